Background: an optimization exercise with open tools, aiming at small area and a short achievable clock period. Do not read the settings as production practice.
At most, simulation tests tie the RTL to the original design; equivalence was not proved.
Runs are listed by start time; runs that overlapped did not see each other's results, and the first one shown may already differ from the original design.
The series may have gaps, and a smaller design here may also do less where the tests do not look.
For run 25, only the layout was checked, not whether the RTL still works.
Power and IR drop assume default switching activity.

**flow/run.sh**
```bash
#!/bin/bash
# synth_recipe.tcl (not shown) runs the flow's synth.tcl, then flattens the netlist and writes it again
# the make line also repeats each setting of config.mk as NAME=value (left out here)
make -C /OpenROAD-flow-scripts/flow DESIGN_CONFIG=/design/flow/config.mk WORK_HOME=/design/flow/orfs CLKGATE_MAP_FILE= SYNTH_SCRIPT=/design/flow/synth_recipe.tcl finish
```
**flow/config.mk**
```make
export PLATFORM = sky130hd
export DESIGN_NAME = alu_top
export DESIGN_NICKNAME = alu_top
export VERILOG_FILES = /design/flow/design.v
export SDC_FILE = /design/flow/constraint.sdc
export NUM_CORES = 4
export LEC_CHECK = 0
export CAP_MARGIN = 20
export CORE_MARGIN = 2
export CORE_UTILIZATION = 40
export SLEW_MARGIN = 20
```
**flow/constraint.sdc**
```tcl
create_clock -name core_clock -period 130.0 [get_ports {CLK}]
set_input_delay 26.0000 -clock core_clock [delete_from_list [all_inputs] [get_ports {CLK}]]
set_output_delay 26.0000 -clock core_clock [all_outputs]
set_load 0.01 [all_outputs]
```
**flow/design.v**
```verilog
module Decoder_Unit (
    input [1 : 0] DEC_ALU_FUNC,
    output reg DEC_Arith_Enable, DEC_Logic_Enable, DEC_CMP_Enable, DEC_Shift_Enable
);
always @(*) begin
    DEC_Arith_Enable = 1'b0;
    DEC_Logic_Enable = 1'b0;
    DEC_CMP_Enable   = 1'b0;
    DEC_Shift_Enable = 1'b0;
    case (DEC_ALU_FUNC)
        2'b00: DEC_Arith_Enable = 1'b1;
        2'b01: DEC_Logic_Enable = 1'b1;
        2'b10: DEC_CMP_Enable   = 1'b1;
        2'b11: DEC_Shift_Enable = 1'b1;
        default: begin
            DEC_Arith_Enable = 1'b0;
            DEC_Logic_Enable = 1'b0;
            DEC_CMP_Enable   = 1'b0;
            DEC_Shift_Enable = 1'b0; 
    end
    endcase
end
endmodule
module Arithmetic_Unit #(
    parameter A_WIDTH = 16,
    parameter B_WIDTH = 16
) (
    input clk,rst,
    input [A_WIDTH - 1 : 0] A,
    input [B_WIDTH - 1 : 0] B,
    input [1 : 0] Arith_ALU_FUNC,
    input Arith_Enable,
    output reg [A_WIDTH + B_WIDTH - 1 : 0] Arith_OUT,
    output reg Carry_OUT, Arith_Flag       
);
reg [A_WIDTH + B_WIDTH - 1 : 0] ADD_Signal;
always @(posedge clk or negedge rst) begin
    if(!rst) begin 
        Arith_OUT  <=  'b0;
        Carry_OUT  <= 1'b0; 
        Arith_Flag <= 1'b0; 
end
else begin
    Arith_Flag <= Arith_Enable;
    if(Arith_Enable) begin
        case (Arith_ALU_FUNC)
            2'b00: begin
                if (A_WIDTH >= B_WIDTH) begin
                    Arith_OUT <= A + B;
                    {Carry_OUT,ADD_Signal[A_WIDTH - 1 : 0]} <= A + B;
                end
                else begin
                    Arith_OUT <= A + B;
                    {Carry_OUT,ADD_Signal[B_WIDTH - 1 : 0]} <= A + B;
                end
            end
            2'b01: Arith_OUT <= A - B;
            2'b10: Arith_OUT <= A * B;
            2'b11: Arith_OUT <= (B == 0) ? 'b0 : A / B;
            default: begin
                Arith_OUT <=  'b0;
                Carry_OUT <= 1'b0; 
            end
        endcase 
    end
  end
end
endmodule
module Logic_Unit #(
    parameter A_WIDTH = 16,
    parameter B_WIDTH = 16
) (
    input clk,rst,
    input [A_WIDTH - 1 : 0] A,
    input [B_WIDTH - 1 : 0] B,
    input [1 : 0] Logic_ALU_FUNC,
    input Logic_Enable,
    output reg [A_WIDTH + B_WIDTH - 1 : 0] Logic_OUT,
    output reg Logic_Flag       
);
always @(posedge clk or negedge rst) begin
    if(!rst) begin
    Logic_OUT  <= 16'b0;
    Logic_Flag <= 1'b0;
end
else begin
    Logic_Flag <= Logic_Enable;
    if(Logic_Enable) begin
        case (Logic_ALU_FUNC)
            2'b00: Logic_OUT <=   A & B; 
            2'b01: Logic_OUT <=   A | B;
            2'b10: Logic_OUT <= ~(A & B);
            2'b11: Logic_OUT <= ~(A | B);
            default: begin
                Logic_OUT <= 16'b0;
            end
        endcase
    end
  end
end
endmodule
module CMP_Unit #(
    parameter A_WIDTH = 16,
    parameter B_WIDTH = 16
) (
    input clk,rst,
    input [A_WIDTH - 1 : 0] A,
    input [B_WIDTH - 1 : 0] B,    
    input [1 : 0] CMP_ALU_FUNC,
    input CMP_Enable,
    output reg [A_WIDTH + B_WIDTH - 1 : 0] CMP_OUT,
    output reg CMP_Flag       
);
always @(posedge clk or negedge rst) begin
    if(!rst) begin
       CMP_OUT  <= 16'b0;
       CMP_Flag <= 1'b0;
    end
    else begin
    CMP_Flag <= CMP_Enable;    
    if(CMP_Enable) begin
        case (CMP_ALU_FUNC)
            2'b00: CMP_OUT <= 16'b0; 
            2'b01: begin
                if( A == B)
                CMP_OUT <= 16'b1;
                else
                CMP_OUT <= 16'b0;
            end
            2'b10:begin
                if( A > B)
                CMP_OUT <= 16'b10;
                else
                CMP_OUT <= 16'b0;
            end
            2'b11:begin
                if( A < B)
                CMP_OUT <= 16'b11;
                else
                CMP_OUT <= 16'b0;
            end
            default: begin
                CMP_OUT <= 16'b0;
            end
        endcase
    end
  end
end
endmodule
module Shift_Unit #(
    parameter A_WIDTH = 16,
    parameter B_WIDTH = 16
) (
    input clk,rst,
    input [A_WIDTH - 1 : 0] A,
    input [B_WIDTH - 1 : 0] B,
    input [1 : 0] Shift_ALU_FUNC,
    input Shift_Enable,
    output reg [A_WIDTH + B_WIDTH - 1 : 0] Shift_OUT,
    output reg Shift_Flag       
);
always @(posedge clk or negedge rst) begin
  if(!rst) begin
    Shift_OUT  <= 16'b0;
    Shift_Flag <= 1'b0;
end
else begin
    Shift_Flag <= Shift_Enable;
    if(Shift_Enable) begin
        case (Shift_ALU_FUNC)
            2'b00: Shift_OUT <= A >> 1; 
            2'b01: Shift_OUT <= A << 1;
            2'b10: Shift_OUT <= B >> 1;
            2'b11: Shift_OUT <= B << 1;
            default: begin
                Shift_OUT <= 16'b0;
            end
        endcase
    end
  end
end
endmodule
module alu_top #(
    parameter A_WIDTH_TOP = 16,
    parameter B_WIDTH_TOP = 16
) (
    input   CLK,rst,
    input   [3 : 0] ALU_FUNC,
    input   [A_WIDTH_TOP - 1 : 0] A,
    input   [B_WIDTH_TOP - 1 : 0] B,
    output  [A_WIDTH_TOP + B_WIDTH_TOP - 1 : 0] Arith_OUT, Logic_OUT, CMP_OUT,Shift_OUT,
    output  Carry_OUT, Arith_Flag, Logic_Flag, CMP_Flag, Shift_Flag
);
wire Arith_EN, Logic_EN, CMP_EN, Shift_EN;
Decoder_Unit U0 (
    .DEC_ALU_FUNC(ALU_FUNC[3 : 2]),
    .DEC_Arith_Enable(Arith_EN),
    .DEC_Logic_Enable(Logic_EN),
    .DEC_CMP_Enable  (CMP_EN),
    .DEC_Shift_Enable(Shift_EN)
);
Arithmetic_Unit #(.A_WIDTH(A_WIDTH_TOP), .B_WIDTH(B_WIDTH_TOP)) U1 (
    .clk(CLK),
    .rst(rst),
    .A(A),
    .B(B),
    .Arith_ALU_FUNC(ALU_FUNC[1 : 0]),
    .Arith_Enable(Arith_EN),
    .Arith_OUT(Arith_OUT),
    .Carry_OUT(Carry_OUT),
    .Arith_Flag(Arith_Flag)
);
Logic_Unit #(.A_WIDTH(A_WIDTH_TOP), .B_WIDTH(B_WIDTH_TOP)) U2 (
    .clk(CLK),
    .rst(rst),
    .A(A),
    .B(B),
    .Logic_ALU_FUNC(ALU_FUNC[1 : 0]),
    .Logic_Enable(Logic_EN),
    .Logic_OUT(Logic_OUT),
    .Logic_Flag(Logic_Flag)
);
CMP_Unit #(.A_WIDTH(A_WIDTH_TOP), .B_WIDTH(B_WIDTH_TOP)) U3 (
    .clk(CLK),
    .rst(rst),
    .A(A),
    .B(B),
    .CMP_ALU_FUNC(ALU_FUNC[1 : 0]),
    .CMP_Enable(CMP_EN),
    .CMP_OUT(CMP_OUT),
    .CMP_Flag(CMP_Flag)
);
Shift_Unit #(.A_WIDTH(A_WIDTH_TOP), .B_WIDTH(B_WIDTH_TOP)) U4 (
    .clk(CLK),
    .rst(rst),
    .A(A),
    .B(B),
    .Shift_ALU_FUNC(ALU_FUNC[1 : 0]),
    .Shift_Enable(Shift_EN),
    .Shift_OUT(Shift_OUT),
    .Shift_Flag(Shift_Flag)
);
endmodule
```
==> flow_metrics.py, run 1 <==
metrics = {
    "logic_synthesis": {
        "netlist_area_sq_um": 36080,
        "synth_seq_cells": 73,
        "syn_inst": 4761,
        "ys_async_sr_fraction_pct": 100.0,
        "yosysTopAreaCell": "ha_1",
        "synth_seq_area_share_pct": 5.063,
        "netlist-cell-type-count": 138,
        "syn_avg_cell_area_sq_um": 7.579,
        "synth_edf_count": 0,
        "ys_top_cells_by_area": "ha_1 19%, fa_1 11%, nand2_1 5.7%",
        "synth_top_area_share_pct": 18.93,
        "yosysWarnings": 5,
        "ys.flop_type": "dfrtp_1",
    },
    "floorplan": {
        "start_util_pct": 40.21,
        "core_area_sq_um": 89740,
        "pin_count": 171,
        "die_w_microns": 304.3,
        "die_area_sq_um": 92630,
        "dieHeight_microns": 304.3,
        "row_count": 110,
    },
    "sta": {
        "fin_crit_ns": 121.51,
        "worst_slew_pin_slew_ns": 1.058,
        "finalSetupViolations": 0,
        "holdWs_ns": 0.4800,
        "slew_headroom_pct": 29.46,
        "fin_skew_ns": 0,
        "rsz0062_at_grt": "false",
        "fin_tns_setup_ns": 0,
        "hold_viol_final": 0,
        "finalCritPeriodShare_pct": 93.47,
        "timing.final.ws_setup_ns": 8.485,
        "slew_violations": 0,
        "fmax_mhz": 8.229,
    },
    "layout": {
        "nNetsFinal": 5592,
        "final_cell_mix": "546 x nand2_1, 546 x ha_1, 443 x nor2_1, 319 x inv_1, 275 x a21oi_1",
        "syn_to_final_growth_pct": 7.320,
        "antennaDiodeCount": 0,
        "drive_gt1_share_pct": 7.474,
    },
    "setup_path": {
        "reg2reg_depth": 6,
        "crit_fanout": 41,
        "critPathCaptureType": "flip-flop",
        "r2r_end": "U1.Arith_OUT[0]",
        "cp_slowest_cell": "clkdlybuf4s50_1",
        "reg2reg_slack_ns": 128.04,
        "cp-start-kind": "primary input",
        "crit_top_cell": "o21a_1",
        "worstPathArrival_ns": 121.80,
        "path_class": "in -> reg",
        "cpPeakStageDelay_ns": 0.87,
        "r2r-start": "U1.Arith_OUT[0]",
        "cp.required_ns": 130.28,
    },
    "route": {
        "wl_per_cell_microns": 20.11,
        "ant_nets": 0,
        "dr.pass1.iters": 6,
        "via_per_inst": 5.893,
        "drc": 0,
        "dr.first_iter.drc_count": 2606,
        "wl_microns": 120500,
        "vias": 35316,
    },
    "flow_run": {
        "cap_violations": 0,
    },
    "placed_design": {
        "dp_slack_ns": 8.703,
        "io_buffers": 125,
        "place_congestion": 0.9380,
        "hpwl_microns": 93400,
    },
    "outcome": {
        "status": "complete, no violations",
    },
    "clock_tree": {
        "clkSlewWorstSetupHoldPaths_ns": 0.08,
        "cts_buffer_depth": 2,
        "cts_tree": "yes",
        "cts-buffers-inserted": 9,
        "cts.sinks": 73,
        "cts_max_level": 3,
        "cts-root-buf": "clkbuf_16",
        "cts_setup_buffers": 0,
        "worstSkewPairLatency_ns": 0.42,
    },
    "worst_hold_path": {
        "hold_end": "U4.Shift_OUT[2]",
        "hp-class": "reg -> reg",
        "min_path_cells": 2,
        "holdCritStartpoint": "U4.Shift_OUT[2]",
    },
    "grt": {
        "grt-ovfl-total": 0,
        "antenna_found_initial": 3,
        "first_global_vias": 33947,
        "grt_max_degree": 59,
        "grtUsageTotal_pct": 25.56,
        "grt_pass1_wl_microns": 190200,
    },
}
## per-layer routing
metal	routed length, microns	global-route usage (%)	part of all wire [%]	vias up
met5	0	0	0	-
met4	3767	7.875	3.1	0
met3	7361	2.918	6.1	189
met2	54650	42.43	45	1142
met1	54750	34.68	45	16824
li1	-	-	-	17161
## worst max path at each step
stage | slack [ns] | endpoint | startpoint | cells after the start
2_1_floorplan | 16.65 | U1.Arith_OUT[0] | B[1] | 439
3_3_place_gp | 11.06 | U1.Arith_OUT[0] | B[5] | 409
3_5_place_dp | 8.70 | U1.Arith_OUT[0] | B[1] | 404
4_1_cts | 8.85 | U1.Arith_OUT[0] | B[1] | 404
5_1_grt | 0.26 | U1.Arith_OUT[0] | B[5] | 410
6_report | 8.49 | U1.Arith_OUT[0] | B[1] | 404
## critical path: cells and delay by family
family	cells	cell delay (ns)
simple gates	85	19.48
mux	12	3.64
buf+inv	18	4.60
fa+ha+maj	31	9.61
compound gates	258	58.11
## state kept, by name (all words and copies together), names as in the netlist
signal and count:
U1.Arith_Flag 1, U1.Arith_OUT 32, U1.Carry_OUT 1, U2.Logic_Flag 1, U2.Logic_OUT 17, U3.CMP_Flag 1
U3.CMP_OUT 2, U4.Shift_Flag 1, U4.Shift_OUT 17
## cell usage after synthesis, types with 37 or more instances
master    instances
a21o_1           96
a21oi_1         276
buf_4            78
clkbuf_1        108
dfrtp_1          73
fa_1            196
ha_1            546
inv_1           328
mux2_2           81
mux2i_1          43
nand2_1         547
nand2b_1         37
nand3_1          62
nand4_1          42
nor2_1          445
nor3_1          218
o211ai_1         46
o21a_1          197
o21ai_0         217
o21ai_1          39
o21bai_1         39
o31ai_1         103
or2_2            57
or3_1            38
xnor2_1         169
xor2_1           87
## stage by stage
step / utilization, % / std cells / cell area, sq um
global placement: 42.83 / 5976 / 38440
floorplan: - / 4821 / 36310
CTS: 43.14 / 5993 / 38710
finish: 43.15 / 5993 / 38720
global route: 43.15 / 5993 / 38720
detailed placement: 42.84 / 5977 / 38440
## cell families (layout without fill, tap and decap cells)
| family | Yosys count | count (layout) | synth area share [%] |
|---|---|---|---|
| fa+ha+maj | 747 | 747 | 29.95 |
| compound gates | 1323 | 1323 | 25.22 |
| xor+xnor | 258 | 258 | 6.304 |
| mux | 146 | 146 | 4.924 |
| buf+inv | 564 | 560 | 6.848 |
| flops | 73 | 73 | 5.063 |
| simple gates | 1649 | 1649 | 21.69 |
| other cells | 1 | 61 | 0.01039 |
## final cells by class
class | count | area, sq um
Fill cell | 9256 | 51010
Multi-Input combinational cell | 4184 | 32040
Timing Repair Buffer | 206 | 1849
Sequential cell | 73 | 1827
Tap cell | 1176 | 1471
Inverter | 338 | 1269
Clock buffer | 10 | 229.0
Clock inverter | 6 | 42.54
## timing repair
| action | 4_1_cts | 5_1_grt |
|---|---|---|
| hold buffers | 0 | 0 |
| gates resized for setup | 0 | 2 |
| endpoints found under the setup margin | 0 | 1 |
| endpoints found under the hold margin | 0 | 0 |
Power of run 1 is left out: the tool's default activity adds up to more than one toggle a clock period on the data nets, which glitch-free logic cannot reach.
==> run 2: changes to the inputs <==
==> flow/design.v (replaced) <==
module Decoder_Unit (
    input [1 : 0] DEC_ALU_FUNC,
    output reg DEC_Arith_Enable, DEC_Logic_Enable, DEC_CMP_Enable, DEC_Shift_Enable
);
always @(*) begin
    DEC_Arith_Enable = 1'b0;
    DEC_Logic_Enable = 1'b0;
    DEC_CMP_Enable   = 1'b0;
    DEC_Shift_Enable = 1'b0;
    case (DEC_ALU_FUNC)
        2'b00: DEC_Arith_Enable = 1'b1;
        2'b01: DEC_Logic_Enable = 1'b1;
        2'b10: DEC_CMP_Enable   = 1'b1;
        2'b11: DEC_Shift_Enable = 1'b1;
        default: begin
            DEC_Arith_Enable = 1'b0;
            DEC_Logic_Enable = 1'b0;
            DEC_CMP_Enable   = 1'b0;
            DEC_Shift_Enable = 1'b0; 
    end
    endcase
end
endmodule
module Arithmetic_Unit (
    input clk,rst,
    input [15 : 0] A,
    input [15 : 0] B,
    input [1 : 0] Arith_ALU_FUNC,
    input Arith_Enable,
    input [16 : 0] Sum,           
    output reg [31 : 0] Arith_OUT,
    output reg Carry_OUT, Arith_Flag
);
wire [31 : 0] Prod = A * B;
wire [15 : 0] Quot;
Div_Unit DIV (.A(A), .B(B), .Q(Quot));
reg [31 : 0] Result;
always @(*) begin
    case (Arith_ALU_FUNC)
        2'b00: Result = {15'b0, Sum};
        2'b01: Result = {{16{~Sum[16]}}, Sum[15 : 0]};
        2'b10: Result = Prod;
        default: Result = {16'b0, Quot};
    endcase
end
always @(posedge clk or negedge rst) begin
    if (!rst) begin
        Arith_OUT  <= 32'b0;
        Carry_OUT  <= 1'b0;
        Arith_Flag <= 1'b0;
    end
    else begin
        Arith_Flag <= Arith_Enable;
        if (Arith_Enable) begin
            Arith_OUT <= Result;
            if (Arith_ALU_FUNC == 2'b00)
                Carry_OUT <= Sum[16];
        end
    end
end
endmodule
module Div_Unit (
    input  [15 : 0] A,
    input  [15 : 0] B,
    output [15 : 0] Q
);
wire bnz = |B;
wire [15 : 0] R [0 : 16];
assign R[16] = 16'd0;
genvar k;
generate
    for (k = 15; k >= 0; k = k - 1) begin : step
        localparam W = 16 - k;
        wire [W - 1 : 0] T;
        if (W == 1) begin : t1
            assign T = A[k];
        end
        else begin : tn
            assign T = {R[k + 1][W - 2 : 0], A[k]};
        end
        wire fits;
        if (W == 16) begin : f16
            assign fits = bnz;
        end
        else begin : fn
            assign fits = bnz & ~|B[15 : W];
        end
        wire [W : 0] D = {1'b0, T} - {1'b0, B[W - 1 : 0]};
        assign Q[k] = fits & ~D[W];
        assign R[k] = Q[k] ? D[W - 1 : 0] : T;
    end
endgenerate
endmodule
module Logic_Unit (
    input clk,rst,
    input [15 : 0] A,
    input [15 : 0] B,
    input [1 : 0] Logic_ALU_FUNC,
    input Logic_Enable,
    output [31 : 0] Logic_OUT,
    output reg Logic_Flag
);
reg [15 : 0] Low;
reg High;
assign Logic_OUT = {{16{High}}, Low};
always @(posedge clk or negedge rst) begin
    if (!rst) begin
        Low        <= 16'b0;
        High       <= 1'b0;
        Logic_Flag <= 1'b0;
    end
    else begin
        Logic_Flag <= Logic_Enable;
        if (Logic_Enable) begin
            High <= Logic_ALU_FUNC[1];
            case (Logic_ALU_FUNC)
                2'b00: Low <=   A & B;
                2'b01: Low <=   A | B;
                2'b10: Low <= ~(A & B);
                default: Low <= ~(A | B);
            endcase
        end
    end
end
endmodule
module CMP_Unit (
    input clk,rst,
    input [16 : 0] Sum,
    input [1 : 0] CMP_ALU_FUNC,
    input CMP_Enable,
    output [31 : 0] CMP_OUT,
    output reg CMP_Flag
);
reg [1 : 0] CMP_Val;
wire eq = ~|Sum[15 : 0];
wire lt = ~Sum[16];
wire gt = Sum[16] & ~eq;
assign CMP_OUT = {30'b0, CMP_Val};
always @(posedge clk or negedge rst) begin
    if (!rst) begin
        CMP_Val  <= 2'b0;
        CMP_Flag <= 1'b0;
    end
    else begin
        CMP_Flag <= CMP_Enable;
        if (CMP_Enable) begin
            case (CMP_ALU_FUNC)
                2'b00: CMP_Val <= 2'b00;
                2'b01: CMP_Val <= {1'b0, eq};
                2'b10: CMP_Val <= {gt, 1'b0};
                default: CMP_Val <= {lt, lt};
            endcase
        end
    end
end
endmodule
module Shift_Unit (
    input clk,rst,
    input [15 : 0] A,
    input [15 : 0] B,
    input [1 : 0] Shift_ALU_FUNC,
    input Shift_Enable,
    output [31 : 0] Shift_OUT,
    output reg Shift_Flag
);
reg [16 : 0] Val;
assign Shift_OUT = {15'b0, Val};
wire [15 : 0] X = Shift_ALU_FUNC[1] ? B : A;
always @(posedge clk or negedge rst) begin
    if (!rst) begin
        Val        <= 17'b0;
        Shift_Flag <= 1'b0;
    end
    else begin
        Shift_Flag <= Shift_Enable;
        if (Shift_Enable) begin
            if (Shift_ALU_FUNC[0])
                Val <= {X, 1'b0};
            else
                Val <= {2'b0, X[15 : 1]};
        end
    end
end
endmodule
module alu_top (
    input   CLK,rst,
    input   [3 : 0] ALU_FUNC,
    input   [15 : 0] A,
    input   [15 : 0] B,
    output  [31 : 0] Arith_OUT, Logic_OUT, CMP_OUT,Shift_OUT,
    output  Carry_OUT, Arith_Flag, Logic_Flag, CMP_Flag, Shift_Flag
);
wire Arith_EN, Logic_EN, CMP_EN, Shift_EN;
Decoder_Unit U0 (
    .DEC_ALU_FUNC(ALU_FUNC[3 : 2]),
    .DEC_Arith_Enable(Arith_EN),
    .DEC_Logic_Enable(Logic_EN),
    .DEC_CMP_Enable  (CMP_EN),
    .DEC_Shift_Enable(Shift_EN)
);
wire Sub = |ALU_FUNC;
wire [17 : 0] Sum_x = {1'b0, A, 1'b1} + {1'b0, B ^ {16{Sub}}, Sub};
wire [16 : 0] Sum = Sum_x[17 : 1];
Arithmetic_Unit U1 (
    .clk(CLK), .rst(rst), .A(A), .B(B),
    .Arith_ALU_FUNC(ALU_FUNC[1 : 0]), .Arith_Enable(Arith_EN), .Sum(Sum),
    .Arith_OUT(Arith_OUT), .Carry_OUT(Carry_OUT), .Arith_Flag(Arith_Flag)
);
Logic_Unit U2 (
    .clk(CLK), .rst(rst), .A(A), .B(B),
    .Logic_ALU_FUNC(ALU_FUNC[1 : 0]), .Logic_Enable(Logic_EN),
    .Logic_OUT(Logic_OUT), .Logic_Flag(Logic_Flag)
);
CMP_Unit U3 (
    .clk(CLK), .rst(rst), .Sum(Sum),
    .CMP_ALU_FUNC(ALU_FUNC[1 : 0]), .CMP_Enable(CMP_EN),
    .CMP_OUT(CMP_OUT), .CMP_Flag(CMP_Flag)
);
Shift_Unit U4 (
    .clk(CLK), .rst(rst), .A(A), .B(B),
    .Shift_ALU_FUNC(ALU_FUNC[1 : 0]), .Shift_Enable(Shift_EN),
    .Shift_OUT(Shift_OUT), .Shift_Flag(Shift_Flag)
);
endmodule
==> run 2 against run 1 <==
Net effect: global-route usage rose by 2.6 points; highest routed layer is now met5; count of clock-buffer cells in the layout decreased by 1; largest cell class unchanged; maximum frequency up 120%; synthesized cell count decreased by 46%; worst hold slack worse by 0.0024 ns; clock skew is the same; die area decreased by 42%; critical endpoint unchanged.
==> flow_metrics.py, run 2 <==
metrics = {
    "outcome": {
        "status": "complete, no violations",
    },
    "logic_synthesis": {
        "syn_avg_cell_area_sq_um": 8.044,
        "synth_edf_count": 0,
        "synthMostInstantiatedCell": "inv_1",
        "netlist_area_sq_um": 20840,
        "yosys-top-cells-count": "309 x inv_1, 304 x nand2_1, 272 x ha_1, 228 x nor2_1, 208 x fa_1",
        "syn_inst": 2591,
        "ys.flop_type": "dfrtp_1",
        "synth_top_area_share_pct": 19.98,
        "ys_async_sr_fraction_pct": 100.0,
        "yosysWarnings": 6,
        "ys_top_cells_by_area": "fa_1 20%, ha_1 16%, dfrtp_1 8.8%",
        "netlist-cell-type-count": 97,
        "synth_seq_cells": 73,
        "yosysTopAreaCell": "fa_1",
        "synth_seq_area_share_pct": 8.765,
    },
    "clock_tree": {
        "ctsResizeCount": 0,
        "worstSkewPairLatency_ns": 0.38,
        "cts_max_level": 3,
        "cts_setup_buffers": 0,
        "cts_tree": "yes",
        "clkSlewWorstSetupHoldPaths_ns": 0.07,
        "cts-buffers-inserted": 9,
        "ctsHoldBuffers": 0,
        "cts_buffer_depth": 2,
        "cts.sinks": 73,
        "cts-root-buf": "clkbuf_16",
    },
    "floorplan": {
        "core_area_sq_um": 51410,
        "die_area_sq_um": 53950,
        "start_util_pct": 40.55,
        "row_count": 83,
        "pin_count": 171,
        "die_w_microns": 232.3,
        "dieHeight_microns": 232.3,
    },
    "grt": {
        "grt-ovfl-total": 0,
        "first_global_vias": 19162,
        "grtUsageTotal_pct": 28.16,
        "grt_max_degree": 74,
        "antenna_found_initial": 4,
        "grt_pass1_wl_microns": 114500,
    },
    "worst_hold_path": {
        "min_path_cells": 2,
        "hp-class": "reg -> reg",
        "holdCritStartpoint": "U1.Arith_OUT[9]",
    },
    "placed_design": {
        "hpwl_microns": 57520,
        "place_congestion": 0.9639,
        "dp_slack_ns": 73.66,
        "io_buffers": 125,
    },
    "sta": {
        "hold_viol_final": 0,
        "slew_violations": 0,
        "fin_skew_ns": 0,
        "slew_headroom_pct": 28.91,
        "finalCritPeriodShare_pct": 43.36,
        "worst_slew_pin_slew_ns": 1.064,
        "fin_tns_setup_ns": 0,
        "finalSetupViolations": 0,
        "timing.final.ws_setup_ns": 73.63,
        "fmax_mhz": 17.74,
        "rsz0062_at_grt": "false",
        "fin_crit_ns": 56.37,
    },
    "route": {
        "vias": 19278,
        "dr.pass1.iters": 6,
        "ant_nets": 0,
        "wl_microns": 75800,
        "dr.first_iter.drc_count": 1616,
        "drc": 0,
        "wl_per_cell_microns": 22.66,
        "via_per_inst": 5.763,
    },
    "setup_path": {
        "crit_fanout": 26,
        "crit_start": "B[7]",
        "critPathCaptureType": "flip-flop",
        "r2r-start": "U1.Arith_OUT[31]",
        "reg2reg_depth": 4,
        "worstPathArrival_ns": 56.59,
        "cpPeakStageDelay_ns": 0.69,
        "cp.required_ns": 130.22,
        "crit_top_cell": "ha_1",
        "cp-start-kind": "primary input",
        "cp_slowest_cell": "o41ai_1",
        "path_class": "in -> reg",
    },
    "layout": {
        "antennaDiodeCount": 0,
        "multiInputGateArea_sq_um": 17110,
        "final_cell_mix": "307 x inv_1, 304 x nand2_1, 272 x ha_1, 228 x nor2_1, 208 x fa_1",
        "largest-register": "U1.Arith_OUT",
        "nNetsFinal": 3178,
        "n_fill_cell": 5200,
        "regArea_sq_um": 1827,
        "top_regs": "U1.Arith_OUT (32), U4.Val (17), U2.Low (16)",
        "largest_reg_flops": 32,
        "mostFrequentLayoutCell": "inv_1",
        "syn_to_final_growth_pct": 9.995,
        "drive_gt1_share_pct": 7.017,
    },
    "flow_run": {
        "cap_violations": 0,
    },
    "pwr": {
        "p_leak_nw": 10.82,
        "ir_worst_vdd_v": 0.00002243,
        "powerDensity_nw_per_um2": 18.40,
    },
}
-- run 2: cell count changes in the layout (fill, tap and decap cells not counted), moves of 68 or more --
| cell | change |
|---|---|
| a21oi_1 | -120 |
| ha_1 | -274 |
| nand2_1 | -242 |
| nor2_1 | -215 |
| nor3_1 | -175 |
| o21a_1 | -144 |
| o21ai_0 | -68 |
| o31ai_1 | -90 |
| xnor2_1 | -76 |
-- run 2: per-layer routing --
metal,part of all wire [%],routed length [microns],global-route usage [%],up-vias
li1,-,-,-,8818
met3,8.2,6245,4.470,189
met1,41,31440,36.82,9408
met2,46,34900,46.36,857
met5,0.057,43,0,-
met4,4.2,3170,11.22,6
-- run 2: final timing paths --
path	to	slack, ns
max	U1.Arith_OUT[0]	73.63
min	U1.Arith_OUT[9]	0.48
max reg2reg	U1.Arith_OUT[31]	128.91
min reg2reg	U1.Arith_OUT[9]	0.48
max in group asynchronous	U2.Low[4]	103.81
min in group asynchronous	U1.Arith_OUT[17]	25.67
-- run 2: cells by family (layout without fill, tap and decap cells) --
kind of cell             after synthesis  in the layout  synth area share [%]
AO/OA/AOI/OAI                        590            590                 18.60
XOR/XNOR                             124            124                 5.211
adder cells (fa/ha/maj)              480            480                 36.31
buffers and inverters                485            515                 10.06
flip-flops                            73             73                 8.765
multiplexers                          64             64                 4.178
other                                  1             45               0.01799
AND/OR/NAND/NOR                      774            774                 16.86
-- run 2: layout make-up --
| type | instances | share of cell area, % |
|---|---|---|
| multi-input cells | 2077 | 74.62 |
| flip-flops and latches | 73 | 7.968 |
| repair buffers | 178 | 7.122 |
| inverters | 321 | 5.256 |
| well taps | 680 | 3.711 |
| clock buffers | 9 | 0.9824 |
| clock inverters | 7 | 0.3438 |
-- run 2: power by group --
group / internal [mW] / total (mW) / switching [mW]
clock: 0.0151 / 0.0271 / 0.0121
sequential: 0.0288 / 0.0329 / 0.00411
combinational: 0.151 / 0.362 / 0.211
total: 0.195 / 0.422 / 0.227
-- run 2: per-stage QoR --
| stage | instances | hold slack [ns] | total power [mW] | utilization, % | area, sq um |
|---|---|---|---|---|---|
| 4_1_cts | 3345 | 0.4839 | 0.4200 | 44.59 | 22920 |
| 3_3_place_gp | 3329 | 0.4651 | 0.3870 | 43.99 | 22620 |
| 3_5_place_dp | 3329 | 0.4697 | 0.3901 | 44.00 | 22620 |
| 2_1_floorplan | 2635 | 0.5162 | 0.2883 | - | 21010 |
| 6_report | 3345 | 0.4775 | 0.4219 | 44.60 | 22930 |
| 5_1_grt | 3345 | 0.5060 | 0.4612 | 44.60 | 22930 |
-- run 2: worst max-delay path, delay by kind of cell --
| kind | cells | cell delay, ns |
|---|---|---|
| buf+inv | 11 | 2.10 |
| mux | 4 | 1.56 |
| fa+ha+maj | 15 | 4.46 |
| compound gates | 62 | 15.17 |
| simple gates | 30 | 7.21 |
==> run 3: changes to the inputs <==
--- a/flow/config.mk
+++ b/flow/config.mk
@@ -6,4 +6,5 @@
 export NUM_CORES = 4
 export LEC_CHECK = 0
+export ABC_AREA = 1
 export CAP_MARGIN = 20
 export CORE_MARGIN = 2
==> run 3 against run 2 <==
Net effect: via count shrank 5.9%; largest cell class unchanged; still clean; first-iteration DRC count shrank 31%; sequential power is essentially flat; clock skew is the same; count of clock-buffer cells in the layout is the same; flip-flop and latch count is the same; final cell count grew 5.4%; non-clock buffer count shrank 15; design area shrank 2.9%; core utilization shrank 0.15 points.
==> flow_metrics.py, run 3 <==
metrics = {
    "setup_path": {
        "reg2reg_depth": 2,
        "crit_fanout": 24,
        "cp.required_ns": 130.30,
        "worstPathArrival_ns": 56.05,
        "crit_top_cell": "nand2_1",
        "cpPeakStageDelay_ns": 1.01,
        "critPathCaptureType": "flip-flop",
        "r2r-start": "U2.High",
        "path_class": "in -> reg",
        "cp_slowest_cell": "clkdlybuf4s50_1",
        "reg2reg_slack_ns": 129.11,
        "cp-start-kind": "primary input",
        "r2r_end": "U2.High",
    },
    "worst_hold_path": {
        "hp-class": "reg -> reg",
        "min_path_cells": 2,
        "hold_end": "U4.Val[3]",
        "holdCritStartpoint": "U4.Val[3]",
    },
    "route": {
        "ant_nets": 0,
        "dr_wl_met2_microns": 33540,
        "top_layer": "met5",
        "wl_per_cell_microns": 19.01,
        "via_per_inst": 5.142,
        "drc": 0,
        "vias": 18132,
        "wl_met3_microns": 2789,
        "dr.pass1.iters": 6,
        "dr.first_iter.drc_count": 1121,
        "wirelength_met1_microns": 26930,
        "wl_microns": 67010,
    },
    "layout": {
        "largest-register": "U1.Arith_OUT",
        "stdcell_count": 3526,
        "syn_to_final_growth_pct": 9.676,
        "final_cell_mix": "654 x nand2_1, 528 x inv_1, 272 x ha_1, 208 x fa_1, 181 x a21oi_1",
        "top_regs": "U1.Arith_OUT (32), U4.Val (17), U2.Low (16)",
        "largest_reg_flops": 32,
        "drive_gt1_share_pct": 7.190,
        "nNetsFinal": 3364,
        "postLayoutCoreUtil_pct": 44.44,
        "n_fill_cell": 5168,
        "mostFrequentLayoutCell": "nand2_1",
        "fin_area_sq_um": 22250,
    },
    "placed_design": {
        "io_buffers": 125,
        "place_congestion": 0.9463,
        "place_area_sq_um": 21910,
        "hpwl_microns": 52870,
        "place_inst": 3507,
    },
    "clock_tree": {
        "cts_setup_buffers": 0,
        "cts.sinks": 73,
        "ctsHoldBuffers": 0,
        "cts-buffers-inserted": 9,
        "cts-root-buf": "clkbuf_16",
        "cts_tree": "yes",
        "ctsResizeCount": 0,
        "clkSlewWorstSetupHoldPaths_ns": 0.06,
        "cts_buffer_depth": 2,
        "worstSkewPairLatency_ns": 0.37,
        "cts_max_level": 3,
    },
    "pwr": {
        "p_leak_nw": 12.17,
        "switching_share_pct": 55.55,
        "p_sw_mw": 0.2083,
        "p_clk_share_pct": 7.8,
        "p_int_mw": 0.1666,
        "pwr-share-seq_pct": 8.7,
        "combPwrFrac_pct": 83.5,
        "ir_worst_vdd_v": 0.00002287,
        "powerDensity_nw_per_um2": 16.85,
    },
    "sta": {
        "fin_crit_ns": 55.75,
        "finalSetupViolations": 0,
        "finalCritPeriodShare_pct": 42.88,
        "rsz0062_at_grt": "false",
        "fin_skew_ns": 0,
        "fmax_mhz": 17.94,
        "worst_slew_pin_slew_ns": 1.064,
        "fin_tns_setup_ns": 0,
        "slew_headroom_pct": 29.02,
        "hold_viol_final": 0,
        "slew_violations": 0,
    },
    "logic_synthesis": {
        "yosys-top-cells-count": "654 x nand2_1, 528 x inv_1, 272 x ha_1, 208 x fa_1, 181 x a21oi_1",
        "synth_seq_area_share_pct": 9.003,
        "ys_async_sr_fraction_pct": 100.0,
        "ys.flop_type": "dfrtp_1",
        "synth_top_area_share_pct": 20.52,
        "netlist-cell-type-count": 65,
        "syn_avg_cell_area_sq_um": 7.285,
        "synth_seq_cells": 73,
        "syn_inst": 2785,
        "synth_edf_count": 0,
        "yosysWarnings": 6,
        "ys_top_cells_by_area": "fa_1 21%, ha_1 17%, nand2_1 12%",
        "yosysTopAreaCell": "fa_1",
        "netlist_area_sq_um": 20290,
        "synthMostInstantiatedCell": "nand2_1",
    },
    "floorplan": {
        "dieHeight_microns": 229.2,
        "pin_count": 171,
        "core_area_sq_um": 50070,
        "die_w_microns": 229.2,
        "start_util_pct": 40.52,
        "row_count": 82,
        "die_area_sq_um": 52540,
    },
    "outcome": {
        "status": "complete, no violations",
    },
    "flow_run": {
        "cap_violations": 0,
    },
    "grt": {
        "grtUsageTotal_pct": 25.99,
        "grt-ovfl-total": 0,
        "grt_max_degree": 70,
        "antenna_found_initial": 6,
        "first_global_vias": 18669,
        "grt_pass1_wl_microns": 105100,
    },
}
-- run 3: worst max path at each step --
stage / from / end / slack [ns] / cells after the start
global placement: A[15] / U1.Arith_OUT[0] / 75.05 / 193
finish: A[15] / U1.Arith_OUT[0] / 74.25 / 191
CTS: A[15] / U1.Arith_OUT[0] / 74.38 / 190
global route: A[15] / U1.Arith_OUT[0] / 70.60 / 194
floorplan: A[15] / U1.Arith_OUT[0] / 80.94 / 201
detailed placement: A[15] / U1.Arith_OUT[0] / 74.11 / 190
-- run 3: cell families after synthesis --
logic type,count (synthesis),synth area share [%]
AND/OR/NAND/NOR,983,21.32
other,1,0.01848
AO/OA/AOI/OAI,445,13.38
adder cells (fa/ha/maj),480,37.30
XOR/XNOR,100,4.317
flip-flops,73,9.003
multiplexers,1,0.1110
buffers and inverters,702,14.56
-- run 3: power groups by stage --
stage                     Combinational, mW  Sequential, mW  Clock, mW
after CTS                             0.316          0.0329     0.0299
after floorplan                       0.215          0.0344          0
final                                 0.313          0.0327     0.0292
after detailed placement              0.313          0.0331          0
after global routing                  0.360          0.0335     0.0306
after global placement                0.309          0.0332          0
-- run 3: worst max-delay path: cells and delay by family --
kind            cells  cell delay (ns)
simple gates       89            10.85
fa+ha+maj          16             5.67
buf+inv            18             3.98
compound gates     68             9.45
-- run 3: stage by stage --
stage	power, mW	hold WS (ns)	worst slack, ns
detailed placement	0.3459	0.4763	74.11
finish	0.3749	0.4992	74.25
floorplan	0.2493	0.5164	80.94
global route	0.4239	0.5266	70.60
CTS	0.3784	0.5007	74.38
global placement	0.3426	0.4835	75.05
-- run 3: area by class of cell --
type / count / area [sq um] / area share, %
Inverter: 545 / 2048 / 9.204
Timing Repair Buffer: 163 / 1528 / 6.865
Multi-Input combinational cell: 2054 / 15670 / 70.44
Tap cell: 672 / 840.8 / 3.778
Clock inverter: 7 / 102.6 / 0.4611
Sequential cell: 73 / 1827 / 8.209
Clock buffer: 9 / 225.2 / 1.012
Antenna cell: 3 / 7.507 / 0.03374
-- run 3: layer usage --
layer / global-route usage [%] / vias to the layer above
li1: - / 8760
met1: 30.80 / 8747
met2: 45.97 / 456
met3: 3.349 / 163
met4: 13.33 / 6
met5: 0 / -
==> run 4: changes to the inputs <==
--- a/flow/design.v
+++ b/flow/design.v
@@ -32,5 +32,6 @@
     output reg Carry_OUT, Arith_Flag
 );
-wire [31 : 0] Prod = A * B;
+wire [31 : 0] Prod;
+Mul_Unit MUL (.A(A), .B(B), .P(Prod));
 wire [15 : 0] Quot;
 Div_Unit DIV (.A(A), .B(B), .Q(Quot));
@@ -60,4 +61,750 @@
 end
 endmodule
+module Mul_Unit (
+    input  [15 : 0] A,
+    input  [15 : 0] B,
+    output [31 : 0] P
+);
+wire pp0_0 = ~(A[0] & B[0]);
+wire pp0_1 = ~(A[1] & B[0]);
+wire pp0_2 = ~(A[2] & B[0]);
+wire pp0_3 = ~(A[3] & B[0]);
+wire pp0_4 = ~(A[4] & B[0]);
+wire pp0_5 = ~(A[5] & B[0]);
+wire pp0_6 = ~(A[6] & B[0]);
+wire pp0_7 = ~(A[7] & B[0]);
+wire pp0_8 = ~(A[8] & B[0]);
+wire pp0_9 = ~(A[9] & B[0]);
+wire pp0_10 = ~(A[10] & B[0]);
+wire pp0_11 = ~(A[11] & B[0]);
+wire pp0_12 = ~(A[12] & B[0]);
+wire pp0_13 = ~(A[13] & B[0]);
+wire pp0_14 = ~(A[14] & B[0]);
+wire pp0_15 = ~(A[15] & B[0]);
+wire pp1_0 = ~(A[0] & B[1]);
+wire pp1_1 = ~(A[1] & B[1]);
+wire pp1_2 = ~(A[2] & B[1]);
+wire pp1_3 = ~(A[3] & B[1]);
+wire pp1_4 = ~(A[4] & B[1]);
+wire pp1_5 = ~(A[5] & B[1]);
+wire pp1_6 = ~(A[6] & B[1]);
+wire pp1_7 = ~(A[7] & B[1]);
+wire pp1_8 = ~(A[8] & B[1]);
+wire pp1_9 = ~(A[9] & B[1]);
+wire pp1_10 = ~(A[10] & B[1]);
+wire pp1_11 = ~(A[11] & B[1]);
+wire pp1_12 = ~(A[12] & B[1]);
+wire pp1_13 = ~(A[13] & B[1]);
+wire pp1_14 = ~(A[14] & B[1]);
+wire pp1_15 = ~(A[15] & B[1]);
+wire pp2_0 = ~(A[0] & B[2]);
+wire pp2_1 = ~(A[1] & B[2]);
+wire pp2_2 = ~(A[2] & B[2]);
+wire pp2_3 = ~(A[3] & B[2]);
+wire pp2_4 = ~(A[4] & B[2]);
+wire pp2_5 = ~(A[5] & B[2]);
+wire pp2_6 = ~(A[6] & B[2]);
+wire pp2_7 = ~(A[7] & B[2]);
+wire pp2_8 = ~(A[8] & B[2]);
+wire pp2_9 = ~(A[9] & B[2]);
+wire pp2_10 = ~(A[10] & B[2]);
+wire pp2_11 = ~(A[11] & B[2]);
+wire pp2_12 = ~(A[12] & B[2]);
+wire pp2_13 = ~(A[13] & B[2]);
+wire pp2_14 = ~(A[14] & B[2]);
+wire pp2_15 = ~(A[15] & B[2]);
+wire pp3_0 = ~(A[0] & B[3]);
+wire pp3_1 = ~(A[1] & B[3]);
+wire pp3_2 = ~(A[2] & B[3]);
+wire pp3_3 = ~(A[3] & B[3]);
+wire pp3_4 = ~(A[4] & B[3]);
+wire pp3_5 = ~(A[5] & B[3]);
+wire pp3_6 = ~(A[6] & B[3]);
+wire pp3_7 = ~(A[7] & B[3]);
+wire pp3_8 = ~(A[8] & B[3]);
+wire pp3_9 = ~(A[9] & B[3]);
+wire pp3_10 = ~(A[10] & B[3]);
+wire pp3_11 = ~(A[11] & B[3]);
+wire pp3_12 = ~(A[12] & B[3]);
+wire pp3_13 = ~(A[13] & B[3]);
+wire pp3_14 = ~(A[14] & B[3]);
+wire pp3_15 = ~(A[15] & B[3]);
+wire pp4_0 = ~(A[0] & B[4]);
+wire pp4_1 = ~(A[1] & B[4]);
+wire pp4_2 = ~(A[2] & B[4]);
+wire pp4_3 = ~(A[3] & B[4]);
+wire pp4_4 = ~(A[4] & B[4]);
+wire pp4_5 = ~(A[5] & B[4]);
+wire pp4_6 = ~(A[6] & B[4]);
+wire pp4_7 = ~(A[7] & B[4]);
+wire pp4_8 = ~(A[8] & B[4]);
+wire pp4_9 = ~(A[9] & B[4]);
+wire pp4_10 = ~(A[10] & B[4]);
+wire pp4_11 = ~(A[11] & B[4]);
+wire pp4_12 = ~(A[12] & B[4]);
+wire pp4_13 = ~(A[13] & B[4]);
+wire pp4_14 = ~(A[14] & B[4]);
+wire pp4_15 = ~(A[15] & B[4]);
+wire pp5_0 = ~(A[0] & B[5]);
+wire pp5_1 = ~(A[1] & B[5]);
+wire pp5_2 = ~(A[2] & B[5]);
+wire pp5_3 = ~(A[3] & B[5]);
+wire pp5_4 = ~(A[4] & B[5]);
+wire pp5_5 = ~(A[5] & B[5]);
+wire pp5_6 = ~(A[6] & B[5]);
+wire pp5_7 = ~(A[7] & B[5]);
+wire pp5_8 = ~(A[8] & B[5]);
+wire pp5_9 = ~(A[9] & B[5]);
+wire pp5_10 = ~(A[10] & B[5]);
+wire pp5_11 = ~(A[11] & B[5]);
+wire pp5_12 = ~(A[12] & B[5]);
+wire pp5_13 = ~(A[13] & B[5]);
+wire pp5_14 = ~(A[14] & B[5]);
+wire pp5_15 = ~(A[15] & B[5]);
+wire pp6_0 = ~(A[0] & B[6]);
+wire pp6_1 = ~(A[1] & B[6]);
+wire pp6_2 = ~(A[2] & B[6]);
+wire pp6_3 = ~(A[3] & B[6]);
+wire pp6_4 = ~(A[4] & B[6]);
+wire pp6_5 = ~(A[5] & B[6]);
+wire pp6_6 = ~(A[6] & B[6]);
+wire pp6_7 = ~(A[7] & B[6]);
+wire pp6_8 = ~(A[8] & B[6]);
+wire pp6_9 = ~(A[9] & B[6]);
+wire pp6_10 = ~(A[10] & B[6]);
+wire pp6_11 = ~(A[11] & B[6]);
+wire pp6_12 = ~(A[12] & B[6]);
+wire pp6_13 = ~(A[13] & B[6]);
+wire pp6_14 = ~(A[14] & B[6]);
+wire pp6_15 = ~(A[15] & B[6]);
+wire pp7_0 = ~(A[0] & B[7]);
+wire pp7_1 = ~(A[1] & B[7]);
+wire pp7_2 = ~(A[2] & B[7]);
+wire pp7_3 = ~(A[3] & B[7]);
+wire pp7_4 = ~(A[4] & B[7]);
+wire pp7_5 = ~(A[5] & B[7]);
+wire pp7_6 = ~(A[6] & B[7]);
+wire pp7_7 = ~(A[7] & B[7]);
+wire pp7_8 = ~(A[8] & B[7]);
+wire pp7_9 = ~(A[9] & B[7]);
+wire pp7_10 = ~(A[10] & B[7]);
+wire pp7_11 = ~(A[11] & B[7]);
+wire pp7_12 = ~(A[12] & B[7]);
+wire pp7_13 = ~(A[13] & B[7]);
+wire pp7_14 = ~(A[14] & B[7]);
+wire pp7_15 = ~(A[15] & B[7]);
+wire pp8_0 = ~(A[0] & B[8]);
+wire pp8_1 = ~(A[1] & B[8]);
+wire pp8_2 = ~(A[2] & B[8]);
+wire pp8_3 = ~(A[3] & B[8]);
+wire pp8_4 = ~(A[4] & B[8]);
+wire pp8_5 = ~(A[5] & B[8]);
+wire pp8_6 = ~(A[6] & B[8]);
+wire pp8_7 = ~(A[7] & B[8]);
+wire pp8_8 = ~(A[8] & B[8]);
+wire pp8_9 = ~(A[9] & B[8]);
+wire pp8_10 = ~(A[10] & B[8]);
+wire pp8_11 = ~(A[11] & B[8]);
+wire pp8_12 = ~(A[12] & B[8]);
+wire pp8_13 = ~(A[13] & B[8]);
+wire pp8_14 = ~(A[14] & B[8]);
+wire pp8_15 = ~(A[15] & B[8]);
+wire pp9_0 = ~(A[0] & B[9]);
+wire pp9_1 = ~(A[1] & B[9]);
+wire pp9_2 = ~(A[2] & B[9]);
+wire pp9_3 = ~(A[3] & B[9]);
+wire pp9_4 = ~(A[4] & B[9]);
+wire pp9_5 = ~(A[5] & B[9]);
+wire pp9_6 = ~(A[6] & B[9]);
+wire pp9_7 = ~(A[7] & B[9]);
+wire pp9_8 = ~(A[8] & B[9]);
+wire pp9_9 = ~(A[9] & B[9]);
+wire pp9_10 = ~(A[10] & B[9]);
+wire pp9_11 = ~(A[11] & B[9]);
+wire pp9_12 = ~(A[12] & B[9]);
+wire pp9_13 = ~(A[13] & B[9]);
+wire pp9_14 = ~(A[14] & B[9]);
+wire pp9_15 = ~(A[15] & B[9]);
+wire pp10_0 = ~(A[0] & B[10]);
+wire pp10_1 = ~(A[1] & B[10]);
+wire pp10_2 = ~(A[2] & B[10]);
+wire pp10_3 = ~(A[3] & B[10]);
+wire pp10_4 = ~(A[4] & B[10]);
+wire pp10_5 = ~(A[5] & B[10]);
+wire pp10_6 = ~(A[6] & B[10]);
+wire pp10_7 = ~(A[7] & B[10]);
+wire pp10_8 = ~(A[8] & B[10]);
+wire pp10_9 = ~(A[9] & B[10]);
+wire pp10_10 = ~(A[10] & B[10]);
+wire pp10_11 = ~(A[11] & B[10]);
+wire pp10_12 = ~(A[12] & B[10]);
+wire pp10_13 = ~(A[13] & B[10]);
+wire pp10_14 = ~(A[14] & B[10]);
+wire pp10_15 = ~(A[15] & B[10]);
+wire pp11_0 = ~(A[0] & B[11]);
+wire pp11_1 = ~(A[1] & B[11]);
+wire pp11_2 = ~(A[2] & B[11]);
+wire pp11_3 = ~(A[3] & B[11]);
+wire pp11_4 = ~(A[4] & B[11]);
+wire pp11_5 = ~(A[5] & B[11]);
+wire pp11_6 = ~(A[6] & B[11]);
+wire pp11_7 = ~(A[7] & B[11]);
+wire pp11_8 = ~(A[8] & B[11]);
+wire pp11_9 = ~(A[9] & B[11]);
+wire pp11_10 = ~(A[10] & B[11]);
+wire pp11_11 = ~(A[11] & B[11]);
+wire pp11_12 = ~(A[12] & B[11]);
+wire pp11_13 = ~(A[13] & B[11]);
+wire pp11_14 = ~(A[14] & B[11]);
+wire pp11_15 = ~(A[15] & B[11]);
+wire pp12_0 = ~(A[0] & B[12]);
+wire pp12_1 = ~(A[1] & B[12]);
+wire pp12_2 = ~(A[2] & B[12]);
+wire pp12_3 = ~(A[3] & B[12]);
+wire pp12_4 = ~(A[4] & B[12]);
+wire pp12_5 = ~(A[5] & B[12]);
+wire pp12_6 = ~(A[6] & B[12]);
+wire pp12_7 = ~(A[7] & B[12]);
+wire pp12_8 = ~(A[8] & B[12]);
+wire pp12_9 = ~(A[9] & B[12]);
+wire pp12_10 = ~(A[10] & B[12]);
+wire pp12_11 = ~(A[11] & B[12]);
+wire pp12_12 = ~(A[12] & B[12]);
+wire pp12_13 = ~(A[13] & B[12]);
+wire pp12_14 = ~(A[14] & B[12]);
+wire pp12_15 = ~(A[15] & B[12]);
+wire pp13_0 = ~(A[0] & B[13]);
+wire pp13_1 = ~(A[1] & B[13]);
+wire pp13_2 = ~(A[2] & B[13]);
+wire pp13_3 = ~(A[3] & B[13]);
+wire pp13_4 = ~(A[4] & B[13]);
+wire pp13_5 = ~(A[5] & B[13]);
+wire pp13_6 = ~(A[6] & B[13]);
+wire pp13_7 = ~(A[7] & B[13]);
+wire pp13_8 = ~(A[8] & B[13]);
+wire pp13_9 = ~(A[9] & B[13]);
+wire pp13_10 = ~(A[10] & B[13]);
+wire pp13_11 = ~(A[11] & B[13]);
+wire pp13_12 = ~(A[12] & B[13]);
+wire pp13_13 = ~(A[13] & B[13]);
+wire pp13_14 = ~(A[14] & B[13]);
+wire pp13_15 = ~(A[15] & B[13]);
+wire pp14_0 = ~(A[0] & B[14]);
+wire pp14_1 = ~(A[1] & B[14]);
+wire pp14_2 = ~(A[2] & B[14]);
+wire pp14_3 = ~(A[3] & B[14]);
+wire pp14_4 = ~(A[4] & B[14]);
+wire pp14_5 = ~(A[5] & B[14]);
+wire pp14_6 = ~(A[6] & B[14]);
+wire pp14_7 = ~(A[7] & B[14]);
+wire pp14_8 = ~(A[8] & B[14]);
+wire pp14_9 = ~(A[9] & B[14]);
+wire pp14_10 = ~(A[10] & B[14]);
+wire pp14_11 = ~(A[11] & B[14]);
+wire pp14_12 = ~(A[12] & B[14]);
+wire pp14_13 = ~(A[13] & B[14]);
+wire pp14_14 = ~(A[14] & B[14]);
+wire pp14_15 = ~(A[15] & B[14]);
+wire pp15_0 = ~(A[0] & B[15]);
+wire pp15_1 = ~(A[1] & B[15]);
+wire pp15_2 = ~(A[2] & B[15]);
+wire pp15_3 = ~(A[3] & B[15]);
+wire pp15_4 = ~(A[4] & B[15]);
+wire pp15_5 = ~(A[5] & B[15]);
+wire pp15_6 = ~(A[6] & B[15]);
+wire pp15_7 = ~(A[7] & B[15]);
+wire pp15_8 = ~(A[8] & B[15]);
+wire pp15_9 = ~(A[9] & B[15]);
+wire pp15_10 = ~(A[10] & B[15]);
+wire pp15_11 = ~(A[11] & B[15]);
+wire pp15_12 = ~(A[12] & B[15]);
+wire pp15_13 = ~(A[13] & B[15]);
+wire pp15_14 = ~(A[14] & B[15]);
+wire pp15_15 = ~(A[15] & B[15]);
+wire n1, n2;
+FA_Cell un1 (.a(pp0_13), .b(pp1_12), .c(1'b1), .s(n1), .co(n2));
+wire n3, n4;
+FA_Cell un3 (.a(pp0_14), .b(pp1_13), .c(pp2_12), .s(n3), .co(n4));
+wire n5, n6;
+FA_Cell un5 (.a(pp3_11), .b(pp4_10), .c(1'b1), .s(n5), .co(n6));
+wire n7, n8;
+FA_Cell un7 (.a(pp0_15), .b(pp1_14), .c(pp2_13), .s(n7), .co(n8));
+wire n9, n10;
+FA_Cell un9 (.a(pp3_12), .b(pp4_11), .c(pp5_10), .s(n9), .co(n10));
+wire n11, n12;
+FA_Cell un11 (.a(pp6_9), .b(pp7_8), .c(1'b1), .s(n11), .co(n12));
+wire n13, n14;
+FA_Cell un13 (.a(pp1_15), .b(pp2_14), .c(pp3_13), .s(n13), .co(n14));
+wire n15, n16;
+FA_Cell un15 (.a(pp4_12), .b(pp5_11), .c(pp6_10), .s(n15), .co(n16));
+wire n17, n18;
+FA_Cell un17 (.a(pp7_9), .b(pp8_8), .c(1'b1), .s(n17), .co(n18));
+wire n19, n20;
+FA_Cell un19 (.a(pp2_15), .b(pp3_14), .c(pp4_13), .s(n19), .co(n20));
+wire n21, n22;
+FA_Cell un21 (.a(pp5_12), .b(pp6_11), .c(pp7_10), .s(n21), .co(n22));
+wire n23, n24;
+FA_Cell un23 (.a(pp3_15), .b(pp4_14), .c(pp5_13), .s(n23), .co(n24));
+wire n25, n26;
+FA_Cell un25 (.a(pp0_9), .b(pp1_8), .c(1'b1), .s(n25), .co(n26));
+wire n27, n28;
+FA_Cell un27 (.a(pp0_10), .b(pp1_9), .c(pp2_8), .s(n27), .co(n28));
+wire n29, n30;
+FA_Cell un29 (.a(pp3_7), .b(pp4_6), .c(1'b1), .s(n29), .co(n30));
+wire n31, n32;
+FA_Cell un31 (.a(pp0_11), .b(pp1_10), .c(pp2_9), .s(n31), .co(n32));
+wire n33, n34;
+FA_Cell un33 (.a(pp3_8), .b(pp4_7), .c(pp5_6), .s(n33), .co(n34));
+wire n35, n36;
+FA_Cell un35 (.a(pp6_5), .b(pp7_4), .c(1'b1), .s(n35), .co(n36));
+wire n37, n38;
+FA_Cell un37 (.a(pp0_12), .b(pp1_11), .c(pp2_10), .s(n37), .co(n38));
+wire n39, n40;
+FA_Cell un39 (.a(pp3_9), .b(pp4_8), .c(pp5_7), .s(n39), .co(n40));
+wire n41, n42;
+FA_Cell un41 (.a(pp6_6), .b(pp7_5), .c(pp8_4), .s(n41), .co(n42));
+wire n43, n44;
+FA_Cell un43 (.a(pp9_3), .b(pp10_2), .c(1'b1), .s(n43), .co(n44));
+wire n45, n46;
+FA_Cell un45 (.a(n1), .b(pp2_11), .c(pp3_10), .s(n45), .co(n46));
+wire n47, n48;
+FA_Cell un47 (.a(pp4_9), .b(pp5_8), .c(pp6_7), .s(n47), .co(n48));
+wire n49, n50;
+FA_Cell un49 (.a(pp7_6), .b(pp8_5), .c(pp9_4), .s(n49), .co(n50));
+wire n51, n52;
+FA_Cell un51 (.a(pp10_3), .b(pp11_2), .c(pp12_1), .s(n51), .co(n52));
+wire n53, n54;
+FA_Cell un53 (.a(n2), .b(n3), .c(n5), .s(n53), .co(n54));
+wire n55, n56;
+FA_Cell un55 (.a(pp5_9), .b(pp6_8), .c(pp7_7), .s(n55), .co(n56));
+wire n57, n58;
+FA_Cell un57 (.a(pp8_6), .b(pp9_5), .c(pp10_4), .s(n57), .co(n58));
+wire n59, n60;
+FA_Cell un59 (.a(pp11_3), .b(pp12_2), .c(pp13_1), .s(n59), .co(n60));
+wire n61, n62;
+FA_Cell un61 (.a(n4), .b(n6), .c(n7), .s(n61), .co(n62));
+wire n63, n64;
+FA_Cell un63 (.a(n9), .b(n11), .c(pp8_7), .s(n63), .co(n64));
+wire n65, n66;
+FA_Cell un65 (.a(pp9_6), .b(pp10_5), .c(pp11_4), .s(n65), .co(n66));
+wire n67, n68;
+FA_Cell un67 (.a(pp12_3), .b(pp13_2), .c(pp14_1), .s(n67), .co(n68));
+wire n69, n70;
+FA_Cell un69 (.a(n8), .b(n10), .c(n12), .s(n69), .co(n70));
+wire n71, n72;
+FA_Cell un71 (.a(n13), .b(n15), .c(n17), .s(n71), .co(n72));
+wire n73, n74;
+FA_Cell un73 (.a(pp9_7), .b(pp10_6), .c(pp11_5), .s(n73), .co(n74));
+wire n75, n76;
+FA_Cell un75 (.a(pp12_4), .b(pp13_3), .c(pp14_2), .s(n75), .co(n76));
+wire n77, n78;
+FA_Cell un77 (.a(n14), .b(n16), .c(n18), .s(n77), .co(n78));
+wire n79, n80;
+FA_Cell un79 (.a(n19), .b(n21), .c(pp8_9), .s(n79), .co(n80));
+wire n81, n82;
+FA_Cell un81 (.a(pp9_8), .b(pp10_7), .c(pp11_6), .s(n81), .co(n82));
+wire n83, n84;
+FA_Cell un83 (.a(pp12_5), .b(pp13_4), .c(pp14_3), .s(n83), .co(n84));
+wire n85, n86;
+FA_Cell un85 (.a(n20), .b(n22), .c(n23), .s(n85), .co(n86));
+wire n87, n88;
+FA_Cell un87 (.a(pp6_12), .b(pp7_11), .c(pp8_10), .s(n87), .co(n88));
+wire n89, n90;
+FA_Cell un89 (.a(pp9_9), .b(pp10_8), .c(pp11_7), .s(n89), .co(n90));
+wire n91, n92;
+FA_Cell un91 (.a(pp12_6), .b(pp13_5), .c(pp14_4), .s(n91), .co(n92));
+wire n93, n94;
+FA_Cell un93 (.a(n24), .b(pp4_15), .c(pp5_14), .s(n93), .co(n94));
+wire n95, n96;
+FA_Cell un95 (.a(pp6_13), .b(pp7_12), .c(pp8_11), .s(n95), .co(n96));
+wire n97, n98;
+FA_Cell un97 (.a(pp9_10), .b(pp10_9), .c(pp11_8), .s(n97), .co(n98));
+wire n99, n100;
+FA_Cell un99 (.a(pp12_7), .b(pp13_6), .c(pp14_5), .s(n99), .co(n100));
+wire n101, n102;
+FA_Cell un101 (.a(pp5_15), .b(pp6_14), .c(pp7_13), .s(n101), .co(n102));
+wire n103, n104;
+FA_Cell un103 (.a(pp8_12), .b(pp9_11), .c(pp10_10), .s(n103), .co(n104));
+wire n105, n106;
+FA_Cell un105 (.a(pp11_9), .b(pp12_8), .c(pp13_7), .s(n105), .co(n106));
+wire n107, n108;
+FA_Cell un107 (.a(pp6_15), .b(pp7_14), .c(pp8_13), .s(n107), .co(n108));
+wire n109, n110;
+FA_Cell un109 (.a(pp9_12), .b(pp10_11), .c(pp11_10), .s(n109), .co(n110));
+wire n111, n112;
+FA_Cell un111 (.a(pp7_15), .b(pp8_14), .c(pp9_13), .s(n111), .co(n112));
+wire n113, n114;
+FA_Cell un113 (.a(pp0_6), .b(pp1_5), .c(1'b1), .s(n113), .co(n114));
+wire n115, n116;
+FA_Cell un115 (.a(pp0_7), .b(pp1_6), .c(pp2_5), .s(n115), .co(n116));
+wire n117, n118;
+FA_Cell un117 (.a(pp3_4), .b(pp4_3), .c(1'b1), .s(n117), .co(n118));
+wire n119, n120;
+FA_Cell un119 (.a(pp0_8), .b(pp1_7), .c(pp2_6), .s(n119), .co(n120));
+wire n121, n122;
+FA_Cell un121 (.a(pp3_5), .b(pp4_4), .c(pp5_3), .s(n121), .co(n122));
+wire n123, n124;
+FA_Cell un123 (.a(pp6_2), .b(pp7_1), .c(1'b1), .s(n123), .co(n124));
+wire n125, n126;
+FA_Cell un125 (.a(n25), .b(pp2_7), .c(pp3_6), .s(n125), .co(n126));
+wire n127, n128;
+FA_Cell un127 (.a(pp4_5), .b(pp5_4), .c(pp6_3), .s(n127), .co(n128));
+wire n129, n130;
+FA_Cell un129 (.a(pp7_2), .b(pp8_1), .c(pp9_0), .s(n129), .co(n130));
+wire n131, n132;
+FA_Cell un131 (.a(n26), .b(n27), .c(n29), .s(n131), .co(n132));
+wire n133, n134;
+FA_Cell un133 (.a(pp5_5), .b(pp6_4), .c(pp7_3), .s(n133), .co(n134));
+wire n135, n136;
+FA_Cell un135 (.a(pp8_2), .b(pp9_1), .c(pp10_0), .s(n135), .co(n136));
+wire n137, n138;
+FA_Cell un137 (.a(n28), .b(n30), .c(n31), .s(n137), .co(n138));
+wire n139, n140;
+FA_Cell un139 (.a(n33), .b(n35), .c(pp8_3), .s(n139), .co(n140));
+wire n141, n142;
+FA_Cell un141 (.a(pp9_2), .b(pp10_1), .c(pp11_0), .s(n141), .co(n142));
+wire n143, n144;
+FA_Cell un143 (.a(n32), .b(n34), .c(n36), .s(n143), .co(n144));
+wire n145, n146;
+FA_Cell un145 (.a(n37), .b(n39), .c(n41), .s(n145), .co(n146));
+wire n147, n148;
+FA_Cell un147 (.a(n43), .b(pp11_1), .c(pp12_0), .s(n147), .co(n148));
+wire n149, n150;
+FA_Cell un149 (.a(n38), .b(n40), .c(n42), .s(n149), .co(n150));
+wire n151, n152;
+FA_Cell un151 (.a(n44), .b(n45), .c(n47), .s(n151), .co(n152));
+wire n153, n154;
+FA_Cell un153 (.a(n49), .b(n51), .c(pp13_0), .s(n153), .co(n154));
+wire n155, n156;
+FA_Cell un155 (.a(n46), .b(n48), .c(n50), .s(n155), .co(n156));
+wire n157, n158;
+FA_Cell un157 (.a(n52), .b(n53), .c(n55), .s(n157), .co(n158));
+wire n159, n160;
+FA_Cell un159 (.a(n57), .b(n59), .c(pp14_0), .s(n159), .co(n160));
+wire n161, n162;
+FA_Cell un161 (.a(n54), .b(n56), .c(n58), .s(n161), .co(n162));
+wire n163, n164;
+FA_Cell un163 (.a(n60), .b(n61), .c(n63), .s(n163), .co(n164));
+wire n165, n166;
+FA_Cell un165 (.a(n65), .b(n67), .c(pp15_0), .s(n165), .co(n166));
+wire n167, n168;
+FA_Cell un167 (.a(n62), .b(n64), .c(n66), .s(n167), .co(n168));
+wire n169, n170;
+FA_Cell un169 (.a(n68), .b(n69), .c(n71), .s(n169), .co(n170));
+wire n171, n172;
+FA_Cell un171 (.a(n73), .b(n75), .c(pp15_1), .s(n171), .co(n172));
+wire n173, n174;
+FA_Cell un173 (.a(n70), .b(n72), .c(n74), .s(n173), .co(n174));
+wire n175, n176;
+FA_Cell un175 (.a(n76), .b(n77), .c(n79), .s(n175), .co(n176));
+wire n177, n178;
+FA_Cell un177 (.a(n81), .b(n83), .c(pp15_2), .s(n177), .co(n178));
+wire n179, n180;
+FA_Cell un179 (.a(n78), .b(n80), .c(n82), .s(n179), .co(n180));
+wire n181, n182;
+FA_Cell un181 (.a(n84), .b(n85), .c(n87), .s(n181), .co(n182));
+wire n183, n184;
+FA_Cell un183 (.a(n89), .b(n91), .c(pp15_3), .s(n183), .co(n184));
+wire n185, n186;
+FA_Cell un185 (.a(n86), .b(n88), .c(n90), .s(n185), .co(n186));
+wire n187, n188;
+FA_Cell un187 (.a(n92), .b(n93), .c(n95), .s(n187), .co(n188));
+wire n189, n190;
+FA_Cell un189 (.a(n97), .b(n99), .c(pp15_4), .s(n189), .co(n190));
+wire n191, n192;
+FA_Cell un191 (.a(n94), .b(n96), .c(n98), .s(n191), .co(n192));
+wire n193, n194;
+FA_Cell un193 (.a(n100), .b(n101), .c(n103), .s(n193), .co(n194));
+wire n195, n196;
+FA_Cell un195 (.a(n105), .b(pp14_6), .c(pp15_5), .s(n195), .co(n196));
+wire n197, n198;
+FA_Cell un197 (.a(n102), .b(n104), .c(n106), .s(n197), .co(n198));
+wire n199, n200;
+FA_Cell un199 (.a(n107), .b(n109), .c(pp12_9), .s(n199), .co(n200));
+wire n201, n202;
+FA_Cell un201 (.a(pp13_8), .b(pp14_7), .c(pp15_6), .s(n201), .co(n202));
+wire n203, n204;
+FA_Cell un203 (.a(n108), .b(n110), .c(n111), .s(n203), .co(n204));
+wire n205, n206;
+FA_Cell un205 (.a(pp10_12), .b(pp11_11), .c(pp12_10), .s(n205), .co(n206));
+wire n207, n208;
+FA_Cell un207 (.a(pp13_9), .b(pp14_8), .c(pp15_7), .s(n207), .co(n208));
+wire n209, n210;
+FA_Cell un209 (.a(n112), .b(pp8_15), .c(pp9_14), .s(n209), .co(n210));
+wire n211, n212;
+FA_Cell un211 (.a(pp10_13), .b(pp11_12), .c(pp12_11), .s(n211), .co(n212));
+wire n213, n214;
+FA_Cell un213 (.a(pp13_10), .b(pp14_9), .c(pp15_8), .s(n213), .co(n214));
+wire n215, n216;
+FA_Cell un215 (.a(pp9_15), .b(pp10_14), .c(pp11_13), .s(n215), .co(n216));
+wire n217, n218;
+FA_Cell un217 (.a(pp12_12), .b(pp13_11), .c(pp14_10), .s(n217), .co(n218));
+wire n219, n220;
+FA_Cell un219 (.a(pp10_15), .b(pp11_14), .c(pp12_13), .s(n219), .co(n220));
+wire n221, n222;
+FA_Cell un221 (.a(pp0_4), .b(pp1_3), .c(1'b1), .s(n221), .co(n222));
+wire n223, n224;
+FA_Cell un223 (.a(pp0_5), .b(pp1_4), .c(pp2_3), .s(n223), .co(n224));
+wire n225, n226;
+FA_Cell un225 (.a(pp3_2), .b(pp4_1), .c(1'b1), .s(n225), .co(n226));
+wire n227, n228;
+FA_Cell un227 (.a(n113), .b(pp2_4), .c(pp3_3), .s(n227), .co(n228));
+wire n229, n230;
+FA_Cell un229 (.a(pp4_2), .b(pp5_1), .c(pp6_0), .s(n229), .co(n230));
+wire n231, n232;
+FA_Cell un231 (.a(n114), .b(n115), .c(n117), .s(n231), .co(n232));
+wire n233, n234;
+FA_Cell un233 (.a(pp5_2), .b(pp6_1), .c(pp7_0), .s(n233), .co(n234));
+wire n235, n236;
+FA_Cell un235 (.a(n116), .b(n118), .c(n119), .s(n235), .co(n236));
+wire n237, n238;
+FA_Cell un237 (.a(n121), .b(n123), .c(pp8_0), .s(n237), .co(n238));
+wire n239, n240;
+FA_Cell un239 (.a(n120), .b(n122), .c(n124), .s(n239), .co(n240));
+wire n241, n242;
+FA_Cell un241 (.a(n125), .b(n127), .c(n129), .s(n241), .co(n242));
+wire n243, n244;
+FA_Cell un243 (.a(n126), .b(n128), .c(n130), .s(n243), .co(n244));
+wire n245, n246;
+FA_Cell un245 (.a(n131), .b(n133), .c(n135), .s(n245), .co(n246));
+wire n247, n248;
+FA_Cell un247 (.a(n132), .b(n134), .c(n136), .s(n247), .co(n248));
+wire n249, n250;
+FA_Cell un249 (.a(n137), .b(n139), .c(n141), .s(n249), .co(n250));
+wire n251, n252;
+FA_Cell un251 (.a(n138), .b(n140), .c(n142), .s(n251), .co(n252));
+wire n253, n254;
+FA_Cell un253 (.a(n143), .b(n145), .c(n147), .s(n253), .co(n254));
+wire n255, n256;
+FA_Cell un255 (.a(n144), .b(n146), .c(n148), .s(n255), .co(n256));
+wire n257, n258;
+FA_Cell un257 (.a(n149), .b(n151), .c(n153), .s(n257), .co(n258));
+wire n259, n260;
+FA_Cell un259 (.a(n150), .b(n152), .c(n154), .s(n259), .co(n260));
+wire n261, n262;
+FA_Cell un261 (.a(n155), .b(n157), .c(n159), .s(n261), .co(n262));
+wire n263, n264;
+FA_Cell un263 (.a(n156), .b(n158), .c(n160), .s(n263), .co(n264));
+wire n265, n266;
+FA_Cell un265 (.a(n161), .b(n163), .c(n165), .s(n265), .co(n266));
+wire n267, n268;
+FA_Cell un267 (.a(n162), .b(n164), .c(n166), .s(n267), .co(n268));
+wire n269, n270;
+FA_Cell un269 (.a(n167), .b(n169), .c(n171), .s(n269), .co(n270));
+wire n271, n272;
+FA_Cell un271 (.a(n168), .b(n170), .c(n172), .s(n271), .co(n272));
+wire n273, n274;
+FA_Cell un273 (.a(n173), .b(n175), .c(n177), .s(n273), .co(n274));
+wire n275, n276;
+FA_Cell un275 (.a(n174), .b(n176), .c(n178), .s(n275), .co(n276));
+wire n277, n278;
+FA_Cell un277 (.a(n179), .b(n181), .c(n183), .s(n277), .co(n278));
+wire n279, n280;
+FA_Cell un279 (.a(n180), .b(n182), .c(n184), .s(n279), .co(n280));
+wire n281, n282;
+FA_Cell un281 (.a(n185), .b(n187), .c(n189), .s(n281), .co(n282));
+wire n283, n284;
+FA_Cell un283 (.a(n186), .b(n188), .c(n190), .s(n283), .co(n284));
+wire n285, n286;
+FA_Cell un285 (.a(n191), .b(n193), .c(n195), .s(n285), .co(n286));
+wire n287, n288;
+FA_Cell un287 (.a(n192), .b(n194), .c(n196), .s(n287), .co(n288));
+wire n289, n290;
+FA_Cell un289 (.a(n197), .b(n199), .c(n201), .s(n289), .co(n290));
+wire n291, n292;
+FA_Cell un291 (.a(n198), .b(n200), .c(n202), .s(n291), .co(n292));
+wire n293, n294;
+FA_Cell un293 (.a(n203), .b(n205), .c(n207), .s(n293), .co(n294));
+wire n295, n296;
+FA_Cell un295 (.a(n204), .b(n206), .c(n208), .s(n295), .co(n296));
+wire n297, n298;
+FA_Cell un297 (.a(n209), .b(n211), .c(n213), .s(n297), .co(n298));
+wire n299, n300;
+FA_Cell un299 (.a(n210), .b(n212), .c(n214), .s(n299), .co(n300));
+wire n301, n302;
+FA_Cell un301 (.a(n215), .b(n217), .c(pp15_9), .s(n301), .co(n302));
+wire n303, n304;
+FA_Cell un303 (.a(n216), .b(n218), .c(n219), .s(n303), .co(n304));
+wire n305, n306;
+FA_Cell un305 (.a(pp13_12), .b(pp14_11), .c(pp15_10), .s(n305), .co(n306));
+wire n307, n308;
+FA_Cell un307 (.a(n220), .b(pp11_15), .c(pp12_14), .s(n307), .co(n308));
+wire n309, n310;
+FA_Cell un309 (.a(pp13_13), .b(pp14_12), .c(pp15_11), .s(n309), .co(n310));
+wire n311, n312;
+FA_Cell un311 (.a(pp12_15), .b(pp13_14), .c(pp14_13), .s(n311), .co(n312));
+wire n313, n314;
+FA_Cell un313 (.a(pp0_3), .b(pp1_2), .c(1'b1), .s(n313), .co(n314));
+wire n315, n316;
+FA_Cell un315 (.a(n221), .b(pp2_2), .c(pp3_1), .s(n315), .co(n316));
+wire n317, n318;
+FA_Cell un317 (.a(n222), .b(n223), .c(n225), .s(n317), .co(n318));
+wire n319, n320;
+FA_Cell un319 (.a(n224), .b(n226), .c(n227), .s(n319), .co(n320));
+wire n321, n322;
+FA_Cell un321 (.a(n228), .b(n230), .c(n231), .s(n321), .co(n322));
+wire n323, n324;
+FA_Cell un323 (.a(n232), .b(n234), .c(n235), .s(n323), .co(n324));
+wire n325, n326;
+FA_Cell un325 (.a(n236), .b(n238), .c(n239), .s(n325), .co(n326));
+wire n327, n328;
+FA_Cell un327 (.a(n240), .b(n242), .c(n243), .s(n327), .co(n328));
+wire n329, n330;
+FA_Cell un329 (.a(n244), .b(n246), .c(n247), .s(n329), .co(n330));
+wire n331, n332;
+FA_Cell un331 (.a(n248), .b(n250), .c(n251), .s(n331), .co(n332));
+wire n333, n334;
+FA_Cell un333 (.a(n252), .b(n254), .c(n255), .s(n333), .co(n334));
+wire n335, n336;
+FA_Cell un335 (.a(n256), .b(n258), .c(n259), .s(n335), .co(n336));
+wire n337, n338;
+FA_Cell un337 (.a(n260), .b(n262), .c(n263), .s(n337), .co(n338));
+wire n339, n340;
+FA_Cell un339 (.a(n264), .b(n266), .c(n267), .s(n339), .co(n340));
+wire n341, n342;
+FA_Cell un341 (.a(n268), .b(n270), .c(n271), .s(n341), .co(n342));
+wire n343, n344;
+FA_Cell un343 (.a(n272), .b(n274), .c(n275), .s(n343), .co(n344));
+wire n345, n346;
+FA_Cell un345 (.a(n276), .b(n278), .c(n279), .s(n345), .co(n346));
+wire n347, n348;
+FA_Cell un347 (.a(n280), .b(n282), .c(n283), .s(n347), .co(n348));
+wire n349, n350;
+FA_Cell un349 (.a(n284), .b(n286), .c(n287), .s(n349), .co(n350));
+wire n351, n352;
+FA_Cell un351 (.a(n288), .b(n290), .c(n291), .s(n351), .co(n352));
+wire n353, n354;
+FA_Cell un353 (.a(n292), .b(n294), .c(n295), .s(n353), .co(n354));
+wire n355, n356;
+FA_Cell un355 (.a(n296), .b(n298), .c(n299), .s(n355), .co(n356));
+wire n357, n358;
+FA_Cell un357 (.a(n300), .b(n302), .c(n303), .s(n357), .co(n358));
+wire n359, n360;
+FA_Cell un359 (.a(n304), .b(n306), .c(n307), .s(n359), .co(n360));
+wire n361, n362;
+FA_Cell un361 (.a(n308), .b(n310), .c(n311), .s(n361), .co(n362));
+wire n363, n364;
+FA_Cell un363 (.a(n312), .b(pp13_15), .c(pp14_14), .s(n363), .co(n364));
+wire n365, n366;
+FA_Cell un365 (.a(pp0_2), .b(pp1_1), .c(1'b1), .s(n365), .co(n366));
+wire n367, n368;
+FA_Cell un367 (.a(n313), .b(pp2_1), .c(pp3_0), .s(n367), .co(n368));
+wire n369, n370;
+FA_Cell un369 (.a(n314), .b(n315), .c(pp4_0), .s(n369), .co(n370));
+wire n371, n372;
+FA_Cell un371 (.a(n316), .b(n317), .c(pp5_0), .s(n371), .co(n372));
+wire n373, n374;
+FA_Cell un373 (.a(n318), .b(n319), .c(n229), .s(n373), .co(n374));
+wire n375, n376;
+FA_Cell un375 (.a(n320), .b(n321), .c(n233), .s(n375), .co(n376));
+wire n377, n378;
+FA_Cell un377 (.a(n322), .b(n323), .c(n237), .s(n377), .co(n378));
+wire n379, n380;
+FA_Cell un379 (.a(n324), .b(n325), .c(n241), .s(n379), .co(n380));
+wire n381, n382;
+FA_Cell un381 (.a(n326), .b(n327), .c(n245), .s(n381), .co(n382));
+wire n383, n384;
+FA_Cell un383 (.a(n328), .b(n329), .c(n249), .s(n383), .co(n384));
+wire n385, n386;
+FA_Cell un385 (.a(n330), .b(n331), .c(n253), .s(n385), .co(n386));
+wire n387, n388;
+FA_Cell un387 (.a(n332), .b(n333), .c(n257), .s(n387), .co(n388));
+wire n389, n390;
+FA_Cell un389 (.a(n334), .b(n335), .c(n261), .s(n389), .co(n390));
+wire n391, n392;
+FA_Cell un391 (.a(n336), .b(n337), .c(n265), .s(n391), .co(n392));
+wire n393, n394;
+FA_Cell un393 (.a(n338), .b(n339), .c(n269), .s(n393), .co(n394));
+wire n395, n396;
+FA_Cell un395 (.a(n340), .b(n341), .c(n273), .s(n395), .co(n396));
+wire n397, n398;
+FA_Cell un397 (.a(n342), .b(n343), .c(n277), .s(n397), .co(n398));
+wire n399, n400;
+FA_Cell un399 (.a(n344), .b(n345), .c(n281), .s(n399), .co(n400));
+wire n401, n402;
+FA_Cell un401 (.a(n346), .b(n347), .c(n285), .s(n401), .co(n402));
+wire n403, n404;
+FA_Cell un403 (.a(n348), .b(n349), .c(n289), .s(n403), .co(n404));
+wire n405, n406;
+FA_Cell un405 (.a(n350), .b(n351), .c(n293), .s(n405), .co(n406));
+wire n407, n408;
+FA_Cell un407 (.a(n352), .b(n353), .c(n297), .s(n407), .co(n408));
+wire n409, n410;
+FA_Cell un409 (.a(n354), .b(n355), .c(n301), .s(n409), .co(n410));
+wire n411, n412;
+FA_Cell un411 (.a(n356), .b(n357), .c(n305), .s(n411), .co(n412));
+wire n413, n414;
+FA_Cell un413 (.a(n358), .b(n359), .c(n309), .s(n413), .co(n414));
+wire n415, n416;
+FA_Cell un415 (.a(n360), .b(n361), .c(pp15_12), .s(n415), .co(n416));
+wire n417, n418;
+FA_Cell un417 (.a(n362), .b(n363), .c(pp15_13), .s(n417), .co(n418));
+wire n419, n420;
+FA_Cell un419 (.a(n364), .b(pp14_15), .c(pp15_14), .s(n419), .co(n420));
+wire n421, n422;
+FA_Cell un421 (.a(pp0_1), .b(pp1_0), .c(1'b1), .s(n421), .co(n422));
+wire n423, n424;
+FA_Cell un423 (.a(n365), .b(pp2_0), .c(n422), .s(n423), .co(n424));
+wire n425, n426;
+FA_Cell un425 (.a(n366), .b(n367), .c(n424), .s(n425), .co(n426));
+wire n427, n428;
+FA_Cell un427 (.a(n368), .b(n369), .c(n426), .s(n427), .co(n428));
+wire n429, n430;
+FA_Cell un429 (.a(n370), .b(n371), .c(n428), .s(n429), .co(n430));
+wire n431, n432;
+FA_Cell un431 (.a(n372), .b(n373), .c(n430), .s(n431), .co(n432));
+wire n433, n434;
+FA_Cell un433 (.a(n374), .b(n375), .c(n432), .s(n433), .co(n434));
+wire n435, n436;
+FA_Cell un435 (.a(n376), .b(n377), .c(n434), .s(n435), .co(n436));
+wire n437, n438;
+FA_Cell un437 (.a(n378), .b(n379), .c(n436), .s(n437), .co(n438));
+wire n439, n440;
+FA_Cell un439 (.a(n380), .b(n381), .c(n438), .s(n439), .co(n440));
+wire n441, n442;
+FA_Cell un441 (.a(n382), .b(n383), .c(n440), .s(n441), .co(n442));
+wire n443, n444;
+FA_Cell un443 (.a(n384), .b(n385), .c(n442), .s(n443), .co(n444));
+wire n445, n446;
+FA_Cell un445 (.a(n386), .b(n387), .c(n444), .s(n445), .co(n446));
+wire n447, n448;
+FA_Cell un447 (.a(n388), .b(n389), .c(n446), .s(n447), .co(n448));
+wire n449, n450;
+FA_Cell un449 (.a(n390), .b(n391), .c(n448), .s(n449), .co(n450));
+wire n451, n452;
+FA_Cell un451 (.a(n392), .b(n393), .c(n450), .s(n451), .co(n452));
+wire n453, n454;
+FA_Cell un453 (.a(n394), .b(n395), .c(n452), .s(n453), .co(n454));
+wire n455, n456;
+FA_Cell un455 (.a(n396), .b(n397), .c(n454), .s(n455), .co(n456));
+wire n457, n458;
+FA_Cell un457 (.a(n398), .b(n399), .c(n456), .s(n457), .co(n458));
+wire n459, n460;
+FA_Cell un459 (.a(n400), .b(n401), .c(n458), .s(n459), .co(n460));
+wire n461, n462;
+FA_Cell un461 (.a(n402), .b(n403), .c(n460), .s(n461), .co(n462));
+wire n463, n464;
+FA_Cell un463 (.a(n404), .b(n405), .c(n462), .s(n463), .co(n464));
+wire n465, n466;
+FA_Cell un465 (.a(n406), .b(n407), .c(n464), .s(n465), .co(n466));
+wire n467, n468;
+FA_Cell un467 (.a(n408), .b(n409), .c(n466), .s(n467), .co(n468));
+wire n469, n470;
+FA_Cell un469 (.a(n410), .b(n411), .c(n468), .s(n469), .co(n470));
+wire n471, n472;
+FA_Cell un471 (.a(n412), .b(n413), .c(n470), .s(n471), .co(n472));
+wire n473, n474;
+FA_Cell un473 (.a(n414), .b(n415), .c(n472), .s(n473), .co(n474));
+wire n475, n476;
+FA_Cell un475 (.a(n416), .b(n417), .c(n474), .s(n475), .co(n476));
+wire n477, n478;
+FA_Cell un477 (.a(n418), .b(n419), .c(n476), .s(n477), .co(n478));
+wire n479, n480;
+FA_Cell un479 (.a(n420), .b(pp15_15), .c(n478), .s(n479), .co(n480));
+assign P = ~{n480, n479, n477, n475, n473, n471, n469, n467, n465, n463, n461, n459, n457, n455, n453, n451, n449, n447, n445, n443, n441, n439, n437, n435, n433, n431, n429, n427, n425, n423, n421, pp0_0};
+endmodule
+module FA_Cell (input a, b, c, output s, co);
+assign {co, s} = a + b + c;
+endmodule
 module Div_Unit (
     input  [15 : 0] A,
@@ -66,29 +813,754 @@
 );
 wire bnz = |B;
-wire [15 : 0] R [0 : 16];
-assign R[16] = 16'd0;
-genvar k;
-generate
-    for (k = 15; k >= 0; k = k - 1) begin : step
-        localparam W = 16 - k;
-        wire [W - 1 : 0] T;
-        if (W == 1) begin : t1
-            assign T = A[k];
-        end
-        else begin : tn
-            assign T = {R[k + 1][W - 2 : 0], A[k]};
-        end
-        wire fits;
-        if (W == 16) begin : f16
-            assign fits = bnz;
-        end
-        else begin : fn
-            assign fits = bnz & ~|B[15 : W];
-        end
-        wire [W : 0] D = {1'b0, T} - {1'b0, B[W - 1 : 0]};
-        assign Q[k] = fits & ~D[W];
-        assign R[k] = Q[k] ? D[W - 1 : 0] : T;
-    end
-endgenerate
+wire [0 : 0] t15 = A[15];
+wire [0 : 0] g15 = ~t15 & B[0 : 0];
+wire [0 : 0] p15 = ~t15 | B[0 : 0];
+wire [0 : 0] r15;
+Div_Step_1 S15 (.G0(g15), .P0(p15), .T(t15), .fit(bnz & ~|B[15 : 1]), .q(Q[15]), .R(r15));
+wire [1 : 0] t14 = {r15[0 : 0], A[14]};
+wire [1 : 0] g14 = ~t14 & B[1 : 0];
+wire [1 : 0] p14 = ~t14 | B[1 : 0];
+wire [1 : 0] r14;
+Div_Step_2 S14 (.G0(g14), .P0(p14), .T(t14), .fit(bnz & ~|B[15 : 2]), .q(Q[14]), .R(r14));
+wire [2 : 0] t13 = {r14[1 : 0], A[13]};
+wire [2 : 0] g13 = ~t13 & B[2 : 0];
+wire [2 : 0] p13 = ~t13 | B[2 : 0];
+wire [2 : 0] r13;
+Div_Step_3 S13 (.G0(g13), .P0(p13), .T(t13), .fit(bnz & ~|B[15 : 3]), .q(Q[13]), .R(r13));
+wire [3 : 0] t12 = {r13[2 : 0], A[12]};
+wire [3 : 0] g12 = ~t12 & B[3 : 0];
+wire [3 : 0] p12 = ~t12 | B[3 : 0];
+wire [3 : 0] r12;
+Div_Step_4 S12 (.G0(g12), .P0(p12), .T(t12), .fit(bnz & ~|B[15 : 4]), .q(Q[12]), .R(r12));
+wire [4 : 0] t11 = {r12[3 : 0], A[11]};
+wire [4 : 0] g11 = ~t11 & B[4 : 0];
+wire [4 : 0] p11 = ~t11 | B[4 : 0];
+wire [4 : 0] r11;
+Div_Step_5 S11 (.G0(g11), .P0(p11), .T(t11), .fit(bnz & ~|B[15 : 5]), .q(Q[11]), .R(r11));
+wire [5 : 0] t10 = {r11[4 : 0], A[10]};
+wire [5 : 0] g10 = ~t10 & B[5 : 0];
+wire [5 : 0] p10 = ~t10 | B[5 : 0];
+wire [5 : 0] r10;
+Div_Step_6 S10 (.G0(g10), .P0(p10), .T(t10), .fit(bnz & ~|B[15 : 6]), .q(Q[10]), .R(r10));
+wire [6 : 0] t9 = {r10[5 : 0], A[9]};
+wire [6 : 0] g9 = ~t9 & B[6 : 0];
+wire [6 : 0] p9 = ~t9 | B[6 : 0];
+wire [6 : 0] r9;
+Div_Step_7 S9 (.G0(g9), .P0(p9), .T(t9), .fit(bnz & ~|B[15 : 7]), .q(Q[9]), .R(r9));
+wire [7 : 0] t8 = {r9[6 : 0], A[8]};
+wire [7 : 0] g8 = ~t8 & B[7 : 0];
+wire [7 : 0] p8 = ~t8 | B[7 : 0];
+wire [7 : 0] r8;
+Div_Step_8 S8 (.G0(g8), .P0(p8), .T(t8), .fit(bnz & ~|B[15 : 8]), .q(Q[8]), .R(r8));
+wire [8 : 0] t7 = {r8[7 : 0], A[7]};
+wire [8 : 0] g7 = ~t7 & B[8 : 0];
+wire [8 : 0] p7 = ~t7 | B[8 : 0];
+wire [8 : 0] r7;
+Div_Step_9 S7 (.G0(g7), .P0(p7), .T(t7), .fit(bnz & ~|B[15 : 9]), .q(Q[7]), .R(r7));
+wire [9 : 0] t6 = {r7[8 : 0], A[6]};
+wire [9 : 0] g6 = ~t6 & B[9 : 0];
+wire [9 : 0] p6 = ~t6 | B[9 : 0];
+wire [9 : 0] r6;
+Div_Step_10 S6 (.G0(g6), .P0(p6), .T(t6), .fit(bnz & ~|B[15 : 10]), .q(Q[6]), .R(r6));
+wire [10 : 0] t5 = {r6[9 : 0], A[5]};
+wire [10 : 0] g5 = ~t5 & B[10 : 0];
+wire [10 : 0] p5 = ~t5 | B[10 : 0];
+wire [10 : 0] r5;
+Div_Step_11 S5 (.G0(g5), .P0(p5), .T(t5), .fit(bnz & ~|B[15 : 11]), .q(Q[5]), .R(r5));
+wire [11 : 0] t4 = {r5[10 : 0], A[4]};
+wire [11 : 0] g4 = ~t4 & B[11 : 0];
+wire [11 : 0] p4 = ~t4 | B[11 : 0];
+wire [11 : 0] r4;
+Div_Step_12 S4 (.G0(g4), .P0(p4), .T(t4), .fit(bnz & ~|B[15 : 12]), .q(Q[4]), .R(r4));
+wire [12 : 0] t3 = {r4[11 : 0], A[3]};
+wire [12 : 0] g3 = ~t3 & B[12 : 0];
+wire [12 : 0] p3 = ~t3 | B[12 : 0];
+wire [12 : 0] r3;
+Div_Step_13 S3 (.G0(g3), .P0(p3), .T(t3), .fit(bnz & ~|B[15 : 13]), .q(Q[3]), .R(r3));
+wire [13 : 0] t2 = {r3[12 : 0], A[2]};
+wire [13 : 0] g2 = ~t2 & B[13 : 0];
+wire [13 : 0] p2 = ~t2 | B[13 : 0];
+wire [13 : 0] r2;
+Div_Step_14 S2 (.G0(g2), .P0(p2), .T(t2), .fit(bnz & ~|B[15 : 14]), .q(Q[2]), .R(r2));
+wire [14 : 0] t1 = {r2[13 : 0], A[1]};
+wire [14 : 0] g1 = ~t1 & B[14 : 0];
+wire [14 : 0] p1 = ~t1 | B[14 : 0];
+wire [14 : 0] r1;
+Div_Step_15 S1 (.G0(g1), .P0(p1), .T(t1), .fit(bnz & ~|B[15 : 15]), .q(Q[1]), .R(r1));
+wire [15 : 0] t0 = {r1[14 : 0], A[0]};
+wire [15 : 0] g0 = ~t0 & B[15 : 0];
+wire [15 : 0] p0 = ~t0 | B[15 : 0];
+Div_Step_16_L S0 (.G0(g0), .P0(p0), .T(t0), .fit(bnz), .q(Q[0]));
+endmodule
+module Div_Step_1 (
+    input  [0 : 0] G0, P0, T,
+    input  fit,
+    output q,
+    output [0 : 0] R
+);
+assign q = fit & ~G0[0];
+assign R[0] = q ? ((G0[0] | ~P0[0])) : T[0];
+endmodule
+module Div_Step_2 (
+    input  [1 : 0] G0, P0, T,
+    input  fit,
+    output q,
+    output [1 : 0] R
+);
+wire g1_1 = G0[1] | (P0[1] & G0[0]);
+wire p1_1 = P0[1] & P0[0];
+assign q = fit & ~g1_1;
+assign R[0] = q ? ((G0[0] | ~P0[0])) : T[0];
+assign R[1] = q ? ((G0[1] | ~P0[1]) ^ G0[0]) : T[1];
+endmodule
+module Div_Step_3 (
+    input  [2 : 0] G0, P0, T,
+    input  fit,
+    output q,
+    output [2 : 0] R
+);
+wire g1_1 = G0[1] | (P0[1] & G0[0]);
+wire p1_1 = P0[1] & P0[0];
+wire g2_2 = G0[2] | (P0[2] & g1_1);
+wire p2_2 = P0[2] & p1_1;
+assign q = fit & ~g2_2;
+assign R[0] = q ? ((G0[0] | ~P0[0])) : T[0];
+assign R[1] = q ? ((G0[1] | ~P0[1]) ^ G0[0]) : T[1];
+assign R[2] = q ? ((G0[2] | ~P0[2]) ^ g1_1) : T[2];
+endmodule
+module Div_Step_4 (
+    input  [3 : 0] G0, P0, T,
+    input  fit,
+    output q,
+    output [3 : 0] R
+);
+wire g1_1 = G0[1] | (P0[1] & G0[0]);
+wire p1_1 = P0[1] & P0[0];
+wire g3_1 = G0[3] | (P0[3] & G0[2]);
+wire p3_1 = P0[3] & P0[2];
+wire g2_2 = G0[2] | (P0[2] & g1_1);
+wire p2_2 = P0[2] & p1_1;
+wire g3_2 = g3_1 | (p3_1 & g1_1);
+wire p3_2 = p3_1 & p1_1;
+assign q = fit & ~g3_2;
+assign R[0] = q ? ((G0[0] | ~P0[0])) : T[0];
+assign R[1] = q ? ((G0[1] | ~P0[1]) ^ G0[0]) : T[1];
+assign R[2] = q ? ((G0[2] | ~P0[2]) ^ g1_1) : T[2];
+assign R[3] = q ? ((G0[3] | ~P0[3]) ^ g2_2) : T[3];
+endmodule
+module Div_Step_5 (
+    input  [4 : 0] G0, P0, T,
+    input  fit,
+    output q,
+    output [4 : 0] R
+);
+wire g1_1 = G0[1] | (P0[1] & G0[0]);
+wire p1_1 = P0[1] & P0[0];
+wire g3_1 = G0[3] | (P0[3] & G0[2]);
+wire p3_1 = P0[3] & P0[2];
+wire g2_2 = G0[2] | (P0[2] & g1_1);
+wire p2_2 = P0[2] & p1_1;
+wire g3_2 = g3_1 | (p3_1 & g1_1);
+wire p3_2 = p3_1 & p1_1;
+wire g4_3 = G0[4] | (P0[4] & g3_2);
+wire p4_3 = P0[4] & p3_2;
+assign q = fit & ~g4_3;
+assign R[0] = q ? ((G0[0] | ~P0[0])) : T[0];
+assign R[1] = q ? ((G0[1] | ~P0[1]) ^ G0[0]) : T[1];
+assign R[2] = q ? ((G0[2] | ~P0[2]) ^ g1_1) : T[2];
+assign R[3] = q ? ((G0[3] | ~P0[3]) ^ g2_2) : T[3];
+assign R[4] = q ? ((G0[4] | ~P0[4]) ^ g3_2) : T[4];
+endmodule
+module Div_Step_6 (
+    input  [5 : 0] G0, P0, T,
+    input  fit,
+    output q,
+    output [5 : 0] R
+);
+wire g1_1 = G0[1] | (P0[1] & G0[0]);
+wire p1_1 = P0[1] & P0[0];
+wire g3_1 = G0[3] | (P0[3] & G0[2]);
+wire p3_1 = P0[3] & P0[2];
+wire g5_1 = G0[5] | (P0[5] & G0[4]);
+wire p5_1 = P0[5] & P0[4];
+wire g2_2 = G0[2] | (P0[2] & g1_1);
+wire p2_2 = P0[2] & p1_1;
+wire g3_2 = g3_1 | (p3_1 & g1_1);
+wire p3_2 = p3_1 & p1_1;
+wire g4_3 = G0[4] | (P0[4] & g3_2);
+wire p4_3 = P0[4] & p3_2;
+wire g5_3 = g5_1 | (p5_1 & g3_2);
+wire p5_3 = p5_1 & p3_2;
+assign q = fit & ~g5_3;
+assign R[0] = q ? ((G0[0] | ~P0[0])) : T[0];
+assign R[1] = q ? ((G0[1] | ~P0[1]) ^ G0[0]) : T[1];
+assign R[2] = q ? ((G0[2] | ~P0[2]) ^ g1_1) : T[2];
+assign R[3] = q ? ((G0[3] | ~P0[3]) ^ g2_2) : T[3];
+assign R[4] = q ? ((G0[4] | ~P0[4]) ^ g3_2) : T[4];
+assign R[5] = q ? ((G0[5] | ~P0[5]) ^ g4_3) : T[5];
+endmodule
+module Div_Step_7 (
+    input  [6 : 0] G0, P0, T,
+    input  fit,
+    output q,
+    output [6 : 0] R
+);
+wire g1_1 = G0[1] | (P0[1] & G0[0]);
+wire p1_1 = P0[1] & P0[0];
+wire g3_1 = G0[3] | (P0[3] & G0[2]);
+wire p3_1 = P0[3] & P0[2];
+wire g5_1 = G0[5] | (P0[5] & G0[4]);
+wire p5_1 = P0[5] & P0[4];
+wire g2_2 = G0[2] | (P0[2] & g1_1);
+wire p2_2 = P0[2] & p1_1;
+wire g3_2 = g3_1 | (p3_1 & g1_1);
+wire p3_2 = p3_1 & p1_1;
+wire g6_2 = G0[6] | (P0[6] & g5_1);
+wire p6_2 = P0[6] & p5_1;
+wire g4_3 = G0[4] | (P0[4] & g3_2);
+wire p4_3 = P0[4] & p3_2;
+wire g5_3 = g5_1 | (p5_1 & g3_2);
+wire p5_3 = p5_1 & p3_2;
+wire g6_3 = g6_2 | (p6_2 & g3_2);
+wire p6_3 = p6_2 & p3_2;
+assign q = fit & ~g6_3;
+assign R[0] = q ? ((G0[0] | ~P0[0])) : T[0];
+assign R[1] = q ? ((G0[1] | ~P0[1]) ^ G0[0]) : T[1];
+assign R[2] = q ? ((G0[2] | ~P0[2]) ^ g1_1) : T[2];
+assign R[3] = q ? ((G0[3] | ~P0[3]) ^ g2_2) : T[3];
+assign R[4] = q ? ((G0[4] | ~P0[4]) ^ g3_2) : T[4];
+assign R[5] = q ? ((G0[5] | ~P0[5]) ^ g4_3) : T[5];
+assign R[6] = q ? ((G0[6] | ~P0[6]) ^ g5_3) : T[6];
+endmodule
+module Div_Step_8 (
+    input  [7 : 0] G0, P0, T,
+    input  fit,
+    output q,
+    output [7 : 0] R
+);
+wire g1_1 = G0[1] | (P0[1] & G0[0]);
+wire p1_1 = P0[1] & P0[0];
+wire g3_1 = G0[3] | (P0[3] & G0[2]);
+wire p3_1 = P0[3] & P0[2];
+wire g5_1 = G0[5] | (P0[5] & G0[4]);
+wire p5_1 = P0[5] & P0[4];
+wire g7_1 = G0[7] | (P0[7] & G0[6]);
+wire p7_1 = P0[7] & P0[6];
+wire g2_2 = G0[2] | (P0[2] & g1_1);
+wire p2_2 = P0[2] & p1_1;
+wire g3_2 = g3_1 | (p3_1 & g1_1);
+wire p3_2 = p3_1 & p1_1;
+wire g6_2 = G0[6] | (P0[6] & g5_1);
+wire p6_2 = P0[6] & p5_1;
+wire g7_2 = g7_1 | (p7_1 & g5_1);
+wire p7_2 = p7_1 & p5_1;
+wire g4_3 = G0[4] | (P0[4] & g3_2);
+wire p4_3 = P0[4] & p3_2;
+wire g5_3 = g5_1 | (p5_1 & g3_2);
+wire p5_3 = p5_1 & p3_2;
+wire g6_3 = g6_2 | (p6_2 & g3_2);
+wire p6_3 = p6_2 & p3_2;
+wire g7_3 = g7_2 | (p7_2 & g3_2);
+wire p7_3 = p7_2 & p3_2;
+assign q = fit & ~g7_3;
+assign R[0] = q ? ((G0[0] | ~P0[0])) : T[0];
+assign R[1] = q ? ((G0[1] | ~P0[1]) ^ G0[0]) : T[1];
+assign R[2] = q ? ((G0[2] | ~P0[2]) ^ g1_1) : T[2];
+assign R[3] = q ? ((G0[3] | ~P0[3]) ^ g2_2) : T[3];
+assign R[4] = q ? ((G0[4] | ~P0[4]) ^ g3_2) : T[4];
+assign R[5] = q ? ((G0[5] | ~P0[5]) ^ g4_3) : T[5];
+assign R[6] = q ? ((G0[6] | ~P0[6]) ^ g5_3) : T[6];
+assign R[7] = q ? ((G0[7] | ~P0[7]) ^ g6_3) : T[7];
+endmodule
+module Div_Step_9 (
+    input  [8 : 0] G0, P0, T,
+    input  fit,
+    output q,
+    output [8 : 0] R
+);
+wire g1_1 = G0[1] | (P0[1] & G0[0]);
+wire p1_1 = P0[1] & P0[0];
+wire g3_1 = G0[3] | (P0[3] & G0[2]);
+wire p3_1 = P0[3] & P0[2];
+wire g5_1 = G0[5] | (P0[5] & G0[4]);
+wire p5_1 = P0[5] & P0[4];
+wire g7_1 = G0[7] | (P0[7] & G0[6]);
+wire p7_1 = P0[7] & P0[6];
+wire g2_2 = G0[2] | (P0[2] & g1_1);
+wire p2_2 = P0[2] & p1_1;
+wire g3_2 = g3_1 | (p3_1 & g1_1);
+wire p3_2 = p3_1 & p1_1;
+wire g6_2 = G0[6] | (P0[6] & g5_1);
+wire p6_2 = P0[6] & p5_1;
+wire g7_2 = g7_1 | (p7_1 & g5_1);
+wire p7_2 = p7_1 & p5_1;
+wire g4_3 = G0[4] | (P0[4] & g3_2);
+wire p4_3 = P0[4] & p3_2;
+wire g5_3 = g5_1 | (p5_1 & g3_2);
+wire p5_3 = p5_1 & p3_2;
+wire g6_3 = g6_2 | (p6_2 & g3_2);
+wire p6_3 = p6_2 & p3_2;
+wire g7_3 = g7_2 | (p7_2 & g3_2);
+wire p7_3 = p7_2 & p3_2;
+wire g8_4 = G0[8] | (P0[8] & g7_3);
+wire p8_4 = P0[8] & p7_3;
+assign q = fit & ~g8_4;
+assign R[0] = q ? ((G0[0] | ~P0[0])) : T[0];
+assign R[1] = q ? ((G0[1] | ~P0[1]) ^ G0[0]) : T[1];
+assign R[2] = q ? ((G0[2] | ~P0[2]) ^ g1_1) : T[2];
+assign R[3] = q ? ((G0[3] | ~P0[3]) ^ g2_2) : T[3];
+assign R[4] = q ? ((G0[4] | ~P0[4]) ^ g3_2) : T[4];
+assign R[5] = q ? ((G0[5] | ~P0[5]) ^ g4_3) : T[5];
+assign R[6] = q ? ((G0[6] | ~P0[6]) ^ g5_3) : T[6];
+assign R[7] = q ? ((G0[7] | ~P0[7]) ^ g6_3) : T[7];
+assign R[8] = q ? ((G0[8] | ~P0[8]) ^ g7_3) : T[8];
+endmodule
+module Div_Step_10 (
+    input  [9 : 0] G0, P0, T,
+    input  fit,
+    output q,
+    output [9 : 0] R
+);
+wire g1_1 = G0[1] | (P0[1] & G0[0]);
+wire p1_1 = P0[1] & P0[0];
+wire g3_1 = G0[3] | (P0[3] & G0[2]);
+wire p3_1 = P0[3] & P0[2];
+wire g5_1 = G0[5] | (P0[5] & G0[4]);
+wire p5_1 = P0[5] & P0[4];
+wire g7_1 = G0[7] | (P0[7] & G0[6]);
+wire p7_1 = P0[7] & P0[6];
+wire g9_1 = G0[9] | (P0[9] & G0[8]);
+wire p9_1 = P0[9] & P0[8];
+wire g2_2 = G0[2] | (P0[2] & g1_1);
+wire p2_2 = P0[2] & p1_1;
+wire g3_2 = g3_1 | (p3_1 & g1_1);
+wire p3_2 = p3_1 & p1_1;
+wire g6_2 = G0[6] | (P0[6] & g5_1);
+wire p6_2 = P0[6] & p5_1;
+wire g7_2 = g7_1 | (p7_1 & g5_1);
+wire p7_2 = p7_1 & p5_1;
+wire g4_3 = G0[4] | (P0[4] & g3_2);
+wire p4_3 = P0[4] & p3_2;
+wire g5_3 = g5_1 | (p5_1 & g3_2);
+wire p5_3 = p5_1 & p3_2;
+wire g6_3 = g6_2 | (p6_2 & g3_2);
+wire p6_3 = p6_2 & p3_2;
+wire g7_3 = g7_2 | (p7_2 & g3_2);
+wire p7_3 = p7_2 & p3_2;
+wire g8_4 = G0[8] | (P0[8] & g7_3);
+wire p8_4 = P0[8] & p7_3;
+wire g9_4 = g9_1 | (p9_1 & g7_3);
+wire p9_4 = p9_1 & p7_3;
+assign q = fit & ~g9_4;
+assign R[0] = q ? ((G0[0] | ~P0[0])) : T[0];
+assign R[1] = q ? ((G0[1] | ~P0[1]) ^ G0[0]) : T[1];
+assign R[2] = q ? ((G0[2] | ~P0[2]) ^ g1_1) : T[2];
+assign R[3] = q ? ((G0[3] | ~P0[3]) ^ g2_2) : T[3];
+assign R[4] = q ? ((G0[4] | ~P0[4]) ^ g3_2) : T[4];
+assign R[5] = q ? ((G0[5] | ~P0[5]) ^ g4_3) : T[5];
+assign R[6] = q ? ((G0[6] | ~P0[6]) ^ g5_3) : T[6];
+assign R[7] = q ? ((G0[7] | ~P0[7]) ^ g6_3) : T[7];
+assign R[8] = q ? ((G0[8] | ~P0[8]) ^ g7_3) : T[8];
+assign R[9] = q ? ((G0[9] | ~P0[9]) ^ g8_4) : T[9];
+endmodule
+module Div_Step_11 (
+    input  [10 : 0] G0, P0, T,
+    input  fit,
+    output q,
+    output [10 : 0] R
+);
+wire g1_1 = G0[1] | (P0[1] & G0[0]);
+wire p1_1 = P0[1] & P0[0];
+wire g3_1 = G0[3] | (P0[3] & G0[2]);
+wire p3_1 = P0[3] & P0[2];
+wire g5_1 = G0[5] | (P0[5] & G0[4]);
+wire p5_1 = P0[5] & P0[4];
+wire g7_1 = G0[7] | (P0[7] & G0[6]);
+wire p7_1 = P0[7] & P0[6];
+wire g9_1 = G0[9] | (P0[9] & G0[8]);
+wire p9_1 = P0[9] & P0[8];
+wire g2_2 = G0[2] | (P0[2] & g1_1);
+wire p2_2 = P0[2] & p1_1;
+wire g3_2 = g3_1 | (p3_1 & g1_1);
+wire p3_2 = p3_1 & p1_1;
+wire g6_2 = G0[6] | (P0[6] & g5_1);
+wire p6_2 = P0[6] & p5_1;
+wire g7_2 = g7_1 | (p7_1 & g5_1);
+wire p7_2 = p7_1 & p5_1;
+wire g10_2 = G0[10] | (P0[10] & g9_1);
+wire p10_2 = P0[10] & p9_1;
+wire g4_3 = G0[4] | (P0[4] & g3_2);
+wire p4_3 = P0[4] & p3_2;
+wire g5_3 = g5_1 | (p5_1 & g3_2);
+wire p5_3 = p5_1 & p3_2;
+wire g6_3 = g6_2 | (p6_2 & g3_2);
+wire p6_3 = p6_2 & p3_2;
+wire g7_3 = g7_2 | (p7_2 & g3_2);
+wire p7_3 = p7_2 & p3_2;
+wire g8_4 = G0[8] | (P0[8] & g7_3);
+wire p8_4 = P0[8] & p7_3;
+wire g9_4 = g9_1 | (p9_1 & g7_3);
+wire p9_4 = p9_1 & p7_3;
+wire g10_4 = g10_2 | (p10_2 & g7_3);
+wire p10_4 = p10_2 & p7_3;
+assign q = fit & ~g10_4;
+assign R[0] = q ? ((G0[0] | ~P0[0])) : T[0];
+assign R[1] = q ? ((G0[1] | ~P0[1]) ^ G0[0]) : T[1];
+assign R[2] = q ? ((G0[2] | ~P0[2]) ^ g1_1) : T[2];
+assign R[3] = q ? ((G0[3] | ~P0[3]) ^ g2_2) : T[3];
+assign R[4] = q ? ((G0[4] | ~P0[4]) ^ g3_2) : T[4];
+assign R[5] = q ? ((G0[5] | ~P0[5]) ^ g4_3) : T[5];
+assign R[6] = q ? ((G0[6] | ~P0[6]) ^ g5_3) : T[6];
+assign R[7] = q ? ((G0[7] | ~P0[7]) ^ g6_3) : T[7];
+assign R[8] = q ? ((G0[8] | ~P0[8]) ^ g7_3) : T[8];
+assign R[9] = q ? ((G0[9] | ~P0[9]) ^ g8_4) : T[9];
+assign R[10] = q ? ((G0[10] | ~P0[10]) ^ g9_4) : T[10];
+endmodule
+module Div_Step_12 (
+    input  [11 : 0] G0, P0, T,
+    input  fit,
+    output q,
+    output [11 : 0] R
+);
+wire g1_1 = G0[1] | (P0[1] & G0[0]);
+wire p1_1 = P0[1] & P0[0];
+wire g3_1 = G0[3] | (P0[3] & G0[2]);
+wire p3_1 = P0[3] & P0[2];
+wire g5_1 = G0[5] | (P0[5] & G0[4]);
+wire p5_1 = P0[5] & P0[4];
+wire g7_1 = G0[7] | (P0[7] & G0[6]);
+wire p7_1 = P0[7] & P0[6];
+wire g9_1 = G0[9] | (P0[9] & G0[8]);
+wire p9_1 = P0[9] & P0[8];
+wire g11_1 = G0[11] | (P0[11] & G0[10]);
+wire p11_1 = P0[11] & P0[10];
+wire g2_2 = G0[2] | (P0[2] & g1_1);
+wire p2_2 = P0[2] & p1_1;
+wire g3_2 = g3_1 | (p3_1 & g1_1);
+wire p3_2 = p3_1 & p1_1;
+wire g6_2 = G0[6] | (P0[6] & g5_1);
+wire p6_2 = P0[6] & p5_1;
+wire g7_2 = g7_1 | (p7_1 & g5_1);
+wire p7_2 = p7_1 & p5_1;
+wire g10_2 = G0[10] | (P0[10] & g9_1);
+wire p10_2 = P0[10] & p9_1;
+wire g11_2 = g11_1 | (p11_1 & g9_1);
+wire p11_2 = p11_1 & p9_1;
+wire g4_3 = G0[4] | (P0[4] & g3_2);
+wire p4_3 = P0[4] & p3_2;
+wire g5_3 = g5_1 | (p5_1 & g3_2);
+wire p5_3 = p5_1 & p3_2;
+wire g6_3 = g6_2 | (p6_2 & g3_2);
+wire p6_3 = p6_2 & p3_2;
+wire g7_3 = g7_2 | (p7_2 & g3_2);
+wire p7_3 = p7_2 & p3_2;
+wire g8_4 = G0[8] | (P0[8] & g7_3);
+wire p8_4 = P0[8] & p7_3;
+wire g9_4 = g9_1 | (p9_1 & g7_3);
+wire p9_4 = p9_1 & p7_3;
+wire g10_4 = g10_2 | (p10_2 & g7_3);
+wire p10_4 = p10_2 & p7_3;
+wire g11_4 = g11_2 | (p11_2 & g7_3);
+wire p11_4 = p11_2 & p7_3;
+assign q = fit & ~g11_4;
+assign R[0] = q ? ((G0[0] | ~P0[0])) : T[0];
+assign R[1] = q ? ((G0[1] | ~P0[1]) ^ G0[0]) : T[1];
+assign R[2] = q ? ((G0[2] | ~P0[2]) ^ g1_1) : T[2];
+assign R[3] = q ? ((G0[3] | ~P0[3]) ^ g2_2) : T[3];
+assign R[4] = q ? ((G0[4] | ~P0[4]) ^ g3_2) : T[4];
+assign R[5] = q ? ((G0[5] | ~P0[5]) ^ g4_3) : T[5];
+assign R[6] = q ? ((G0[6] | ~P0[6]) ^ g5_3) : T[6];
+assign R[7] = q ? ((G0[7] | ~P0[7]) ^ g6_3) : T[7];
+assign R[8] = q ? ((G0[8] | ~P0[8]) ^ g7_3) : T[8];
+assign R[9] = q ? ((G0[9] | ~P0[9]) ^ g8_4) : T[9];
+assign R[10] = q ? ((G0[10] | ~P0[10]) ^ g9_4) : T[10];
+assign R[11] = q ? ((G0[11] | ~P0[11]) ^ g10_4) : T[11];
+endmodule
+module Div_Step_13 (
+    input  [12 : 0] G0, P0, T,
+    input  fit,
+    output q,
+    output [12 : 0] R
+);
+wire g1_1 = G0[1] | (P0[1] & G0[0]);
+wire p1_1 = P0[1] & P0[0];
+wire g3_1 = G0[3] | (P0[3] & G0[2]);
+wire p3_1 = P0[3] & P0[2];
+wire g5_1 = G0[5] | (P0[5] & G0[4]);
+wire p5_1 = P0[5] & P0[4];
+wire g7_1 = G0[7] | (P0[7] & G0[6]);
+wire p7_1 = P0[7] & P0[6];
+wire g9_1 = G0[9] | (P0[9] & G0[8]);
+wire p9_1 = P0[9] & P0[8];
+wire g11_1 = G0[11] | (P0[11] & G0[10]);
+wire p11_1 = P0[11] & P0[10];
+wire g2_2 = G0[2] | (P0[2] & g1_1);
+wire p2_2 = P0[2] & p1_1;
+wire g3_2 = g3_1 | (p3_1 & g1_1);
+wire p3_2 = p3_1 & p1_1;
+wire g6_2 = G0[6] | (P0[6] & g5_1);
+wire p6_2 = P0[6] & p5_1;
+wire g7_2 = g7_1 | (p7_1 & g5_1);
+wire p7_2 = p7_1 & p5_1;
+wire g10_2 = G0[10] | (P0[10] & g9_1);
+wire p10_2 = P0[10] & p9_1;
+wire g11_2 = g11_1 | (p11_1 & g9_1);
+wire p11_2 = p11_1 & p9_1;
+wire g4_3 = G0[4] | (P0[4] & g3_2);
+wire p4_3 = P0[4] & p3_2;
+wire g5_3 = g5_1 | (p5_1 & g3_2);
+wire p5_3 = p5_1 & p3_2;
+wire g6_3 = g6_2 | (p6_2 & g3_2);
+wire p6_3 = p6_2 & p3_2;
+wire g7_3 = g7_2 | (p7_2 & g3_2);
+wire p7_3 = p7_2 & p3_2;
+wire g12_3 = G0[12] | (P0[12] & g11_2);
+wire p12_3 = P0[12] & p11_2;
+wire g8_4 = G0[8] | (P0[8] & g7_3);
+wire p8_4 = P0[8] & p7_3;
+wire g9_4 = g9_1 | (p9_1 & g7_3);
+wire p9_4 = p9_1 & p7_3;
+wire g10_4 = g10_2 | (p10_2 & g7_3);
+wire p10_4 = p10_2 & p7_3;
+wire g11_4 = g11_2 | (p11_2 & g7_3);
+wire p11_4 = p11_2 & p7_3;
+wire g12_4 = g12_3 | (p12_3 & g7_3);
+wire p12_4 = p12_3 & p7_3;
+assign q = fit & ~g12_4;
+assign R[0] = q ? ((G0[0] | ~P0[0])) : T[0];
+assign R[1] = q ? ((G0[1] | ~P0[1]) ^ G0[0]) : T[1];
+assign R[2] = q ? ((G0[2] | ~P0[2]) ^ g1_1) : T[2];
+assign R[3] = q ? ((G0[3] | ~P0[3]) ^ g2_2) : T[3];
+assign R[4] = q ? ((G0[4] | ~P0[4]) ^ g3_2) : T[4];
+assign R[5] = q ? ((G0[5] | ~P0[5]) ^ g4_3) : T[5];
+assign R[6] = q ? ((G0[6] | ~P0[6]) ^ g5_3) : T[6];
+assign R[7] = q ? ((G0[7] | ~P0[7]) ^ g6_3) : T[7];
+assign R[8] = q ? ((G0[8] | ~P0[8]) ^ g7_3) : T[8];
+assign R[9] = q ? ((G0[9] | ~P0[9]) ^ g8_4) : T[9];
+assign R[10] = q ? ((G0[10] | ~P0[10]) ^ g9_4) : T[10];
+assign R[11] = q ? ((G0[11] | ~P0[11]) ^ g10_4) : T[11];
+assign R[12] = q ? ((G0[12] | ~P0[12]) ^ g11_4) : T[12];
+endmodule
+module Div_Step_14 (
+    input  [13 : 0] G0, P0, T,
+    input  fit,
+    output q,
+    output [13 : 0] R
+);
+wire g1_1 = G0[1] | (P0[1] & G0[0]);
+wire p1_1 = P0[1] & P0[0];
+wire g3_1 = G0[3] | (P0[3] & G0[2]);
+wire p3_1 = P0[3] & P0[2];
+wire g5_1 = G0[5] | (P0[5] & G0[4]);
+wire p5_1 = P0[5] & P0[4];
+wire g7_1 = G0[7] | (P0[7] & G0[6]);
+wire p7_1 = P0[7] & P0[6];
+wire g9_1 = G0[9] | (P0[9] & G0[8]);
+wire p9_1 = P0[9] & P0[8];
+wire g11_1 = G0[11] | (P0[11] & G0[10]);
+wire p11_1 = P0[11] & P0[10];
+wire g13_1 = G0[13] | (P0[13] & G0[12]);
+wire p13_1 = P0[13] & P0[12];
+wire g2_2 = G0[2] | (P0[2] & g1_1);
+wire p2_2 = P0[2] & p1_1;
+wire g3_2 = g3_1 | (p3_1 & g1_1);
+wire p3_2 = p3_1 & p1_1;
+wire g6_2 = G0[6] | (P0[6] & g5_1);
+wire p6_2 = P0[6] & p5_1;
+wire g7_2 = g7_1 | (p7_1 & g5_1);
+wire p7_2 = p7_1 & p5_1;
+wire g10_2 = G0[10] | (P0[10] & g9_1);
+wire p10_2 = P0[10] & p9_1;
+wire g11_2 = g11_1 | (p11_1 & g9_1);
+wire p11_2 = p11_1 & p9_1;
+wire g4_3 = G0[4] | (P0[4] & g3_2);
+wire p4_3 = P0[4] & p3_2;
+wire g5_3 = g5_1 | (p5_1 & g3_2);
+wire p5_3 = p5_1 & p3_2;
+wire g6_3 = g6_2 | (p6_2 & g3_2);
+wire p6_3 = p6_2 & p3_2;
+wire g7_3 = g7_2 | (p7_2 & g3_2);
+wire p7_3 = p7_2 & p3_2;
+wire g12_3 = G0[12] | (P0[12] & g11_2);
+wire p12_3 = P0[12] & p11_2;
+wire g13_3 = g13_1 | (p13_1 & g11_2);
+wire p13_3 = p13_1 & p11_2;
+wire g8_4 = G0[8] | (P0[8] & g7_3);
+wire p8_4 = P0[8] & p7_3;
+wire g9_4 = g9_1 | (p9_1 & g7_3);
+wire p9_4 = p9_1 & p7_3;
+wire g10_4 = g10_2 | (p10_2 & g7_3);
+wire p10_4 = p10_2 & p7_3;
+wire g11_4 = g11_2 | (p11_2 & g7_3);
+wire p11_4 = p11_2 & p7_3;
+wire g12_4 = g12_3 | (p12_3 & g7_3);
+wire p12_4 = p12_3 & p7_3;
+wire g13_4 = g13_3 | (p13_3 & g7_3);
+wire p13_4 = p13_3 & p7_3;
+assign q = fit & ~g13_4;
+assign R[0] = q ? ((G0[0] | ~P0[0])) : T[0];
+assign R[1] = q ? ((G0[1] | ~P0[1]) ^ G0[0]) : T[1];
+assign R[2] = q ? ((G0[2] | ~P0[2]) ^ g1_1) : T[2];
+assign R[3] = q ? ((G0[3] | ~P0[3]) ^ g2_2) : T[3];
+assign R[4] = q ? ((G0[4] | ~P0[4]) ^ g3_2) : T[4];
+assign R[5] = q ? ((G0[5] | ~P0[5]) ^ g4_3) : T[5];
+assign R[6] = q ? ((G0[6] | ~P0[6]) ^ g5_3) : T[6];
+assign R[7] = q ? ((G0[7] | ~P0[7]) ^ g6_3) : T[7];
+assign R[8] = q ? ((G0[8] | ~P0[8]) ^ g7_3) : T[8];
+assign R[9] = q ? ((G0[9] | ~P0[9]) ^ g8_4) : T[9];
+assign R[10] = q ? ((G0[10] | ~P0[10]) ^ g9_4) : T[10];
+assign R[11] = q ? ((G0[11] | ~P0[11]) ^ g10_4) : T[11];
+assign R[12] = q ? ((G0[12] | ~P0[12]) ^ g11_4) : T[12];
+assign R[13] = q ? ((G0[13] | ~P0[13]) ^ g12_4) : T[13];
+endmodule
+module Div_Step_15 (
+    input  [14 : 0] G0, P0, T,
+    input  fit,
+    output q,
+    output [14 : 0] R
+);
+wire g1_1 = G0[1] | (P0[1] & G0[0]);
+wire p1_1 = P0[1] & P0[0];
+wire g3_1 = G0[3] | (P0[3] & G0[2]);
+wire p3_1 = P0[3] & P0[2];
+wire g5_1 = G0[5] | (P0[5] & G0[4]);
+wire p5_1 = P0[5] & P0[4];
+wire g7_1 = G0[7] | (P0[7] & G0[6]);
+wire p7_1 = P0[7] & P0[6];
+wire g9_1 = G0[9] | (P0[9] & G0[8]);
+wire p9_1 = P0[9] & P0[8];
+wire g11_1 = G0[11] | (P0[11] & G0[10]);
+wire p11_1 = P0[11] & P0[10];
+wire g13_1 = G0[13] | (P0[13] & G0[12]);
+wire p13_1 = P0[13] & P0[12];
+wire g2_2 = G0[2] | (P0[2] & g1_1);
+wire p2_2 = P0[2] & p1_1;
+wire g3_2 = g3_1 | (p3_1 & g1_1);
+wire p3_2 = p3_1 & p1_1;
+wire g6_2 = G0[6] | (P0[6] & g5_1);
+wire p6_2 = P0[6] & p5_1;
+wire g7_2 = g7_1 | (p7_1 & g5_1);
+wire p7_2 = p7_1 & p5_1;
+wire g10_2 = G0[10] | (P0[10] & g9_1);
+wire p10_2 = P0[10] & p9_1;
+wire g11_2 = g11_1 | (p11_1 & g9_1);
+wire p11_2 = p11_1 & p9_1;
+wire g14_2 = G0[14] | (P0[14] & g13_1);
+wire p14_2 = P0[14] & p13_1;
+wire g4_3 = G0[4] | (P0[4] & g3_2);
+wire p4_3 = P0[4] & p3_2;
+wire g5_3 = g5_1 | (p5_1 & g3_2);
+wire p5_3 = p5_1 & p3_2;
+wire g6_3 = g6_2 | (p6_2 & g3_2);
+wire p6_3 = p6_2 & p3_2;
+wire g7_3 = g7_2 | (p7_2 & g3_2);
+wire p7_3 = p7_2 & p3_2;
+wire g12_3 = G0[12] | (P0[12] & g11_2);
+wire p12_3 = P0[12] & p11_2;
+wire g13_3 = g13_1 | (p13_1 & g11_2);
+wire p13_3 = p13_1 & p11_2;
+wire g14_3 = g14_2 | (p14_2 & g11_2);
+wire p14_3 = p14_2 & p11_2;
+wire g8_4 = G0[8] | (P0[8] & g7_3);
+wire p8_4 = P0[8] & p7_3;
+wire g9_4 = g9_1 | (p9_1 & g7_3);
+wire p9_4 = p9_1 & p7_3;
+wire g10_4 = g10_2 | (p10_2 & g7_3);
+wire p10_4 = p10_2 & p7_3;
+wire g11_4 = g11_2 | (p11_2 & g7_3);
+wire p11_4 = p11_2 & p7_3;
+wire g12_4 = g12_3 | (p12_3 & g7_3);
+wire p12_4 = p12_3 & p7_3;
+wire g13_4 = g13_3 | (p13_3 & g7_3);
+wire p13_4 = p13_3 & p7_3;
+wire g14_4 = g14_3 | (p14_3 & g7_3);
+wire p14_4 = p14_3 & p7_3;
+assign q = fit & ~g14_4;
+assign R[0] = q ? ((G0[0] | ~P0[0])) : T[0];
+assign R[1] = q ? ((G0[1] | ~P0[1]) ^ G0[0]) : T[1];
+assign R[2] = q ? ((G0[2] | ~P0[2]) ^ g1_1) : T[2];
+assign R[3] = q ? ((G0[3] | ~P0[3]) ^ g2_2) : T[3];
+assign R[4] = q ? ((G0[4] | ~P0[4]) ^ g3_2) : T[4];
+assign R[5] = q ? ((G0[5] | ~P0[5]) ^ g4_3) : T[5];
+assign R[6] = q ? ((G0[6] | ~P0[6]) ^ g5_3) : T[6];
+assign R[7] = q ? ((G0[7] | ~P0[7]) ^ g6_3) : T[7];
+assign R[8] = q ? ((G0[8] | ~P0[8]) ^ g7_3) : T[8];
+assign R[9] = q ? ((G0[9] | ~P0[9]) ^ g8_4) : T[9];
+assign R[10] = q ? ((G0[10] | ~P0[10]) ^ g9_4) : T[10];
+assign R[11] = q ? ((G0[11] | ~P0[11]) ^ g10_4) : T[11];
+assign R[12] = q ? ((G0[12] | ~P0[12]) ^ g11_4) : T[12];
+assign R[13] = q ? ((G0[13] | ~P0[13]) ^ g12_4) : T[13];
+assign R[14] = q ? ((G0[14] | ~P0[14]) ^ g13_4) : T[14];
+endmodule
+module Div_Step_16_L (
+    input  [15 : 0] G0, P0, T,
+    input  fit,
+    output q
+);
+wire g1_1 = G0[1] | (P0[1] & G0[0]);
+wire p1_1 = P0[1] & P0[0];
+wire g3_1 = G0[3] | (P0[3] & G0[2]);
+wire p3_1 = P0[3] & P0[2];
+wire g5_1 = G0[5] | (P0[5] & G0[4]);
+wire p5_1 = P0[5] & P0[4];
+wire g7_1 = G0[7] | (P0[7] & G0[6]);
+wire p7_1 = P0[7] & P0[6];
+wire g9_1 = G0[9] | (P0[9] & G0[8]);
+wire p9_1 = P0[9] & P0[8];
+wire g11_1 = G0[11] | (P0[11] & G0[10]);
+wire p11_1 = P0[11] & P0[10];
+wire g13_1 = G0[13] | (P0[13] & G0[12]);
+wire p13_1 = P0[13] & P0[12];
+wire g15_1 = G0[15] | (P0[15] & G0[14]);
+wire p15_1 = P0[15] & P0[14];
+wire g2_2 = G0[2] | (P0[2] & g1_1);
+wire p2_2 = P0[2] & p1_1;
+wire g3_2 = g3_1 | (p3_1 & g1_1);
+wire p3_2 = p3_1 & p1_1;
+wire g6_2 = G0[6] | (P0[6] & g5_1);
+wire p6_2 = P0[6] & p5_1;
+wire g7_2 = g7_1 | (p7_1 & g5_1);
+wire p7_2 = p7_1 & p5_1;
+wire g10_2 = G0[10] | (P0[10] & g9_1);
+wire p10_2 = P0[10] & p9_1;
+wire g11_2 = g11_1 | (p11_1 & g9_1);
+wire p11_2 = p11_1 & p9_1;
+wire g14_2 = G0[14] | (P0[14] & g13_1);
+wire p14_2 = P0[14] & p13_1;
+wire g15_2 = g15_1 | (p15_1 & g13_1);
+wire p15_2 = p15_1 & p13_1;
+wire g4_3 = G0[4] | (P0[4] & g3_2);
+wire p4_3 = P0[4] & p3_2;
+wire g5_3 = g5_1 | (p5_1 & g3_2);
+wire p5_3 = p5_1 & p3_2;
+wire g6_3 = g6_2 | (p6_2 & g3_2);
+wire p6_3 = p6_2 & p3_2;
+wire g7_3 = g7_2 | (p7_2 & g3_2);
+wire p7_3 = p7_2 & p3_2;
+wire g12_3 = G0[12] | (P0[12] & g11_2);
+wire p12_3 = P0[12] & p11_2;
+wire g13_3 = g13_1 | (p13_1 & g11_2);
+wire p13_3 = p13_1 & p11_2;
+wire g14_3 = g14_2 | (p14_2 & g11_2);
+wire p14_3 = p14_2 & p11_2;
+wire g15_3 = g15_2 | (p15_2 & g11_2);
+wire p15_3 = p15_2 & p11_2;
+wire g8_4 = G0[8] | (P0[8] & g7_3);
+wire p8_4 = P0[8] & p7_3;
+wire g9_4 = g9_1 | (p9_1 & g7_3);
+wire p9_4 = p9_1 & p7_3;
+wire g10_4 = g10_2 | (p10_2 & g7_3);
+wire p10_4 = p10_2 & p7_3;
+wire g11_4 = g11_2 | (p11_2 & g7_3);
+wire p11_4 = p11_2 & p7_3;
+wire g12_4 = g12_3 | (p12_3 & g7_3);
+wire p12_4 = p12_3 & p7_3;
+wire g13_4 = g13_3 | (p13_3 & g7_3);
+wire p13_4 = p13_3 & p7_3;
+wire g14_4 = g14_3 | (p14_3 & g7_3);
+wire p14_4 = p14_3 & p7_3;
+wire g15_4 = g15_3 | (p15_3 & g7_3);
+wire p15_4 = p15_3 & p7_3;
+assign q = fit & ~g15_4;
 endmodule
 module Logic_Unit (
--- a/flow/config.mk
+++ b/flow/config.mk
@@ -11,2 +11,4 @@
 export CORE_UTILIZATION = 40
 export SLEW_MARGIN = 20
+export SYNTH_HIERARCHICAL = 1
+export SYNTH_MINIMUM_KEEP_SIZE = 0
==> run 4 against run 3 <==
Net effect: largest cell class unchanged; area after synthesis rose by 0.38%; highest routed layer is now met4; flip-flop and latch count unchanged; sequential power fell by 4%; count of clock-buffer cells in the layout did not move.
==> flow_metrics.py, run 4 <==
metrics = {
    "floorplan": {
        "dieHeight_microns": 229.6,
        "pin_count": 171,
        "core_area_sq_um": 50170,
        "row_count": 82,
        "start_util_pct": 40.59,
        "die_w_microns": 229.6,
        "die_area_sq_um": 52730,
    },
    "route": {
        "wl_microns": 60000,
        "wl_per_cell_microns": 15.86,
        "vias": 18522,
        "drc": 0,
        "dr.first_iter.drc_count": 1284,
        "dr.pass1.iters": 6,
        "via_per_inst": 4.896,
        "ant_nets": 0,
    },
    "grt": {
        "antenna_found_initial": 0,
        "first_global_vias": 17459,
        "grt_max_degree": 60,
        "grt_pass1_wl_microns": 95650,
        "grtUsageTotal_pct": 22.72,
        "grt-ovfl-total": 0,
    },
    "placed_design": {
        "place_area_sq_um": 21220,
        "hpwl_microns": 45410,
        "io_buffers": 125,
        "place_congestion": 0.9280,
    },
    "layout": {
        "fin_area_sq_um": 21510,
        "n_fill_cell": 5322,
        "largest_reg_flops": 32,
        "antennaDiodeCount": 0,
        "largest-register": "U1.Arith_OUT",
        "multiInputGateArea_sq_um": 15700,
        "nNetsFinal": 3400,
        "drive_gt1_share_pct": 11.48,
        "mostFrequentLayoutCell": "nand2_1",
        "final_cell_mix": "1265 x nand2_1, 310 x inv_1, 259 x nor2_1, 240 x fa_1, 189 x nand3_1",
        "top_regs": "U1.Arith_OUT (32), U4.Val (17), U2.Low (16)",
        "syn_to_final_growth_pct": 5.597,
        "regArea_sq_um": 1827,
        "postLayoutCoreUtil_pct": 42.86,
    },
    "sta": {
        "fin_skew_ns": 0,
        "finalCritPeriodShare_pct": 33.54,
        "finalSetupViolations": 0,
        "hold_viol_final": 0,
        "rsz0062_at_grt": "false",
        "holdWs_ns": 0.4776,
        "worst_slew_pin_slew_ns": 0.9061,
        "slew_violations": 0,
        "fin_tns_setup_ns": 0,
        "slew_headroom_pct": 39.53,
        "fin_crit_ns": 43.60,
        "fmax_mhz": 22.94,
    },
    "setup_path": {
        "crit_top_cell": "nand2_1",
        "critPathCaptureType": "flip-flop",
        "crit_fanout": 23,
        "reg2reg_slack_ns": 129.17,
        "crit_start": "B[5]",
        "cp_slowest_cell": "inv_1",
        "path_class": "in -> reg",
        "cp.required_ns": 130.30,
        "r2r_end": "U2.High",
        "r2r-start": "U2.High",
        "reg2reg_depth": 2,
        "cp-start-kind": "primary input",
        "worstPathArrival_ns": 43.90,
        "cpPeakStageDelay_ns": 0.70,
    },
    "clock_tree": {
        "clkSlewWorstSetupHoldPaths_ns": 0.07,
        "cts-buffers-inserted": 9,
        "cts_max_level": 3,
        "ctsResizeCount": 0,
        "ctsHoldBuffers": 0,
        "cts_tree": "yes",
        "cts.sinks": 73,
        "cts_buffer_depth": 2,
        "cts-root-buf": "clkbuf_16",
        "cts_setup_buffers": 0,
        "worstSkewPairLatency_ns": 0.36,
    },
    "flow_run": {
        "cap_violations": 0,
    },
    "outcome": {
        "status": "complete, no violations",
    },
    "logic_synthesis": {
        "syn_avg_cell_area_sq_um": 6.647,
        "yosysWarnings": 11,
        "netlist_area_sq_um": 20370,
        "syn_inst": 3064,
    },
    "pwr": {
        "powerDensity_nw_per_um2": 13.91,
        "power.total_mw": 0.2992,
        "p_leak_nw": 10.84,
        "ir_worst_vdd_v": 0.00002477,
    },
    "worst_hold_path": {
        "min_path_cells": 2,
        "hp-class": "reg -> reg",
        "hold_end": "U1.Arith_OUT[3]",
        "holdCritStartpoint": "U1.Arith_OUT[3]",
    },
}
[run 4: cell types whose count changed in the layout (fill, tap and decap cells not counted), moves of 66 or more]
cell     before   now
a21oi_1     181    61
nand2_1     654  1265
nor2_1      111   259
nand2_2      30    96
nand3_1      80   189
o21ai_0      98    25
ha_1        272    16
inv_1       528   310
[run 4: per-layer routing]
metal / up-vias / share of wire, % / GRT usage (%)
li1: 9220 / - / -
met1: 8698 / 45 / 31.40
met2: 541 / 47 / 38.38
met3: 63 / 5.8 / 2.527
met4: 0 / 1.6 / 4.525
met5: - / 0 / 0
[run 4: worst max-delay path by stage]
stage	endpoint
finish	U1.Arith_OUT[0]
global route	U1.Arith_OUT[0]
CTS	U1.Arith_OUT[0]
detailed placement	U1.Arith_OUT[0]
global placement	U1.Arith_OUT[0]
floorplan	U1.Arith_OUT[0]
[run 4: final cells by class]
| type | instances | share of cell area [%] |
|---|---|---|
| multi-input cells | 2512 | 73.02 |
| flip-flops and latches | 73 | 8.494 |
| repair buffers | 163 | 7.110 |
| inverters | 347 | 6.144 |
| well taps | 672 | 3.910 |
| clock buffers | 9 | 1.047 |
| clock inverters | 7 | 0.2793 |
[run 4: metrics by stage]
step	std cells	setup WS, ns
floorplan	3122	90.77
global placement	3767	86.43
detailed placement	3767	86.11
CTS	3783	86.48
global route	3783	84.30
finish	3783	86.40
[run 4: worst max-delay path, delay by kind of cell]
family,cells,cell delay (ns)
and+or+nand+nor,87,10.27
buffers and inverters,10,2.00
AOI/OAI and AO/OA,21,5.58
[run 4: where the power goes]
group | leakage (nW) | switching, mW | internal, mW | total [mW]
Clock | 0.131 | 0.0120 | 0.0133 | 0.0253
Combinational | 9.78 | 0.149 | 0.0933 | 0.243
Sequential | 0.929 | 0.00322 | 0.0281 | 0.0313
Total | 10.8 | 0.165 | 0.135 | 0.299
==> run 5: changes to the inputs <==
--- a/flow/config.mk
+++ b/flow/config.mk
@@ -6,5 +6,5 @@
 export NUM_CORES = 4
 export LEC_CHECK = 0
-export ABC_AREA = 1
+export ABC_AREA = 0
 export CAP_MARGIN = 20
 export CORE_MARGIN = 2
==> run 5 against run 4 <==
Net effect: synthesized cell count fell by 30%; final cell count is 25% lower; area after synthesis fell by 4.7%; still clean; worst setup slack lost 4.1 ns; first-iteration DRC count fell by 9.4%; critical path type unchanged.
==> flow_metrics.py, run 5 <==
metrics = {
    "outcome": {
        "status": "complete, no violations",
    },
    "setup_path": {
        "path_class": "in -> reg",
        "crit_buf_inv": 2,
        "cpPeakStageDelay_ns": 0.58,
        "cpLargestDelayFamily": "compound AO/OA/AOI/OAI gates",
        "crit_fanout": 41,
        "cp.required_ns": 130.28,
        "cp_slowest_cell": "a31oi_4",
        "worstPathArrival_ns": 47.95,
        "cp-start-kind": "primary input",
        "critPathCaptureType": "flip-flop",
    },
    "grt": {
        "grtUsageTotal_pct": 23.03,
        "grt_pass1_wl_microns": 90110,
        "grt_max_degree": 74,
        "grt-ovfl-total": 0,
        "antenna_found_initial": 0,
        "first_global_vias": 15742,
    },
    "layout": {
        "nNetsFinal": 2495,
        "antennaDiodeCount": 0,
        "syn_to_final_growth_pct": 6.670,
        "mostFrequentLayoutCell": "nand2_1",
        "postLayoutCoreUtil_pct": 43.28,
        "largest-register": "U1.Arith_OUT",
        "final_cell_mix": "301 x nand2_1, 240 x fa_1, 230 x nand2b_1, 191 x nor2b_1, 120 x xnor2_1",
        "top_regs": "U1.Arith_OUT (32), U4.Val (17), U2.Low (16)",
        "largest_reg_flops": 32,
        "drive_gt1_share_pct": 12.42,
    },
    "floorplan": {
        "core_area_sq_um": 47850,
        "die_area_sq_um": 50310,
        "dieHeight_microns": 224.3,
        "die_w_microns": 224.3,
        "pin_count": 171,
        "row_count": 80,
        "start_util_pct": 40.58,
    },
    "placed_design": {
        "hpwl_microns": 41070,
        "io_buffers": 125,
        "place_congestion": 0.8783,
    },
    "sta": {
        "rsz0062_at_grt": "false",
        "slew_headroom_pct": 32.73,
        "worst_slew_pin_slew_ns": 1.009,
        "finalSetupViolations": 0,
        "slew_violations": 0,
        "fin_tns_setup_ns": 0,
        "finalCritPeriodShare_pct": 36.68,
        "hold_viol_final": 0,
        "fin_crit_ns": 47.68,
        "fin_skew_ns": 0,
        "fmax_mhz": 20.97,
    },
    "logic_synthesis": {
        "yosysWarnings": 11,
        "syn_avg_cell_area_sq_um": 8.996,
        "syn_inst": 2158,
        "netlist_area_sq_um": 19410,
    },
    "route": {
        "ant_nets": 0,
        "drc": 0,
        "dr.first_iter.drc_count": 1163,
        "dr.pass1.iters": 8,
        "vias": 15530,
        "wl_microns": 57760,
        "via_per_inst": 5.505,
        "wl_per_cell_microns": 20.48,
    },
    "clock_tree": {
        "cts.sinks": 73,
        "cts_setup_buffers": 0,
        "cts_max_level": 3,
        "ctsResizeCount": 0,
        "ctsHoldBuffers": 0,
        "worstSkewPairLatency_ns": 0.36,
        "clkSlewWorstSetupHoldPaths_ns": 0.07,
        "cts_tree": "yes",
        "cts_buffer_depth": 2,
        "cts-buffers-inserted": 9,
        "cts-root-buf": "clkbuf_16",
    },
    "pwr": {
        "powerDensity_nw_per_um2": 14.67,
        "ir_worst_vdd_v": 0.00002164,
        "p_leak_nw": 7.933,
    },
    "flow_run": {
        "cap_violations": 0,
    },
    "worst_hold_path": {
        "hp-class": "reg -> reg",
    },
}
-- run 5: changes by cell type in the layout (fill, tap and decap cells not counted), sizes merged, moves of 20 or more --
cell    change
a21o       +20
o211ai     +25
nand3     -192
mux2i      +35
mux2      +101
o21ai      -22
xnor2      +79
xor2       -27
nor2      -236
inv       -258
nand2b    +233
nor2b     +194
nand2    -1106
-- run 5: through the flow --
stage | setup slack [ns] | instances | power, mW | hold slack (ns) | area (sq um)
final | 82.32 | 2821 | 0.3037 | 0.5048 | 20710
after CTS | 82.35 | 2821 | 0.3030 | 0.5062 | 20710
after detailed placement | 81.97 | 2805 | 0.2723 | 0.4905 | 20420
after floorplan | 85.67 | 2216 | 0.1841 | 0.5283 | 19630
after global placement | 82.71 | 2805 | 0.2751 | 0.4812 | 20420
after global routing | 80.71 | 2821 | 0.3289 | 0.5284 | 20710
-- run 5: tightest hold or removal path: cells and delay by family (launching register included) --
family,cells,cell delay [ns]
AO/OA/AOI/OAI,1,0.06
flip-flops,1,0.34
AND/OR/NAND/NOR,1,0.06
-- run 5: metal layers --
layer | routed length, microns | global-route usage, %
met5 | 0 | 0
met3 | 4693 | 4.729
met1 | 25020 | 31.47
met4 | 1567 | 7.007
met2 | 26480 | 36.79
-- run 5: path summary, 6_finish.rpt --
path / from / endpoint / slack, ns / depth (start not counted)
worst max-delay path: B[7] / U1.Arith_OUT[0] / 82.32 / 91
worst min-delay path: U4.Val[12] / U4.Val[12] / 0.50 / 2
worst max register to register: U1.Arith_OUT[24] / U1.Arith_OUT[24] / 129.02 / 2
worst min register to register: U4.Val[12] / U4.Val[12] / 0.50 / 2
max in group asynchronous: rst / U2.Low[2] / 103.54 / 1
min in group asynchronous: rst / U3.CMP_Val[0] / 25.81 / 1
-- run 5: cell type report --
type | count | area [sq um]
fillers | 4658 | 27140
clock buffers | 10 | 239.0
multi-input cells | 1863 | 15980
inverters | 90 | 337.8
flip-flops and latches | 73 | 1827
repair buffers | 164 | 1501
clock inverters | 6 | 50.05
well taps | 615 | 769.5
-- run 5: where the power goes --
part / leakage, nW / internal [mW] / switching, mW
registers: 0.903 / 0.0284 / 0.00442
clock network: 0.136 / 0.0136 / 0.0114
logic: 6.89 / 0.107 / 0.138
==> run 6: changes to the inputs <==
--- a/flow/config.mk
+++ b/flow/config.mk
@@ -6,8 +6,9 @@
 export NUM_CORES = 4
 export LEC_CHECK = 0
-export ABC_AREA = 0
+export ABC_AREA = 1
 export CAP_MARGIN = 20
 export CORE_MARGIN = 2
-export CORE_UTILIZATION = 40
+export CORE_UTILIZATION = 70
+export PLACE_DENSITY = 0.8
 export SLEW_MARGIN = 20
 export SYNTH_HIERARCHICAL = 1
==> run 6 against run 5 <==
Net effect: maximum frequency up 9.6%; critical path type unchanged; still clean on timing, DRC and antenna; area after synthesis up 4.9%; clock skew unchanged; critical endpoint unchanged; clock power up 3%; sequential power down 5%; non-clock buffer count down 1; worst setup slack better by 4.2 ns.
==> flow_metrics.py, run 6 <==
metrics = {
    "sta": {
        "hold_viol_final": 0,
        "timing.final.ws_setup_ns": 86.51,
        "slew_violations": 0,
        "fmax_mhz": 22.99,
        "fin_tns_setup_ns": 0,
        "rsz0062_at_grt": "false",
        "slew_headroom_pct": 37.94,
        "worst_slew_pin_slew_ns": 0.9308,
        "holdWs_ns": 0.4797,
        "fin_skew_ns": 0,
        "fin_crit_ns": 43.49,
        "finalSetupViolations": 0,
        "finalCritPeriodShare_pct": 33.45,
    },
    "setup_path": {
        "r2r-start": "U2.High",
        "critPathCaptureType": "flip-flop",
        "cp_slowest_cell": "inv_2",
        "crit_top_cell": "nand2_1",
        "reg2reg_slack_ns": 129.10,
        "r2r_end": "U2.High",
        "crit_fanout": 25,
        "path_class": "in -> reg",
        "cpPeakStageDelay_ns": 0.50,
        "cp.required_ns": 130.29,
        "cp-start-kind": "primary input",
        "worstPathArrival_ns": 43.78,
        "crit_end": "U1.Arith_OUT[0]",
        "reg2reg_depth": 2,
        "crit_start": "B[4]",
    },
    "layout": {
        "mostFrequentLayoutCell": "nand2_1",
        "nNetsFinal": 3400,
        "largest-register": "U1.Arith_OUT",
        "multiInputGateArea_sq_um": 15700,
        "largest_reg_flops": 32,
        "postLayoutCoreUtil_pct": 73.71,
        "top_regs": "U1.Arith_OUT (32), U4.Val (17), U2.Low (16)",
        "syn_to_final_growth_pct": 3.889,
        "stdcell_count": 3495,
        "antennaDiodeCount": 0,
        "regArea_sq_um": 1827,
        "n_fill_cell": 2415,
        "final_cell_mix": "1265 x nand2_1, 310 x inv_1, 259 x nor2_1, 240 x fa_1, 189 x nand3_1",
        "drive_gt1_share_pct": 11.48,
        "fin_area_sq_um": 21160,
    },
    "floorplan": {
        "row_count": 62,
        "core_area_sq_um": 28700,
        "pin_count": 171,
        "die_area_sq_um": 30470,
        "dieHeight_microns": 174.6,
        "die_w_microns": 174.6,
        "start_util_pct": 70.95,
    },
    "route": {
        "drc": 0,
        "wl_microns": 60080,
        "dr.first_iter.drc_count": 1960,
        "dr.pass1.iters": 10,
        "via_per_inst": 5.669,
        "vias": 19814,
        "ant_nets": 0,
        "wl_per_cell_microns": 17.19,
    },
    "placed_design": {
        "place_congestion": 0.9570,
        "place_area_sq_um": 20860,
        "place_inst": 3479,
        "dp_slack_ns": 86.52,
        "hpwl_microns": 44290,
        "io_buffers": 125,
    },
    "pwr": {
        "pwr-share-seq_pct": 10.0,
        "powerDensity_nw_per_um2": 14.78,
        "p_int_mw": 0.1371,
        "ir_worst_vdd_v": 0.00002662,
        "switching_share_pct": 56.15,
        "power.total_mw": 0.3127,
        "p_sw_mw": 0.1756,
        "p_leak_nw": 10.86,
        "p_clk_share_pct": 8.2,
        "combPwrFrac_pct": 81.8,
    },
    "grt": {
        "grtUsageTotal_pct": 39.90,
        "first_global_vias": 19446,
        "antenna_found_initial": 1,
        "grt_max_degree": 74,
        "grt_pass1_wl_microns": 97180,
        "grt-ovfl-total": 0,
    },
    "flow_run": {
        "cap_violations": 0,
    },
    "outcome": {
        "status": "complete, no violations",
    },
    "clock_tree": {
        "cts_buffer_depth": 2,
        "cts.sinks": 73,
        "cts_max_level": 3,
        "cts-root-buf": "clkbuf_16",
        "cts_tree": "yes",
        "ctsResizeCount": 0,
        "ctsHoldBuffers": 0,
        "worstSkewPairLatency_ns": 0.34,
        "clkSlewWorstSetupHoldPaths_ns": 0.07,
        "cts_setup_buffers": 0,
        "cts-buffers-inserted": 9,
    },
    "worst_hold_path": {
        "hp-class": "reg -> reg",
    },
    "logic_synthesis": {
        "syn_inst": 3064,
        "yosysWarnings": 11,
        "syn_avg_cell_area_sq_um": 6.647,
        "netlist_area_sq_um": 20370,
    },
}
[run 6: layout make-up]
type | instances | share of cell area [%]
multi-input cells | 2512 | 74.22
flip-flops and latches | 73 | 8.634
repair buffers | 163 | 7.215
inverters | 347 | 6.245
well taps | 384 | 2.271
clock buffers | 9 | 1.064
clock inverters | 7 | 0.3548
[run 6: worst min-delay path by stage]
stage | startpoint | endpoint | slack (ns) | cells after the start
detailed placement | U1.Arith_OUT[25] | U1.Arith_OUT[25] | 0.46 | 2
global route | U1.Arith_OUT[12] | U1.Arith_OUT[12] | 0.50 | 2
CTS | U1.Arith_OUT[25] | U1.Arith_OUT[25] | 0.48 | 2
finish | U1.Arith_OUT[8] | U1.Arith_OUT[8] | 0.48 | 2
floorplan | U1.Arith_OUT[25] | U1.Arith_OUT[25] | 0.51 | 2
global placement | U1.Arith_OUT[8] | U1.Arith_OUT[8] | 0.46 | 2
[run 6: critical path: cells and delay by family]
| kind | cells | cell delay, ns |
|---|---|---|
| simple gates | 97 | 10.98 |
| compound gates | 18 | 4.62 |
| buf+inv | 12 | 1.88 |
| xor+xnor | 1 | 0.21 |
[run 6: power groups by stage]
stage	registers, mW	clock network, mW	logic, mW
3_5_place_dp	0.0315	0	0.245
2_1_floorplan	0.0337	0	0.160
6_report	0.0312	0.0258	0.256
5_1_grt	0.0318	0.0270	0.286
3_3_place_gp	0.0314	0	0.238
4_1_cts	0.0312	0.0257	0.247
[run 6: routing by layer]
layer	GRT usage [%]	up-vias	routed length, microns
li1	-	9203	-
met1	51.27	9259	22770
met2	64.45	1138	27480
met3	11.62	212	7536
met4	14.51	2	2275
met5	0	-	12
==> run 7: changes to the inputs <==
--- a/flow/design.v
+++ b/flow/design.v
@@ -1672,6 +1672,14 @@
 );
 wire Sub = |ALU_FUNC;
-wire [17 : 0] Sum_x = {1'b0, A, 1'b1} + {1'b0, B ^ {16{Sub}}, Sub};
-wire [16 : 0] Sum = Sum_x[17 : 1];
+wire [16 : 0] Sum;
+wire [16 : 0] Carry;
+assign Carry[0] = Sub;
+genvar i;
+generate
+    for (i = 0; i < 16; i = i + 1) begin : add
+        FA_Cell FA (.a(A[i]), .b(B[i] ^ Sub), .c(Carry[i]), .s(Sum[i]), .co(Carry[i + 1]));
+    end
+endgenerate
+assign Sum[16] = Carry[16];
 Arithmetic_Unit U1 (
     .clk(CLK), .rst(rst), .A(A), .B(B),
--- a/flow/config.mk
+++ b/flow/config.mk
@@ -9,6 +9,5 @@
 export CAP_MARGIN = 20
 export CORE_MARGIN = 2
-export CORE_UTILIZATION = 70
-export PLACE_DENSITY = 0.8
+export CORE_UTILIZATION = 40
 export SLEW_MARGIN = 20
 export SYNTH_HIERARCHICAL = 1
==> run 7 against run 6 <==
Net effect: clock power increased by 17%; register-to-register slack improved by 0.08 ns; worst setup slack improved by 0.062 ns; synthesized cell count is 3.4% lower; clock skew did not move; core utilization decreased by 31 points; area after synthesis decreased by 2.3%; count of clock-buffer cells in the layout grew 1; sequential share of layout area about the same; global-route usage fell by 16 points; via count decreased by 6.3%; highest routed layer is now met4.
==> flow_metrics.py, run 7 <==
metrics = {
    "outcome": {
        "status": "complete, no violations",
    },
    "floorplan": {
        "die_w_microns": 227.0,
        "die_area_sq_um": 51530,
        "dieHeight_microns": 227.0,
        "row_count": 81,
        "pin_count": 171,
        "core_area_sq_um": 49050,
        "start_util_pct": 40.55,
    },
    "pwr": {
        "powerDensity_nw_per_um2": 14.04,
        "ir_worst_vdd_v": 0.00001344,
        "p_leak_nw": 10.60,
    },
    "grt": {
        "antenna_found_initial": 0,
        "grtUsageTotal_pct": 24.05,
        "grt-ovfl-total": 0,
        "grt_max_degree": 66,
        "first_global_vias": 18160,
        "grt_pass1_wl_microns": 96950,
    },
    "flow_run": {
        "cap_violations": 0,
    },
    "setup_path": {
        "reg2reg_depth": 2,
        "cp-start-kind": "primary input",
        "cpPeakStageDelay_ns": 0.54,
        "r2r_end": "U2.High",
        "critPathCaptureType": "flip-flop",
        "cp_slowest_cell": "o21ai_0",
        "r2r-start": "U2.High",
        "worstPathArrival_ns": 43.72,
        "crit_fanout": 23,
        "path_class": "in -> reg",
        "crit_top_cell": "nand2_1",
        "reg2reg_slack_ns": 129.18,
        "cp.required_ns": 130.29,
    },
    "layout": {
        "syn_to_final_growth_pct": 5.868,
        "stdcell_count": 3669,
        "top_regs": "U1.Arith_OUT (32), U4.Val (17), U2.Low (16)",
        "largest_reg_flops": 32,
        "mostFrequentLayoutCell": "nand2_1",
        "final_cell_mix": "1243 x nand2_1, 304 x inv_1, 256 x fa_1, 243 x nor2_1, 195 x nand3_1",
        "largest-register": "U1.Arith_OUT",
        "antennaDiodeCount": 0,
        "drive_gt1_share_pct": 11.31,
        "nNetsFinal": 3294,
        "n_fill_cell": 5078,
    },
    "logic_synthesis": {
        "syn_avg_cell_area_sq_um": 6.721,
        "syn_inst": 2960,
        "netlist_area_sq_um": 19890,
        "yosysWarnings": 11,
    },
    "clock_tree": {
        "cts_max_level": 3,
        "cts_setup_buffers": 0,
        "worstSkewPairLatency_ns": 0.35,
        "cts_tree": "yes",
        "clkSlewWorstSetupHoldPaths_ns": 0.07,
        "cts-buffers-inserted": 9,
        "cts.sinks": 73,
        "ctsResizeCount": 0,
        "cts-root-buf": "clkbuf_16",
        "ctsHoldBuffers": 0,
        "cts_buffer_depth": 2,
    },
    "route": {
        "dr.first_iter.drc_count": 1497,
        "vias": 18559,
        "top_layer": "met4",
        "wl_met3_microns": 5226,
        "wl_per_cell_microns": 16.85,
        "dr.pass1.iters": 6,
        "wl_microns": 61820,
        "drc": 0,
        "dr_wl_met2_microns": 28310,
        "wirelength_met1_microns": 26530,
        "via_per_inst": 5.058,
        "ant_nets": 0,
    },
    "sta": {
        "finalSetupViolations": 0,
        "fin_crit_ns": 43.43,
        "fmax_mhz": 23.03,
        "hold_viol_final": 0,
        "fin_skew_ns": 0,
        "slew_headroom_pct": 40.37,
        "worst_slew_pin_slew_ns": 0.8944,
        "finalCritPeriodShare_pct": 33.41,
        "fin_tns_setup_ns": 0,
        "slew_violations": 0,
        "rsz0062_at_grt": "false",
    },
    "worst_hold_path": {
        "hp-class": "reg -> reg",
        "hold_end": "U1.Arith_OUT[29]",
        "holdCritStartpoint": "U1.Arith_OUT[29]",
        "min_path_cells": 2,
    },
    "placed_design": {
        "place_congestion": 0.9221,
        "io_buffers": 125,
        "hpwl_microns": 45120,
        "place_inst": 3653,
    },
}
==> run 7: final cells by class <==
type / count / area (sq um) / share of cell area, %
repair buffers: 163 / 1529 / 7.260
flip-flops and latches: 73 / 1827 / 8.674
multi-input cells: 2412 / 15230 / 72.32
clock inverters: 6 / 115.1 / 0.5466
clock buffers: 10 / 229.0 / 1.087
inverters: 341 / 1299 / 6.167
well taps: 664 / 830.8 / 3.945
==> run 7: worst max-delay path, delay by kind of cell <==
family                 cells  cell delay (ns)
AND/OR/NAND/NOR           88            10.16
buffers and inverters     11             1.86
AO/OA/AOI/OAI             22             5.60
==> run 7: where the power goes <==
group          switching, mW  internal (mW)  total [mW]
Sequential           0.00331         0.0280      0.0313
Clock                 0.0114         0.0189      0.0303
Combinational          0.142         0.0922       0.234
==> run 7: layer usage <==
layer,up-vias,track usage (%)
met4,0,7.295
met5,-,0
li1,8842,-
met2,691,39.20
met1,8907,32.04
met3,119,5.188
==> run 7: worst max path at each step <==
| stage | from | to | slack, ns | depth (start not counted) |
|---|---|---|---|---|
| 2_1_floorplan | B[7] | U1.Arith_OUT[0] | 90.77 | 128 |
| 3_3_place_gp | B[4] | U1.Arith_OUT[0] | 87.04 | 123 |
| 3_5_place_dp | B[4] | U1.Arith_OUT[0] | 86.36 | 124 |
| 4_1_cts | B[4] | U1.Arith_OUT[0] | 86.71 | 123 |
| 5_1_grt | B[6] | U1.Arith_OUT[0] | 84.42 | 125 |
| 6_report | B[6] | U1.Arith_OUT[0] | 86.57 | 121 |
==> run 7: per-stage QoR <==
| step | total power, mW | util, % | setup WS, ns | hold WS (ns) | area (sq um) |
|---|---|---|---|---|---|
| 2_1_floorplan | 0.1899 | - | 90.77 | 0.5130 | 20110 |
| 3_3_place_gp | 0.2611 | 42.23 | 87.04 | 0.4661 | 20720 |
| 3_5_place_dp | 0.2645 | 42.23 | 86.36 | 0.4653 | 20720 |
| 4_1_cts | 0.2962 | 42.93 | 86.71 | 0.4819 | 21060 |
| 5_1_grt | 0.3260 | 42.93 | 84.42 | 0.5012 | 21060 |
| 6_report | 0.2957 | 42.93 | 86.57 | 0.4751 | 21060 |
==> run 8: changes to the inputs <==
==> flow/flow/run.sh (new file) <==
#!/bin/bash
# The standard layout, with the port buffers made of the smallest buffer
# cell (sky130_fd_sc_hd__buf_1) instead of the one buffer_ports picks itself.
set -euo pipefail
export BUFFER_PORTS_ARGS="-buffer_cell sky130_fd_sc_hd__buf_1"
bash standard.sh > standard.log 2>&1
==> flow/standard.sh (new file) <==
#!/bin/bash
# synth_recipe.tcl (not shown) runs the flow's synth.tcl, then flattens the netlist and writes it again
# the make line also repeats each setting of config.mk as NAME=value (left out here)
make -C /OpenROAD-flow-scripts/flow DESIGN_CONFIG=/design/flow/config.mk WORK_HOME=/design/flow/orfs CLKGATE_MAP_FILE= SYNTH_SCRIPT=/design/flow/synth_recipe.tcl "${@:-finish}"
removed: flow/run.sh
==> run 8 against run 7 <==
Net effect: still clean on timing, DRC and antenna; register-to-register slack gained 0.03 ns; flip-flop and latch count is the same; routed wire length shrank 4.6%; clock skew is the same; combinational power shrank 4%.
==> flow_metrics.py, run 8 <==
metrics = {
    "outcome": {
        "status": "complete, no violations",
    },
    "sta": {
        "finalSetupViolations": 0,
        "fin_tns_setup_ns": 0,
        "slew_headroom_pct": 46.56,
        "holdWs_ns": 0.4764,
        "hold_viol_final": 0,
        "fin_skew_ns": 0,
        "timing.final.ws_setup_ns": 87.23,
        "worst_slew_pin_slew_ns": 0.8017,
        "rsz0062_at_grt": "false",
        "fin_crit_ns": 42.77,
        "finalCritPeriodShare_pct": 32.90,
        "slew_violations": 0,
        "fmax_mhz": 23.38,
    },
    "clock_tree": {
        "cts.sinks": 73,
        "cts_tree": "yes",
        "cts-root-buf": "clkbuf_16",
        "cts-buffers-inserted": 9,
        "ctsResizeCount": 0,
        "cts_max_level": 3,
        "cts_setup_buffers": 0,
        "cts_buffer_depth": 2,
        "worstSkewPairLatency_ns": 0.35,
        "ctsHoldBuffers": 0,
        "clkSlewWorstSetupHoldPaths_ns": 0.07,
    },
    "layout": {
        "syn_to_final_growth_pct": 1.962,
        "postLayoutCoreUtil_pct": 41.35,
        "drive_gt1_share_pct": 11.50,
        "final_cell_mix": "1243 x nand2_1, 304 x inv_1, 256 x fa_1, 243 x nor2_1, 195 x nand3_1",
        "n_fill_cell": 5240,
        "fin_area_sq_um": 20280,
        "mostFrequentLayoutCell": "nand2_1",
        "largest_reg_flops": 32,
        "top_regs": "U1.Arith_OUT (32), U4.Val (17), U2.Low (16)",
        "stdcell_count": 3674,
        "nNetsFinal": 3299,
        "largest-register": "U1.Arith_OUT",
    },
    "setup_path": {
        "cp.required_ns": 130.29,
        "cpPeakStageDelay_ns": 0.50,
        "path_class": "in -> reg",
        "worstPathArrival_ns": 43.06,
        "cp-start-kind": "primary input",
        "r2r-start": "U2.High",
        "reg2reg_slack_ns": 129.21,
        "r2r_end": "U2.High",
        "crit_start": "B[3]",
        "crit_top_cell": "nand2_1",
        "crit_end": "U1.Arith_OUT[0]",
        "cp_slowest_cell": "inv_2",
        "critPathCaptureType": "flip-flop",
        "reg2reg_depth": 2,
        "crit_fanout": 27,
    },
    "placed_design": {
        "hpwl_microns": 43190,
        "place_area_sq_um": 19990,
        "place_inst": 3658,
        "place_congestion": 0.8907,
        "io_buffers": 125,
        "dp_slack_ns": 87.11,
    },
    "floorplan": {
        "dieHeight_microns": 227.0,
        "start_util_pct": 40.55,
        "core_area_sq_um": 49050,
        "die_area_sq_um": 51530,
        "row_count": 81,
        "pin_count": 171,
        "die_w_microns": 227.0,
    },
    "grt": {
        "busiest_layer": "met2",
        "grt_util_met3_pct": 3.691,
        "met2_usage_pct": 38.01,
        "grt_max_degree": 61,
        "grt_pass1_wl_microns": 93290,
        "use_met1_pct": 32.20,
        "grtUsageTotal_pct": 23.20,
        "antenna_found_initial": 2,
        "grt-ovfl-total": 0,
        "first_global_vias": 16995,
    },
    "logic_synthesis": {
        "syn_avg_cell_area_sq_um": 6.721,
        "netlist_area_sq_um": 19890,
        "yosysWarnings": 11,
        "syn_inst": 2960,
    },
    "route": {
        "dr.pass1.iters": 7,
        "dr.first_iter.drc_count": 1382,
        "ant_nets": 0,
        "drc": 0,
        "wl_per_cell_microns": 16.05,
        "wl_microns": 58990,
        "vias": 18011,
        "via_per_inst": 4.902,
    },
    "worst_hold_path": {
        "min_path_cells": 2,
        "hp-class": "reg -> reg",
    },
    "flow_run": {
        "cap_violations": 0,
    },
    "pwr": {
        "ir_worst_vdd_v": 0.00001707,
        "p_leak_nw": 10.30,
        "power.total_mw": 0.2831,
        "powerDensity_nw_per_um2": 13.96,
    },
}
==> run 8: worst min path at each step <==
stage	start	slack, ns	endpoint
floorplan	U1.Arith_OUT[25]	0.51	U1.Arith_OUT[25]
global placement	U1.Arith_OUT[29]	0.46	U1.Arith_OUT[29]
detailed placement	U1.Arith_OUT[29]	0.47	U1.Arith_OUT[29]
CTS	U1.Arith_OUT[29]	0.48	U1.Arith_OUT[29]
global route	U1.Arith_OUT[17]	0.50	U1.Arith_OUT[17]
finish	U1.Arith_OUT[2]	0.48	U1.Arith_OUT[2]
==> run 8: area by class of cell <==
class                   count  area [sq um]  area share, %
diodes                      1         2.502        0.01234
clock buffers              10         239.0          1.178
clock inverters             5         56.30         0.2776
inverters                 341          1299          6.403
multi-input cells        2412         15230          75.09
flip-flops and latches     73          1827          9.006
well taps                 664         830.8          4.096
repair buffers            168         798.3          3.936
==> run 8: per-layer routing <==
metal,part of all wire (%),wire [microns]
met1,44,26050
met2,46,27400
met3,7.2,4248
met4,2.1,1266
met5,0.027,16
==> run 8: where the power goes <==
| part | leakage [nW] | internal (mW) | total [mW] | switching, mW |
|---|---|---|---|---|
| clock | 0.144 | 0.0153 | 0.0262 | 0.0109 |
| combinational | 9.22 | 0.0838 | 0.225 | 0.142 |
| sequential | 0.929 | 0.0280 | 0.0314 | 0.00342 |
| total | 10.3 | 0.127 | 0.283 | 0.156 |
==> run 8: worst max-delay path, delay by kind of cell <==
family                 cells  cell delay, ns
buffers and inverters      9            1.35
AO/OA/AOI/OAI             23            5.69
AND/OR/NAND/NOR           89            9.91
==> run 9: changes to the inputs <==
==> flow/flow/run.sh (replaced) <==
#!/bin/bash
# The standard layout, with the port buffers made of the smallest buffer
# cell (sky130_fd_sc_hd__buf_1), and timing repair asked to leave 88 ns of setup
# slack at the design's clock period, so that it sizes up the critical paths.
set -euo pipefail
export BUFFER_PORTS_ARGS="-buffer_cell sky130_fd_sc_hd__buf_1"
export SETUP_SLACK_MARGIN=88
bash standard.sh > standard.log 2>&1
==> run 9 against run 8 <==
Net effect: routed wire length up 4.4%; register-to-register slack is essentially flat; die area unchanged; combinational power rose by 3%; final cell count grew 1.9%; global-route usage hardly changed; non-clock buffer count rose by 56; worst hold slack is essentially flat; sequential power about the same; critical path depth up 17; critical path type unchanged; critical endpoint unchanged; largest cell class unchanged; largest power group unchanged; highest routed layer unchanged.
==> flow_metrics.py, run 9 <==
metrics = {
    "flow_run": {
        "cap_violations": 0,
    },
    "route": {
        "wirelength_met1_microns": 26700,
        "wl_met3_microns": 4665,
        "wl_per_cell_microns": 16.46,
        "vias": 18643,
        "dr.pass1.iters": 5,
        "dr.first_iter.drc_count": 1488,
        "dr_wl_met2_microns": 28940,
        "ant_nets": 0,
        "drc": 0,
        "top_layer": "met5",
        "wl_microns": 61610,
        "via_per_inst": 4.982,
    },
    "pwr": {
        "powerDensity_nw_per_um2": 13.31,
        "ir_worst_vdd_v": 0.00001600,
        "p_leak_nw": 10.71,
    },
    "clock_tree": {
        "cts.sinks": 73,
        "cts_tree": "yes",
        "worstSkewPairLatency_ns": 0.35,
        "clkSlewWorstSetupHoldPaths_ns": 0.07,
        "cts_max_level": 3,
        "cts-buffers-inserted": 9,
        "cts_buffer_depth": 2,
        "cts-root-buf": "clkbuf_16",
    },
    "logic_synthesis": {
        "yosysWarnings": 11,
        "syn_avg_cell_area_sq_um": 6.721,
        "netlist_area_sq_um": 19890,
        "syn_inst": 2960,
    },
    "layout": {
        "largest_reg_flops": 32,
        "syn_to_final_growth_pct": 9.208,
        "final_cell_mix": "1183 x nand2_1, 302 x inv_1, 256 x fa_1, 227 x nor2_1, 193 x nand3_1",
        "mostFrequentLayoutCell": "nand2_1",
        "nNetsFinal": 3367,
        "drive_gt1_share_pct": 16.87,
        "postLayoutCoreUtil_pct": 44.29,
        "top_regs": "U1.Arith_OUT (32), U4.Val (17), U2.Low (16)",
        "largest-register": "U1.Arith_OUT",
        "stdcell_count": 3742,
    },
    "sta": {
        "slew_headroom_pct": 45.72,
        "slew_violations": 0,
        "finalSetupViolations": 0,
        "fmax_mhz": 24.45,
        "rsz0062_at_grt": "false",
        "finalCritPeriodShare_pct": 31.46,
        "fin_tns_setup_ns": 0,
        "fin_skew_ns": 0,
        "worst_slew_pin_slew_ns": 0.8112,
        "fin_crit_ns": 40.90,
        "hold_viol_final": 0,
    },
    "setup_path": {
        "r2r_end": "U2.High",
        "crit_buf_inv": 15,
        "critPathCaptureType": "flip-flop",
        "cp-start-kind": "primary input",
        "r2r-start": "U2.High",
        "worstPathArrival_ns": 41.19,
        "reg2reg_slack_ns": 129.21,
        "cp_slowest_cell": "a21oi_1",
        "crit_fanout": 23,
        "cpPeakStageDelay_ns": 0.45,
        "cpLargestDelayFamily": "simple AND/OR/NAND/NOR gates",
        "worst-path-stages": 138,
        "crit_top_cell": "nand2_1",
        "reg2reg_depth": 2,
        "path_class": "in -> reg",
        "cp.required_ns": 130.29,
    },
    "floorplan": {
        "row_count": 81,
        "dieHeight_microns": 227.0,
        "die_w_microns": 227.0,
        "die_area_sq_um": 51530,
        "core_area_sq_um": 49050,
        "pin_count": 171,
        "start_util_pct": 40.55,
    },
    "placed_design": {
        "io_buffers": 125,
        "place_congestion": 0.8907,
        "hpwl_microns": 43190,
        "place_inst": 3658,
    },
    "grt": {
        "first_global_vias": 17004,
        "grtUsageTotal_pct": 23.21,
        "grt-ovfl-total": 0,
        "grt_max_degree": 61,
        "antenna_found_initial": 2,
        "grt_pass1_wl_microns": 93360,
    },
    "worst_hold_path": {
        "holdCritStartpoint": "U1.Arith_OUT[2]",
        "min_path_cells": 2,
        "hp-class": "reg -> reg",
        "hold_end": "U1.Arith_OUT[2]",
    },
    "outcome": {
        "status": "complete, no violations",
    },
}
## run 9: changes by cell type in the layout (fill, tap and decap cells not counted), sizes merged
cell / before / now
buf: 166 / 220
nand3: 215 / 227
inv: 340 / 335
clkinv: 4 / 8
clkbuf: 12 / 14
clkinvlp: 1 / 2
## run 9: worst min-delay path, delay by kind of cell, from the launching register on
kind / cells / cell delay [ns]
DFF: 1 / 0.34
and+or+nand+nor: 2 / 0.10
## run 9: area by class of cell
cell class	count	area, sq um
clock inverter	5	56.30
fill	5164	27330
antenna	1	2.502
clock buffer	10	239.0
tap	664	830.8
inverter	341	1378
timing repair buffer	224	1364
sequential	73	1827
multi-input combinational	2424	16030
## run 9: metal layers
metal  vias up  track usage (%)
met2       677            38.09
met3        95            3.640
met4         2            5.208
met5         -                0
met1      8843            32.28
li1       9026                -
## run 9: how the worst max path moves through the flow
stage                     start              end  slack [ns]
final                      B[4]  U1.Arith_OUT[0]       89.10
after CTS                  B[4]  U1.Arith_OUT[0]       88.03
after detailed placement  B[11]  U1.Arith_OUT[0]       87.11
after global placement    B[11]  U1.Arith_OUT[0]       87.41
after global routing      B[12]  U1.Arith_OUT[0]       87.82
after floorplan            B[7]  U1.Arith_OUT[0]       90.77
## run 9: metrics by stage
step	area [sq um]	setup WS (ns)	power (mW)	hold slack, ns
CTS	20310	88.03	0.2821	0.4821
finish	21720	89.10	0.2891	0.4764
global route	21720	87.82	0.3187	0.4983
global placement	19990	87.41	0.2532	0.4606
floorplan	20110	90.77	0.1899	0.5130
detailed placement	19990	87.11	0.2548	0.4672
## run 9: report_power, final
group / switching [mW] / total, mW / leakage (nW) / internal, mW
Clock: 0.0110 / 0.0263 / 0.144 / 0.0153
Sequential: 0.00342 / 0.0314 / 0.929 / 0.0280
Combinational: 0.145 / 0.231 / 9.64 / 0.0869
## run 9: repair_timing
item	4_1_cts	5_1_grt
hold endpoints to repair	0	0
setup endpoints to repair	1	3
cloned	0	14
hold buffers	0	0
buffers inserted	1	53
gates resized for setup	13	215
pin swaps	0	50
==> run 10: changes to the inputs <==
==> flow/flow/run.sh (replaced) <==
#!/bin/bash
# The standard layout, with the port buffers made of the smallest buffer
# cell (sky130_fd_sc_hd__buf_1), and timing repair asked to leave 92 ns of setup
# slack at the design's clock period, so that it sizes up the critical paths.
set -euo pipefail
export BUFFER_PORTS_ARGS="-buffer_cell sky130_fd_sc_hd__buf_1"
export SETUP_SLACK_MARGIN=92
bash standard.sh > standard.log 2>&1
==> run 10 against run 9 <==
Net effect: still clean; clock skew did not move; via count rose by 9.4%; sequential share of layout area fell by 1.2 points; combinational power rose by 15%; worst hold slack improved by 0.0030 ns; clock power rose by 7%; sequential power barely moved; non-clock buffer count rose by 165; count of clock-buffer cells in the layout rose by 1; worst setup slack improved by 0.46 ns; critical path type unchanged.
==> flow_metrics.py, run 10 <==
metrics = {
    "route": {
        "drc": 0,
        "wl_per_cell_microns": 18.36,
        "via_per_inst": 5.211,
        "wl_microns": 71860,
        "dr.first_iter.drc_count": 1602,
        "ant_nets": 0,
        "vias": 20389,
        "dr.pass1.iters": 6,
    },
    "worst_hold_path": {
        "hp-class": "reg -> reg",
        "min_path_cells": 2,
        "holdCritStartpoint": "U1.Arith_OUT[23]",
        "hold_end": "U1.Arith_OUT[23]",
    },
    "layout": {
        "top_regs": "U1.Arith_OUT (32), U4.Val (17), U2.Low (16)",
        "syn_to_final_growth_pct": 27.05,
        "n_fill_cell": 4678,
        "nNetsFinal": 3538,
        "drive_gt1_share_pct": 30.66,
        "mostFrequentLayoutCell": "nand2_1",
        "final_cell_mix": "1005 x nand2_1, 288 x inv_1, 269 x nand2_2, 234 x fa_1, 187 x buf_4",
        "largest-register": "U1.Arith_OUT",
        "antennaDiodeCount": 0,
        "fin_area_sq_um": 25270,
        "largest_reg_flops": 32,
    },
    "setup_path": {
        "r2r_end": "U2.High",
        "crit_fanout": 16,
        "cp.required_ns": 130.29,
        "critPathCaptureType": "flip-flop",
        "worstPathArrival_ns": 40.72,
        "r2r-start": "U2.High",
        "cpPeakStageDelay_ns": 0.29,
        "reg2reg_depth": 2,
        "cp-start-kind": "primary input",
        "cp_slowest_cell": "nor3_4",
        "path_class": "in -> reg",
        "crit_top_cell": "nand2_4",
        "reg2reg_slack_ns": 129.20,
    },
    "pwr": {
        "ir_worst_vdd_v": 0.00001528,
        "p_leak_nw": 12.19,
        "powerDensity_nw_per_um2": 12.89,
    },
    "placed_design": {
        "place_area_sq_um": 20350,
        "place_congestion": 0.9220,
        "io_buffers": 125,
        "hpwl_microns": 44760,
    },
    "clock_tree": {
        "cts_tree": "yes",
        "cts_max_level": 3,
        "cts.sinks": 73,
        "cts_buffer_depth": 2,
        "cts-buffers-inserted": 9,
        "clkSlewWorstSetupHoldPaths_ns": 0.06,
        "worstSkewPairLatency_ns": 0.34,
        "cts-root-buf": "clkbuf_16",
    },
    "sta": {
        "worst_slew_pin_slew_ns": 0.9290,
        "finalCritPeriodShare_pct": 31.11,
        "slew_headroom_pct": 37.84,
        "finalSetupViolations": 0,
        "hold_viol_final": 0,
        "rsz0062_at_grt": "true",
        "slew_violations": 0,
        "fin_skew_ns": 0,
        "fmax_mhz": 24.73,
        "fin_tns_setup_ns": 0,
        "fin_crit_ns": 40.44,
    },
    "floorplan": {
        "row_count": 81,
        "dieHeight_microns": 227.0,
        "die_w_microns": 227.0,
        "pin_count": 171,
        "die_area_sq_um": 51530,
        "core_area_sq_um": 49050,
        "start_util_pct": 40.55,
    },
    "grt": {
        "grt-ovfl-total": 0,
        "first_global_vias": 19654,
        "grtUsageTotal_pct": 26.51,
        "grt_max_degree": 62,
        "grt_pass1_wl_microns": 106600,
        "antenna_found_initial": 3,
    },
    "logic_synthesis": {
        "netlist_area_sq_um": 19890,
        "syn_inst": 2960,
        "yosysWarnings": 11,
        "syn_avg_cell_area_sq_um": 6.721,
    },
    "outcome": {
        "status": "complete, no violations",
    },
    "flow_run": {
        "cap_violations": 0,
    },
}
run 10: area by class of cell:
class | instances | area [sq um] | area share (%)
well taps | 664 | 830.8 | 3.287
multi-input cells | 2424 | 17370 | 68.75
repair buffers | 389 | 3324 | 13.15
flip-flops and latches | 73 | 1827 | 7.228
clock inverters | 5 | 78.83 | 0.3119
clock buffers | 11 | 242.7 | 0.9604
inverters | 341 | 1543 | 6.104
repair inverters | 6 | 52.55 | 0.2079
run 10: power breakdown:
| part | internal, mW | total [mW] | switching, mW |
|---|---|---|---|
| Clock | 0.0173 | 0.0281 | 0.0108 |
| Sequential | 0.0280 | 0.0314 | 0.00342 |
| Combinational | 0.107 | 0.266 | 0.159 |
| Total | 0.152 | 0.326 | 0.173 |
run 10: metrics by stage:
step / util (%) / std cells / hold slack [ns] / power, mW / setup WS, ns
floorplan: - / 3018 / 0.5130 / 0.1933 / 91.31
global placement: 41.48 / 3652 / 0.4643 / 0.2604 / 87.66
detailed placement: 41.48 / 3652 / 0.4640 / 0.2630 / 87.10
CTS: 47.42 / 3804 / 0.4815 / 0.3091 / 89.98
global route: 51.52 / 3913 / 0.5144 / 0.3553 / 88.66
finish: 51.52 / 3913 / 0.4794 / 0.3258 / 89.56
run 10: what timing repair did:
item	4_1_cts	5_1_grt
cloned	29	6
hold buffers	0	0
gates resized for setup	330	312
buffers inserted	107	103
endpoints found under the setup margin	8	7
pin swaps	77	218
run 10: routing by layer:
metal | global-route usage, % | vias to the layer above | part of all wire [%]
met2 | 45.00 | 966 | 47
met5 | 0 | - | 0.047
met4 | 9.677 | 6 | 5.2
met1 | 33.79 | 9810 | 39
met3 | 4.737 | 247 | 8.3
li1 | - | 9360 | -
run 10: worst max-delay path by stage:
stage,cells past startpoint,endpoint,startpoint
final,139,U1.Arith_OUT[0],B[1]
after global routing,140,U1.Arith_OUT[0],B[9]
after CTS,135,U1.Arith_OUT[0],B[10]
after detailed placement,127,U1.Arith_OUT[0],B[1]
after global placement,116,U1.Arith_OUT[0],B[1]
after floorplan,147,U1.Arith_OUT[0],B[3]
run 10: worst max-delay path: cells and delay by family:
kind | cells | cell delay, ns
buf+inv | 19 | 2.12
simple gates | 108 | 10.51
compound gates | 12 | 2.00
==> run 11: changes to the inputs <==
==> flow/flow/run.sh (replaced) <==
#!/bin/bash
# The standard layout, with the port buffers made of the smallest buffer
# cell (sky130_fd_sc_hd__buf_1) instead of the one buffer_ports picks itself.
set -euo pipefail
export BUFFER_PORTS_ARGS="-buffer_cell sky130_fd_sc_hd__buf_1"
bash standard.sh > standard.log 2>&1
--- a/flow/config.mk
+++ b/flow/config.mk
@@ -10,4 +10,5 @@
 export CORE_MARGIN = 2
 export CORE_UTILIZATION = 40
+export CTS_BUF_LIST = sky130_fd_sc_hd__clkbuf_4 sky130_fd_sc_hd__clkbuf_8
 export SLEW_MARGIN = 20
 export SYNTH_HIERARCHICAL = 1
==> run 11 against run 10 <==
Net effect: sequential power about the same; clock power fell by 31%; worst setup slack got worse by 2.3 ns; register-to-register slack is essentially flat; first-iteration DRC count down 7.1%; design area is 20% lower; maximum frequency decreased by 5.4%; flip-flop and latch count unchanged; worst hold slack better by 0.0015 ns; largest cell class unchanged; largest power group unchanged.
==> flow_metrics.py, run 11 <==
metrics = {
    "layout": {
        "regArea_sq_um": 1827,
        "multiInputGateArea_sq_um": 15230,
        "largest-register": "U1.Arith_OUT",
        "top_regs": "U1.Arith_OUT (32), U4.Val (17), U2.Low (16)",
        "nNetsFinal": 3299,
        "n_fill_cell": 5263,
        "largest_reg_flops": 32,
        "syn_to_final_growth_pct": 1.453,
        "drive_gt1_share_pct": 11.50,
        "postLayoutCoreUtil_pct": 41.14,
        "mostFrequentLayoutCell": "nand2_1",
        "final_cell_mix": "1243 x nand2_1, 304 x inv_1, 256 x fa_1, 243 x nor2_1, 195 x nand3_1",
    },
    "route": {
        "ant_nets": 0,
        "wl_per_cell_microns": 16.06,
        "dr.pass1.iters": 5,
        "wl_microns": 59000,
        "vias": 18095,
        "via_per_inst": 4.925,
        "dr.first_iter.drc_count": 1489,
        "drc": 0,
    },
    "clock_tree": {
        "cts_buffer_depth": 2,
        "ctsHoldBuffers": 0,
        "cts-root-buf": "clkbuf_8",
        "cts-buffers-inserted": 9,
        "cts.sinks": 73,
        "clkSlewWorstSetupHoldPaths_ns": 0.09,
        "cts_setup_buffers": 0,
        "worstSkewPairLatency_ns": 0.38,
        "cts_max_level": 3,
        "cts_tree": "yes",
        "ctsResizeCount": 0,
    },
    "placed_design": {
        "io_buffers": 125,
        "place_congestion": 0.8907,
        "hpwl_microns": 43190,
    },
    "floorplan": {
        "pin_count": 171,
        "die_w_microns": 227.0,
        "core_area_sq_um": 49050,
        "die_area_sq_um": 51530,
        "row_count": 81,
        "dieHeight_microns": 227.0,
        "start_util_pct": 40.55,
    },
    "pwr": {
        "powerDensity_nw_per_um2": 13.59,
        "p_leak_nw": 10.25,
        "ir_worst_vdd_v": 0.00001637,
    },
    "grt": {
        "grt_pass1_wl_microns": 93610,
        "grt-ovfl-total": 0,
        "first_global_vias": 17026,
        "grtUsageTotal_pct": 23.26,
        "grt_max_degree": 61,
        "antenna_found_initial": 2,
    },
    "flow_run": {
        "cap_violations": 0,
    },
    "sta": {
        "fmax_mhz": 23.39,
        "finalCritPeriodShare_pct": 32.89,
        "hold_viol_final": 0,
        "worst_slew_pin_slew_ns": 0.7958,
        "finalSetupViolations": 0,
        "holdWs_ns": 0.4810,
        "fin_skew_ns": 0,
        "slew_headroom_pct": 46.95,
        "slew_violations": 0,
        "fin_crit_ns": 42.75,
        "fin_tns_setup_ns": 0,
        "rsz0062_at_grt": "false",
    },
    "setup_path": {
        "cp_slowest_cell": "inv_2",
        "cpPeakStageDelay_ns": 0.50,
        "crit_fanout": 27,
        "path_class": "in -> reg",
        "cp-start-kind": "primary input",
        "worstPathArrival_ns": 43.08,
        "crit_top_cell": "nand2_1",
        "cp.required_ns": 130.32,
        "critPathCaptureType": "flip-flop",
    },
    "worst_hold_path": {
        "hp-class": "reg -> reg",
    },
    "logic_synthesis": {
        "syn_avg_cell_area_sq_um": 6.721,
        "netlist_area_sq_um": 19890,
        "syn_inst": 2960,
        "yosysWarnings": 11,
    },
    "outcome": {
        "status": "complete, no violations",
    },
}
run 11: critical path, delay by kind of cell:
family | cells | cell delay [ns]
AO/OA/AOI/OAI | 23 | 5.66
AND/OR/NAND/NOR | 89 | 10.00
buffers and inverters | 9 | 1.31
run 11: area by class of cell:
cell class,count,share of cell area (%)
tap,664,4.117
antenna,1,0.01240
clock inverter,5,0.2790
sequential,73,9.051
inverter,341,6.435
clock buffer,10,0.6820
multi-input combinational,2412,75.47
timing repair buffer,168,3.955
run 11: worst paths after layout:
path | startpoint | endpoint | slack, ns | cells past startpoint
worst min-delay path | U1.Arith_OUT[2] | U1.Arith_OUT[2] | 0.48 | 2
worst min register to register | U1.Arith_OUT[2] | U1.Arith_OUT[2] | 0.48 | 2
max in group asynchronous | rst | U4.Val[16] | 103.48 | 2
worst max register to register | U2.High | U2.High | 129.21 | 2
worst max-delay path | B[3] | U1.Arith_OUT[0] | 87.25 | 121
min in group asynchronous | rst | U1.Arith_OUT[17] | 25.48 | 1
run 11: through the flow:
step                      cells  instance area [sq um]  power [mW]  worst slack [ns]
after floorplan            3018                  20110      0.1899             90.77
after global placement     3658                  19990      0.2532             87.41
after detailed placement   3658                  19990      0.2548             87.11
after CTS                  3673                  20180      0.2750             87.45
after global routing       3673                  20180      0.3045             84.97
final                      3674                  20180      0.2743             87.25
run 11: power by group:
| group | internal, mW | switching (mW) | leakage (nW) |
|---|---|---|---|
| clock network | 0.00927 | 0.0101 | 0.0981 |
| logic | 0.0834 | 0.140 | 9.22 |
| registers | 0.0280 | 0.00338 | 0.929 |
run 11: routing by layer:
metal	GRT usage, %	vias to the layer above	share of wire, %
met5	0	-	0.027
met4	5.292	2	2.2
met3	3.575	95	7.5
met2	38.04	663	46
met1	32.46	8488	44
li1	-	8847	-
==> run 12: changes to the inputs <==
==> flow/flow/run.sh (replaced) <==
#!/bin/bash
# The standard layout with two changes:
# * synthesis maps the divider modules (Div_Unit, Div_Step_*) with ORFS's ABC area
#   script, which gives the faster divider here, and every other module with ORFS's
#   ABC speed script (ABC_AREA 0 in config.mk), which gives the smaller netlist there.
#   Everything else in synthesis is the standard synthesis (synth_recipe.tcl).
# * the port buffers are the smallest buffer cell (sky130_fd_sc_hd__buf_1).
set -euo pipefail
HERE=$(pwd)
# ORFS's synth.tcl with its one abc call split in two
sed 's|^  log_cmd abc {\*}\$abc_args$|  set abc_args_area [lreplace $abc_args 1 1 $::env(SCRIPTS_DIR)/abc_area.script]\n  log_cmd abc {*}$abc_args_area Div_Unit Div_Step_*\n  log_cmd abc {*}$abc_args|' \
    "$FLOW_HOME/scripts/synth.tcl" > "$HERE/synth_mixed.tcl"
grep -q 'abc_args_area Div_Unit' "$HERE/synth_mixed.tcl"
# The standard flow's synthesis script, sourcing that synth.tcl
sed "s|source \$::env(SCRIPTS_DIR)/synth.tcl|source $HERE/synth_mixed.tcl|" synth_recipe.tcl > "$HERE/mixed_synth.tcl"
grep -q "source $HERE/synth_mixed.tcl" "$HERE/mixed_synth.tcl"
# The standard layout command, with that synthesis script
sed "s|SYNTH_SCRIPT=[^ ]*|SYNTH_SCRIPT=$HERE/mixed_synth.tcl|" standard.sh > "$HERE/mixed_standard.sh"
grep -q "SYNTH_SCRIPT=$HERE/mixed_synth.tcl" "$HERE/mixed_standard.sh"
export BUFFER_PORTS_ARGS="-buffer_cell sky130_fd_sc_hd__buf_1"
bash "$HERE/mixed_standard.sh" > standard.log 2>&1
--- a/flow/config.mk
+++ b/flow/config.mk
@@ -6,9 +6,8 @@
 export NUM_CORES = 4
 export LEC_CHECK = 0
-export ABC_AREA = 1
+export ABC_AREA = 0
 export CAP_MARGIN = 20
 export CORE_MARGIN = 2
 export CORE_UTILIZATION = 40
-export CTS_BUF_LIST = sky130_fd_sc_hd__clkbuf_4 sky130_fd_sc_hd__clkbuf_8
 export SLEW_MARGIN = 20
 export SYNTH_HIERARCHICAL = 1
==> run 12 against run 11 <==
Net effect: still clean on timing, DRC and antenna; critical path depth is 2 higher; die area is 3.4% lower; core utilization is 0.31 points higher; design area is 2.3% lower; via count is 6.8% lower; largest cell class unchanged.
==> flow_metrics.py, run 12 <==
metrics = {
    "setup_path": {
        "reg2reg_slack_ns": 129.04,
        "cp-start-kind": "primary input",
        "crit_fanout": 22,
        "worstPathArrival_ns": 43.31,
        "critPathCaptureType": "flip-flop",
        "r2r_end": "U1.Arith_OUT[24]",
        "r2r-start": "U1.Arith_OUT[24]",
        "crit_top_cell": "nand2_1",
        "reg2reg_depth": 2,
        "cpPeakStageDelay_ns": 0.48,
        "cp_slowest_cell": "o21ai_0",
        "cp.required_ns": 130.25,
        "path_class": "in -> reg",
    },
    "placed_design": {
        "place_area_sq_um": 19400,
        "hpwl_microns": 40490,
        "place_congestion": 0.8766,
        "io_buffers": 125,
    },
    "pwr": {
        "ir_worst_vdd_v": 0.00002809,
        "pwr-share-seq_pct": 12.0,
        "powerDensity_nw_per_um2": 13.61,
        "switching_share_pct": 51.79,
        "p_clk_share_pct": 10.2,
        "power.total_mw": 0.2682,
        "p_int_mw": 0.1293,
        "p_sw_mw": 0.1389,
        "combPwrFrac_pct": 77.8,
        "p_leak_nw": 9.253,
    },
    "floorplan": {
        "die_area_sq_um": 49780,
        "core_area_sq_um": 47550,
        "die_w_microns": 223.1,
        "dieHeight_microns": 223.1,
        "pin_count": 171,
        "start_util_pct": 40.39,
        "row_count": 80,
    },
    "route": {
        "dr.pass1.iters": 5,
        "wl_microns": 56220,
        "drc": 0,
        "dr.first_iter.drc_count": 1008,
        "via_per_inst": 5.129,
        "vias": 16859,
        "ant_nets": 0,
        "wl_per_cell_microns": 17.10,
    },
    "clock_tree": {
        "ctsHoldBuffers": 0,
        "cts_setup_buffers": 0,
        "cts_buffer_depth": 2,
        "cts-root-buf": "clkbuf_16",
        "cts_tree": "yes",
        "cts-buffers-inserted": 9,
        "cts_max_level": 3,
        "clkSlewWorstSetupHoldPaths_ns": 0.07,
        "cts.sinks": 73,
        "ctsResizeCount": 0,
        "worstSkewPairLatency_ns": 0.34,
    },
    "grt": {
        "grt_pass1_wl_microns": 90280,
        "grt_max_degree": 59,
        "first_global_vias": 16910,
        "grt-ovfl-total": 0,
        "antenna_found_initial": 0,
        "grtUsageTotal_pct": 22.91,
    },
    "layout": {
        "nNetsFinal": 2961,
        "postLayoutCoreUtil_pct": 41.45,
        "antennaDiodeCount": 0,
        "mostFrequentLayoutCell": "nand2_1",
        "top_regs": "U1.Arith_OUT (32), U4.Val (17), U2.Low (16)",
        "syn_to_final_growth_pct": 2.619,
        "largest-register": "U1.Arith_OUT",
        "largest_reg_flops": 32,
        "drive_gt1_share_pct": 12.65,
        "fin_area_sq_um": 19710,
        "final_cell_mix": "894 x nand2_1, 256 x fa_1, 252 x inv_1, 245 x nor2_1, 122 x buf_1",
    },
    "logic_synthesis": {
        "syn_inst": 2621,
        "yosysWarnings": 11,
        "syn_avg_cell_area_sq_um": 7.327,
        "netlist_area_sq_um": 19200,
    },
    "worst_hold_path": {
        "min_path_cells": 2,
        "hp-class": "reg -> reg",
        "hold_end": "U4.Val[2]",
        "holdCritStartpoint": "U4.Val[2]",
    },
    "sta": {
        "fin_crit_ns": 43.05,
        "fin_skew_ns": 0,
        "finalCritPeriodShare_pct": 33.12,
        "slew_violations": 0,
        "worst_slew_pin_slew_ns": 0.8156,
        "fin_tns_setup_ns": 0,
        "hold_viol_final": 0,
        "finalSetupViolations": 0,
        "slew_headroom_pct": 45.63,
        "rsz0062_at_grt": "false",
        "holdWs_ns": 0.5092,
        "fmax_mhz": 23.23,
    },
    "outcome": {
        "status": "complete, no violations",
    },
    "flow_run": {
        "cap_violations": 0,
    },
}
==> run 12: changes by cell type in the layout (fill, tap and decap cells not counted), sizes merged, moves of 32 or more <==
cell / change
mux2i: +32
inv: -56
nand2: -366
xnor2: +32
nand2b: +32
nand3: -129
==> run 12: cell type report <==
| cell class | instances | area (sq um) |
|---|---|---|
| flip-flops and latches | 73 | 1827 |
| inverters | 281 | 1064 |
| well taps | 615 | 769.5 |
| clock inverters | 7 | 82.58 |
| clock buffers | 9 | 225.2 |
| fillers | 4855 | 27840 |
| repair buffers | 165 | 775.7 |
| multi-input cells | 2137 | 14960 |
==> run 12: stage by stage <==
step | setup slack [ns] | std cells
2_1_floorplan | 90.78 | 2679
3_3_place_gp | 87.15 | 3271
3_5_place_dp | 86.68 | 3271
4_1_cts | 86.95 | 3287
5_1_grt | 84.69 | 3287
6_report | 86.95 | 3287
==> run 12: worst max path at each step <==
| stage | startpoint | endpoint | slack, ns | depth (start not counted) |
|---|---|---|---|---|
| 3_3_place_gp | B[4] | U1.Arith_OUT[0] | 87.15 | 125 |
| 3_5_place_dp | B[4] | U1.Arith_OUT[0] | 86.68 | 123 |
| 2_1_floorplan | B[7] | U1.Arith_OUT[0] | 90.78 | 126 |
| 6_report | B[11] | U1.Arith_OUT[0] | 86.95 | 123 |
| 4_1_cts | B[1] | U1.Arith_OUT[0] | 86.95 | 123 |
| 5_1_grt | B[1] | U1.Arith_OUT[0] | 84.69 | 121 |
==> run 12: per-layer routing <==
layer  vias to the layer above  GRT usage, %  part of all wire, %
met5                         -             0                    0
met4                         0         5.586                  2.6
met3                        98         3.609                  6.5
met2                       534         40.13                   49
met1                      8232         29.58                   42
li1                       7995             -                    -
==> run 12: critical path, delay by kind of cell <==
family,cells,cell delay [ns]
buffers and inverters,11,1.40
and+or+nand+nor,90,10.48
AOI/OAI and AO/OA,21,5.24
muxes,1,0.08
==> run 12: power groups by stage <==
stage	sequential [mW]	combinational [mW]	clock (mW)
final	0.0322	0.209	0.0275
after global routing	0.0328	0.237	0.0286
after CTS	0.0321	0.212	0.0277
after detailed placement	0.0323	0.210	0
after global placement	0.0322	0.210	0
after floorplan	0.0341	0.149	0
==> run 13: changes to the inputs <==
--- a/flow/config.mk
+++ b/flow/config.mk
@@ -10,4 +10,5 @@
 export CORE_MARGIN = 2
 export CORE_UTILIZATION = 40
+export CTS_BUF_LIST = sky130_fd_sc_hd__clkbuf_4 sky130_fd_sc_hd__clkbuf_8
 export SLEW_MARGIN = 20
 export SYNTH_HIERARCHICAL = 1
==> run 13 against run 12 <==
Net effect: synthesized cell count did not move; sequential power barely moved; count of clock-buffer cells in the layout unchanged; area after synthesis stayed put; highest routed layer unchanged; power down 2.6%; flip-flop and latch count is the same; worst hold slack improved by 0.0031 ns; maximum frequency about the same; still clean; register-to-register slack is essentially flat; largest cell class unchanged.
==> flow_metrics.py, run 13 <==
metrics = {
    "floorplan": {
        "dieHeight_microns": 223.1,
        "start_util_pct": 40.39,
        "core_area_sq_um": 47550,
        "die_area_sq_um": 49780,
        "row_count": 80,
        "die_w_microns": 223.1,
        "pin_count": 171,
    },
    "layout": {
        "largest-register": "U1.Arith_OUT",
        "n_fill_cell": 4863,
        "largest_reg_flops": 32,
        "mostFrequentLayoutCell": "nand2_1",
        "syn_to_final_growth_pct": 2.091,
        "top_regs": "U1.Arith_OUT (32), U4.Val (17), U2.Low (16)",
        "antennaDiodeCount": 0,
        "fin_area_sq_um": 19610,
        "final_cell_mix": "894 x nand2_1, 256 x fa_1, 252 x inv_1, 245 x nor2_1, 122 x buf_1",
        "drive_gt1_share_pct": 12.65,
        "nNetsFinal": 2961,
    },
    "sta": {
        "holdWs_ns": 0.5124,
        "slew_violations": 0,
        "slew_headroom_pct": 45.48,
        "fin_tns_setup_ns": 0,
        "hold_viol_final": 0,
        "fin_crit_ns": 43.09,
        "finalCritPeriodShare_pct": 33.14,
        "fin_skew_ns": 0,
        "rsz0062_at_grt": "false",
        "worst_slew_pin_slew_ns": 0.8178,
        "finalSetupViolations": 0,
        "fmax_mhz": 23.21,
    },
    "setup_path": {
        "cp_slowest_cell": "o21ai_0",
        "crit_top_cell": "nand2_1",
        "cp.required_ns": 130.29,
        "r2r_end": "U1.Arith_OUT[24]",
        "reg2reg_slack_ns": 129.03,
        "worstPathArrival_ns": 43.37,
        "crit_buf_inv": 11,
        "cpLargestDelayFamily": "simple AND/OR/NAND/NOR gates",
        "critPathCaptureType": "flip-flop",
        "reg2reg_depth": 2,
        "cpPeakStageDelay_ns": 0.48,
        "crit_fanout": 22,
        "r2r-start": "U1.Arith_OUT[24]",
        "cp-start-kind": "primary input",
        "path_class": "in -> reg",
    },
    "flow_run": {
        "cap_violations": 0,
    },
    "clock_tree": {
        "ctsResizeCount": 0,
        "cts_setup_buffers": 0,
        "cts.sinks": 73,
        "cts_buffer_depth": 2,
        "cts_tree": "yes",
        "cts_max_level": 3,
        "worstSkewPairLatency_ns": 0.37,
        "cts-buffers-inserted": 9,
        "clkSlewWorstSetupHoldPaths_ns": 0.10,
        "cts-root-buf": "clkbuf_8",
        "ctsHoldBuffers": 0,
    },
    "route": {
        "top_layer": "met4",
        "dr.pass1.iters": 7,
        "wl_met3_microns": 3725,
        "via_per_inst": 5.118,
        "wl_microns": 56170,
        "drc": 0,
        "dr.first_iter.drc_count": 1224,
        "vias": 16822,
        "wirelength_met1_microns": 23590,
        "wl_per_cell_microns": 17.09,
        "ant_nets": 0,
        "dr_wl_met2_microns": 27480,
    },
    "outcome": {
        "status": "complete, no violations",
    },
    "worst_hold_path": {
        "hold_end": "U4.Val[2]",
        "min_path_cells": 2,
        "holdCritStartpoint": "U4.Val[2]",
        "hp-class": "reg -> reg",
    },
    "logic_synthesis": {
        "netlist_area_sq_um": 19200,
        "syn_avg_cell_area_sq_um": 7.327,
        "syn_inst": 2621,
        "yosysWarnings": 11,
    },
    "grt": {
        "first_global_vias": 16908,
        "grt_pass1_wl_microns": 90270,
        "grt_max_degree": 59,
        "antenna_found_initial": 0,
        "grtUsageTotal_pct": 22.87,
        "grt-ovfl-total": 0,
    },
    "pwr": {
        "powerDensity_nw_per_um2": 13.33,
        "p_leak_nw": 9.207,
        "ir_worst_vdd_v": 0.00002798,
    },
    "placed_design": {
        "place_area_sq_um": 19400,
        "place_congestion": 0.8766,
        "hpwl_microns": 40490,
        "io_buffers": 125,
    },
}
[run 13: routing by layer]
metal,up-vias,track usage (%)
li1,7994,-
met1,8193,29.82
met2,533,40.19
met3,102,3.095
met4,0,5.326
met5,-,0
[run 13: layout make-up]
type	count	area, sq um	share of cell area, %
clock buffers	9	123.9	0.6318
clock inverters	7	82.58	0.4212
inverters	281	1064	5.424
multi-input cells	2137	14960	76.32
flip-flops and latches	73	1827	9.317
well taps	615	769.5	3.925
repair buffers	165	775.7	3.957
[run 13: report_power, final]
part	switching (mW)	internal, mW
clock network	0.0113	0.00923
registers	0.00381	0.0282
logic	0.123	0.0859
total	0.138	0.123
[run 13: worst max path at each step]
| stage | start | endpoint | slack, ns | depth (start not counted) |
|---|---|---|---|---|
| 2_1_floorplan | B[7] | U1.Arith_OUT[0] | 90.78 | 126 |
| 3_3_place_gp | B[4] | U1.Arith_OUT[0] | 87.15 | 125 |
| 3_5_place_dp | B[4] | U1.Arith_OUT[0] | 86.68 | 123 |
| 4_1_cts | B[1] | U1.Arith_OUT[0] | 86.98 | 123 |
| 5_1_grt | B[1] | U1.Arith_OUT[0] | 84.72 | 121 |
| 6_report | B[11] | U1.Arith_OUT[0] | 86.91 | 123 |
[run 13: through the flow]
step / util, % / std cells / worst slack (ns) / total power, mW
4_1_cts: 41.24 / 3287 / 86.98 / 0.2652
5_1_grt: 41.24 / 3287 / 84.72 / 0.2907
6_report: 41.24 / 3287 / 86.91 / 0.2613
2_1_floorplan: - / 2679 / 90.78 / 0.1829
3_5_place_dp: 40.80 / 3271 / 86.68 / 0.2427
3_3_place_gp: 40.80 / 3271 / 87.15 / 0.2419
[run 13: worst min-delay path, stage by stage (launching register included)]
cell and delay, ns:
dfrtp_1 0.35, nand2b_1 0.05, o221ai_1 0.07
==> run 14: changes to the inputs <==
==> flow/flow/run.sh (replaced) <==
#!/bin/bash
# The standard layout with two changes:
# * synthesis maps the divider modules (Div_Unit, Div_Step_*) with flow/abc_div.script
#   and every other module with flow/abc_other.script (ORFS's area and speed ABC
#   scripts without their "buffer -c" step, whose buffers placement removes anyway).
#   Everything else in synthesis is the standard synthesis (synth_recipe.tcl).
# * the port buffers are the smallest buffer cell (sky130_fd_sc_hd__buf_1).
set -euo pipefail
HERE=$(pwd)
DIV="$HERE/flow/abc_div.script"
OTHER="$HERE/flow/abc_other.script"
# ORFS's synth.tcl with its one abc call split in two
sed "s|^  log_cmd abc {\*}\$abc_args\$|  log_cmd abc {*}[lreplace \$abc_args 1 1 $DIV] Div_Unit Div_Step_*\n  log_cmd abc {*}[lreplace \$abc_args 1 1 $OTHER]|" \
    "$FLOW_HOME/scripts/synth.tcl" > "$HERE/synth_mixed.tcl"
grep -q "abc_div.script\] Div_Unit" "$HERE/synth_mixed.tcl"
# The standard flow's synthesis script, sourcing that synth.tcl
sed "s|source \$::env(SCRIPTS_DIR)/synth.tcl|source $HERE/synth_mixed.tcl|" synth_recipe.tcl > "$HERE/mixed_synth.tcl"
grep -q "source $HERE/synth_mixed.tcl" "$HERE/mixed_synth.tcl"
# The standard layout command, with that synthesis script
sed "s|SYNTH_SCRIPT=[^ ]*|SYNTH_SCRIPT=$HERE/mixed_synth.tcl|" standard.sh > "$HERE/mixed_standard.sh"
grep -q "SYNTH_SCRIPT=$HERE/mixed_synth.tcl" "$HERE/mixed_standard.sh"
export BUFFER_PORTS_ARGS="-buffer_cell sky130_fd_sc_hd__buf_1"
bash "$HERE/mixed_standard.sh" > standard.log 2>&1
==> flow/flow/abc_div.script (new file) <==
strash
dch
map -B 0.9
topo
stime -c
upsize -c
dnsize -c
==> flow/flow/abc_other.script (new file) <==
&get -n
&st
&dch
&nf
&st
&syn2
&if -g -K 6
&synch2
&nf
&st
&syn2
&if -g -K 6
&synch2
&nf
&st
&syn2
&if -g -K 6
&synch2
&nf
&st
&syn2
&if -g -K 6
&synch2
&nf
&st
&syn2
&if -g -K 6
&synch2
&nf
&put
topo
stime -c
upsize -c
dnsize -c
==> run 14 against run 13 <==
Net effect: still clean; worst hold slack lost 0.00068 ns; critical path type unchanged; area after synthesis is 5.8% lower; design area down 0.22%.
==> flow_metrics.py, run 14 <==
metrics = {
    "grt": {
        "grt_pass1_wl_microns": 89560,
        "grt-ovfl-total": 0,
        "first_global_vias": 17088,
        "antenna_found_initial": 0,
        "grtUsageTotal_pct": 23.99,
        "grt_max_degree": 59,
    },
    "setup_path": {
        "critPathCaptureType": "flip-flop",
        "cpLargestDelayFamily": "simple AND/OR/NAND/NOR gates",
        "crit_top_cell": "nand2_1",
        "reg2reg_depth": 1,
        "cp-start-kind": "primary input",
        "cp.required_ns": 130.31,
        "r2r_end": "U2.High",
        "worst-path-stages": 118,
        "crit_start": "B[8]",
        "path_class": "in -> reg",
        "crit_buf_inv": 6,
        "reg2reg_slack_ns": 129.04,
        "r2r-start": "U2.High",
        "crit_fanout": 22,
        "crit_end": "U1.Arith_OUT[0]",
        "cp_slowest_cell": "clkinv_2",
        "worstPathArrival_ns": 42.33,
        "cpPeakStageDelay_ns": 0.40,
    },
    "sta": {
        "rsz0062_at_grt": "false",
        "worst_slew_pin_slew_ns": 0.8390,
        "fin_crit_ns": 42.02,
        "slew_headroom_pct": 44.06,
        "fin_skew_ns": 0,
        "finalCritPeriodShare_pct": 32.32,
        "finalSetupViolations": 0,
        "fin_tns_setup_ns": 0,
        "slew_violations": 0,
        "fmax_mhz": 23.80,
        "hold_viol_final": 0,
    },
    "worst_hold_path": {
        "hp-class": "reg -> reg",
    },
    "layout": {
        "mostFrequentLayoutCell": "nand2_1",
        "largest-register": "U1.Arith_OUT",
        "antennaDiodeCount": 0,
        "multiInputGateArea_sq_um": 14940,
        "postLayoutCoreUtil_pct": 44.05,
        "drive_gt1_share_pct": 11.01,
        "final_cell_mix": "916 x nand2_1, 256 x fa_1, 241 x nor2_1, 183 x clkinv_1, 122 x buf_1",
        "regArea_sq_um": 1827,
        "top_regs": "U1.Arith_OUT (32), U4.Val (17), U2.Low (16)",
        "n_fill_cell": 4555,
        "nNetsFinal": 2959,
        "largest_reg_flops": 32,
        "syn_to_final_growth_pct": 8.185,
    },
    "pwr": {
        "p_leak_nw": 8.562,
        "powerDensity_nw_per_um2": 13.71,
        "ir_worst_vdd_v": 0.00001697,
    },
    "clock_tree": {
        "worstSkewPairLatency_ns": 0.39,
        "cts-buffers-inserted": 9,
        "cts_setup_buffers": 0,
        "cts_buffer_depth": 2,
        "cts_max_level": 3,
        "ctsResizeCount": 0,
        "cts-root-buf": "clkbuf_8",
        "clkSlewWorstSetupHoldPaths_ns": 0.10,
        "cts_tree": "yes",
        "cts.sinks": 73,
        "ctsHoldBuffers": 0,
    },
    "floorplan": {
        "row_count": 77,
        "dieHeight_microns": 216.6,
        "die_w_microns": 216.6,
        "start_util_pct": 40.72,
        "die_area_sq_um": 46930,
        "pin_count": 171,
        "core_area_sq_um": 44410,
    },
    "route": {
        "vias": 16839,
        "dr.first_iter.drc_count": 1103,
        "drc": 0,
        "wl_per_cell_microns": 16.92,
        "ant_nets": 0,
        "via_per_inst": 5.162,
        "wl_microns": 55190,
        "dr.pass1.iters": 5,
    },
    "placed_design": {
        "place_congestion": 0.8717,
        "hpwl_microns": 40170,
        "io_buffers": 125,
    },
    "outcome": {
        "status": "complete, no violations",
    },
    "logic_synthesis": {
        "syn_avg_cell_area_sq_um": 7.251,
        "syn_inst": 2494,
        "yosysWarnings": 11,
        "netlist_area_sq_um": 18080,
    },
    "flow_run": {
        "cap_violations": 0,
    },
}
==> run 14: cell count changes in the layout (fill, tap and decap cells not counted), moves of 12 or more <==
cell and delta:
inv_2 +12, o21ai_2 -26, o21ai_1 +36, inv_1 -205, nand2_2 -26, nand2_1 +22
clkinv_1 +183
==> run 14: final cells by class <==
type / instances / area share [%]
multi-input cells: 2137 / 76.36
flip-flops and latches: 73 / 9.337
inverters: 281 / 5.570
repair buffers: 163 / 3.888
well taps: 592 / 3.786
clock buffers: 9 / 0.6332
clock inverters: 7 / 0.4221
==> run 14: power by group <==
| part | leakage, nW | switching (mW) | internal, mW |
|---|---|---|---|
| logic | 7.56 | 0.126 | 0.0892 |
| clock network | 0.0988 | 0.0115 | 0.00922 |
| registers | 0.904 | 0.00405 | 0.0282 |
==> run 14: metal layers <==
layer	GRT usage, %	vias up	part of all wire (%)
li1	-	7989	-
met1	31.62	8245	43
met2	42.20	534	49
met3	2.989	71	6.2
met4	4.977	0	1.7
met5	0	-	0
==> run 14: worst min-delay path, delay by kind of cell (launching register included) <==
family | cells | cell delay [ns]
flip-flops | 1 | 0.36
AND/OR/NAND/NOR | 1 | 0.06
AO/OA/AOI/OAI | 1 | 0.06
==> run 14: per-stage QoR <==
step / hold WS (ns) / setup slack, ns / instance area [sq um] / instances / power (mW)
after floorplan: 0.5286 / 91.15 / 18300 / 2552 / 0.1839
after global placement: 0.4816 / 88.09 / 19350 / 3246 / 0.2452
after detailed placement: 0.4841 / 87.67 / 19350 / 3246 / 0.2474
after CTS: 0.5063 / 88.04 / 19560 / 3262 / 0.2703
after global routing: 0.5346 / 86.20 / 19560 / 3262 / 0.2987
final: 0.5117 / 87.98 / 19560 / 3262 / 0.2682
==> run 14: how the worst min path moves through the flow <==
stage / startpoint / endpoint / slack [ns] / depth (start not counted)
2_1_floorplan: U4.Val[10] / U4.Val[10] / 0.53 / 2
3_3_place_gp: U1.Carry_OUT / U1.Carry_OUT / 0.48 / 1
3_5_place_dp: U1.Carry_OUT / U1.Carry_OUT / 0.48 / 1
4_1_cts: U1.Carry_OUT / U1.Carry_OUT / 0.51 / 1
5_1_grt: U4.Val[10] / U4.Val[10] / 0.53 / 2
6_report: U4.Val[13] / U4.Val[13] / 0.51 / 2
==> run 15: changes to the inputs <==
--- a/flow/config.mk
+++ b/flow/config.mk
@@ -9,6 +9,7 @@
 export CAP_MARGIN = 20
 export CORE_MARGIN = 2
-export CORE_UTILIZATION = 40
+export CORE_UTILIZATION = 65
 export CTS_BUF_LIST = sky130_fd_sc_hd__clkbuf_4 sky130_fd_sc_hd__clkbuf_8
+export PLACE_DENSITY = 0.75
 export SLEW_MARGIN = 20
 export SYNTH_HIERARCHICAL = 1
==> run 15 against run 14 <==
Net effect: count of clock-buffer cells in the layout rose by 2; die area down 38%; maximum frequency is 0.17% lower; still clean; largest power group unchanged; global-route usage increased by 13 points; via count grew 2.7%; critical path type unchanged; routed wire length is 4.2% lower.
==> flow_metrics.py, run 15 <==
metrics = {
    "setup_path": {
        "crit_end": "U1.Arith_OUT[0]",
        "crit_start": "B[8]",
        "cp.required_ns": 130.30,
        "worstPathArrival_ns": 42.39,
        "reg2reg_depth": 1,
        "critPathCaptureType": "flip-flop",
        "cp-start-kind": "primary input",
        "cpLargestDelayFamily": "simple AND/OR/NAND/NOR gates",
        "crit_top_cell": "nand2_1",
        "reg2reg_slack_ns": 129.06,
        "crit_buf_inv": 7,
        "worst-path-stages": 118,
        "cp_slowest_cell": "clkinv_2",
        "path_class": "in -> reg",
        "cpPeakStageDelay_ns": 0.39,
        "crit_fanout": 22,
        "r2r-start": "U2.High",
        "r2r_end": "U2.High",
    },
    "floorplan": {
        "pin_count": 171,
        "die_w_microns": 170.8,
        "start_util_pct": 65.63,
        "core_area_sq_um": 27550,
        "row_count": 61,
        "dieHeight_microns": 170.8,
        "die_area_sq_um": 29170,
    },
    "route": {
        "ant_nets": 0,
        "dr.first_iter.drc_count": 1387,
        "wl_microns": 52900,
        "drc": 0,
        "via_per_inst": 5.675,
        "wl_per_cell_microns": 17.35,
        "dr.pass1.iters": 6,
        "vias": 17296,
    },
    "layout": {
        "largest_reg_flops": 32,
        "n_fill_cell": 2429,
        "postLayoutCoreUtil_pct": 70.19,
        "top_regs": "U1.Arith_OUT (32), U4.Val (17), U2.Low (16)",
        "drive_gt1_share_pct": 10.94,
        "final_cell_mix": "916 x nand2_1, 256 x fa_1, 241 x nor2_1, 183 x clkinv_1, 122 x buf_1",
        "fin_area_sq_um": 19340,
        "largest-register": "U1.Arith_OUT",
        "syn_to_final_growth_pct": 6.947,
        "nNetsFinal": 2959,
        "stdcell_count": 3048,
        "mostFrequentLayoutCell": "nand2_1",
    },
    "placed_design": {
        "place_inst": 3032,
        "hpwl_microns": 38800,
        "place_area_sq_um": 19090,
        "dp_slack_ns": 87.84,
        "place_congestion": 0.9031,
        "io_buffers": 125,
    },
    "logic_synthesis": {
        "yosysWarnings": 11,
        "netlist_area_sq_um": 18080,
        "syn_inst": 2494,
        "syn_avg_cell_area_sq_um": 7.251,
    },
    "grt": {
        "grt_max_degree": 74,
        "first_global_vias": 17049,
        "grt_pass1_wl_microns": 84660,
        "grtUsageTotal_pct": 37.48,
        "antenna_found_initial": 1,
        "grt-ovfl-total": 0,
    },
    "sta": {
        "holdWs_ns": 0.5113,
        "fin_skew_ns": 0,
        "finalCritPeriodShare_pct": 32.38,
        "timing.final.ws_setup_ns": 87.91,
        "fin_tns_setup_ns": 0,
        "rsz0062_at_grt": "false",
        "fmax_mhz": 23.76,
        "hold_viol_final": 0,
        "slew_violations": 0,
        "fin_crit_ns": 42.09,
        "finalSetupViolations": 0,
        "worst_slew_pin_slew_ns": 0.9906,
        "slew_headroom_pct": 33.96,
    },
    "worst_hold_path": {
        "hp-class": "reg -> reg",
    },
    "clock_tree": {
        "cts_tree": "yes",
        "ctsResizeCount": 0,
        "cts_max_level": 3,
        "clkSlewWorstSetupHoldPaths_ns": 0.09,
        "ctsHoldBuffers": 0,
        "cts-root-buf": "clkbuf_8",
        "cts_buffer_depth": 2,
        "cts.sinks": 73,
        "cts_setup_buffers": 0,
        "worstSkewPairLatency_ns": 0.38,
        "cts-buffers-inserted": 9,
    },
    "flow_run": {
        "cap_violations": 0,
    },
    "outcome": {
        "status": "complete, no violations",
    },
    "pwr": {
        "powerDensity_nw_per_um2": 13.87,
        "ir_worst_vdd_v": 0.00001864,
        "power.total_mw": 0.2682,
        "p_leak_nw": 8.589,
    },
}
run 15: per-layer routing:
metal	global-route usage, %	wire length (microns)	vias to the layer above
met1	47.69	20050	8244
met4	15.05	1989	0
met2	61.36	25040	876
met5	0	0	-
met3	9.577	5817	166
li1	-	-	8010
run 15: where the power goes:
part           internal, mW  switching (mW)
Sequential           0.0283         0.00373
Combinational        0.0875           0.125
Clock                0.0138         0.00962
run 15: layout make-up:
cell class,count,area (sq um),area share (%)
well taps,378,473.0,2.445
flip-flops and latches,73,1827,9.446
diodes,1,2.502,0.01294
clock buffers,11,151.4,0.7828
repair buffers,163,760.7,3.933
inverters,281,1090,5.635
clock inverters,4,98.84,0.5111
multi-input cells,2137,14940,77.23
run 15: worst min path at each step:
| stage | from | to | depth (start not counted) |
|---|---|---|---|
| finish | U4.Val[12] | U4.Val[12] | 2 |
| global route | U4.Val[12] | U4.Val[12] | 2 |
| CTS | U4.Val[12] | U4.Val[12] | 2 |
| detailed placement | U4.Val[12] | U4.Val[12] | 2 |
| global placement | U4.Val[4] | U4.Val[4] | 2 |
| floorplan | U4.Val[10] | U4.Val[10] | 2 |
run 15: worst min-delay path, stage by stage (launching register included):
cell	delay [ns]
dfrtp_1	0.35
nand2b_1	0.06
o221ai_1	0.06
==> run 16: changes to the inputs <==
--- a/flow/flow/run.sh
+++ b/flow/flow/run.sh
@@ -6,4 +6,6 @@
 #   Everything else in synthesis is the standard synthesis (synth_recipe.tcl).
 # * the port buffers are the smallest buffer cell (sky130_fd_sc_hd__buf_1).
+# * tie cells are not split per load (SKIP_REPAIR_TIE_FANOUT), so the constant
+#   outputs share their tie cells.
 set -euo pipefail
 HERE=$(pwd)
@@ -21,3 +23,4 @@
 grep -q "SYNTH_SCRIPT=$HERE/mixed_synth.tcl" "$HERE/mixed_standard.sh"
 export BUFFER_PORTS_ARGS="-buffer_cell sky130_fd_sc_hd__buf_1"
+export SKIP_REPAIR_TIE_FANOUT=1
 bash "$HERE/mixed_standard.sh" > standard.log 2>&1
--- a/flow/config.mk
+++ b/flow/config.mk
@@ -9,7 +9,6 @@
 export CAP_MARGIN = 20
 export CORE_MARGIN = 2
-export CORE_UTILIZATION = 65
+export CORE_UTILIZATION = 40
 export CTS_BUF_LIST = sky130_fd_sc_hd__clkbuf_4 sky130_fd_sc_hd__clkbuf_8
-export PLACE_DENSITY = 0.75
 export SLEW_MARGIN = 20
 export SYNTH_HIERARCHICAL = 1
==> run 16 against run 15 <==
Net effect: worst setup slack gained 0.31 ns; combinational power barely moved; sequential power grew 2%; die area rose by 61%; clock power decreased by 16%; critical path depth rose by 4; non-clock buffer count stayed put; core utilization down 27 points; first-iteration DRC count down 15%; design area about the same; final cell count is 5.1% higher; still clean on timing, DRC and antenna.
==> flow_metrics.py, run 16 <==
metrics = {
    "clock_tree": {
        "cts_buffer_depth": 2,
        "cts-buffers-inserted": 9,
        "cts_max_level": 3,
        "ctsHoldBuffers": 0,
        "cts_tree": "yes",
        "worstSkewPairLatency_ns": 0.37,
        "ctsResizeCount": 0,
        "clkSlewWorstSetupHoldPaths_ns": 0.09,
        "cts_setup_buffers": 0,
        "cts-root-buf": "clkbuf_8",
        "cts.sinks": 73,
    },
    "grt": {
        "grtUsageTotal_pct": 23.68,
        "grt_max_degree": 74,
        "antenna_found_initial": 0,
        "grt-ovfl-total": 0,
        "grt_pass1_wl_microns": 89140,
        "first_global_vias": 17184,
    },
    "layout": {
        "largest_reg_flops": 32,
        "nNetsFinal": 2901,
        "n_fill_cell": 4509,
        "largest-register": "U1.Arith_OUT",
        "syn_to_final_growth_pct": 7.016,
        "final_cell_mix": "916 x nand2_1, 256 x fa_1, 241 x nor2_1, 183 x clkinv_1, 122 x buf_1",
        "mostFrequentLayoutCell": "nand2_1",
        "antennaDiodeCount": 0,
        "top_regs": "U1.Arith_OUT (32), U4.Val (17), U2.Low (16)",
        "drive_gt1_share_pct": 11.26,
    },
    "sta": {
        "finalCritPeriodShare_pct": 32.14,
        "worst_slew_pin_slew_ns": 0.7927,
        "fin_tns_setup_ns": 0,
        "slew_headroom_pct": 47.15,
        "slew_violations": 0,
        "fin_crit_ns": 41.78,
        "finalSetupViolations": 0,
        "hold_viol_final": 0,
        "rsz0062_at_grt": "false",
        "fin_skew_ns": 0,
        "fmax_mhz": 23.93,
    },
    "route": {
        "dr.pass1.iters": 7,
        "dr.first_iter.drc_count": 1182,
        "vias": 16705,
        "wl_per_cell_microns": 16.84,
        "drc": 0,
        "wl_microns": 53970,
        "via_per_inst": 5.214,
        "ant_nets": 0,
    },
    "setup_path": {
        "crit_top_cell": "nand2_1",
        "crit_buf_inv": 10,
        "cpLargestDelayFamily": "simple AND/OR/NAND/NOR gates",
        "crit_fanout": 22,
        "critPathCaptureType": "flip-flop",
        "worst-path-stages": 122,
        "reg2reg_depth": 2,
        "cp-start-kind": "primary input",
        "cp.required_ns": 130.29,
        "cp_slowest_cell": "clkinv_2",
        "path_class": "in -> reg",
        "cpPeakStageDelay_ns": 0.38,
        "worstPathArrival_ns": 42.08,
    },
    "logic_synthesis": {
        "syn_inst": 2494,
        "yosysWarnings": 11,
        "syn_avg_cell_area_sq_um": 7.251,
        "netlist_area_sq_um": 18080,
    },
    "floorplan": {
        "core_area_sq_um": 44410,
        "pin_count": 171,
        "die_w_microns": 216.6,
        "start_util_pct": 40.72,
        "dieHeight_microns": 216.6,
        "die_area_sq_um": 46930,
        "row_count": 77,
    },
    "outcome": {
        "status": "complete, no violations",
    },
    "worst_hold_path": {
        "hp-class": "reg -> reg",
        "min_path_cells": 1,
    },
    "placed_design": {
        "io_buffers": 125,
        "hpwl_microns": 39620,
        "place_congestion": 0.8914,
    },
    "flow_run": {
        "cap_violations": 0,
    },
    "pwr": {
        "p_leak_nw": 8.380,
        "powerDensity_nw_per_um2": 13.62,
        "power.total_mw": 0.2636,
        "ir_worst_vdd_v": 0.00001508,
    },
}
-- run 16: cell types whose count changed in the layout (fill, tap and decap cells not counted), sizes merged --
cell      before  now
bufinv         3    1
buf          161  160
conb          61    3
clkbuf        13   14
clkinvlp       0    1
diode          1    0
clkinv       187  189
-- run 16: area by class of cell --
class / instances / area (sq um) / share of cell area, %
flip-flops and latches: 73 / 1827 / 9.439
multi-input cells: 2079 / 14720 / 76.07
inverters: 281 / 1090 / 5.631
repair buffers: 163 / 764.5 / 3.950
well taps: 592 / 740.7 / 3.828
clock buffers: 11 / 145.1 / 0.7500
clock inverters: 5 / 63.81 / 0.3297
-- run 16: worst paths after layout --
check	startpoint	end	slack, ns
worst max-delay path	B[8]	U1.Arith_OUT[0]	88.22
worst min-delay path	U1.Carry_OUT	U1.Carry_OUT	0.50
worst max register to register	U1.Arith_OUT[17]	U1.Arith_OUT[17]	129.05
worst min register to register	U1.Carry_OUT	U1.Carry_OUT	0.50
max in group asynchronous	rst	U2.Low[3]	103.71
min in group asynchronous	rst	U1.Arith_OUT[17]	25.77
-- run 16: per-stage QoR --
stage	worst slack (ns)	hold slack (ns)	cells	util (%)	cell area [sq um]
after floorplan	91.15	0.5286	2494	-	18080
after global placement	88.25	0.4775	3188	43.09	19140
after detailed placement	87.97	0.4856	3188	43.09	19140
after CTS	88.34	0.5041	3204	43.56	19350
after global routing	86.27	0.5332	3204	43.57	19350
final	88.22	0.5020	3204	43.57	19350
-- run 16: power breakdown --
part,switching [mW],internal (mW)
Clock,0.00994,0.00975
Combinational,0.123,0.0883
Sequential,0.00422,0.0283
Total,0.137,0.126
-- run 16: routing by layer --
metal | share of wire [%] | vias to the layer above | GRT usage [%] | wire (microns)
met2 | 49 | 565 | 41.62 | 26380
met4 | 2.1 | 0 | 5.616 | 1136
met3 | 6.5 | 75 | 2.779 | 3526
li1 | - | 7938 | - | -
met5 | 0 | - | 0 | 0
met1 | 42 | 8127 | 31.08 | 22930
-- run 16: worst register-to-register path, stage by stage (launching register included) --
cell and delay [ns]:
dfrtp_1 0.40, nor2b_1 0.14, a311o_1 0.30
==> run 17: changes to the inputs <==
--- a/flow/design.v
+++ b/flow/design.v
@@ -935,17 +935,16 @@
     output [3 : 0] R
 );
-wire g1_1 = G0[1] | (P0[1] & G0[0]);
-wire p1_1 = P0[1] & P0[0];
-wire g3_1 = G0[3] | (P0[3] & G0[2]);
-wire p3_1 = P0[3] & P0[2];
-wire g2_2 = G0[2] | (P0[2] & g1_1);
-wire p2_2 = P0[2] & p1_1;
-wire g3_2 = g3_1 | (p3_1 & g1_1);
-wire p3_2 = p3_1 & p1_1;
-assign q = fit & ~g3_2;
+wire h1_g = G0[1] | (P0[1] & G0[0]);
+wire h1_p = P0[1] & P0[0];
+wire h3_g = G0[3] | (P0[3] & G0[2]);
+wire h3_p = P0[3] & P0[2];
+wire s3_0g = h3_g | (h3_p & h1_g);
+wire s3_0p = h3_p & h1_p;
+wire e2_g = G0[2] | (P0[2] & h1_g);
+assign q = fit & ~s3_0g;
 assign R[0] = q ? ((G0[0] | ~P0[0])) : T[0];
 assign R[1] = q ? ((G0[1] | ~P0[1]) ^ G0[0]) : T[1];
-assign R[2] = q ? ((G0[2] | ~P0[2]) ^ g1_1) : T[2];
-assign R[3] = q ? ((G0[3] | ~P0[3]) ^ g2_2) : T[3];
+assign R[2] = q ? ((G0[2] | ~P0[2]) ^ h1_g) : T[2];
+assign R[3] = q ? ((G0[3] | ~P0[3]) ^ e2_g) : T[3];
 endmodule
 module Div_Step_5 (
@@ -955,20 +954,18 @@
     output [4 : 0] R
 );
-wire g1_1 = G0[1] | (P0[1] & G0[0]);
-wire p1_1 = P0[1] & P0[0];
-wire g3_1 = G0[3] | (P0[3] & G0[2]);
-wire p3_1 = P0[3] & P0[2];
-wire g2_2 = G0[2] | (P0[2] & g1_1);
-wire p2_2 = P0[2] & p1_1;
-wire g3_2 = g3_1 | (p3_1 & g1_1);
-wire p3_2 = p3_1 & p1_1;
-wire g4_3 = G0[4] | (P0[4] & g3_2);
-wire p4_3 = P0[4] & p3_2;
-assign q = fit & ~g4_3;
-assign R[0] = q ? ((G0[0] | ~P0[0])) : T[0];
-assign R[1] = q ? ((G0[1] | ~P0[1]) ^ G0[0]) : T[1];
-assign R[2] = q ? ((G0[2] | ~P0[2]) ^ g1_1) : T[2];
-assign R[3] = q ? ((G0[3] | ~P0[3]) ^ g2_2) : T[3];
-assign R[4] = q ? ((G0[4] | ~P0[4]) ^ g3_2) : T[4];
+wire h1_g = G0[1] | (P0[1] & G0[0]);
+wire h1_p = P0[1] & P0[0];
+wire h3_g = G0[3] | (P0[3] & G0[2]);
+wire h3_p = P0[3] & P0[2];
+wire s3_0g = h3_g | (h3_p & h1_g);
+wire s3_0p = h3_p & h1_p;
+wire e2_g = G0[2] | (P0[2] & h1_g);
+wire e4_g = G0[4] | (P0[4] & s3_0g);
+assign q = fit & ~e4_g;
+assign R[0] = q ? ((G0[0] | ~P0[0])) : T[0];
+assign R[1] = q ? ((G0[1] | ~P0[1]) ^ G0[0]) : T[1];
+assign R[2] = q ? ((G0[2] | ~P0[2]) ^ h1_g) : T[2];
+assign R[3] = q ? ((G0[3] | ~P0[3]) ^ e2_g) : T[3];
+assign R[4] = q ? ((G0[4] | ~P0[4]) ^ s3_0g) : T[4];
 endmodule
 module Div_Step_6 (
@@ -978,25 +975,23 @@
     output [5 : 0] R
 );
-wire g1_1 = G0[1] | (P0[1] & G0[0]);
-wire p1_1 = P0[1] & P0[0];
-wire g3_1 = G0[3] | (P0[3] & G0[2]);
-wire p3_1 = P0[3] & P0[2];
-wire g5_1 = G0[5] | (P0[5] & G0[4]);
-wire p5_1 = P0[5] & P0[4];
-wire g2_2 = G0[2] | (P0[2] & g1_1);
-wire p2_2 = P0[2] & p1_1;
-wire g3_2 = g3_1 | (p3_1 & g1_1);
-wire p3_2 = p3_1 & p1_1;
-wire g4_3 = G0[4] | (P0[4] & g3_2);
-wire p4_3 = P0[4] & p3_2;
-wire g5_3 = g5_1 | (p5_1 & g3_2);
-wire p5_3 = p5_1 & p3_2;
-assign q = fit & ~g5_3;
-assign R[0] = q ? ((G0[0] | ~P0[0])) : T[0];
-assign R[1] = q ? ((G0[1] | ~P0[1]) ^ G0[0]) : T[1];
-assign R[2] = q ? ((G0[2] | ~P0[2]) ^ g1_1) : T[2];
-assign R[3] = q ? ((G0[3] | ~P0[3]) ^ g2_2) : T[3];
-assign R[4] = q ? ((G0[4] | ~P0[4]) ^ g3_2) : T[4];
-assign R[5] = q ? ((G0[5] | ~P0[5]) ^ g4_3) : T[5];
+wire h1_g = G0[1] | (P0[1] & G0[0]);
+wire h1_p = P0[1] & P0[0];
+wire h3_g = G0[3] | (P0[3] & G0[2]);
+wire h3_p = P0[3] & P0[2];
+wire h5_g = G0[5] | (P0[5] & G0[4]);
+wire h5_p = P0[5] & P0[4];
+wire s3_0g = h3_g | (h3_p & h1_g);
+wire s3_0p = h3_p & h1_p;
+wire s5_1g = h5_g | (h5_p & s3_0g);
+wire s5_1p = h5_p & s3_0p;
+wire e2_g = G0[2] | (P0[2] & h1_g);
+wire e4_g = G0[4] | (P0[4] & s3_0g);
+assign q = fit & ~s5_1g;
+assign R[0] = q ? ((G0[0] | ~P0[0])) : T[0];
+assign R[1] = q ? ((G0[1] | ~P0[1]) ^ G0[0]) : T[1];
+assign R[2] = q ? ((G0[2] | ~P0[2]) ^ h1_g) : T[2];
+assign R[3] = q ? ((G0[3] | ~P0[3]) ^ e2_g) : T[3];
+assign R[4] = q ? ((G0[4] | ~P0[4]) ^ s3_0g) : T[4];
+assign R[5] = q ? ((G0[5] | ~P0[5]) ^ e4_g) : T[5];
 endmodule
 module Div_Step_7 (
@@ -1006,30 +1001,25 @@
     output [6 : 0] R
 );
-wire g1_1 = G0[1] | (P0[1] & G0[0]);
-wire p1_1 = P0[1] & P0[0];
-wire g3_1 = G0[3] | (P0[3] & G0[2]);
-wire p3_1 = P0[3] & P0[2];
-wire g5_1 = G0[5] | (P0[5] & G0[4]);
-wire p5_1 = P0[5] & P0[4];
-wire g2_2 = G0[2] | (P0[2] & g1_1);
-wire p2_2 = P0[2] & p1_1;
-wire g3_2 = g3_1 | (p3_1 & g1_1);
-wire p3_2 = p3_1 & p1_1;
-wire g6_2 = G0[6] | (P0[6] & g5_1);
-wire p6_2 = P0[6] & p5_1;
-wire g4_3 = G0[4] | (P0[4] & g3_2);
-wire p4_3 = P0[4] & p3_2;
-wire g5_3 = g5_1 | (p5_1 & g3_2);
-wire p5_3 = p5_1 & p3_2;
-wire g6_3 = g6_2 | (p6_2 & g3_2);
-wire p6_3 = p6_2 & p3_2;
-assign q = fit & ~g6_3;
-assign R[0] = q ? ((G0[0] | ~P0[0])) : T[0];
-assign R[1] = q ? ((G0[1] | ~P0[1]) ^ G0[0]) : T[1];
-assign R[2] = q ? ((G0[2] | ~P0[2]) ^ g1_1) : T[2];
-assign R[3] = q ? ((G0[3] | ~P0[3]) ^ g2_2) : T[3];
-assign R[4] = q ? ((G0[4] | ~P0[4]) ^ g3_2) : T[4];
-assign R[5] = q ? ((G0[5] | ~P0[5]) ^ g4_3) : T[5];
-assign R[6] = q ? ((G0[6] | ~P0[6]) ^ g5_3) : T[6];
+wire h1_g = G0[1] | (P0[1] & G0[0]);
+wire h1_p = P0[1] & P0[0];
+wire h3_g = G0[3] | (P0[3] & G0[2]);
+wire h3_p = P0[3] & P0[2];
+wire h5_g = G0[5] | (P0[5] & G0[4]);
+wire h5_p = P0[5] & P0[4];
+wire s3_0g = h3_g | (h3_p & h1_g);
+wire s3_0p = h3_p & h1_p;
+wire s5_1g = h5_g | (h5_p & s3_0g);
+wire s5_1p = h5_p & s3_0p;
+wire e2_g = G0[2] | (P0[2] & h1_g);
+wire e4_g = G0[4] | (P0[4] & s3_0g);
+wire e6_g = G0[6] | (P0[6] & s5_1g);
+assign q = fit & ~e6_g;
+assign R[0] = q ? ((G0[0] | ~P0[0])) : T[0];
+assign R[1] = q ? ((G0[1] | ~P0[1]) ^ G0[0]) : T[1];
+assign R[2] = q ? ((G0[2] | ~P0[2]) ^ h1_g) : T[2];
+assign R[3] = q ? ((G0[3] | ~P0[3]) ^ e2_g) : T[3];
+assign R[4] = q ? ((G0[4] | ~P0[4]) ^ s3_0g) : T[4];
+assign R[5] = q ? ((G0[5] | ~P0[5]) ^ e4_g) : T[5];
+assign R[6] = q ? ((G0[6] | ~P0[6]) ^ s5_1g) : T[6];
 endmodule
 module Div_Step_8 (
@@ -1039,37 +1029,32 @@
     output [7 : 0] R
 );
-wire g1_1 = G0[1] | (P0[1] & G0[0]);
-wire p1_1 = P0[1] & P0[0];
-wire g3_1 = G0[3] | (P0[3] & G0[2]);
-wire p3_1 = P0[3] & P0[2];
-wire g5_1 = G0[5] | (P0[5] & G0[4]);
-wire p5_1 = P0[5] & P0[4];
-wire g7_1 = G0[7] | (P0[7] & G0[6]);
-wire p7_1 = P0[7] & P0[6];
-wire g2_2 = G0[2] | (P0[2] & g1_1);
-wire p2_2 = P0[2] & p1_1;
-wire g3_2 = g3_1 | (p3_1 & g1_1);
-wire p3_2 = p3_1 & p1_1;
-wire g6_2 = G0[6] | (P0[6] & g5_1);
-wire p6_2 = P0[6] & p5_1;
-wire g7_2 = g7_1 | (p7_1 & g5_1);
-wire p7_2 = p7_1 & p5_1;
-wire g4_3 = G0[4] | (P0[4] & g3_2);
-wire p4_3 = P0[4] & p3_2;
-wire g5_3 = g5_1 | (p5_1 & g3_2);
-wire p5_3 = p5_1 & p3_2;
-wire g6_3 = g6_2 | (p6_2 & g3_2);
-wire p6_3 = p6_2 & p3_2;
-wire g7_3 = g7_2 | (p7_2 & g3_2);
-wire p7_3 = p7_2 & p3_2;
-assign q = fit & ~g7_3;
-assign R[0] = q ? ((G0[0] | ~P0[0])) : T[0];
-assign R[1] = q ? ((G0[1] | ~P0[1]) ^ G0[0]) : T[1];
-assign R[2] = q ? ((G0[2] | ~P0[2]) ^ g1_1) : T[2];
-assign R[3] = q ? ((G0[3] | ~P0[3]) ^ g2_2) : T[3];
-assign R[4] = q ? ((G0[4] | ~P0[4]) ^ g3_2) : T[4];
-assign R[5] = q ? ((G0[5] | ~P0[5]) ^ g4_3) : T[5];
-assign R[6] = q ? ((G0[6] | ~P0[6]) ^ g5_3) : T[6];
-assign R[7] = q ? ((G0[7] | ~P0[7]) ^ g6_3) : T[7];
+wire h1_g = G0[1] | (P0[1] & G0[0]);
+wire h1_p = P0[1] & P0[0];
+wire h3_g = G0[3] | (P0[3] & G0[2]);
+wire h3_p = P0[3] & P0[2];
+wire h5_g = G0[5] | (P0[5] & G0[4]);
+wire h5_p = P0[5] & P0[4];
+wire h7_g = G0[7] | (P0[7] & G0[6]);
+wire h7_p = P0[7] & P0[6];
+wire s3_0g = h3_g | (h3_p & h1_g);
+wire s3_0p = h3_p & h1_p;
+wire s7_0g = h7_g | (h7_p & h5_g);
+wire s7_0p = h7_p & h5_p;
+wire s5_1g = h5_g | (h5_p & s3_0g);
+wire s5_1p = h5_p & s3_0p;
+wire s7_1g = s7_0g | (s7_0p & s3_0g);
+wire s7_1p = s7_0p & s3_0p;
+wire e2_g = G0[2] | (P0[2] & h1_g);
+wire e4_g = G0[4] | (P0[4] & s3_0g);
+wire e6_g = G0[6] | (P0[6] & s5_1g);
+assign q = fit & ~s7_1g;
+assign R[0] = q ? ((G0[0] | ~P0[0])) : T[0];
+assign R[1] = q ? ((G0[1] | ~P0[1]) ^ G0[0]) : T[1];
+assign R[2] = q ? ((G0[2] | ~P0[2]) ^ h1_g) : T[2];
+assign R[3] = q ? ((G0[3] | ~P0[3]) ^ e2_g) : T[3];
+assign R[4] = q ? ((G0[4] | ~P0[4]) ^ s3_0g) : T[4];
+assign R[5] = q ? ((G0[5] | ~P0[5]) ^ e4_g) : T[5];
+assign R[6] = q ? ((G0[6] | ~P0[6]) ^ s5_1g) : T[6];
+assign R[7] = q ? ((G0[7] | ~P0[7]) ^ e6_g) : T[7];
 endmodule
 module Div_Step_9 (
@@ -1079,40 +1064,34 @@
     output [8 : 0] R
 );
-wire g1_1 = G0[1] | (P0[1] & G0[0]);
-wire p1_1 = P0[1] & P0[0];
-wire g3_1 = G0[3] | (P0[3] & G0[2]);
-wire p3_1 = P0[3] & P0[2];
-wire g5_1 = G0[5] | (P0[5] & G0[4]);
-wire p5_1 = P0[5] & P0[4];
-wire g7_1 = G0[7] | (P0[7] & G0[6]);
-wire p7_1 = P0[7] & P0[6];
-wire g2_2 = G0[2] | (P0[2] & g1_1);
-wire p2_2 = P0[2] & p1_1;
-wire g3_2 = g3_1 | (p3_1 & g1_1);
-wire p3_2 = p3_1 & p1_1;
-wire g6_2 = G0[6] | (P0[6] & g5_1);
-wire p6_2 = P0[6] & p5_1;
-wire g7_2 = g7_1 | (p7_1 & g5_1);
-wire p7_2 = p7_1 & p5_1;
-wire g4_3 = G0[4] | (P0[4] & g3_2);
-wire p4_3 = P0[4] & p3_2;
-wire g5_3 = g5_1 | (p5_1 & g3_2);
-wire p5_3 = p5_1 & p3_2;
-wire g6_3 = g6_2 | (p6_2 & g3_2);
-wire p6_3 = p6_2 & p3_2;
-wire g7_3 = g7_2 | (p7_2 & g3_2);
-wire p7_3 = p7_2 & p3_2;
-wire g8_4 = G0[8] | (P0[8] & g7_3);
-wire p8_4 = P0[8] & p7_3;
-assign q = fit & ~g8_4;
-assign R[0] = q ? ((G0[0] | ~P0[0])) : T[0];
-assign R[1] = q ? ((G0[1] | ~P0[1]) ^ G0[0]) : T[1];
-assign R[2] = q ? ((G0[2] | ~P0[2]) ^ g1_1) : T[2];
-assign R[3] = q ? ((G0[3] | ~P0[3]) ^ g2_2) : T[3];
-assign R[4] = q ? ((G0[4] | ~P0[4]) ^ g3_2) : T[4];
-assign R[5] = q ? ((G0[5] | ~P0[5]) ^ g4_3) : T[5];
-assign R[6] = q ? ((G0[6] | ~P0[6]) ^ g5_3) : T[6];
-assign R[7] = q ? ((G0[7] | ~P0[7]) ^ g6_3) : T[7];
-assign R[8] = q ? ((G0[8] | ~P0[8]) ^ g7_3) : T[8];
+wire h1_g = G0[1] | (P0[1] & G0[0]);
+wire h1_p = P0[1] & P0[0];
+wire h3_g = G0[3] | (P0[3] & G0[2]);
+wire h3_p = P0[3] & P0[2];
+wire h5_g = G0[5] | (P0[5] & G0[4]);
+wire h5_p = P0[5] & P0[4];
+wire h7_g = G0[7] | (P0[7] & G0[6]);
+wire h7_p = P0[7] & P0[6];
+wire s3_0g = h3_g | (h3_p & h1_g);
+wire s3_0p = h3_p & h1_p;
+wire s7_0g = h7_g | (h7_p & h5_g);
+wire s7_0p = h7_p & h5_p;
+wire s5_1g = h5_g | (h5_p & s3_0g);
+wire s5_1p = h5_p & s3_0p;
+wire s7_1g = s7_0g | (s7_0p & s3_0g);
+wire s7_1p = s7_0p & s3_0p;
+wire e2_g = G0[2] | (P0[2] & h1_g);
+wire e4_g = G0[4] | (P0[4] & s3_0g);
+wire e6_g = G0[6] | (P0[6] & s5_1g);
+wire e8_g = G0[8] | (P0[8] & s7_1g);
+assign q = fit & ~e8_g;
+assign R[0] = q ? ((G0[0] | ~P0[0])) : T[0];
+assign R[1] = q ? ((G0[1] | ~P0[1]) ^ G0[0]) : T[1];
+assign R[2] = q ? ((G0[2] | ~P0[2]) ^ h1_g) : T[2];
+assign R[3] = q ? ((G0[3] | ~P0[3]) ^ e2_g) : T[3];
+assign R[4] = q ? ((G0[4] | ~P0[4]) ^ s3_0g) : T[4];
+assign R[5] = q ? ((G0[5] | ~P0[5]) ^ e4_g) : T[5];
+assign R[6] = q ? ((G0[6] | ~P0[6]) ^ s5_1g) : T[6];
+assign R[7] = q ? ((G0[7] | ~P0[7]) ^ e6_g) : T[7];
+assign R[8] = q ? ((G0[8] | ~P0[8]) ^ s7_1g) : T[8];
 endmodule
 module Div_Step_10 (
@@ -1122,45 +1101,39 @@
     output [9 : 0] R
 );
-wire g1_1 = G0[1] | (P0[1] & G0[0]);
-wire p1_1 = P0[1] & P0[0];
-wire g3_1 = G0[3] | (P0[3] & G0[2]);
-wire p3_1 = P0[3] & P0[2];
-wire g5_1 = G0[5] | (P0[5] & G0[4]);
-wire p5_1 = P0[5] & P0[4];
-wire g7_1 = G0[7] | (P0[7] & G0[6]);
-wire p7_1 = P0[7] & P0[6];
-wire g9_1 = G0[9] | (P0[9] & G0[8]);
-wire p9_1 = P0[9] & P0[8];
-wire g2_2 = G0[2] | (P0[2] & g1_1);
-wire p2_2 = P0[2] & p1_1;
-wire g3_2 = g3_1 | (p3_1 & g1_1);
-wire p3_2 = p3_1 & p1_1;
-wire g6_2 = G0[6] | (P0[6] & g5_1);
-wire p6_2 = P0[6] & p5_1;
-wire g7_2 = g7_1 | (p7_1 & g5_1);
-wire p7_2 = p7_1 & p5_1;
-wire g4_3 = G0[4] | (P0[4] & g3_2);
-wire p4_3 = P0[4] & p3_2;
-wire g5_3 = g5_1 | (p5_1 & g3_2);
-wire p5_3 = p5_1 & p3_2;
-wire g6_3 = g6_2 | (p6_2 & g3_2);
-wire p6_3 = p6_2 & p3_2;
-wire g7_3 = g7_2 | (p7_2 & g3_2);
-wire p7_3 = p7_2 & p3_2;
-wire g8_4 = G0[8] | (P0[8] & g7_3);
-wire p8_4 = P0[8] & p7_3;
-wire g9_4 = g9_1 | (p9_1 & g7_3);
-wire p9_4 = p9_1 & p7_3;
-assign q = fit & ~g9_4;
-assign R[0] = q ? ((G0[0] | ~P0[0])) : T[0];
-assign R[1] = q ? ((G0[1] | ~P0[1]) ^ G0[0]) : T[1];
-assign R[2] = q ? ((G0[2] | ~P0[2]) ^ g1_1) : T[2];
-assign R[3] = q ? ((G0[3] | ~P0[3]) ^ g2_2) : T[3];
-assign R[4] = q ? ((G0[4] | ~P0[4]) ^ g3_2) : T[4];
-assign R[5] = q ? ((G0[5] | ~P0[5]) ^ g4_3) : T[5];
-assign R[6] = q ? ((G0[6] | ~P0[6]) ^ g5_3) : T[6];
-assign R[7] = q ? ((G0[7] | ~P0[7]) ^ g6_3) : T[7];
-assign R[8] = q ? ((G0[8] | ~P0[8]) ^ g7_3) : T[8];
-assign R[9] = q ? ((G0[9] | ~P0[9]) ^ g8_4) : T[9];
+wire h1_g = G0[1] | (P0[1] & G0[0]);
+wire h1_p = P0[1] & P0[0];
+wire h3_g = G0[3] | (P0[3] & G0[2]);
+wire h3_p = P0[3] & P0[2];
+wire h5_g = G0[5] | (P0[5] & G0[4]);
+wire h5_p = P0[5] & P0[4];
+wire h7_g = G0[7] | (P0[7] & G0[6]);
+wire h7_p = P0[7] & P0[6];
+wire h9_g = G0[9] | (P0[9] & G0[8]);
+wire h9_p = P0[9] & P0[8];
+wire s3_0g = h3_g | (h3_p & h1_g);
+wire s3_0p = h3_p & h1_p;
+wire s7_0g = h7_g | (h7_p & h5_g);
+wire s7_0p = h7_p & h5_p;
+wire s5_1g = h5_g | (h5_p & s3_0g);
+wire s5_1p = h5_p & s3_0p;
+wire s7_1g = s7_0g | (s7_0p & s3_0g);
+wire s7_1p = s7_0p & s3_0p;
+wire s9_2g = h9_g | (h9_p & s7_1g);
+wire s9_2p = h9_p & s7_1p;
+wire e2_g = G0[2] | (P0[2] & h1_g);
+wire e4_g = G0[4] | (P0[4] & s3_0g);
+wire e6_g = G0[6] | (P0[6] & s5_1g);
+wire e8_g = G0[8] | (P0[8] & s7_1g);
+assign q = fit & ~s9_2g;
+assign R[0] = q ? ((G0[0] | ~P0[0])) : T[0];
+assign R[1] = q ? ((G0[1] | ~P0[1]) ^ G0[0]) : T[1];
+assign R[2] = q ? ((G0[2] | ~P0[2]) ^ h1_g) : T[2];
+assign R[3] = q ? ((G0[3] | ~P0[3]) ^ e2_g) : T[3];
+assign R[4] = q ? ((G0[4] | ~P0[4]) ^ s3_0g) : T[4];
+assign R[5] = q ? ((G0[5] | ~P0[5]) ^ e4_g) : T[5];
+assign R[6] = q ? ((G0[6] | ~P0[6]) ^ s5_1g) : T[6];
+assign R[7] = q ? ((G0[7] | ~P0[7]) ^ e6_g) : T[7];
+assign R[8] = q ? ((G0[8] | ~P0[8]) ^ s7_1g) : T[8];
+assign R[9] = q ? ((G0[9] | ~P0[9]) ^ e8_g) : T[9];
 endmodule
 module Div_Step_11 (
@@ -1170,50 +1143,41 @@
     output [10 : 0] R
 );
-wire g1_1 = G0[1] | (P0[1] & G0[0]);
-wire p1_1 = P0[1] & P0[0];
-wire g3_1 = G0[3] | (P0[3] & G0[2]);
-wire p3_1 = P0[3] & P0[2];
-wire g5_1 = G0[5] | (P0[5] & G0[4]);
-wire p5_1 = P0[5] & P0[4];
-wire g7_1 = G0[7] | (P0[7] & G0[6]);
-wire p7_1 = P0[7] & P0[6];
-wire g9_1 = G0[9] | (P0[9] & G0[8]);
-wire p9_1 = P0[9] & P0[8];
-wire g2_2 = G0[2] | (P0[2] & g1_1);
-wire p2_2 = P0[2] & p1_1;
-wire g3_2 = g3_1 | (p3_1 & g1_1);
-wire p3_2 = p3_1 & p1_1;
-wire g6_2 = G0[6] | (P0[6] & g5_1);
-wire p6_2 = P0[6] & p5_1;
-wire g7_2 = g7_1 | (p7_1 & g5_1);
-wire p7_2 = p7_1 & p5_1;
-wire g10_2 = G0[10] | (P0[10] & g9_1);
-wire p10_2 = P0[10] & p9_1;
-wire g4_3 = G0[4] | (P0[4] & g3_2);
-wire p4_3 = P0[4] & p3_2;
-wire g5_3 = g5_1 | (p5_1 & g3_2);
-wire p5_3 = p5_1 & p3_2;
-wire g6_3 = g6_2 | (p6_2 & g3_2);
-wire p6_3 = p6_2 & p3_2;
-wire g7_3 = g7_2 | (p7_2 & g3_2);
-wire p7_3 = p7_2 & p3_2;
-wire g8_4 = G0[8] | (P0[8] & g7_3);
-wire p8_4 = P0[8] & p7_3;
-wire g9_4 = g9_1 | (p9_1 & g7_3);
-wire p9_4 = p9_1 & p7_3;
-wire g10_4 = g10_2 | (p10_2 & g7_3);
-wire p10_4 = p10_2 & p7_3;
-assign q = fit & ~g10_4;
-assign R[0] = q ? ((G0[0] | ~P0[0])) : T[0];
-assign R[1] = q ? ((G0[1] | ~P0[1]) ^ G0[0]) : T[1];
-assign R[2] = q ? ((G0[2] | ~P0[2]) ^ g1_1) : T[2];
-assign R[3] = q ? ((G0[3] | ~P0[3]) ^ g2_2) : T[3];
-assign R[4] = q ? ((G0[4] | ~P0[4]) ^ g3_2) : T[4];
-assign R[5] = q ? ((G0[5] | ~P0[5]) ^ g4_3) : T[5];
-assign R[6] = q ? ((G0[6] | ~P0[6]) ^ g5_3) : T[6];
-assign R[7] = q ? ((G0[7] | ~P0[7]) ^ g6_3) : T[7];
-assign R[8] = q ? ((G0[8] | ~P0[8]) ^ g7_3) : T[8];
-assign R[9] = q ? ((G0[9] | ~P0[9]) ^ g8_4) : T[9];
-assign R[10] = q ? ((G0[10] | ~P0[10]) ^ g9_4) : T[10];
+wire h1_g = G0[1] | (P0[1] & G0[0]);
+wire h1_p = P0[1] & P0[0];
+wire h3_g = G0[3] | (P0[3] & G0[2]);
+wire h3_p = P0[3] & P0[2];
+wire h5_g = G0[5] | (P0[5] & G0[4]);
+wire h5_p = P0[5] & P0[4];
+wire h7_g = G0[7] | (P0[7] & G0[6]);
+wire h7_p = P0[7] & P0[6];
+wire h9_g = G0[9] | (P0[9] & G0[8]);
+wire h9_p = P0[9] & P0[8];
+wire s3_0g = h3_g | (h3_p & h1_g);
+wire s3_0p = h3_p & h1_p;
+wire s7_0g = h7_g | (h7_p & h5_g);
+wire s7_0p = h7_p & h5_p;
+wire s5_1g = h5_g | (h5_p & s3_0g);
+wire s5_1p = h5_p & s3_0p;
+wire s7_1g = s7_0g | (s7_0p & s3_0g);
+wire s7_1p = s7_0p & s3_0p;
+wire s9_2g = h9_g | (h9_p & s7_1g);
+wire s9_2p = h9_p & s7_1p;
+wire e2_g = G0[2] | (P0[2] & h1_g);
+wire e4_g = G0[4] | (P0[4] & s3_0g);
+wire e6_g = G0[6] | (P0[6] & s5_1g);
+wire e8_g = G0[8] | (P0[8] & s7_1g);
+wire e10_g = G0[10] | (P0[10] & s9_2g);
+assign q = fit & ~e10_g;
+assign R[0] = q ? ((G0[0] | ~P0[0])) : T[0];
+assign R[1] = q ? ((G0[1] | ~P0[1]) ^ G0[0]) : T[1];
+assign R[2] = q ? ((G0[2] | ~P0[2]) ^ h1_g) : T[2];
+assign R[3] = q ? ((G0[3] | ~P0[3]) ^ e2_g) : T[3];
+assign R[4] = q ? ((G0[4] | ~P0[4]) ^ s3_0g) : T[4];
+assign R[5] = q ? ((G0[5] | ~P0[5]) ^ e4_g) : T[5];
+assign R[6] = q ? ((G0[6] | ~P0[6]) ^ s5_1g) : T[6];
+assign R[7] = q ? ((G0[7] | ~P0[7]) ^ e6_g) : T[7];
+assign R[8] = q ? ((G0[8] | ~P0[8]) ^ s7_1g) : T[8];
+assign R[9] = q ? ((G0[9] | ~P0[9]) ^ e8_g) : T[9];
+assign R[10] = q ? ((G0[10] | ~P0[10]) ^ s9_2g) : T[10];
 endmodule
 module Div_Step_12 (
@@ -1223,57 +1187,48 @@
     output [11 : 0] R
 );
-wire g1_1 = G0[1] | (P0[1] & G0[0]);
-wire p1_1 = P0[1] & P0[0];
-wire g3_1 = G0[3] | (P0[3] & G0[2]);
-wire p3_1 = P0[3] & P0[2];
-wire g5_1 = G0[5] | (P0[5] & G0[4]);
-wire p5_1 = P0[5] & P0[4];
-wire g7_1 = G0[7] | (P0[7] & G0[6]);
-wire p7_1 = P0[7] & P0[6];
-wire g9_1 = G0[9] | (P0[9] & G0[8]);
-wire p9_1 = P0[9] & P0[8];
-wire g11_1 = G0[11] | (P0[11] & G0[10]);
-wire p11_1 = P0[11] & P0[10];
-wire g2_2 = G0[2] | (P0[2] & g1_1);
-wire p2_2 = P0[2] & p1_1;
-wire g3_2 = g3_1 | (p3_1 & g1_1);
-wire p3_2 = p3_1 & p1_1;
-wire g6_2 = G0[6] | (P0[6] & g5_1);
-wire p6_2 = P0[6] & p5_1;
-wire g7_2 = g7_1 | (p7_1 & g5_1);
-wire p7_2 = p7_1 & p5_1;
-wire g10_2 = G0[10] | (P0[10] & g9_1);
-wire p10_2 = P0[10] & p9_1;
-wire g11_2 = g11_1 | (p11_1 & g9_1);
-wire p11_2 = p11_1 & p9_1;
-wire g4_3 = G0[4] | (P0[4] & g3_2);
-wire p4_3 = P0[4] & p3_2;
-wire g5_3 = g5_1 | (p5_1 & g3_2);
-wire p5_3 = p5_1 & p3_2;
-wire g6_3 = g6_2 | (p6_2 & g3_2);
-wire p6_3 = p6_2 & p3_2;
-wire g7_3 = g7_2 | (p7_2 & g3_2);
-wire p7_3 = p7_2 & p3_2;
-wire g8_4 = G0[8] | (P0[8] & g7_3);
-wire p8_4 = P0[8] & p7_3;
-wire g9_4 = g9_1 | (p9_1 & g7_3);
-wire p9_4 = p9_1 & p7_3;
-wire g10_4 = g10_2 | (p10_2 & g7_3);
-wire p10_4 = p10_2 & p7_3;
-wire g11_4 = g11_2 | (p11_2 & g7_3);
-wire p11_4 = p11_2 & p7_3;
-assign q = fit & ~g11_4;
-assign R[0] = q ? ((G0[0] | ~P0[0])) : T[0];
-assign R[1] = q ? ((G0[1] | ~P0[1]) ^ G0[0]) : T[1];
-assign R[2] = q ? ((G0[2] | ~P0[2]) ^ g1_1) : T[2];
-assign R[3] = q ? ((G0[3] | ~P0[3]) ^ g2_2) : T[3];
-assign R[4] = q ? ((G0[4] | ~P0[4]) ^ g3_2) : T[4];
-assign R[5] = q ? ((G0[5] | ~P0[5]) ^ g4_3) : T[5];
-assign R[6] = q ? ((G0[6] | ~P0[6]) ^ g5_3) : T[6];
-assign R[7] = q ? ((G0[7] | ~P0[7]) ^ g6_3) : T[7];
-assign R[8] = q ? ((G0[8] | ~P0[8]) ^ g7_3) : T[8];
-assign R[9] = q ? ((G0[9] | ~P0[9]) ^ g8_4) : T[9];
-assign R[10] = q ? ((G0[10] | ~P0[10]) ^ g9_4) : T[10];
-assign R[11] = q ? ((G0[11] | ~P0[11]) ^ g10_4) : T[11];
+wire h1_g = G0[1] | (P0[1] & G0[0]);
+wire h1_p = P0[1] & P0[0];
+wire h3_g = G0[3] | (P0[3] & G0[2]);
+wire h3_p = P0[3] & P0[2];
+wire h5_g = G0[5] | (P0[5] & G0[4]);
+wire h5_p = P0[5] & P0[4];
+wire h7_g = G0[7] | (P0[7] & G0[6]);
+wire h7_p = P0[7] & P0[6];
+wire h9_g = G0[9] | (P0[9] & G0[8]);
+wire h9_p = P0[9] & P0[8];
+wire h11_g = G0[11] | (P0[11] & G0[10]);
+wire h11_p = P0[11] & P0[10];
+wire s3_0g = h3_g | (h3_p & h1_g);
+wire s3_0p = h3_p & h1_p;
+wire s7_0g = h7_g | (h7_p & h5_g);
+wire s7_0p = h7_p & h5_p;
+wire s11_0g = h11_g | (h11_p & h9_g);
+wire s11_0p = h11_p & h9_p;
+wire s5_1g = h5_g | (h5_p & s3_0g);
+wire s5_1p = h5_p & s3_0p;
+wire s7_1g = s7_0g | (s7_0p & s3_0g);
+wire s7_1p = s7_0p & s3_0p;
+wire s9_2g = h9_g | (h9_p & s7_1g);
+wire s9_2p = h9_p & s7_1p;
+wire s11_2g = s11_0g | (s11_0p & s7_1g);
+wire s11_2p = s11_0p & s7_1p;
+wire e2_g = G0[2] | (P0[2] & h1_g);
+wire e4_g = G0[4] | (P0[4] & s3_0g);
+wire e6_g = G0[6] | (P0[6] & s5_1g);
+wire e8_g = G0[8] | (P0[8] & s7_1g);
+wire e10_g = G0[10] | (P0[10] & s9_2g);
+assign q = fit & ~s11_2g;
+assign R[0] = q ? ((G0[0] | ~P0[0])) : T[0];
+assign R[1] = q ? ((G0[1] | ~P0[1]) ^ G0[0]) : T[1];
+assign R[2] = q ? ((G0[2] | ~P0[2]) ^ h1_g) : T[2];
+assign R[3] = q ? ((G0[3] | ~P0[3]) ^ e2_g) : T[3];
+assign R[4] = q ? ((G0[4] | ~P0[4]) ^ s3_0g) : T[4];
+assign R[5] = q ? ((G0[5] | ~P0[5]) ^ e4_g) : T[5];
+assign R[6] = q ? ((G0[6] | ~P0[6]) ^ s5_1g) : T[6];
+assign R[7] = q ? ((G0[7] | ~P0[7]) ^ e6_g) : T[7];
+assign R[8] = q ? ((G0[8] | ~P0[8]) ^ s7_1g) : T[8];
+assign R[9] = q ? ((G0[9] | ~P0[9]) ^ e8_g) : T[9];
+assign R[10] = q ? ((G0[10] | ~P0[10]) ^ s9_2g) : T[10];
+assign R[11] = q ? ((G0[11] | ~P0[11]) ^ e10_g) : T[11];
 endmodule
 module Div_Step_13 (
@@ -1283,62 +1238,50 @@
     output [12 : 0] R
 );
-wire g1_1 = G0[1] | (P0[1] & G0[0]);
-wire p1_1 = P0[1] & P0[0];
-wire g3_1 = G0[3] | (P0[3] & G0[2]);
-wire p3_1 = P0[3] & P0[2];
-wire g5_1 = G0[5] | (P0[5] & G0[4]);
-wire p5_1 = P0[5] & P0[4];
-wire g7_1 = G0[7] | (P0[7] & G0[6]);
-wire p7_1 = P0[7] & P0[6];
-wire g9_1 = G0[9] | (P0[9] & G0[8]);
-wire p9_1 = P0[9] & P0[8];
-wire g11_1 = G0[11] | (P0[11] & G0[10]);
-wire p11_1 = P0[11] & P0[10];
-wire g2_2 = G0[2] | (P0[2] & g1_1);
-wire p2_2 = P0[2] & p1_1;
-wire g3_2 = g3_1 | (p3_1 & g1_1);
-wire p3_2 = p3_1 & p1_1;
-wire g6_2 = G0[6] | (P0[6] & g5_1);
-wire p6_2 = P0[6] & p5_1;
-wire g7_2 = g7_1 | (p7_1 & g5_1);
-wire p7_2 = p7_1 & p5_1;
-wire g10_2 = G0[10] | (P0[10] & g9_1);
-wire p10_2 = P0[10] & p9_1;
-wire g11_2 = g11_1 | (p11_1 & g9_1);
-wire p11_2 = p11_1 & p9_1;
-wire g4_3 = G0[4] | (P0[4] & g3_2);
-wire p4_3 = P0[4] & p3_2;
-wire g5_3 = g5_1 | (p5_1 & g3_2);
-wire p5_3 = p5_1 & p3_2;
-wire g6_3 = g6_2 | (p6_2 & g3_2);
-wire p6_3 = p6_2 & p3_2;
-wire g7_3 = g7_2 | (p7_2 & g3_2);
-wire p7_3 = p7_2 & p3_2;
-wire g12_3 = G0[12] | (P0[12] & g11_2);
-wire p12_3 = P0[12] & p11_2;
-wire g8_4 = G0[8] | (P0[8] & g7_3);
-wire p8_4 = P0[8] & p7_3;
-wire g9_4 = g9_1 | (p9_1 & g7_3);
-wire p9_4 = p9_1 & p7_3;
-wire g10_4 = g10_2 | (p10_2 & g7_3);
-wire p10_4 = p10_2 & p7_3;
-wire g11_4 = g11_2 | (p11_2 & g7_3);
-wire p11_4 = p11_2 & p7_3;
-wire g12_4 = g12_3 | (p12_3 & g7_3);
-wire p12_4 = p12_3 & p7_3;
-assign q = fit & ~g12_4;
-assign R[0] = q ? ((G0[0] | ~P0[0])) : T[0];
-assign R[1] = q ? ((G0[1] | ~P0[1]) ^ G0[0]) : T[1];
-assign R[2] = q ? ((G0[2] | ~P0[2]) ^ g1_1) : T[2];
-assign R[3] = q ? ((G0[3] | ~P0[3]) ^ g2_2) : T[3];
-assign R[4] = q ? ((G0[4] | ~P0[4]) ^ g3_2) : T[4];
-assign R[5] = q ? ((G0[5] | ~P0[5]) ^ g4_3) : T[5];
-assign R[6] = q ? ((G0[6] | ~P0[6]) ^ g5_3) : T[6];
-assign R[7] = q ? ((G0[7] | ~P0[7]) ^ g6_3) : T[7];
-assign R[8] = q ? ((G0[8] | ~P0[8]) ^ g7_3) : T[8];
-assign R[9] = q ? ((G0[9] | ~P0[9]) ^ g8_4) : T[9];
-assign R[10] = q ? ((G0[10] | ~P0[10]) ^ g9_4) : T[10];
-assign R[11] = q ? ((G0[11] | ~P0[11]) ^ g10_4) : T[11];
-assign R[12] = q ? ((G0[12] | ~P0[12]) ^ g11_4) : T[12];
+wire h1_g = G0[1] | (P0[1] & G0[0]);
+wire h1_p = P0[1] & P0[0];
+wire h3_g = G0[3] | (P0[3] & G0[2]);
+wire h3_p = P0[3] & P0[2];
+wire h5_g = G0[5] | (P0[5] & G0[4]);
+wire h5_p = P0[5] & P0[4];
+wire h7_g = G0[7] | (P0[7] & G0[6]);
+wire h7_p = P0[7] & P0[6];
+wire h9_g = G0[9] | (P0[9] & G0[8]);
+wire h9_p = P0[9] & P0[8];
+wire h11_g = G0[11] | (P0[11] & G0[10]);
+wire h11_p = P0[11] & P0[10];
+wire s3_0g = h3_g | (h3_p & h1_g);
+wire s3_0p = h3_p & h1_p;
+wire s7_0g = h7_g | (h7_p & h5_g);
+wire s7_0p = h7_p & h5_p;
+wire s11_0g = h11_g | (h11_p & h9_g);
+wire s11_0p = h11_p & h9_p;
+wire s5_1g = h5_g | (h5_p & s3_0g);
+wire s5_1p = h5_p & s3_0p;
+wire s7_1g = s7_0g | (s7_0p & s3_0g);
+wire s7_1p = s7_0p & s3_0p;
+wire s9_2g = h9_g | (h9_p & s7_1g);
+wire s9_2p = h9_p & s7_1p;
+wire s11_2g = s11_0g | (s11_0p & s7_1g);
+wire s11_2p = s11_0p & s7_1p;
+wire e2_g = G0[2] | (P0[2] & h1_g);
+wire e4_g = G0[4] | (P0[4] & s3_0g);
+wire e6_g = G0[6] | (P0[6] & s5_1g);
+wire e8_g = G0[8] | (P0[8] & s7_1g);
+wire e10_g = G0[10] | (P0[10] & s9_2g);
+wire e12_g = G0[12] | (P0[12] & s11_2g);
+assign q = fit & ~e12_g;
+assign R[0] = q ? ((G0[0] | ~P0[0])) : T[0];
+assign R[1] = q ? ((G0[1] | ~P0[1]) ^ G0[0]) : T[1];
+assign R[2] = q ? ((G0[2] | ~P0[2]) ^ h1_g) : T[2];
+assign R[3] = q ? ((G0[3] | ~P0[3]) ^ e2_g) : T[3];
+assign R[4] = q ? ((G0[4] | ~P0[4]) ^ s3_0g) : T[4];
+assign R[5] = q ? ((G0[5] | ~P0[5]) ^ e4_g) : T[5];
+assign R[6] = q ? ((G0[6] | ~P0[6]) ^ s5_1g) : T[6];
+assign R[7] = q ? ((G0[7] | ~P0[7]) ^ e6_g) : T[7];
+assign R[8] = q ? ((G0[8] | ~P0[8]) ^ s7_1g) : T[8];
+assign R[9] = q ? ((G0[9] | ~P0[9]) ^ e8_g) : T[9];
+assign R[10] = q ? ((G0[10] | ~P0[10]) ^ s9_2g) : T[10];
+assign R[11] = q ? ((G0[11] | ~P0[11]) ^ e10_g) : T[11];
+assign R[12] = q ? ((G0[12] | ~P0[12]) ^ s11_2g) : T[12];
 endmodule
 module Div_Step_14 (
@@ -1348,69 +1291,57 @@
     output [13 : 0] R
 );
-wire g1_1 = G0[1] | (P0[1] & G0[0]);
-wire p1_1 = P0[1] & P0[0];
-wire g3_1 = G0[3] | (P0[3] & G0[2]);
-wire p3_1 = P0[3] & P0[2];
-wire g5_1 = G0[5] | (P0[5] & G0[4]);
-wire p5_1 = P0[5] & P0[4];
-wire g7_1 = G0[7] | (P0[7] & G0[6]);
-wire p7_1 = P0[7] & P0[6];
-wire g9_1 = G0[9] | (P0[9] & G0[8]);
-wire p9_1 = P0[9] & P0[8];
-wire g11_1 = G0[11] | (P0[11] & G0[10]);
-wire p11_1 = P0[11] & P0[10];
-wire g13_1 = G0[13] | (P0[13] & G0[12]);
-wire p13_1 = P0[13] & P0[12];
-wire g2_2 = G0[2] | (P0[2] & g1_1);
-wire p2_2 = P0[2] & p1_1;
-wire g3_2 = g3_1 | (p3_1 & g1_1);
-wire p3_2 = p3_1 & p1_1;
-wire g6_2 = G0[6] | (P0[6] & g5_1);
-wire p6_2 = P0[6] & p5_1;
-wire g7_2 = g7_1 | (p7_1 & g5_1);
-wire p7_2 = p7_1 & p5_1;
-wire g10_2 = G0[10] | (P0[10] & g9_1);
-wire p10_2 = P0[10] & p9_1;
-wire g11_2 = g11_1 | (p11_1 & g9_1);
-wire p11_2 = p11_1 & p9_1;
-wire g4_3 = G0[4] | (P0[4] & g3_2);
-wire p4_3 = P0[4] & p3_2;
-wire g5_3 = g5_1 | (p5_1 & g3_2);
-wire p5_3 = p5_1 & p3_2;
-wire g6_3 = g6_2 | (p6_2 & g3_2);
-wire p6_3 = p6_2 & p3_2;
-wire g7_3 = g7_2 | (p7_2 & g3_2);
-wire p7_3 = p7_2 & p3_2;
-wire g12_3 = G0[12] | (P0[12] & g11_2);
-wire p12_3 = P0[12] & p11_2;
-wire g13_3 = g13_1 | (p13_1 & g11_2);
-wire p13_3 = p13_1 & p11_2;
-wire g8_4 = G0[8] | (P0[8] & g7_3);
-wire p8_4 = P0[8] & p7_3;
-wire g9_4 = g9_1 | (p9_1 & g7_3);
-wire p9_4 = p9_1 & p7_3;
-wire g10_4 = g10_2 | (p10_2 & g7_3);
-wire p10_4 = p10_2 & p7_3;
-wire g11_4 = g11_2 | (p11_2 & g7_3);
-wire p11_4 = p11_2 & p7_3;
-wire g12_4 = g12_3 | (p12_3 & g7_3);
-wire p12_4 = p12_3 & p7_3;
-wire g13_4 = g13_3 | (p13_3 & g7_3);
-wire p13_4 = p13_3 & p7_3;
-assign q = fit & ~g13_4;
-assign R[0] = q ? ((G0[0] | ~P0[0])) : T[0];
-assign R[1] = q ? ((G0[1] | ~P0[1]) ^ G0[0]) : T[1];
-assign R[2] = q ? ((G0[2] | ~P0[2]) ^ g1_1) : T[2];
-assign R[3] = q ? ((G0[3] | ~P0[3]) ^ g2_2) : T[3];
-assign R[4] = q ? ((G0[4] | ~P0[4]) ^ g3_2) : T[4];
-assign R[5] = q ? ((G0[5] | ~P0[5]) ^ g4_3) : T[5];
-assign R[6] = q ? ((G0[6] | ~P0[6]) ^ g5_3) : T[6];
-assign R[7] = q ? ((G0[7] | ~P0[7]) ^ g6_3) : T[7];
-assign R[8] = q ? ((G0[8] | ~P0[8]) ^ g7_3) : T[8];
-assign R[9] = q ? ((G0[9] | ~P0[9]) ^ g8_4) : T[9];
-assign R[10] = q ? ((G0[10] | ~P0[10]) ^ g9_4) : T[10];
-assign R[11] = q ? ((G0[11] | ~P0[11]) ^ g10_4) : T[11];
-assign R[12] = q ? ((G0[12] | ~P0[12]) ^ g11_4) : T[12];
-assign R[13] = q ? ((G0[13] | ~P0[13]) ^ g12_4) : T[13];
+wire h1_g = G0[1] | (P0[1] & G0[0]);
+wire h1_p = P0[1] & P0[0];
+wire h3_g = G0[3] | (P0[3] & G0[2]);
+wire h3_p = P0[3] & P0[2];
+wire h5_g = G0[5] | (P0[5] & G0[4]);
+wire h5_p = P0[5] & P0[4];
+wire h7_g = G0[7] | (P0[7] & G0[6]);
+wire h7_p = P0[7] & P0[6];
+wire h9_g = G0[9] | (P0[9] & G0[8]);
+wire h9_p = P0[9] & P0[8];
+wire h11_g = G0[11] | (P0[11] & G0[10]);
+wire h11_p = P0[11] & P0[10];
+wire h13_g = G0[13] | (P0[13] & G0[12]);
+wire h13_p = P0[13] & P0[12];
+wire s3_0g = h3_g | (h3_p & h1_g);
+wire s3_0p = h3_p & h1_p;
+wire s7_0g = h7_g | (h7_p & h5_g);
+wire s7_0p = h7_p & h5_p;
+wire s11_0g = h11_g | (h11_p & h9_g);
+wire s11_0p = h11_p & h9_p;
+wire s5_1g = h5_g | (h5_p & s3_0g);
+wire s5_1p = h5_p & s3_0p;
+wire s7_1g = s7_0g | (s7_0p & s3_0g);
+wire s7_1p = s7_0p & s3_0p;
+wire s13_1g = h13_g | (h13_p & s11_0g);
+wire s13_1p = h13_p & s11_0p;
+wire s9_2g = h9_g | (h9_p & s7_1g);
+wire s9_2p = h9_p & s7_1p;
+wire s11_2g = s11_0g | (s11_0p & s7_1g);
+wire s11_2p = s11_0p & s7_1p;
+wire s13_2g = s13_1g | (s13_1p & s7_1g);
+wire s13_2p = s13_1p & s7_1p;
+wire e2_g = G0[2] | (P0[2] & h1_g);
+wire e4_g = G0[4] | (P0[4] & s3_0g);
+wire e6_g = G0[6] | (P0[6] & s5_1g);
+wire e8_g = G0[8] | (P0[8] & s7_1g);
+wire e10_g = G0[10] | (P0[10] & s9_2g);
+wire e12_g = G0[12] | (P0[12] & s11_2g);
+assign q = fit & ~s13_2g;
+assign R[0] = q ? ((G0[0] | ~P0[0])) : T[0];
+assign R[1] = q ? ((G0[1] | ~P0[1]) ^ G0[0]) : T[1];
+assign R[2] = q ? ((G0[2] | ~P0[2]) ^ h1_g) : T[2];
+assign R[3] = q ? ((G0[3] | ~P0[3]) ^ e2_g) : T[3];
+assign R[4] = q ? ((G0[4] | ~P0[4]) ^ s3_0g) : T[4];
+assign R[5] = q ? ((G0[5] | ~P0[5]) ^ e4_g) : T[5];
+assign R[6] = q ? ((G0[6] | ~P0[6]) ^ s5_1g) : T[6];
+assign R[7] = q ? ((G0[7] | ~P0[7]) ^ e6_g) : T[7];
+assign R[8] = q ? ((G0[8] | ~P0[8]) ^ s7_1g) : T[8];
+assign R[9] = q ? ((G0[9] | ~P0[9]) ^ e8_g) : T[9];
+assign R[10] = q ? ((G0[10] | ~P0[10]) ^ s9_2g) : T[10];
+assign R[11] = q ? ((G0[11] | ~P0[11]) ^ e10_g) : T[11];
+assign R[12] = q ? ((G0[12] | ~P0[12]) ^ s11_2g) : T[12];
+assign R[13] = q ? ((G0[13] | ~P0[13]) ^ e12_g) : T[13];
 endmodule
 module Div_Step_15 (
@@ -1420,76 +1351,59 @@
     output [14 : 0] R
 );
-wire g1_1 = G0[1] | (P0[1] & G0[0]);
-wire p1_1 = P0[1] & P0[0];
-wire g3_1 = G0[3] | (P0[3] & G0[2]);
-wire p3_1 = P0[3] & P0[2];
-wire g5_1 = G0[5] | (P0[5] & G0[4]);
-wire p5_1 = P0[5] & P0[4];
-wire g7_1 = G0[7] | (P0[7] & G0[6]);
-wire p7_1 = P0[7] & P0[6];
-wire g9_1 = G0[9] | (P0[9] & G0[8]);
-wire p9_1 = P0[9] & P0[8];
-wire g11_1 = G0[11] | (P0[11] & G0[10]);
-wire p11_1 = P0[11] & P0[10];
-wire g13_1 = G0[13] | (P0[13] & G0[12]);
-wire p13_1 = P0[13] & P0[12];
-wire g2_2 = G0[2] | (P0[2] & g1_1);
-wire p2_2 = P0[2] & p1_1;
-wire g3_2 = g3_1 | (p3_1 & g1_1);
-wire p3_2 = p3_1 & p1_1;
-wire g6_2 = G0[6] | (P0[6] & g5_1);
-wire p6_2 = P0[6] & p5_1;
-wire g7_2 = g7_1 | (p7_1 & g5_1);
-wire p7_2 = p7_1 & p5_1;
-wire g10_2 = G0[10] | (P0[10] & g9_1);
-wire p10_2 = P0[10] & p9_1;
-wire g11_2 = g11_1 | (p11_1 & g9_1);
-wire p11_2 = p11_1 & p9_1;
-wire g14_2 = G0[14] | (P0[14] & g13_1);
-wire p14_2 = P0[14] & p13_1;
-wire g4_3 = G0[4] | (P0[4] & g3_2);
-wire p4_3 = P0[4] & p3_2;
-wire g5_3 = g5_1 | (p5_1 & g3_2);
-wire p5_3 = p5_1 & p3_2;
-wire g6_3 = g6_2 | (p6_2 & g3_2);
-wire p6_3 = p6_2 & p3_2;
-wire g7_3 = g7_2 | (p7_2 & g3_2);
-wire p7_3 = p7_2 & p3_2;
-wire g12_3 = G0[12] | (P0[12] & g11_2);
-wire p12_3 = P0[12] & p11_2;
-wire g13_3 = g13_1 | (p13_1 & g11_2);
-wire p13_3 = p13_1 & p11_2;
-wire g14_3 = g14_2 | (p14_2 & g11_2);
-wire p14_3 = p14_2 & p11_2;
-wire g8_4 = G0[8] | (P0[8] & g7_3);
-wire p8_4 = P0[8] & p7_3;
-wire g9_4 = g9_1 | (p9_1 & g7_3);
-wire p9_4 = p9_1 & p7_3;
-wire g10_4 = g10_2 | (p10_2 & g7_3);
-wire p10_4 = p10_2 & p7_3;
-wire g11_4 = g11_2 | (p11_2 & g7_3);
-wire p11_4 = p11_2 & p7_3;
-wire g12_4 = g12_3 | (p12_3 & g7_3);
-wire p12_4 = p12_3 & p7_3;
-wire g13_4 = g13_3 | (p13_3 & g7_3);
-wire p13_4 = p13_3 & p7_3;
-wire g14_4 = g14_3 | (p14_3 & g7_3);
-wire p14_4 = p14_3 & p7_3;
-assign q = fit & ~g14_4;
-assign R[0] = q ? ((G0[0] | ~P0[0])) : T[0];
-assign R[1] = q ? ((G0[1] | ~P0[1]) ^ G0[0]) : T[1];
-assign R[2] = q ? ((G0[2] | ~P0[2]) ^ g1_1) : T[2];
-assign R[3] = q ? ((G0[3] | ~P0[3]) ^ g2_2) : T[3];
-assign R[4] = q ? ((G0[4] | ~P0[4]) ^ g3_2) : T[4];
-assign R[5] = q ? ((G0[5] | ~P0[5]) ^ g4_3) : T[5];
-assign R[6] = q ? ((G0[6] | ~P0[6]) ^ g5_3) : T[6];
-assign R[7] = q ? ((G0[7] | ~P0[7]) ^ g6_3) : T[7];
-assign R[8] = q ? ((G0[8] | ~P0[8]) ^ g7_3) : T[8];
-assign R[9] = q ? ((G0[9] | ~P0[9]) ^ g8_4) : T[9];
-assign R[10] = q ? ((G0[10] | ~P0[10]) ^ g9_4) : T[10];
-assign R[11] = q ? ((G0[11] | ~P0[11]) ^ g10_4) : T[11];
-assign R[12] = q ? ((G0[12] | ~P0[12]) ^ g11_4) : T[12];
-assign R[13] = q ? ((G0[13] | ~P0[13]) ^ g12_4) : T[13];
-assign R[14] = q ? ((G0[14] | ~P0[14]) ^ g13_4) : T[14];
+wire h1_g = G0[1] | (P0[1] & G0[0]);
+wire h1_p = P0[1] & P0[0];
+wire h3_g = G0[3] | (P0[3] & G0[2]);
+wire h3_p = P0[3] & P0[2];
+wire h5_g = G0[5] | (P0[5] & G0[4]);
+wire h5_p = P0[5] & P0[4];
+wire h7_g = G0[7] | (P0[7] & G0[6]);
+wire h7_p = P0[7] & P0[6];
+wire h9_g = G0[9] | (P0[9] & G0[8]);
+wire h9_p = P0[9] & P0[8];
+wire h11_g = G0[11] | (P0[11] & G0[10]);
+wire h11_p = P0[11] & P0[10];
+wire h13_g = G0[13] | (P0[13] & G0[12]);
+wire h13_p = P0[13] & P0[12];
+wire s3_0g = h3_g | (h3_p & h1_g);
+wire s3_0p = h3_p & h1_p;
+wire s7_0g = h7_g | (h7_p & h5_g);
+wire s7_0p = h7_p & h5_p;
+wire s11_0g = h11_g | (h11_p & h9_g);
+wire s11_0p = h11_p & h9_p;
+wire s5_1g = h5_g | (h5_p & s3_0g);
+wire s5_1p = h5_p & s3_0p;
+wire s7_1g = s7_0g | (s7_0p & s3_0g);
+wire s7_1p = s7_0p & s3_0p;
+wire s13_1g = h13_g | (h13_p & s11_0g);
+wire s13_1p = h13_p & s11_0p;
+wire s9_2g = h9_g | (h9_p & s7_1g);
+wire s9_2p = h9_p & s7_1p;
+wire s11_2g = s11_0g | (s11_0p & s7_1g);
+wire s11_2p = s11_0p & s7_1p;
+wire s13_2g = s13_1g | (s13_1p & s7_1g);
+wire s13_2p = s13_1p & s7_1p;
+wire e2_g = G0[2] | (P0[2] & h1_g);
+wire e4_g = G0[4] | (P0[4] & s3_0g);
+wire e6_g = G0[6] | (P0[6] & s5_1g);
+wire e8_g = G0[8] | (P0[8] & s7_1g);
+wire e10_g = G0[10] | (P0[10] & s9_2g);
+wire e12_g = G0[12] | (P0[12] & s11_2g);
+wire e14_g = G0[14] | (P0[14] & s13_2g);
+assign q = fit & ~e14_g;
+assign R[0] = q ? ((G0[0] | ~P0[0])) : T[0];
+assign R[1] = q ? ((G0[1] | ~P0[1]) ^ G0[0]) : T[1];
+assign R[2] = q ? ((G0[2] | ~P0[2]) ^ h1_g) : T[2];
+assign R[3] = q ? ((G0[3] | ~P0[3]) ^ e2_g) : T[3];
+assign R[4] = q ? ((G0[4] | ~P0[4]) ^ s3_0g) : T[4];
+assign R[5] = q ? ((G0[5] | ~P0[5]) ^ e4_g) : T[5];
+assign R[6] = q ? ((G0[6] | ~P0[6]) ^ s5_1g) : T[6];
+assign R[7] = q ? ((G0[7] | ~P0[7]) ^ e6_g) : T[7];
+assign R[8] = q ? ((G0[8] | ~P0[8]) ^ s7_1g) : T[8];
+assign R[9] = q ? ((G0[9] | ~P0[9]) ^ e8_g) : T[9];
+assign R[10] = q ? ((G0[10] | ~P0[10]) ^ s9_2g) : T[10];
+assign R[11] = q ? ((G0[11] | ~P0[11]) ^ e10_g) : T[11];
+assign R[12] = q ? ((G0[12] | ~P0[12]) ^ s11_2g) : T[12];
+assign R[13] = q ? ((G0[13] | ~P0[13]) ^ e12_g) : T[13];
+assign R[14] = q ? ((G0[14] | ~P0[14]) ^ s13_2g) : T[14];
 endmodule
 module Div_Step_16_L (
@@ -1498,69 +1412,52 @@
     output q
 );
-wire g1_1 = G0[1] | (P0[1] & G0[0]);
-wire p1_1 = P0[1] & P0[0];
-wire g3_1 = G0[3] | (P0[3] & G0[2]);
-wire p3_1 = P0[3] & P0[2];
-wire g5_1 = G0[5] | (P0[5] & G0[4]);
-wire p5_1 = P0[5] & P0[4];
-wire g7_1 = G0[7] | (P0[7] & G0[6]);
-wire p7_1 = P0[7] & P0[6];
-wire g9_1 = G0[9] | (P0[9] & G0[8]);
-wire p9_1 = P0[9] & P0[8];
-wire g11_1 = G0[11] | (P0[11] & G0[10]);
-wire p11_1 = P0[11] & P0[10];
-wire g13_1 = G0[13] | (P0[13] & G0[12]);
-wire p13_1 = P0[13] & P0[12];
-wire g15_1 = G0[15] | (P0[15] & G0[14]);
-wire p15_1 = P0[15] & P0[14];
-wire g2_2 = G0[2] | (P0[2] & g1_1);
-wire p2_2 = P0[2] & p1_1;
-wire g3_2 = g3_1 | (p3_1 & g1_1);
-wire p3_2 = p3_1 & p1_1;
-wire g6_2 = G0[6] | (P0[6] & g5_1);
-wire p6_2 = P0[6] & p5_1;
-wire g7_2 = g7_1 | (p7_1 & g5_1);
-wire p7_2 = p7_1 & p5_1;
-wire g10_2 = G0[10] | (P0[10] & g9_1);
-wire p10_2 = P0[10] & p9_1;
-wire g11_2 = g11_1 | (p11_1 & g9_1);
-wire p11_2 = p11_1 & p9_1;
-wire g14_2 = G0[14] | (P0[14] & g13_1);
-wire p14_2 = P0[14] & p13_1;
-wire g15_2 = g15_1 | (p15_1 & g13_1);
-wire p15_2 = p15_1 & p13_1;
-wire g4_3 = G0[4] | (P0[4] & g3_2);
-wire p4_3 = P0[4] & p3_2;
-wire g5_3 = g5_1 | (p5_1 & g3_2);
-wire p5_3 = p5_1 & p3_2;
-wire g6_3 = g6_2 | (p6_2 & g3_2);
-wire p6_3 = p6_2 & p3_2;
-wire g7_3 = g7_2 | (p7_2 & g3_2);
-wire p7_3 = p7_2 & p3_2;
-wire g12_3 = G0[12] | (P0[12] & g11_2);
-wire p12_3 = P0[12] & p11_2;
-wire g13_3 = g13_1 | (p13_1 & g11_2);
-wire p13_3 = p13_1 & p11_2;
-wire g14_3 = g14_2 | (p14_2 & g11_2);
-wire p14_3 = p14_2 & p11_2;
-wire g15_3 = g15_2 | (p15_2 & g11_2);
-wire p15_3 = p15_2 & p11_2;
-wire g8_4 = G0[8] | (P0[8] & g7_3);
-wire p8_4 = P0[8] & p7_3;
-wire g9_4 = g9_1 | (p9_1 & g7_3);
-wire p9_4 = p9_1 & p7_3;
-wire g10_4 = g10_2 | (p10_2 & g7_3);
-wire p10_4 = p10_2 & p7_3;
-wire g11_4 = g11_2 | (p11_2 & g7_3);
-wire p11_4 = p11_2 & p7_3;
-wire g12_4 = g12_3 | (p12_3 & g7_3);
-wire p12_4 = p12_3 & p7_3;
-wire g13_4 = g13_3 | (p13_3 & g7_3);
-wire p13_4 = p13_3 & p7_3;
-wire g14_4 = g14_3 | (p14_3 & g7_3);
-wire p14_4 = p14_3 & p7_3;
-wire g15_4 = g15_3 | (p15_3 & g7_3);
-wire p15_4 = p15_3 & p7_3;
-assign q = fit & ~g15_4;
+wire h1_g = G0[1] | (P0[1] & G0[0]);
+wire h1_p = P0[1] & P0[0];
+wire h3_g = G0[3] | (P0[3] & G0[2]);
+wire h3_p = P0[3] & P0[2];
+wire h5_g = G0[5] | (P0[5] & G0[4]);
+wire h5_p = P0[5] & P0[4];
+wire h7_g = G0[7] | (P0[7] & G0[6]);
+wire h7_p = P0[7] & P0[6];
+wire h9_g = G0[9] | (P0[9] & G0[8]);
+wire h9_p = P0[9] & P0[8];
+wire h11_g = G0[11] | (P0[11] & G0[10]);
+wire h11_p = P0[11] & P0[10];
+wire h13_g = G0[13] | (P0[13] & G0[12]);
+wire h13_p = P0[13] & P0[12];
+wire h15_g = G0[15] | (P0[15] & G0[14]);
+wire h15_p = P0[15] & P0[14];
+wire s3_0g = h3_g | (h3_p & h1_g);
+wire s3_0p = h3_p & h1_p;
+wire s7_0g = h7_g | (h7_p & h5_g);
+wire s7_0p = h7_p & h5_p;
+wire s11_0g = h11_g | (h11_p & h9_g);
+wire s11_0p = h11_p & h9_p;
+wire s15_0g = h15_g | (h15_p & h13_g);
+wire s15_0p = h15_p & h13_p;
+wire s5_1g = h5_g | (h5_p & s3_0g);
+wire s5_1p = h5_p & s3_0p;
+wire s7_1g = s7_0g | (s7_0p & s3_0g);
+wire s7_1p = s7_0p & s3_0p;
+wire s13_1g = h13_g | (h13_p & s11_0g);
+wire s13_1p = h13_p & s11_0p;
+wire s15_1g = s15_0g | (s15_0p & s11_0g);
+wire s15_1p = s15_0p & s11_0p;
+wire s9_2g = h9_g | (h9_p & s7_1g);
+wire s9_2p = h9_p & s7_1p;
+wire s11_2g = s11_0g | (s11_0p & s7_1g);
+wire s11_2p = s11_0p & s7_1p;
+wire s13_2g = s13_1g | (s13_1p & s7_1g);
+wire s13_2p = s13_1p & s7_1p;
+wire s15_2g = s15_1g | (s15_1p & s7_1g);
+wire s15_2p = s15_1p & s7_1p;
+wire e2_g = G0[2] | (P0[2] & h1_g);
+wire e4_g = G0[4] | (P0[4] & s3_0g);
+wire e6_g = G0[6] | (P0[6] & s5_1g);
+wire e8_g = G0[8] | (P0[8] & s7_1g);
+wire e10_g = G0[10] | (P0[10] & s9_2g);
+wire e12_g = G0[12] | (P0[12] & s11_2g);
+wire e14_g = G0[14] | (P0[14] & s13_2g);
+assign q = fit & ~s15_2g;
 endmodule
 module Logic_Unit (
--- a/flow/flow/run.sh
+++ b/flow/flow/run.sh
@@ -6,6 +6,4 @@
 #   Everything else in synthesis is the standard synthesis (synth_recipe.tcl).
 # * the port buffers are the smallest buffer cell (sky130_fd_sc_hd__buf_1).
-# * tie cells are not split per load (SKIP_REPAIR_TIE_FANOUT), so the constant
-#   outputs share their tie cells.
 set -euo pipefail
 HERE=$(pwd)
@@ -23,4 +21,3 @@
 grep -q "SYNTH_SCRIPT=$HERE/mixed_synth.tcl" "$HERE/mixed_standard.sh"
 export BUFFER_PORTS_ARGS="-buffer_cell sky130_fd_sc_hd__buf_1"
-export SKIP_REPAIR_TIE_FANOUT=1
 bash "$HERE/mixed_standard.sh" > standard.log 2>&1
==> run 17 against run 16 <==
Net effect: worst hold slack better by 0.0035 ns; core utilization rose by 0.071 points; flip-flop and latch count stayed put; die area fell by 2.1%; count of clock-buffer cells in the layout fell by 2; area after synthesis down 2.1%; critical path type unchanged.
==> flow_metrics.py, run 17 <==
metrics = {
    "pwr": {
        "powerDensity_nw_per_um2": 13.65,
        "power.total_mw": 0.2617,
        "ir_worst_vdd_v": 0.00001600,
        "p_leak_nw": 8.237,
    },
    "floorplan": {
        "dieHeight_microns": 214.4,
        "core_area_sq_um": 43930,
        "pin_count": 171,
        "start_util_pct": 40.29,
        "die_w_microns": 214.4,
        "row_count": 77,
        "die_area_sq_um": 45950,
    },
    "sta": {
        "finalCritPeriodShare_pct": 32.41,
        "rsz0062_at_grt": "false",
        "fmax_mhz": 23.73,
        "fin_tns_setup_ns": 0,
        "finalSetupViolations": 0,
        "slew_headroom_pct": 44.11,
        "hold_viol_final": 0,
        "holdWs_ns": 0.5055,
        "slew_violations": 0,
        "fin_skew_ns": 0,
        "timing.final.ws_setup_ns": 87.87,
        "fin_crit_ns": 42.13,
        "worst_slew_pin_slew_ns": 0.8383,
    },
    "layout": {
        "final_cell_mix": "851 x nand2_1, 256 x fa_1, 228 x nor2_1, 200 x clkinv_1, 121 x buf_1",
        "top_regs": "U1.Arith_OUT (32), U4.Val (17), U2.Low (16)",
        "mostFrequentLayoutCell": "nand2_1",
        "fin_area_sq_um": 19170,
        "largest-register": "U1.Arith_OUT",
        "largest_reg_flops": 32,
        "antennaDiodeCount": 0,
        "syn_to_final_growth_pct": 8.328,
        "drive_gt1_share_pct": 11.38,
        "nNetsFinal": 2864,
    },
    "setup_path": {
        "reg2reg_depth": 1,
        "crit_buf_inv": 11,
        "cp-start-kind": "primary input",
        "critPathCaptureType": "flip-flop",
        "path_class": "in -> reg",
        "cp_slowest_cell": "o21ai_0",
        "crit_start": "B[8]",
        "r2r-start": "U2.High",
        "crit_fanout": 27,
        "reg2reg_slack_ns": 129.03,
        "r2r_end": "U2.High",
        "cp.required_ns": 130.31,
        "worstPathArrival_ns": 42.45,
        "cpLargestDelayFamily": "simple AND/OR/NAND/NOR gates",
        "cpPeakStageDelay_ns": 0.44,
        "crit_top_cell": "nand2_1",
    },
    "route": {
        "wl_microns": 53690,
        "vias": 16341,
        "dr.pass1.iters": 8,
        "dr.first_iter.drc_count": 1014,
        "via_per_inst": 5.160,
        "drc": 0,
        "wl_per_cell_microns": 16.95,
        "ant_nets": 0,
    },
    "logic_synthesis": {
        "syn_avg_cell_area_sq_um": 7.375,
        "netlist_area_sq_um": 17700,
        "syn_inst": 2400,
        "yosysWarnings": 11,
    },
    "clock_tree": {
        "cts-root-buf": "clkbuf_8",
        "ctsHoldBuffers": 0,
        "cts_buffer_depth": 2,
        "cts_max_level": 3,
        "cts-buffers-inserted": 9,
        "ctsResizeCount": 0,
        "cts.sinks": 73,
        "cts_tree": "yes",
        "cts_setup_buffers": 0,
        "clkSlewWorstSetupHoldPaths_ns": 0.11,
        "worstSkewPairLatency_ns": 0.39,
    },
    "grt": {
        "grt_max_degree": 69,
        "antenna_found_initial": 0,
        "grt_pass1_wl_microns": 86950,
        "grt-ovfl-total": 0,
        "grtUsageTotal_pct": 23.62,
        "first_global_vias": 16784,
    },
    "placed_design": {
        "place_area_sq_um": 18960,
        "place_congestion": 0.8701,
        "dp_slack_ns": 87.57,
        "hpwl_microns": 38630,
        "io_buffers": 125,
    },
    "outcome": {
        "status": "complete, no violations",
    },
    "worst_hold_path": {
        "hp-class": "reg -> reg",
        "hold_end": "U4.Val[13]",
        "holdCritStartpoint": "U4.Val[13]",
        "min_path_cells": 2,
    },
    "flow_run": {
        "cap_violations": 0,
    },
}
[run 17: worst max path at each step]
stage | cells past startpoint | end | slack (ns)
floorplan | 130 | U1.Arith_OUT[0] | 90.86
global placement | 127 | U1.Arith_OUT[0] | 87.94
detailed placement | 133 | U1.Arith_OUT[0] | 87.57
CTS | 133 | U1.Arith_OUT[0] | 87.91
global route | 132 | U1.Arith_OUT[0] | 85.89
finish | 127 | U1.Arith_OUT[0] | 87.87
[run 17: final cells by class]
class | instances | area [sq um]
fillers | 4524 | 24760
multi-input cells | 2058 | 14600
flip-flops and latches | 73 | 1827
inverters | 266 | 1046
repair buffers | 162 | 754.5
well taps | 592 | 740.7
clock buffers | 9 | 123.9
clock inverters | 7 | 82.58
[run 17: where the power goes]
group	switching [mW]	leakage (nW)	internal, mW
clock	0.0110	0.0988	0.00922
sequential	0.00411	0.904	0.0282
combinational	0.122	7.23	0.0875
total	0.137	8.24	0.125
[run 17: metal layers]
metal | up-vias | wire (microns) | track usage (%)
met1 | 8017 | 23120 | 31.24
met3 | 99 | 3456 | 3.291
met2 | 510 | 25610 | 40.14
met5 | - | 0 | 0
li1 | 7715 | - | -
met4 | 0 | 1506 | 7.245
[run 17: per-stage QoR]
step	util, %	std cells
CTS	43.64	3167
global placement	43.17	3151
detailed placement	43.17	3151
global route	43.64	3167
finish	43.64	3167
floorplan	-	2458
==> run 18: changes to the inputs <==
--- a/flow/flow/run.sh
+++ b/flow/flow/run.sh
@@ -6,4 +6,6 @@
 #   Everything else in synthesis is the standard synthesis (synth_recipe.tcl).
 # * the port buffers are the smallest buffer cell (sky130_fd_sc_hd__buf_1).
+# * tie cells are not split per load (SKIP_REPAIR_TIE_FANOUT), so the constant
+#   outputs share their tie cells.
 set -euo pipefail
 HERE=$(pwd)
@@ -21,3 +23,4 @@
 grep -q "SYNTH_SCRIPT=$HERE/mixed_synth.tcl" "$HERE/mixed_standard.sh"
 export BUFFER_PORTS_ARGS="-buffer_cell sky130_fd_sc_hd__buf_1"
+export SKIP_REPAIR_TIE_FANOUT=1
 bash "$HERE/mixed_standard.sh" > standard.log 2>&1
==> run 18 against run 17 <==
Net effect: still clean on timing, DRC and antenna; sequential share of layout area increased by 0.10 points; sequential power about the same; register-to-register slack improved by 0.02 ns; critical path type unchanged; critical endpoint unchanged.
==> flow_metrics.py, run 18 <==
metrics = {
    "route": {
        "ant_nets": 0,
        "vias": 16334,
        "wl_microns": 53110,
        "wl_per_cell_microns": 17.08,
        "dr.first_iter.drc_count": 1200,
        "dr.pass1.iters": 5,
        "via_per_inst": 5.252,
        "drc": 0,
    },
    "pwr": {
        "combPwrFrac_pct": 80.0,
        "powerDensity_nw_per_um2": 13.78,
        "p_leak_nw": 8.057,
        "ir_worst_vdd_v": 0.00001456,
        "p_int_mw": 0.1255,
        "p_clk_share_pct": 7.7,
        "p_sw_mw": 0.1359,
        "pwr-share-seq_pct": 12.3,
        "switching_share_pct": 51.99,
    },
    "grt": {
        "grt_max_degree": 74,
        "grtUsageTotal_pct": 23.52,
        "first_global_vias": 16866,
        "grt-ovfl-total": 0,
        "antenna_found_initial": 0,
        "grt_pass1_wl_microns": 87020,
    },
    "layout": {
        "largest-register": "U1.Arith_OUT",
        "top_regs": "U1.Arith_OUT (32), U4.Val (17), U2.Low (16)",
        "largest_reg_flops": 32,
        "syn_to_final_growth_pct": 7.175,
        "final_cell_mix": "851 x nand2_1, 256 x fa_1, 228 x nor2_1, 200 x clkinv_1, 122 x buf_1",
        "antennaDiodeCount": 0,
        "nNetsFinal": 2807,
        "mostFrequentLayoutCell": "nand2_1",
        "drive_gt1_share_pct": 11.64,
    },
    "placed_design": {
        "io_buffers": 125,
        "hpwl_microns": 38620,
        "dp_slack_ns": 87.52,
        "place_congestion": 0.8975,
    },
    "flow_run": {
        "cap_violations": 0,
    },
    "clock_tree": {
        "cts_setup_buffers": 0,
        "clkSlewWorstSetupHoldPaths_ns": 0.10,
        "worstSkewPairLatency_ns": 0.38,
        "ctsHoldBuffers": 0,
        "cts_tree": "yes",
        "ctsResizeCount": 0,
        "cts-buffers-inserted": 9,
        "cts-root-buf": "clkbuf_8",
        "cts.sinks": 73,
        "cts_buffer_depth": 2,
        "cts_max_level": 3,
    },
    "sta": {
        "finalCritPeriodShare_pct": 32.53,
        "finalSetupViolations": 0,
        "fin_crit_ns": 42.29,
        "slew_violations": 0,
        "hold_viol_final": 0,
        "fin_tns_setup_ns": 0,
        "slew_headroom_pct": 43.60,
        "worst_slew_pin_slew_ns": 0.8460,
        "rsz0062_at_grt": "false",
        "fin_skew_ns": 0,
        "fmax_mhz": 23.65,
        "timing.final.ws_setup_ns": 87.71,
    },
    "logic_synthesis": {
        "syn_inst": 2400,
        "netlist_area_sq_um": 17700,
        "syn_avg_cell_area_sq_um": 7.375,
        "yosysWarnings": 11,
    },
    "floorplan": {
        "die_w_microns": 214.4,
        "row_count": 77,
        "die_area_sq_um": 45950,
        "start_util_pct": 40.29,
        "core_area_sq_um": 43930,
        "pin_count": 171,
        "dieHeight_microns": 214.4,
    },
    "setup_path": {
        "critPathCaptureType": "flip-flop",
        "path_class": "in -> reg",
        "cp_slowest_cell": "o31ai_1",
        "cpLargestDelayFamily": "simple AND/OR/NAND/NOR gates",
        "worstPathArrival_ns": 42.59,
        "crit_buf_inv": 11,
        "crit_top_cell": "nand2_1",
        "cpPeakStageDelay_ns": 0.48,
        "cp.required_ns": 130.30,
        "crit_fanout": 27,
        "cp-start-kind": "primary input",
    },
    "worst_hold_path": {
        "hp-class": "reg -> reg",
    },
    "outcome": {
        "status": "complete, no violations",
    },
}
## run 18: final cells by class
type | count | area (sq um)
multi-input combinational | 2000 | 14380
fill | 4511 | 24960
timing repair buffer | 163 | 764.5
tap | 592 | 740.7
inverter | 266 | 1046
sequential | 73 | 1827
clock buffer | 9 | 123.9
clock inverter | 7 | 86.33
## run 18: through the flow
stage                     std cells  power [mW]  hold slack [ns]  util (%)  area (sq um)
after floorplan                2400      0.1814           0.5286         -         17700
after global placement         3094      0.2394           0.4735     42.69         18750
after detailed placement       3094      0.2411           0.4796     42.69         18760
after CTS                      3110      0.2650           0.5024     43.17         18970
after global routing           3110      0.2911           0.5184     43.18         18970
final                          3110      0.2614           0.4974     43.18         18970
## run 18: worst paths after layout
path / start / to / slack [ns] / depth (start not counted)
worst max register to register: U2.High / U2.High / 129.05 / 1
worst min-delay path: U1.Carry_OUT / U1.Carry_OUT / 0.50 / 1
min in group asynchronous: rst / U1.Arith_OUT[17] / 25.77 / 2
max in group asynchronous: rst / U2.Low[15] / 103.71 / 2
worst min register to register: U1.Carry_OUT / U1.Carry_OUT / 0.50 / 1
worst max-delay path: B[8] / U1.Arith_OUT[0] / 87.71 / 126
## run 18: power by group through the flow
stage	Sequential, mW	Clock (mW)	Combinational [mW]
after detailed placement	0.0326	0	0.209
after floorplan	0.0341	0	0.147
after CTS	0.0321	0.0208	0.212
after global routing	0.0328	0.0215	0.237
after global placement	0.0325	0	0.207
final	0.0321	0.0202	0.209
## run 18: per-layer routing
metal,wire [microns],track usage [%],share of wire [%]
met1,22390,30.71,42
met2,26220,41.09,49
met3,3294,2.879,6.2
met4,1207,6.505,2.3
met5,0,0,0
==> run 19: changes to the inputs <==
--- a/flow/config.mk
+++ b/flow/config.mk
@@ -9,6 +9,7 @@
 export CAP_MARGIN = 20
 export CORE_MARGIN = 2
-export CORE_UTILIZATION = 40
+export CORE_UTILIZATION = 55
 export CTS_BUF_LIST = sky130_fd_sc_hd__clkbuf_4 sky130_fd_sc_hd__clkbuf_8
+export GPL_ROUTABILITY_DRIVEN = 0
 export SLEW_MARGIN = 20
 export SYNTH_HIERARCHICAL = 1
==> run 19 against run 18 <==
Net effect: critical path depth increased by 2; highest routed layer unchanged; sequential power down 1%; worst setup slack got worse by 0.044 ns; global-route usage is 9.7 points higher; maximum frequency is 0.10% lower; critical endpoint unchanged; clock power down 3%; largest cell class unchanged; non-clock buffer count is 1 higher; still clean on timing, DRC and antenna; sequential share of layout area is 0.12 points higher; power is 1.2% lower; largest power group unchanged.
==> flow_metrics.py, run 19 <==
metrics = {
    "floorplan": {
        "row_count": 65,
        "dieHeight_microns": 183.4,
        "start_util_pct": 55.95,
        "core_area_sq_um": 31640,
        "pin_count": 171,
        "die_area_sq_um": 33630,
        "die_w_microns": 183.4,
    },
    "route": {
        "drc": 0,
        "dr.pass1.iters": 5,
        "vias": 16354,
        "via_per_inst": 5.599,
        "dr.first_iter.drc_count": 1107,
        "wl_per_cell_microns": 18.29,
        "wl_microns": 53430,
        "ant_nets": 0,
    },
    "placed_design": {
        "dp_slack_ns": 87.49,
        "io_buffers": 125,
        "place_area_sq_um": 18520,
        "hpwl_microns": 38990,
        "place_inst": 2904,
    },
    "sta": {
        "fin_crit_ns": 42.33,
        "fin_tns_setup_ns": 0,
        "holdWs_ns": 0.5035,
        "timing.final.ws_setup_ns": 87.67,
        "hold_viol_final": 0,
        "rsz0062_at_grt": "false",
        "slew_violations": 0,
        "finalSetupViolations": 0,
        "finalCritPeriodShare_pct": 32.56,
        "fin_skew_ns": 0,
        "worst_slew_pin_slew_ns": 0.8182,
        "slew_headroom_pct": 45.45,
        "fmax_mhz": 23.62,
    },
    "pwr": {
        "combPwrFrac_pct": 80.2,
        "powerDensity_nw_per_um2": 13.78,
        "p_leak_nw": 8.064,
        "p_clk_share_pct": 7.5,
        "ir_worst_vdd_v": 0.00001720,
        "p_int_mw": 0.1229,
        "p_sw_mw": 0.1353,
        "power.total_mw": 0.2583,
        "switching_share_pct": 52.39,
        "pwr-share-seq_pct": 12.3,
    },
    "setup_path": {
        "cp-start-kind": "primary input",
        "critPathCaptureType": "flip-flop",
        "worstPathArrival_ns": 42.64,
        "cp.required_ns": 130.31,
        "crit_buf_inv": 9,
        "cpLargestDelayFamily": "simple AND/OR/NAND/NOR gates",
        "path_class": "in -> reg",
        "cpPeakStageDelay_ns": 0.56,
        "crit_fanout": 27,
        "crit_top_cell": "nand2_1",
        "cp_slowest_cell": "o21ai_0",
    },
    "grt": {
        "antenna_found_initial": 0,
        "grt_max_degree": 74,
        "grt-ovfl-total": 0,
        "grtUsageTotal_pct": 33.23,
        "first_global_vias": 16493,
        "grt_pass1_wl_microns": 86580,
    },
    "layout": {
        "top_regs": "U1.Arith_OUT (32), U4.Val (17), U2.Low (16)",
        "mostFrequentLayoutCell": "nand2_1",
        "largest-register": "U1.Arith_OUT",
        "n_fill_cell": 3035,
        "postLayoutCoreUtil_pct": 59.25,
        "syn_to_final_growth_pct": 5.910,
        "final_cell_mix": "851 x nand2_1, 256 x fa_1, 228 x nor2_1, 200 x clkinv_1, 122 x buf_1",
        "nNetsFinal": 2808,
        "stdcell_count": 2921,
        "largest_reg_flops": 32,
        "fin_area_sq_um": 18750,
        "drive_gt1_share_pct": 11.67,
        "antennaDiodeCount": 0,
    },
    "clock_tree": {
        "cts_setup_buffers": 0,
        "worstSkewPairLatency_ns": 0.38,
        "ctsResizeCount": 0,
        "ctsHoldBuffers": 0,
        "cts_max_level": 3,
        "cts_buffer_depth": 2,
        "cts-buffers-inserted": 9,
        "cts.sinks": 73,
        "cts_tree": "yes",
        "clkSlewWorstSetupHoldPaths_ns": 0.09,
        "cts-root-buf": "clkbuf_8",
    },
    "logic_synthesis": {
        "yosysWarnings": 11,
        "netlist_area_sq_um": 17700,
        "syn_inst": 2400,
        "syn_avg_cell_area_sq_um": 7.375,
    },
    "outcome": {
        "status": "complete, no violations",
    },
    "worst_hold_path": {
        "hp-class": "reg -> reg",
    },
    "flow_run": {
        "cap_violations": 0,
    },
}
-- run 19: power by group through the flow --
| stage | clock network (mW) | registers (mW) | logic [mW] |
|---|---|---|---|
| after global placement | 0 | 0.0319 | 0.206 |
| after global routing | 0.0203 | 0.0322 | 0.236 |
| after floorplan | 0 | 0.0341 | 0.147 |
| after CTS | 0.0198 | 0.0317 | 0.209 |
| final | 0.0195 | 0.0317 | 0.207 |
| after detailed placement | 0 | 0.0320 | 0.208 |
-- run 19: final cells by class --
| class | instances | area [sq um] | area share [%] |
|---|---|---|---|
| clock buffers | 10 | 131.4 | 0.7008 |
| clock inverters | 6 | 68.82 | 0.3671 |
| inverters | 266 | 1046 | 5.580 |
| multi-input cells | 2000 | 14380 | 76.72 |
| flip-flops and latches | 73 | 1827 | 9.745 |
| well taps | 402 | 503.0 | 2.683 |
| repair buffers | 164 | 788.3 | 4.205 |
-- run 19: layer usage --
layer  part of all wire, %  global-route usage [%]  up-vias
li1                      -                       -     7676
met1                    43                   46.04     7932
met2                    46                   54.14      644
met3                   7.8                   4.885      102
met4                   2.8                   10.08        0
met5                     0                       0        -
-- run 19: final timing paths --
path / startpoint / end / slack [ns] / cells after the start
max: B[8] / U1.Arith_OUT[0] / 87.67 / 128
min reg2reg: U1.Carry_OUT / U1.Carry_OUT / 0.50 / 1
min in group asynchronous: rst / U1.Arith_OUT[30] / 25.64 / 2
max in group asynchronous: rst / U1.Arith_OUT[2] / 103.76 / 3
min: U1.Carry_OUT / U1.Carry_OUT / 0.50 / 1
max reg2reg: U2.High / U2.High / 129.04 / 1
==> run 20: changes to the inputs <==
--- a/flow/flow/run.sh
+++ b/flow/flow/run.sh
@@ -1,7 +1,8 @@
 #!/bin/bash
-# The standard layout with two changes:
+# The standard layout with three changes:
 # * synthesis maps the divider modules (Div_Unit, Div_Step_*) with flow/abc_div.script
 #   and every other module with flow/abc_other.script (ORFS's area and speed ABC
-#   scripts without their "buffer -c" step, whose buffers placement removes anyway).
+#   scripts without their "buffer -c" step, whose buffers placement removes anyway;
+#   the other modules are not resized either).
 #   Everything else in synthesis is the standard synthesis (synth_recipe.tcl).
 # * the port buffers are the smallest buffer cell (sky130_fd_sc_hd__buf_1).
--- a/flow/flow/abc_other.script
+++ b/flow/flow/abc_other.script
@@ -29,6 +29,2 @@
 &nf
 &put
-topo
-stime -c
-upsize -c
-dnsize -c
--- a/flow/config.mk
+++ b/flow/config.mk
@@ -9,7 +9,6 @@
 export CAP_MARGIN = 20
 export CORE_MARGIN = 2
-export CORE_UTILIZATION = 55
+export CORE_UTILIZATION = 40
 export CTS_BUF_LIST = sky130_fd_sc_hd__clkbuf_4 sky130_fd_sc_hd__clkbuf_8
-export GPL_ROUTABILITY_DRIVEN = 0
 export SLEW_MARGIN = 20
 export SYNTH_HIERARCHICAL = 1
==> run 20 against run 19 <==
Net effect: synthesized cell count is the same; highest routed layer unchanged; sequential power grew 1%; worst hold slack lost 0.00075 ns; critical path type unchanged; maximum frequency grew 0.31%; count of clock-buffer cells in the layout shrank 1; clock skew is the same; flip-flop and latch count is the same.
==> flow_metrics.py, run 20 <==
metrics = {
    "outcome": {
        "status": "complete, no violations",
    },
    "floorplan": {
        "start_util_pct": 40.77,
        "pin_count": 171,
        "die_area_sq_um": 45790,
        "dieHeight_microns": 214.0,
        "core_area_sq_um": 43270,
        "die_w_microns": 214.0,
        "row_count": 76,
    },
    "sta": {
        "fmax_mhz": 23.69,
        "worst_slew_pin_slew_ns": 0.9340,
        "fin_skew_ns": 0,
        "slew_violations": 0,
        "hold_viol_final": 0,
        "fin_crit_ns": 42.20,
        "rsz0062_at_grt": "false",
        "finalSetupViolations": 0,
        "finalCritPeriodShare_pct": 32.46,
        "holdWs_ns": 0.5027,
        "fin_tns_setup_ns": 0,
        "slew_headroom_pct": 37.70,
    },
    "placed_design": {
        "hpwl_microns": 38580,
        "io_buffers": 125,
        "place_congestion": 0.8690,
    },
    "layout": {
        "largest_reg_flops": 32,
        "final_cell_mix": "852 x nand2_1, 256 x fa_1, 228 x nor2_1, 200 x clkinv_1, 122 x buf_1",
        "n_fill_cell": 4413,
        "antennaDiodeCount": 0,
        "syn_to_final_growth_pct": 7.228,
        "top_regs": "U1.Arith_OUT (32), U4.Val (17), U2.Low (16)",
        "mostFrequentLayoutCell": "nand2_1",
        "nNetsFinal": 2808,
        "largest-register": "U1.Arith_OUT",
        "drive_gt1_share_pct": 11.39,
    },
    "route": {
        "wl_microns": 52820,
        "ant_nets": 0,
        "via_per_inst": 5.233,
        "dr.first_iter.drc_count": 1020,
        "dr.pass1.iters": 5,
        "vias": 16244,
        "drc": 0,
        "wl_per_cell_microns": 17.02,
    },
    "logic_synthesis": {
        "syn_avg_cell_area_sq_um": 7.349,
        "netlist_area_sq_um": 17640,
        "yosysWarnings": 11,
        "syn_inst": 2400,
    },
    "worst_hold_path": {
        "hp-class": "reg -> reg",
        "holdCritStartpoint": "U1.Carry_OUT",
    },
    "clock_tree": {
        "cts_tree": "yes",
        "cts-root-buf": "clkbuf_8",
        "cts-buffers-inserted": 9,
        "clkSlewWorstSetupHoldPaths_ns": 0.11,
        "ctsHoldBuffers": 0,
        "ctsResizeCount": 0,
        "cts_setup_buffers": 0,
        "cts_max_level": 3,
        "cts.sinks": 73,
        "cts_buffer_depth": 2,
        "worstSkewPairLatency_ns": 0.39,
    },
    "pwr": {
        "p_leak_nw": 8.044,
        "ir_worst_vdd_v": 0.00001888,
        "powerDensity_nw_per_um2": 13.64,
    },
    "setup_path": {
        "r2r-start": "U2.High",
        "cpPeakStageDelay_ns": 0.51,
        "cp_slowest_cell": "o21ai_0",
        "critPathCaptureType": "flip-flop",
        "cp.required_ns": 130.31,
        "worstPathArrival_ns": 42.51,
        "cp-start-kind": "primary input",
        "crit_fanout": 27,
        "crit_top_cell": "nand2_1",
        "path_class": "in -> reg",
        "crit_start": "B[8]",
    },
    "grt": {
        "grtUsageTotal_pct": 23.41,
        "grt_pass1_wl_microns": 86320,
        "antenna_found_initial": 0,
        "grt_max_degree": 60,
        "grt-ovfl-total": 0,
        "first_global_vias": 16707,
    },
    "flow_run": {
        "cap_violations": 0,
    },
}
-- run 20: final timing paths --
kind | endpoint | slack, ns | depth (start not counted)
max in group asynchronous | U2.Low[6] | 103.41 | 2
hold reg to reg | U1.Carry_OUT | 0.50 | 1
setup / recovery | U1.Arith_OUT[0] | 87.80 | 119
hold / removal | U1.Carry_OUT | 0.50 | 1
setup reg to reg | U2.High | 129.03 | 1
min in group asynchronous | U1.Arith_OUT[0] | 25.50 | 1
-- run 20: final cells by class --
type | instances | area (sq um) | share of cell area (%)
Multi-Input combinational cell | 2000 | 14330 | 75.78
Inverter | 266 | 1046 | 5.531
Sequential cell | 73 | 1827 | 9.659
Timing Repair Buffer | 164 | 768.2 | 4.062
Clock inverter | 7 | 83.83 | 0.4432
Tap cell | 585 | 732.0 | 3.870
Clock buffer | 9 | 123.9 | 0.6549
-- run 20: power breakdown --
part	total, mW	internal (mW)	switching [mW]	leakage, nW
Combinational	0.206	0.0865	0.119	7.04
Clock	0.0201	0.00924	0.0109	0.103
Sequential	0.0321	0.0282	0.00382	0.904
-- run 20: per-layer routing --
metal	track usage, %	vias up	wire length (microns)
met5	0	-	0
met4	5.897	0	1084
met3	3.110	88	3546
met2	40.62	561	25890
met1	30.82	7926	22300
li1	-	7669	-
-- run 20: critical path: cells and delay by family --
| family | cells | cell delay [ns] |
|---|---|---|
| mux | 1 | 0.09 |
| simple gates | 85 | 9.17 |
| buf+inv | 9 | 1.20 |
| compound gates | 24 | 5.96 |
-- run 20: per-stage QoR --
step	power (mW)	utilization [%]	instance area, sq um	setup WS [ns]	cells
after floorplan	0.1809	-	17640	90.86	2400
after global placement	0.2369	43.23	18700	87.83	3088
after detailed placement	0.2390	43.23	18700	87.47	3088
after CTS	0.2618	43.71	18910	87.83	3104
after global routing	0.2903	43.71	18910	85.89	3104
final	0.2579	43.71	18910	87.80	3104
==> run 21: changes to the inputs <==
--- a/flow/config.mk
+++ b/flow/config.mk
@@ -10,5 +10,7 @@
 export CORE_MARGIN = 2
 export CORE_UTILIZATION = 40
-export CTS_BUF_LIST = sky130_fd_sc_hd__clkbuf_4 sky130_fd_sc_hd__clkbuf_8
+export CTS_BUF_LIST = sky130_fd_sc_hd__clkbuf_8
+export CTS_CLUSTER_DIAMETER = 150
+export CTS_CLUSTER_SIZE = 30
 export SLEW_MARGIN = 20
 export SYNTH_HIERARCHICAL = 1
==> run 21 against run 20 <==
Net effect: final cell count is the same; power is the same; worst setup slack is the same; combinational power is essentially flat; largest cell class unchanged; design area is the same; first-iteration DRC count is the same; critical endpoint unchanged; count of clock-buffer cells in the layout is the same; largest power group unchanged; still clean on timing, DRC and antenna.
==> flow_metrics.py, run 21 <==
metrics = {
    "pwr": {
        "ir_worst_vdd_v": 0.00001888,
        "p_leak_nw": 8.044,
        "powerDensity_nw_per_um2": 13.64,
        "power.total_mw": 0.2579,
    },
    "worst_hold_path": {
        "min_path_cells": 1,
        "holdCritStartpoint": "U1.Carry_OUT",
        "hold_end": "U1.Carry_OUT",
        "hp-class": "reg -> reg",
    },
    "layout": {
        "largest-register": "U1.Arith_OUT",
        "syn_to_final_growth_pct": 7.228,
        "top_regs": "U1.Arith_OUT (32), U4.Val (17), U2.Low (16)",
        "antennaDiodeCount": 0,
        "final_cell_mix": "852 x nand2_1, 256 x fa_1, 228 x nor2_1, 200 x clkinv_1, 122 x buf_1",
        "drive_gt1_share_pct": 11.39,
        "largest_reg_flops": 32,
        "mostFrequentLayoutCell": "nand2_1",
        "nNetsFinal": 2808,
    },
    "setup_path": {
        "r2r_end": "U2.High",
        "cp-start-kind": "primary input",
        "critPathCaptureType": "flip-flop",
        "crit_top_cell": "nand2_1",
        "cp_slowest_cell": "o21ai_0",
        "cpLargestDelayFamily": "simple AND/OR/NAND/NOR gates",
        "cp.required_ns": 130.31,
        "r2r-start": "U2.High",
        "reg2reg_depth": 1,
        "crit_buf_inv": 9,
        "path_class": "in -> reg",
        "worstPathArrival_ns": 42.51,
        "crit_fanout": 27,
        "reg2reg_slack_ns": 129.03,
        "cpPeakStageDelay_ns": 0.51,
    },
    "route": {
        "drc": 0,
        "dr.pass1.iters": 5,
        "vias": 16244,
        "wl_microns": 52820,
        "via_per_inst": 5.233,
        "wl_per_cell_microns": 17.02,
        "dr.first_iter.drc_count": 1020,
        "ant_nets": 0,
    },
    "grt": {
        "first_global_vias": 16707,
        "grt_pass1_wl_microns": 86320,
        "grt-ovfl-total": 0,
        "antenna_found_initial": 0,
        "grt_max_degree": 60,
        "grtUsageTotal_pct": 23.41,
    },
    "placed_design": {
        "place_congestion": 0.8690,
        "io_buffers": 125,
        "dp_slack_ns": 87.47,
        "hpwl_microns": 38580,
    },
    "logic_synthesis": {
        "syn_inst": 2400,
        "syn_avg_cell_area_sq_um": 7.349,
        "yosysWarnings": 11,
        "netlist_area_sq_um": 17640,
    },
    "sta": {
        "fmax_mhz": 23.69,
        "fin_skew_ns": 0,
        "slew_headroom_pct": 37.70,
        "slew_violations": 0,
        "finalCritPeriodShare_pct": 32.46,
        "hold_viol_final": 0,
        "fin_tns_setup_ns": 0,
        "fin_crit_ns": 42.20,
        "finalSetupViolations": 0,
        "rsz0062_at_grt": "false",
        "timing.final.ws_setup_ns": 87.80,
        "worst_slew_pin_slew_ns": 0.9340,
    },
    "clock_tree": {
        "cts_max_level": 3,
        "worstSkewPairLatency_ns": 0.39,
        "cts_buffer_depth": 2,
        "cts_tree": "yes",
        "ctsResizeCount": 0,
        "cts-root-buf": "clkbuf_8",
        "cts.sinks": 73,
        "cts-buffers-inserted": 9,
        "ctsHoldBuffers": 0,
        "cts_setup_buffers": 0,
        "clkSlewWorstSetupHoldPaths_ns": 0.11,
    },
    "floorplan": {
        "row_count": 76,
        "die_w_microns": 214.0,
        "start_util_pct": 40.77,
        "die_area_sq_um": 45790,
        "dieHeight_microns": 214.0,
        "pin_count": 171,
        "core_area_sq_um": 43270,
    },
    "outcome": {
        "status": "complete, no violations",
    },
    "flow_run": {
        "cap_violations": 0,
    },
}
-- run 21: worst max-delay path by stage --
stage                     startpoint              end  slack [ns]  cells after the start
after detailed placement        B[9]  U1.Arith_OUT[0]       87.47                    125
final                           B[8]  U1.Arith_OUT[0]       87.80                    119
after global routing            B[8]  U1.Arith_OUT[0]       85.89                    132
after CTS                      B[10]  U1.Arith_OUT[0]       87.83                    125
after floorplan                 B[9]  U1.Arith_OUT[0]       90.86                    130
after global placement         B[10]  U1.Arith_OUT[0]       87.83                    123
-- run 21: final cells by class --
class	count	area [sq um]
Timing Repair Buffer	164	768.2
Inverter	266	1046
Clock buffer	9	123.9
Fill cell	4413	24350
Clock inverter	7	83.83
Tap cell	585	732.0
Sequential cell	73	1827
Multi-Input combinational cell	2000	14330
-- run 21: routing by layer --
metal  up-vias  global-route usage [%]  share of wire (%)
li1       7669                       -                  -
met1      7926                   30.82                 42
met2       561                   40.62                 49
met3        88                   3.110                6.7
met4         0                   5.897                2.1
met5         -                       0                  0
-- run 21: stage by stage --
step	util [%]	cell area (sq um)	std cells	hold WS [ns]
6_report	43.71	18910	3104	0.5027
5_1_grt	43.71	18910	3104	0.5388
4_1_cts	43.71	18910	3104	0.5051
3_5_place_dp	43.23	18700	3088	0.4824
3_3_place_gp	43.23	18700	3088	0.4727
2_1_floorplan	-	17640	2400	0.5286
-- run 21: power breakdown --
group | switching, mW | internal (mW) | leakage [nW]
logic | 0.119 | 0.0865 | 7.04
clock network | 0.0109 | 0.00924 | 0.103
registers | 0.00382 | 0.0282 | 0.904
total | 0.134 | 0.124 | 8.04
==> run 22: changes to the inputs <==
--- a/flow/design.v
+++ b/flow/design.v
@@ -813,111 +813,117 @@
 );
 wire bnz = |B;
-wire [0 : 0] t15 = A[15];
-wire [0 : 0] g15 = ~t15 & B[0 : 0];
-wire [0 : 0] p15 = ~t15 | B[0 : 0];
+wire [0 : 0] t15 = ~A[15];
+wire [0 : 0] g15 = ~(t15 & B[0 : 0]);
+wire [0 : 0] p15 = ~(t15 | B[0 : 0]);
 wire [0 : 0] r15;
-Div_Step_1 S15 (.G0(g15), .P0(p15), .T(t15), .fit(bnz & ~|B[15 : 1]), .q(Q[15]), .R(r15));
-wire [1 : 0] t14 = {r15[0 : 0], A[14]};
-wire [1 : 0] g14 = ~t14 & B[1 : 0];
-wire [1 : 0] p14 = ~t14 | B[1 : 0];
+Div_Step_1 S15 (.GN0(g15), .PN0(p15), .NT(t15), .fit(bnz & ~|B[15 : 1]), .q(Q[15]), .NR(r15));
+wire [1 : 0] t14 = {r15[0 : 0], ~A[14]};
+wire [1 : 0] g14 = ~(t14 & B[1 : 0]);
+wire [1 : 0] p14 = ~(t14 | B[1 : 0]);
 wire [1 : 0] r14;
-Div_Step_2 S14 (.G0(g14), .P0(p14), .T(t14), .fit(bnz & ~|B[15 : 2]), .q(Q[14]), .R(r14));
-wire [2 : 0] t13 = {r14[1 : 0], A[13]};
-wire [2 : 0] g13 = ~t13 & B[2 : 0];
-wire [2 : 0] p13 = ~t13 | B[2 : 0];
+Div_Step_2 S14 (.GN0(g14), .PN0(p14), .NT(t14), .fit(bnz & ~|B[15 : 2]), .q(Q[14]), .NR(r14));
+wire [2 : 0] t13 = {r14[1 : 0], ~A[13]};
+wire [2 : 0] g13 = ~(t13 & B[2 : 0]);
+wire [2 : 0] p13 = ~(t13 | B[2 : 0]);
 wire [2 : 0] r13;
-Div_Step_3 S13 (.G0(g13), .P0(p13), .T(t13), .fit(bnz & ~|B[15 : 3]), .q(Q[13]), .R(r13));
-wire [3 : 0] t12 = {r13[2 : 0], A[12]};
-wire [3 : 0] g12 = ~t12 & B[3 : 0];
-wire [3 : 0] p12 = ~t12 | B[3 : 0];
+Div_Step_3 S13 (.GN0(g13), .PN0(p13), .NT(t13), .fit(bnz & ~|B[15 : 3]), .q(Q[13]), .NR(r13));
+wire [3 : 0] t12 = {r13[2 : 0], ~A[12]};
+wire [3 : 0] g12 = ~(t12 & B[3 : 0]);
+wire [3 : 0] p12 = ~(t12 | B[3 : 0]);
 wire [3 : 0] r12;
-Div_Step_4 S12 (.G0(g12), .P0(p12), .T(t12), .fit(bnz & ~|B[15 : 4]), .q(Q[12]), .R(r12));
-wire [4 : 0] t11 = {r12[3 : 0], A[11]};
-wire [4 : 0] g11 = ~t11 & B[4 : 0];
-wire [4 : 0] p11 = ~t11 | B[4 : 0];
+Div_Step_4 S12 (.GN0(g12), .PN0(p12), .NT(t12), .fit(bnz & ~|B[15 : 4]), .q(Q[12]), .NR(r12));
+wire [4 : 0] t11 = {r12[3 : 0], ~A[11]};
+wire [4 : 0] g11 = ~(t11 & B[4 : 0]);
+wire [4 : 0] p11 = ~(t11 | B[4 : 0]);
 wire [4 : 0] r11;
-Div_Step_5 S11 (.G0(g11), .P0(p11), .T(t11), .fit(bnz & ~|B[15 : 5]), .q(Q[11]), .R(r11));
-wire [5 : 0] t10 = {r11[4 : 0], A[10]};
-wire [5 : 0] g10 = ~t10 & B[5 : 0];
-wire [5 : 0] p10 = ~t10 | B[5 : 0];
+Div_Step_5 S11 (.GN0(g11), .PN0(p11), .NT(t11), .fit(bnz & ~|B[15 : 5]), .q(Q[11]), .NR(r11));
+wire [5 : 0] t10 = {r11[4 : 0], ~A[10]};
+wire [5 : 0] g10 = ~(t10 & B[5 : 0]);
+wire [5 : 0] p10 = ~(t10 | B[5 : 0]);
 wire [5 : 0] r10;
-Div_Step_6 S10 (.G0(g10), .P0(p10), .T(t10), .fit(bnz & ~|B[15 : 6]), .q(Q[10]), .R(r10));
-wire [6 : 0] t9 = {r10[5 : 0], A[9]};
-wire [6 : 0] g9 = ~t9 & B[6 : 0];
-wire [6 : 0] p9 = ~t9 | B[6 : 0];
+Div_Step_6 S10 (.GN0(g10), .PN0(p10), .NT(t10), .fit(bnz & ~|B[15 : 6]), .q(Q[10]), .NR(r10));
+wire [6 : 0] t9 = {r10[5 : 0], ~A[9]};
+wire [6 : 0] g9 = ~(t9 & B[6 : 0]);
+wire [6 : 0] p9 = ~(t9 | B[6 : 0]);
 wire [6 : 0] r9;
-Div_Step_7 S9 (.G0(g9), .P0(p9), .T(t9), .fit(bnz & ~|B[15 : 7]), .q(Q[9]), .R(r9));
-wire [7 : 0] t8 = {r9[6 : 0], A[8]};
-wire [7 : 0] g8 = ~t8 & B[7 : 0];
-wire [7 : 0] p8 = ~t8 | B[7 : 0];
+Div_Step_7 S9 (.GN0(g9), .PN0(p9), .NT(t9), .fit(bnz & ~|B[15 : 7]), .q(Q[9]), .NR(r9));
+wire [7 : 0] t8 = {r9[6 : 0], ~A[8]};
+wire [7 : 0] g8 = ~(t8 & B[7 : 0]);
+wire [7 : 0] p8 = ~(t8 | B[7 : 0]);
 wire [7 : 0] r8;
-Div_Step_8 S8 (.G0(g8), .P0(p8), .T(t8), .fit(bnz & ~|B[15 : 8]), .q(Q[8]), .R(r8));
-wire [8 : 0] t7 = {r8[7 : 0], A[7]};
-wire [8 : 0] g7 = ~t7 & B[8 : 0];
-wire [8 : 0] p7 = ~t7 | B[8 : 0];
+Div_Step_8 S8 (.GN0(g8), .PN0(p8), .NT(t8), .fit(bnz & ~|B[15 : 8]), .q(Q[8]), .NR(r8));
+wire [8 : 0] t7 = {r8[7 : 0], ~A[7]};
+wire [8 : 0] g7 = ~(t7 & B[8 : 0]);
+wire [8 : 0] p7 = ~(t7 | B[8 : 0]);
 wire [8 : 0] r7;
-Div_Step_9 S7 (.G0(g7), .P0(p7), .T(t7), .fit(bnz & ~|B[15 : 9]), .q(Q[7]), .R(r7));
-wire [9 : 0] t6 = {r7[8 : 0], A[6]};
-wire [9 : 0] g6 = ~t6 & B[9 : 0];
-wire [9 : 0] p6 = ~t6 | B[9 : 0];
+Div_Step_9 S7 (.GN0(g7), .PN0(p7), .NT(t7), .fit(bnz & ~|B[15 : 9]), .q(Q[7]), .NR(r7));
+wire [9 : 0] t6 = {r7[8 : 0], ~A[6]};
+wire [9 : 0] g6 = ~(t6 & B[9 : 0]);
+wire [9 : 0] p6 = ~(t6 | B[9 : 0]);
 wire [9 : 0] r6;
-Div_Step_10 S6 (.G0(g6), .P0(p6), .T(t6), .fit(bnz & ~|B[15 : 10]), .q(Q[6]), .R(r6));
-wire [10 : 0] t5 = {r6[9 : 0], A[5]};
-wire [10 : 0] g5 = ~t5 & B[10 : 0];
-wire [10 : 0] p5 = ~t5 | B[10 : 0];
+Div_Step_10 S6 (.GN0(g6), .PN0(p6), .NT(t6), .fit(bnz & ~|B[15 : 10]), .q(Q[6]), .NR(r6));
+wire [10 : 0] t5 = {r6[9 : 0], ~A[5]};
+wire [10 : 0] g5 = ~(t5 & B[10 : 0]);
+wire [10 : 0] p5 = ~(t5 | B[10 : 0]);
 wire [10 : 0] r5;
-Div_Step_11 S5 (.G0(g5), .P0(p5), .T(t5), .fit(bnz & ~|B[15 : 11]), .q(Q[5]), .R(r5));
-wire [11 : 0] t4 = {r5[10 : 0], A[4]};
-wire [11 : 0] g4 = ~t4 & B[11 : 0];
-wire [11 : 0] p4 = ~t4 | B[11 : 0];
+Div_Step_11 S5 (.GN0(g5), .PN0(p5), .NT(t5), .fit(bnz & ~|B[15 : 11]), .q(Q[5]), .NR(r5));
+wire [11 : 0] t4 = {r5[10 : 0], ~A[4]};
+wire [11 : 0] g4 = ~(t4 & B[11 : 0]);
+wire [11 : 0] p4 = ~(t4 | B[11 : 0]);
 wire [11 : 0] r4;
-Div_Step_12 S4 (.G0(g4), .P0(p4), .T(t4), .fit(bnz & ~|B[15 : 12]), .q(Q[4]), .R(r4));
-wire [12 : 0] t3 = {r4[11 : 0], A[3]};
-wire [12 : 0] g3 = ~t3 & B[12 : 0];
-wire [12 : 0] p3 = ~t3 | B[12 : 0];
+Div_Step_12 S4 (.GN0(g4), .PN0(p4), .NT(t4), .fit(bnz & ~|B[15 : 12]), .q(Q[4]), .NR(r4));
+wire [12 : 0] t3 = {r4[11 : 0], ~A[3]};
+wire [12 : 0] g3 = ~(t3 & B[12 : 0]);
+wire [12 : 0] p3 = ~(t3 | B[12 : 0]);
 wire [12 : 0] r3;
-Div_Step_13 S3 (.G0(g3), .P0(p3), .T(t3), .fit(bnz & ~|B[15 : 13]), .q(Q[3]), .R(r3));
-wire [13 : 0] t2 = {r3[12 : 0], A[2]};
-wire [13 : 0] g2 = ~t2 & B[13 : 0];
-wire [13 : 0] p2 = ~t2 | B[13 : 0];
+Div_Step_13 S3 (.GN0(g3), .PN0(p3), .NT(t3), .fit(bnz & ~|B[15 : 13]), .q(Q[3]), .NR(r3));
+wire [13 : 0] t2 = {r3[12 : 0], ~A[2]};
+wire [13 : 0] g2 = ~(t2 & B[13 : 0]);
+wire [13 : 0] p2 = ~(t2 | B[13 : 0]);
 wire [13 : 0] r2;
-Div_Step_14 S2 (.G0(g2), .P0(p2), .T(t2), .fit(bnz & ~|B[15 : 14]), .q(Q[2]), .R(r2));
-wire [14 : 0] t1 = {r2[13 : 0], A[1]};
-wire [14 : 0] g1 = ~t1 & B[14 : 0];
-wire [14 : 0] p1 = ~t1 | B[14 : 0];
+Div_Step_14 S2 (.GN0(g2), .PN0(p2), .NT(t2), .fit(bnz & ~|B[15 : 14]), .q(Q[2]), .NR(r2));
+wire [14 : 0] t1 = {r2[13 : 0], ~A[1]};
+wire [14 : 0] g1 = ~(t1 & B[14 : 0]);
+wire [14 : 0] p1 = ~(t1 | B[14 : 0]);
 wire [14 : 0] r1;
-Div_Step_15 S1 (.G0(g1), .P0(p1), .T(t1), .fit(bnz & ~|B[15 : 15]), .q(Q[1]), .R(r1));
-wire [15 : 0] t0 = {r1[14 : 0], A[0]};
-wire [15 : 0] g0 = ~t0 & B[15 : 0];
-wire [15 : 0] p0 = ~t0 | B[15 : 0];
-Div_Step_16_L S0 (.G0(g0), .P0(p0), .T(t0), .fit(bnz), .q(Q[0]));
+Div_Step_15 S1 (.GN0(g1), .PN0(p1), .NT(t1), .fit(bnz & ~|B[15 : 15]), .q(Q[1]), .NR(r1));
+wire [15 : 0] t0 = {r1[14 : 0], ~A[0]};
+wire [15 : 0] g0 = ~(t0 & B[15 : 0]);
+wire [15 : 0] p0 = ~(t0 | B[15 : 0]);
+Div_Step_16_L S0 (.GN0(g0), .PN0(p0), .NT(t0), .fit(bnz), .q(Q[0]));
 endmodule
 module Div_Step_1 (
-    input  [0 : 0] G0, P0, T,
+    input  [0 : 0] GN0, PN0, NT,
     input  fit,
     output q,
-    output [0 : 0] R
+    output [0 : 0] NR
 );
+wire [0 : 0] G0 = ~GN0;
+wire [0 : 0] P0 = ~PN0;
 assign q = fit & ~G0[0];
-assign R[0] = q ? ((G0[0] | ~P0[0])) : T[0];
+assign NR[0] = q ? ~((G0[0] | ~P0[0])) : NT[0];
 endmodule
 module Div_Step_2 (
-    input  [1 : 0] G0, P0, T,
+    input  [1 : 0] GN0, PN0, NT,
     input  fit,
     output q,
-    output [1 : 0] R
+    output [1 : 0] NR
 );
+wire [1 : 0] G0 = ~GN0;
+wire [1 : 0] P0 = ~PN0;
 wire g1_1 = G0[1] | (P0[1] & G0[0]);
 wire p1_1 = P0[1] & P0[0];
 assign q = fit & ~g1_1;
-assign R[0] = q ? ((G0[0] | ~P0[0])) : T[0];
-assign R[1] = q ? ((G0[1] | ~P0[1]) ^ G0[0]) : T[1];
+assign NR[0] = q ? ~((G0[0] | ~P0[0])) : NT[0];
+assign NR[1] = q ? ~((G0[1] | ~P0[1]) ^ G0[0]) : NT[1];
 endmodule
 module Div_Step_3 (
-    input  [2 : 0] G0, P0, T,
+    input  [2 : 0] GN0, PN0, NT,
     input  fit,
     output q,
-    output [2 : 0] R
+    output [2 : 0] NR
 );
+wire [2 : 0] G0 = ~GN0;
+wire [2 : 0] P0 = ~PN0;
 wire g1_1 = G0[1] | (P0[1] & G0[0]);
 wire p1_1 = P0[1] & P0[0];
@@ -925,14 +931,16 @@
 wire p2_2 = P0[2] & p1_1;
 assign q = fit & ~g2_2;
-assign R[0] = q ? ((G0[0] | ~P0[0])) : T[0];
-assign R[1] = q ? ((G0[1] | ~P0[1]) ^ G0[0]) : T[1];
-assign R[2] = q ? ((G0[2] | ~P0[2]) ^ g1_1) : T[2];
+assign NR[0] = q ? ~((G0[0] | ~P0[0])) : NT[0];
+assign NR[1] = q ? ~((G0[1] | ~P0[1]) ^ G0[0]) : NT[1];
+assign NR[2] = q ? ~((G0[2] | ~P0[2]) ^ g1_1) : NT[2];
 endmodule
 module Div_Step_4 (
-    input  [3 : 0] G0, P0, T,
+    input  [3 : 0] GN0, PN0, NT,
     input  fit,
     output q,
-    output [3 : 0] R
+    output [3 : 0] NR
 );
+wire [3 : 0] G0 = ~GN0;
+wire [3 : 0] P0 = ~PN0;
 wire h1_g = G0[1] | (P0[1] & G0[0]);
 wire h1_p = P0[1] & P0[0];
@@ -943,15 +951,17 @@
 wire e2_g = G0[2] | (P0[2] & h1_g);
 assign q = fit & ~s3_0g;
-assign R[0] = q ? ((G0[0] | ~P0[0])) : T[0];
-assign R[1] = q ? ((G0[1] | ~P0[1]) ^ G0[0]) : T[1];
-assign R[2] = q ? ((G0[2] | ~P0[2]) ^ h1_g) : T[2];
-assign R[3] = q ? ((G0[3] | ~P0[3]) ^ e2_g) : T[3];
+assign NR[0] = q ? ~((G0[0] | ~P0[0])) : NT[0];
+assign NR[1] = q ? ~((G0[1] | ~P0[1]) ^ G0[0]) : NT[1];
+assign NR[2] = q ? ~((G0[2] | ~P0[2]) ^ h1_g) : NT[2];
+assign NR[3] = q ? ~((G0[3] | ~P0[3]) ^ e2_g) : NT[3];
 endmodule
 module Div_Step_5 (
-    input  [4 : 0] G0, P0, T,
+    input  [4 : 0] GN0, PN0, NT,
     input  fit,
     output q,
-    output [4 : 0] R
+    output [4 : 0] NR
 );
+wire [4 : 0] G0 = ~GN0;
+wire [4 : 0] P0 = ~PN0;
 wire h1_g = G0[1] | (P0[1] & G0[0]);
 wire h1_p = P0[1] & P0[0];
@@ -963,16 +973,18 @@
 wire e4_g = G0[4] | (P0[4] & s3_0g);
 assign q = fit & ~e4_g;
-assign R[0] = q ? ((G0[0] | ~P0[0])) : T[0];
-assign R[1] = q ? ((G0[1] | ~P0[1]) ^ G0[0]) : T[1];
-assign R[2] = q ? ((G0[2] | ~P0[2]) ^ h1_g) : T[2];
-assign R[3] = q ? ((G0[3] | ~P0[3]) ^ e2_g) : T[3];
-assign R[4] = q ? ((G0[4] | ~P0[4]) ^ s3_0g) : T[4];
+assign NR[0] = q ? ~((G0[0] | ~P0[0])) : NT[0];
+assign NR[1] = q ? ~((G0[1] | ~P0[1]) ^ G0[0]) : NT[1];
+assign NR[2] = q ? ~((G0[2] | ~P0[2]) ^ h1_g) : NT[2];
+assign NR[3] = q ? ~((G0[3] | ~P0[3]) ^ e2_g) : NT[3];
+assign NR[4] = q ? ~((G0[4] | ~P0[4]) ^ s3_0g) : NT[4];
 endmodule
 module Div_Step_6 (
-    input  [5 : 0] G0, P0, T,
+    input  [5 : 0] GN0, PN0, NT,
     input  fit,
     output q,
-    output [5 : 0] R
+    output [5 : 0] NR
 );
+wire [5 : 0] G0 = ~GN0;
+wire [5 : 0] P0 = ~PN0;
 wire h1_g = G0[1] | (P0[1] & G0[0]);
 wire h1_p = P0[1] & P0[0];
@@ -988,17 +1000,19 @@
 wire e4_g = G0[4] | (P0[4] & s3_0g);
 assign q = fit & ~s5_1g;
-assign R[0] = q ? ((G0[0] | ~P0[0])) : T[0];
-assign R[1] = q ? ((G0[1] | ~P0[1]) ^ G0[0]) : T[1];
-assign R[2] = q ? ((G0[2] | ~P0[2]) ^ h1_g) : T[2];
-assign R[3] = q ? ((G0[3] | ~P0[3]) ^ e2_g) : T[3];
-assign R[4] = q ? ((G0[4] | ~P0[4]) ^ s3_0g) : T[4];
-assign R[5] = q ? ((G0[5] | ~P0[5]) ^ e4_g) : T[5];
+assign NR[0] = q ? ~((G0[0] | ~P0[0])) : NT[0];
+assign NR[1] = q ? ~((G0[1] | ~P0[1]) ^ G0[0]) : NT[1];
+assign NR[2] = q ? ~((G0[2] | ~P0[2]) ^ h1_g) : NT[2];
+assign NR[3] = q ? ~((G0[3] | ~P0[3]) ^ e2_g) : NT[3];
+assign NR[4] = q ? ~((G0[4] | ~P0[4]) ^ s3_0g) : NT[4];
+assign NR[5] = q ? ~((G0[5] | ~P0[5]) ^ e4_g) : NT[5];
 endmodule
 module Div_Step_7 (
-    input  [6 : 0] G0, P0, T,
+    input  [6 : 0] GN0, PN0, NT,
     input  fit,
     output q,
-    output [6 : 0] R
+    output [6 : 0] NR
 );
+wire [6 : 0] G0 = ~GN0;
+wire [6 : 0] P0 = ~PN0;
 wire h1_g = G0[1] | (P0[1] & G0[0]);
 wire h1_p = P0[1] & P0[0];
@@ -1015,18 +1029,20 @@
 wire e6_g = G0[6] | (P0[6] & s5_1g);
 assign q = fit & ~e6_g;
-assign R[0] = q ? ((G0[0] | ~P0[0])) : T[0];
-assign R[1] = q ? ((G0[1] | ~P0[1]) ^ G0[0]) : T[1];
-assign R[2] = q ? ((G0[2] | ~P0[2]) ^ h1_g) : T[2];
-assign R[3] = q ? ((G0[3] | ~P0[3]) ^ e2_g) : T[3];
-assign R[4] = q ? ((G0[4] | ~P0[4]) ^ s3_0g) : T[4];
-assign R[5] = q ? ((G0[5] | ~P0[5]) ^ e4_g) : T[5];
-assign R[6] = q ? ((G0[6] | ~P0[6]) ^ s5_1g) : T[6];
+assign NR[0] = q ? ~((G0[0] | ~P0[0])) : NT[0];
+assign NR[1] = q ? ~((G0[1] | ~P0[1]) ^ G0[0]) : NT[1];
+assign NR[2] = q ? ~((G0[2] | ~P0[2]) ^ h1_g) : NT[2];
+assign NR[3] = q ? ~((G0[3] | ~P0[3]) ^ e2_g) : NT[3];
+assign NR[4] = q ? ~((G0[4] | ~P0[4]) ^ s3_0g) : NT[4];
+assign NR[5] = q ? ~((G0[5] | ~P0[5]) ^ e4_g) : NT[5];
+assign NR[6] = q ? ~((G0[6] | ~P0[6]) ^ s5_1g) : NT[6];
 endmodule
 module Div_Step_8 (
-    input  [7 : 0] G0, P0, T,
+    input  [7 : 0] GN0, PN0, NT,
     input  fit,
     output q,
-    output [7 : 0] R
+    output [7 : 0] NR
 );
+wire [7 : 0] G0 = ~GN0;
+wire [7 : 0] P0 = ~PN0;
 wire h1_g = G0[1] | (P0[1] & G0[0]);
 wire h1_p = P0[1] & P0[0];
@@ -1049,19 +1065,21 @@
 wire e6_g = G0[6] | (P0[6] & s5_1g);
 assign q = fit & ~s7_1g;
-assign R[0] = q ? ((G0[0] | ~P0[0])) : T[0];
-assign R[1] = q ? ((G0[1] | ~P0[1]) ^ G0[0]) : T[1];
-assign R[2] = q ? ((G0[2] | ~P0[2]) ^ h1_g) : T[2];
-assign R[3] = q ? ((G0[3] | ~P0[3]) ^ e2_g) : T[3];
-assign R[4] = q ? ((G0[4] | ~P0[4]) ^ s3_0g) : T[4];
-assign R[5] = q ? ((G0[5] | ~P0[5]) ^ e4_g) : T[5];
-assign R[6] = q ? ((G0[6] | ~P0[6]) ^ s5_1g) : T[6];
-assign R[7] = q ? ((G0[7] | ~P0[7]) ^ e6_g) : T[7];
+assign NR[0] = q ? ~((G0[0] | ~P0[0])) : NT[0];
+assign NR[1] = q ? ~((G0[1] | ~P0[1]) ^ G0[0]) : NT[1];
+assign NR[2] = q ? ~((G0[2] | ~P0[2]) ^ h1_g) : NT[2];
+assign NR[3] = q ? ~((G0[3] | ~P0[3]) ^ e2_g) : NT[3];
+assign NR[4] = q ? ~((G0[4] | ~P0[4]) ^ s3_0g) : NT[4];
+assign NR[5] = q ? ~((G0[5] | ~P0[5]) ^ e4_g) : NT[5];
+assign NR[6] = q ? ~((G0[6] | ~P0[6]) ^ s5_1g) : NT[6];
+assign NR[7] = q ? ~((G0[7] | ~P0[7]) ^ e6_g) : NT[7];
 endmodule
 module Div_Step_9 (
-    input  [8 : 0] G0, P0, T,
+    input  [8 : 0] GN0, PN0, NT,
     input  fit,
     output q,
-    output [8 : 0] R
+    output [8 : 0] NR
 );
+wire [8 : 0] G0 = ~GN0;
+wire [8 : 0] P0 = ~PN0;
 wire h1_g = G0[1] | (P0[1] & G0[0]);
 wire h1_p = P0[1] & P0[0];
@@ -1085,20 +1103,22 @@
 wire e8_g = G0[8] | (P0[8] & s7_1g);
 assign q = fit & ~e8_g;
-assign R[0] = q ? ((G0[0] | ~P0[0])) : T[0];
-assign R[1] = q ? ((G0[1] | ~P0[1]) ^ G0[0]) : T[1];
-assign R[2] = q ? ((G0[2] | ~P0[2]) ^ h1_g) : T[2];
-assign R[3] = q ? ((G0[3] | ~P0[3]) ^ e2_g) : T[3];
-assign R[4] = q ? ((G0[4] | ~P0[4]) ^ s3_0g) : T[4];
-assign R[5] = q ? ((G0[5] | ~P0[5]) ^ e4_g) : T[5];
-assign R[6] = q ? ((G0[6] | ~P0[6]) ^ s5_1g) : T[6];
-assign R[7] = q ? ((G0[7] | ~P0[7]) ^ e6_g) : T[7];
-assign R[8] = q ? ((G0[8] | ~P0[8]) ^ s7_1g) : T[8];
+assign NR[0] = q ? ~((G0[0] | ~P0[0])) : NT[0];
+assign NR[1] = q ? ~((G0[1] | ~P0[1]) ^ G0[0]) : NT[1];
+assign NR[2] = q ? ~((G0[2] | ~P0[2]) ^ h1_g) : NT[2];
+assign NR[3] = q ? ~((G0[3] | ~P0[3]) ^ e2_g) : NT[3];
+assign NR[4] = q ? ~((G0[4] | ~P0[4]) ^ s3_0g) : NT[4];
+assign NR[5] = q ? ~((G0[5] | ~P0[5]) ^ e4_g) : NT[5];
+assign NR[6] = q ? ~((G0[6] | ~P0[6]) ^ s5_1g) : NT[6];
+assign NR[7] = q ? ~((G0[7] | ~P0[7]) ^ e6_g) : NT[7];
+assign NR[8] = q ? ~((G0[8] | ~P0[8]) ^ s7_1g) : NT[8];
 endmodule
 module Div_Step_10 (
-    input  [9 : 0] G0, P0, T,
+    input  [9 : 0] GN0, PN0, NT,
     input  fit,
     output q,
-    output [9 : 0] R
+    output [9 : 0] NR
 );
+wire [9 : 0] G0 = ~GN0;
+wire [9 : 0] P0 = ~PN0;
 wire h1_g = G0[1] | (P0[1] & G0[0]);
 wire h1_p = P0[1] & P0[0];
@@ -1126,21 +1146,23 @@
 wire e8_g = G0[8] | (P0[8] & s7_1g);
 assign q = fit & ~s9_2g;
-assign R[0] = q ? ((G0[0] | ~P0[0])) : T[0];
-assign R[1] = q ? ((G0[1] | ~P0[1]) ^ G0[0]) : T[1];
-assign R[2] = q ? ((G0[2] | ~P0[2]) ^ h1_g) : T[2];
-assign R[3] = q ? ((G0[3] | ~P0[3]) ^ e2_g) : T[3];
-assign R[4] = q ? ((G0[4] | ~P0[4]) ^ s3_0g) : T[4];
-assign R[5] = q ? ((G0[5] | ~P0[5]) ^ e4_g) : T[5];
-assign R[6] = q ? ((G0[6] | ~P0[6]) ^ s5_1g) : T[6];
-assign R[7] = q ? ((G0[7] | ~P0[7]) ^ e6_g) : T[7];
-assign R[8] = q ? ((G0[8] | ~P0[8]) ^ s7_1g) : T[8];
-assign R[9] = q ? ((G0[9] | ~P0[9]) ^ e8_g) : T[9];
+assign NR[0] = q ? ~((G0[0] | ~P0[0])) : NT[0];
+assign NR[1] = q ? ~((G0[1] | ~P0[1]) ^ G0[0]) : NT[1];
+assign NR[2] = q ? ~((G0[2] | ~P0[2]) ^ h1_g) : NT[2];
+assign NR[3] = q ? ~((G0[3] | ~P0[3]) ^ e2_g) : NT[3];
+assign NR[4] = q ? ~((G0[4] | ~P0[4]) ^ s3_0g) : NT[4];
+assign NR[5] = q ? ~((G0[5] | ~P0[5]) ^ e4_g) : NT[5];
+assign NR[6] = q ? ~((G0[6] | ~P0[6]) ^ s5_1g) : NT[6];
+assign NR[7] = q ? ~((G0[7] | ~P0[7]) ^ e6_g) : NT[7];
+assign NR[8] = q ? ~((G0[8] | ~P0[8]) ^ s7_1g) : NT[8];
+assign NR[9] = q ? ~((G0[9] | ~P0[9]) ^ e8_g) : NT[9];
 endmodule
 module Div_Step_11 (
-    input  [10 : 0] G0, P0, T,
+    input  [10 : 0] GN0, PN0, NT,
     input  fit,
     output q,
-    output [10 : 0] R
+    output [10 : 0] NR
 );
+wire [10 : 0] G0 = ~GN0;
+wire [10 : 0] P0 = ~PN0;
 wire h1_g = G0[1] | (P0[1] & G0[0]);
 wire h1_p = P0[1] & P0[0];
@@ -1169,22 +1191,24 @@
 wire e10_g = G0[10] | (P0[10] & s9_2g);
 assign q = fit & ~e10_g;
-assign R[0] = q ? ((G0[0] | ~P0[0])) : T[0];
-assign R[1] = q ? ((G0[1] | ~P0[1]) ^ G0[0]) : T[1];
-assign R[2] = q ? ((G0[2] | ~P0[2]) ^ h1_g) : T[2];
-assign R[3] = q ? ((G0[3] | ~P0[3]) ^ e2_g) : T[3];
-assign R[4] = q ? ((G0[4] | ~P0[4]) ^ s3_0g) : T[4];
-assign R[5] = q ? ((G0[5] | ~P0[5]) ^ e4_g) : T[5];
-assign R[6] = q ? ((G0[6] | ~P0[6]) ^ s5_1g) : T[6];
-assign R[7] = q ? ((G0[7] | ~P0[7]) ^ e6_g) : T[7];
-assign R[8] = q ? ((G0[8] | ~P0[8]) ^ s7_1g) : T[8];
-assign R[9] = q ? ((G0[9] | ~P0[9]) ^ e8_g) : T[9];
-assign R[10] = q ? ((G0[10] | ~P0[10]) ^ s9_2g) : T[10];
+assign NR[0] = q ? ~((G0[0] | ~P0[0])) : NT[0];
+assign NR[1] = q ? ~((G0[1] | ~P0[1]) ^ G0[0]) : NT[1];
+assign NR[2] = q ? ~((G0[2] | ~P0[2]) ^ h1_g) : NT[2];
+assign NR[3] = q ? ~((G0[3] | ~P0[3]) ^ e2_g) : NT[3];
+assign NR[4] = q ? ~((G0[4] | ~P0[4]) ^ s3_0g) : NT[4];
+assign NR[5] = q ? ~((G0[5] | ~P0[5]) ^ e4_g) : NT[5];
+assign NR[6] = q ? ~((G0[6] | ~P0[6]) ^ s5_1g) : NT[6];
+assign NR[7] = q ? ~((G0[7] | ~P0[7]) ^ e6_g) : NT[7];
+assign NR[8] = q ? ~((G0[8] | ~P0[8]) ^ s7_1g) : NT[8];
+assign NR[9] = q ? ~((G0[9] | ~P0[9]) ^ e8_g) : NT[9];
+assign NR[10] = q ? ~((G0[10] | ~P0[10]) ^ s9_2g) : NT[10];
 endmodule
 module Div_Step_12 (
-    input  [11 : 0] G0, P0, T,
+    input  [11 : 0] GN0, PN0, NT,
     input  fit,
     output q,
-    output [11 : 0] R
+    output [11 : 0] NR
 );
+wire [11 : 0] G0 = ~GN0;
+wire [11 : 0] P0 = ~PN0;
 wire h1_g = G0[1] | (P0[1] & G0[0]);
 wire h1_p = P0[1] & P0[0];
@@ -1219,23 +1243,25 @@
 wire e10_g = G0[10] | (P0[10] & s9_2g);
 assign q = fit & ~s11_2g;
-assign R[0] = q ? ((G0[0] | ~P0[0])) : T[0];
-assign R[1] = q ? ((G0[1] | ~P0[1]) ^ G0[0]) : T[1];
-assign R[2] = q ? ((G0[2] | ~P0[2]) ^ h1_g) : T[2];
-assign R[3] = q ? ((G0[3] | ~P0[3]) ^ e2_g) : T[3];
-assign R[4] = q ? ((G0[4] | ~P0[4]) ^ s3_0g) : T[4];
-assign R[5] = q ? ((G0[5] | ~P0[5]) ^ e4_g) : T[5];
-assign R[6] = q ? ((G0[6] | ~P0[6]) ^ s5_1g) : T[6];
-assign R[7] = q ? ((G0[7] | ~P0[7]) ^ e6_g) : T[7];
-assign R[8] = q ? ((G0[8] | ~P0[8]) ^ s7_1g) : T[8];
-assign R[9] = q ? ((G0[9] | ~P0[9]) ^ e8_g) : T[9];
-assign R[10] = q ? ((G0[10] | ~P0[10]) ^ s9_2g) : T[10];
-assign R[11] = q ? ((G0[11] | ~P0[11]) ^ e10_g) : T[11];
+assign NR[0] = q ? ~((G0[0] | ~P0[0])) : NT[0];
+assign NR[1] = q ? ~((G0[1] | ~P0[1]) ^ G0[0]) : NT[1];
+assign NR[2] = q ? ~((G0[2] | ~P0[2]) ^ h1_g) : NT[2];
+assign NR[3] = q ? ~((G0[3] | ~P0[3]) ^ e2_g) : NT[3];
+assign NR[4] = q ? ~((G0[4] | ~P0[4]) ^ s3_0g) : NT[4];
+assign NR[5] = q ? ~((G0[5] | ~P0[5]) ^ e4_g) : NT[5];
+assign NR[6] = q ? ~((G0[6] | ~P0[6]) ^ s5_1g) : NT[6];
+assign NR[7] = q ? ~((G0[7] | ~P0[7]) ^ e6_g) : NT[7];
+assign NR[8] = q ? ~((G0[8] | ~P0[8]) ^ s7_1g) : NT[8];
+assign NR[9] = q ? ~((G0[9] | ~P0[9]) ^ e8_g) : NT[9];
+assign NR[10] = q ? ~((G0[10] | ~P0[10]) ^ s9_2g) : NT[10];
+assign NR[11] = q ? ~((G0[11] | ~P0[11]) ^ e10_g) : NT[11];
 endmodule
 module Div_Step_13 (
-    input  [12 : 0] G0, P0, T,
+    input  [12 : 0] GN0, PN0, NT,
     input  fit,
     output q,
-    output [12 : 0] R
+    output [12 : 0] NR
 );
+wire [12 : 0] G0 = ~GN0;
+wire [12 : 0] P0 = ~PN0;
 wire h1_g = G0[1] | (P0[1] & G0[0]);
 wire h1_p = P0[1] & P0[0];
@@ -1271,24 +1297,26 @@
 wire e12_g = G0[12] | (P0[12] & s11_2g);
 assign q = fit & ~e12_g;
-assign R[0] = q ? ((G0[0] | ~P0[0])) : T[0];
-assign R[1] = q ? ((G0[1] | ~P0[1]) ^ G0[0]) : T[1];
-assign R[2] = q ? ((G0[2] | ~P0[2]) ^ h1_g) : T[2];
-assign R[3] = q ? ((G0[3] | ~P0[3]) ^ e2_g) : T[3];
-assign R[4] = q ? ((G0[4] | ~P0[4]) ^ s3_0g) : T[4];
-assign R[5] = q ? ((G0[5] | ~P0[5]) ^ e4_g) : T[5];
-assign R[6] = q ? ((G0[6] | ~P0[6]) ^ s5_1g) : T[6];
-assign R[7] = q ? ((G0[7] | ~P0[7]) ^ e6_g) : T[7];
-assign R[8] = q ? ((G0[8] | ~P0[8]) ^ s7_1g) : T[8];
-assign R[9] = q ? ((G0[9] | ~P0[9]) ^ e8_g) : T[9];
-assign R[10] = q ? ((G0[10] | ~P0[10]) ^ s9_2g) : T[10];
-assign R[11] = q ? ((G0[11] | ~P0[11]) ^ e10_g) : T[11];
-assign R[12] = q ? ((G0[12] | ~P0[12]) ^ s11_2g) : T[12];
+assign NR[0] = q ? ~((G0[0] | ~P0[0])) : NT[0];
+assign NR[1] = q ? ~((G0[1] | ~P0[1]) ^ G0[0]) : NT[1];
+assign NR[2] = q ? ~((G0[2] | ~P0[2]) ^ h1_g) : NT[2];
+assign NR[3] = q ? ~((G0[3] | ~P0[3]) ^ e2_g) : NT[3];
+assign NR[4] = q ? ~((G0[4] | ~P0[4]) ^ s3_0g) : NT[4];
+assign NR[5] = q ? ~((G0[5] | ~P0[5]) ^ e4_g) : NT[5];
+assign NR[6] = q ? ~((G0[6] | ~P0[6]) ^ s5_1g) : NT[6];
+assign NR[7] = q ? ~((G0[7] | ~P0[7]) ^ e6_g) : NT[7];
+assign NR[8] = q ? ~((G0[8] | ~P0[8]) ^ s7_1g) : NT[8];
+assign NR[9] = q ? ~((G0[9] | ~P0[9]) ^ e8_g) : NT[9];
+assign NR[10] = q ? ~((G0[10] | ~P0[10]) ^ s9_2g) : NT[10];
+assign NR[11] = q ? ~((G0[11] | ~P0[11]) ^ e10_g) : NT[11];
+assign NR[12] = q ? ~((G0[12] | ~P0[12]) ^ s11_2g) : NT[12];
 endmodule
 module Div_Step_14 (
-    input  [13 : 0] G0, P0, T,
+    input  [13 : 0] GN0, PN0, NT,
     input  fit,
     output q,
-    output [13 : 0] R
+    output [13 : 0] NR
 );
+wire [13 : 0] G0 = ~GN0;
+wire [13 : 0] P0 = ~PN0;
 wire h1_g = G0[1] | (P0[1] & G0[0]);
 wire h1_p = P0[1] & P0[0];
@@ -1330,25 +1358,27 @@
 wire e12_g = G0[12] | (P0[12] & s11_2g);
 assign q = fit & ~s13_2g;
-assign R[0] = q ? ((G0[0] | ~P0[0])) : T[0];
-assign R[1] = q ? ((G0[1] | ~P0[1]) ^ G0[0]) : T[1];
-assign R[2] = q ? ((G0[2] | ~P0[2]) ^ h1_g) : T[2];
-assign R[3] = q ? ((G0[3] | ~P0[3]) ^ e2_g) : T[3];
-assign R[4] = q ? ((G0[4] | ~P0[4]) ^ s3_0g) : T[4];
-assign R[5] = q ? ((G0[5] | ~P0[5]) ^ e4_g) : T[5];
-assign R[6] = q ? ((G0[6] | ~P0[6]) ^ s5_1g) : T[6];
-assign R[7] = q ? ((G0[7] | ~P0[7]) ^ e6_g) : T[7];
-assign R[8] = q ? ((G0[8] | ~P0[8]) ^ s7_1g) : T[8];
-assign R[9] = q ? ((G0[9] | ~P0[9]) ^ e8_g) : T[9];
-assign R[10] = q ? ((G0[10] | ~P0[10]) ^ s9_2g) : T[10];
-assign R[11] = q ? ((G0[11] | ~P0[11]) ^ e10_g) : T[11];
-assign R[12] = q ? ((G0[12] | ~P0[12]) ^ s11_2g) : T[12];
-assign R[13] = q ? ((G0[13] | ~P0[13]) ^ e12_g) : T[13];
+assign NR[0] = q ? ~((G0[0] | ~P0[0])) : NT[0];
+assign NR[1] = q ? ~((G0[1] | ~P0[1]) ^ G0[0]) : NT[1];
+assign NR[2] = q ? ~((G0[2] | ~P0[2]) ^ h1_g) : NT[2];
+assign NR[3] = q ? ~((G0[3] | ~P0[3]) ^ e2_g) : NT[3];
+assign NR[4] = q ? ~((G0[4] | ~P0[4]) ^ s3_0g) : NT[4];
+assign NR[5] = q ? ~((G0[5] | ~P0[5]) ^ e4_g) : NT[5];
+assign NR[6] = q ? ~((G0[6] | ~P0[6]) ^ s5_1g) : NT[6];
+assign NR[7] = q ? ~((G0[7] | ~P0[7]) ^ e6_g) : NT[7];
+assign NR[8] = q ? ~((G0[8] | ~P0[8]) ^ s7_1g) : NT[8];
+assign NR[9] = q ? ~((G0[9] | ~P0[9]) ^ e8_g) : NT[9];
+assign NR[10] = q ? ~((G0[10] | ~P0[10]) ^ s9_2g) : NT[10];
+assign NR[11] = q ? ~((G0[11] | ~P0[11]) ^ e10_g) : NT[11];
+assign NR[12] = q ? ~((G0[12] | ~P0[12]) ^ s11_2g) : NT[12];
+assign NR[13] = q ? ~((G0[13] | ~P0[13]) ^ e12_g) : NT[13];
 endmodule
 module Div_Step_15 (
-    input  [14 : 0] G0, P0, T,
+    input  [14 : 0] GN0, PN0, NT,
     input  fit,
     output q,
-    output [14 : 0] R
+    output [14 : 0] NR
 );
+wire [14 : 0] G0 = ~GN0;
+wire [14 : 0] P0 = ~PN0;
 wire h1_g = G0[1] | (P0[1] & G0[0]);
 wire h1_p = P0[1] & P0[0];
@@ -1391,25 +1421,27 @@
 wire e14_g = G0[14] | (P0[14] & s13_2g);
 assign q = fit & ~e14_g;
-assign R[0] = q ? ((G0[0] | ~P0[0])) : T[0];
-assign R[1] = q ? ((G0[1] | ~P0[1]) ^ G0[0]) : T[1];
-assign R[2] = q ? ((G0[2] | ~P0[2]) ^ h1_g) : T[2];
-assign R[3] = q ? ((G0[3] | ~P0[3]) ^ e2_g) : T[3];
-assign R[4] = q ? ((G0[4] | ~P0[4]) ^ s3_0g) : T[4];
-assign R[5] = q ? ((G0[5] | ~P0[5]) ^ e4_g) : T[5];
-assign R[6] = q ? ((G0[6] | ~P0[6]) ^ s5_1g) : T[6];
-assign R[7] = q ? ((G0[7] | ~P0[7]) ^ e6_g) : T[7];
-assign R[8] = q ? ((G0[8] | ~P0[8]) ^ s7_1g) : T[8];
-assign R[9] = q ? ((G0[9] | ~P0[9]) ^ e8_g) : T[9];
-assign R[10] = q ? ((G0[10] | ~P0[10]) ^ s9_2g) : T[10];
-assign R[11] = q ? ((G0[11] | ~P0[11]) ^ e10_g) : T[11];
-assign R[12] = q ? ((G0[12] | ~P0[12]) ^ s11_2g) : T[12];
-assign R[13] = q ? ((G0[13] | ~P0[13]) ^ e12_g) : T[13];
-assign R[14] = q ? ((G0[14] | ~P0[14]) ^ s13_2g) : T[14];
+assign NR[0] = q ? ~((G0[0] | ~P0[0])) : NT[0];
+assign NR[1] = q ? ~((G0[1] | ~P0[1]) ^ G0[0]) : NT[1];
+assign NR[2] = q ? ~((G0[2] | ~P0[2]) ^ h1_g) : NT[2];
+assign NR[3] = q ? ~((G0[3] | ~P0[3]) ^ e2_g) : NT[3];
+assign NR[4] = q ? ~((G0[4] | ~P0[4]) ^ s3_0g) : NT[4];
+assign NR[5] = q ? ~((G0[5] | ~P0[5]) ^ e4_g) : NT[5];
+assign NR[6] = q ? ~((G0[6] | ~P0[6]) ^ s5_1g) : NT[6];
+assign NR[7] = q ? ~((G0[7] | ~P0[7]) ^ e6_g) : NT[7];
+assign NR[8] = q ? ~((G0[8] | ~P0[8]) ^ s7_1g) : NT[8];
+assign NR[9] = q ? ~((G0[9] | ~P0[9]) ^ e8_g) : NT[9];
+assign NR[10] = q ? ~((G0[10] | ~P0[10]) ^ s9_2g) : NT[10];
+assign NR[11] = q ? ~((G0[11] | ~P0[11]) ^ e10_g) : NT[11];
+assign NR[12] = q ? ~((G0[12] | ~P0[12]) ^ s11_2g) : NT[12];
+assign NR[13] = q ? ~((G0[13] | ~P0[13]) ^ e12_g) : NT[13];
+assign NR[14] = q ? ~((G0[14] | ~P0[14]) ^ s13_2g) : NT[14];
 endmodule
 module Div_Step_16_L (
-    input  [15 : 0] G0, P0, T,
+    input  [15 : 0] GN0, PN0, NT,
     input  fit,
     output q
 );
+wire [15 : 0] G0 = ~GN0;
+wire [15 : 0] P0 = ~PN0;
 wire h1_g = G0[1] | (P0[1] & G0[0]);
 wire h1_p = P0[1] & P0[0];
--- a/flow/config.mk
+++ b/flow/config.mk
@@ -10,7 +10,5 @@
 export CORE_MARGIN = 2
 export CORE_UTILIZATION = 40
-export CTS_BUF_LIST = sky130_fd_sc_hd__clkbuf_8
-export CTS_CLUSTER_DIAMETER = 150
-export CTS_CLUSTER_SIZE = 30
+export CTS_BUF_LIST = sky130_fd_sc_hd__clkbuf_4 sky130_fd_sc_hd__clkbuf_8
 export SLEW_MARGIN = 20
 export SYNTH_HIERARCHICAL = 1
==> run 22 against run 21 <==
Net effect: first-iteration DRC count grew 27%; sequential share of layout area grew 0.12 points; flip-flop and latch count did not move; count of clock-buffer cells in the layout rose by 2; final cell count fell by 0.87%; non-clock buffer count increased by 1; design area is 1.2% lower; largest power group unchanged; core utilization decreased by 0.24 points; power is 3.1% lower; largest cell class unchanged; clock skew did not move.
==> flow_metrics.py, run 22 <==
metrics = {
    "setup_path": {
        "cp.required_ns": 130.23,
        "path_class": "in -> reg",
        "critPathCaptureType": "flip-flop",
        "crit_start": "B[10]",
        "r2r-start": "U2.High",
        "crit_fanout": 33,
        "crit_end": "U1.Arith_OUT[0]",
        "r2r_end": "U2.High",
        "cp-start-kind": "primary input",
        "cp_slowest_cell": "o21ai_0",
        "crit_top_cell": "nand2_1",
        "reg2reg_depth": 1,
        "cpPeakStageDelay_ns": 0.43,
        "reg2reg_slack_ns": 129.03,
        "worstPathArrival_ns": 42.72,
    },
    "logic_synthesis": {
        "yosysWarnings": 11,
        "syn_inst": 2372,
        "netlist_area_sq_um": 17420,
        "syn_avg_cell_area_sq_um": 7.342,
    },
    "clock_tree": {
        "worstSkewPairLatency_ns": 0.37,
        "clkSlewWorstSetupHoldPaths_ns": 0.09,
        "cts_buffer_depth": 2,
        "cts-root-buf": "clkbuf_8",
        "cts-buffers-inserted": 9,
        "ctsResizeCount": 0,
        "cts_tree": "yes",
        "cts_max_level": 3,
        "cts_setup_buffers": 0,
        "ctsHoldBuffers": 0,
        "cts.sinks": 73,
    },
    "layout": {
        "antennaDiodeCount": 0,
        "top_regs": "U1.Arith_OUT (32), U4.Val (17), U2.Low (16)",
        "mostFrequentLayoutCell": "nand2_1",
        "drive_gt1_share_pct": 10.43,
        "syn_to_final_growth_pct": 7.300,
        "postLayoutCoreUtil_pct": 43.48,
        "final_cell_mix": "789 x nand2_1, 281 x nor2_1, 256 x fa_1, 185 x clkinv_1, 110 x buf_1",
        "fin_area_sq_um": 18690,
        "nNetsFinal": 2781,
        "largest-register": "U1.Arith_OUT",
        "largest_reg_flops": 32,
        "stdcell_count": 3077,
    },
    "pwr": {
        "powerDensity_nw_per_um2": 13.37,
        "power.total_mw": 0.2499,
        "p_int_mw": 0.1207,
        "p_clk_share_pct": 7.1,
        "p_sw_mw": 0.1292,
        "ir_worst_vdd_v": 0.00001466,
        "switching_share_pct": 51.71,
        "p_leak_nw": 7.891,
        "combPwrFrac_pct": 80.0,
        "pwr-share-seq_pct": 12.8,
    },
    "placed_design": {
        "hpwl_microns": 38050,
        "place_congestion": 0.8844,
        "place_inst": 3060,
        "io_buffers": 125,
        "place_area_sq_um": 18500,
        "dp_slack_ns": 87.27,
    },
    "grt": {
        "grtUsageTotal_pct": 24.69,
        "grt_pass1_wl_microns": 87590,
        "first_global_vias": 16693,
        "antenna_found_initial": 0,
        "grt_max_degree": 74,
        "grt-ovfl-total": 0,
    },
    "route": {
        "vias": 16183,
        "wl_microns": 54270,
        "wl_per_cell_microns": 17.64,
        "dr.pass1.iters": 7,
        "via_per_inst": 5.259,
        "dr.first_iter.drc_count": 1291,
        "drc": 0,
        "ant_nets": 0,
    },
    "flow_run": {
        "cap_violations": 0,
    },
    "floorplan": {
        "dieHeight_microns": 212.7,
        "die_area_sq_um": 45220,
        "pin_count": 171,
        "row_count": 76,
        "start_util_pct": 40.52,
        "core_area_sq_um": 42980,
        "die_w_microns": 212.7,
    },
    "worst_hold_path": {
        "hp-class": "reg -> reg",
    },
    "sta": {
        "fin_crit_ns": 42.49,
        "fmax_mhz": 23.53,
        "timing.final.ws_setup_ns": 87.51,
        "hold_viol_final": 0,
        "finalSetupViolations": 0,
        "slew_violations": 0,
        "worst_slew_pin_slew_ns": 1.010,
        "holdWs_ns": 0.5119,
        "finalCritPeriodShare_pct": 32.69,
        "slew_headroom_pct": 32.64,
        "fin_skew_ns": 0,
        "fin_tns_setup_ns": 0,
        "rsz0062_at_grt": "false",
    },
    "outcome": {
        "status": "complete, no violations",
    },
}
-- run 22: worst min path at each step --
| stage | from | endpoint | cells past startpoint | slack (ns) |
|---|---|---|---|---|
| 6_report | U4.Val[11] | U4.Val[11] | 2 | 0.51 |
| 5_1_grt | U4.Val[9] | U4.Val[9] | 2 | 0.53 |
| 4_1_cts | U4.Val[13] | U4.Val[13] | 2 | 0.51 |
| 3_5_place_dp | U4.Val[13] | U4.Val[13] | 2 | 0.48 |
| 3_3_place_gp | U4.Val[2] | U4.Val[2] | 2 | 0.48 |
| 2_1_floorplan | U4.Val[10] | U4.Val[10] | 2 | 0.53 |
-- run 22: critical path, delay by kind of cell --
kind                   cells  cell delay, ns
AOI/OAI and AO/OA         24            4.77
buffers and inverters      7            0.82
muxes                      1            0.13
and+or+nand+nor           98           10.85
-- run 22: layout make-up --
cell class,instances,area (sq um)
fill,4412,24290
timing repair buffer,165,790.8
multi-input combinational,1978,14140
inverter,260,1016
sequential,73,1827
tap,585,732.0
clock inverter,5,38.79
clock buffer,11,145.1
-- run 22: per-layer routing --
layer,track usage (%),part of all wire (%),vias to the layer above
met5,0,0,-
met4,6.077,2.2,0
met3,2.383,5.4,99
met2,42.80,48,501
met1,33.23,44,7991
li1,-,-,7592
-- run 22: power by group through the flow --
stage | clock network (mW) | logic (mW) | registers [mW]
floorplan | 0 | 0.146 | 0.0341
global placement | 0 | 0.200 | 0.0324
detailed placement | 0 | 0.203 | 0.0325
CTS | 0.0183 | 0.203 | 0.0321
global route | 0.0193 | 0.230 | 0.0327
finish | 0.0178 | 0.200 | 0.0321
==> run 23: changes to the inputs <==
--- a/flow/flow/run.sh
+++ b/flow/flow/run.sh
@@ -1,4 +1,4 @@
 #!/bin/bash
-# The standard layout with three changes:
+# The standard layout with four changes:
 # * synthesis maps the divider modules (Div_Unit, Div_Step_*) with flow/abc_div.script
 #   and every other module with flow/abc_other.script (ORFS's area and speed ABC
@@ -9,4 +9,5 @@
 # * tie cells are not split per load (SKIP_REPAIR_TIE_FANOUT), so the constant
 #   outputs share their tie cells.
+# * floorplan's resize-only timing repair aims at more setup slack (see below).
 set -euo pipefail
 HERE=$(pwd)
@@ -25,3 +26,7 @@
 export BUFFER_PORTS_ARGS="-buffer_cell sky130_fd_sc_hd__buf_1"
 export SKIP_REPAIR_TIE_FANOUT=1
+# Floorplan's timing repair only resizes gates and swaps pins (no buffering); ask it
+# for more setup slack than the design has, so it sizes up the slowest paths.  The
+# later steps run with the default margin.
+SETUP_SLACK_MARGIN=${FLOORPLAN_SETUP_MARGIN:-90} bash "$HERE/mixed_standard.sh" synth floorplan > standard_floorplan.log 2>&1
 bash "$HERE/mixed_standard.sh" > standard.log 2>&1
==> run 23 against run 22 <==
Net effect: critical path type unchanged; sequential power about the same; clock skew unchanged; largest power group unchanged; still clean; power unchanged.
==> flow_metrics.py, run 23 <==
metrics = {
    "outcome": {
        "status": "complete, no violations",
    },
    "layout": {
        "mostFrequentLayoutCell": "nand2_1",
        "final_cell_mix": "789 x nand2_1, 281 x nor2_1, 256 x fa_1, 185 x clkinv_1, 110 x buf_1",
        "nNetsFinal": 2781,
        "fin_area_sq_um": 18690,
        "largest-register": "U1.Arith_OUT",
        "syn_to_final_growth_pct": 7.300,
        "stdcell_count": 3077,
        "largest_reg_flops": 32,
        "postLayoutCoreUtil_pct": 43.48,
        "top_regs": "U1.Arith_OUT (32), U4.Val (17), U2.Low (16)",
        "antennaDiodeCount": 0,
        "drive_gt1_share_pct": 10.43,
    },
    "route": {
        "wl_microns": 54270,
        "ant_nets": 0,
        "vias": 16183,
        "via_per_inst": 5.259,
        "wl_per_cell_microns": 17.64,
        "dr.first_iter.drc_count": 1291,
        "drc": 0,
        "dr.pass1.iters": 7,
    },
    "floorplan": {
        "start_util_pct": 40.52,
        "die_area_sq_um": 45220,
        "dieHeight_microns": 212.7,
        "core_area_sq_um": 42980,
        "pin_count": 171,
        "row_count": 76,
        "die_w_microns": 212.7,
    },
    "grt": {
        "antenna_found_initial": 0,
        "grt-ovfl-total": 0,
        "grt_pass1_wl_microns": 87590,
        "grtUsageTotal_pct": 24.69,
        "grt_max_degree": 74,
        "first_global_vias": 16693,
    },
    "pwr": {
        "powerDensity_nw_per_um2": 13.37,
        "p_leak_nw": 7.891,
        "ir_worst_vdd_v": 0.00001466,
        "power.total_mw": 0.2499,
    },
    "sta": {
        "hold_viol_final": 0,
        "slew_headroom_pct": 32.64,
        "worst_slew_pin_slew_ns": 1.010,
        "fmax_mhz": 23.53,
        "timing.final.ws_setup_ns": 87.51,
        "holdWs_ns": 0.5119,
        "slew_violations": 0,
        "fin_skew_ns": 0,
        "rsz0062_at_grt": "false",
        "fin_tns_setup_ns": 0,
        "finalCritPeriodShare_pct": 32.69,
        "finalSetupViolations": 0,
        "fin_crit_ns": 42.49,
    },
    "setup_path": {
        "cpPeakStageDelay_ns": 0.43,
        "cp.required_ns": 130.23,
        "critPathCaptureType": "flip-flop",
        "cp-start-kind": "primary input",
        "path_class": "in -> reg",
        "crit_fanout": 33,
        "reg2reg_depth": 1,
        "reg2reg_slack_ns": 129.03,
        "r2r-start": "U2.High",
        "crit_top_cell": "nand2_1",
        "r2r_end": "U2.High",
        "worstPathArrival_ns": 42.72,
        "cp_slowest_cell": "o21ai_0",
    },
    "placed_design": {
        "dp_slack_ns": 87.27,
        "io_buffers": 125,
        "place_congestion": 0.8844,
        "place_inst": 3060,
        "place_area_sq_um": 18500,
        "hpwl_microns": 38050,
    },
    "logic_synthesis": {
        "syn_avg_cell_area_sq_um": 7.342,
        "netlist_area_sq_um": 17420,
        "yosysWarnings": 11,
        "syn_inst": 2372,
    },
    "clock_tree": {
        "worstSkewPairLatency_ns": 0.37,
        "cts-buffers-inserted": 9,
        "ctsResizeCount": 0,
        "cts_tree": "yes",
        "cts_max_level": 3,
        "cts_buffer_depth": 2,
        "cts_setup_buffers": 0,
        "cts.sinks": 73,
        "cts-root-buf": "clkbuf_8",
        "clkSlewWorstSetupHoldPaths_ns": 0.09,
        "ctsHoldBuffers": 0,
    },
    "worst_hold_path": {
        "hold_end": "U4.Val[11]",
        "min_path_cells": 2,
        "holdCritStartpoint": "U4.Val[11]",
        "hp-class": "reg -> reg",
    },
    "flow_run": {
        "cap_violations": 0,
    },
}
==> run 23: how the worst max path moves through the flow <==
stage          start               to  cells after the start
6_report       B[10]  U1.Arith_OUT[0]                    130
5_1_grt        B[10]  U1.Arith_OUT[0]                    128
4_1_cts         B[6]  U1.Arith_OUT[0]                    130
3_5_place_dp    B[6]  U1.Arith_OUT[0]                    130
3_3_place_gp    B[6]  U1.Arith_OUT[0]                    128
2_1_floorplan   B[6]  U1.Arith_OUT[0]                    128
==> run 23: cell type report <==
cell class                      count  area (sq um)
Inverter                          260          1016
Timing Repair Buffer              165         790.8
Fill cell                        4412         24290
Multi-Input combinational cell   1978         14140
Clock buffer                       11         145.1
Sequential cell                    73          1827
Tap cell                          585         732.0
Clock inverter                      5         38.79
==> run 23: power breakdown <==
group / internal [mW] / switching (mW) / total (mW)
logic: 0.0846 / 0.115 / 0.200
registers: 0.0283 / 0.00380 / 0.0321
clock network: 0.00778 / 0.0101 / 0.0178
==> run 23: per-layer routing <==
layer / vias to the layer above / global-route usage [%] / wire length, microns
li1: 7592 / - / -
met1: 7991 / 33.23 / 23960
met2: 501 / 42.80 / 26180
met3: 99 / 2.383 / 2933
met4: 0 / 6.077 / 1197
met5: - / 0 / 0
==> run 23: worst max-delay path, delay by kind of cell <==
family	cells	cell delay, ns
AND/OR/NAND/NOR	98	10.85
AO/OA/AOI/OAI	24	4.77
buffers and inverters	7	0.82
multiplexers	1	0.13
==> run 24: changes to the inputs <==
--- a/flow/flow/run.sh
+++ b/flow/flow/run.sh
@@ -29,4 +29,4 @@
 # for more setup slack than the design has, so it sizes up the slowest paths.  The
 # later steps run with the default margin.
-SETUP_SLACK_MARGIN=${FLOORPLAN_SETUP_MARGIN:-90} bash "$HERE/mixed_standard.sh" synth floorplan > standard_floorplan.log 2>&1
+SETUP_SLACK_MARGIN=${FLOORPLAN_SETUP_MARGIN:-93} bash "$HERE/mixed_standard.sh" synth floorplan > standard_floorplan.log 2>&1
 bash "$HERE/mixed_standard.sh" > standard.log 2>&1
==> run 24 against run 23 <==
Net effect: sequential power about the same; critical endpoint unchanged; maximum frequency is 1.6% higher; design area rose by 1.8%; still clean; largest power group unchanged; routed wire length increased by 0.68%; core utilization is 0.76 points higher; register-to-register slack is essentially flat.
==> flow_metrics.py, run 24 <==
metrics = {
    "route": {
        "top_layer": "met4",
        "vias": 16034,
        "ant_nets": 0,
        "dr.first_iter.drc_count": 1092,
        "wl_per_cell_microns": 17.76,
        "wirelength_met1_microns": 23180,
        "drc": 0,
        "dr_wl_met2_microns": 26550,
        "wl_met3_microns": 3332,
        "via_per_inst": 5.213,
        "wl_microns": 54640,
        "dr.pass1.iters": 5,
    },
    "layout": {
        "mostFrequentLayoutCell": "nand2_1",
        "final_cell_mix": "772 x nand2_1, 251 x nor2_1, 229 x fa_1, 185 x clkinv_1, 110 x buf_1",
        "antennaDiodeCount": 0,
        "fin_area_sq_um": 19010,
        "syn_to_final_growth_pct": 9.182,
        "top_regs": "U1.Arith_OUT (32), U4.Val (17), U2.Low (16)",
        "nNetsFinal": 2780,
        "largest-register": "U1.Arith_OUT",
        "largest_reg_flops": 32,
        "drive_gt1_share_pct": 14.37,
    },
    "clock_tree": {
        "cts-buffers-inserted": 9,
        "cts_tree": "yes",
        "cts.sinks": 73,
        "cts_setup_buffers": 0,
        "clkSlewWorstSetupHoldPaths_ns": 0.11,
        "ctsResizeCount": 0,
        "ctsHoldBuffers": 0,
        "cts_max_level": 3,
        "cts_buffer_depth": 2,
        "cts-root-buf": "clkbuf_8",
        "worstSkewPairLatency_ns": 0.39,
    },
    "grt": {
        "grt-ovfl-total": 0,
        "first_global_vias": 16511,
        "grt_pass1_wl_microns": 88130,
        "grtUsageTotal_pct": 25.09,
        "antenna_found_initial": 0,
        "grt_max_degree": 74,
    },
    "setup_path": {
        "crit_fanout": 39,
        "critPathCaptureType": "flip-flop",
        "cp-start-kind": "primary input",
        "path_class": "in -> reg",
        "cpPeakStageDelay_ns": 0.51,
        "cp_slowest_cell": "buf_4",
        "cp.required_ns": 130.30,
        "crit_top_cell": "nand2_1",
        "worstPathArrival_ns": 42.15,
    },
    "floorplan": {
        "pin_count": 171,
        "core_area_sq_um": 42980,
        "die_w_microns": 212.7,
        "start_util_pct": 40.52,
        "dieHeight_microns": 212.7,
        "row_count": 76,
        "die_area_sq_um": 45220,
    },
    "logic_synthesis": {
        "syn_avg_cell_area_sq_um": 7.342,
        "yosysWarnings": 11,
        "syn_inst": 2372,
        "netlist_area_sq_um": 17420,
    },
    "pwr": {
        "p_leak_nw": 7.928,
        "ir_worst_vdd_v": 0.00001403,
        "powerDensity_nw_per_um2": 13.55,
    },
    "sta": {
        "fin_crit_ns": 41.84,
        "finalCritPeriodShare_pct": 32.19,
        "fin_tns_setup_ns": 0,
        "rsz0062_at_grt": "false",
        "finalSetupViolations": 0,
        "fmax_mhz": 23.90,
        "fin_skew_ns": 0,
        "hold_viol_final": 0,
        "slew_headroom_pct": 25.15,
        "worst_slew_pin_slew_ns": 1.120,
        "slew_violations": 0,
    },
    "placed_design": {
        "place_area_sq_um": 18820,
        "io_buffers": 125,
        "place_congestion": 0.8805,
        "hpwl_microns": 38260,
    },
    "outcome": {
        "status": "complete, no violations",
    },
    "worst_hold_path": {
        "hp-class": "reg -> reg",
    },
    "flow_run": {
        "cap_violations": 0,
    },
}
## run 24: worst paths after layout
kind                       slack [ns]        startpoint               end  depth (start not counted)
max in group asynchronous      103.75               rst  U1.Arith_OUT[14]                          2
hold / removal                   0.51      U1.Carry_OUT      U1.Carry_OUT                          1
setup reg to reg               129.02  U1.Arith_OUT[17]  U1.Arith_OUT[17]                          2
setup / recovery                88.16              B[7]   U1.Arith_OUT[0]                        135
hold reg to reg                  0.51      U1.Carry_OUT      U1.Carry_OUT                          1
min in group asynchronous       25.76               rst         U4.Val[9]                          2
## run 24: cell type report
cell class                 count  area, sq um
tap                          585        732.0
multi-input combinational   1978        14460
timing repair buffer         164        787.0
clock buffer                   9        123.9
inverter                     260         1016
clock inverter                 7        68.82
sequential                    73         1827
fill                        4390        23970
## run 24: routing by layer
layer | global-route usage (%) | up-vias
met1 | 33.00 | 7850
met2 | 42.60 | 485
met5 | 0 | -
met4 | 8.223 | 0
met3 | 3.545 | 107
li1 | - | 7592
## run 24: critical path: cells and delay by family
kind | cells | cell delay (ns)
muxes | 1 | 0.08
AOI/OAI and AO/OA | 17 | 2.94
and+or+nand+nor | 107 | 11.68
buffers and inverters | 10 | 1.31
## run 24: through the flow
stage               instances  power [mW]  setup slack (ns)  utilization [%]  hold WS, ns
floorplan                2372      0.1880             91.11                -       0.5286
global placement         3060      0.2382             88.40            43.78       0.4733
detailed placement       3060      0.2413             87.87            43.78       0.4864
CTS                      3076      0.2618             88.25            44.23       0.5079
global route             3076      0.2907             86.40            44.24       0.5185
finish                   3076      0.2577             88.16            44.24       0.5073
## run 24: power by group
group	total [mW]	switching (mW)	internal (mW)
Combinational	0.206	0.115	0.0907
Sequential	0.0322	0.00392	0.0282
Clock	0.0195	0.0119	0.00760
==> run 25: changes to the inputs <==
--- a/flow/design.v
+++ b/flow/design.v
@@ -812,84 +812,98 @@
     output [15 : 0] Q
 );
-wire bnz = |B;
+wire [16 : 1] fit;
+Div_Fit FIT (.B(B), .fit(fit));
 wire [0 : 0] t15 = ~A[15];
 wire [0 : 0] g15 = ~(t15 & B[0 : 0]);
 wire [0 : 0] p15 = ~(t15 | B[0 : 0]);
 wire [0 : 0] r15;
-Div_Step_1 S15 (.GN0(g15), .PN0(p15), .NT(t15), .fit(bnz & ~|B[15 : 1]), .q(Q[15]), .NR(r15));
+Div_Step_1 S15 (.GN0(g15), .PN0(p15), .NT(t15), .fit(fit[1]), .q(Q[15]), .NR(r15));
 wire [1 : 0] t14 = {r15[0 : 0], ~A[14]};
 wire [1 : 0] g14 = ~(t14 & B[1 : 0]);
 wire [1 : 0] p14 = ~(t14 | B[1 : 0]);
 wire [1 : 0] r14;
-Div_Step_2 S14 (.GN0(g14), .PN0(p14), .NT(t14), .fit(bnz & ~|B[15 : 2]), .q(Q[14]), .NR(r14));
+Div_Step_2 S14 (.GN0(g14), .PN0(p14), .NT(t14), .fit(fit[2]), .q(Q[14]), .NR(r14));
 wire [2 : 0] t13 = {r14[1 : 0], ~A[13]};
 wire [2 : 0] g13 = ~(t13 & B[2 : 0]);
 wire [2 : 0] p13 = ~(t13 | B[2 : 0]);
 wire [2 : 0] r13;
-Div_Step_3 S13 (.GN0(g13), .PN0(p13), .NT(t13), .fit(bnz & ~|B[15 : 3]), .q(Q[13]), .NR(r13));
+Div_Step_3 S13 (.GN0(g13), .PN0(p13), .NT(t13), .fit(fit[3]), .q(Q[13]), .NR(r13));
 wire [3 : 0] t12 = {r13[2 : 0], ~A[12]};
 wire [3 : 0] g12 = ~(t12 & B[3 : 0]);
 wire [3 : 0] p12 = ~(t12 | B[3 : 0]);
 wire [3 : 0] r12;
-Div_Step_4 S12 (.GN0(g12), .PN0(p12), .NT(t12), .fit(bnz & ~|B[15 : 4]), .q(Q[12]), .NR(r12));
+Div_Step_4 S12 (.GN0(g12), .PN0(p12), .NT(t12), .fit(fit[4]), .q(Q[12]), .NR(r12));
 wire [4 : 0] t11 = {r12[3 : 0], ~A[11]};
 wire [4 : 0] g11 = ~(t11 & B[4 : 0]);
 wire [4 : 0] p11 = ~(t11 | B[4 : 0]);
 wire [4 : 0] r11;
-Div_Step_5 S11 (.GN0(g11), .PN0(p11), .NT(t11), .fit(bnz & ~|B[15 : 5]), .q(Q[11]), .NR(r11));
+Div_Step_5 S11 (.GN0(g11), .PN0(p11), .NT(t11), .fit(fit[5]), .q(Q[11]), .NR(r11));
 wire [5 : 0] t10 = {r11[4 : 0], ~A[10]};
 wire [5 : 0] g10 = ~(t10 & B[5 : 0]);
 wire [5 : 0] p10 = ~(t10 | B[5 : 0]);
 wire [5 : 0] r10;
-Div_Step_6 S10 (.GN0(g10), .PN0(p10), .NT(t10), .fit(bnz & ~|B[15 : 6]), .q(Q[10]), .NR(r10));
+Div_Step_6 S10 (.GN0(g10), .PN0(p10), .NT(t10), .fit(fit[6]), .q(Q[10]), .NR(r10));
 wire [6 : 0] t9 = {r10[5 : 0], ~A[9]};
 wire [6 : 0] g9 = ~(t9 & B[6 : 0]);
 wire [6 : 0] p9 = ~(t9 | B[6 : 0]);
 wire [6 : 0] r9;
-Div_Step_7 S9 (.GN0(g9), .PN0(p9), .NT(t9), .fit(bnz & ~|B[15 : 7]), .q(Q[9]), .NR(r9));
+Div_Step_7 S9 (.GN0(g9), .PN0(p9), .NT(t9), .fit(fit[7]), .q(Q[9]), .NR(r9));
 wire [7 : 0] t8 = {r9[6 : 0], ~A[8]};
 wire [7 : 0] g8 = ~(t8 & B[7 : 0]);
 wire [7 : 0] p8 = ~(t8 | B[7 : 0]);
 wire [7 : 0] r8;
-Div_Step_8 S8 (.GN0(g8), .PN0(p8), .NT(t8), .fit(bnz & ~|B[15 : 8]), .q(Q[8]), .NR(r8));
+Div_Step_8 S8 (.GN0(g8), .PN0(p8), .NT(t8), .fit(fit[8]), .q(Q[8]), .NR(r8));
 wire [8 : 0] t7 = {r8[7 : 0], ~A[7]};
 wire [8 : 0] g7 = ~(t7 & B[8 : 0]);
 wire [8 : 0] p7 = ~(t7 | B[8 : 0]);
 wire [8 : 0] r7;
-Div_Step_9 S7 (.GN0(g7), .PN0(p7), .NT(t7), .fit(bnz & ~|B[15 : 9]), .q(Q[7]), .NR(r7));
+Div_Step_9 S7 (.GN0(g7), .PN0(p7), .NT(t7), .fit(fit[9]), .q(Q[7]), .NR(r7));
 wire [9 : 0] t6 = {r7[8 : 0], ~A[6]};
 wire [9 : 0] g6 = ~(t6 & B[9 : 0]);
 wire [9 : 0] p6 = ~(t6 | B[9 : 0]);
 wire [9 : 0] r6;
-Div_Step_10 S6 (.GN0(g6), .PN0(p6), .NT(t6), .fit(bnz & ~|B[15 : 10]), .q(Q[6]), .NR(r6));
+Div_Step_10 S6 (.GN0(g6), .PN0(p6), .NT(t6), .fit(fit[10]), .q(Q[6]), .NR(r6));
 wire [10 : 0] t5 = {r6[9 : 0], ~A[5]};
 wire [10 : 0] g5 = ~(t5 & B[10 : 0]);
 wire [10 : 0] p5 = ~(t5 | B[10 : 0]);
 wire [10 : 0] r5;
-Div_Step_11 S5 (.GN0(g5), .PN0(p5), .NT(t5), .fit(bnz & ~|B[15 : 11]), .q(Q[5]), .NR(r5));
+Div_Step_11 S5 (.GN0(g5), .PN0(p5), .NT(t5), .fit(fit[11]), .q(Q[5]), .NR(r5));
 wire [11 : 0] t4 = {r5[10 : 0], ~A[4]};
 wire [11 : 0] g4 = ~(t4 & B[11 : 0]);
 wire [11 : 0] p4 = ~(t4 | B[11 : 0]);
 wire [11 : 0] r4;
-Div_Step_12 S4 (.GN0(g4), .PN0(p4), .NT(t4), .fit(bnz & ~|B[15 : 12]), .q(Q[4]), .NR(r4));
+Div_Step_12 S4 (.GN0(g4), .PN0(p4), .NT(t4), .fit(fit[12]), .q(Q[4]), .NR(r4));
 wire [12 : 0] t3 = {r4[11 : 0], ~A[3]};
 wire [12 : 0] g3 = ~(t3 & B[12 : 0]);
 wire [12 : 0] p3 = ~(t3 | B[12 : 0]);
 wire [12 : 0] r3;
-Div_Step_13 S3 (.GN0(g3), .PN0(p3), .NT(t3), .fit(bnz & ~|B[15 : 13]), .q(Q[3]), .NR(r3));
+Div_Step_13 S3 (.GN0(g3), .PN0(p3), .NT(t3), .fit(fit[13]), .q(Q[3]), .NR(r3));
 wire [13 : 0] t2 = {r3[12 : 0], ~A[2]};
 wire [13 : 0] g2 = ~(t2 & B[13 : 0]);
 wire [13 : 0] p2 = ~(t2 | B[13 : 0]);
 wire [13 : 0] r2;
-Div_Step_14 S2 (.GN0(g2), .PN0(p2), .NT(t2), .fit(bnz & ~|B[15 : 14]), .q(Q[2]), .NR(r2));
+Div_Step_14 S2 (.GN0(g2), .PN0(p2), .NT(t2), .fit(fit[14]), .q(Q[2]), .NR(r2));
 wire [14 : 0] t1 = {r2[13 : 0], ~A[1]};
 wire [14 : 0] g1 = ~(t1 & B[14 : 0]);
 wire [14 : 0] p1 = ~(t1 | B[14 : 0]);
 wire [14 : 0] r1;
-Div_Step_15 S1 (.GN0(g1), .PN0(p1), .NT(t1), .fit(bnz & ~|B[15 : 15]), .q(Q[1]), .NR(r1));
+Div_Step_15 S1 (.GN0(g1), .PN0(p1), .NT(t1), .fit(fit[15]), .q(Q[1]), .NR(r1));
 wire [15 : 0] t0 = {r1[14 : 0], ~A[0]};
 wire [15 : 0] g0 = ~(t0 & B[15 : 0]);
 wire [15 : 0] p0 = ~(t0 | B[15 : 0]);
-Div_Step_16_L S0 (.GN0(g0), .PN0(p0), .NT(t0), .fit(bnz), .q(Q[0]));
+Div_Step_16_L S0 (.GN0(g0), .PN0(p0), .NT(t0), .fit(fit[16]), .q(Q[0]));
+endmodule
+module Div_Fit (
+    input  [15 : 0] B,
+    output [16 : 1] fit
+);
+wire bnz = |B;
+genvar w;
+generate
+    for (w = 1; w < 16; w = w + 1) begin : f
+        assign fit[w] = bnz & ~|B[15 : w];
+    end
+endgenerate
+assign fit[16] = bnz;
 endmodule
 module Div_Step_1 (
==> flow/flow/run.sh (replaced) <==
#!/bin/bash
# The standard layout with three changes:
# * synthesis maps the divider modules (Div_Unit, Div_Step_*, Div_Fit) with flow/abc_div.script
#   and every other module with flow/abc_other.script (ORFS's area and speed ABC
#   scripts without their "buffer -c" step, whose buffers placement removes anyway;
#   the other modules are not resized either).
#   Everything else in synthesis is the standard synthesis (synth_recipe.tcl).
# * the port buffers are the smallest buffer cell (sky130_fd_sc_hd__buf_1).
# * tie cells are not split per load (SKIP_REPAIR_TIE_FANOUT), so the constant
#   outputs share their tie cells.
set -euo pipefail
HERE=$(pwd)
DIV="$HERE/flow/abc_div.script"
OTHER="$HERE/flow/abc_other.script"
# ORFS's synth.tcl with its one abc call split in two
sed "s|^  log_cmd abc {\*}\$abc_args\$|  log_cmd abc {*}[lreplace \$abc_args 1 1 $DIV] Div_*\n  log_cmd abc {*}[lreplace \$abc_args 1 1 $OTHER]|" \
    "$FLOW_HOME/scripts/synth.tcl" > "$HERE/synth_mixed.tcl"
grep -q "abc_div.script\] Div_\*" "$HERE/synth_mixed.tcl"
# The standard flow's synthesis script, sourcing that synth.tcl
sed "s|source \$::env(SCRIPTS_DIR)/synth.tcl|source $HERE/synth_mixed.tcl|" synth_recipe.tcl > "$HERE/mixed_synth.tcl"
grep -q "source $HERE/synth_mixed.tcl" "$HERE/mixed_synth.tcl"
# The standard layout command, with that synthesis script
sed "s|SYNTH_SCRIPT=[^ ]*|SYNTH_SCRIPT=$HERE/mixed_synth.tcl|" standard.sh > "$HERE/mixed_standard.sh"
grep -q "SYNTH_SCRIPT=$HERE/mixed_synth.tcl" "$HERE/mixed_standard.sh"
export BUFFER_PORTS_ARGS="-buffer_cell sky130_fd_sc_hd__buf_1"
export SKIP_REPAIR_TIE_FANOUT=1
bash "$HERE/mixed_standard.sh" > standard.log 2>&1
==> run 25 against run 24 <==
Net effect: still clean on timing, DRC and antenna; clock skew unchanged; critical path type unchanged; clock power rose by 21%; critical path depth decreased by 6; power decreased by 1.7%; via count rose by 0.69%; largest power group unchanged; non-clock buffer count unchanged; synthesized cell count about the same; maximum frequency down 1.4%.
==> flow_metrics.py, run 25 <==
metrics = {
    "clock_tree": {
        "cts_tree": "yes",
        "cts_max_level": 3,
        "cts_setup_buffers": 0,
        "ctsHoldBuffers": 0,
        "cts-root-buf": "clkbuf_8",
        "cts_buffer_depth": 2,
        "cts.sinks": 73,
        "clkSlewWorstSetupHoldPaths_ns": 0.10,
        "cts-buffers-inserted": 9,
        "ctsResizeCount": 0,
        "worstSkewPairLatency_ns": 0.38,
    },
    "sta": {
        "hold_viol_final": 0,
        "slew_headroom_pct": 22.89,
        "fin_skew_ns": 0,
        "slew_violations": 0,
        "finalCritPeriodShare_pct": 32.64,
        "timing.final.ws_setup_ns": 87.56,
        "fin_crit_ns": 42.44,
        "finalSetupViolations": 0,
        "fmax_mhz": 23.57,
        "rsz0062_at_grt": "false",
        "worst_slew_pin_slew_ns": 1.154,
        "fin_tns_setup_ns": 0,
    },
    "floorplan": {
        "die_area_sq_um": 45190,
        "core_area_sq_um": 42980,
        "start_util_pct": 40.48,
        "row_count": 76,
        "pin_count": 171,
        "die_w_microns": 212.6,
        "dieHeight_microns": 212.6,
    },
    "layout": {
        "mostFrequentLayoutCell": "nand2_1",
        "largest-register": "U1.Arith_OUT",
        "top_regs": "U1.Arith_OUT (32), U4.Val (17), U2.Low (16)",
        "drive_gt1_share_pct": 10.00,
        "syn_to_final_growth_pct": 7.673,
        "largest_reg_flops": 32,
        "final_cell_mix": "790 x nand2_1, 289 x nor2_1, 256 x fa_1, 188 x clkinv_1, 110 x buf_1",
        "postLayoutCoreUtil_pct": 43.59,
        "nNetsFinal": 2780,
    },
    "logic_synthesis": {
        "yosysWarnings": 11,
        "netlist_area_sq_um": 17400,
        "syn_avg_cell_area_sq_um": 7.333,
        "syn_inst": 2373,
    },
    "placed_design": {
        "hpwl_microns": 38020,
        "place_congestion": 0.8687,
        "io_buffers": 125,
        "dp_slack_ns": 87.24,
    },
    "worst_hold_path": {
        "holdCritStartpoint": "U1.Carry_OUT",
        "hp-class": "reg -> reg",
    },
    "setup_path": {
        "cp.required_ns": 130.29,
        "cp_slowest_cell": "buf_4",
        "cpPeakStageDelay_ns": 0.53,
        "cp-start-kind": "primary input",
        "crit_fanout": 49,
        "path_class": "in -> reg",
        "critPathCaptureType": "flip-flop",
        "r2r-start": "U2.High",
        "crit_start": "B[2]",
        "crit_top_cell": "nand2_1",
        "worstPathArrival_ns": 42.73,
    },
    "route": {
        "dr.first_iter.drc_count": 1186,
        "vias": 16144,
        "drc": 0,
        "wl_microns": 54260,
        "ant_nets": 0,
        "wl_per_cell_microns": 17.64,
        "dr.pass1.iters": 5,
        "via_per_inst": 5.248,
    },
    "pwr": {
        "power.total_mw": 0.2534,
        "p_leak_nw": 7.872,
        "powerDensity_nw_per_um2": 13.53,
        "ir_worst_vdd_v": 0.00001242,
    },
    "outcome": {
        "status": "complete, no violations",
    },
    "grt": {
        "grtUsageTotal_pct": 24.78,
        "antenna_found_initial": 2,
        "grt_max_degree": 74,
        "grt-ovfl-total": 0,
        "first_global_vias": 16624,
        "grt_pass1_wl_microns": 87110,
    },
    "flow_run": {
        "cap_violations": 0,
    },
}
[run 25: power by group]
| group | switching (mW) | leakage [nW] | internal (mW) |
|---|---|---|---|
| logic | 0.113 | 6.85 | 0.0843 |
| clock network | 0.0107 | 0.120 | 0.0128 |
| registers | 0.00404 | 0.904 | 0.0283 |
[run 25: layout make-up]
class	count	area, sq um
clock inverters	6	116.4
fillers	4405	24250
clock buffers	9	123.9
repair buffers	164	803.3
flip-flops and latches	73	1827
well taps	585	732.0
diodes	1	2.502
inverters	260	1016
multi-input cells	1978	14110
[run 25: metal layers]
| layer | part of all wire (%) | GRT usage, % |
|---|---|---|
| met4 | 2.5 | 6.897 |
| met3 | 7.1 | 4.771 |
| met5 | 0 | 0 |
| met2 | 48 | 42.45 |
| met1 | 42 | 31.88 |
[run 25: worst paths after layout]
| kind | endpoint | slack (ns) | cells after the start |
|---|---|---|---|
| worst max register to register | U2.High | 129.04 | 1 |
| min in group asynchronous | U1.Arith_OUT[4] | 25.52 | 1 |
| worst max-delay path | U1.Arith_OUT[0] | 87.56 | 129 |
| max in group asynchronous | U2.Low[4] | 103.88 | 2 |
| worst min register to register | U1.Carry_OUT | 0.50 | 1 |
| worst min-delay path | U1.Carry_OUT | 0.50 | 1 |
[run 25: through the flow]
stage | cells | area (sq um) | hold slack [ns]
after detailed placement | 3059 | 18470 | 0.4817
after global placement | 3059 | 18470 | 0.4724
after global routing | 3075 | 18730 | 0.5162
after CTS | 3074 | 18710 | 0.5018
final | 3076 | 18740 | 0.5013
after floorplan | 2373 | 17400 | 0.5286
[run 25: critical path, delay by kind of cell]
family / cells / cell delay, ns
buffers and inverters: 7 / 1.19
AOI/OAI and AO/OA: 23 / 4.98
muxes: 1 / 0.08
and+or+nand+nor: 98 / 10.36

==> port drivers added, routing unchanged <==
The flow's constraints put no driver on any port. The routed layouts listed below were extracted and timed again, unchanged, in two steps. Step 1 (the two cells are an assumption about what drives the block):
set clk [get_ports {CLK}]
set_driving_cell -lib_cell sky130_fd_sc_hd__clkbuf_16 $clk
set_driving_cell -lib_cell sky130_fd_sc_hd__buf_2 [delete_from_list [all_inputs] $clk]
Step 2 also shifts input and output timing later by t, the mid clock arrival at the registers, as if the neighbouring blocks saw the same clock. Three values: no drivers, after step 1, after step 2; two values: the first two.
run | shift t [ns] | setup slack, ns | worst hold slack (ns) | latest minus earliest clock arrival (ns) | cell pins on the clock port's net
run 1 | 0.459 | 8.485 / 8.499 / 8.040 | 0.480 / 0.480 / 0.480 | 0.023 / 0.023 | 1
run 2 | 0.431 | 73.635 / 73.672 / 73.241 | 0.478 / 0.478 / 0.478 | 0.014 / 0.014 | 1
run 3 | 0.435 | 74.252 / 74.201 / 73.765 | 0.499 / 0.499 / 0.499 | 0.013 / 0.013 | 1
run 4 | 0.404 | 86.404 / 86.428 / 86.024 | 0.478 / 0.478 / 0.478 | 0.015 / 0.015 | 1
run 5 | 0.396 | 82.322 / 82.338 / 81.942 | 0.505 / 0.505 / 0.505 | 0.011 / 0.011 | 1
run 6 | 0.386 | 86.509 / 86.535 / 86.149 | 0.480 / 0.480 / 0.480 | 0.012 / 0.013 | 1
run 7 | 0.391 | 86.571 / 86.597 / 86.206 | 0.475 / 0.475 / 0.475 | 0.018 / 0.018 | 1
run 8 | 0.390 | 87.227 / 87.254 / 86.864 | 0.476 / 0.476 / 0.476 | 0.018 / 0.018 | 1
run 9 | 0.390 | 89.098 / 89.124 / 88.734 | 0.476 / 0.476 / 0.476 | 0.019 / 0.018 | 1
run 10 | 0.390 | 89.561 / 89.581 / 89.191 | 0.479 / 0.479 / 0.479 | 0.014 / 0.015 | 1
run 11 | 0.408 | 87.246 / 87.267 / 86.859 | 0.481 / 0.481 / 0.481 | 0.024 / 0.024 | 1
run 12 | 0.387 | 86.948 / 86.969 / 86.582 | 0.509 / 0.509 / 0.509 | 0.010 / 0.010 | 1
run 13 | 0.409 | 86.913 / 86.932 / 86.523 | 0.512 / 0.512 / 0.512 | 0.022 / 0.022 | 1
run 14 | 0.426 | 87.981 / 87.994 / 87.568 | 0.512 / 0.512 / 0.512 | 0.020 / 0.020 | 1
run 15 | 0.415 | 87.911 / 87.925 / 87.509 | 0.511 / 0.511 / 0.511 | 0.022 / 0.021 | 1
run 16 | 0.409 | 88.217 / 88.234 / 87.825 | 0.502 / 0.502 / 0.502 | 0.014 / 0.015 | 1
run 17 | 0.422 | 87.865 / 87.882 / 87.460 | 0.505 / 0.505 / 0.505 | 0.019 / 0.020 | 1
run 18 | 0.418 | 87.711 / 87.729 / 87.311 | 0.497 / 0.497 / 0.497 | 0.014 / 0.014 | 1
run 19 | 0.423 | 87.666 / 87.682 / 87.259 | 0.503 / 0.503 / 0.503 | 0.016 / 0.015 | 1
run 20 | 0.426 | 87.796 / 87.811 / 87.385 | 0.503 / 0.503 / 0.503 | 0.019 / 0.019 | 1
run 21 | 0.426 | 87.796 / 87.811 / 87.385 | 0.503 / 0.503 / 0.503 | 0.019 / 0.019 | 1
run 22 | 0.413 | 87.506 / 87.522 / 87.109 | 0.512 / 0.512 / 0.512 | 0.012 / 0.012 | 1
run 23 | 0.413 | 87.506 / 87.522 / 87.109 | 0.512 / 0.512 / 0.512 | 0.012 / 0.012 | 1
run 24 | 0.422 | 88.157 / 88.172 / 87.750 | 0.507 / 0.507 / 0.507 | 0.015 / 0.016 | 1
run 25 | 0.415 | 87.564 / 87.572 / 87.157 | 0.501 / 0.501 / 0.501 | 0.021 / 0.022 | 1
After both steps setup and hold are still met in every run listed. For run 3, which loses most, drivers alone change the setup slack by -0.051 ns; drivers and shift together by -0.487 ns.
